From an optimization exercise on the open Yosys and OpenROAD flow, aimed at small area, a short achievable clock period and few clock cycles per item; shortcuts taken in it are not production practice. Where RTL was checked, it was by simulation tests only, not by an equivalence proof against the original. Runs are listed by start time; runs that overlapped did not see each other's results, and the first one shown may already differ from the original design. Some runs may be left out. An edit can pass the tests and still lose a function that they never use. Only the layout flow was run in runs 1, 2, 9, 10, 13, 15, 16, 19, 21, 27, 29 and 30; the RTL was not checked for function there. Power and IR drop assume default switching activity.

**flow/config.mk**
```make
export PLATFORM = sky130hd
export DESIGN_NAME = single_prec_mult
export DESIGN_NICKNAME = single_prec_mult
export VERILOG_FILES = /design/flow/design.v
export SDC_FILE = /design/flow/constraint.sdc
export NUM_CORES = 4
export LEC_CHECK = 0
export CAP_MARGIN = 20
export CORE_MARGIN = 2
export CORE_UTILIZATION = 40
export SLEW_MARGIN = 20
```
**flow/constraint.sdc**
```tcl
create_clock -name core_clock -period 5.0 [get_ports {clk}]
set_input_delay 1.0000 -clock core_clock [delete_from_list [all_inputs] [get_ports {clk}]]
set_output_delay 1.0000 -clock core_clock [all_outputs]
set_load 0.01 [all_outputs]
```
**flow/design.v**
```verilog
module mant_mult
  (
    input  wire [22:0] x,
    input  wire [22:0] y,
    output wire [47:0] p
  );
assign p = {1'b1, x} * {1'b1, y};
endmodule
module single_prec_mult
  (
    input  wire        clk,
    input  wire        reset,
    input  wire        start,
    input  wire [31:0] a,
    input  wire [31:0] b,
    output reg  [31:0] product,
    output reg         mult_done
  );
wire        o_sign = a[31] ^ b[31];
wire        prod0  = (a[30:0] == 31'd0) || (b[30:0] == 31'd0);
wire [47:0] p;
wire [ 7:0] e_sum  = a[30:23] + b[30:23] + 8'd129 + {7'd0, p[47]};
wire [22:0] man    = p[47] ? p[46:24] : p[45:23];
mant_mult mant_mult (.x(a[22:0]), .y(b[22:0]), .p(p));
always @(posedge clk, posedge reset)
  if (reset)
    mult_done <= 1'b0;
  else if (start)
    mult_done <= 1'b1;
always @(posedge clk)
  if (start)
    product <= prod0 ? {o_sign, 31'd0} : {o_sign, e_sum, man};
endmodule
```
**flow/run.sh**
```bash
#!/bin/bash
# synth_recipe.tcl (not shown) runs the flow's synth.tcl, then flattens the netlist and writes it again
# the make line also repeats each setting of config.mk as NAME=value (left out here)
make -C /OpenROAD-flow-scripts/flow DESIGN_CONFIG=/design/flow/config.mk WORK_HOME=/design/flow/orfs CLKGATE_MAP_FILE= SYNTH_SCRIPT=/design/flow/synth_recipe.tcl finish
```
==> impl.org, run 1 <==
** Status
- The run finished, with violations left.
- In this run the layout check failures are negative setup slack.

** Floorplan
- The die covers 51600 sq um.
- Measured along the y axis, the die boundary spans between 200 and 250 um.
- After floorplanning, the core was sized to cover 49100 sq um.
- # rows :: 81
- 100 I/O pins were placed.
- Width of the die :: 227 um
- Starting density of the core :: 0.406

** Final layout
- Fin area :: 27000 sq um
- Final core utilization :: 0.550
- Relative to the synthesized area, the layout overhead comes to 35.4%.
- After filler insertion, the fill cell instance count of the layout stands at 4345.
- After the last flow step, the layout net total stands at 3351.
- Of the cells placed in the final design, the portion with a size suffix greater than 1 is 0.265.
- Number of diodes added for antenna fixing :: 0

** Clock tree
- CTS placed an instance of clkbuf_16 at the clock tree root.
- Insertion delay of the later-clocked pin in the worst-skew pair :: 0.28 ns
- In this run the deepest clock path goes through 2 buffers.
- Clock tree synthesis inserted a total of 5 buffers.
- The clock net in this run drives a total of 33 sinks.
- Clock H-tree levels :: 2
- TritonCTS clock tree :: built
- Hold repair after CTS inserted 0 buffers.
- After clock tree synthesis, the clock-pin slew on the worst setup and hold paths is 0.06 ns.

** Synthesis
- Synthesis instantiated 53 different standard cells from the library.
- Per-instance average area after synthesis :: between 9 and 10 sq um
- Area share of the largest cell type after synthesis :: 0.485
- YS warnings :: 1
- Synthesis handed over a netlist of roughly 2200 instances.
- Seq cells post-synth :: 33
- For this run, the leading register cell type out of synthesis is edfxtp_1.
- Commonest cells in the synthesized netlist :: 572 x inv_1, 482 x fa_1, 302 x nand2_1
- Yosys instantiated no cell more often than inv_1.
- Of the synthesized area, sequential elements account for 0.0495.
- When the netlist entered floorplanning its net count stood at slightly below 3000.
- By area the synthesized netlist is led by fa_1 48%, ha_1 11%, inv_1 11%, and2_1 6.7%, nand2_1 5.7%.
- The synthesized design contains 32 enable-type register cells.
- Proportion of synthesized flip-flops having asynchronous set or reset :: 0.0303
- Summing every instance area after synthesis gives 19900 sq um.
- Largest area contributor in the synthesized netlist :: fa_1

** Critical path
- Critical Path Slowest Stage Cell :: fa_1
- Of all nets on the critical path, the largest fanout is 4.
- Sort of element at the end of the critical path :: flip-flop
- In this design, the critical path's most frequently occurring cell is fa_1.
- The critical path is of the input port to flip-flop type.
- Maximum single-stage delay on the critical path :: 0.56 ns
- STA classifies the critical path startpoint as an input port.
- Critical path required time :: ~5.0 ns
- Worst EP arrival :: between 8 and 9 ns

** Placement
- Number of buffers inserted by port buffering :: between 90 and 100
- Final GP Congestion :: 0.921
- DPL Wire Length :: 52200 um
- Area post-placement :: 24500 sq um

** Detailed routing
- Wire length on met2 :: 32200 um
- In the final routed layout, each cell accounts on average for 21.1 um.
- For this block, the routed nets add up to 69400 um of wire.
- Metal1 wirelength :: roughly 26000 um
- DRT antenna net count :: 0
- Vias post-DR :: 16793
- After the first detailed-routing iteration, the DRC count stood at 1140.
- Iteration count of the initial detailed-routing pass :: 7
- Using the TritonRoute via totals, the vias-per-cell ratio works out to 5.11.
- Residual DRC count :: 0
- Highest routing layer actually used :: met4
- Routed length on met3 :: about 6000 um

** Global routing
- Overall global routing resource usage :: 0.278
- First-pass GRT wire length :: 105000 um
- The number of antenna violations at the first check in global routing is 0.
- Overflow left after global routing :: 0
- Largest net degree at the start of global routing :: 32
- The via count of the first global-routing pass was 18468.

** STA
- At the pin with the least slew margin, the transition time is about 0.6 ns.
- Max-slew violation count :: 0
- Final Cycle Share :: 1.70
- Worst clock skew :: 0 ns
- Setup repair after global routing could not meet its margin everywhere.
- The worst path in the final design needs a cycle of roughly 8.5 ns, including I/O delays and setup.
- Hold Fails Final Rpt :: 0
- Highest attainable clock frequency :: 0.117 GHz
- Final setup slack of the worst path :: -3.52 ns
- Final-report setup violation count :: 31
- Worst hold slack :: 0.462 ns
- Tightest slew margin relative to the limit :: 0.601

** Flow run
- Max cap viols :: 0

** Hold path
- The tightest min-delay check is of the flip-flop to flip-flop type.
[logic make-up after synthesis]
group / count (synthesis) / share of synthesized area
AO/OA/AOI/OAI: 116 / 0.0395
XOR/XNOR: 36 / 0.0168
adder cells (fa/ha/maj): 664 / 0.599
buffers and inverters: 670 / 0.127
flip-flops: 33 / 0.0495
multiplexers: 23 / 0.0116
AND/OR/NAND/NOR: 650 / 0.157
[final timing paths]
kind,startpoint,endpoint,slack (ns),depth (start not counted)
min reg2reg,mult_done$_DFFE_PP0P_,mult_done$_DFFE_PP0P_,0.46,1
max reg2reg,mult_done$_DFFE_PP0P_,mult_done$_DFFE_PP0P_,4.23,1
min in group asynchronous,reset,mult_done$_DFFE_PP0P_,0.86,2
min,mult_done$_DFFE_PP0P_,mult_done$_DFFE_PP0P_,0.46,1
max,b[7],product[30]$_SDFFCE_PP0P_,-3.52,31
max in group asynchronous,reset,mult_done$_DFFE_PP0P_,4.06,2
[critical path, delay by kind of cell]
family | cells | cell delay [ns]
buffers and inverters | 4 | 0.47
XOR/XNOR | 2 | 0.29
AO/OA/AOI/OAI | 13 | 2.41
adder cells (fa/ha/maj) | 9 | 4.02
AND/OR/NAND/NOR | 3 | 0.32
[layer usage]
metal	up-vias	track usage
met1	8519	0.343
met4	0	0.151
met5	-	0
li1	7296	-
met2	749	0.452
met3	229	0.0638
[flip-flops by register name, summed over array words and instances (netlist names)]
signal	count
product	32
mult_done	1
[area by class of cell]
| class | count | area, sq um | share of cell area |
|---|---|---|---|
| multi-input cells | 1489 | 17300 | 0.641 |
| repair buffers | 517 | 5500 | 0.204 |
| inverters | 574 | 2190 | 0.0812 |
| flip-flops and latches | 33 | 986 | 0.0366 |
| well taps | 664 | 831 | 0.0308 |
| clock buffers | 5 | 125 | 0.00464 |
| clock inverters | 3 | 46.3 | 0.00172 |
[per-stage QoR]
stage | instances | setup slack (ns) | TNS [ns]
after floorplan | 2192 | -3.42 | -75.18
after global placement | 3162 | -4.37 | -110.42
after detailed placement | 3162 | -4.37 | -111.65
after CTS | 3273 | -3.59 | -86.91
after global routing | 3285 | -3.72 | -91.13
final | 3285 | -3.52 | -85.25
[cell usage in the layout (no fill, tap or decap), types with 38 or more instances in the layout]
master / synthesis / final
and2_1: 214 / 183
buf_12: 0 / 59
buf_4: 0 / 310
buf_6: 2 / 38
clkdlybuf4s50_1: 0 / 53
fa_1: 482 / 445
ha_1: 182 / 158
inv_1: 572 / 532
nand2_1: 302 / 275
nor2_1: 78 / 63
[what timing repair did]
action                                  in CTS  in global routing
endpoints found under the setup margin      31                 31
resized for setup                          336                134
buffers inserted                            81                 16
pin swaps                                   95                 66
gates cloned                                24                  0
Power of run 1 is left out: the tool's default activity adds up to more than one toggle a clock period on the data nets, which glitch-free logic cannot reach.
==> run 2, diff against run 1 <==
==> flow/design.v (replaced) <==
module mant_l1
  (
    input  wire [22:0] x,
    input  wire [22:0] y,
    output wire [89:0] cut
  );
wire s1;
wire c2;
wire s3;
wire c4;
wire s5;
wire c6;
wire s7;
wire c8;
wire s9;
wire c10;
wire s11;
wire c12;
wire s13;
wire c14;
wire s15;
wire c16;
wire s17;
wire c18;
wire s19;
wire c20;
wire s21;
wire c22;
wire s23;
wire c24;
wire s25;
wire c26;
wire s27;
wire c28;
wire s29;
wire c30;
wire s31;
wire c32;
wire s33;
wire c34;
wire s35;
wire c36;
wire s37;
wire c38;
wire s39;
wire c40;
wire s41;
wire c42;
wire s43;
wire c44;
wire s45;
wire c46;
wire s47;
wire c48;
wire s49;
wire c50;
wire s51;
wire c52;
wire s53;
wire c54;
wire s55;
wire c56;
wire s57;
wire c58;
wire s59;
wire c60;
wire s61;
wire c62;
wire s63;
wire c64;
wire s65;
wire c66;
wire s67;
wire c68;
wire s69;
wire c70;
wire s71;
wire c72;
wire s73;
wire c74;
wire s75;
wire c76;
wire s77;
wire c78;
wire s79;
wire c80;
wire s81;
wire c82;
wire s83;
wire c84;
wire s85;
wire c86;
wire s87;
wire c88;
wire s89;
wire c90;
wire s91;
wire c92;
wire s93;
wire c94;
wire s95;
wire c96;
wire s97;
wire c98;
wire s99;
wire c100;
wire s101;
wire c102;
wire s103;
wire c104;
wire s105;
wire c106;
wire s107;
wire c108;
wire s109;
wire c110;
wire s111;
wire c112;
wire s113;
wire c114;
wire s115;
wire c116;
wire s117;
wire c118;
wire s119;
wire c120;
wire s121;
wire c122;
wire s123;
wire c124;
wire s125;
wire c126;
wire s127;
wire c128;
wire s129;
wire c130;
wire s131;
wire c132;
wire s133;
wire c134;
wire s135;
wire c136;
wire s137;
wire c138;
wire s139;
wire c140;
wire s141;
wire c142;
wire s143;
wire c144;
wire s145;
wire c146;
wire s147;
wire c148;
wire s149;
wire c150;
wire s151;
wire c152;
wire s153;
wire c154;
wire s155;
wire c156;
wire s157;
wire c158;
wire s159;
wire c160;
wire s161;
wire c162;
wire s163;
wire c164;
wire s165;
wire c166;
wire s167;
wire c168;
wire s169;
wire c170;
wire s171;
wire c172;
wire s173;
wire c174;
wire s175;
wire c176;
wire s177;
wire c178;
wire s179;
wire c180;
wire s181;
wire c182;
wire s183;
wire c184;
wire s185;
wire c186;
wire s187;
wire c188;
wire s189;
wire c190;
wire s191;
wire c192;
wire s193;
wire c194;
wire s195;
wire c196;
wire s197;
wire c198;
wire s199;
wire c200;
wire s201;
wire c202;
wire s203;
wire c204;
wire s205;
wire c206;
wire s207;
wire c208;
wire s209;
wire c210;
wire s211;
wire c212;
wire s213;
wire c214;
wire s215;
wire c216;
wire s217;
wire c218;
wire s219;
wire c220;
wire s221;
wire c222;
wire s223;
wire c224;
wire s225;
wire c226;
wire s227;
wire c228;
wire s229;
wire c230;
wire s231;
wire c232;
wire s233;
wire c234;
wire s235;
wire c236;
wire s237;
wire c238;
wire s239;
wire c240;
wire s241;
wire c242;
wire s243;
wire c244;
wire s245;
wire c246;
wire s247;
wire c248;
wire s249;
wire c250;
wire s251;
wire c252;
wire s253;
wire c254;
wire s255;
wire c256;
wire s257;
wire c258;
wire s259;
wire c260;
wire s261;
wire c262;
wire s263;
wire c264;
wire s265;
wire c266;
wire s267;
wire c268;
wire s269;
wire c270;
wire s271;
wire c272;
wire s273;
wire c274;
wire s275;
wire c276;
wire s277;
wire c278;
wire s279;
wire c280;
wire s281;
wire c282;
wire s283;
wire c284;
wire s285;
wire c286;
wire s287;
wire c288;
wire s289;
wire c290;
wire s291;
wire c292;
wire s293;
wire c294;
wire s295;
wire c296;
wire s297;
wire c298;
wire s299;
wire c300;
wire s301;
wire c302;
wire s303;
wire c304;
wire s305;
wire c306;
wire s307;
wire c308;
wire s309;
wire c310;
wire s311;
wire c312;
wire s313;
wire c314;
wire s315;
wire c316;
wire s317;
wire c318;
wire s319;
wire c320;
wire s321;
wire c322;
wire s323;
wire c324;
wire s325;
wire c326;
wire s327;
wire c328;
wire s329;
wire c330;
wire s331;
wire c332;
wire s333;
wire c334;
wire s335;
wire c336;
wire s337;
wire c338;
wire s339;
wire c340;
wire s341;
wire c342;
wire s343;
wire c344;
wire s345;
wire c346;
wire s347;
wire c348;
wire s349;
wire c350;
wire s351;
wire c352;
wire s353;
wire c354;
wire s355;
wire c356;
wire s357;
wire c358;
wire s359;
wire c360;
wire s361;
wire c362;
wire s363;
wire c364;
wire s365;
wire c366;
wire s367;
wire c368;
wire s369;
wire c370;
wire s371;
wire c372;
wire s373;
wire c374;
wire s375;
wire c376;
wire s377;
wire c378;
wire s379;
wire c380;
wire s381;
wire c382;
wire s383;
wire c384;
wire s385;
wire c386;
wire s387;
wire c388;
wire s389;
wire c390;
wire s391;
wire c392;
wire s393;
wire c394;
wire s395;
wire c396;
wire s397;
wire c398;
wire s399;
wire c400;
wire s401;
wire c402;
wire s403;
wire c404;
wire s405;
wire c406;
wire s407;
wire c408;
wire s409;
wire c410;
wire s411;
wire c412;
wire s413;
wire c414;
wire s415;
wire c416;
wire s417;
wire c418;
wire s419;
wire c420;
wire s421;
wire c422;
wire s423;
wire c424;
wire s425;
wire c426;
wire s427;
wire c428;
wire s429;
wire c430;
wire s431;
wire c432;
wire s433;
wire c434;
wire s435;
wire c436;
wire s437;
wire c438;
wire s439;
wire c440;
wire s441;
wire c442;
wire s443;
wire c444;
wire s445;
wire c446;
wire s447;
wire c448;
wire s449;
wire c450;
wire s451;
wire c452;
wire s453;
wire c454;
wire s455;
wire c456;
wire s457;
wire c458;
wire s459;
wire c460;
wire s461;
wire c462;
wire s463;
wire c464;
wire s465;
wire c466;
wire s467;
wire c468;
wire s469;
wire c470;
wire s471;
wire c472;
wire s473;
wire c474;
wire s475;
wire c476;
wire s477;
wire c478;
wire s479;
wire c480;
wire s481;
wire c482;
wire s483;
wire c484;
wire s485;
wire c486;
wire s487;
wire c488;
wire s489;
wire c490;
wire s491;
wire c492;
wire s493;
wire c494;
wire s495;
wire c496;
wire s497;
wire c498;
wire s499;
wire c500;
wire s501;
wire c502;
wire s503;
wire c504;
wire s505;
wire c506;
wire s507;
wire c508;
wire s509;
wire c510;
wire s511;
wire c512;
wire s513;
wire c514;
wire s515;
wire c516;
wire s517;
wire c518;
wire s519;
wire c520;
wire s521;
wire c522;
wire s523;
wire c524;
wire s525;
wire c526;
wire s527;
wire c528;
wire s529;
wire c530;
wire s531;
wire c532;
wire s533;
wire c534;
wire s535;
wire c536;
wire s537;
wire c538;
wire s539;
wire c540;
wire s541;
wire c542;
wire s543;
wire c544;
wire s545;
wire c546;
wire s547;
wire c548;
wire s549;
wire c550;
wire s551;
wire c552;
wire s553;
wire c554;
wire s555;
wire c556;
wire s557;
wire c558;
wire one0 = y[0] ^ 1'b0;
wire two0 = (y[1] & ~y[0] & ~1'b0) | (~y[1] & y[0] & 1'b0);
wire neg0 = y[1];
wire pp0_0 = ((one0 & x[0]) | (two0 & 1'b0)) ^ neg0;
wire pp0_1 = ((one0 & x[1]) | (two0 & x[0])) ^ neg0;
wire pp0_2 = ((one0 & x[2]) | (two0 & x[1])) ^ neg0;
wire pp0_3 = ((one0 & x[3]) | (two0 & x[2])) ^ neg0;
wire pp0_4 = ((one0 & x[4]) | (two0 & x[3])) ^ neg0;
wire pp0_5 = ((one0 & x[5]) | (two0 & x[4])) ^ neg0;
wire pp0_6 = ((one0 & x[6]) | (two0 & x[5])) ^ neg0;
wire pp0_7 = ((one0 & x[7]) | (two0 & x[6])) ^ neg0;
wire pp0_8 = ((one0 & x[8]) | (two0 & x[7])) ^ neg0;
wire pp0_9 = ((one0 & x[9]) | (two0 & x[8])) ^ neg0;
wire pp0_10 = ((one0 & x[10]) | (two0 & x[9])) ^ neg0;
wire pp0_11 = ((one0 & x[11]) | (two0 & x[10])) ^ neg0;
wire pp0_12 = ((one0 & x[12]) | (two0 & x[11])) ^ neg0;
wire pp0_13 = ((one0 & x[13]) | (two0 & x[12])) ^ neg0;
wire pp0_14 = ((one0 & x[14]) | (two0 & x[13])) ^ neg0;
wire pp0_15 = ((one0 & x[15]) | (two0 & x[14])) ^ neg0;
wire pp0_16 = ((one0 & x[16]) | (two0 & x[15])) ^ neg0;
wire pp0_17 = ((one0 & x[17]) | (two0 & x[16])) ^ neg0;
wire pp0_18 = ((one0 & x[18]) | (two0 & x[17])) ^ neg0;
wire pp0_19 = ((one0 & x[19]) | (two0 & x[18])) ^ neg0;
wire pp0_20 = ((one0 & x[20]) | (two0 & x[19])) ^ neg0;
wire pp0_21 = ((one0 & x[21]) | (two0 & x[20])) ^ neg0;
wire pp0_22 = ((one0 & x[22]) | (two0 & x[21])) ^ neg0;
wire pp0_23 = ((one0 & 1'b1) | (two0 & x[22])) ^ neg0;
wire pp0_24 = ((one0 & 1'b0) | (two0 & 1'b1)) ^ neg0;
wire one1 = y[2] ^ y[1];
wire two1 = (y[3] & ~y[2] & ~y[1]) | (~y[3] & y[2] & y[1]);
wire neg1 = y[3];
wire pp1_0 = ((one1 & x[0]) | (two1 & 1'b0)) ^ neg1;
wire pp1_1 = ((one1 & x[1]) | (two1 & x[0])) ^ neg1;
wire pp1_2 = ((one1 & x[2]) | (two1 & x[1])) ^ neg1;
wire pp1_3 = ((one1 & x[3]) | (two1 & x[2])) ^ neg1;
wire pp1_4 = ((one1 & x[4]) | (two1 & x[3])) ^ neg1;
wire pp1_5 = ((one1 & x[5]) | (two1 & x[4])) ^ neg1;
wire pp1_6 = ((one1 & x[6]) | (two1 & x[5])) ^ neg1;
wire pp1_7 = ((one1 & x[7]) | (two1 & x[6])) ^ neg1;
wire pp1_8 = ((one1 & x[8]) | (two1 & x[7])) ^ neg1;
wire pp1_9 = ((one1 & x[9]) | (two1 & x[8])) ^ neg1;
wire pp1_10 = ((one1 & x[10]) | (two1 & x[9])) ^ neg1;
wire pp1_11 = ((one1 & x[11]) | (two1 & x[10])) ^ neg1;
wire pp1_12 = ((one1 & x[12]) | (two1 & x[11])) ^ neg1;
wire pp1_13 = ((one1 & x[13]) | (two1 & x[12])) ^ neg1;
wire pp1_14 = ((one1 & x[14]) | (two1 & x[13])) ^ neg1;
wire pp1_15 = ((one1 & x[15]) | (two1 & x[14])) ^ neg1;
wire pp1_16 = ((one1 & x[16]) | (two1 & x[15])) ^ neg1;
wire pp1_17 = ((one1 & x[17]) | (two1 & x[16])) ^ neg1;
wire pp1_18 = ((one1 & x[18]) | (two1 & x[17])) ^ neg1;
wire pp1_19 = ((one1 & x[19]) | (two1 & x[18])) ^ neg1;
wire pp1_20 = ((one1 & x[20]) | (two1 & x[19])) ^ neg1;
wire pp1_21 = ((one1 & x[21]) | (two1 & x[20])) ^ neg1;
wire pp1_22 = ((one1 & x[22]) | (two1 & x[21])) ^ neg1;
wire pp1_23 = ((one1 & 1'b1) | (two1 & x[22])) ^ neg1;
wire pp1_24 = ((one1 & 1'b0) | (two1 & 1'b1)) ^ neg1;
wire one2 = y[4] ^ y[3];
wire two2 = (y[5] & ~y[4] & ~y[3]) | (~y[5] & y[4] & y[3]);
wire neg2 = y[5];
wire pp2_0 = ((one2 & x[0]) | (two2 & 1'b0)) ^ neg2;
wire pp2_1 = ((one2 & x[1]) | (two2 & x[0])) ^ neg2;
wire pp2_2 = ((one2 & x[2]) | (two2 & x[1])) ^ neg2;
wire pp2_3 = ((one2 & x[3]) | (two2 & x[2])) ^ neg2;
wire pp2_4 = ((one2 & x[4]) | (two2 & x[3])) ^ neg2;
wire pp2_5 = ((one2 & x[5]) | (two2 & x[4])) ^ neg2;
wire pp2_6 = ((one2 & x[6]) | (two2 & x[5])) ^ neg2;
wire pp2_7 = ((one2 & x[7]) | (two2 & x[6])) ^ neg2;
wire pp2_8 = ((one2 & x[8]) | (two2 & x[7])) ^ neg2;
wire pp2_9 = ((one2 & x[9]) | (two2 & x[8])) ^ neg2;
wire pp2_10 = ((one2 & x[10]) | (two2 & x[9])) ^ neg2;
wire pp2_11 = ((one2 & x[11]) | (two2 & x[10])) ^ neg2;
wire pp2_12 = ((one2 & x[12]) | (two2 & x[11])) ^ neg2;
wire pp2_13 = ((one2 & x[13]) | (two2 & x[12])) ^ neg2;
wire pp2_14 = ((one2 & x[14]) | (two2 & x[13])) ^ neg2;
wire pp2_15 = ((one2 & x[15]) | (two2 & x[14])) ^ neg2;
wire pp2_16 = ((one2 & x[16]) | (two2 & x[15])) ^ neg2;
wire pp2_17 = ((one2 & x[17]) | (two2 & x[16])) ^ neg2;
wire pp2_18 = ((one2 & x[18]) | (two2 & x[17])) ^ neg2;
wire pp2_19 = ((one2 & x[19]) | (two2 & x[18])) ^ neg2;
wire pp2_20 = ((one2 & x[20]) | (two2 & x[19])) ^ neg2;
wire pp2_21 = ((one2 & x[21]) | (two2 & x[20])) ^ neg2;
wire pp2_22 = ((one2 & x[22]) | (two2 & x[21])) ^ neg2;
wire pp2_23 = ((one2 & 1'b1) | (two2 & x[22])) ^ neg2;
wire pp2_24 = ((one2 & 1'b0) | (two2 & 1'b1)) ^ neg2;
wire one3 = y[6] ^ y[5];
wire two3 = (y[7] & ~y[6] & ~y[5]) | (~y[7] & y[6] & y[5]);
wire neg3 = y[7];
wire pp3_0 = ((one3 & x[0]) | (two3 & 1'b0)) ^ neg3;
wire pp3_1 = ((one3 & x[1]) | (two3 & x[0])) ^ neg3;
wire pp3_2 = ((one3 & x[2]) | (two3 & x[1])) ^ neg3;
wire pp3_3 = ((one3 & x[3]) | (two3 & x[2])) ^ neg3;
wire pp3_4 = ((one3 & x[4]) | (two3 & x[3])) ^ neg3;
wire pp3_5 = ((one3 & x[5]) | (two3 & x[4])) ^ neg3;
wire pp3_6 = ((one3 & x[6]) | (two3 & x[5])) ^ neg3;
wire pp3_7 = ((one3 & x[7]) | (two3 & x[6])) ^ neg3;
wire pp3_8 = ((one3 & x[8]) | (two3 & x[7])) ^ neg3;
wire pp3_9 = ((one3 & x[9]) | (two3 & x[8])) ^ neg3;
wire pp3_10 = ((one3 & x[10]) | (two3 & x[9])) ^ neg3;
wire pp3_11 = ((one3 & x[11]) | (two3 & x[10])) ^ neg3;
wire pp3_12 = ((one3 & x[12]) | (two3 & x[11])) ^ neg3;
wire pp3_13 = ((one3 & x[13]) | (two3 & x[12])) ^ neg3;
wire pp3_14 = ((one3 & x[14]) | (two3 & x[13])) ^ neg3;
wire pp3_15 = ((one3 & x[15]) | (two3 & x[14])) ^ neg3;
wire pp3_16 = ((one3 & x[16]) | (two3 & x[15])) ^ neg3;
wire pp3_17 = ((one3 & x[17]) | (two3 & x[16])) ^ neg3;
wire pp3_18 = ((one3 & x[18]) | (two3 & x[17])) ^ neg3;
wire pp3_19 = ((one3 & x[19]) | (two3 & x[18])) ^ neg3;
wire pp3_20 = ((one3 & x[20]) | (two3 & x[19])) ^ neg3;
wire pp3_21 = ((one3 & x[21]) | (two3 & x[20])) ^ neg3;
wire pp3_22 = ((one3 & x[22]) | (two3 & x[21])) ^ neg3;
wire pp3_23 = ((one3 & 1'b1) | (two3 & x[22])) ^ neg3;
wire pp3_24 = ((one3 & 1'b0) | (two3 & 1'b1)) ^ neg3;
wire one4 = y[8] ^ y[7];
wire two4 = (y[9] & ~y[8] & ~y[7]) | (~y[9] & y[8] & y[7]);
wire neg4 = y[9];
wire pp4_0 = ((one4 & x[0]) | (two4 & 1'b0)) ^ neg4;
wire pp4_1 = ((one4 & x[1]) | (two4 & x[0])) ^ neg4;
wire pp4_2 = ((one4 & x[2]) | (two4 & x[1])) ^ neg4;
wire pp4_3 = ((one4 & x[3]) | (two4 & x[2])) ^ neg4;
wire pp4_4 = ((one4 & x[4]) | (two4 & x[3])) ^ neg4;
wire pp4_5 = ((one4 & x[5]) | (two4 & x[4])) ^ neg4;
wire pp4_6 = ((one4 & x[6]) | (two4 & x[5])) ^ neg4;
wire pp4_7 = ((one4 & x[7]) | (two4 & x[6])) ^ neg4;
wire pp4_8 = ((one4 & x[8]) | (two4 & x[7])) ^ neg4;
wire pp4_9 = ((one4 & x[9]) | (two4 & x[8])) ^ neg4;
wire pp4_10 = ((one4 & x[10]) | (two4 & x[9])) ^ neg4;
wire pp4_11 = ((one4 & x[11]) | (two4 & x[10])) ^ neg4;
wire pp4_12 = ((one4 & x[12]) | (two4 & x[11])) ^ neg4;
wire pp4_13 = ((one4 & x[13]) | (two4 & x[12])) ^ neg4;
wire pp4_14 = ((one4 & x[14]) | (two4 & x[13])) ^ neg4;
wire pp4_15 = ((one4 & x[15]) | (two4 & x[14])) ^ neg4;
wire pp4_16 = ((one4 & x[16]) | (two4 & x[15])) ^ neg4;
wire pp4_17 = ((one4 & x[17]) | (two4 & x[16])) ^ neg4;
wire pp4_18 = ((one4 & x[18]) | (two4 & x[17])) ^ neg4;
wire pp4_19 = ((one4 & x[19]) | (two4 & x[18])) ^ neg4;
wire pp4_20 = ((one4 & x[20]) | (two4 & x[19])) ^ neg4;
wire pp4_21 = ((one4 & x[21]) | (two4 & x[20])) ^ neg4;
wire pp4_22 = ((one4 & x[22]) | (two4 & x[21])) ^ neg4;
wire pp4_23 = ((one4 & 1'b1) | (two4 & x[22])) ^ neg4;
wire pp4_24 = ((one4 & 1'b0) | (two4 & 1'b1)) ^ neg4;
wire one5 = y[10] ^ y[9];
wire two5 = (y[11] & ~y[10] & ~y[9]) | (~y[11] & y[10] & y[9]);
wire neg5 = y[11];
wire pp5_0 = ((one5 & x[0]) | (two5 & 1'b0)) ^ neg5;
wire pp5_1 = ((one5 & x[1]) | (two5 & x[0])) ^ neg5;
wire pp5_2 = ((one5 & x[2]) | (two5 & x[1])) ^ neg5;
wire pp5_3 = ((one5 & x[3]) | (two5 & x[2])) ^ neg5;
wire pp5_4 = ((one5 & x[4]) | (two5 & x[3])) ^ neg5;
wire pp5_5 = ((one5 & x[5]) | (two5 & x[4])) ^ neg5;
wire pp5_6 = ((one5 & x[6]) | (two5 & x[5])) ^ neg5;
wire pp5_7 = ((one5 & x[7]) | (two5 & x[6])) ^ neg5;
wire pp5_8 = ((one5 & x[8]) | (two5 & x[7])) ^ neg5;
wire pp5_9 = ((one5 & x[9]) | (two5 & x[8])) ^ neg5;
wire pp5_10 = ((one5 & x[10]) | (two5 & x[9])) ^ neg5;
wire pp5_11 = ((one5 & x[11]) | (two5 & x[10])) ^ neg5;
wire pp5_12 = ((one5 & x[12]) | (two5 & x[11])) ^ neg5;
wire pp5_13 = ((one5 & x[13]) | (two5 & x[12])) ^ neg5;
wire pp5_14 = ((one5 & x[14]) | (two5 & x[13])) ^ neg5;
wire pp5_15 = ((one5 & x[15]) | (two5 & x[14])) ^ neg5;
wire pp5_16 = ((one5 & x[16]) | (two5 & x[15])) ^ neg5;
wire pp5_17 = ((one5 & x[17]) | (two5 & x[16])) ^ neg5;
wire pp5_18 = ((one5 & x[18]) | (two5 & x[17])) ^ neg5;
wire pp5_19 = ((one5 & x[19]) | (two5 & x[18])) ^ neg5;
wire pp5_20 = ((one5 & x[20]) | (two5 & x[19])) ^ neg5;
wire pp5_21 = ((one5 & x[21]) | (two5 & x[20])) ^ neg5;
wire pp5_22 = ((one5 & x[22]) | (two5 & x[21])) ^ neg5;
wire pp5_23 = ((one5 & 1'b1) | (two5 & x[22])) ^ neg5;
wire pp5_24 = ((one5 & 1'b0) | (two5 & 1'b1)) ^ neg5;
wire one6 = y[12] ^ y[11];
wire two6 = (y[13] & ~y[12] & ~y[11]) | (~y[13] & y[12] & y[11]);
wire neg6 = y[13];
wire pp6_0 = ((one6 & x[0]) | (two6 & 1'b0)) ^ neg6;
wire pp6_1 = ((one6 & x[1]) | (two6 & x[0])) ^ neg6;
wire pp6_2 = ((one6 & x[2]) | (two6 & x[1])) ^ neg6;
wire pp6_3 = ((one6 & x[3]) | (two6 & x[2])) ^ neg6;
wire pp6_4 = ((one6 & x[4]) | (two6 & x[3])) ^ neg6;
wire pp6_5 = ((one6 & x[5]) | (two6 & x[4])) ^ neg6;
wire pp6_6 = ((one6 & x[6]) | (two6 & x[5])) ^ neg6;
wire pp6_7 = ((one6 & x[7]) | (two6 & x[6])) ^ neg6;
wire pp6_8 = ((one6 & x[8]) | (two6 & x[7])) ^ neg6;
wire pp6_9 = ((one6 & x[9]) | (two6 & x[8])) ^ neg6;
wire pp6_10 = ((one6 & x[10]) | (two6 & x[9])) ^ neg6;
wire pp6_11 = ((one6 & x[11]) | (two6 & x[10])) ^ neg6;
wire pp6_12 = ((one6 & x[12]) | (two6 & x[11])) ^ neg6;
wire pp6_13 = ((one6 & x[13]) | (two6 & x[12])) ^ neg6;
wire pp6_14 = ((one6 & x[14]) | (two6 & x[13])) ^ neg6;
wire pp6_15 = ((one6 & x[15]) | (two6 & x[14])) ^ neg6;
wire pp6_16 = ((one6 & x[16]) | (two6 & x[15])) ^ neg6;
wire pp6_17 = ((one6 & x[17]) | (two6 & x[16])) ^ neg6;
wire pp6_18 = ((one6 & x[18]) | (two6 & x[17])) ^ neg6;
wire pp6_19 = ((one6 & x[19]) | (two6 & x[18])) ^ neg6;
wire pp6_20 = ((one6 & x[20]) | (two6 & x[19])) ^ neg6;
wire pp6_21 = ((one6 & x[21]) | (two6 & x[20])) ^ neg6;
wire pp6_22 = ((one6 & x[22]) | (two6 & x[21])) ^ neg6;
wire pp6_23 = ((one6 & 1'b1) | (two6 & x[22])) ^ neg6;
wire pp6_24 = ((one6 & 1'b0) | (two6 & 1'b1)) ^ neg6;
wire one7 = y[14] ^ y[13];
wire two7 = (y[15] & ~y[14] & ~y[13]) | (~y[15] & y[14] & y[13]);
wire neg7 = y[15];
wire pp7_0 = ((one7 & x[0]) | (two7 & 1'b0)) ^ neg7;
wire pp7_1 = ((one7 & x[1]) | (two7 & x[0])) ^ neg7;
wire pp7_2 = ((one7 & x[2]) | (two7 & x[1])) ^ neg7;
wire pp7_3 = ((one7 & x[3]) | (two7 & x[2])) ^ neg7;
wire pp7_4 = ((one7 & x[4]) | (two7 & x[3])) ^ neg7;
wire pp7_5 = ((one7 & x[5]) | (two7 & x[4])) ^ neg7;
wire pp7_6 = ((one7 & x[6]) | (two7 & x[5])) ^ neg7;
wire pp7_7 = ((one7 & x[7]) | (two7 & x[6])) ^ neg7;
wire pp7_8 = ((one7 & x[8]) | (two7 & x[7])) ^ neg7;
wire pp7_9 = ((one7 & x[9]) | (two7 & x[8])) ^ neg7;
wire pp7_10 = ((one7 & x[10]) | (two7 & x[9])) ^ neg7;
wire pp7_11 = ((one7 & x[11]) | (two7 & x[10])) ^ neg7;
wire pp7_12 = ((one7 & x[12]) | (two7 & x[11])) ^ neg7;
wire pp7_13 = ((one7 & x[13]) | (two7 & x[12])) ^ neg7;
wire pp7_14 = ((one7 & x[14]) | (two7 & x[13])) ^ neg7;
wire pp7_15 = ((one7 & x[15]) | (two7 & x[14])) ^ neg7;
wire pp7_16 = ((one7 & x[16]) | (two7 & x[15])) ^ neg7;
wire pp7_17 = ((one7 & x[17]) | (two7 & x[16])) ^ neg7;
wire pp7_18 = ((one7 & x[18]) | (two7 & x[17])) ^ neg7;
wire pp7_19 = ((one7 & x[19]) | (two7 & x[18])) ^ neg7;
wire pp7_20 = ((one7 & x[20]) | (two7 & x[19])) ^ neg7;
wire pp7_21 = ((one7 & x[21]) | (two7 & x[20])) ^ neg7;
wire pp7_22 = ((one7 & x[22]) | (two7 & x[21])) ^ neg7;
wire pp7_23 = ((one7 & 1'b1) | (two7 & x[22])) ^ neg7;
wire pp7_24 = ((one7 & 1'b0) | (two7 & 1'b1)) ^ neg7;
wire one8 = y[16] ^ y[15];
wire two8 = (y[17] & ~y[16] & ~y[15]) | (~y[17] & y[16] & y[15]);
wire neg8 = y[17];
wire pp8_0 = ((one8 & x[0]) | (two8 & 1'b0)) ^ neg8;
wire pp8_1 = ((one8 & x[1]) | (two8 & x[0])) ^ neg8;
wire pp8_2 = ((one8 & x[2]) | (two8 & x[1])) ^ neg8;
wire pp8_3 = ((one8 & x[3]) | (two8 & x[2])) ^ neg8;
wire pp8_4 = ((one8 & x[4]) | (two8 & x[3])) ^ neg8;
wire pp8_5 = ((one8 & x[5]) | (two8 & x[4])) ^ neg8;
wire pp8_6 = ((one8 & x[6]) | (two8 & x[5])) ^ neg8;
wire pp8_7 = ((one8 & x[7]) | (two8 & x[6])) ^ neg8;
wire pp8_8 = ((one8 & x[8]) | (two8 & x[7])) ^ neg8;
wire pp8_9 = ((one8 & x[9]) | (two8 & x[8])) ^ neg8;
wire pp8_10 = ((one8 & x[10]) | (two8 & x[9])) ^ neg8;
wire pp8_11 = ((one8 & x[11]) | (two8 & x[10])) ^ neg8;
wire pp8_12 = ((one8 & x[12]) | (two8 & x[11])) ^ neg8;
wire pp8_13 = ((one8 & x[13]) | (two8 & x[12])) ^ neg8;
wire pp8_14 = ((one8 & x[14]) | (two8 & x[13])) ^ neg8;
wire pp8_15 = ((one8 & x[15]) | (two8 & x[14])) ^ neg8;
wire pp8_16 = ((one8 & x[16]) | (two8 & x[15])) ^ neg8;
wire pp8_17 = ((one8 & x[17]) | (two8 & x[16])) ^ neg8;
wire pp8_18 = ((one8 & x[18]) | (two8 & x[17])) ^ neg8;
wire pp8_19 = ((one8 & x[19]) | (two8 & x[18])) ^ neg8;
wire pp8_20 = ((one8 & x[20]) | (two8 & x[19])) ^ neg8;
wire pp8_21 = ((one8 & x[21]) | (two8 & x[20])) ^ neg8;
wire pp8_22 = ((one8 & x[22]) | (two8 & x[21])) ^ neg8;
wire pp8_23 = ((one8 & 1'b1) | (two8 & x[22])) ^ neg8;
wire pp8_24 = ((one8 & 1'b0) | (two8 & 1'b1)) ^ neg8;
wire one9 = y[18] ^ y[17];
wire two9 = (y[19] & ~y[18] & ~y[17]) | (~y[19] & y[18] & y[17]);
wire neg9 = y[19];
wire pp9_0 = ((one9 & x[0]) | (two9 & 1'b0)) ^ neg9;
wire pp9_1 = ((one9 & x[1]) | (two9 & x[0])) ^ neg9;
wire pp9_2 = ((one9 & x[2]) | (two9 & x[1])) ^ neg9;
wire pp9_3 = ((one9 & x[3]) | (two9 & x[2])) ^ neg9;
wire pp9_4 = ((one9 & x[4]) | (two9 & x[3])) ^ neg9;
wire pp9_5 = ((one9 & x[5]) | (two9 & x[4])) ^ neg9;
wire pp9_6 = ((one9 & x[6]) | (two9 & x[5])) ^ neg9;
wire pp9_7 = ((one9 & x[7]) | (two9 & x[6])) ^ neg9;
wire pp9_8 = ((one9 & x[8]) | (two9 & x[7])) ^ neg9;
wire pp9_9 = ((one9 & x[9]) | (two9 & x[8])) ^ neg9;
wire pp9_10 = ((one9 & x[10]) | (two9 & x[9])) ^ neg9;
wire pp9_11 = ((one9 & x[11]) | (two9 & x[10])) ^ neg9;
wire pp9_12 = ((one9 & x[12]) | (two9 & x[11])) ^ neg9;
wire pp9_13 = ((one9 & x[13]) | (two9 & x[12])) ^ neg9;
wire pp9_14 = ((one9 & x[14]) | (two9 & x[13])) ^ neg9;
wire pp9_15 = ((one9 & x[15]) | (two9 & x[14])) ^ neg9;
wire pp9_16 = ((one9 & x[16]) | (two9 & x[15])) ^ neg9;
wire pp9_17 = ((one9 & x[17]) | (two9 & x[16])) ^ neg9;
wire pp9_18 = ((one9 & x[18]) | (two9 & x[17])) ^ neg9;
wire pp9_19 = ((one9 & x[19]) | (two9 & x[18])) ^ neg9;
wire pp9_20 = ((one9 & x[20]) | (two9 & x[19])) ^ neg9;
wire pp9_21 = ((one9 & x[21]) | (two9 & x[20])) ^ neg9;
wire pp9_22 = ((one9 & x[22]) | (two9 & x[21])) ^ neg9;
wire pp9_23 = ((one9 & 1'b1) | (two9 & x[22])) ^ neg9;
wire pp9_24 = ((one9 & 1'b0) | (two9 & 1'b1)) ^ neg9;
wire one10 = y[20] ^ y[19];
wire two10 = (y[21] & ~y[20] & ~y[19]) | (~y[21] & y[20] & y[19]);
wire neg10 = y[21];
wire pp10_0 = ((one10 & x[0]) | (two10 & 1'b0)) ^ neg10;
wire pp10_1 = ((one10 & x[1]) | (two10 & x[0])) ^ neg10;
wire pp10_2 = ((one10 & x[2]) | (two10 & x[1])) ^ neg10;
wire pp10_3 = ((one10 & x[3]) | (two10 & x[2])) ^ neg10;
wire pp10_4 = ((one10 & x[4]) | (two10 & x[3])) ^ neg10;
wire pp10_5 = ((one10 & x[5]) | (two10 & x[4])) ^ neg10;
wire pp10_6 = ((one10 & x[6]) | (two10 & x[5])) ^ neg10;
wire pp10_7 = ((one10 & x[7]) | (two10 & x[6])) ^ neg10;
wire pp10_8 = ((one10 & x[8]) | (two10 & x[7])) ^ neg10;
wire pp10_9 = ((one10 & x[9]) | (two10 & x[8])) ^ neg10;
wire pp10_10 = ((one10 & x[10]) | (two10 & x[9])) ^ neg10;
wire pp10_11 = ((one10 & x[11]) | (two10 & x[10])) ^ neg10;
wire pp10_12 = ((one10 & x[12]) | (two10 & x[11])) ^ neg10;
wire pp10_13 = ((one10 & x[13]) | (two10 & x[12])) ^ neg10;
wire pp10_14 = ((one10 & x[14]) | (two10 & x[13])) ^ neg10;
wire pp10_15 = ((one10 & x[15]) | (two10 & x[14])) ^ neg10;
wire pp10_16 = ((one10 & x[16]) | (two10 & x[15])) ^ neg10;
wire pp10_17 = ((one10 & x[17]) | (two10 & x[16])) ^ neg10;
wire pp10_18 = ((one10 & x[18]) | (two10 & x[17])) ^ neg10;
wire pp10_19 = ((one10 & x[19]) | (two10 & x[18])) ^ neg10;
wire pp10_20 = ((one10 & x[20]) | (two10 & x[19])) ^ neg10;
wire pp10_21 = ((one10 & x[21]) | (two10 & x[20])) ^ neg10;
wire pp10_22 = ((one10 & x[22]) | (two10 & x[21])) ^ neg10;
wire pp10_23 = ((one10 & 1'b1) | (two10 & x[22])) ^ neg10;
wire pp10_24 = ((one10 & 1'b0) | (two10 & 1'b1)) ^ neg10;
wire one11 = y[22] ^ y[21];
wire two11 = (1'b1 & ~y[22] & ~y[21]) | (~1'b1 & y[22] & y[21]);
wire neg11 = 1'b1;
wire pp11_0 = ((one11 & x[0]) | (two11 & 1'b0)) ^ neg11;
wire pp11_1 = ((one11 & x[1]) | (two11 & x[0])) ^ neg11;
wire pp11_2 = ((one11 & x[2]) | (two11 & x[1])) ^ neg11;
wire pp11_3 = ((one11 & x[3]) | (two11 & x[2])) ^ neg11;
wire pp11_4 = ((one11 & x[4]) | (two11 & x[3])) ^ neg11;
wire pp11_5 = ((one11 & x[5]) | (two11 & x[4])) ^ neg11;
wire pp11_6 = ((one11 & x[6]) | (two11 & x[5])) ^ neg11;
wire pp11_7 = ((one11 & x[7]) | (two11 & x[6])) ^ neg11;
wire pp11_8 = ((one11 & x[8]) | (two11 & x[7])) ^ neg11;
wire pp11_9 = ((one11 & x[9]) | (two11 & x[8])) ^ neg11;
wire pp11_10 = ((one11 & x[10]) | (two11 & x[9])) ^ neg11;
wire pp11_11 = ((one11 & x[11]) | (two11 & x[10])) ^ neg11;
wire pp11_12 = ((one11 & x[12]) | (two11 & x[11])) ^ neg11;
wire pp11_13 = ((one11 & x[13]) | (two11 & x[12])) ^ neg11;
wire pp11_14 = ((one11 & x[14]) | (two11 & x[13])) ^ neg11;
wire pp11_15 = ((one11 & x[15]) | (two11 & x[14])) ^ neg11;
wire pp11_16 = ((one11 & x[16]) | (two11 & x[15])) ^ neg11;
wire pp11_17 = ((one11 & x[17]) | (two11 & x[16])) ^ neg11;
wire pp11_18 = ((one11 & x[18]) | (two11 & x[17])) ^ neg11;
wire pp11_19 = ((one11 & x[19]) | (two11 & x[18])) ^ neg11;
wire pp11_20 = ((one11 & x[20]) | (two11 & x[19])) ^ neg11;
wire pp11_21 = ((one11 & x[21]) | (two11 & x[20])) ^ neg11;
wire pp11_22 = ((one11 & x[22]) | (two11 & x[21])) ^ neg11;
wire pp11_23 = ((one11 & 1'b1) | (two11 & x[22])) ^ neg11;
wire pp11_24 = ((one11 & 1'b0) | (two11 & 1'b1)) ^ neg11;
assign s1 = neg1 ^ pp0_2;
assign c2 = neg1 & pp0_2;
assign s3 = pp0_3 ^ pp1_1;
assign c4 = pp0_3 & pp1_1;
assign s5 = neg2 ^ pp0_4 ^ pp1_2;
assign c6 = (neg2 & pp0_4) | (pp1_2 & (neg2 ^ pp0_4));
assign s7 = pp2_0 ^ c4;
assign c8 = pp2_0 & c4;
assign s9 = pp0_5 ^ pp1_3 ^ pp2_1;
assign c10 = (pp0_5 & pp1_3) | (pp2_1 & (pp0_5 ^ pp1_3));
assign s11 = c6 ^ c8;
assign c12 = c6 & c8;
assign s13 = neg3 ^ pp0_6 ^ pp1_4;
assign c14 = (neg3 & pp0_6) | (pp1_4 & (neg3 ^ pp0_6));
assign s15 = pp2_2 ^ pp3_0 ^ c10;
assign c16 = (pp2_2 & pp3_0) | (c10 & (pp2_2 ^ pp3_0));
assign s17 = s13 ^ c12;
assign c18 = s13 & c12;
assign s19 = pp0_7 ^ pp1_5 ^ pp2_3;
assign c20 = (pp0_7 & pp1_5) | (pp2_3 & (pp0_7 ^ pp1_5));
assign s21 = pp3_1 ^ c14 ^ s19;
assign c22 = (pp3_1 & c14) | (s19 & (pp3_1 ^ c14));
assign s23 = c16 ^ c18;
assign c24 = c16 & c18;
assign s25 = neg4 ^ pp0_8 ^ pp1_6;
assign c26 = (neg4 & pp0_8) | (pp1_6 & (neg4 ^ pp0_8));
assign s27 = pp2_4 ^ pp3_2 ^ pp4_0;
assign c28 = (pp2_4 & pp3_2) | (pp4_0 & (pp2_4 ^ pp3_2));
assign s29 = c20 ^ s25 ^ s27;
assign c30 = (c20 & s25) | (s27 & (c20 ^ s25));
assign s31 = c22 ^ s29;
assign c32 = c22 & s29;
assign s33 = pp0_9 ^ pp1_7 ^ pp2_5;
assign c34 = (pp0_9 & pp1_7) | (pp2_5 & (pp0_9 ^ pp1_7));
assign s35 = pp3_3 ^ pp4_1 ^ c26;
assign c36 = (pp3_3 & pp4_1) | (c26 & (pp3_3 ^ pp4_1));
assign s37 = c28 ^ s33 ^ s35;
assign c38 = (c28 & s33) | (s35 & (c28 ^ s33));
assign s39 = c30 ^ c32;
assign c40 = c30 & c32;
wire [10:0] lowsum = {1'b0, s37, c24, s21, s15, s9, s5, c2, pp1_0, pp0_1, neg0} + {1'b0, s39, s31, s23, s17, s11, s7, s3, s1, 1'b0, pp0_0};
assign s41 = neg5 ^ pp0_10 ^ pp1_8;
assign c42 = (neg5 & pp0_10) | (pp1_8 & (neg5 ^ pp0_10));
assign s43 = pp2_6 ^ pp3_4 ^ pp4_2;
assign c44 = (pp2_6 & pp3_4) | (pp4_2 & (pp2_6 ^ pp3_4));
assign s45 = pp5_0 ^ c34 ^ s41;
assign c46 = (pp5_0 & c34) | (s41 & (pp5_0 ^ c34));
assign s47 = s43 ^ c36 ^ s45;
assign c48 = (s43 & c36) | (s45 & (s43 ^ c36));
assign s49 = c38 ^ s47 ^ c40;
assign c50 = (c38 & s47) | (c40 & (c38 ^ s47));
assign s51 = pp0_11 ^ pp1_9 ^ pp2_7;
assign c52 = (pp0_11 & pp1_9) | (pp2_7 & (pp0_11 ^ pp1_9));
assign s53 = pp3_5 ^ pp4_3 ^ pp5_1;
assign c54 = (pp3_5 & pp4_3) | (pp5_1 & (pp3_5 ^ pp4_3));
assign s55 = c42 ^ c44 ^ s51;
assign c56 = (c42 & c44) | (s51 & (c42 ^ c44));
assign s57 = s53 ^ c46 ^ s55;
assign c58 = (s53 & c46) | (s55 & (s53 ^ c46));
assign s59 = c48 ^ s57;
assign c60 = c48 & s57;
assign s61 = neg6 ^ pp0_12 ^ pp1_10;
assign c62 = (neg6 & pp0_12) | (pp1_10 & (neg6 ^ pp0_12));
assign s63 = pp2_8 ^ pp3_6 ^ pp4_4;
assign c64 = (pp2_8 & pp3_6) | (pp4_4 & (pp2_8 ^ pp3_6));
assign s65 = pp5_2 ^ pp6_0 ^ c52;
assign c66 = (pp5_2 & pp6_0) | (c52 & (pp5_2 ^ pp6_0));
assign s67 = c54 ^ s61 ^ s63;
assign c68 = (c54 & s61) | (s63 & (c54 ^ s61));
assign s69 = s65 ^ c56 ^ s67;
assign c70 = (s65 & c56) | (s67 & (s65 ^ c56));
assign s71 = c58 ^ s69;
assign c72 = c58 & s69;
assign s73 = pp0_13 ^ pp1_11 ^ pp2_9;
assign c74 = (pp0_13 & pp1_11) | (pp2_9 & (pp0_13 ^ pp1_11));
assign s75 = pp3_7 ^ pp4_5 ^ pp5_3;
assign c76 = (pp3_7 & pp4_5) | (pp5_3 & (pp3_7 ^ pp4_5));
assign s77 = pp6_1 ^ c62 ^ c64;
assign c78 = (pp6_1 & c62) | (c64 & (pp6_1 ^ c62));
assign s79 = s73 ^ s75 ^ c66;
assign c80 = (s73 & s75) | (c66 & (s73 ^ s75));
assign s81 = c68 ^ s77 ^ s79;
assign c82 = (c68 & s77) | (s79 & (c68 ^ s77));
assign s83 = c70 ^ c72;
assign c84 = c70 & c72;
assign s85 = neg7 ^ pp0_14 ^ pp1_12;
assign c86 = (neg7 & pp0_14) | (pp1_12 & (neg7 ^ pp0_14));
assign s87 = pp2_10 ^ pp3_8 ^ pp4_6;
assign c88 = (pp2_10 & pp3_8) | (pp4_6 & (pp2_10 ^ pp3_8));
assign s89 = pp5_4 ^ pp6_2 ^ pp7_0;
assign c90 = (pp5_4 & pp6_2) | (pp7_0 & (pp5_4 ^ pp6_2));
assign s91 = c74 ^ c76 ^ s85;
assign c92 = (c74 & c76) | (s85 & (c74 ^ c76));
assign s93 = s87 ^ s89 ^ c78;
assign c94 = (s87 & s89) | (c78 & (s87 ^ s89));
assign s95 = s91 ^ c80 ^ s93;
assign c96 = (s91 & c80) | (s93 & (s91 ^ c80));
assign s97 = c82 ^ s95;
assign c98 = c82 & s95;
assign s99 = pp0_15 ^ pp1_13 ^ pp2_11;
assign c100 = (pp0_15 & pp1_13) | (pp2_11 & (pp0_15 ^ pp1_13));
assign s101 = pp3_9 ^ pp4_7 ^ pp5_5;
assign c102 = (pp3_9 & pp4_7) | (pp5_5 & (pp3_9 ^ pp4_7));
assign s103 = pp6_3 ^ pp7_1 ^ c86;
assign c104 = (pp6_3 & pp7_1) | (c86 & (pp6_3 ^ pp7_1));
assign s105 = c88 ^ c90 ^ s101;
assign c106 = (c88 & c90) | (s101 & (c88 ^ c90));
assign s107 = s99 ^ s103 ^ c92;
assign c108 = (s99 & s103) | (c92 & (s99 ^ s103));
assign s109 = s105 ^ c94 ^ s107;
assign c110 = (s105 & c94) | (s107 & (s105 ^ c94));
assign s111 = c96 ^ s109;
assign c112 = c96 & s109;
assign s113 = neg8 ^ pp0_16 ^ pp1_14;
assign c114 = (neg8 & pp0_16) | (pp1_14 & (neg8 ^ pp0_16));
assign s115 = pp2_12 ^ pp3_10 ^ pp4_8;
assign c116 = (pp2_12 & pp3_10) | (pp4_8 & (pp2_12 ^ pp3_10));
assign s117 = pp5_6 ^ pp6_4 ^ pp7_2;
assign c118 = (pp5_6 & pp6_4) | (pp7_2 & (pp5_6 ^ pp6_4));
assign s119 = pp8_0 ^ c100 ^ c102;
assign c120 = (pp8_0 & c100) | (c102 & (pp8_0 ^ c100));
assign s121 = s113 ^ s115 ^ s117;
assign c122 = (s113 & s115) | (s117 & (s113 ^ s115));
assign s123 = c104 ^ c106 ^ s119;
assign c124 = (c104 & c106) | (s119 & (c104 ^ c106));
assign s125 = s121 ^ c108 ^ s123;
assign c126 = (s121 & c108) | (s123 & (s121 ^ c108));
assign s127 = c110 ^ s125;
assign c128 = c110 & s125;
assign s129 = pp0_17 ^ pp1_15 ^ pp2_13;
assign c130 = (pp0_17 & pp1_15) | (pp2_13 & (pp0_17 ^ pp1_15));
assign s131 = pp3_11 ^ pp4_9 ^ pp5_7;
assign c132 = (pp3_11 & pp4_9) | (pp5_7 & (pp3_11 ^ pp4_9));
assign s133 = pp6_5 ^ pp7_3 ^ pp8_1;
assign c134 = (pp6_5 & pp7_3) | (pp8_1 & (pp6_5 ^ pp7_3));
assign s135 = c114 ^ c116 ^ c118;
assign c136 = (c114 & c116) | (c118 & (c114 ^ c116));
assign s137 = s129 ^ s131 ^ s133;
assign c138 = (s129 & s131) | (s133 & (s129 ^ s131));
assign s139 = c120 ^ c122 ^ s135;
assign c140 = (c120 & c122) | (s135 & (c120 ^ c122));
assign s141 = s137 ^ c124 ^ s139;
assign c142 = (s137 & c124) | (s139 & (s137 ^ c124));
assign s143 = c126 ^ s141;
assign c144 = c126 & s141;
assign s145 = neg9 ^ pp0_18 ^ pp1_16;
assign c146 = (neg9 & pp0_18) | (pp1_16 & (neg9 ^ pp0_18));
assign s147 = pp2_14 ^ pp3_12 ^ pp4_10;
assign c148 = (pp2_14 & pp3_12) | (pp4_10 & (pp2_14 ^ pp3_12));
assign s149 = pp5_8 ^ pp6_6 ^ pp7_4;
assign c150 = (pp5_8 & pp6_6) | (pp7_4 & (pp5_8 ^ pp6_6));
assign s151 = pp8_2 ^ pp9_0 ^ c130;
assign c152 = (pp8_2 & pp9_0) | (c130 & (pp8_2 ^ pp9_0));
assign s153 = c132 ^ c134 ^ s145;
assign c154 = (c132 & c134) | (s145 & (c132 ^ c134));
assign s155 = s147 ^ s149 ^ c136;
assign c156 = (s147 & s149) | (c136 & (s147 ^ s149));
assign s157 = s151 ^ c138 ^ s153;
assign c158 = (s151 & c138) | (s153 & (s151 ^ c138));
assign s159 = s155 ^ c140 ^ s157;
assign c160 = (s155 & c140) | (s157 & (s155 ^ c140));
assign s161 = c142 ^ s159;
assign c162 = c142 & s159;
assign s163 = pp0_19 ^ pp1_17 ^ pp2_15;
assign c164 = (pp0_19 & pp1_17) | (pp2_15 & (pp0_19 ^ pp1_17));
assign s165 = pp3_13 ^ pp4_11 ^ pp5_9;
assign c166 = (pp3_13 & pp4_11) | (pp5_9 & (pp3_13 ^ pp4_11));
assign s167 = pp6_7 ^ pp7_5 ^ pp8_3;
assign c168 = (pp6_7 & pp7_5) | (pp8_3 & (pp6_7 ^ pp7_5));
assign s169 = pp9_1 ^ c146 ^ c148;
assign c170 = (pp9_1 & c146) | (c148 & (pp9_1 ^ c146));
assign s171 = c150 ^ s163 ^ s165;
assign c172 = (c150 & s163) | (s165 & (c150 ^ s163));
assign s173 = s167 ^ c152 ^ c154;
assign c174 = (s167 & c152) | (c154 & (s167 ^ c152));
assign s175 = s169 ^ s171 ^ c156;
assign c176 = (s169 & s171) | (c156 & (s169 ^ s171));
assign s177 = s173 ^ c158 ^ s175;
assign c178 = (s173 & c158) | (s175 & (s173 ^ c158));
assign s179 = neg10 ^ pp0_20 ^ pp10_0;
assign c180 = (neg10 & pp0_20) | (pp10_0 & (neg10 ^ pp0_20));
assign s181 = pp1_18 ^ pp2_16 ^ pp3_14;
assign c182 = (pp1_18 & pp2_16) | (pp3_14 & (pp1_18 ^ pp2_16));
assign s183 = pp4_12 ^ pp5_10 ^ pp6_8;
assign c184 = (pp4_12 & pp5_10) | (pp6_8 & (pp4_12 ^ pp5_10));
assign s185 = pp7_6 ^ pp8_4 ^ pp9_2;
assign c186 = (pp7_6 & pp8_4) | (pp9_2 & (pp7_6 ^ pp8_4));
assign s187 = c164 ^ c166 ^ c168;
assign c188 = (c164 & c166) | (c168 & (c164 ^ c166));
assign s189 = s179 ^ s181 ^ s183;
assign c190 = (s179 & s181) | (s183 & (s179 ^ s181));
assign s191 = s185 ^ c170 ^ c172;
assign c192 = (s185 & c170) | (c172 & (s185 ^ c170));
assign s193 = s187 ^ s189 ^ c174;
assign c194 = (s187 & s189) | (c174 & (s187 ^ s189));
assign s195 = s191 ^ c176 ^ s193;
assign c196 = (s191 & c176) | (s193 & (s191 ^ c176));
assign s197 = pp0_21 ^ pp10_1 ^ pp1_19;
assign c198 = (pp0_21 & pp10_1) | (pp1_19 & (pp0_21 ^ pp10_1));
assign s199 = pp2_17 ^ pp3_15 ^ pp4_13;
assign c200 = (pp2_17 & pp3_15) | (pp4_13 & (pp2_17 ^ pp3_15));
assign s201 = pp5_11 ^ pp6_9 ^ pp7_7;
assign c202 = (pp5_11 & pp6_9) | (pp7_7 & (pp5_11 ^ pp6_9));
assign s203 = pp8_5 ^ pp9_3 ^ c180;
assign c204 = (pp8_5 & pp9_3) | (c180 & (pp8_5 ^ pp9_3));
assign s205 = c182 ^ c184 ^ c186;
assign c206 = (c182 & c184) | (c186 & (c182 ^ c184));
assign s207 = s197 ^ s199 ^ s201;
assign c208 = (s197 & s199) | (s201 & (s197 ^ s199));
assign s209 = c188 ^ s203 ^ c190;
assign c210 = (c188 & s203) | (c190 & (c188 ^ s203));
assign s211 = s205 ^ s207 ^ c192;
assign c212 = (s205 & s207) | (c192 & (s205 ^ s207));
assign s213 = 1'b1 ^ pp0_22 ^ pp10_2;
assign c214 = (1'b1 & pp0_22) | (pp10_2 & (1'b1 ^ pp0_22));
assign s215 = pp11_0 ^ pp1_20 ^ pp2_18;
assign c216 = (pp11_0 & pp1_20) | (pp2_18 & (pp11_0 ^ pp1_20));
assign s217 = pp3_16 ^ pp4_14 ^ pp5_12;
assign c218 = (pp3_16 & pp4_14) | (pp5_12 & (pp3_16 ^ pp4_14));
assign s219 = pp6_10 ^ pp7_8 ^ pp8_6;
assign c220 = (pp6_10 & pp7_8) | (pp8_6 & (pp6_10 ^ pp7_8));
assign s221 = pp9_4 ^ c198 ^ c200;
assign c222 = (pp9_4 & c198) | (c200 & (pp9_4 ^ c198));
assign s223 = c202 ^ s213 ^ s215;
assign c224 = (c202 & s213) | (s215 & (c202 ^ s213));
assign s225 = s217 ^ s219 ^ c204;
assign c226 = (s217 & s219) | (c204 & (s217 ^ s219));
assign s227 = c206 ^ c208 ^ s221;
assign c228 = (c206 & c208) | (s221 & (c206 ^ c208));
assign s229 = s223 ^ s225 ^ c210;
assign c230 = (s223 & s225) | (c210 & (s223 ^ s225));
assign s231 = s227 ^ c212;
assign c232 = s227 & c212;
assign s233 = pp0_23 ^ pp10_3 ^ pp11_1;
assign c234 = (pp0_23 & pp10_3) | (pp11_1 & (pp0_23 ^ pp10_3));
assign s235 = pp1_21 ^ pp2_19 ^ pp3_17;
assign c236 = (pp1_21 & pp2_19) | (pp3_17 & (pp1_21 ^ pp2_19));
assign s237 = pp4_15 ^ pp5_13 ^ pp6_11;
assign c238 = (pp4_15 & pp5_13) | (pp6_11 & (pp4_15 ^ pp5_13));
assign s239 = pp7_9 ^ pp8_7 ^ pp9_5;
assign c240 = (pp7_9 & pp8_7) | (pp9_5 & (pp7_9 ^ pp8_7));
assign s241 = c214 ^ c216 ^ c218;
assign c242 = (c214 & c216) | (c218 & (c214 ^ c216));
assign s243 = c220 ^ s233 ^ s235;
assign c244 = (c220 & s233) | (s235 & (c220 ^ s233));
assign s245 = s237 ^ s239 ^ c222;
assign c246 = (s237 & s239) | (c222 & (s237 ^ s239));
assign s247 = c224 ^ s241 ^ s243;
assign c248 = (c224 & s241) | (s243 & (c224 ^ s241));
assign s249 = c226 ^ s245 ^ c228;
assign c250 = (c226 & s245) | (c228 & (c226 ^ s245));
assign s251 = x[0] ^ pp0_24 ^ pp10_4;
assign c252 = (x[0] & pp0_24) | (pp10_4 & (x[0] ^ pp0_24));
assign s253 = pp11_2 ^ pp1_22 ^ pp2_20;
assign c254 = (pp11_2 & pp1_22) | (pp2_20 & (pp11_2 ^ pp1_22));
assign s255 = pp3_18 ^ pp4_16 ^ pp5_14;
assign c256 = (pp3_18 & pp4_16) | (pp5_14 & (pp3_18 ^ pp4_16));
assign s257 = pp6_12 ^ pp7_10 ^ pp8_8;
assign c258 = (pp6_12 & pp7_10) | (pp8_8 & (pp6_12 ^ pp7_10));
assign s259 = pp9_6 ^ c234 ^ c236;
assign c260 = (pp9_6 & c234) | (c236 & (pp9_6 ^ c234));
assign s261 = c238 ^ c240 ^ s251;
assign c262 = (c238 & c240) | (s251 & (c238 ^ c240));
assign s263 = s253 ^ s255 ^ s257;
assign c264 = (s253 & s255) | (s257 & (s253 ^ s255));
assign s265 = c242 ^ c244 ^ s259;
assign c266 = (c242 & c244) | (s259 & (c242 ^ c244));
assign s267 = s261 ^ s263 ^ c246;
assign c268 = (s261 & s263) | (c246 & (s261 ^ s263));
assign s269 = c248 ^ s265 ^ s267;
assign c270 = (c248 & s265) | (s267 & (c248 ^ s265));
assign s271 = 1'b1 ^ x[1] ^ ~neg0;
assign c272 = (1'b1 & x[1]) | (~neg0 & (1'b1 ^ x[1]));
assign s273 = pp10_5 ^ pp11_3 ^ pp1_23;
assign c274 = (pp10_5 & pp11_3) | (pp1_23 & (pp10_5 ^ pp11_3));
assign s275 = pp2_21 ^ pp3_19 ^ pp4_17;
assign c276 = (pp2_21 & pp3_19) | (pp4_17 & (pp2_21 ^ pp3_19));
assign s277 = pp5_15 ^ pp6_13 ^ pp7_11;
assign c278 = (pp5_15 & pp6_13) | (pp7_11 & (pp5_15 ^ pp6_13));
assign s279 = pp8_9 ^ pp9_7 ^ s271;
assign c280 = (pp8_9 & pp9_7) | (s271 & (pp8_9 ^ pp9_7));
assign s281 = c252 ^ c254 ^ c256;
assign c282 = (c252 & c254) | (c256 & (c252 ^ c254));
assign s283 = c258 ^ s273 ^ s275;
assign c284 = (c258 & s273) | (s275 & (c258 ^ s273));
assign s285 = s277 ^ s279 ^ c260;
assign c286 = (s277 & s279) | (c260 & (s277 ^ s279));
assign s287 = c262 ^ c264 ^ s281;
assign c288 = (c262 & c264) | (s281 & (c262 ^ c264));
assign s289 = s283 ^ s285 ^ c266;
assign c290 = (s283 & s285) | (c266 & (s283 ^ s285));
assign s291 = 1'b1 ^ x[2] ^ pp10_6;
assign c292 = (1'b1 & x[2]) | (pp10_6 & (1'b1 ^ x[2]));
assign s293 = pp11_4 ^ pp1_24 ^ pp2_22;
assign c294 = (pp11_4 & pp1_24) | (pp2_22 & (pp11_4 ^ pp1_24));
assign s295 = pp3_20 ^ pp4_18 ^ pp5_16;
assign c296 = (pp3_20 & pp4_18) | (pp5_16 & (pp3_20 ^ pp4_18));
assign s297 = pp6_14 ^ pp7_12 ^ pp8_10;
assign c298 = (pp6_14 & pp7_12) | (pp8_10 & (pp6_14 ^ pp7_12));
assign s299 = pp9_8 ^ c272 ^ c274;
assign c300 = (pp9_8 & c272) | (c274 & (pp9_8 ^ c272));
assign s301 = c276 ^ c278 ^ s291;
assign c302 = (c276 & c278) | (s291 & (c276 ^ c278));
assign s303 = s293 ^ s295 ^ s297;
assign c304 = (s293 & s295) | (s297 & (s293 ^ s295));
assign s305 = c280 ^ c282 ^ s299;
assign c306 = (c280 & c282) | (s299 & (c280 ^ c282));
assign s307 = c284 ^ s301 ^ s303;
assign c308 = (c284 & s301) | (s303 & (c284 ^ s301));
assign s309 = c286 ^ c288 ^ s305;
assign c310 = (c286 & c288) | (s305 & (c286 ^ c288));
assign s311 = s307 ^ c290;
assign c312 = s307 & c290;
assign s313 = x[3] ^ ~neg1 ^ pp10_7;
assign c314 = (x[3] & ~neg1) | (pp10_7 & (x[3] ^ ~neg1));
assign s315 = pp11_5 ^ pp2_23 ^ pp3_21;
assign c316 = (pp11_5 & pp2_23) | (pp3_21 & (pp11_5 ^ pp2_23));
assign s317 = pp4_19 ^ pp5_17 ^ pp6_15;
assign c318 = (pp4_19 & pp5_17) | (pp6_15 & (pp4_19 ^ pp5_17));
assign s319 = pp7_13 ^ pp8_11 ^ pp9_9;
assign c320 = (pp7_13 & pp8_11) | (pp9_9 & (pp7_13 ^ pp8_11));
assign s321 = c292 ^ c294 ^ c296;
assign c322 = (c292 & c294) | (c296 & (c292 ^ c294));
assign s323 = c298 ^ s313 ^ s315;
assign c324 = (c298 & s313) | (s315 & (c298 ^ s313));
assign s325 = s317 ^ s319 ^ c300;
assign c326 = (s317 & s319) | (c300 & (s317 ^ s319));
assign s327 = c302 ^ c304 ^ s321;
assign c328 = (c302 & c304) | (s321 & (c302 ^ c304));
assign s329 = s323 ^ s325 ^ c306;
assign c330 = (s323 & s325) | (c306 & (s323 ^ s325));
assign s331 = 1'b1 ^ x[4] ^ pp10_8;
assign c332 = (1'b1 & x[4]) | (pp10_8 & (1'b1 ^ x[4]));
assign s333 = pp11_6 ^ pp2_24 ^ pp3_22;
assign c334 = (pp11_6 & pp2_24) | (pp3_22 & (pp11_6 ^ pp2_24));
assign s335 = pp4_20 ^ pp5_18 ^ pp6_16;
assign c336 = (pp4_20 & pp5_18) | (pp6_16 & (pp4_20 ^ pp5_18));
assign s337 = pp7_14 ^ pp8_12 ^ pp9_10;
assign c338 = (pp7_14 & pp8_12) | (pp9_10 & (pp7_14 ^ pp8_12));
assign s339 = c314 ^ c316 ^ c318;
assign c340 = (c314 & c316) | (c318 & (c314 ^ c316));
assign s341 = c320 ^ s331 ^ s333;
assign c342 = (c320 & s331) | (s333 & (c320 ^ s331));
assign s343 = s335 ^ s337 ^ c322;
assign c344 = (s335 & s337) | (c322 & (s335 ^ s337));
assign s345 = c324 ^ s339 ^ s341;
assign c346 = (c324 & s339) | (s341 & (c324 ^ s339));
assign s347 = c326 ^ s343 ^ c328;
assign c348 = (c326 & s343) | (c328 & (c326 ^ s343));
assign s349 = s345 ^ c330;
assign c350 = s345 & c330;
assign s351 = x[5] ^ ~neg2 ^ pp10_9;
assign c352 = (x[5] & ~neg2) | (pp10_9 & (x[5] ^ ~neg2));
assign s353 = pp11_7 ^ pp3_23 ^ pp4_21;
assign c354 = (pp11_7 & pp3_23) | (pp4_21 & (pp11_7 ^ pp3_23));
assign s355 = pp5_19 ^ pp6_17 ^ pp7_15;
assign c356 = (pp5_19 & pp6_17) | (pp7_15 & (pp5_19 ^ pp6_17));
assign s357 = pp8_13 ^ pp9_11 ^ c332;
assign c358 = (pp8_13 & pp9_11) | (c332 & (pp8_13 ^ pp9_11));
assign s359 = c334 ^ c336 ^ c338;
assign c360 = (c334 & c336) | (c338 & (c334 ^ c336));
assign s361 = s351 ^ s353 ^ s355;
assign c362 = (s351 & s353) | (s355 & (s351 ^ s353));
assign s363 = s357 ^ c340 ^ c342;
assign c364 = (s357 & c340) | (c342 & (s357 ^ c340));
assign s365 = s359 ^ s361 ^ c344;
assign c366 = (s359 & s361) | (c344 & (s359 ^ s361));
assign s367 = c346 ^ s363 ^ s365;
assign c368 = (c346 & s363) | (s365 & (c346 ^ s363));
assign s369 = c348 ^ c350;
assign c370 = c348 & c350;
assign s371 = 1'b1 ^ x[6] ^ pp10_10;
assign c372 = (1'b1 & x[6]) | (pp10_10 & (1'b1 ^ x[6]));
assign s373 = pp11_8 ^ pp3_24 ^ pp4_22;
assign c374 = (pp11_8 & pp3_24) | (pp4_22 & (pp11_8 ^ pp3_24));
assign s375 = pp5_20 ^ pp6_18 ^ pp7_16;
assign c376 = (pp5_20 & pp6_18) | (pp7_16 & (pp5_20 ^ pp6_18));
assign s377 = pp8_14 ^ pp9_12 ^ c352;
assign c378 = (pp8_14 & pp9_12) | (c352 & (pp8_14 ^ pp9_12));
assign s379 = c354 ^ c356 ^ s371;
assign c380 = (c354 & c356) | (s371 & (c354 ^ c356));
assign s381 = s373 ^ s375 ^ c358;
assign c382 = (s373 & s375) | (c358 & (s373 ^ s375));
assign s383 = s377 ^ c360 ^ c362;
assign c384 = (s377 & c360) | (c362 & (s377 ^ c360));
assign s385 = s379 ^ s381 ^ c364;
assign c386 = (s379 & s381) | (c364 & (s379 ^ s381));
assign s387 = s383 ^ c366 ^ s385;
assign c388 = (s383 & c366) | (s385 & (s383 ^ c366));
assign s389 = x[7] ^ ~neg3 ^ pp10_11;
assign c390 = (x[7] & ~neg3) | (pp10_11 & (x[7] ^ ~neg3));
assign s391 = pp11_9 ^ pp4_23 ^ pp5_21;
assign c392 = (pp11_9 & pp4_23) | (pp5_21 & (pp11_9 ^ pp4_23));
assign s393 = pp6_19 ^ pp7_17 ^ pp8_15;
assign c394 = (pp6_19 & pp7_17) | (pp8_15 & (pp6_19 ^ pp7_17));
assign s395 = pp9_13 ^ c372 ^ c374;
assign c396 = (pp9_13 & c372) | (c374 & (pp9_13 ^ c372));
assign s397 = c376 ^ s389 ^ s391;
assign c398 = (c376 & s389) | (s391 & (c376 ^ s389));
assign s399 = s393 ^ c378 ^ c380;
assign c400 = (s393 & c378) | (c380 & (s393 ^ c378));
assign s401 = s395 ^ s397 ^ c382;
assign c402 = (s395 & s397) | (c382 & (s395 ^ s397));
assign s403 = s399 ^ c384 ^ s401;
assign c404 = (s399 & c384) | (s401 & (s399 ^ c384));
assign s405 = 1'b1 ^ x[8] ^ pp10_12;
assign c406 = (1'b1 & x[8]) | (pp10_12 & (1'b1 ^ x[8]));
assign s407 = pp11_10 ^ pp4_24 ^ pp5_22;
assign c408 = (pp11_10 & pp4_24) | (pp5_22 & (pp11_10 ^ pp4_24));
assign s409 = pp6_20 ^ pp7_18 ^ pp8_16;
assign c410 = (pp6_20 & pp7_18) | (pp8_16 & (pp6_20 ^ pp7_18));
assign s411 = pp9_14 ^ c390 ^ c392;
assign c412 = (pp9_14 & c390) | (c392 & (pp9_14 ^ c390));
assign s413 = c394 ^ s405 ^ s407;
assign c414 = (c394 & s405) | (s407 & (c394 ^ s405));
assign s415 = s409 ^ c396 ^ c398;
assign c416 = (s409 & c396) | (c398 & (s409 ^ c396));
assign s417 = s411 ^ s413 ^ c400;
assign c418 = (s411 & s413) | (c400 & (s411 ^ s413));
assign s419 = s415 ^ c402 ^ s417;
assign c420 = (s415 & c402) | (s417 & (s415 ^ c402));
assign s421 = x[9] ^ ~neg4 ^ pp10_13;
assign c422 = (x[9] & ~neg4) | (pp10_13 & (x[9] ^ ~neg4));
assign s423 = pp11_11 ^ pp5_23 ^ pp6_21;
assign c424 = (pp11_11 & pp5_23) | (pp6_21 & (pp11_11 ^ pp5_23));
assign s425 = pp7_19 ^ pp8_17 ^ pp9_15;
assign c426 = (pp7_19 & pp8_17) | (pp9_15 & (pp7_19 ^ pp8_17));
assign s427 = c406 ^ c408 ^ c410;
assign c428 = (c406 & c408) | (c410 & (c406 ^ c408));
assign s429 = s421 ^ s423 ^ s425;
assign c430 = (s421 & s423) | (s425 & (s421 ^ s423));
assign s431 = c412 ^ c414 ^ s427;
assign c432 = (c412 & c414) | (s427 & (c412 ^ c414));
assign s433 = s429 ^ c416 ^ s431;
assign c434 = (s429 & c416) | (s431 & (s429 ^ c416));
assign s435 = c418 ^ s433;
assign c436 = c418 & s433;
assign s437 = 1'b1 ^ x[10] ^ pp10_14;
assign c438 = (1'b1 & x[10]) | (pp10_14 & (1'b1 ^ x[10]));
assign s439 = pp11_12 ^ pp5_24 ^ pp6_22;
assign c440 = (pp11_12 & pp5_24) | (pp6_22 & (pp11_12 ^ pp5_24));
assign s441 = pp7_20 ^ pp8_18 ^ pp9_16;
assign c442 = (pp7_20 & pp8_18) | (pp9_16 & (pp7_20 ^ pp8_18));
assign s443 = c422 ^ c424 ^ c426;
assign c444 = (c422 & c424) | (c426 & (c422 ^ c424));
assign s445 = s437 ^ s439 ^ s441;
assign c446 = (s437 & s439) | (s441 & (s437 ^ s439));
assign s447 = c428 ^ c430 ^ s443;
assign c448 = (c428 & c430) | (s443 & (c428 ^ c430));
assign s449 = s445 ^ c432 ^ s447;
assign c450 = (s445 & c432) | (s447 & (s445 ^ c432));
assign s451 = c434 ^ s449;
assign c452 = c434 & s449;
assign s453 = x[11] ^ ~neg5 ^ pp10_15;
assign c454 = (x[11] & ~neg5) | (pp10_15 & (x[11] ^ ~neg5));
assign s455 = pp11_13 ^ pp6_23 ^ pp7_21;
assign c456 = (pp11_13 & pp6_23) | (pp7_21 & (pp11_13 ^ pp6_23));
assign s457 = pp8_19 ^ pp9_17 ^ c438;
assign c458 = (pp8_19 & pp9_17) | (c438 & (pp8_19 ^ pp9_17));
assign s459 = c440 ^ c442 ^ s453;
assign c460 = (c440 & c442) | (s453 & (c440 ^ c442));
assign s461 = s455 ^ s457 ^ c444;
assign c462 = (s455 & s457) | (c444 & (s455 ^ s457));
assign s463 = c446 ^ s459 ^ s461;
assign c464 = (c446 & s459) | (s461 & (c446 ^ s459));
assign s465 = 1'b1 ^ x[12] ^ pp10_16;
assign c466 = (1'b1 & x[12]) | (pp10_16 & (1'b1 ^ x[12]));
assign s467 = pp11_14 ^ pp6_24 ^ pp7_22;
assign c468 = (pp11_14 & pp6_24) | (pp7_22 & (pp11_14 ^ pp6_24));
assign s469 = pp8_20 ^ pp9_18 ^ c454;
assign c470 = (pp8_20 & pp9_18) | (c454 & (pp8_20 ^ pp9_18));
assign s471 = c456 ^ s465 ^ s467;
assign c472 = (c456 & s465) | (s467 & (c456 ^ s465));
assign s473 = c458 ^ s469 ^ c460;
assign c474 = (c458 & s469) | (c460 & (c458 ^ s469));
assign s475 = s471 ^ c462 ^ s473;
assign c476 = (s471 & c462) | (s473 & (s471 ^ c462));
assign s477 = x[13] ^ ~neg6 ^ pp10_17;
assign c478 = (x[13] & ~neg6) | (pp10_17 & (x[13] ^ ~neg6));
assign s479 = pp11_15 ^ pp7_23 ^ pp8_21;
assign c480 = (pp11_15 & pp7_23) | (pp8_21 & (pp11_15 ^ pp7_23));
assign s481 = pp9_19 ^ c466 ^ c468;
assign c482 = (pp9_19 & c466) | (c468 & (pp9_19 ^ c466));
assign s483 = s477 ^ s479 ^ c470;
assign c484 = (s477 & s479) | (c470 & (s477 ^ s479));
assign s485 = c472 ^ s481 ^ s483;
assign c486 = (c472 & s481) | (s483 & (c472 ^ s481));
assign s487 = c474 ^ s485;
assign c488 = c474 & s485;
assign s489 = 1'b1 ^ x[14] ^ pp10_18;
assign c490 = (1'b1 & x[14]) | (pp10_18 & (1'b1 ^ x[14]));
assign s491 = pp11_16 ^ pp7_24 ^ pp8_22;
assign c492 = (pp11_16 & pp7_24) | (pp8_22 & (pp11_16 ^ pp7_24));
assign s493 = pp9_20 ^ c478 ^ c480;
assign c494 = (pp9_20 & c478) | (c480 & (pp9_20 ^ c478));
assign s495 = s489 ^ s491 ^ c482;
assign c496 = (s489 & s491) | (c482 & (s489 ^ s491));
assign s497 = s493 ^ c484 ^ s495;
assign c498 = (s493 & c484) | (s495 & (s493 ^ c484));
assign s499 = c486 ^ s497;
assign c500 = c486 & s497;
assign s501 = x[15] ^ ~neg7 ^ pp10_19;
assign c502 = (x[15] & ~neg7) | (pp10_19 & (x[15] ^ ~neg7));
assign s503 = pp11_17 ^ pp8_23 ^ pp9_21;
assign c504 = (pp11_17 & pp8_23) | (pp9_21 & (pp11_17 ^ pp8_23));
assign s505 = c490 ^ c492 ^ s501;
assign c506 = (c490 & c492) | (s501 & (c490 ^ c492));
assign s507 = s503 ^ c494 ^ s505;
assign c508 = (s503 & c494) | (s505 & (s503 ^ c494));
assign s509 = c496 ^ s507 ^ c498;
assign c510 = (c496 & s507) | (c498 & (c496 ^ s507));
assign s511 = 1'b1 ^ x[16] ^ pp10_20;
assign c512 = (1'b1 & x[16]) | (pp10_20 & (1'b1 ^ x[16]));
assign s513 = pp11_18 ^ pp8_24 ^ pp9_22;
assign c514 = (pp11_18 & pp8_24) | (pp9_22 & (pp11_18 ^ pp8_24));
assign s515 = c502 ^ c504 ^ s511;
assign c516 = (c502 & c504) | (s511 & (c502 ^ c504));
assign s517 = s513 ^ c506 ^ s515;
assign c518 = (s513 & c506) | (s515 & (s513 ^ c506));
assign s519 = c508 ^ s517;
assign c520 = c508 & s517;
assign s521 = x[17] ^ ~neg8 ^ pp10_21;
assign c522 = (x[17] & ~neg8) | (pp10_21 & (x[17] ^ ~neg8));
assign s523 = pp11_19 ^ pp9_23 ^ c512;
assign c524 = (pp11_19 & pp9_23) | (c512 & (pp11_19 ^ pp9_23));
assign s525 = c514 ^ s521 ^ s523;
assign c526 = (c514 & s521) | (s523 & (c514 ^ s521));
assign s527 = c516 ^ s525 ^ c518;
assign c528 = (c516 & s525) | (c518 & (c516 ^ s525));
assign s529 = 1'b1 ^ x[18] ^ pp10_22;
assign c530 = (1'b1 & x[18]) | (pp10_22 & (1'b1 ^ x[18]));
assign s531 = pp11_20 ^ pp9_24 ^ c522;
assign c532 = (pp11_20 & pp9_24) | (c522 & (pp11_20 ^ pp9_24));
assign s533 = s529 ^ c524 ^ s531;
assign c534 = (s529 & c524) | (s531 & (s529 ^ c524));
assign s535 = c526 ^ s533;
assign c536 = c526 & s533;
assign s537 = x[19] ^ ~neg9 ^ pp10_23;
assign c538 = (x[19] & ~neg9) | (pp10_23 & (x[19] ^ ~neg9));
assign s539 = pp11_21 ^ c530 ^ s537;
assign c540 = (pp11_21 & c530) | (s537 & (pp11_21 ^ c530));
assign s541 = c532 ^ s539 ^ c534;
assign c542 = (c532 & s539) | (c534 & (c532 ^ s539));
assign s543 = 1'b1 ^ x[20] ^ pp10_24;
assign c544 = (1'b1 & x[20]) | (pp10_24 & (1'b1 ^ x[20]));
assign s545 = pp11_22 ^ c538 ^ s543;
assign c546 = (pp11_22 & c538) | (s543 & (pp11_22 ^ c538));
assign s547 = c540 ^ s545;
assign c548 = c540 & s545;
assign s549 = x[21] ^ ~neg10 ^ pp11_23;
assign c550 = (x[21] & ~neg10) | (pp11_23 & (x[21] ^ ~neg10));
assign s551 = c544 ^ s549 ^ c546;
assign c552 = (c544 & s549) | (c546 & (c544 ^ s549));
assign s553 = 1'b1 ^ x[22] ^ pp11_24;
assign c554 = (1'b1 & x[22]) | (pp11_24 & (1'b1 ^ x[22]));
assign s555 = c550 ^ s553;
assign c556 = c550 & s553;
assign s557 = 1'b1 ^ c554;
assign c558 = 1'b1 & c554;
assign cut = {c556, s557, c552, s555, s551, c548, c542, s547, s541, c536, c528, s535, s527, c520, c510, s519, s509, c500, s499, c488, s487, c476, s475, c464, c452, c450, s463, c448, s451, c436, s435, c420, s419, c404, c388, s403, c386, s387, c370, c368, s369, s367, s349, s347, c312, c310, s329, s327, c308, s311, s309, c270, s289, c268, s287, s269, c250, c232, s249, c230, s247, s231, s229, c196, s211, c194, s209, s195, c178, s177, c162, c160, s161, c144, s143, c128, s127, c112, s111, c98, s97, c84, s83, s81, s71, c60, c50, s59, lowsum[10], s49};
endmodule
module mant_l2
  (
    input  wire [89:0] q,
    output wire [24:0] p
  );
wire s559;
wire c560;
wire s561;
wire c562;
wire s563;
wire c564;
wire s565;
wire c566;
wire s567;
wire c568;
wire s569;
wire c570;
wire s571;
wire c572;
wire s573;
wire c574;
wire s575;
wire c576;
wire s577;
wire c578;
wire s579;
wire c580;
wire s581;
wire c582;
wire s583;
wire c584;
wire s585;
wire c586;
wire s587;
wire c588;
wire s589;
wire c590;
wire s591;
wire c592;
wire s593;
wire c594;
wire s595;
wire c596;
wire s597;
wire c598;
wire s599;
wire c600;
wire s601;
wire c602;
wire s603;
wire c604;
wire s605;
wire c606;
wire s607;
wire c608;
wire s609;
wire c610;
wire s611;
wire c612;
wire s613;
wire c614;
wire s615;
wire c616;
wire s617;
wire c618;
wire s619;
wire c620;
wire s621;
wire c622;
wire s623;
wire c624;
wire s625;
wire c626;
assign s559 = q[18] ^ q[19];
assign c560 = q[18] & q[19];
assign s561 = q[21] ^ q[22];
assign c562 = q[21] & q[22];
assign s563 = q[23] ^ q[24] ^ q[25];
assign c564 = (q[23] & q[24]) | (q[25] & (q[23] ^ q[24]));
assign s565 = q[26] ^ c562;
assign c566 = q[26] & c562;
assign s567 = q[27] ^ q[28] ^ c564;
assign c568 = (q[27] & q[28]) | (c564 & (q[27] ^ q[28]));
assign s569 = q[29] ^ q[30] ^ q[31];
assign c570 = (q[29] & q[30]) | (q[31] & (q[29] ^ q[30]));
assign s571 = q[32] ^ s569;
assign c572 = q[32] & s569;
assign s573 = q[33] ^ q[34] ^ c570;
assign c574 = (q[33] & q[34]) | (c570 & (q[33] ^ q[34]));
assign s575 = q[35] ^ q[36] ^ q[37];
assign c576 = (q[35] & q[36]) | (q[37] & (q[35] ^ q[36]));
assign s577 = q[38] ^ s575;
assign c578 = q[38] & s575;
assign s579 = q[39] ^ q[40] ^ c576;
assign c580 = (q[39] & q[40]) | (c576 & (q[39] ^ q[40]));
assign s581 = q[41] ^ q[42] ^ q[43];
assign c582 = (q[41] & q[42]) | (q[43] & (q[41] ^ q[42]));
assign s583 = q[44] ^ q[45] ^ s581;
assign c584 = (q[44] & q[45]) | (s581 & (q[44] ^ q[45]));
assign s585 = q[46] ^ q[47] ^ c582;
assign c586 = (q[46] & q[47]) | (c582 & (q[46] ^ q[47]));
assign s587 = q[48] ^ q[49];
assign c588 = q[48] & q[49];
assign s589 = q[50] ^ q[51] ^ q[52];
assign c590 = (q[50] & q[51]) | (q[52] & (q[50] ^ q[51]));
assign s591 = q[53] ^ q[54] ^ q[55];
assign c592 = (q[53] & q[54]) | (q[55] & (q[53] ^ q[54]));
assign s593 = q[56] ^ q[57];
assign c594 = q[56] & q[57];
assign s595 = q[58] ^ q[59];
assign c596 = q[58] & q[59];
assign s597 = q[60] ^ q[61];
assign c598 = q[60] & q[61];
assign s599 = q[62] ^ q[63] ^ q[64];
assign c600 = (q[62] & q[63]) | (q[64] & (q[62] ^ q[63]));
assign s601 = q[65] ^ c598;
assign c602 = q[65] & c598;
assign s603 = q[66] ^ q[67] ^ c600;
assign c604 = (q[66] & q[67]) | (c600 & (q[66] ^ q[67]));
assign s605 = q[68] ^ q[69];
assign c606 = q[68] & q[69];
assign s607 = q[70] ^ q[71];
assign c608 = q[70] & q[71];
assign s609 = q[72] ^ q[73];
assign c610 = q[72] & q[73];
assign s611 = q[74] ^ q[75];
assign c612 = q[74] & q[75];
assign s613 = q[76] ^ q[77];
assign c614 = q[76] & q[77];
assign s615 = q[78] ^ q[79];
assign c616 = q[78] & q[79];
assign s617 = q[80] ^ q[81];
assign c618 = q[80] & q[81];
assign s619 = q[82] ^ q[83];
assign c620 = q[82] & q[83];
assign s621 = q[84] ^ q[85];
assign c622 = q[84] & q[85];
assign s623 = q[86] ^ q[87];
assign c624 = q[86] & q[87];
assign s625 = q[88] ^ q[89];
assign c626 = q[88] & q[89];
wire [37:0] fsum = {c624, c622, c620, c618, c616, c614, c612, c610, c608, c606, s605, c602, s599, c596, c594, s593, c590, c588, s587, s585, c580, c578, s577, c572, s571, c566, s563, c560, q[20], q[16], q[14], q[12], q[10], q[8], q[6], q[4], q[2], q[0]} + {s625, s623, s621, s619, s617, s615, s613, s611, s609, s607, c604, s603, s601, s597, s595, c592, s591, s589, c586, c584, s583, s579, c574, s573, c568, s567, s565, s561, s559, q[17], q[15], q[13], q[11], q[9], q[7], q[5], q[3], q[1]};
assign p = fsum[37:13];
endmodule
module mant_pipe
  (
    input  wire        clk,
    input  wire        en,
    input  wire [22:0] x,
    input  wire [22:0] y,
    output wire [24:0] p
  );
wire [89:0] cut;
reg  [89:0] cut_q;
mant_l1 mant_l1 (.x(x), .y(y), .cut(cut));
always @(posedge clk)
  if (en)
    cut_q <= cut;
mant_l2 mant_l2 (.q(cut_q), .p(p));
endmodule
module single_prec_mult
  (
    input  wire        clk,
    input  wire        reset,
    input  wire        start,
    input  wire [31:0] a,
    input  wire [31:0] b,
    output wire [31:0] product,
    output reg         mult_done
  );
wire        prod0 = (a[30:0] == 31'd0) || (b[30:0] == 31'd0);
wire [24:0] p;                    
reg  [ 7:0] e_q;                  
reg         s_q;
reg         z_q;
always @(posedge clk, posedge reset)
  if (reset)
    mult_done <= 1'b0;
  else if (start)
    mult_done <= 1'b1;
always @(posedge clk)
  if (start) begin
    e_q <= a[30:23] + b[30:23] + 8'd129;
    s_q <= a[31] ^ b[31];
    z_q <= prod0;
  end
mant_pipe mant_pipe (.clk(clk), .en(start), .x(a[22:0]), .y(b[22:0]), .p(p));
wire [ 7:0] e_inc = e_q + 8'd1;
wire [ 7:0] o_exp = p[24] ? e_inc : e_q;
wire [22:0] o_man = p[24] ? p[23:1] : p[22:0];
assign product = z_q ? {s_q, 31'd0} : {s_q, o_exp, o_man};
endmodule
==> impl.org, run 2 <==
** Synthesis
- The synthesized design contains 100 enable-type register cells.
- The Yosys step of the flow raised 2 warnings.
- Most frequent cell after synthesis :: nor2_1
- Largest cells by area after synthesis :: fa_1 22%, edfxtp_1 13%, ha_1 6.8%, a21oi_1 6.1%, o21ai_0 5.5%
- After synthesis the netlist holds a flip-flop and latch count of approximately 100.
- Mapped Nets :: about 3300
- Main synth FF type :: edfxtp_1
- The synthesized design spends more area on one cell type than any other, namely fa_1.
- Cell Area, Synth :: 22400 sq um
- Counting flops with an async set or reset pin after synthesis yields a share of 0.00990.
- Of the post-synthesis cell area, the dominant cell type holds 0.224.
- Post-synthesis sequential area ratio :: 0.135
- Commonest cells in the synthesized netlist :: 295 x nor2_1, 293 x inv_1, 273 x a21oi_1, 273 x clkbuf_1, 250 x fa_1
- Per-instance average area after synthesis :: 7.70 sq um
- Cell count after synthesis :: 2904
- The synthesized netlist contains 75 unique library cells.

** Flow run
- Across the run, the number of max-cap violations was 0.

** Floorplan
- # rows :: 86
- Starting density of the core :: 0.405
- Area of the core :: ~55000 sq um
- Area enclosed by the die boundary :: 57800 sq um
- I/O Pins :: 100
- In this run the horizontal extent of the chip is 240 um.
- The die is 240 um tall.

** Critical path
- The critical path is of the flip-flop to output pin type.
- Worst EP arrival :: 4.02 ns
- Of all nets on the critical path, the largest fanout is 3.
- Worst Setup Start Kind :: flip-flop
- Critical path required time :: 4.00 ns
- Sort of element at the end of the critical path :: output pin

** Placement
- Port buffering added 99 buffers.
- Area post-placement :: 25700 sq um
- Pre-CTS setup slack :: -0.148 ns
- After detailed placement, the design holds a cell count of 3748.
- Final GP Congestion :: 0.989
- Detailed placement finished with a half-perimeter wire length of 67000 um.

** Power
- Of the total power, registers draw 0.108.
- Dividing total power by cell area gives a power density of 647 nW/um^2.
- Of the total power, combinational logic draws 0.851.
- Overall power after layout :: approximately 17 mW
- VDD sags by at most between 0.7 and 0.8 mV.
- Net switching power :: between 8 and 9 mW
- Internal power comes to 8.65 mW.
- Of the total power, the share spent switching nets is 0.498.
- Static Leakage :: 11.1 nW
- The share of total power dissipated in the clock network is 0.041.

** Final layout
- Area added between synthesis and finish :: 19.0%
- Largest registers ranked by flip-flop count :: mant_pipe.cut_q x90, e_q x8
- Leaving out fill and tap cells, the most frequent cells in the layout are 302 x buf_4, 288 x nor2_1, 287 x inv_1.
- Ranked by flip-flop count, first place goes to mant_pipe.cut_q.
- Final core utilization :: 0.482
- Number of flip-flops in the largest register :: 90
- After the flow finishes, the layout carries non-filler instances totaling about 3800.
- Fin area :: 26600 sq um
- Leading cell type in the layout, fill and taps excluded :: buf_4
- In the final design database the tool counted 3469 nets.
- Share of final-layout standard cells stronger than drive strength 1 :: 0.177

** Detailed routing
- For this run, the detailed router's first-pass iteration total came to 6.
- Starting DRT DRC Count :: 3090
- Wire length on met2 :: 37500 um
- The routed design uses 8450 um of met3 wire.
- Residual DRC count :: 0
- Vias post-DR :: 22902
- In the routed layout, each cell is associated on average with a via count of 6.05.
- Highest routing layer actually used :: met5
- Metal1 wirelength :: 36600 um
- In this run the remaining antenna-violating nets after routing total 0.
- Summed over all layers, the routed wires come to 85000 um.
- Dividing the detail-routed wire length by the instance count gives 22.5 um.

** STA
- Setup repair after global routing could not meet its margin everywhere.
- Final Cycle Share :: 1.00
- Highest attainable clock frequency :: ~0.2 GHz
- On the final layout, the worst clock skew is 0 ns.
- Transition time at the pin with the least slew margin :: 1.19 ns
- Measured against its own limit, the worst slew margin works out to 0.204.
- Final setup slack of the worst path :: -0.0159 ns
- Period minus WS final :: 5.02 ns
- The number of pins exceeding their max-slew limit in the final report came to 0.
- Hold Fails Final Rpt :: 0
- Final-report setup violation count :: 1

** Status
- Outcome :: failed layout checks
- Violated Checks :: negative setup slack

** Clock tree
- Largest buffer count on any clock path :: 2
- Number of CTS-inserted buffers :: 9
- Insertion delay of the later-clocked pin in the worst-skew pair :: about 0.36 ns
- TritonCTS clock tree :: built
- Clock tree sinks :: just over 100
- In this run the number of H-tree levels came out at 3.
- Clock slew at reported path FFs :: approximately 0.080 ns
- The root buffer cell chosen for the clock tree is clkbuf_16.
- In this run, post-CTS hold repair placed 0 buffers.

** Global routing
- Global routing finished with a remaining overflow of 0.
- The number of antenna violations at the first check in global routing came to 2.
- The via count of the first global-routing pass came to about 21000.
- First-pass GRT wire length :: 128000 um
- Largest net degree at the start of global routing :: 61
- Overall global routing resource usage :: 0.289

** Hold path
- In this run the worst hold path is classified as flip-flop to flip-flop.
## run 2: cell types whose count changed after synthesis, moves of 184 or more
cell      previous run  this run
o21ai_0             19       247
inv_1              572       293
a21oi_1             30       273
nor2_1              78       295
and2_1             214        15
fa_1               482       250
clkbuf_1            89       273
## run 2: final cells by class
class | instances | area (sq um)
clock inverter | 7 | 88.8
sequential | 101 | 3030
clock buffer | 9 | 225
timing repair buffer | 449 | 3760
multi-input combinational | 2174 | 17500
tap | 748 | 936
inverter | 296 | 1110
antenna | 1 | 2.50
fill | 5330 | 28600
## run 2: critical path: stages (launching register included)
cell and delay [ns]:
edfxtp_1 0.35, inv_2 0.05, fa_2 0.38, inv_2 0.06, fa_2 0.45, ha_4 0.26
buf_6 0.12, nor3_2 0.16, nor2_1 0.07, o21ai_1 0.16, o21ai_2 0.11, a221o_1 0.40
buf_6 0.14, nor3_4 0.18, buf_4 0.14, buf_6 0.09, nor2_1 0.04, nor4_2 0.27
buf_2 0.21
## run 2: routing by layer
metal  up-vias  track usage
li1      10430            -
met4         2       0.0794
met2      1240        0.445
met3       165       0.0447
met5         -            0
met1     11065        0.420
## run 2: worst paths after layout
check | start | end | slack [ns] | depth (start not counted)
worst min-delay path | mult_done$_DFFE_PP0P_ | mult_done$_DFFE_PP0P_ | 0.48 | 1
max in group asynchronous | reset | mult_done$_DFFE_PP0P_ | 4.15 | 2
worst min register to register | mult_done$_DFFE_PP0P_ | mult_done$_DFFE_PP0P_ | 0.48 | 1
min in group asynchronous | reset | mult_done$_DFFE_PP0P_ | 0.76 | 2
worst max register to register | mult_done$_DFFE_PP0P_ | mult_done$_DFFE_PP0P_ | 4.22 | 1
worst max-delay path | mant_pipe.cut_q[62]$_DFFE_PP_ | product[8] | -0.02 | 18
## run 2: metrics by stage
step	hold slack, ns	setup TNS, ns
floorplan	0.512	0
finish	0.477	-0.0159
CTS	0.479	-0.500
global placement	0.451	-1.72
detailed placement	0.462	-2.40
global route	0.492	-2.42
## run 2: power by group through the flow
stage	combinational, mW	sequential [mW]	clock, mW
2_1_floorplan	7.73	1.82	0
3_3_place_gp	12.8	1.87	0
3_5_place_dp	13.0	1.88	0
4_1_cts	13.4	1.86	0.732
5_1_grt	16.1	1.89	0.756
6_report	14.7	1.85	0.709
## run 2: kinds of logic (layout without fill, tap and decap cells)
| kind of cell | Yosys count | after routing | synth area share |
|---|---|---|---|
| adders and majority gates | 405 | 405 | 0.307 |
| xor gates and xnor gates | 69 | 69 | 0.0270 |
| buffers and inverters | 630 | 761 | 0.107 |
| and+or+nand+nor | 677 | 678 | 0.133 |
| muxes | 3 | 3 | 0.00134 |
| other | 0 | 1 | 0 |
| AOI/OAI and AO/OA | 1019 | 1019 | 0.290 |
| DFF | 101 | 101 | 0.135 |
## run 2: what timing repair did
| item | CTS | global route |
|---|---|---|
| buffers inserted | 8 | 11 |
| hold endpoints to repair | 0 | 0 |
| endpoints found under the setup margin | 31 | 31 |
| resized for setup | 158 | 96 |
| cloned | 2 | 0 |
| pin swaps | 19 | 35 |
--- run 3: outline of the changes from run 2 ---
flow/design.v: 1653 -> 1593 lines; modules unchanged: 1
  mant_l1: edited, 1461 -> 1537 lines, shown in part
  mant_l2: edited, 144 -> 8 lines, not shown
  mant_pipe: edited, 16 -> 16 lines
==> module mant_l1, changes in run 3, first 52 of 859 lines <==
@@ -2,7 +2,7 @@
   (
     input  wire [22:0] x,
     input  wire [22:0] y,
-    output wire [89:0] cut
+    output wire [75:0] cut
   );
 wire s1;
 wire c2;
@@ -562,6 +562,44 @@
 wire c556;
 wire s557;
 wire c558;
+wire s559;
+wire c560;
+wire s561;
+wire c562;
+wire s563;
+wire c564;
+wire s565;
+wire c566;
+wire s567;
+wire c568;
+wire s569;
+wire c570;
+wire s571;
+wire c572;
+wire s573;
+wire c574;
+wire s575;
+wire c576;
+wire s577;
+wire c578;
+wire s579;
+wire c580;
+wire s581;
+wire c582;
+wire s583;
+wire c584;
+wire s585;
+wire c586;
+wire s587;
+wire c588;
+wire s589;
+wire c590;
+wire s591;
+wire c592;
+wire s593;
+wire c594;
+wire s595;
+wire c596;
 wire one0 = y[0] ^ 1'b0;
==> module mant_pipe, changes in run 3 <==
@@ -6,8 +6,8 @@
     input  wire [22:0] y,
     output wire [24:0] p
   );
-wire [89:0] cut;
-reg  [89:0] cut_q;
+wire [75:0] cut;
+reg  [75:0] cut_q;
 mant_l1 mant_l1 (.x(x), .y(y), .cut(cut));
 always @(posedge clk)
   if (en)
--- a/flow/config.mk
+++ b/flow/config.mk
@@ -5,7 +5,10 @@
 export SDC_FILE = /design/flow/constraint.sdc
 export NUM_CORES = 4
 export LEC_CHECK = 0
+export ABC_AREA = 1
 export CAP_MARGIN = 20
 export CORE_MARGIN = 2
-export CORE_UTILIZATION = 40
+export CORE_UTILIZATION = 60
+export PLACE_DENSITY = 0.72
+export SETUP_SLACK_MARGIN = 0.1
 export SLEW_MARGIN = 20
==> impl.org, run 3 <==
** Power
- Static Leakage :: 10.7 nW
- Across the VDD grid, the largest voltage drop is 0.526 mV.
- PD cells :: 643 nW/um^2
- Summing internal, switching and leakage power gives between 10 and 15 mW.

** Clock tree
- TritonCTS built the clock tree.
- Largest buffer count on any clock path :: 2
- Clock slew at reported path FFs :: 0.07 ns
- Clock tree sinks :: 87
- Buffer type at the clock tree root :: clkbuf_16
- The H-tree was split into 3 levels.
- Number of CTS-inserted buffers :: 9
- Insertion delay of the later-clocked pin in the worst-skew pair :: 0.35 ns
- # hold bufs at CTS :: 0

** Critical path
- Worst EP arrival :: 4.93 ns
- The worst register-to-register path ends at mult_done$_DFFE_PP0P_.
- The setup check on the worst reg-to-reg path leaves a slack of 4.18 ns.
- At the worst endpoint, the required time is 5.08 ns.
- The critical path is of the input port to flip-flop type.
- Maximum net fanout on the critical path :: 5
- Sort of element at the end of the critical path :: flip-flop
- Worst Setup Start Kind :: input port
- Number of cells on the worst reg-to-reg path :: 1
- FF-to-FF Start :: mult_done$_DFFE_PP0P_

** Global routing
- The via count of the first global-routing pass is 16693.
- Overflow left after global routing :: 0
- Antenna violations before repair :: 0
- For this run, the total global-route usage over all layers was measured as 0.397.
- Largest net degree at the start of global routing :: 55
- First-pass GRT wire length :: 93600 um

** Hold path
- The worst hold path terminates at mult_done$_DFFE_PP0P_.
- Worst hold stages :: 1
- Min-delay src :: mult_done$_DFFE_PP0P_
- Hold/Removal Path Class :: flip-flop to flip-flop

** Final layout
- Register containing the most flip-flops in the final layout :: mant_pipe.cut_q
- Most frequent cells in the layout :: 340 x inv_1, 338 x nand2_1, 259 x xor2_1
- From synthesis to final layout, the design area changed by 24.7%.
- Number of diodes added for antenna fixing :: 0
- Share of final-layout standard cells stronger than drive strength 1 :: 0.202
- After the last flow step, the layout net total stands at 2869.
- Largest registers ranked by flip-flop count :: mant_pipe.cut_q x76, e_q x8
- Leading cell type in the layout, fill and taps excluded :: inv_1
- Fin cells :: 2840
- After routing the design area is 22400 sq um.
- Once layout is complete, the utilization of the core stands at 0.758.
- Number of flip-flops in the largest register :: 76

** Synthesis
- Main synth FF type :: edfxtp_1
- Combinational family with the most area after synthesis :: adder cells
- YS warnings :: 2
- The most common cell in the synthesized netlist is inv_1.
- Xor/xnor cell area share of the yosys netlist :: 0.138
- Largest area contributor in the synthesized netlist :: fa_1
- Count of flip-flops with a built-in enable after synthesis :: 86
- Area share of the largest cell type after synthesis :: 0.280
- By count the netlist is led by 360 x inv_1, 349 x nand2_1, 273 x xor2_1.
- Seq cells post-synth :: 87
- Mapped Nets :: 2602
- Of the post-synthesis cell area, the part taken by muxes is 0.
- Of the total synthesized cell area, the portion taken by AND, OR, NAND and NOR gates is 0.135.
- Synth cell types :: 41
- Proportion of synthesized flip-flops having asynchronous set or reset :: 0.0115
- Cell count after synthesis :: 2178
- Compound-Gate Fraction of Synth Area :: 0.117
- Largest cells by area after synthesis :: fa_1 28%, edfxtp_1 14%, xor2_1 13%, o22ai_1 9.2%, inv_1 7.5%
- Per-instance average area after synthesis :: 8.25 sq um
- Post-synthesis sequential area ratio :: 0.145
- Post-synthesis share of cell area spent on full adders, half adders and majority gates :: 0.353
- Cell Area, Synth :: 18000 sq um

** Detailed routing
- The final route contains approximately 17000 vias.
- Iteration count of the initial detailed-routing pass :: 6
- DRT antenna net count :: 0
- In the final routed layout, each cell accounts on average for 21.8 um.
- Residual DRC count :: 0
- The first routing iteration left 2029 violations.
- Vias per std cell :: roughly 5.9
- Summed over all layers, the routed wires come to 61800 um.

** STA
- Final-report setup violation count :: 0
- Between clock sinks in the finished design, the worst skew comes to 0 ns.
- The worst pin sits at a relative slew slack of 0.361.
- In the finished design, the share of the clock period the worst path needs comes to 0.970.
- The number of hold-slack violations in the final timing report was 0.
- The number of pins exceeding their max-slew limit in the final report came to 0.
- Worst hold slack :: 0.525 ns
- Based on the critical path, the design can be clocked at up to 0.206 GHz.
- The worst path in the final design needs a cycle of slightly below 5 ns, including I/O delays and setup.
- Transition time at the pin with the least slew margin :: 0.950 ns
- Setup repair after global routing missed its margin :: yes

** Flow run
- Max-cap violations in this run came to 0.

** Floorplan
- In this run the core area contains 63 standard-cell rows.
- Area enclosed by the die boundary :: 31400 sq um
- Pin placement for this block handled 100 I/O pins.
- Measured along the x axis, the die boundary spans 177 um.
- Starting density of the core :: 0.608
- Height of the chip :: roughly 180 um
- Area of the core :: 29600 sq um

** Status
- The flow ran to the end and the layout has no timing, DRC or antenna violations.

** Placement
- Routability-driven placement finished with a final weighted congestion of 1.04.
- The wire-length estimate of the detail-placed layout is 49400 um.
- During placement, the flow inserted port buffers numbering between 90 and 100.
- Placed Instances :: 2787
- Area post-placement :: around 21000 sq um
[run 3: cell count changes in the layout (fill, tap and decap cells not counted), sizes merged, moves of 30 or more]
cell,delta
a21oi,-245
xor2,+239
o21ai,-220
o22ai,+204
nand2,+155
nor2,-147
buf,-119
a211oi,-113
a22oi,-110
inv,+85
a221oi,-57
maj3,-34
o211ai,-34
clkdlybuf4s50,+30
[run 3: layer usage]
layer | wire length (um) | global-route usage | up-vias | share of wire
li1 | - | - | 7513 | -
met2 | 28200 | 0.637 | 996 | 0.46
met1 | 24300 | 0.536 | 8135 | 0.39
met3 | 5950 | 0.0530 | 210 | 0.096
met4 | 3300 | 0.185 | 0 | 0.053
met5 | 0 | 0 | - | 0
[run 3: through the flow]
| step | setup TNS (ns) | worst slack [ns] |
|---|---|---|
| floorplan | 0 | 0.0798 |
| global placement | -19.49 | -0.676 |
| detailed placement | -21.49 | -0.715 |
| CTS | 0 | 0.101 |
| global route | 0 | 0.0691 |
| finish | 0 | 0.148 |
[run 3: layout make-up]
class | instances | area, sq um
Tap cell | 390 | 488
Clock inverter | 7 | 103
Multi-Input combinational cell | 1576 | 14000
Clock buffer | 9 | 225
Timing Repair inverter | 2 | 15.0
Timing Repair Buffer | 386 | 3440
Inverter | 383 | 1480
Sequential cell | 87 | 2610
Fill cell | 2233 | 7150
[run 3: how the worst max path moves through the flow]
stage	from	end	slack [ns]	depth (start not counted)
after detailed placement	b[19]	mant_pipe.cut_q[43]$_DFFE_PP_	-0.71	16
after floorplan	b[1]	mant_pipe.cut_q[35]$_DFFE_PP_	0.08	14
after global routing	a[11]	mant_pipe.cut_q[43]$_DFFE_PP_	0.07	14
after global placement	b[19]	mant_pipe.cut_q[43]$_DFFE_PP_	-0.68	16
after CTS	b[19]	mant_pipe.cut_q[43]$_DFFE_PP_	0.10	17
final	b[19]	mant_pipe.cut_q[43]$_DFFE_PP_	0.15	17
[run 3: where the power goes]
group | switching, mW | internal (mW)
registers | 0.128 | 1.81
clock network | 0.305 | 0.446
logic | 6.96 | 4.75
[run 3: cell families (layout without fill, tap and decap cells)]
group | after synthesis | count (layout)
compound gates | 346 | 346
xor+xnor | 284 | 284
fa+ha+maj | 357 | 357
buf+inv | 515 | 787
flops | 87 | 87
simple gates | 589 | 589
[run 3: worst max-delay path, stage by stage]
cell and delay, ns:
clkbuf_2 0.23, nor2_4 0.05, buf_4 0.14, o21ai_4 0.13, buf_6 0.16, buf_6 0.11
o22ai_2 0.07, xor2_2 0.19, fa_1 0.55, inv_1 0.05, fa_1 0.50, inv_1 0.05
fa_1 0.50, inv_1 0.06, fa_1 0.56, inv_2 0.05, fa_1 0.52
[run 3: what timing repair did]
action | CTS | global route
endpoints found under the setup margin | 42 | 35
gates resized for setup | 128 | 134
pin swaps | 35 | 34
buffers inserted | 19 | 15
gates cloned | 3 | 0
Testbench counts for the RTL of run 3, summed over its fixed seeds: cycles 2,048, items 2,048.
--- run 4: outline of the changes from run 3 ---
flow/design.v: 1593 -> 1665 lines; modules unchanged: 1
  mant_l1: edited, 1537 -> 1493 lines, shown in part
  mant_l2: edited, 8 -> 124 lines, not shown
  mant_pipe: edited, 16 -> 16 lines
==> module mant_l1 as of run 4, first 100 of 1493 lines <==
module mant_l1
  (
    input  wire [22:0] x,
    input  wire [22:0] y,
    output wire [81:0] cut
  );
wire s1;
wire c2;
wire s3;
wire c4;
wire s5;
wire c6;
wire s7;
wire c8;
wire s9;
wire c10;
wire s11;
wire c12;
wire s13;
wire c14;
wire s15;
wire c16;
wire s17;
wire c18;
wire s19;
wire c20;
wire s21;
wire c22;
wire s23;
wire c24;
wire s25;
wire c26;
wire s27;
wire c28;
wire s29;
wire c30;
wire s31;
wire c32;
wire s33;
wire c34;
wire s35;
wire c36;
wire s37;
wire c38;
wire s39;
wire c40;
wire s41;
wire c42;
wire s43;
wire c44;
wire s45;
wire c46;
wire s47;
wire c48;
wire s49;
wire c50;
wire s51;
wire c52;
wire s53;
wire c54;
wire s55;
wire c56;
wire s57;
wire c58;
wire s59;
wire c60;
wire s61;
wire c62;
wire s63;
wire c64;
wire s65;
wire c66;
wire s67;
wire c68;
wire s69;
wire c70;
wire s71;
wire c72;
wire s73;
wire c74;
wire s75;
wire c76;
wire s77;
wire c78;
wire s79;
wire c80;
wire s81;
wire c82;
wire s83;
wire c84;
wire s85;
wire c86;
wire s87;
wire c88;
wire s89;
wire c90;
wire s91;
wire c92;
wire s93;
wire c94;
==> module mant_pipe, changes in run 4 <==
@@ -6,8 +6,8 @@
     input  wire [22:0] y,
     output wire [24:0] p
   );
-wire [75:0] cut;
-reg  [75:0] cut_q;
+wire [81:0] cut;
+reg  [81:0] cut_q;
 mant_l1 mant_l1 (.x(x), .y(y), .cut(cut));
 always @(posedge clk)
   if (en)
==> impl.org, run 4 <==
** Status
- Outcome :: no timing/DRC/antenna violations

** Placement
- The wire-length estimate of the detail-placed layout is 50000 um.
- Number of buffers inserted by port buffering :: roughly 100
- The congestion estimate from routability-driven global placement came to about 1.
- Pre-CTS setup slack :: -0.396 ns
- Once placement completed, the tool counted placed cells totaling 2844.

** Detailed routing
- The pre-antenna-repair detailed-routing pass consisted of 6 iterations.
- Routed length per instance :: 21.8 um
- Dividing the detail-routed via count by the number of cells gives 5.92.
- Once detail routing completed, the nets flagged for antenna violations numbered 0.
- Residual DRC count :: 0
- Starting DRT DRC Count :: 1939
- The final route contains 17075 vias.
- Sum of routed wire length over all layers :: about 63000 um

** Synthesis
- Ranked by total cell area, the synthesized netlist is headed by fa_1 27%, edfxtp_1 15%, xor2_1 13%, o22ai_1 8.8%, ha_1 8.3%.
- Post-synthesis sequential area ratio :: 0.150
- The synthesized design contains between 90 and 100 enable-type register cells.
- Cell Area, Synth :: 18600 sq um
- Main synth FF type :: edfxtp_1
- In the synthesized netlist the async set-or-reset flop fraction comes to 0.0108.
- When the netlist entered floorplanning its net count stood at 2700.
- The Yosys step of the flow raised 2 warnings.
- After technology mapping, the gate count stands at 2259.
- Most frequent cell after synthesis :: inv_1
- In this run the mean area of a mapped cell was 8.24 sq um.
- Of the post-synthesis cell area, the dominant cell type holds 0.269.
- After synthesis, the netlist uses 39 different library cells.
- Counting flops and latches in the post-synthesis netlist gives 93.
- Commonest cells in the synthesized netlist :: 401 x inv_1, 362 x nand2_1, 276 x xor2_1
- Summed over all instances, the cell type with the most area after synthesis is fa_1.

** Hold path
- Worst hold stages :: 1
- For hold timing, the worst endpoint is mult_done$_DFFE_PP0P_.
- The startpoint identified for the worst hold timing path is mult_done$_DFFE_PP0P_.
- The worst hold path belongs to the class flip-flop to flip-flop.

** Critical path
- Sort of element at the end of the critical path :: flip-flop
- Maximum net fanout on the critical path :: 14
- Launch point of the critical path :: a[9]
- FF-to-FF Start :: mult_done$_DFFE_PP0P_
- Number of cells on the worst reg-to-reg path :: 1
- The endpoint identified for the worst register-to-register timing path is mult_done$_DFFE_PP0P_.
- Category of the most critical setup path :: input port to flip-flop
- Worst setup slack for register-to-register paths :: 4.21 ns
- Worst Setup Start Kind :: input port
- At the worst endpoint, the required time is 5.10 ns.
- At the worst endpoint, the arrival time is 4.97 ns.

** Clock tree
- TritonCTS clock tree :: built
- Insertion delay of the later-clocked pin in the worst-skew pair :: ~0.35 ns
- Clock slew at reported path FFs :: ~0.070 ns
- Number of CTS-inserted buffers :: 9
- Buffer type at the clock tree root :: clkbuf_16
- Largest buffer count on any clock path :: 2
- Clock tree sinks :: 93
- Clock H-tree levels :: 3

** Global routing
- Overflow left after global routing :: 0
- Largest net degree at the start of global routing :: 68
- For this run, the total global-route usage over all layers was measured as 0.382.
- First-pass GRT wire length :: 95200 um
- Number of global-route vias before repair :: roughly 17000
- Antenna violations before repair :: 0

** Final layout
- The register with the most flip-flops in the final layout is mant_pipe.cut_q.
- From synthesis to final layout, the design area changed by 19.5%.
- The largest registers in the layout are mant_pipe.cut_q x82, e_q x8.
- Layout net count :: 2923
- After the flow finishes, the layout carries non-filler instances totaling 2883.
- Number of diodes added for antenna fixing :: 0
- The register with the most flip-flops in the layout has 82 of them.
- Most frequent cells in the layout :: 398 x inv_1, 358 x nand2_1, 276 x xor2_1
- Share of final-layout standard cells stronger than drive strength 1 :: 0.130
- Leading cell type in the layout, fill and taps excluded :: inv_1
- Counting the fill cells in the layout gives 2373.

** STA
- The number of pins exceeding their max-slew limit in the final report was 0.
- The number of hold-slack violations in the final timing report came to 0.
- Final setup slack of the worst path :: roughly 0.12 ns
- Setup repair after global routing missed its margin :: yes
- Period minus WS final :: slightly below 5 ns
- Final Cycle Share :: 0.975
- For the final routed database, the setup TNS stands at 0 ns.
- Setup violations remaining at the end of the flow were counted as 0.
- Headroom to the max-slew limit came out at 0.377.
- Transition time at the pin with the least slew margin :: 0.931 ns
- Based on the critical path, the design can be clocked at up to 0.205 GHz.
- Worst clock skew :: 0 ns

** Flow run
- Max-cap violations in this run came to 0.

** Floorplan
- The floorplan step defined a core boundary enclosing 30600 sq um.
- Height of the chip :: 180 um
- Width of the die :: 180 um
- The die covers around 32000 sq um.
- # rows :: 64
- In this run the count of I/O pins placed on the die edge is 100.
- Starting density of the core :: 0.608
-- run 4: timing repair --
action | in CTS | in global routing
setup buffers | 1 | 16
hold buffers | 0 | 0
pin swaps | 4 | 12
endpoints found under the setup margin | 35 | 49
cloned | 1 | 5
gates resized for setup | 11 | 72
-- run 4: cell type report --
cell class	instances	area [sq um]	area share
clock inverters	5	60.1	0.00270
flip-flops and latches	93	2790	0.125
multi-input cells	1617	13900	0.625
inverters	419	1570	0.0708
repair buffers	342	3190	0.143
clock buffers	11	233	0.0105
well taps	396	495	0.0223
-- run 4: kinds of logic (layout without fill, tap and decap cells) --
kind of cell / after synthesis / after routing / synth area share
xor+xnor: 285 / 285 / 0.134
simple gates: 608 / 613 / 0.135
flops: 93 / 93 / 0.150
compound gates: 345 / 345 / 0.112
buf+inv: 554 / 777 / 0.116
fa+ha+maj: 374 / 374 / 0.352
-- run 4: through the flow --
stage                      util  area, sq um  hold WS (ns)
final                     0.727        22200         0.489
after global routing      0.727        22200         0.491
after CTS                 0.714        21800         0.478
after detailed placement  0.702        21500         0.464
after global placement    0.702        21500         0.451
after floorplan               -        18600         0.512
-- run 4: per-layer routing --
layer | GRT usage | wire [um]
met5 | 0 | 0
met4 | 0.148 | 2830
met3 | 0.0938 | 7190
met2 | 0.599 | 28300
met1 | 0.514 | 24500
-- run 4: how the worst max path moves through the flow --
stage                                                to  slack, ns
final                     mant_pipe.cut_q[19]$_DFFE_PP_       0.12
after global placement    mant_pipe.cut_q[19]$_DFFE_PP_      -0.25
after CTS                                   product[27]       0.14
after floorplan           mant_pipe.cut_q[49]$_DFFE_PP_       0.12
after detailed placement  mant_pipe.cut_q[19]$_DFFE_PP_      -0.40
after global routing                        product[14]      -0.05
-- run 4: critical path: stages --
cell             delay [ns]
clkdlybuf4s50_1        0.44
inv_1                  0.61
o22ai_1                0.21
xor2_1                 0.19
fa_1                   0.46
fa_1                   0.56
inv_1                  0.06
fa_1                   0.51
fa_1                   0.43
ha_1                   0.20
ha_1                   0.28
Testbench counts for the RTL of run 4, summed over its fixed seeds: cycles 2,048, items 2,048.
Power of run 4 is not shown: the default activity estimate is doubtful for this run.
==> run 5, diff against run 4 <==
--- a/flow/config.mk
+++ b/flow/config.mk
@@ -10,5 +10,5 @@
 export CORE_MARGIN = 2
 export CORE_UTILIZATION = 60
 export PLACE_DENSITY = 0.72
-export SETUP_SLACK_MARGIN = 0.1
+export SETUP_SLACK_MARGIN = 1.0
 export SLEW_MARGIN = 20
==> impl.org, run 5 <==
** Status
- Exit stage :: global routing
- Error Message :: [ERROR GRT-0232] Routing congestion too high. Check the congestion heatmap in the GUI.
- The flow did not finish.

** Synthesis
- YS warnings :: 2
- By count the netlist is led by 401 x inv_1, 362 x nand2_1, 276 x xor2_1.
- Each instance of the synthesized netlist takes up on average about 8 sq um.
- Largest area contributor in the synthesized netlist :: fa_1
- After synthesis the netlist holds a flip-flop and latch count of between 90 and 100.
- When the netlist entered floorplanning its net count stood at 2700.
- Of the synthesized area, sequential elements account for 0.150.
- Area share of the largest cell type after synthesis :: 0.269
- Counting flops with an async set or reset pin after synthesis yields a share of 0.0108.
- After synthesis, the cell types taking the most area are fa_1 27%, edfxtp_1 15%, xor2_1 13%, o22ai_1 8.8%, ha_1 8.3%.
- Yosys mapped a number of flops with a built-in enable equal to 92.
- Cell count after synthesis :: 2259
- The cell area that synthesis handed to floorplanning was about 19000 sq um.
- Yosys mapped the design onto 39 distinct sky130hd cell types.
- Among all cell types in the netlist, the one instantiated most often is inv_1.
- For this run, the leading register cell type out of synthesis is edfxtp_1.

** Floorplan
- The die is 180 um wide.
- # rows :: 64
- Height of the chip :: roughly 180 um
- The initial utilization of the core area, before any placement, comes to 0.608.
- For this design the top-level I/O count stands at 100.

** Clock tree
- Buffer type at the clock tree root :: clkbuf_16
- Clock tree synthesis found a total of 93 sinks.
- The H-tree generated during clock tree synthesis spans 3 levels.
- Number of CTS-inserted buffers :: 9
- Hold repair after CTS inserted 0 buffers.
- Largest buffer count on any clock path :: 2

** Placement
- Counting tap cells, the placed design contains a total of ~2800 instances.
- At the end of routability-driven placement, the weighted congestion stood at ~1.1.
- DPL Wire Length :: 50100 um
- The count of buffers added on input and output ports is 99.
- Once placement finished, the instance area stood at 22000 sq um.
- Timing analysis after detailed placement gives a worst setup slack of -0.117 ns.

** Global routing
- Overflow left after global routing :: 10
- Antenna violations before repair :: 6
- Across every metal layer, demand over resource in global routing totals 0.770.
- Largest net degree at the start of global routing :: 63

** STA
- Worst endpoint pin kind :: top-level output
- Endpoint with the least setup slack after the last repair :: product[11]
## run 5: stage by stage
stage | util | hold WS (ns)
floorplan | - | 0.512
global placement | 0.721 | 0.451
detailed placement | 0.721 | 0.459
CTS | 0.823 | 0.480
## run 5: kinds of logic after synthesis
group                      after synthesis  synth area share
xor gates and xnor gates               285             0.134
DFF                                     93             0.150
adders and majority gates              374             0.352
buffers and inverters                  554             0.116
AOI/OAI and AO/OA                      345             0.112
and+or+nand+nor                        608             0.135
## run 5: timing repair
item / CTS
buffers inserted: 144
pin swaps: 134
cloned: 19
endpoints found under the hold margin: 0
setup endpoints to repair: 103
resized for setup: 584
## run 5: worst max-delay path by stage
stage	start	slack [ns]	depth (start not counted)	to
after floorplan	b[11]	0.60	14	mant_pipe.cut_q[30]$_DFFE_PP_
after CTS	mant_pipe.cut_q[52]$_DFFE_PP_	0.43	20	product[2]
after detailed placement	b[5]	-0.12	14	mant_pipe.cut_q[19]$_DFFE_PP_
after global placement	b[21]	-0.03	13	mant_pipe.cut_q[49]$_DFFE_PP_
## run 5: metal layers
layer  overflow  GRT usage
met5          0      0.487
met4          8      0.756
met3          0      0.665
met2          2      0.910
met1          0      0.750
==> run 6, diff against run 5 <==
--- a/flow/config.mk
+++ b/flow/config.mk
@@ -10,5 +10,5 @@
 export CORE_MARGIN = 2
 export CORE_UTILIZATION = 60
 export PLACE_DENSITY = 0.72
-export SETUP_SLACK_MARGIN = 1.0
+export SETUP_SLACK_MARGIN = 0.5
 export SLEW_MARGIN = 20
==> impl.org, run 6 <==
** Floorplan
- I/O Pins :: 100
- The floorplan has 64 rows.
- The die is between 150 and 200 um tall.
- Area enclosed by the die boundary :: 32400 sq um
- Area of the core :: 30600 sq um
- The initial utilization of the core area, before any placement, comes to 0.608.
- Width of the die :: 180 um

** STA
- Setup repair after global routing missed its margin :: yes
- In this run the tightest slew margin relative to its limit is 0.396.
- Static timing analysis puts the maximum clock frequency at between 0.2 and 0.25 GHz.
- Max-slew violation count :: 0
- Transition time at the pin with the least slew margin :: 0.905 ns
- Of the available clock period, the critical path in the final layout requires 0.912.
- Hold is met by 0.493 ns.
- In the final timing run, aggregate negative setup slack is 0 ns.
- Period minus WS final :: 4.56 ns
- On the final layout, the worst clock skew is 0 ns.
- Setup violations remaining at the end of the flow were counted as 0.
- Hold Fails Final Rpt :: 0

** Detailed routing
- Vias post-DR :: 18083
- In the routed layout, each cell is associated on average with a via count of just over 6.
- Iteration count of the initial detailed-routing pass :: 8
- Residual DRC count :: 0
- DRT antenna net count :: 0
- Starting DRT DRC Count :: 2401
- Sum of routed wire length over all layers :: 68900 um
- Routed length per instance :: about 23 um

** Final layout
- Final core utilization :: 0.788
- Number of flip-flops in the largest register :: 82
- In the final design database the tool counted ~3000 nets.
- In the layout the commonest cells are 371 x inv_1, 318 x nand2_1, 258 x xor2_1.
- Area added between synthesis and finish :: 29.6%
- Largest registers ranked by flip-flop count :: mant_pipe.cut_q x82, e_q x8
- Counting flops per register, the top entry is mant_pipe.cut_q.
- Fin cells :: 2963
- The library cell used most frequently in the layout, excluding fill and tap cells, is inv_1.
- Of the cells placed in the final design, the portion with a size suffix greater than 1 is 0.258.

** Global routing
- After global routing the overflow that remains totals 0.
- Antenna violations before repair :: 4
- Met1 usage :: 0.524
- The via count of the first global-routing pass was 17772.
- Largest net degree at the start of global routing :: between 60 and 70
- For met2 alone, demand over resource in global routing was 0.631.
- GR Layer Usage met3 :: 0.104
- First-pass GRT wire length :: 100000 um
- The global routing stage identified its most utilized layer as met2.
- Overall global routing resource usage :: 0.402

** Synthesis
- Synthesis produced a netlist with a net count of 2700.
- Seq cells post-synth :: 93
- Cell count after synthesis :: 2259
- Of all flip-flops after synthesis, the portion carrying an async set or reset was 0.0108.
- Largest area contributor in the synthesized netlist :: fa_1
- Among all cell types in the netlist, the one instantiated most often is inv_1.
- The share of the Yosys chip area taken by registers is 0.150.
- Count of flip-flops with a built-in enable after synthesis :: 92
- Main synth FF type :: edfxtp_1
- Synth cell types :: 39
- Summing every instance area after synthesis gives 18600 sq um.
- Area share of the largest cell type after synthesis :: 0.269
- A synthesized cell averages 8.24 sq um.
- By count the netlist is led by 401 x inv_1, 362 x nand2_1, 276 x xor2_1.
- By area the synthesized netlist is led by fa_1 27%, edfxtp_1 15%, xor2_1 13%, o22ai_1 8.8%, ha_1 8.3%.
- YS warnings :: 2

** Hold path
- Min-delay src :: mult_done$_DFFE_PP0P_
- The tightest min-delay check is of the flip-flop to flip-flop type.

** Status
- The run finished with no timing, DRC or antenna violations.

** Critical path
- Launch point of the critical path :: mant_pipe.cut_q[51]$_DFFE_PP_
- Critical path required time :: 4.00 ns
- STA classifies the critical path startpoint as a flip-flop.
- Sort of element at the end of the critical path :: output pin
- Of all nets on the critical path, the largest fanout is 6.
- The critical path is of the flip-flop to output pin type.
- In this run the critical register-to-register path is launched from mult_done$_DFFE_PP0P_.
- Data arrives at the worst endpoint at 3.56 ns.

** Clock tree
- The clock reaches the later pin of the worst-skew pair after 0.36 ns.
- Number of CTS-inserted buffers :: 9
- The root buffer cell chosen for the clock tree is clkbuf_16.
- Largest buffer count on any clock path :: 2
- The clock drives 93 sinks.
- CTS built an H-tree with a depth of 3.
- TritonCTS clock tree :: built
- Clock slew at reported path FFs :: ~0.080 ns

** Placement
- Input and output buffers added on the ports amount to 99.
- Placed Instances :: 2835
- DPL Wire Length :: 49600 um
- At the end of routability-driven placement, the weighted congestion stood at 1.01.

** Flow run
- Max cap viols :: 0
==> run 6: cell counts after synthesis <==
No cell type changed its count.
==> run 6: stage by stage <==
| stage | instance area [sq um] | setup slack, ns |
|---|---|---|
| 6_report | 24100 | 0.439 |
| 3_3_place_gp | 21500 | -0.329 |
| 4_1_cts | 23000 | 0.474 |
| 2_1_floorplan | 18900 | 0.467 |
| 5_1_grt | 24100 | 0.304 |
| 3_5_place_dp | 21500 | -0.379 |
==> run 6: final cells by class <==
type                            instances  area [sq um]
Multi-Input combinational cell       1620         15000
Fill cell                            2012          6470
Timing Repair Buffer                  417          3870
Sequential cell                        93          2790
Inverter                              419          1650
Tap cell                              396           495
Clock buffer                            9           225
Clock inverter                          7          92.6
Timing Repair inverter                  1          7.51
Antenna cell                            1          2.50
==> run 6: final timing paths <==
check                           slack, ns  cells past startpoint                    end
worst max-delay path                 0.44                     21             product[7]
worst min-delay path                 0.49                      1  mult_done$_DFFE_PP0P_
worst max register to register       4.21                      1  mult_done$_DFFE_PP0P_
worst min register to register       0.49                      1  mult_done$_DFFE_PP0P_
max in group asynchronous            4.14                      2  mult_done$_DFFE_PP0P_
min in group asynchronous            0.76                      2  mult_done$_DFFE_PP0P_
==> run 6: cells by family after synthesis <==
group                    share of synthesized area
AO/OA/AOI/OAI                                0.112
XOR/XNOR                                     0.134
adder cells (fa/ha/maj)                      0.352
buffers and inverters                        0.116
flip-flops                                   0.150
AND/OR/NAND/NOR                              0.135
==> run 6: repair_timing <==
item | in CTS | in global routing
endpoints found under the setup margin | 89 | 73
gates resized for setup | 307 | 236
gates cloned | 12 | 4
buffers inserted | 60 | 35
hold buffers | 0 | 0
pin swaps | 84 | 105
==> run 6: critical path, stage by stage (launching register included) <==
cell	delay [ns]
edfxtp_1	0.36
inv_2	0.05
fa_2	0.38
inv_2	0.07
fa_2	0.46
ha_4	0.33
nand2_4	0.08
inv_2	0.07
nand2_2	0.05
nand2_2	0.08
a21oi_2	0.06
nor2_2	0.13
nor2_4	0.06
buf_6	0.13
nand3_4	0.08
nand2_4	0.08
buf_6	0.12
buf_6	0.12
nand2_1	0.07
nand2_1	0.08
nor2_1	0.17
buf_2	0.15
==> run 6: per-layer routing <==
layer,share of wire,up-vias
li1,-,7809
met1,0.37,8626
met2,0.44,1290
met3,0.12,352
met4,0.065,6
met5,0.00057,-
Power of run 6 is not shown: the default activity estimate is doubtful for this run.
==> run 7, diff against run 6 <==
==> flow/flow/run.sh (new file) <==
#!/bin/bash
# Standard layout, but the port buffers use buf_2 instead of the resizer's
# default pick (a slow delay buffer).
set -euo pipefail
export BUFFER_PORTS_ARGS="-buffer_cell sky130_fd_sc_hd__buf_2"
bash standard.sh > standard.log 2>&1
==> flow/standard.sh (new file) <==
#!/bin/bash
# synth_recipe.tcl (not shown) runs the flow's synth.tcl, then flattens the netlist and writes it again
# the make line also repeats each setting of config.mk as NAME=value (left out here)
make -C /OpenROAD-flow-scripts/flow DESIGN_CONFIG=/design/flow/config.mk WORK_HOME=/design/flow/orfs CLKGATE_MAP_FILE= SYNTH_SCRIPT=/design/flow/synth_recipe.tcl "${@:-finish}"
--- a/flow/config.mk
+++ b/flow/config.mk
@@ -10,5 +10,5 @@
 export CORE_MARGIN = 2
 export CORE_UTILIZATION = 60
 export PLACE_DENSITY = 0.72
-export SETUP_SLACK_MARGIN = 0.5
+export SETUP_SLACK_MARGIN = 0.1
 export SLEW_MARGIN = 20
removed: flow/run.sh
==> impl.org, run 7 <==
** Clock tree
- Clock H-tree levels :: 3
- The tree built by TritonCTS fans out to 93 sinks.
- Clock slew at reported path FFs :: 0.07 ns
- Largest buffer count on any clock path :: 2
- The tree is rooted in a clkbuf_16.
- TritonCTS built the clock tree.
- Insertion delay of the later-clocked pin in the worst-skew pair :: 0.35 ns
- # hold bufs at CTS :: 0
- Buffers inserted during clock tree synthesis total 9.

** Detailed routing
- Routed length per instance :: 21.6 um
- Vias post-DR :: between 15000 and 20000
- In the routed design, unresolved DRC markers number 0.
- The detailed router finished its first iteration with 1926 violations.
- Iteration count of the initial detailed-routing pass :: 6
- DRT antenna net count :: 0
- Dividing the detail-routed via count by the number of cells gives a little under 6.
- For this block, the routed nets add up to 59400 um of wire.

** Final layout
- Register containing the most flip-flops in the final layout :: mant_pipe.cut_q
- Largest registers ranked by flip-flop count :: mant_pipe.cut_q x82, e_q x8
- Number of flip-flops in the largest register :: 82
- The final layout contains 2794 nets.
- Share of final-layout standard cells stronger than drive strength 1 :: 0.115
- Leaving out fill and tap cells, the most frequent cell in the layout is inv_1.
- Most frequent cells in the layout :: 401 x inv_1, 362 x nand2_1, 276 x xor2_1
- Relative to the synthesized area, the layout overhead comes to 10.0%.
- Number of diodes added for antenna fixing :: 0

** Floorplan
- The floorplan step defined a die boundary enclosing 32400 sq um.
- From bottom edge to top edge, the die measures 180 um.
- Measured along the x axis, the die boundary spans between 150 and 200 um.
- Area of the core :: 30600 sq um
- For this configuration, the core starts out at a cell density of 0.608.
- In this run the core area contains 64 standard-cell rows.
- I/O Pins :: 100

** Synthesis
- Ranked by total cell area, the synthesized netlist is headed by fa_1 27%, edfxtp_1 15%, xor2_1 13%, o22ai_1 8.8%, ha_1 8.3%.
- The netlist uses 39 different library cells.
- The synthesized netlist occupies a cell area of 18600 sq um.
- Mapped Nets :: 2700
- Post-synthesis sequential area ratio :: 0.150
- Counting flops and latches in the post-synthesis netlist gives 93.
- Dividing the synthesized area by the synthesized cell count gives 8.24 sq um.
- YS warnings :: 2
- In the synthesized netlist the dominant register cell turns out to be edfxtp_1.
- Commonest cells in the synthesized netlist :: 401 x inv_1, 362 x nand2_1, 276 x xor2_1
- Most frequent cell after synthesis :: inv_1
- Of all cell types, the one taking the most synthesized area is fa_1.
- In this run, synthesis inferred ~90 flip-flops with an integrated enable.
- Proportion of synthesized flip-flops having asynchronous set or reset :: 0.0108
- Area share of the largest cell type after synthesis :: 0.269
- Cell count after synthesis :: ~2300

** STA
- Final setup slack of the worst path :: between 0.3 and 0.4 ns
- Derived from the worst setup path, the maximum achievable clock frequency is 0.216 GHz.
- Final Cycle Share :: 0.927
- Setup repair after global routing missed its margin :: no
- The smallest clock period supported by the final layout is computed as approximately 4.6 ns.
- Final-report setup violation count :: 0
- The worst pin sits at a relative slew slack of 0.405.
- Max-slew violation count :: 0
- For the pin with the worst max-slew slack, the measured transition is 0.893 ns.
- The number of hold-slack violations in the final timing report was 0.
- Worst clock skew :: 0 ns

** Global routing
- Overall global routing resource usage :: 0.370
- For met2 alone, demand over resource in global routing was 0.567.
- Entering global routing, the biggest net connects 67 pins.
- For met1 alone, demand over resource in global routing was 0.512.
- GR Layer Usage met3 :: 0.0855
- Antenna violations before repair :: 0
- met2 is the most crowded layer.
- Overflow left after global routing :: 0
- First-pass GRT wire length :: 92400 um
- The via count of the first global-routing pass was about 16000.

** Critical path
- Crit-path cells :: buf_2 > nor2_1 > buf_4 > inv_1 > nand2_1 > buf_12 > o22ai_1 > xor2_1 > fa_1 > inv_1 > fa_1 > fa_1 > fa_1 > inv_1 > fa_1
- Of all nets on the critical path, the largest fanout is 15.
- For this design, the slowest cell found on the critical path is fa_1.
- Cell repeated most along the worst path :: fa_1
- Worst Setup Start Kind :: input port
- Worst EP arrival :: about 4.7 ns
- Data on the critical path is required at its endpoint by 5.09 ns.
- Maximum single-stage delay on the critical path :: 0.55 ns
- Sort of element at the end of the critical path :: flip-flop
- Category of the most critical setup path :: input port to flip-flop

** Status
- Outcome :: no timing/DRC/antenna violations

** Placement
- Routability-driven placement finished with a final weighted congestion of about 1.
- Timing analysis after detailed placement gives a worst setup slack of -0.0968 ns.
- After legalization and detailed placement, the total HPWL measured 47200 um.
- Number of buffers inserted by port buffering :: 99

** Flow run
- Max cap viols :: 0

** Hold path
- Hold/Removal Path Class :: input port to async pin
[run 7: final cells by class]
cell class              instances  area [sq um]
fillers                      2648         10100
clock buffers                   9           225
well taps                     396           495
multi-input cells            1612         13700
inverters                     419          1570
clock inverters                 7          87.6
repair buffers                218          1620
flip-flops and latches         93          2790
[run 7: timing repair]
| item | CTS | global route |
|---|---|---|
| resized for setup | 0 | 5 |
| hold endpoints to repair | 0 | 0 |
| setup endpoints to repair | 0 | 32 |
| buffers inserted | 0 | 0 |
[run 7: critical path: cells and delay by family]
family / cells / cell delay (ns)
simple gates: 2 / 0.44
compound gates: 1 / 0.09
buf+inv: 6 / 0.68
xor+xnor: 1 / 0.19
fa+ha+maj: 5 / 2.31
[run 7: worst paths after layout]
kind	startpoint	end	slack, ns	cells past startpoint
min in group core_clock	mult_done$_DFFE_PP0P_	mult_done$_DFFE_PP0P_	0.49	1
setup / recovery	b[9]	mant_pipe.cut_q[28]$_DFFE_PP_	0.36	15
max in group asynchronous	reset	mult_done$_DFFE_PP0P_	4.44	2
hold reg to reg	mult_done$_DFFE_PP0P_	mult_done$_DFFE_PP0P_	0.49	1
setup reg to reg	mult_done$_DFFE_PP0P_	mult_done$_DFFE_PP0P_	4.21	1
hold / removal	reset	mult_done$_DFFE_PP0P_	0.47	2
[run 7: per-layer routing]
layer | wire, um | share of wire
met1 | 24000 | 0.40
met2 | 26000 | 0.44
met3 | 6680 | 0.11
met4 | 2820 | 0.048
met5 | 0 | 0
[run 7: cell families (layout without fill, tap and decap cells)]
| group | after synthesis | count (layout) | synth area share |
|---|---|---|---|
| AO/OA/AOI/OAI | 345 | 345 | 0.112 |
| XOR/XNOR | 285 | 285 | 0.134 |
| flip-flops | 93 | 93 | 0.150 |
| AND/OR/NAND/NOR | 608 | 608 | 0.135 |
| adder cells (fa/ha/maj) | 374 | 374 | 0.352 |
| buffers and inverters | 554 | 653 | 0.116 |
[run 7: metrics by stage]
| step | cells | utilization | area [sq um] | setup TNS (ns) | hold slack [ns] |
|---|---|---|---|---|---|
| after global routing | 2754 | 0.669 | 20500 | 0 | 0.473 |
| after global placement | 2738 | 0.658 | 20100 | -0.319 | 0.446 |
| after CTS | 2754 | 0.668 | 20400 | 0 | 0.457 |
| after floorplan | 2259 | - | 18600 | 0 | 0.512 |
| after detailed placement | 2738 | 0.658 | 20100 | -0.224 | 0.460 |
| final | 2754 | 0.669 | 20500 | 0 | 0.467 |
Power of run 7 is not shown: the default activity estimate is doubtful for this run.
==> run 8, diff against run 7 <==
==> flow/flow/run.sh (replaced) <==
#!/bin/bash
# Standard layout with two changes:
#  - the port buffers are buf_2 cells rather than the resizer's default pick
#    (a slow delay buffer);
#  - after the standard synthesis, polarity.py flips full adders (which are
#    self-dual) to remove inverters between them; registers are untouched.
set -euo pipefail
export BUFFER_PORTS_ARGS="-buffer_cell sky130_fd_sc_hd__buf_2"
R="$PWD/orfs/results/$FLOW_PLATFORM/single_prec_mult/base"
bash standard.sh "$R/1_2_yosys.v" > synth.log 2>&1
python3 flow/polarity.py "$R/1_2_yosys.v" "$R/1_2_yosys.pol.v" > polarity.log 2>&1
cp "$R/1_2_yosys.v" "$R/1_2_yosys.std.v"
mv "$R/1_2_yosys.pol.v" "$R/1_2_yosys.v"
bash standard.sh > standard.log 2>&1
==> flow/flow/polarity.py (new file) <==
#!/usr/bin/env python3
"""Remove inverters around full adders in a mapped sky130 netlist.

A full adder is self-dual: FA(~a,~b,~c) = (~sum, ~cout).  So a full adder may be
replaced by the same cell fed with the complements of its inputs, its outputs then
carrying the complements.  This picks, by local search, which full adders to flip
so that fewest signals need an inverted copy, and rebuilds the inverters: one
inverter per signal whose inverted copy some load still needs.  Everything else
in the netlist (registers included) is kept as it is.

usage: polarity.py IN.v OUT.v
"""
import re, sys, collections

src = open(sys.argv[1]).read()
m = re.search(r'^(module .*?;\n)(.*)^endmodule', src, re.S | re.M)
head, body = m.group(1), m.group(2)
inst_re = re.compile(r'^\s*(sky130_fd_sc_hd__\w+)\s+(\S+)\s*\((.*?)\);\n', re.S | re.M)
decls = []
cells = []
pos = 0
for mm in inst_re.finditer(body):
    pre = body[pos:mm.start()]
    decls.append(pre)
    pins = [(p, n.strip()) for p, n in re.findall(r'\.(\w+)\(([^()]*)\)', mm.group(3))]
    cells.append([mm.group(1), mm.group(2), pins])
    pos = mm.end()
tail = body[pos:]
decl_txt = ''.join(decls)
assert 'assign' not in decl_txt and 'assign' not in tail, 'assign statements not handled'

OUTPINS = {'X', 'Y', 'Q', 'Q_N', 'SUM', 'COUT', 'HI', 'LO'}
def is_inv(t):
    return re.match(r'sky130_fd_sc_hd__(clk)?inv_\d+$', t) is not None
def is_fa(t):
    return re.match(r'sky130_fd_sc_hd__fa_\d+$', t) is not None

ports_out = set()
for mm in re.finditer(r'^\s*output\s+(\[(\d+):(\d+)\]\s+)?(\S+);', head + decl_txt, re.M):
    name = mm.group(4)
    if mm.group(1):
        hi, lo = int(mm.group(2)), int(mm.group(3))
        for i in range(min(hi, lo), max(hi, lo) + 1):
            ports_out.add('%s[%d]' % (name, i))
    else:
        ports_out.add(name)

driver = {}
for ci, (t, n, pins) in enumerate(cells):
    for p, net in pins:
        if p in OUTPINS:
            driver[net] = (ci, p)
invs = set(ci for ci, c in enumerate(cells) if is_inv(c[0]))
fas = [ci for ci, c in enumerate(cells) if is_fa(c[0])]

def base_of(net):
    par = 0
    seen = 0
    while net in driver and driver[net][0] in invs:
        ci = driver[net][0]
        net = dict(cells[ci][2])['A']
        par ^= 1
        seen += 1
        assert seen < 100
    return net, par

# loads: every input pin of a non-inverter cell, plus output ports driven through inverters
loads = []   # (cell index or None, pin, base, parity)
for ci, (t, n, pins) in enumerate(cells):
    if ci in invs:
        continue
    for pi, (p, net) in enumerate(pins):
        if p in OUTPINS:
            continue
        if net.startswith("1'") or net == '':
            continue
        b, par = base_of(net)
        loads.append((ci, pi, b, par))
# output ports driven by inverters need a load entry too
port_loads = []
for net in ports_out:
    if net in driver and driver[net][0] in invs:
        b, par = base_of(net)
        port_loads.append((net, b, par))

fixed = set()
for ci in fas:
    for p, net in cells[ci][2]:
        if p in ('SUM', 'COUT') and net in ports_out:
            fixed.add(ci)
fa_set = set(fas)
flip = collections.defaultdict(int)

by_base = collections.defaultdict(list)
for L in loads:
    by_base[L[2]].append(L)
for net, b, par in port_loads:
    by_base[b].append((None, net, b, par))
cell_bases = collections.defaultdict(set)   # bases touching an FA (as load or driver)
for b, Ls in by_base.items():
    for L in Ls:
        if L[0] is not None and L[0] in fa_set:
            cell_bases[L[0]].add(b)
    if b in driver and driver[b][0] in fa_set:
        cell_bases[driver[b][0]].add(b)

def need_inv(b):
    d = flip[driver[b][0]] if b in driver and driver[b][0] in fa_set else 0
    for ci, pi, bb, par in by_base[b]:
        f = flip[ci] if ci is not None and ci in fa_set else 0
        if par ^ f ^ d:
            return 1
    return 0

def cost_around(ci):
    return sum(need_inv(b) for b in cell_bases[ci])

before = sum(need_inv(b) for b in by_base)
changed = True
passes = 0
while changed and passes < 50:
    changed = False
    passes += 1
    for ci in fas:
        if ci in fixed:
            continue
        c0 = cost_around(ci)
        flip[ci] ^= 1
        c1 = cost_around(ci)
        if c1 < c0:
            changed = True
        else:
            flip[ci] ^= 1
# simulated annealing from the greedy result (deterministic seed)
import random, math
rng = random.Random(1)
cur = sum(need_inv(b) for b in by_base)
best = cur; best_flip = dict(flip)
free = [c for c in fas if c not in fixed]
T = 2.0
for it in range(200000):
    ci = free[rng.randrange(len(free))]
    c0 = cost_around(ci)
    flip[ci] ^= 1
    c1 = cost_around(ci)
    dlt = c1 - c0
    if dlt <= 0 or rng.random() < math.exp(-dlt / T):
        cur += dlt
        if cur < best:
            best = cur; best_flip = dict(flip)
    else:
        flip[ci] ^= 1
    T = max(0.05, 2.0 * (1 - it / 150000.0))
flip = collections.defaultdict(int, best_flip)
after = sum(need_inv(b) for b in by_base)

# rebuild
newcells = []
inv_net = {}
extra_wires = []
cnt = [0]
def inverted(b):
    if b not in inv_net:
        cnt[0] += 1
        nn = '_pol_n%d_' % cnt[0]
        extra_wires.append(nn)
        inv_net[b] = nn
        newcells.append(['sky130_fd_sc_hd__inv_1', '_pol_i%d_' % cnt[0], [('A', b), ('Y', nn)]])
    return inv_net[b]
load_map = {}
for b, Ls in by_base.items():
    d = flip[driver[b][0]] if b in driver and driver[b][0] in fa_set else 0
    for ci, pi, bb, par in Ls:
        f = flip[ci] if ci is not None and ci in fa_set else 0
        want_inv = par ^ f ^ d
        load_map[(ci, pi)] = inverted(b) if want_inv else b
out_cells = []
port_assign = []
for ci, (t, n, pins) in enumerate(cells):
    if ci in invs:
        continue
    newpins = []
    for pi, (p, net) in enumerate(pins):
        if (ci, pi) in load_map:
            net = load_map[(ci, pi)]
        newpins.append((p, net))
    out_cells.append([t, n, newpins])
# output ports that were driven by inverters: drive them with a buffer-free inverter or direct
for (ci, net), nn in ((k, v) for k, v in load_map.items() if k[0] is None):
    pass
for net, b, par in port_loads:
    d = flip[driver[b][0]] if b in driver and driver[b][0] in fa_set else 0
    if par ^ d:
        cnt[0] += 1
        out_cells.append(['sky130_fd_sc_hd__inv_1', '_pol_o%d_' % cnt[0], [('A', b), ('Y', net)]])
    else:
        cnt[0] += 1
        out_cells.append(['sky130_fd_sc_hd__buf_1', '_pol_o%d_' % cnt[0], [('A', b), ('X', net)]])
out_cells.extend(newcells)

# drop declarations of nets no longer used? keep them (dangling wires are harmless)
o = [head, decl_txt]
for w in extra_wires:
    o.append('  wire %s;\n' % w)
for t, n, pins in out_cells:
    o.append('  %s %s (\n%s\n  );\n' % (t, n, ',\n'.join('    .%s(%s%s)' % (p, net, ' ' if net.startswith('\\') else '') for p, net in pins)))
o.append(tail)
o.append('endmodule\n')
open(sys.argv[2], 'w').write(''.join(o) + src[m.end():])
sys.stderr.write('polarity: %d FAs, %d flipped, inverters %d -> %d (old inverter cells %d), %d passes\n'
                 % (len(fas), sum(flip[c] for c in fas), before, after, len(invs), passes))
==> impl.org, run 8 <==
** Status
- Outcome :: no timing/DRC/antenna violations

** Synthesis
- Cell Area, Synth :: about 18000 sq um
- The number of nets in the synthesized netlist is 2587.
- YS warnings :: 2
- After technology mapping, the gate count stands at 2146.
- Averaged over all synthesized cells, the footprint is 8.47 sq um.

** Critical path
- In this run the critical register-to-register path is launched from mult_done$_DFFE_PP0P_.
- The worst setup path is launched from an input port.
- Crit Reg-Reg Endpoint :: mult_done$_DFFE_PP0P_
- For the worst flop-to-flop path, the logic depth is 1.
- On the worst path, the slowest cell contributes a delay of about 0.50 ns.
- Crit-path cells :: buf_2 > buf_4 > nor2_1 > o21ai_1 > buf_12 > o22ai_1 > xor2_1 > fa_1 > fa_1 > fa_1 > fa_1 > inv_1 > ha_1 > ha_1
- Worst setup slack for register-to-register paths :: around 4.2 ns
- Cell repeated most along the worst path :: fa_1
- Critical Path Slowest Stage Cell :: fa_1
- Maximum net fanout on the critical path :: 23
- Worst EP arrival :: 4.85 ns
- Launch point of the critical path :: b[15]
- Grouping stages by cell kind, the critical path spends the most delay in adder cells.
- Sort of element at the end of the critical path :: flip-flop
- Critical path required time :: 5.13 ns
- Count of buffering cells on the critical path with inverters included :: 4
- The worst setup path is of the input port to flip-flop kind.

** Clock tree
- Post-CTS sizing :: 0
- Counting the buffers created by CTS gives 9.
- # hold bufs at CTS :: 0
- Counting along the longest clock path gives a buffer depth of 2.
- TritonCTS built the clock tree.
- Insertion delay of the later-clocked pin in the worst-skew pair :: around 0.36 ns
- Clock slew at reported path FFs :: 0.09 ns
- Buffer type at the clock tree root :: clkbuf_16
- Post-CTS timing repair inserted 0 buffers for setup.
- For this design, the sink count on the clock tree is 93.
- In this run the number of H-tree levels came out at 3.

** Final layout
- The library cell used most frequently in the layout, excluding fill and tap cells, is nand2_1.
- Layout filler cell count :: 2463
- Area added between synthesis and finish :: 10.9%
- Share of final-layout standard cells stronger than drive strength 1 :: 0.123
- Most frequent cells in the layout :: 361 x nand2_1, 305 x inv_1, 276 x xor2_1
- The largest registers in the layout are mant_pipe.cut_q x82, e_q x8.
- Fin cells :: 2658
- Ranked by flip-flop count, first place goes to mant_pipe.cut_q.
- The sequential cells in the finished layout cover a total of 2790 sq um.
- Area of combinational cells with multiple inputs :: 13700 sq um
- Number of diodes added for antenna fixing :: 0
- Number of flip-flops in the largest register :: roughly 80
- Layout net count :: roughly 2700

** Floorplan
- The floorplan step defined a die boundary enclosing 31700 sq um.
- The region available for standard cell placement spans 29700 sq um.
- In this run the core area contains 63 standard-cell rows.
- For this configuration, the core starts out at a cell density of 0.612.
- Measured along the y axis, the die boundary spans approximately 180 um.
- The die is 178 um wide.
- In this run the count of I/O pins placed on the die edge is 100.

** STA
- Worst clock skew :: 0 ns
- Hold Fails Final Rpt :: 0
- Tightest slew margin relative to the limit :: 0.412
- Setup repair after global routing missed its margin :: yes
- Highest attainable clock frequency :: 0.212 GHz
- Final Cycle Share :: 0.945
- At the pin with the least slew margin, the transition time is just under 0.9 ns.
- The smallest clock period supported by the final layout is computed as 4.73 ns.
- Max-slew violation count :: 0
- Setup violations remaining at the end of the flow were counted as 0.
- Adding up every negative setup slack in the final design gives 0 ns.

** Detailed routing
- For this run, design rule violations remaining after detail routing come to 0.
- Vias per std cell :: 6.05
- Starting DRT DRC Count :: 1741
- For this run, the detailed router's first-pass iteration total came to 6.
- Detailed routing inserted a total of 16090 vias.
- After detailed routing, the average wire length per cell comes to 22.7 um.
- The routed design has ~60000 um of wire.
- Once detail routing completed, the nets flagged for antenna violations numbered 0.

** Global routing
- Antenna violations before repair :: 1
- Overflow left after global routing :: 0
- Largest net degree at the start of global routing :: 60
- Across every metal layer, demand over resource in global routing totals 0.389.
- First-pass GRT wire length :: 91000 um
- Number of global-route vias before repair :: 15637

** Placement
- Routability-driven placement finished with a final weighted congestion of 1.03.
- DPL Wire Length :: 49100 um
- After detailed placement, the design holds a cell count of 2642.
- Number of buffers inserted by port buffering :: 99

** Hold path
- Hold/Removal Path Class :: input port to async pin

** Flow run
- The tool flagged a number of max-cap violations equal to 0.
==> run 8: area by class of cell <==
| class | instances | share of cell area |
|---|---|---|
| tap | 390 | 0.0242 |
| multi-input combinational | 1612 | 0.679 |
| inverter | 306 | 0.0570 |
| timing repair buffer | 241 | 0.0875 |
| clock buffer | 9 | 0.0112 |
| sequential | 93 | 0.138 |
| clock inverter | 7 | 0.00329 |
==> run 8: through the flow <==
| stage | hold slack, ns | utilization | area [sq um] | setup WS, ns |
|---|---|---|---|---|
| after floorplan | 0.512 | - | 18200 | 0.140 |
| after global placement | 0.453 | 0.668 | 19800 | 0.00886 |
| after detailed placement | 0.451 | 0.668 | 19800 | 0.00221 |
| after CTS | 0.452 | 0.678 | 20100 | 0.209 |
| after global routing | 0.472 | 0.678 | 20200 | 0.101 |
| final | 0.462 | 0.678 | 20200 | 0.273 |
==> run 8: routing by layer <==
layer / up-vias / track usage / share of wire
met5: - / 0 / 0
met3: 175 / 0.0987 / 0.11
met2: 975 / 0.578 / 0.43
met4: 0 / 0.157 / 0.046
met1: 7723 / 0.544 / 0.41
li1: 7217 / - / -
==> run 8: how the worst max path moves through the flow <==
stage                                          to  cells past startpoint
floorplan           mant_pipe.cut_q[49]$_DFFE_PP_                     14
global route                           product[0]                     16
global placement    mant_pipe.cut_q[19]$_DFFE_PP_                     14
CTS                                   product[21]                     17
finish              mant_pipe.cut_q[19]$_DFFE_PP_                     14
detailed placement  mant_pipe.cut_q[19]$_DFFE_PP_                     14
Power of run 8 is not shown: the default activity estimate is doubtful for this run.
==> run 9, diff against run 8 <==
--- a/flow/design.v
+++ b/flow/design.v
@@ -1612,7 +1612,145 @@
 assign c630 = q[78] & q[79];
 assign s631 = q[80] ^ q[81];
 assign c632 = q[80] & q[81];
-wire [37:0] fsum = {c630, c628, c626, c624, c622, c620, c618, c616, c614, c612, c610, c608, s607, c604, s601, c598, s597, c594, c592, s591, c588, s587, c584, c582, c580, c578, c576, q[22], q[18], q[16], q[14], q[12], q[10], q[8], q[6], q[4], q[2], q[0]} + {s631, s629, s627, s625, s623, s621, s619, s617, s615, s613, s611, s609, c606, s605, s603, s599, c596, s595, s593, c590, s589, c586, s585, s583, s581, s579, s577, s575, q[19], q[17], q[15], q[13], q[11], q[9], q[7], q[5], q[3], q[1]};
+wire [37:0] fa_a = {c630, c628, c626, c624, c622, c620, c618, c616, c614, c612, c610, c608, s607, c604, s601, c598, s597, c594, c592, s591, c588, s587, c584, c582, c580, c578, c576, q[22], q[18], q[16], q[14], q[12], q[10], q[8], q[6], q[4], q[2], q[0]};
+wire [37:0] fa_b = {s631, s629, s627, s625, s623, s621, s619, s617, s615, s613, s611, s609, c606, s605, s603, s599, c596, s595, s593, c590, s589, c586, s585, s583, s581, s579, s577, s575, q[19], q[17], q[15], q[13], q[11], q[9], q[7], q[5], q[3], q[1]};
+wire [37:0] fg = fa_a & fa_b;
+wire [37:0] fp = fa_a ^ fa_b;
+wire bg1 = fg[1] | (fp[1] & fg[0]);
+wire bp1 = fp[1] & fp[0];
+wire bg2 = fg[3] | (fp[3] & fg[2]);
+wire bp2 = fp[3] & fp[2];
+wire bg3 = fg[5] | (fp[5] & fg[4]);
+wire bp3 = fp[5] & fp[4];
+wire bg4 = fg[7] | (fp[7] & fg[6]);
+wire bp4 = fp[7] & fp[6];
+wire bg5 = fg[9] | (fp[9] & fg[8]);
+wire bp5 = fp[9] & fp[8];
+wire bg6 = fg[11] | (fp[11] & fg[10]);
+wire bp6 = fp[11] & fp[10];
+wire bg7 = fg[13] | (fp[13] & fg[12]);
+wire bp7 = fp[13] & fp[12];
+wire bg8 = fg[15] | (fp[15] & fg[14]);
+wire bp8 = fp[15] & fp[14];
+wire bg9 = fg[17] | (fp[17] & fg[16]);
+wire bp9 = fp[17] & fp[16];
+wire bg10 = fg[19] | (fp[19] & fg[18]);
+wire bp10 = fp[19] & fp[18];
+wire bg11 = fg[21] | (fp[21] & fg[20]);
+wire bp11 = fp[21] & fp[20];
+wire bg12 = fg[23] | (fp[23] & fg[22]);
+wire bp12 = fp[23] & fp[22];
+wire bg13 = fg[25] | (fp[25] & fg[24]);
+wire bp13 = fp[25] & fp[24];
+wire bg14 = fg[27] | (fp[27] & fg[26]);
+wire bp14 = fp[27] & fp[26];
+wire bg15 = fg[29] | (fp[29] & fg[28]);
+wire bp15 = fp[29] & fp[28];
+wire bg16 = fg[31] | (fp[31] & fg[30]);
+wire bp16 = fp[31] & fp[30];
+wire bg17 = fg[33] | (fp[33] & fg[32]);
+wire bp17 = fp[33] & fp[32];
+wire bg18 = fg[35] | (fp[35] & fg[34]);
+wire bp18 = fp[35] & fp[34];
+wire bg19 = fg[37] | (fp[37] & fg[36]);
+wire bp19 = fp[37] & fp[36];
+wire bg20 = bg2 | (bp2 & bg1);
+wire bp20 = bp2 & bp1;
+wire bg21 = bg4 | (bp4 & bg3);
+wire bp21 = bp4 & bp3;
+wire bg22 = bg6 | (bp6 & bg5);
+wire bp22 = bp6 & bp5;
+wire bg23 = bg8 | (bp8 & bg7);
+wire bp23 = bp8 & bp7;
+wire bg24 = bg10 | (bp10 & bg9);
+wire bp24 = bp10 & bp9;
+wire bg25 = bg12 | (bp12 & bg11);
+wire bp25 = bp12 & bp11;
+wire bg26 = bg14 | (bp14 & bg13);
+wire bp26 = bp14 & bp13;
+wire bg27 = bg16 | (bp16 & bg15);
+wire bp27 = bp16 & bp15;
+wire bg28 = bg18 | (bp18 & bg17);
+wire bp28 = bp18 & bp17;
+wire bg29 = bg21 | (bp21 & bg20);
+wire bp29 = bp21 & bp20;
+wire bg30 = bg23 | (bp23 & bg22);
+wire bp30 = bp23 & bp22;
+wire bg31 = bg25 | (bp25 & bg24);
+wire bp31 = bp25 & bp24;
+wire bg32 = bg27 | (bp27 & bg26);
+wire bp32 = bp27 & bp26;
+wire bg33 = bg30 | (bp30 & bg29);
+wire bp33 = bp30 & bp29;
+wire bg34 = bg32 | (bp32 & bg31);
+wire bp34 = bp32 & bp31;
+wire bg35 = bg34 | (bp34 & bg33);
+wire bp35 = bp34 & bp33;
+wire bg36 = bg31 | (bp31 & bg33);
+wire bp36 = bp31 & bp33;
+wire bg37 = bg22 | (bp22 & bg29);
+wire bp37 = bp22 & bp29;
+wire bg38 = bg24 | (bp24 & bg33);
+wire bp38 = bp24 & bp33;
+wire bg39 = bg26 | (bp26 & bg36);
+wire bp39 = bp26 & bp36;
+wire bg40 = bg28 | (bp28 & bg35);
+wire bp40 = bp28 & bp35;
+wire bg41 = bg3 | (bp3 & bg20);
+wire bp41 = bp3 & bp20;
+wire bg42 = bg5 | (bp5 & bg29);
+wire bp42 = bp5 & bp29;
+wire bg43 = bg7 | (bp7 & bg37);
+wire bp43 = bp7 & bp37;
+wire bg44 = bg9 | (bp9 & bg33);
+wire bp44 = bp9 & bp33;
+wire bg45 = bg11 | (bp11 & bg38);
+wire bp45 = bp11 & bp38;
+wire bg46 = bg13 | (bp13 & bg36);
+wire bp46 = bp13 & bp36;
+wire bg47 = bg15 | (bp15 & bg39);
+wire bp47 = bp15 & bp39;
+wire bg48 = bg17 | (bp17 & bg35);
+wire bp48 = bp17 & bp35;
+wire bg49 = bg19 | (bp19 & bg40);
+wire bp49 = bp19 & bp40;
+wire bg50 = fg[2] | (fp[2] & bg1);
+wire bp50 = fp[2] & bp1;
+wire bg51 = fg[4] | (fp[4] & bg20);
+wire bp51 = fp[4] & bp20;
+wire bg52 = fg[6] | (fp[6] & bg41);
+wire bp52 = fp[6] & bp41;
+wire bg53 = fg[8] | (fp[8] & bg29);
+wire bp53 = fp[8] & bp29;
+wire bg54 = fg[10] | (fp[10] & bg42);
+wire bp54 = fp[10] & bp42;
+wire bg55 = fg[12] | (fp[12] & bg37);
+wire bp55 = fp[12] & bp37;
+wire bg56 = fg[14] | (fp[14] & bg43);
+wire bp56 = fp[14] & bp43;
+wire bg57 = fg[16] | (fp[16] & bg33);
+wire bp57 = fp[16] & bp33;
+wire bg58 = fg[18] | (fp[18] & bg44);
+wire bp58 = fp[18] & bp44;
+wire bg59 = fg[20] | (fp[20] & bg38);
+wire bp59 = fp[20] & bp38;
+wire bg60 = fg[22] | (fp[22] & bg45);
+wire bp60 = fp[22] & bp45;
+wire bg61 = fg[24] | (fp[24] & bg36);
+wire bp61 = fp[24] & bp36;
+wire bg62 = fg[26] | (fp[26] & bg46);
+wire bp62 = fp[26] & bp46;
+wire bg63 = fg[28] | (fp[28] & bg39);
+wire bp63 = fp[28] & bp39;
+wire bg64 = fg[30] | (fp[30] & bg47);
+wire bp64 = fp[30] & bp47;
+wire bg65 = fg[32] | (fp[32] & bg35);
+wire bp65 = fp[32] & bp35;
+wire bg66 = fg[34] | (fp[34] & bg48);
+wire bp66 = fp[34] & bp48;
+wire bg67 = fg[36] | (fp[36] & bg40);
+wire bp67 = fp[36] & bp40;
+wire [37:0] fsum = {fp[37] ^ bg67, fp[36] ^ bg40, fp[35] ^ bg66, fp[34] ^ bg48, fp[33] ^ bg65, fp[32] ^ bg35, fp[31] ^ bg64, fp[30] ^ bg47, fp[29] ^ bg63, fp[28] ^ bg39, fp[27] ^ bg62, fp[26] ^ bg46, fp[25] ^ bg61, fp[24] ^ bg36, fp[23] ^ bg60, fp[22] ^ bg45, fp[21] ^ bg59, fp[20] ^ bg38, fp[19] ^ bg58, fp[18] ^ bg44, fp[17] ^ bg57, fp[16] ^ bg33, fp[15] ^ bg56, fp[14] ^ bg43, fp[13] ^ bg55, fp[12] ^ bg37, fp[11] ^ bg54, fp[10] ^ bg42, fp[9] ^ bg53, fp[8] ^ bg29, fp[7] ^ bg52, fp[6] ^ bg41, fp[5] ^ bg51, fp[4] ^ bg20, fp[3] ^ bg50, fp[2] ^ bg1, fp[1] ^ fg[0], fp[0]};
 assign p = fsum[37:13];
 endmodule
 module mant_pipe
@@ -1658,8 +1796,10 @@
     z_q <= prod0;
   end
 mant_pipe mant_pipe (.clk(clk), .en(start), .x(a[22:0]), .y(b[22:0]), .p(p));
-wire [ 7:0] e_inc = e_q + 8'd1;
-wire [ 7:0] o_exp = p[24] ? e_inc : e_q;
-wire [22:0] o_man = p[24] ? p[23:1] : p[22:0];
-assign product = z_q ? {s_q, 31'd0} : {s_q, o_exp, o_man};
+wire        sel_hi = ~z_q &  p[24];
+wire        sel_lo = ~z_q & ~p[24];
+wire [ 7:0] e_inc  = e_q + 8'd1;
+wire [ 7:0] o_exp  = ({8{sel_hi}} & e_inc) | ({8{sel_lo}} & e_q);
+wire [22:0] o_man  = ({23{sel_hi}} & p[23:1]) | ({23{sel_lo}} & p[22:0]);
+assign product = {s_q, o_exp, o_man};
 endmodule
==> impl.org, run 9 <==
** Clock tree
- Clock slew at reported path FFs :: approximately 0.08 ns
- Buffer type at the clock tree root :: clkbuf_16
- At the later pin of the worst-skew pair, clock insertion delay measures 0.37 ns.
- Clock tree sinks :: 93
- TritonCTS clock tree :: built
- The clock tree synthesis step divided the H-tree into 3 levels.
- Largest buffer count on any clock path :: 2
- In this run, CTS created clock tree buffers numbering 9.

** Synthesis
- When the netlist entered floorplanning its net count stood at 2131.
- Yosys printed 2 warnings.
- Summing every instance area after synthesis gives 17000 sq um.
- Per-instance average area after synthesis :: 10.1 sq um
- Cell count after synthesis :: 1679

** Final layout
- Number of flip-flops in the largest register :: 82
- Layout filler cell count :: 2168
- 0 antenna diodes ended up in the layout.
- The top cell types in the final layout, fill and taps aside, are 276 x xor2_1, 260 x fa_1, 237 x inv_1.
- Largest registers ranked by flip-flop count :: mant_pipe.cut_q x82, e_q x8
- Layout net count :: 2260
- FF+latch area :: 2790 sq um
- Summing all non-filler instances in the final layout gives an area of about 19000 sq um.
- Area of combinational cells with multiple inputs :: about 13000 sq um
- Area added between synthesis and finish :: 11.6%
- mant_pipe.cut_q holds more flip-flops than any other register.
- The library cell used most frequently in the layout, excluding fill and tap cells, is xor2_1.
- Of the cells placed in the final design, the portion with a size suffix greater than 1 is 0.203.

** Status
- Outcome :: failed layout checks
- Violated Checks :: negative setup slack

** STA
- The number of pins exceeding their max-slew limit in the final report came to 0.
- In the finished design, the share of the clock period the worst path needs comes to 1.03.
- Final sum of negative setup slack :: -3.26 ns
- Final setup slack of the worst path :: -0.142 ns
- The routed design could run at a clock period as short as 5.14 ns.
- Tightest slew margin relative to the limit :: 0.348
- Transition time at the pin with the least slew margin :: 0.977 ns
- Between clock sinks in the finished design, the worst skew comes to 0 ns.
- Setup repair after global routing missed its margin :: yes
- Highest attainable clock frequency :: 0.194 GHz
- Final-report setup violation count :: 29
- Hold Fails Final Rpt :: 0

** Critical path
- Traced cell by cell, the critical path runs through fa_2 > fa_1 > ha_4 > a21o_1 > nand2_1 > nand2_1 > a21oi_2 > nand3_2 > a21oi_2 > fa_2 > xnor2_2 > or2_4 > nand2_4 > clkinvlp_4 > nor2_8 > inv_2 > buf_12 > o22ai_2 > buf_2.
- Data arrives at the worst endpoint at 4.14 ns.
- Of all nets on the critical path, the largest fanout is 23.
- The worst setup path is launched from a flip-flop.
- Number of cells on the worst reg-to-reg path :: 1
- The largest single stage delay on the critical path is 0.43 ns.
- Critical path required time :: around 4.0 ns
- The setup check on the worst reg-to-reg path leaves a slack of 4.23 ns.
- Sort of element at the end of the critical path :: output pin
- FF-to-FF Start :: mult_done$_DFFE_PP0P_
- Category of the most critical setup path :: flip-flop to output pin
- The worst register-to-register path ends at mult_done$_DFFE_PP0P_.
- The slowest stage of the critical path belongs to the cell fa_1.

** Placement
- Pre-CTS setup slack :: -0.00725 ns
- During placement, the flow inserted port buffers numbering just under 100.
- DPL Wire Length :: 41600 um
- The congestion estimate from routability-driven global placement came to 1.05.
- After detailed placement, the total cell area comes to 18500 sq um.

** Detailed routing
- Iteration count of the initial detailed-routing pass :: 7
- Across all layers, the routed design uses 13650 vias.
- Using the TritonRoute via totals, the vias-per-cell ratio works out to 6.23.
- DRT antenna net count :: 0
- Routed length per instance :: 24.0 um
- Residual DRC count :: 0
- Sum of routed wire length over all layers :: ~53000 um
- The first routing iteration left 1510 violations.

** Power
- Power spread over the standard cell area amounts to 643 nW/um^2.
- Static Leakage :: 8.67 nW
- The worst-case IR drop observed on VDD is 0.602 mV.

** Floorplan
- Starting density of the core :: 0.612
- Height of the chip :: 173 um
- Width of the die :: 173 um
- # rows :: 61
- The core region is 27900 sq um.
- Area enclosed by the die boundary :: 29800 sq um
- In this run the count of I/O pins placed on the die edge is 100.

** Global routing
- Largest net degree at the start of global routing :: 68
- For this run, the total global-route usage over all layers was measured as 0.361.
- The first global-routing pass estimated 82100 um of wire.
- Number of global-route vias before repair :: 14246
- Antenna violations before repair :: 1
- Global routing finished with a remaining overflow of 0.

** Flow run
- Max cap viols :: 0

** Hold path
- In this run the worst hold path is classified as input port to async pin.
[run 9: worst max-delay path by stage]
stage	end	cells after the start	slack (ns)	from
after floorplan	mant_pipe.cut_q[49]$_DFFE_PP_	14	0.12	b[21]
after global placement	product[3]	19	0.08	mant_pipe.cut_q[50]$_DFFE_PP_
after detailed placement	product[9]	19	-0.007	mant_pipe.cut_q[50]$_DFFE_PP_
after CTS	product[30]	20	-0.11	mant_pipe.cut_q[50]$_DFFE_PP_
after global routing	product[29]	20	-0.37	mant_pipe.cut_q[50]$_DFFE_PP_
final	product[30]	19	-0.14	mant_pipe.cut_q[50]$_DFFE_PP_
[run 9: layout make-up]
cell class              instances  share of cell area
clock buffers                  10              0.0120
repair buffers                247              0.0914
well taps                     378              0.0249
clock inverters                 5             0.00322
multi-input cells            1216               0.674
flip-flops and latches         93               0.147
inverters                     241              0.0478
[run 9: per-layer routing]
metal | share of wire | up-vias | wire length, um | global-route usage
li1 | - | 5896 | - | -
met1 | 0.40 | 6733 | 21200 | 0.503
met2 | 0.44 | 863 | 23000 | 0.540
met3 | 0.12 | 158 | 6230 | 0.101
met4 | 0.042 | 0 | 2210 | 0.140
met5 | 0 | - | 0 | 0
[run 9: timing repair]
action                                  4_1_cts  5_1_grt
gates resized for setup                      13       22
hold buffers                                  0        0
buffers inserted                              5        1
endpoints found under the setup margin       31       31
pin swaps                                     4        4
[run 9: critical path, delay by kind of cell (launching register included)]
| kind | cells | cell delay [ns] |
|---|---|---|
| AND/OR/NAND/NOR | 6 | 0.74 |
| flip-flops | 1 | 0.41 |
| adder cells (fa/ha/maj) | 4 | 1.51 |
| XOR/XNOR | 1 | 0.14 |
| AO/OA/AOI/OAI | 4 | 0.43 |
| buffers and inverters | 4 | 0.50 |
[run 9: stage by stage]
stage | cells | power (mW) | utilization | hold WS, ns
6_report | 2190 | 12.2 | 0.683 | 0.451
5_1_grt | 2190 | 13.5 | 0.683 | 0.447
4_1_cts | 2190 | 12.0 | 0.679 | 0.451
3_5_place_dp | 2170 | 11.0 | 0.664 | 0.448
3_3_place_gp | 2170 | 10.7 | 0.664 | 0.446
2_1_floorplan | 1679 | 8.01 | - | 0.512
[run 9: report_power, final]
part	leakage (nW)	total, mW	internal, mW	switching (mW)
registers	0.906	1.91	1.77	0.138
logic	7.64	9.62	4.13	5.49
clock network	0.131	0.711	0.387	0.324
==> run 10: too many edits to list; what changed since run 9 <==
flow/design.v: 1805 -> 1809 lines; modules unchanged: 1
  mant_l1: edited, 1493 -> 1529 lines, not shown
  mant_l2: edited, 262 -> 230 lines, not shown
  mant_pipe: edited, 16 -> 16 lines
==> module mant_pipe, changes in run 10 <==
@@ -6,8 +6,8 @@
     input  wire [22:0] y,
     output wire [24:0] p
   );
-wire [81:0] cut;
-reg  [81:0] cut_q;
+wire [77:0] cut;
+reg  [77:0] cut_q;
 mant_l1 mant_l1 (.x(x), .y(y), .cut(cut));
 always @(posedge clk)
   if (en)
==> impl.org, run 10 <==
** Detailed routing
- Vias post-DR :: between 10000 and 15000
- Vias per std cell :: 6.17
- The routed design has 51400 um of wire.
- Routed length per instance :: ~23 um
- Starting DRT DRC Count :: 1475
- DRT antenna net count :: 0
- The first detailed-routing pass ran for 6 iterations.
- In the routed design, unresolved DRC markers number 0.

** Global routing
- For this run, the total global-route usage over all layers was measured as 0.342.
- The via count of the first global-routing pass is 13963.
- The number of antenna violations at the first check in global routing is 0.
- The first global-routing pass estimated 77800 um of wire.
- Largest net degree at the start of global routing :: 48
- Overflow left after global routing :: 0

** Floorplan
- The die covers 29800 sq um.
- Area of the core :: 27900 sq um
- For this configuration, the core starts out at a cell density of 0.612.
- The floorplan step set the die width to 173 um.
- From bottom edge to top edge, the die measures between 150 and 200 um.
- I/O Pins :: 100
- Row generation in the floorplan step produced between 60 and 70 rows.

** Final layout
- The final layout contains 2278 nets.
- Number of diodes added for antenna fixing :: 0
- For this run, the share of the core covered by cells in the final layout is 0.699.
- Area added between synthesis and finish :: 14.2%
- Number of flip-flops in the largest register :: 78
- Leading cell type in the layout, fill and taps excluded :: xor2_1
- The register with the most flip-flops in the final layout is mant_pipe.cut_q.
- In the final layout, the share of cells above drive strength 1 is 0.236.
- Most frequent cells in the layout :: 276 x xor2_1, 261 x fa_1, 228 x inv_1
- In the final layout, the registers with the most flip-flops are mant_pipe.cut_q x78, e_q x8.

** Power
- Net switching power :: 6.22 mW
- Overall power after layout :: 12.8 mW
- The share of total power dissipated in the clock network is 0.051.
- Of the total power, the share spent switching nets is 0.487.
- Flop pwr share :: 0.154
- PD cells :: approximately 660 nW/um^2
- Internal power of the cells :: 6.56 mW
- Across the VDD grid, the largest voltage drop is approximately 0.47 mV.
- Combinational cell fraction of total power :: 0.794
- Static Leakage :: 8.87 nW

** Clock tree
- Buffer type at the clock tree root :: clkbuf_16
- Clock-pin slew was measured on the worst setup and hold paths at 0.06 ns.
- Largest buffer count on any clock path :: 2
- In this run the number of H-tree levels came out at 3.
- TritonCTS clock tree :: built
- The clock reaches the later pin of the worst-skew pair after ~0.35 ns.
- Number of CTS-inserted buffers :: 9
- Clock tree sinks :: 89

** Critical path
- Sort of element at the end of the critical path :: output pin
- Number of cells on the worst reg-to-reg path :: 1
- The cell that appears most often on the critical path is nand2_1.
- The worst setup path is launched from a flip-flop.
- Crit-path cells :: fa_1 > ha_4 > a21o_1 > nand3_1 > nand2_1 > nand2_1 > nand3_2 > a21oi_2 > nand2_1 > a21oi_2 > fa_2 > xnor2_2 > or2_1 > nand2_4 > nand2_8 > clkbuf_16 > o22ai_2 > buf_2
- In this run the critical register-to-register path is captured at mult_done$_DFFE_PP0P_.
- Data on the critical path is required at its endpoint by about 4 ns.
- For this run, the slowest stage of the critical path takes ~0.54 ns.
- Worst EP arrival :: ~3.9 ns
- FF-to-FF Start :: mult_done$_DFFE_PP0P_
- Critical Path Slowest Stage Cell :: fa_1
- Worst setup slack for register-to-register paths :: between 4 and 5 ns
- The setup path with the least slack is of type flip-flop to output pin.
- Maximum net fanout on the critical path :: 6

** STA
- Period minus WS final :: 4.85 ns
- In this run the tightest slew margin relative to its limit is 0.446.
- Final Cycle Share :: 0.970
- On the final layout, the worst clock skew is 0 ns.
- For the pin with the worst max-slew slack, the measured transition is 0.825 ns.
- The number of pins exceeding their max-slew limit in the final report is 0.
- Setup violations remaining at the end of the flow were counted as 0.
- Timing would allow up to ~0.21 GHz.
- The number of hold-slack violations in the final timing report is 0.
- Setup repair after global routing missed its margin :: yes

** Synthesis
- A synthesized cell averages 10.3 sq um.
- YS warnings :: 2
- Cell Area, Synth :: 17000 sq um
- Mapped Nets :: 2110
- The cell count after synthesis came out at around 1700.

** Status
- Outcome :: no timing/DRC/antenna violations

** Placement
- Final GP Congestion :: 1.01
- Summed over all nets, the half-perimeter wirelength after detailed placement is just over 40000 um.
- Number of buffers inserted by port buffering :: 99

** Flow run
- Max cap viols :: 0

** Hold path
- Hold/Removal Path Class :: input port to async pin
## run 10: layout make-up
class / count / area, sq um
multi-input combinational: 1210 / 13000
fill: 2111 / 8390
sequential: 89 / 2670
timing repair buffer: 284 / 2180
inverter: 231 / 878
tap: 378 / 473
clock buffer: 9 / 225
clock inverter: 7 / 46.3
## run 10: metal layers
| layer | routed length [um] | track usage |
|---|---|---|
| met1 | 20700 | 0.478 |
| met2 | 22400 | 0.513 |
| met3 | 6380 | 0.104 |
| met4 | 1860 | 0.114 |
| met5 | 0 | 0 |
## run 10: repair_timing
item                                    in CTS  in global routing
hold endpoints to repair                     0                  0
setup buffers                                0                 10
cloned                                       0                  4
endpoints found under the setup margin      29                 34
hold buffers                                 0                  0
pin swaps                                    0                  9
gates resized for setup                      5                 48
## run 10: worst max path at each step
stage / from / to / slack (ns)
final: mant_pipe.cut_q[36]$_DFFE_PP_ / product[7] / 0.15
after global routing: mant_pipe.cut_q[45]$_DFFE_PP_ / product[27] / -0.02
after CTS: mant_pipe.cut_q[34]$_DFFE_PP_ / product[0] / 0.11
after detailed placement: b[11] / mant_pipe.cut_q[23]$_DFFE_PP_ / -0.14
after global placement: b[9] / mant_pipe.cut_q[29]$_DFFE_PP_ / -0.14
after floorplan: b[21] / mant_pipe.cut_q[49]$_DFFE_PP_ / 0.11
## run 10: through the flow
stage	hold slack (ns)	cell area (sq um)	TNS, ns	instances	setup slack [ns]
after global routing	0.453	19500	-0.148	2208	-0.0249
after global placement	0.448	18700	-0.367	2178	-0.139
after floorplan	0.512	17100	0	1657	0.114
after detailed placement	0.454	18700	-1.14	2178	-0.141
final	0.462	19500	0	2208	0.151
after CTS	0.443	19000	0	2194	0.106
## run 10: power by group through the flow
stage	Sequential [mW]	Combinational (mW)	Clock (mW)
after floorplan	1.91	6.42	0
after global placement	1.97	8.86	0
after detailed placement	1.98	9.24	0
after CTS	1.97	9.39	0.664
after global routing	2.00	11.5	0.691
final	1.97	10.2	0.654
## run 10: worst max-delay path: cells and delay by family, from the launching register on
family	cells	cell delay [ns]
simple gates	8	0.94
compound gates	4	0.41
flops	1	0.40
fa+ha+maj	3	1.23
buf+inv	2	0.35
xor+xnor	1	0.14
==> run 11: too many edits to list; what changed since run 10 <==
flow/design.v: 1809 -> 1857 lines; modules unchanged: 1
  mant_l1: edited, 1529 -> 1493 lines, shown in part
  mant_l2: edited, 230 -> 314 lines, not shown
  mant_pipe: edited, 16 -> 16 lines
==> module mant_l1 as of run 11, first 100 of 1493 lines <==
module mant_l1
  (
    input  wire [22:0] x,
    input  wire [22:0] y,
    output wire [81:0] cut
  );
wire s1;
wire c2;
wire s3;
wire c4;
wire s5;
wire c6;
wire s7;
wire c8;
wire s9;
wire c10;
wire s11;
wire c12;
wire s13;
wire c14;
wire s15;
wire c16;
wire s17;
wire c18;
wire s19;
wire c20;
wire s21;
wire c22;
wire s23;
wire c24;
wire s25;
wire c26;
wire s27;
wire c28;
wire s29;
wire c30;
wire s31;
wire c32;
wire s33;
wire c34;
wire s35;
wire c36;
wire s37;
wire c38;
wire s39;
wire c40;
wire s41;
wire c42;
wire s43;
wire c44;
wire s45;
wire c46;
wire s47;
wire c48;
wire s49;
wire c50;
wire s51;
wire c52;
wire s53;
wire c54;
wire s55;
wire c56;
wire s57;
wire c58;
wire s59;
wire c60;
wire s61;
wire c62;
wire s63;
wire c64;
wire s65;
wire c66;
wire s67;
wire c68;
wire s69;
wire c70;
wire s71;
wire c72;
wire s73;
wire c74;
wire s75;
wire c76;
wire s77;
wire c78;
wire s79;
wire c80;
wire s81;
wire c82;
wire s83;
wire c84;
wire s85;
wire c86;
wire s87;
wire c88;
wire s89;
wire c90;
wire s91;
wire c92;
wire s93;
wire c94;
==> module mant_pipe, changes in run 11 <==
@@ -6,8 +6,8 @@
     input  wire [22:0] y,
     output wire [24:0] p
   );
-wire [77:0] cut;
-reg  [77:0] cut_q;
+wire [81:0] cut;
+reg  [81:0] cut_q;
 mant_l1 mant_l1 (.x(x), .y(y), .cut(cut));
 always @(posedge clk)
   if (en)
==> impl.org, run 11 <==
** STA
- Final sum of negative setup slack :: 0 ns
- The clock period could shrink to 4.74 ns.
- The number of pins exceeding their max-slew limit in the final report came to 0.
- Worst clock skew :: 0 ns
- Transition time at the pin with the least slew margin :: 1.07 ns
- In this run the tightest slew margin relative to its limit is 0.280.
- The number of hold-slack violations in the final timing report was 0.
- Based on the critical path, the design can be clocked at up to around 0.21 GHz.
- Setup repair after global routing left no endpoint under its margin.
- Final Cycle Share :: 0.948
- Final-report setup violation count :: 0

** Detailed routing
- The final layout contains routed wiring with a total length of approximately 54000 um.
- Dividing the detail-routed via count by the number of cells gives 6.19.
- Starting DRT DRC Count :: 1522
- The first TritonRoute pass finished after 6 iterations.
- In this run the remaining antenna-violating nets after routing total 0.
- Detailed routing inserted a total of around 14000 vias.
- After detailed routing, the average wire length per cell comes to 23.3 um.
- Residual DRC count :: 0

** Critical path
- At the worst endpoint, the required time is 4.00 ns.
- Top delay family on crit path :: simple AND/OR/NAND/NOR gates
- For the worst setup path, the data arrival time is 3.74 ns.
- Maximum net fanout on the critical path :: 15
- Counting buffers and inverters, the worst setup path is 18 cells deep.
- Number of cells on the worst reg-to-reg path :: 1
- Traced cell by cell, the critical path runs through fa_2 > fa_1 > ha_4 > nand2_2 > nor2_4 > nand2_4 > nor2_4 > nand2_2 > nor2_1 > a21oi_2 > nand2_4 > nand2_4 > nand2_4 > nand2_4 > nand2_4 > nand3_2 > nand2_1 > buf_2.
- Critical Path Slowest Stage Cell :: fa_1
- In this design, the stage delay of the slowest critical-path cell is 0.53 ns.
- Among the stages of the critical path, the cell type that occurs most often is nand2_4.
- The number of buffers and inverters on the critical path is 1.
- Sort of element at the end of the critical path :: output pin
- Setup slack on the worst reg-to-reg path comes out at 4.22 ns.
- The critical path is of the flip-flop to output pin type.
- The worst setup path is launched from a flip-flop.
- Crit Reg-Reg Endpoint :: mult_done$_DFFE_PP0P_
- FF-to-FF Start :: mult_done$_DFFE_PP0P_

** Power
- PD cells :: 658 nW/um^2
- Of the total power, the share spent switching nets is 0.507.
- In this run the static leakage power is 9.00 nW.
- In this run the power spent charging and discharging nets is about 6.4 mW.
- Of the total power, registers draw 0.152.
- The internal portion of the total power is 6.24 mW.
- Combinational cell fraction of total power :: 0.793
- The share of total power dissipated in the clock network is 0.055.
- Peak supply drop :: 0.465 mV

** Clock tree
- For the worst-skew pair, the clock arrives at the later sink with an insertion delay of 0.37 ns.
- The tree is rooted in a clkbuf_16.
- Largest buffer count on any clock path :: 2
- Clock-pin slew was measured on the worst setup and hold paths at 0.07 ns.
- The tree built by TritonCTS fans out to 93 sinks.
- In this run the post-CTS setup repair buffer count came out at 0.
- Hold repair after CTS inserted 0 buffers.
- Clock H-tree levels :: 3
- TritonCTS clock tree :: built
- Number of CTS-inserted buffers :: 9

** Global routing
- The via count of the first global-routing pass is 14404.
- The first global-routing pass estimated slightly above 80000 um of wire.
- The number of antenna violations at the first check in global routing is 0.
- Entering global routing, the biggest net connects 49 pins.
- Overflow left after global routing :: 0
- In the global route stage, overall resource usage came out at 0.361.

** Final layout
- Most frequent cells in the layout :: 281 x xor2_1, 262 x o22ai_1, 254 x inv_1
- Once layout is complete, the cells apart from fillers number 2321.
- Compared with the post-synthesis result, the final layout area differs by 11.0%.
- mant_pipe.cut_q holds more flip-flops than any other register.
- In the final layout, the registers with the most flip-flops are mant_pipe.cut_q x82, e_q x8.
- Number of flip-flops in the largest register :: about 80
- The library cell used most frequently in the layout, excluding fill and tap cells, is xor2_1.
- In the final design database the tool counted 2374 nets.
- Of the cells placed in the final design, the portion with a size suffix greater than 1 is 0.154.

** Placement
- Number of buffers inserted by port buffering :: 99
- Placed Instances :: 2301
- Detailed placement finished with a half-perimeter wire length of 41800 um.
- Final GP Congestion :: around 0.99

** Floorplan
- I/O Pins :: 100
- # rows :: 62
- Height of the chip :: 174 um
- Area of the core :: around 29000 sq um
- For this configuration, the core starts out at a cell density of 0.607.
- Measured along the x axis, the die boundary spans 174 um.
- The die covers 30200 sq um.

** Synthesis
- Cell Area, Synth :: between 15000 and 20000 sq um
- Mapped Nets :: 2276
- Averaged over all synthesized cells, the footprint is 9.45 sq um.
- Cell count after synthesis :: 1833
- YS warnings :: 2

** Flow run
- Max cap viols :: 0

** Status
- Outcome :: no timing/DRC/antenna violations

** Hold path
- Hold/Removal Path Class :: input port to async pin
[run 11: changes by cell type in the layout (fill, tap and decap cells not counted), moves of 12 or more]
cell	before	now
buf_4	164	105
inv_1	228	254
nand2_1	84	157
nand3_1	10	58
nand3_2	1	32
nor2_1	26	38
o22ai_1	206	262
o22ai_2	77	0
[run 11: final cells by class]
cell class              instances  area, sq um
clock inverters                 4         51.3
fillers                      2355         9320
inverters                     256          961
clock buffers                  12          236
flip-flops and latches         93         2790
well taps                     384          480
repair buffers                224         1700
diodes                          1         2.50
multi-input cells            1347        13000
[run 11: how the worst max path moves through the flow]
stage / startpoint / slack [ns] / endpoint
final: mant_pipe.cut_q[50]$_DFFE_PP_ / 0.26 / product[24]
after floorplan: b[21] / 0.13 / mant_pipe.cut_q[49]$_DFFE_PP_
after CTS: mant_pipe.cut_q[50]$_DFFE_PP_ / 0.12 / product[0]
after detailed placement: b[13] / 0.09 / mant_pipe.cut_q[44]$_DFFE_PP_
after global placement: b[15] / 0.14 / mant_pipe.cut_q[44]$_DFFE_PP_
after global routing: mant_pipe.cut_q[50]$_DFFE_PP_ / 0.11 / product[3]
[run 11: timing repair]
action                                 4_1_cts  5_1_grt
cloned                                       0        3
pin swaps                                    0        2
resized for setup                            2        6
endpoints found under the hold margin        0        0
setup endpoints to repair                   15       31
[run 11: layer usage]
metal	track usage	part of all wire	wire, um	vias up
li1	-	-	-	6323
met1	0.505	0.41	22000	7051
met2	0.551	0.45	24100	843
met3	0.0919	0.11	5990	141
met4	0.124	0.035	1880	0
met5	0	0	0	-
[run 11: per-stage QoR]
stage                     total power [mW]  hold WS (ns)  setup slack, ns  cell area (sq um)   util
after floorplan                       8.91         0.512            0.127              17300      -
after global placement                11.4         0.448            0.144              18800  0.660
after detailed placement              11.8         0.450           0.0932              18900  0.660
after CTS                             12.5         0.444            0.122              19200  0.671
after global routing                  14.1         0.445            0.111              19200  0.673
final                                 12.7         0.449            0.258              19200  0.673
[run 11: power groups by stage]
stage | clock, mW | sequential (mW) | combinational [mW]
CTS | 0.706 | 1.92 | 9.92
floorplan | 0 | 1.88 | 7.03
detailed placement | 0 | 1.94 | 9.83
global placement | 0 | 1.92 | 9.47
global route | 0.731 | 1.95 | 11.4
finish | 0.696 | 1.92 | 10.0
Testbench counts for the RTL of run 11, summed over its fixed seeds: cycles 2,048, items 2,048.
==> run 12, diff against run 11 <==
--- a/flow/config.mk
+++ b/flow/config.mk
@@ -8,7 +8,7 @@
 export ABC_AREA = 1
 export CAP_MARGIN = 20
 export CORE_MARGIN = 2
-export CORE_UTILIZATION = 60
-export PLACE_DENSITY = 0.72
+export CORE_UTILIZATION = 70
+export PLACE_DENSITY = 0.8
 export SETUP_SLACK_MARGIN = 0.1
 export SLEW_MARGIN = 20
==> impl.org, run 12 <==
** Synthesis
- The Yosys step of the flow raised 2 warnings.
- After synthesis, the mean cell area works out to 9.45 sq um.
- Synthesis produced 1833 cells.
- The synthesized netlist occupies a cell area of about 17000 sq um.
- The number of nets in the synthesized netlist is 2276.

** Clock tree
- In this run the post-CTS setup repair buffer count came out at 0.
- After clock tree synthesis, the flow added hold-fix buffers numbering 0.
- Clock tree sinks :: 93
- TritonCTS built the clock tree.
- TritonCTS created 9 clock buffers.
- Buffer type at the clock tree root :: clkbuf_16
- Clock H-tree levels :: 3
- Clock-pin slew was measured on the worst setup and hold paths at 0.08 ns.
- At the later pin of the worst-skew pair, clock insertion delay measures 0.37 ns.
- The clock passes through at most 2 buffers.

** Detailed routing
- Detailed routing inserted a total of ~15000 vias.
- Iteration count of the initial detailed-routing pass :: 7
- Summed over all layers, the routed wires come to 56000 um.
- For this run, design rule violations remaining after detail routing come to 0.
- Vias per std cell :: about 6.6
- Starting DRT DRC Count :: between 1500 and 2000
- Routed length per instance :: 24.8 um
- DRT antenna net count :: 0

** Floorplan
- In this run the count of I/O pins placed on the die edge is 100.
- Width of the die :: 161 um
- For this configuration, the core starts out at a cell density of 0.712.
- The floorplan step set the die height to 161 um.
- The floorplan step defined a core boundary enclosing around 24000 sq um.
- After floorplanning, the core was divided into 57 placement rows.
- The floorplan step defined a die boundary enclosing 26000 sq um.

** STA
- After layout, the minimum clock period comes to ~4.7 ns.
- Summed over all failing endpoints, the final setup total negative slack is 0 ns.
- Setup repair after global routing missed its margin :: no
- Dividing the final minimum period by the clock period gives 0.944.
- The number of pins exceeding their max-slew limit in the final report was 0.
- Tightest slew margin relative to the limit :: 0.350
- Transition time at the pin with the least slew margin :: 0.974 ns
- Worst clock skew :: 0 ns
- Timing would allow up to around 0.21 GHz.
- Setup violations remaining at the end of the flow were counted as 0.
- Hold Fails Final Rpt :: 0

** Placement
- DPL Wire Length :: 42900 um
- Number of buffers inserted by port buffering :: 99
- Area post-placement :: 18600 sq um
- Final GP Congestion :: 1.03
- Placed Instances :: 2235

** Critical path
- The worst setup path is captured at an output pin.
- Traced cell by cell, the critical path runs through fa_2 > fa_2 > ha_4 > nand2_2 > nor2_4 > nand2_4 > nor2_4 > nand2_2 > nor2_1 > a21oi_2 > nand2_4 > nand2_4 > nand2_4 > nand2_4 > nand2_4 > nand3_2 > nand2_1 > buf_2.
- The worst setup path is launched from a flip-flop.
- For this run, the slowest stage of the critical path takes 0.49 ns.
- The largest individual stage delay along the critical path comes from the cell fa_2.
- In this design, the critical path's most frequently occurring cell is nand2_4.
- The critical path in this run is classified as flip-flop to output pin.
- Data on the critical path arrives at its endpoint at ~3.7 ns.
- Critical path required time :: 4.00 ns
- For the worst flop-to-flop path, the logic depth is 1.
- Along the worst path, the maximum fanout reaches 8.

** Flow run
- Max cap viols :: 0

** Global routing
- The number of antenna violations at the first check in global routing is 0.
- First-pass GRT wire length :: 85400 um
- The via count of the first global-routing pass is 15108.
- Entering global routing, the biggest net connects 63 pins.
- Overall global routing resource usage :: 0.439
- Global routing finished with a remaining overflow of 0.

** Final layout
- Final core utilization :: 0.783
- In the final layout, the share of cells above drive strength 1 is 0.155.
- Register containing the most flip-flops in the final layout :: mant_pipe.cut_q
- Number of diodes added for antenna fixing :: 0
- The largest registers in the layout are mant_pipe.cut_q x82, e_q x8.
- Leaving out fill and tap cells, the most frequent cell in the layout is xor2_1.
- Fin cells :: 2255
- Layout net count :: 2369
- Most frequent cells in the layout :: 281 x xor2_1, 262 x o22ai_1, 254 x inv_1
- The register with the most flip-flops in the layout has 82 of them.
- Fin area :: ~19000 sq um
- From synthesis to final layout, the design area changed by 9.99%.

** Power
- Summed over all cells, the static leakage comes to 8.95 nW.
- Peak supply drop :: 0.638 mV
- Overall power after layout :: 12.9 mW
- For this design the ratio of total power to cell area is between 600 and 700 nW/um^2.

** Hold path
- In this run the worst hold path is classified as input port to async pin.

** Status
- Outcome :: no timing/DRC/antenna violations
## run 12: through the flow
stage / worst slack [ns] / hold WS, ns
floorplan: 0.127 / 0.512
global placement: 0.126 / 0.449
detailed placement: 0.0671 / 0.456
CTS: 0.116 / 0.473
global route: 0.115 / 0.485
finish: 0.278 / 0.474
## run 12: area by class of cell
class | instances | area (sq um)
Clock inverter | 7 | 82.6
Fill cell | 1664 | 5280
Timing Repair Buffer | 218 | 1540
Tap cell | 324 | 405
Multi-Input combinational cell | 1348 | 13000
Inverter | 256 | 962
Clock buffer | 9 | 225
Sequential cell | 93 | 2790
## run 12: repair_timing
action                                  in CTS  in global routing
endpoints found under the hold margin        0                  0
resized for setup                            3                  7
pin swaps                                    1                  4
endpoints found under the setup margin      31                 31
gates cloned                                 1                  3
## run 12: final timing paths
check                                                   start  slack (ns)               endpoint
worst min register to register          mult_done$_DFFE_PP0P_        0.48  mult_done$_DFFE_PP0P_
worst max-delay path            mant_pipe.cut_q[50]$_DFFE_PP_        0.28             product[3]
min in group core_clock                 mult_done$_DFFE_PP0P_        0.48  mult_done$_DFFE_PP0P_
worst min-delay path                                    reset        0.47  mult_done$_DFFE_PP0P_
max in group asynchronous                               reset        4.42  mult_done$_DFFE_PP0P_
worst max register to register          mult_done$_DFFE_PP0P_        4.22  mult_done$_DFFE_PP0P_
## run 12: where the power goes
group	internal [mW]	switching, mW
clock	0.398	0.355
sequential	1.77	0.159
combinational	4.07	6.10
total	6.25	6.62
## run 12: per-layer routing
| layer | track usage | part of all wire | vias up |
|---|---|---|---|
| li1 | - | - | 6299 |
| met1 | 0.587 | 0.37 | 7132 |
| met2 | 0.677 | 0.44 | 1113 |
| met3 | 0.126 | 0.13 | 256 |
| met4 | 0.190 | 0.055 | 0 |
| met5 | 0 | 0 | - |
## run 12: critical path, delay by kind of cell, from the launching register on
family	cells	cell delay [ns]
AO/OA/AOI/OAI	1	0.09
adder cells (fa/ha/maj)	3	1.25
AND/OR/NAND/NOR	13	1.49
flip-flops	1	0.40
buffers and inverters	1	0.13
## Run 13: large edit since run 12, in outline
flow/design.v: 1857 -> 1865 lines; modules unchanged: 1
  mant_l1: edited, 1493 -> 1513 lines, not shown
  mant_l2: edited, 314 -> 302 lines, not shown
  mant_pipe: edited, 16 -> 16 lines
==> module mant_pipe, changes in run 13 <==
@@ -6,8 +6,8 @@
     input  wire [22:0] y,
     output wire [24:0] p
   );
-wire [81:0] cut;
-reg  [81:0] cut_q;
+wire [80:0] cut;
+reg  [80:0] cut_q;
 mant_l1 mant_l1 (.x(x), .y(y), .cut(cut));
 always @(posedge clk)
   if (en)
==> impl.org, run 13 <==
** STA
- Highest attainable clock frequency :: 0.211 GHz
- Tightest slew margin relative to the limit :: 0.396
- Hold Fails Final Rpt :: 0
- Period minus WS final :: 4.74 ns
- The number of pins exceeding their max-slew limit in the final report was 0.
- Transition time at the pin with the least slew margin :: ~0.91 ns
- Final setup slack of the worst path :: 0.258 ns
- Worst clock skew :: 0 ns
- Of the available clock period, the critical path in the final layout requires 0.948.
- Setup repair after global routing missed its margin :: yes
- Final-report setup violation count :: 0

** Detailed routing
- The routed layout has between 10000 and 15000 vias.
- Residual DRC count :: 0
- Once detail routing completed, the nets flagged for antenna violations numbered 0.
- Vias per std cell :: 6.47
- Routed length per instance :: 23.4 um
- The detailed router finished its first iteration with 1788 violations.
- Iteration count of the initial detailed-routing pass :: 8
- Sum of routed wire length over all layers :: approximately 52000 um

** Global routing
- Overflow left after global routing :: 0
- Antenna violations before repair :: 0
- Number of global-route vias before repair :: 14914
- The first global-routing pass estimated 82300 um of wire.
- Overall global routing resource usage :: 0.418
- Largest net degree at the start of global routing :: 63

** Final layout
- Area added between synthesis and finish :: 10.2%
- Layout filler cell count :: 1626
- Layout net count :: 2339
- Largest registers ranked by flip-flop count :: mant_pipe.cut_q x81, e_q x8
- The register with the most flip-flops in the layout has around 80 of them.
- Leading cell type in the layout, fill and taps excluded :: xor2_1
- Most frequent cells in the layout :: 279 x xor2_1, 263 x o22ai_1, 252 x fa_1
- Number of diodes added for antenna fixing :: 0
- In the final layout, the share of cells above drive strength 1 is 0.149.
- Ranked by flip-flop count, first place goes to mant_pipe.cut_q.

** Critical path
- Maximum net fanout on the critical path :: 12
- Critical path required time :: 5.10 ns
- Worst Setup Start Kind :: input port
- Sort of element at the end of the critical path :: flip-flop
- Data on the critical path arrives at its endpoint at about 4.9 ns.
- The worst setup path is of the input port to flip-flop kind.

** Power
- Summed over all cells, the static leakage comes to 8.86 nW.
- Peak supply drop :: 0.702 mV
- Overall power after layout :: ~13 mW
- For this design the ratio of total power to cell area is 682 nW/um^2.

** Placement
- In this run the tool buffered the top-level ports with 99 buffer cells.
- Routability-driven placement finished with a final weighted congestion of 1.02.
- Prior to clock tree synthesis, the placed netlist has a worst setup slack of -0.0386 ns.
- DPL Wire Length :: roughly 40000 um

** Synthesis
- YS warnings :: 2
- Cell count after synthesis :: between 1500 and 2000
- Counting every net in the synthesized netlist gives 2258.
- Summing every instance area after synthesis gives roughly 17000 sq um.
- The average instance in the mapped netlist occupies 9.46 sq um.

** Clock tree
- # hold bufs at CTS :: 0
- Post-CTS repair changed the size of 0 cells.
- Clock H-tree levels :: 3
- Clock slew at reported path FFs :: approximately 0.070 ns
- TritonCTS built the clock tree.
- Clock tree sinks :: between 90 and 100
- Largest buffer count on any clock path :: 2
- Insertion delay of the later-clocked pin in the worst-skew pair :: 0.35 ns
- Buffer type at the clock tree root :: clkbuf_16
- The number of clock buffers added by TritonCTS is 9.
- In this run the post-CTS setup repair buffer count came out at 0.

** Status
- Outcome :: no timing/DRC/antenna violations

** Flow run
- The tool flagged a number of max-cap violations equal to 0.

** Hold path
- The path class of the tightest hold or removal check is input port to async pin.

** Floorplan
- I/O Pins :: 100
- Area enclosed by the die boundary :: approximately 26000 sq um
- Area of the core :: 24200 sq um
- Row generation in the floorplan step produced 57 rows.
- The floorplan step set the die height to roughly 160 um.
- For this configuration, the core starts out at a cell density of 0.710.
- Width of the die :: 161 um
run 13: cell types whose count changed in the layout (fill, tap and decap cells not counted), sizes merged, moves of 2 or more:
cell and delta:
nor4 +2, nand4 -4, or2 +8, o2111ai -2, buf -8, o21ai -11
o21bai +2, ha +2, xor2 -2, a21oi -2, inv -28, nand2 +11
run 13: area by class of cell:
class | instances | area [sq um] | area share
clock buffer | 10 | 229 | 0.0121
clock inverter | 6 | 71.3 | 0.00377
sequential | 92 | 2760 | 0.146
tap | 324 | 405 | 0.0215
multi-input combinational | 1352 | 12900 | 0.685
inverter | 229 | 861 | 0.0456
timing repair buffer | 210 | 1630 | 0.0863
run 13: through the flow:
step	hold WS [ns]	cells	area [sq um]	setup TNS [ns]	util
final	0.470	2223	18900	0	0.782
after global routing	0.468	2223	18900	0	0.782
after CTS	0.462	2223	18900	0	0.781
after detailed placement	0.460	2207	18600	-0.111	0.768
after global placement	0.448	2207	18600	0	0.768
after floorplan	0.512	1813	17200	0	-
run 13: power by group:
group          internal (mW)  switching (mW)  leakage [nW]
clock network          0.394           0.360         0.140
logic                   4.16            6.02          7.83
registers               1.81           0.143         0.896
total                   6.36            6.52          8.86
run 13: final timing paths:
kind                                       start                       endpoint  slack [ns]  cells past startpoint
min                                        reset          mult_done$_DFFE_PP0P_        0.47                      2
min in group core_clock    mult_done$_DFFE_PP0P_          mult_done$_DFFE_PP0P_        0.47                      1
max                                        b[15]  mant_pipe.cut_q[42]$_DFFE_PP_        0.26                     13
min reg2reg                mult_done$_DFFE_PP0P_          mult_done$_DFFE_PP0P_        0.47                      1
max in group asynchronous                  reset          mult_done$_DFFE_PP0P_        4.44                      2
max reg2reg                mult_done$_DFFE_PP0P_          mult_done$_DFFE_PP0P_        4.23                      1
run 13: per-layer routing:
| layer | vias to the layer above | part of all wire | global-route usage |
|---|---|---|---|
| met3 | 220 | 0.13 | 0.123 |
| met2 | 1029 | 0.44 | 0.638 |
| met5 | - | 0 | 0 |
| li1 | 6216 | - | - |
| met1 | 6918 | 0.38 | 0.566 |
| met4 | 0 | 0.048 | 0.172 |
run 13: worst max-delay path, stage by stage:
cell	delay, ns
buf_2	0.14
or2_2	0.32
nand2_1	0.07
nand2_1	0.31
buf_4	0.33
o22ai_1	0.25
xor2_1	0.26
fa_1	0.47
fa_1	0.42
fa_1	0.46
fa_1	0.50
inv_1	0.05
ha_1	0.27
==> run 14, diff against run 13 <==
==> flow/design.v: back to that of run 11 <==
==> flow/flow/run.sh (replaced) <==
#!/bin/bash
# Standard layout with two changes:
#  - the port buffers are buf_1 cells rather than the resizer's default pick
#    (a slow delay buffer);
#  - after the standard synthesis, polarity.py flips full adders (which are
#    self-dual) to remove inverters between them; registers are untouched.
set -euo pipefail
export BUFFER_PORTS_ARGS="-buffer_cell sky130_fd_sc_hd__buf_1"
R="$PWD/orfs/results/$FLOW_PLATFORM/single_prec_mult/base"
bash standard.sh "$R/1_2_yosys.v" > synth.log 2>&1
python3 flow/polarity.py "$R/1_2_yosys.v" "$R/1_2_yosys.pol.v" > polarity.log 2>&1
cp "$R/1_2_yosys.v" "$R/1_2_yosys.std.v"
mv "$R/1_2_yosys.pol.v" "$R/1_2_yosys.v"
bash standard.sh > standard.log 2>&1
==> impl.org, run 14 <==
** Status
- Outcome :: no timing/DRC/antenna violations

** Final layout
- The layout has 1651 filler cells.
- Relative to the synthesized area, the layout overhead comes to 10.3%.
- Most frequent cells in the layout :: 281 x xor2_1, 262 x o22ai_1, 254 x inv_1
- Register containing the most flip-flops in the final layout :: mant_pipe.cut_q
- Share of final-layout standard cells stronger than drive strength 1 :: 0.112
- Number of flip-flops in the largest register :: 82
- The largest registers in the layout are mant_pipe.cut_q x82, e_q x8.
- The net count of the finished layout is 2387.
- Leading cell type in the layout, fill and taps excluded :: xor2_1
- The finished layout holds 2275 standard cells, fillers aside.
- Final core utilization :: 0.785

** Floorplan
- Height of the chip :: approximately 160 um
- Starting density of the core :: 0.712
- The floorplan step defined a core boundary enclosing 24300 sq um.
- The floorplan step defined a die boundary enclosing about 26000 sq um.
- Width of the die :: between 150 and 200 um
- After floorplanning, the core was divided into 57 placement rows.
- I/O Pins :: 100

** STA
- Hold Fails Final Rpt :: 0
- The number of pins exceeding their max-slew limit in the final report is 0.
- Period minus WS final :: 4.78 ns
- Worst clock skew :: 0 ns
- Static timing analysis puts the maximum clock frequency at 0.209 GHz.
- Summed over all failing endpoints, the final setup total negative slack is 0 ns.
- For the pin with the worst max-slew slack, the measured transition is 0.978 ns.
- Tightest slew margin relative to the limit :: 0.342
- Setup repair after global routing left no endpoint under its margin.
- In the finished design, the share of the clock period the worst path needs comes to 0.956.
- Setup violations remaining at the end of the flow were counted as 0.

** Clock tree
- Clock tree synthesis inserted a total of 9 buffers.
- Clock slew at reported path FFs :: 0.08 ns
- TritonCTS clock tree :: built
- Clock H-tree levels :: 3
- After clock tree synthesis, the flow added hold-fix buffers numbering 0.
- Largest buffer count on any clock path :: 2
- Clock latency on the worst-skew pair, taken at its later pin, is around 0.36 ns.
- Clock tree sinks :: 93
- The tree is rooted in a clkbuf_16.

** Power
- The internal portion of the total power is 6.18 mW.
- Flop pwr share :: 0.151
- Of the total power, the clock network draws 0.057.
- Of the total power, the share spent switching nets is 0.518.
- Summed over all cells, the static leakage comes to 8.75 nW.
- Net switching power :: roughly 6.7 mW
- Peak supply drop :: 0.731 mV
- Combinational cell fraction of total power :: 0.792
- PD cells :: 672 nW/um^2
- After layout, the design draws a total of around 13 mW.

** Global routing
- Largest net degree at the start of global routing :: 60
- First-pass GRT wire length :: 84000 um
- For this run, the total global-route usage over all layers was measured as 0.429.
- The via count of the first global-routing pass was 15267.
- Overflow left after global routing :: 0
- The number of antenna violations at the first check in global routing came to 2.

** Critical path
- Grouping stages by cell kind, the critical path spends the most delay in simple AND/OR/NAND/NOR gates.
- Category of the most critical setup path :: flip-flop to output pin
- At the worst endpoint, the required time is about 4.0 ns.
- FF-to-FF Start :: mult_done$_DFFE_PP0P_
- Critical Path Slowest Stage Cell :: fa_1
- Worst Setup Start Kind :: flip-flop
- Counting stages on the worst path, the most repeated cell is nand2_4.
- Of all nets on the critical path, the largest fanout is 15.
- Number of cells on the worst reg-to-reg path :: 1
- Maximum single-stage delay on the critical path :: about 0.53 ns
- Data on the critical path arrives at its endpoint at 3.78 ns.
- Worst setup slack for register-to-register paths :: 4.19 ns
- Crit-path cells :: fa_2 > fa_1 > ha_4 > nand2_2 > nor2_4 > nand2_4 > nor2_4 > nand2_2 > nor3_2 > nand2_2 > nand2_4 > nand2_4 > nand2_4 > nand2_4 > nand2_8 > nand3_2 > nand2_1 > buf_1
- Count of buffering cells on the critical path with inverters included :: 1
- Sort of element at the end of the critical path :: output pin
- Crit Reg-Reg Endpoint :: mult_done$_DFFE_PP0P_

** Synthesis
- After synthesis the cells add up to 17300 sq um.
- Per-instance average area after synthesis :: 9.45 sq um
- When the netlist entered floorplanning its net count stood at 2276.
- Cell count after synthesis :: 1833
- For this run, the number of Yosys warnings is 2.

** Detailed routing
- Residual DRC count :: 0
- Before antenna repair, the detailed router went through 7 iterations.
- The final layout contains routed wiring with a total length of 54900 um.
- Starting DRT DRC Count :: roughly 1700
- Routed length per instance :: 24.1 um
- DRT antenna net count :: 0
- The routed layout has 14919 vias.
- Vias per std cell :: 6.56

** Placement
- In this run, placement finished with an instance count of roughly 2300.
- The HPWL after detailed placement is 41900 um.
- Number of buffers inserted by port buffering :: between 90 and 100
- At the end of routability-driven placement, the weighted congestion stood at 1.03.

** Hold path
- The worst hold path belongs to the class input port to async pin.

** Flow run
- Max cap viols :: 0
run 14: timing repair:
action,4_1_cts,5_1_grt
pin swaps,1,4
resized for setup,3,6
buffers inserted,0,0
setup endpoints to repair,31,31
hold endpoints to repair,0,0
cloned,2,2
run 14: how the worst max path moves through the flow:
| stage | start | endpoint | slack (ns) | cells after the start |
|---|---|---|---|---|
| detailed placement | b[1] | mant_pipe.cut_q[19]$_DFFE_PP_ | 0.02 | 14 |
| floorplan | b[21] | mant_pipe.cut_q[49]$_DFFE_PP_ | 0.13 | 14 |
| CTS | mant_pipe.cut_q[50]$_DFFE_PP_ | product[29] | 0.12 | 18 |
| global route | mant_pipe.cut_q[50]$_DFFE_PP_ | product[5] | 0.09 | 18 |
| finish | mant_pipe.cut_q[50]$_DFFE_PP_ | product[5] | 0.22 | 18 |
| global placement | b[1] | mant_pipe.cut_q[19]$_DFFE_PP_ | 0.13 | 13 |
run 14: metrics by stage:
step                hold WS, ns  instance area [sq um]  worst slack (ns)
floorplan                 0.512                  17300             0.127
global placement          0.451                  18700             0.132
detailed placement        0.492                  18700            0.0171
CTS                       0.429                  19000             0.117
global route              0.440                  19100            0.0935
finish                    0.436                  19100             0.219
run 14: cell type report:
class | instances | area (sq um) | share of cell area
multi-input combinational | 1348 | 13000 | 0.683
clock inverter | 6 | 68.8 | 0.00360
sequential | 93 | 2790 | 0.146
clock buffer | 10 | 229 | 0.0120
timing repair buffer | 236 | 1600 | 0.0840
tap | 324 | 405 | 0.0212
antenna | 2 | 5.00 | 0.000262
inverter | 256 | 961 | 0.0503
run 14: power groups by stage:
stage	Clock [mW]	Sequential, mW	Combinational (mW)
global placement	0	1.92	9.15
global route	0.759	1.96	11.4
detailed placement	0	1.95	9.72
CTS	0.743	1.93	9.98
finish	0.735	1.93	10.2
floorplan	0	1.88	7.03
run 14: routing by layer:
metal / GRT usage / up-vias / wire [um]
met2: 0.681 / 1141 / 25000
li1: - / 6348 / -
met5: 0 / - / 13
met1: 0.563 / 7211 / 20500
met3: 0.114 / 217 / 6730
met4: 0.182 / 2 / 2630
Testbench counts for the RTL of run 14, summed over its fixed seeds: cycles 2,048, items 2,048.
==> run 15, diff against run 14 <==
--- a/flow/design.v
+++ b/flow/design.v
@@ -2,7 +2,7 @@
   (
     input  wire [22:0] x,
     input  wire [22:0] y,
-    output wire [81:0] cut
+    output wire [80:0] cut
   );
 wire s1;
 wire c2;
@@ -578,6 +578,10 @@
 wire c572;
 wire s573;
 wire c574;
+wire s575;
+wire c576;
+wire s577;
+wire c578;
 wire one0 = y[0] ^ 1'b0;
 wire two0 = (y[1] & ~y[0] & ~1'b0) | (~y[1] & y[0] & 1'b0);
 wire neg0 = y[1];
@@ -1365,141 +1369,141 @@
 assign c448 = (c426 & c428) | (s443 & (c426 ^ c428));
 assign s449 = s445 ^ c430 ^ s447;
 assign c450 = (s445 & c430) | (s447 & (s445 ^ c430));
-assign s451 = 1'b1 ^ x[10] ^ pp10_14;
-assign c452 = (1'b1 & x[10]) | (pp10_14 & (1'b1 ^ x[10]));
-assign s453 = pp11_12 ^ pp5_24 ^ pp6_22;
-assign c454 = (pp11_12 & pp5_24) | (pp6_22 & (pp11_12 ^ pp5_24));
-assign s455 = pp7_20 ^ pp8_18 ^ pp9_16;
-assign c456 = (pp7_20 & pp8_18) | (pp9_16 & (pp7_20 ^ pp8_18));
-assign s457 = c438 ^ c440 ^ c442;
-assign c458 = (c438 & c440) | (c442 & (c438 ^ c440));
-assign s459 = s451 ^ s453 ^ s455;
-assign c460 = (s451 & s453) | (s455 & (s451 ^ s453));
-assign s461 = c444 ^ c446 ^ s457;
-assign c462 = (c444 & c446) | (s457 & (c444 ^ c446));
-assign s463 = s459 ^ c448 ^ s461;
-assign c464 = (s459 & c448) | (s461 & (s459 ^ c448));
-assign s465 = x[11] ^ ~neg5 ^ pp10_15;
-assign c466 = (x[11] & ~neg5) | (pp10_15 & (x[11] ^ ~neg5));
-assign s467 = pp11_13 ^ pp6_23 ^ pp7_21;
-assign c468 = (pp11_13 & pp6_23) | (pp7_21 & (pp11_13 ^ pp6_23));
-assign s469 = pp8_19 ^ pp9_17 ^ c452;
-assign c470 = (pp8_19 & pp9_17) | (c452 & (pp8_19 ^ pp9_17));
-assign s471 = c454 ^ c456 ^ s465;
-assign c472 = (c454 & c456) | (s465 & (c454 ^ c456));
-assign s473 = s467 ^ s469 ^ c458;
-assign c474 = (s467 & s469) | (c458 & (s467 ^ s469));
-assign s475 = c460 ^ s471 ^ s473;
-assign c476 = (c460 & s471) | (s473 & (c460 ^ s471));
-assign s477 = c462 ^ s475;
-assign c478 = c462 & s475;
-assign s479 = 1'b1 ^ x[12] ^ pp10_16;
-assign c480 = (1'b1 & x[12]) | (pp10_16 & (1'b1 ^ x[12]));
-assign s481 = pp11_14 ^ pp6_24 ^ pp7_22;
-assign c482 = (pp11_14 & pp6_24) | (pp7_22 & (pp11_14 ^ pp6_24));
-assign s483 = pp8_20 ^ pp9_18 ^ c466;
-assign c484 = (pp8_20 & pp9_18) | (c466 & (pp8_20 ^ pp9_18));
-assign s485 = c468 ^ s479 ^ s481;
-assign c486 = (c468 & s479) | (s481 & (c468 ^ s479));
-assign s487 = c470 ^ s483 ^ c472;
-assign c488 = (c470 & s483) | (c472 & (c470 ^ s483));
-assign s489 = s485 ^ c474 ^ s487;
-assign c490 = (s485 & c474) | (s487 & (s485 ^ c474));
-assign s491 = c476 ^ s489;
-assign c492 = c476 & s489;
-assign s493 = x[13] ^ ~neg6 ^ pp10_17;
-assign c494 = (x[13] & ~neg6) | (pp10_17 & (x[13] ^ ~neg6));
-assign s495 = pp11_15 ^ pp7_23 ^ pp8_21;
-assign c496 = (pp11_15 & pp7_23) | (pp8_21 & (pp11_15 ^ pp7_23));
-assign s497 = pp9_19 ^ c480 ^ c482;
-assign c498 = (pp9_19 & c480) | (c482 & (pp9_19 ^ c480));
-assign s499 = s493 ^ s495 ^ c484;
-assign c500 = (s493 & s495) | (c484 & (s493 ^ s495));
-assign s501 = c486 ^ s497 ^ s499;
-assign c502 = (c486 & s497) | (s499 & (c486 ^ s497));
-assign s503 = c488 ^ s501 ^ c490;
-assign c504 = (c488 & s501) | (c490 & (c488 ^ s501));
-assign s505 = 1'b1 ^ x[14] ^ pp10_18;
-assign c506 = (1'b1 & x[14]) | (pp10_18 & (1'b1 ^ x[14]));
-assign s507 = pp11_16 ^ pp7_24 ^ pp8_22;
-assign c508 = (pp11_16 & pp7_24) | (pp8_22 & (pp11_16 ^ pp7_24));
-assign s509 = pp9_20 ^ c494 ^ c496;
-assign c510 = (pp9_20 & c494) | (c496 & (pp9_20 ^ c494));
-assign s511 = s505 ^ s507 ^ c498;
-assign c512 = (s505 & s507) | (c498 & (s505 ^ s507));
-assign s513 = s509 ^ c500 ^ s511;
-assign c514 = (s509 & c500) | (s511 & (s509 ^ c500));
-assign s515 = c502 ^ s513;
-assign c516 = c502 & s513;
-assign s517 = x[15] ^ ~neg7 ^ pp10_19;
-assign c518 = (x[15] & ~neg7) | (pp10_19 & (x[15] ^ ~neg7));
-assign s519 = pp11_17 ^ pp8_23 ^ pp9_21;
-assign c520 = (pp11_17 & pp8_23) | (pp9_21 & (pp11_17 ^ pp8_23));
-assign s521 = c506 ^ c508 ^ s517;
-assign c522 = (c506 & c508) | (s517 & (c506 ^ c508));
-assign s523 = s519 ^ c510 ^ s521;
-assign c524 = (s519 & c510) | (s521 & (s519 ^ c510));
-assign s525 = c512 ^ s523 ^ c514;
-assign c526 = (c512 & s523) | (c514 & (c512 ^ s523));
-assign s527 = 1'b1 ^ x[16] ^ pp10_20;
-assign c528 = (1'b1 & x[16]) | (pp10_20 & (1'b1 ^ x[16]));
-assign s529 = pp11_18 ^ pp8_24 ^ pp9_22;
-assign c530 = (pp11_18 & pp8_24) | (pp9_22 & (pp11_18 ^ pp8_24));
-assign s531 = c518 ^ c520 ^ s527;
-assign c532 = (c518 & c520) | (s527 & (c518 ^ c520));
-assign s533 = s529 ^ c522 ^ s531;
-assign c534 = (s529 & c522) | (s531 & (s529 ^ c522));
-assign s535 = c524 ^ s533;
-assign c536 = c524 & s533;
-assign s537 = x[17] ^ ~neg8 ^ pp10_21;
-assign c538 = (x[17] & ~neg8) | (pp10_21 & (x[17] ^ ~neg8));
-assign s539 = pp11_19 ^ pp9_23 ^ c528;
-assign c540 = (pp11_19 & pp9_23) | (c528 & (pp11_19 ^ pp9_23));
-assign s541 = c530 ^ s537 ^ s539;
-assign c542 = (c530 & s537) | (s539 & (c530 ^ s537));
-assign s543 = c532 ^ s541 ^ c534;
-assign c544 = (c532 & s541) | (c534 & (c532 ^ s541));
-assign s545 = 1'b1 ^ x[18] ^ pp10_22;
-assign c546 = (1'b1 & x[18]) | (pp10_22 & (1'b1 ^ x[18]));
-assign s547 = pp11_20 ^ pp9_24 ^ c538;
-assign c548 = (pp11_20 & pp9_24) | (c538 & (pp11_20 ^ pp9_24));
-assign s549 = s545 ^ c540 ^ s547;
-assign c550 = (s545 & c540) | (s547 & (s545 ^ c540));
-assign s551 = c542 ^ s549;
-assign c552 = c542 & s549;
-assign s553 = x[19] ^ ~neg9 ^ pp10_23;
-assign c554 = (x[19] & ~neg9) | (pp10_23 & (x[19] ^ ~neg9));
-assign s555 = pp11_21 ^ c546 ^ s553;
-assign c556 = (pp11_21 & c546) | (s553 & (pp11_21 ^ c546));
-assign s557 = c548 ^ s555 ^ c550;
-assign c558 = (c548 & s555) | (c550 & (c548 ^ s555));
-assign s559 = 1'b1 ^ x[20] ^ pp10_24;
-assign c560 = (1'b1 & x[20]) | (pp10_24 & (1'b1 ^ x[20]));
-assign s561 = pp11_22 ^ c554 ^ s559;
-assign c562 = (pp11_22 & c554) | (s559 & (pp11_22 ^ c554));
-assign s563 = c556 ^ s561;
-assign c564 = c556 & s561;
-assign s565 = x[21] ^ ~neg10 ^ pp11_23;
-assign c566 = (x[21] & ~neg10) | (pp11_23 & (x[21] ^ ~neg10));
-assign s567 = c560 ^ s565 ^ c562;
-assign c568 = (c560 & s565) | (c562 & (c560 ^ s565));
-assign s569 = 1'b1 ^ x[22] ^ pp11_24;
-assign c570 = (1'b1 & x[22]) | (pp11_24 & (1'b1 ^ x[22]));
-assign s571 = c566 ^ s569;
-assign c572 = c566 & s569;
-assign s573 = 1'b1 ^ c570;
-assign c574 = 1'b1 & c570;
-assign cut = {c572, s573, c568, s571, s567, c564, c558, s563, s557, c552, c544, s551, s543, c536, c526, s535, s525, c516, c504, s515, s503, c492, s491, c478, s477, c464, s463, c450, c436, c434, s449, c432, s435, c418, s417, c400, c382, s399, c380, s381, c362, s361, c342, c322, s341, c320, s321, c300, c278, s299, c276, s277, c256, s255, c236, s235, c216, s215, c198, c180, s197, c178, s179, s177, s161, c144, s143, c128, s127, c112, s111, c98, s97, c84, s83, s81, s71, c60, c50, s59, lowsum[10], s49};
+assign s451 = c432 ^ s449;
+assign c452 = c432 & s449;
+assign s453 = 1'b1 ^ x[10] ^ pp10_14;
+assign c454 = (1'b1 & x[10]) | (pp10_14 & (1'b1 ^ x[10]));
+assign s455 = pp11_12 ^ pp5_24 ^ pp6_22;
+assign c456 = (pp11_12 & pp5_24) | (pp6_22 & (pp11_12 ^ pp5_24));
+assign s457 = pp7_20 ^ pp8_18 ^ pp9_16;
+assign c458 = (pp7_20 & pp8_18) | (pp9_16 & (pp7_20 ^ pp8_18));
+assign s459 = c438 ^ c440 ^ c442;
+assign c460 = (c438 & c440) | (c442 & (c438 ^ c440));
+assign s461 = s453 ^ s455 ^ s457;
+assign c462 = (s453 & s455) | (s457 & (s453 ^ s455));
+assign s463 = c444 ^ c446 ^ s459;
+assign c464 = (c444 & c446) | (s459 & (c444 ^ c446));
+assign s465 = s461 ^ c448 ^ s463;
+assign c466 = (s461 & c448) | (s463 & (s461 ^ c448));
+assign s467 = c450 ^ s465;
+assign c468 = c450 & s465;
+assign s469 = x[11] ^ ~neg5 ^ pp10_15;
+assign c470 = (x[11] & ~neg5) | (pp10_15 & (x[11] ^ ~neg5));
+assign s471 = pp11_13 ^ pp6_23 ^ pp7_21;
+assign c472 = (pp11_13 & pp6_23) | (pp7_21 & (pp11_13 ^ pp6_23));
+assign s473 = pp8_19 ^ pp9_17 ^ c454;
+assign c474 = (pp8_19 & pp9_17) | (c454 & (pp8_19 ^ pp9_17));
+assign s475 = c456 ^ c458 ^ s469;
+assign c476 = (c456 & c458) | (s469 & (c456 ^ c458));
+assign s477 = s471 ^ s473 ^ c460;
+assign c478 = (s471 & s473) | (c460 & (s471 ^ s473));
+assign s479 = c462 ^ s475 ^ s477;
+assign c480 = (c462 & s475) | (s477 & (c462 ^ s475));
+assign s481 = c464 ^ s479 ^ c466;
+assign c482 = (c464 & s479) | (c466 & (c464 ^ s479));
+assign s483 = 1'b1 ^ x[12] ^ pp10_16;
+assign c484 = (1'b1 & x[12]) | (pp10_16 & (1'b1 ^ x[12]));
+assign s485 = pp11_14 ^ pp6_24 ^ pp7_22;
+assign c486 = (pp11_14 & pp6_24) | (pp7_22 & (pp11_14 ^ pp6_24));
+assign s487 = pp8_20 ^ pp9_18 ^ c470;
+assign c488 = (pp8_20 & pp9_18) | (c470 & (pp8_20 ^ pp9_18));
+assign s489 = c472 ^ s483 ^ s485;
+assign c490 = (c472 & s483) | (s485 & (c472 ^ s483));
+assign s491 = c474 ^ s487 ^ c476;
+assign c492 = (c474 & s487) | (c476 & (c474 ^ s487));
+assign s493 = s489 ^ c478 ^ s491;
+assign c494 = (s489 & c478) | (s491 & (s489 ^ c478));
+assign s495 = c480 ^ s493;
+assign c496 = c480 & s493;
+assign s497 = x[13] ^ ~neg6 ^ pp10_17;
+assign c498 = (x[13] & ~neg6) | (pp10_17 & (x[13] ^ ~neg6));
+assign s499 = pp11_15 ^ pp7_23 ^ pp8_21;
+assign c500 = (pp11_15 & pp7_23) | (pp8_21 & (pp11_15 ^ pp7_23));
+assign s501 = pp9_19 ^ c484 ^ c486;
+assign c502 = (pp9_19 & c484) | (c486 & (pp9_19 ^ c484));
+assign s503 = s497 ^ s499 ^ c488;
+assign c504 = (s497 & s499) | (c488 & (s497 ^ s499));
+assign s505 = c490 ^ s501 ^ s503;
+assign c506 = (c490 & s501) | (s503 & (c490 ^ s501));
+assign s507 = c492 ^ s505 ^ c494;
+assign c508 = (c492 & s505) | (c494 & (c492 ^ s505));
+assign s509 = 1'b1 ^ x[14] ^ pp10_18;
+assign c510 = (1'b1 & x[14]) | (pp10_18 & (1'b1 ^ x[14]));
+assign s511 = pp11_16 ^ pp7_24 ^ pp8_22;
+assign c512 = (pp11_16 & pp7_24) | (pp8_22 & (pp11_16 ^ pp7_24));
+assign s513 = pp9_20 ^ c498 ^ c500;
+assign c514 = (pp9_20 & c498) | (c500 & (pp9_20 ^ c498));
+assign s515 = s509 ^ s511 ^ c502;
+assign c516 = (s509 & s511) | (c502 & (s509 ^ s511));
+assign s517 = s513 ^ c504 ^ s515;
+assign c518 = (s513 & c504) | (s515 & (s513 ^ c504));
+assign s519 = c506 ^ s517;
+assign c520 = c506 & s517;
+assign s521 = x[15] ^ ~neg7 ^ pp10_19;
+assign c522 = (x[15] & ~neg7) | (pp10_19 & (x[15] ^ ~neg7));
+assign s523 = pp11_17 ^ pp8_23 ^ pp9_21;
+assign c524 = (pp11_17 & pp8_23) | (pp9_21 & (pp11_17 ^ pp8_23));
+assign s525 = c510 ^ c512 ^ s521;
+assign c526 = (c510 & c512) | (s521 & (c510 ^ c512));
+assign s527 = s523 ^ c514 ^ s525;
+assign c528 = (s523 & c514) | (s525 & (s523 ^ c514));
+assign s529 = c516 ^ s527 ^ c518;
+assign c530 = (c516 & s527) | (c518 & (c516 ^ s527));
+assign s531 = 1'b1 ^ x[16] ^ pp10_20;
+assign c532 = (1'b1 & x[16]) | (pp10_20 & (1'b1 ^ x[16]));
+assign s533 = pp11_18 ^ pp8_24 ^ pp9_22;
+assign c534 = (pp11_18 & pp8_24) | (pp9_22 & (pp11_18 ^ pp8_24));
+assign s535 = c522 ^ c524 ^ s531;
+assign c536 = (c522 & c524) | (s531 & (c522 ^ c524));
+assign s537 = s533 ^ c526 ^ s535;
+assign c538 = (s533 & c526) | (s535 & (s533 ^ c526));
+assign s539 = c528 ^ s537;
+assign c540 = c528 & s537;
+assign s541 = x[17] ^ ~neg8 ^ pp10_21;
+assign c542 = (x[17] & ~neg8) | (pp10_21 & (x[17] ^ ~neg8));
+assign s543 = pp11_19 ^ pp9_23 ^ c532;
+assign c544 = (pp11_19 & pp9_23) | (c532 & (pp11_19 ^ pp9_23));
+assign s545 = c534 ^ s541 ^ s543;
+assign c546 = (c534 & s541) | (s543 & (c534 ^ s541));
+assign s547 = c536 ^ s545 ^ c538;
+assign c548 = (c536 & s545) | (c538 & (c536 ^ s545));
+assign s549 = 1'b1 ^ x[18] ^ pp10_22;
+assign c550 = (1'b1 & x[18]) | (pp10_22 & (1'b1 ^ x[18]));
+assign s551 = pp11_20 ^ pp9_24 ^ c542;
+assign c552 = (pp11_20 & pp9_24) | (c542 & (pp11_20 ^ pp9_24));
+assign s553 = s549 ^ c544 ^ s551;
+assign c554 = (s549 & c544) | (s551 & (s549 ^ c544));
+assign s555 = c546 ^ s553;
+assign c556 = c546 & s553;
+assign s557 = x[19] ^ ~neg9 ^ pp10_23;
+assign c558 = (x[19] & ~neg9) | (pp10_23 & (x[19] ^ ~neg9));
+assign s559 = pp11_21 ^ c550 ^ s557;
+assign c560 = (pp11_21 & c550) | (s557 & (pp11_21 ^ c550));
+assign s561 = c552 ^ s559 ^ c554;
+assign c562 = (c552 & s559) | (c554 & (c552 ^ s559));
+assign s563 = 1'b1 ^ x[20] ^ pp10_24;
+assign c564 = (1'b1 & x[20]) | (pp10_24 & (1'b1 ^ x[20]));
+assign s565 = pp11_22 ^ c558 ^ s563;
+assign c566 = (pp11_22 & c558) | (s563 & (pp11_22 ^ c558));
+assign s567 = c560 ^ s565;
+assign c568 = c560 & s565;
+assign s569 = x[21] ^ ~neg10 ^ pp11_23;
+assign c570 = (x[21] & ~neg10) | (pp11_23 & (x[21] ^ ~neg10));
+assign s571 = c564 ^ s569 ^ c566;
+assign c572 = (c564 & s569) | (c566 & (c564 ^ s569));
+assign s573 = 1'b1 ^ x[22] ^ pp11_24;
+assign c574 = (1'b1 & x[22]) | (pp11_24 & (1'b1 ^ x[22]));
+assign s575 = c570 ^ s573;
+assign c576 = c570 & s573;
+assign s577 = 1'b1 ^ c574;
+assign c578 = 1'b1 & c574;
+assign cut = {c576, s577, c572, s575, s571, c568, c562, s567, s561, c556, c548, s555, s547, c540, c530, s539, s529, c520, c508, s519, s507, c496, c482, s495, s481, c468, s467, c452, c436, s451, c434, s435, c418, s417, c400, c382, s399, c380, s381, c362, s361, c342, c322, s341, c320, s321, c300, c278, s299, c276, s277, c256, s255, c236, s235, c216, s215, c198, c180, s197, c178, s179, s177, s161, c144, s143, c128, s127, c112, s111, c98, s97, c84, s83, s81, s71, c60, c50, s59, lowsum[10], s49};
 endmodule
 module mant_l2
   (
-    input  wire [81:0] q,
+    input  wire [80:0] q,
     output wire [24:0] p
   );
-wire s575;
-wire c576;
-wire s577;
-wire c578;
 wire s579;
 wire c580;
 wire s581;
@@ -1554,66 +1558,66 @@
 wire c630;
 wire s631;
 wire c632;
-assign s575 = q[20] ^ q[21];
-assign c576 = q[20] & q[21];
-assign s577 = q[23] ^ q[24];
-assign c578 = q[23] & q[24];
-assign s579 = q[25] ^ q[26];
-assign c580 = q[25] & q[26];
-assign s581 = q[27] ^ q[28];
-assign c582 = q[27] & q[28];
-assign s583 = q[29] ^ q[30];
-assign c584 = q[29] & q[30];
-assign s585 = q[31] ^ q[32] ^ q[33];
-assign c586 = (q[31] & q[32]) | (q[33] & (q[31] ^ q[32]));
-assign s587 = q[34] ^ q[35];
-assign c588 = q[34] & q[35];
-assign s589 = q[36] ^ q[37] ^ q[38];
-assign c590 = (q[36] & q[37]) | (q[38] & (q[36] ^ q[37]));
-assign s591 = q[39] ^ q[40];
-assign c592 = q[39] & q[40];
-assign s593 = q[41] ^ q[42];
-assign c594 = q[41] & q[42];
-assign s595 = q[43] ^ q[44] ^ q[45];
-assign c596 = (q[43] & q[44]) | (q[45] & (q[43] ^ q[44]));
-assign s597 = q[46] ^ q[47];
-assign c598 = q[46] & q[47];
-assign s599 = q[48] ^ q[49];
-assign c600 = q[48] & q[49];
-assign s601 = q[50] ^ q[51] ^ q[52];
-assign c602 = (q[50] & q[51]) | (q[52] & (q[50] ^ q[51]));
-assign s603 = q[53] ^ c600;
-assign c604 = q[53] & c600;
-assign s605 = q[54] ^ q[55] ^ c602;
-assign c606 = (q[54] & q[55]) | (c602 & (q[54] ^ q[55]));
-assign s607 = q[56] ^ q[57];
-assign c608 = q[56] & q[57];
-assign s609 = q[58] ^ q[59];
-assign c610 = q[58] & q[59];
-assign s611 = q[60] ^ q[61];
-assign c612 = q[60] & q[61];
-assign s613 = q[62] ^ q[63];
-assign c614 = q[62] & q[63];
-assign s615 = q[64] ^ q[65];
-assign c616 = q[64] & q[65];
-assign s617 = q[66] ^ q[67];
-assign c618 = q[66] & q[67];
-assign s619 = q[68] ^ q[69];
-assign c620 = q[68] & q[69];
-assign s621 = q[70] ^ q[71];
-assign c622 = q[70] & q[71];
-assign s623 = q[72] ^ q[73];
-assign c624 = q[72] & q[73];
-assign s625 = q[74] ^ q[75];
-assign c626 = q[74] & q[75];
-assign s627 = q[76] ^ q[77];
-assign c628 = q[76] & q[77];
-assign s629 = q[78] ^ q[79];
-assign c630 = q[78] & q[79];
-assign s631 = q[80] ^ q[81];
-assign c632 = q[80] & q[81];
-wire [37:0] fa_a = {c630, c628, c626, c624, c622, c620, c618, c616, c614, c612, c610, c608, s607, c604, s601, c598, s597, c594, c592, s591, c588, s587, c584, c582, c580, c578, c576, q[22], q[18], q[16], q[14], q[12], q[10], q[8], q[6], q[4], q[2], q[0]};
-wire [37:0] fa_b = {s631, s629, s627, s625, s623, s621, s619, s617, s615, s613, s611, s609, c606, s605, s603, s599, c596, s595, s593, c590, s589, c586, s585, s583, s581, s579, s577, s575, q[19], q[17], q[15], q[13], q[11], q[9], q[7], q[5], q[3], q[1]};
+wire s633;
+wire c634;
+assign s579 = q[20] ^ q[21];
+assign c580 = q[20] & q[21];
+assign s581 = q[23] ^ q[24];
+assign c582 = q[23] & q[24];
+assign s583 = q[25] ^ q[26];
+assign c584 = q[25] & q[26];
+assign s585 = q[27] ^ q[28];
+assign c586 = q[27] & q[28];
+assign s587 = q[29] ^ q[30];
+assign c588 = q[29] & q[30];
+assign s589 = q[31] ^ q[32] ^ q[33];
+assign c590 = (q[31] & q[32]) | (q[33] & (q[31] ^ q[32]));
+assign s591 = q[34] ^ q[35];
+assign c592 = q[34] & q[35];
+assign s593 = q[36] ^ q[37] ^ q[38];
+assign c594 = (q[36] & q[37]) | (q[38] & (q[36] ^ q[37]));
+assign s595 = q[39] ^ q[40];
+assign c596 = q[39] & q[40];
+assign s597 = q[41] ^ q[42];
+assign c598 = q[41] & q[42];
+assign s599 = q[43] ^ q[44] ^ q[45];
+assign c600 = (q[43] & q[44]) | (q[45] & (q[43] ^ q[44]));
+assign s601 = q[46] ^ q[47];
+assign c602 = q[46] & q[47];
+assign s603 = q[48] ^ q[49];
+assign c604 = q[48] & q[49];
+assign s605 = q[50] ^ q[51] ^ q[52];
+assign c606 = (q[50] & q[51]) | (q[52] & (q[50] ^ q[51]));
+assign s607 = q[53] ^ q[54];
+assign c608 = q[53] & q[54];
+assign s609 = q[55] ^ q[56];
+assign c610 = q[55] & q[56];
+assign s611 = q[57] ^ q[58];
+assign c612 = q[57] & q[58];
+assign s613 = q[59] ^ q[60];
+assign c614 = q[59] & q[60];
+assign s615 = q[61] ^ q[62];
+assign c616 = q[61] & q[62];
+assign s617 = q[63] ^ q[64];
+assign c618 = q[63] & q[64];
+assign s619 = q[65] ^ q[66];
+assign c620 = q[65] & q[66];
+assign s621 = q[67] ^ q[68];
+assign c622 = q[67] & q[68];
+assign s623 = q[69] ^ q[70];
+assign c624 = q[69] & q[70];
+assign s625 = q[71] ^ q[72];
+assign c626 = q[71] & q[72];
+assign s627 = q[73] ^ q[74];
+assign c628 = q[73] & q[74];
+assign s629 = q[75] ^ q[76];
+assign c630 = q[75] & q[76];
+assign s631 = q[77] ^ q[78];
+assign c632 = q[77] & q[78];
+assign s633 = q[79] ^ q[80];
+assign c634 = q[79] & q[80];
+wire [37:0] fa_a = {c632, c630, c628, c626, c624, c622, c620, c618, c616, c614, c612, c610, c608, s607, c604, c602, s601, c598, c596, s595, c592, s591, c588, c586, c584, c582, c580, q[22], q[18], q[16], q[14], q[12], q[10], q[8], q[6], q[4], q[2], q[0]};
+wire [37:0] fa_b = {s633, s631, s629, s627, s625, s623, s621, s619, s617, s615, s613, s611, s609, c606, s605, s603, c600, s599, s597, c594, s593, c590, s589, s587, s585, s583, s581, s579, q[19], q[17], q[15], q[13], q[11], q[9], q[7], q[5], q[3], q[1]};
 wire [37:0] fg = fa_a & fa_b;
 wire [37:0] fp = fa_a ^ fa_b;
 wire bg1 = fg[1] | (fp[1] & fg[0]);
@@ -1813,8 +1817,8 @@
     input  wire [22:0] y,
     output wire [24:0] p
   );
-wire [81:0] cut;
-reg  [81:0] cut_q;
+wire [80:0] cut;
+reg  [80:0] cut_q;
 mant_l1 mant_l1 (.x(x), .y(y), .cut(cut));
 always @(posedge clk)
   if (en)
==> flow/flow/run.sh (replaced) <==
#!/bin/bash
# Standard layout with two changes:
#  - the port buffers are buf_2 cells rather than the resizer's default pick
#    (a slow delay buffer);
#  - after the standard synthesis, polarity.py flips full adders (which are
#    self-dual) to remove inverters between them; registers are untouched.
set -euo pipefail
export BUFFER_PORTS_ARGS="-buffer_cell sky130_fd_sc_hd__buf_2"
R="$PWD/orfs/results/$FLOW_PLATFORM/single_prec_mult/base"
bash standard.sh "$R/1_2_yosys.v" > synth.log 2>&1
python3 flow/polarity.py "$R/1_2_yosys.v" "$R/1_2_yosys.pol.v" > polarity.log 2>&1
cp "$R/1_2_yosys.v" "$R/1_2_yosys.std.v"
mv "$R/1_2_yosys.pol.v" "$R/1_2_yosys.v"
bash standard.sh > standard.log 2>&1
==> impl.org, run 15 <==
** Floorplan
- During I/O placement, the number of pins put on the boundary was 100.
- Starting density of the core :: 0.719
- After floorplanning, the core was divided into 56 placement rows.
- The floorplan step defined a die boundary enclosing 25500 sq um.
- Height of the chip :: 160 um
- Width of the die :: 160 um
- Area of the core :: 23600 sq um

** Final layout
- The register with the most flip-flops in the layout has 81 of them.
- For this run, the post-layout net count is 2360.
- Relative to the synthesized area, the layout overhead comes to 10.8%.
- Most frequent cells in the layout :: 282 x xor2_1, 263 x o22ai_1, 252 x fa_1
- Summing all multi-input logic gate instances after layout gives 12800 sq um.
- In the final layout, flip-flops and latches occupy 2760 sq um.
- Register containing the most flip-flops in the final layout :: mant_pipe.cut_q
- The largest registers in the layout are mant_pipe.cut_q x81, e_q x8.
- Share of final-layout standard cells stronger than drive strength 1 :: 0.149
- Counting the fill cells in the layout gives between 1500 and 2000.
- Leading cell type in the layout, fill and taps excluded :: xor2_1

** STA
- Final sum of negative setup slack :: 0 ns
- Final-report setup violation count :: 0
- Worst hold slack :: between 0.4 and 0.5 ns
- Hold Fails Final Rpt :: 0
- Tightest slew margin relative to the limit :: 0.272
- Max-slew violation count :: 0
- Setup repair after global routing missed its margin :: no
- The clock period could shrink to 4.67 ns.
- Highest attainable clock frequency :: 0.214 GHz
- Worst clock skew :: 0 ns
- In the finished design, the share of the clock period the worst path needs comes to 0.934.
- Transition time at the pin with the least slew margin :: 1.08 ns
- In the post-route analysis, the smallest setup slack over all paths is between 0.3 and 0.4 ns.

** Clock tree
- Largest buffer count on any clock path :: 2
- CTS built an H-tree with a depth of 3.
- Clock tree sinks :: 92
- After clock tree synthesis, the clock-pin slew on the worst setup and hold paths is roughly 0.080 ns.
- # hold bufs at CTS :: 0
- Setup fix buffers added after clock tree synthesis :: 0
- Buffer type at the clock tree root :: clkbuf_16
- For the worst-skew pair, the clock arrives at the later sink with an insertion delay of 0.36 ns.
- TritonCTS built the clock tree.
- Number of CTS-inserted buffers :: 9

** Power
- Static Leakage :: roughly 8.9 nW
- VDD sags by at most approximately 0.6 mV.
- Dividing total power by cell area gives a power density of 681 nW/um^2.

** Critical path
- Worst EP arrival :: 4.78 ns
- Worst Setup Start Kind :: input port
- Sort of element at the end of the critical path :: flip-flop
- In this run the worst path has a maximum fanout of 14.
- STA puts the critical path data required time at slightly above 5 ns.
- By startpoint and endpoint, the worst setup path is classified as input port to flip-flop.

** Flow run
- Max cap viols :: 0

** Placement
- Buffers placed on the I/O ports in this run total 99.
- Final GP Congestion :: 1.01
- Pre-CTS setup slack :: 0.00352 ns
- DPL Wire Length :: about 43000 um

** Detailed routing
- In the routed layout, each cell is associated on average with a via count of 6.55.
- Vias post-DR :: approximately 15000
- For this block, the routed nets add up to 55100 um of wire.
- In the routed design, unresolved DRC markers number 0.
- The first detailed-routing pass ran for 7 iterations.
- The detail route stage leaves a number of antenna-violating nets equal to 0.
- Starting DRT DRC Count :: 2108
- Routed length per instance :: approximately 25 um

** Global routing
- The number of antenna violations at the first check in global routing is 1.
- First-pass GRT wire length :: 84800 um
- In the global route stage, overall resource usage came out at 0.439.
- Largest net degree at the start of global routing :: 63
- Overflow left after global routing :: 0
- Number of global-route vias before repair :: 14923

** Synthesis
- Mapped Nets :: 2246
- For this run, the number of Yosys warnings is 2.
- In this run the mean area of a mapped cell was 9.42 sq um.
- Cell count after synthesis :: about 1800
- Summing every instance area after synthesis gives 17000 sq um.

** Hold path
- The min-delay analysis places its worst path in the category input port to async pin.

** Status
- The flow ran to the end and the layout has no timing, DRC or antenna violations.
==> run 15: final timing paths <==
| path | start | to | slack [ns] | cells after the start |
|---|---|---|---|---|
| max | b[3] | mant_pipe.cut_q[30]$_DFFE_PP_ | 0.33 | 12 |
| min | reset | mult_done$_DFFE_PP0P_ | 0.47 | 2 |
| max reg2reg | mult_done$_DFFE_PP0P_ | mult_done$_DFFE_PP0P_ | 4.21 | 1 |
| min reg2reg | mult_done$_DFFE_PP0P_ | mult_done$_DFFE_PP0P_ | 0.49 | 1 |
| max in group asynchronous | reset | mult_done$_DFFE_PP0P_ | 4.45 | 2 |
| min in group core_clock | mult_done$_DFFE_PP0P_ | mult_done$_DFFE_PP0P_ | 0.49 | 1 |
==> run 15: cell type report <==
cell class                 count  share of cell area
multi-input combinational   1341               0.679
sequential                    92               0.147
timing repair buffer         243              0.0913
inverter                     229              0.0457
tap                          319              0.0212
clock buffer                   9              0.0120
clock inverter                 7             0.00459
antenna                        1            0.000133
==> run 15: stage by stage <==
step                      total power [mW]   util  cell area [sq um]  instances
after floorplan                       8.61      -              17000       1802
after global placement                11.1  0.783              18500       2224
after detailed placement              11.8  0.783              18500       2224
after CTS                             12.6  0.796              18800       2240
after global routing                  14.0  0.797              18800       2240
final                                 12.8  0.797              18800       2241
==> run 15: routing by layer <==
layer / part of all wire / GRT usage / vias up
met3: 0.15 / 0.155 / 234
met4: 0.048 / 0.176 / 0
met1: 0.37 / 0.596 / 7014
met5: 0 / 0 / -
met2: 0.43 / 0.649 / 1169
li1: - / - / 6259
==> run 15: power breakdown <==
part / leakage, nW / total (mW) / internal (mW) / switching, mW
clock network: 0.148 / 0.760 / 0.398 / 0.362
logic: 7.83 / 10.1 / 4.03 / 6.09
registers: 0.896 / 1.93 / 1.77 / 0.155
total: 8.87 / 12.8 / 6.20 / 6.61
==> run 15: critical path, cell delays in order <==
cell and delay (ns):
buf_2 0.10, or2_2 0.32, nand2_1 0.07, nand2_1 0.34
o22ai_1 0.28, xor2_1 0.13, fa_1 0.50, fa_1 0.41
fa_1 0.40, fa_1 0.52, fa_1 0.42, ha_1 0.29
==> run 15: what timing repair did <==
item,in CTS,in global routing
endpoints found under the hold margin,0,0
gates resized for setup,0,2
endpoints found under the setup margin,0,31
==> run 16, diff against run 15 <==
--- a/flow/design.v
+++ b/flow/design.v
@@ -2,7 +2,7 @@
   (
     input  wire [22:0] x,
     input  wire [22:0] y,
-    output wire [80:0] cut
+    output wire [72:0] cut
   );
 wire s1;
 wire c2;
@@ -958,7 +958,6 @@
 assign c38 = (c28 & s33) | (s35 & (c28 ^ s33));
 assign s39 = c30 ^ c32;
 assign c40 = c30 & c32;
-wire [10:0] lowsum = {1'b0, s37, c24, s21, s15, s9, s5, c2, pp1_0, pp0_1, neg0} + {1'b0, s39, s31, s23, s17, s11, s7, s3, s1, 1'b0, pp0_0};
 assign s41 = neg5 ^ pp0_10 ^ pp1_8;
 assign c42 = (neg5 & pp0_10) | (pp1_8 & (neg5 ^ pp0_10));
 assign s43 = pp2_6 ^ pp3_4 ^ pp4_2;
@@ -967,8 +966,8 @@
 assign c46 = (pp5_0 & c34) | (s41 & (pp5_0 ^ c34));
 assign s47 = s43 ^ c36 ^ s45;
 assign c48 = (s43 & c36) | (s45 & (s43 ^ c36));
-assign s49 = c38 ^ s47 ^ c40;
-assign c50 = (c38 & s47) | (c40 & (c38 ^ s47));
+assign s49 = c38 ^ s47;
+assign c50 = c38 & s47;
 assign s51 = pp0_11 ^ pp1_9 ^ pp2_7;
 assign c52 = (pp0_11 & pp1_9) | (pp2_7 & (pp0_11 ^ pp1_9));
 assign s53 = pp3_5 ^ pp4_3 ^ pp5_1;
@@ -1003,6 +1002,7 @@
 assign c82 = (c68 & s77) | (s79 & (c68 ^ s77));
 assign s83 = c70 ^ c72;
 assign c84 = c70 & c72;
+wire [14:0] lowsum = {1'b0, s81, c60, c50, c40, s37, c24, s21, s15, s9, s5, c2, pp1_0, pp0_1, neg0} + {1'b0, s83, s71, s59, s49, s39, s31, s23, s17, s11, s7, s3, s1, 1'b0, pp0_0};
 assign s85 = neg7 ^ pp0_14 ^ pp1_12;
 assign c86 = (neg7 & pp0_14) | (pp1_12 & (neg7 ^ pp0_14));
 assign s87 = pp2_10 ^ pp3_8 ^ pp4_6;
@@ -1015,8 +1015,8 @@
 assign c94 = (s87 & s89) | (c78 & (s87 ^ s89));
 assign s95 = s91 ^ c80 ^ s93;
 assign c96 = (s91 & c80) | (s93 & (s91 ^ c80));
-assign s97 = c82 ^ s95;
-assign c98 = c82 & s95;
+assign s97 = c82 ^ s95 ^ c84;
+assign c98 = (c82 & s95) | (c84 & (c82 ^ s95));
 assign s99 = pp0_15 ^ pp1_13 ^ pp2_11;
 assign c100 = (pp0_15 & pp1_13) | (pp2_11 & (pp0_15 ^ pp1_13));
 assign s101 = pp3_9 ^ pp4_7 ^ pp5_5;
@@ -1497,11 +1497,11 @@
 assign c576 = c570 & s573;
 assign s577 = 1'b1 ^ c574;
 assign c578 = 1'b1 & c574;
-assign cut = {c576, s577, c572, s575, s571, c568, c562, s567, s561, c556, c548, s555, s547, c540, c530, s539, s529, c520, c508, s519, s507, c496, c482, s495, s481, c468, s467, c452, c436, s451, c434, s435, c418, s417, c400, c382, s399, c380, s381, c362, s361, c342, c322, s341, c320, s321, c300, c278, s299, c276, s277, c256, s255, c236, s235, c216, s215, c198, c180, s197, c178, s179, s177, s161, c144, s143, c128, s127, c112, s111, c98, s97, c84, s83, s81, s71, c60, c50, s59, lowsum[10], s49};
+assign cut = {c576, s577, c572, s575, s571, c568, c562, s567, s561, c556, c548, s555, s547, c540, c530, s539, s529, c520, c508, s519, s507, c496, c482, s495, s481, c468, s467, c452, c436, s451, c434, s435, c418, s417, c400, c382, s399, c380, s381, c362, s361, c342, c322, s341, c320, s321, c300, c278, s299, c276, s277, c256, s255, c236, s235, c216, s215, c198, c180, s197, c178, s179, s177, s161, c144, s143, c128, s127, c112, c98, s111, lowsum[14], s97};
 endmodule
 module mant_l2
   (
-    input  wire [80:0] q,
+    input  wire [72:0] q,
     output wire [24:0] p
   );
 wire s579;
@@ -1560,66 +1560,66 @@
 wire c632;
 wire s633;
 wire c634;
-assign s579 = q[20] ^ q[21];
-assign c580 = q[20] & q[21];
-assign s581 = q[23] ^ q[24];
-assign c582 = q[23] & q[24];
-assign s583 = q[25] ^ q[26];
-assign c584 = q[25] & q[26];
-assign s585 = q[27] ^ q[28];
-assign c586 = q[27] & q[28];
-assign s587 = q[29] ^ q[30];
-assign c588 = q[29] & q[30];
-assign s589 = q[31] ^ q[32] ^ q[33];
-assign c590 = (q[31] & q[32]) | (q[33] & (q[31] ^ q[32]));
-assign s591 = q[34] ^ q[35];
-assign c592 = q[34] & q[35];
-assign s593 = q[36] ^ q[37] ^ q[38];
-assign c594 = (q[36] & q[37]) | (q[38] & (q[36] ^ q[37]));
-assign s595 = q[39] ^ q[40];
-assign c596 = q[39] & q[40];
-assign s597 = q[41] ^ q[42];
-assign c598 = q[41] & q[42];
-assign s599 = q[43] ^ q[44] ^ q[45];
-assign c600 = (q[43] & q[44]) | (q[45] & (q[43] ^ q[44]));
-assign s601 = q[46] ^ q[47];
-assign c602 = q[46] & q[47];
-assign s603 = q[48] ^ q[49];
-assign c604 = q[48] & q[49];
-assign s605 = q[50] ^ q[51] ^ q[52];
-assign c606 = (q[50] & q[51]) | (q[52] & (q[50] ^ q[51]));
-assign s607 = q[53] ^ q[54];
-assign c608 = q[53] & q[54];
-assign s609 = q[55] ^ q[56];
-assign c610 = q[55] & q[56];
-assign s611 = q[57] ^ q[58];
-assign c612 = q[57] & q[58];
-assign s613 = q[59] ^ q[60];
-assign c614 = q[59] & q[60];
-assign s615 = q[61] ^ q[62];
-assign c616 = q[61] & q[62];
-assign s617 = q[63] ^ q[64];
-assign c618 = q[63] & q[64];
-assign s619 = q[65] ^ q[66];
-assign c620 = q[65] & q[66];
-assign s621 = q[67] ^ q[68];
-assign c622 = q[67] & q[68];
-assign s623 = q[69] ^ q[70];
-assign c624 = q[69] & q[70];
-assign s625 = q[71] ^ q[72];
-assign c626 = q[71] & q[72];
-assign s627 = q[73] ^ q[74];
-assign c628 = q[73] & q[74];
-assign s629 = q[75] ^ q[76];
-assign c630 = q[75] & q[76];
-assign s631 = q[77] ^ q[78];
-assign c632 = q[77] & q[78];
-assign s633 = q[79] ^ q[80];
-assign c634 = q[79] & q[80];
-wire [37:0] fa_a = {c632, c630, c628, c626, c624, c622, c620, c618, c616, c614, c612, c610, c608, s607, c604, c602, s601, c598, c596, s595, c592, s591, c588, c586, c584, c582, c580, q[22], q[18], q[16], q[14], q[12], q[10], q[8], q[6], q[4], q[2], q[0]};
-wire [37:0] fa_b = {s633, s631, s629, s627, s625, s623, s621, s619, s617, s615, s613, s611, s609, c606, s605, s603, c600, s599, s597, c594, s593, c590, s589, s587, s585, s583, s581, s579, q[19], q[17], q[15], q[13], q[11], q[9], q[7], q[5], q[3], q[1]};
-wire [37:0] fg = fa_a & fa_b;
-wire [37:0] fp = fa_a ^ fa_b;
+assign s579 = q[12] ^ q[13];
+assign c580 = q[12] & q[13];
+assign s581 = q[15] ^ q[16];
+assign c582 = q[15] & q[16];
+assign s583 = q[17] ^ q[18];
+assign c584 = q[17] & q[18];
+assign s585 = q[19] ^ q[20];
+assign c586 = q[19] & q[20];
+assign s587 = q[21] ^ q[22];
+assign c588 = q[21] & q[22];
+assign s589 = q[23] ^ q[24] ^ q[25];
+assign c590 = (q[23] & q[24]) | (q[25] & (q[23] ^ q[24]));
+assign s591 = q[26] ^ q[27];
+assign c592 = q[26] & q[27];
+assign s593 = q[28] ^ q[29] ^ q[30];
+assign c594 = (q[28] & q[29]) | (q[30] & (q[28] ^ q[29]));
+assign s595 = q[31] ^ q[32];
+assign c596 = q[31] & q[32];
+assign s597 = q[33] ^ q[34];
+assign c598 = q[33] & q[34];
+assign s599 = q[35] ^ q[36] ^ q[37];
+assign c600 = (q[35] & q[36]) | (q[37] & (q[35] ^ q[36]));
+assign s601 = q[38] ^ q[39];
+assign c602 = q[38] & q[39];
+assign s603 = q[40] ^ q[41];
+assign c604 = q[40] & q[41];
+assign s605 = q[42] ^ q[43] ^ q[44];
+assign c606 = (q[42] & q[43]) | (q[44] & (q[42] ^ q[43]));
+assign s607 = q[45] ^ q[46];
+assign c608 = q[45] & q[46];
+assign s609 = q[47] ^ q[48];
+assign c610 = q[47] & q[48];
+assign s611 = q[49] ^ q[50];
+assign c612 = q[49] & q[50];
+assign s613 = q[51] ^ q[52];
+assign c614 = q[51] & q[52];
+assign s615 = q[53] ^ q[54];
+assign c616 = q[53] & q[54];
+assign s617 = q[55] ^ q[56];
+assign c618 = q[55] & q[56];
+assign s619 = q[57] ^ q[58];
+assign c620 = q[57] & q[58];
+assign s621 = q[59] ^ q[60];
+assign c622 = q[59] & q[60];
+assign s623 = q[61] ^ q[62];
+assign c624 = q[61] & q[62];
+assign s625 = q[63] ^ q[64];
+assign c626 = q[63] & q[64];
+assign s627 = q[65] ^ q[66];
+assign c628 = q[65] & q[66];
+assign s629 = q[67] ^ q[68];
+assign c630 = q[67] & q[68];
+assign s631 = q[69] ^ q[70];
+assign c632 = q[69] & q[70];
+assign s633 = q[71] ^ q[72];
+assign c634 = q[71] & q[72];
+wire [33:0] fa_a = {c632, c630, c628, c626, c624, c622, c620, c618, c616, c614, c612, c610, c608, s607, c604, c602, s601, c598, c596, s595, c592, s591, c588, c586, c584, c582, c580, q[14], q[10], q[8], q[6], q[4], q[2], q[0]};
+wire [33:0] fa_b = {s633, s631, s629, s627, s625, s623, s621, s619, s617, s615, s613, s611, s609, c606, s605, s603, c600, s599, s597, c594, s593, c590, s589, s587, s585, s583, s581, s579, q[11], q[9], q[7], q[5], q[3], q[1]};
+wire [33:0] fg = fa_a & fa_b;
+wire [33:0] fp = fa_a ^ fa_b;
 wire bg1 = fg[1] | (fp[1] & fg[0]);
 wire bp1 = fp[1] & fp[0];
 wire bg2 = fg[3] | (fp[3] & fg[2]);
@@ -1654,160 +1654,140 @@
 wire bp16 = fp[31] & fp[30];
 wire bg17 = fg[33] | (fp[33] & fg[32]);
 wire bp17 = fp[33] & fp[32];
-wire bg18 = fg[35] | (fp[35] & fg[34]);
-wire bp18 = fp[35] & fp[34];
-wire bg19 = fg[37] | (fp[37] & fg[36]);
-wire bp19 = fp[37] & fp[36];
-wire bg20 = fg[2] | (fp[2] & bg1);
-wire bp20 = fp[2] & bp1;
-wire bg21 = bg2 | (bp2 & bg1);
-wire bp21 = bp2 & bp1;
-wire bg22 = fg[6] | (fp[6] & bg3);
-wire bp22 = fp[6] & bp3;
-wire bg23 = bg4 | (bp4 & bg3);
-wire bp23 = bp4 & bp3;
-wire bg24 = fg[10] | (fp[10] & bg5);
-wire bp24 = fp[10] & bp5;
-wire bg25 = bg6 | (bp6 & bg5);
-wire bp25 = bp6 & bp5;
-wire bg26 = fg[14] | (fp[14] & bg7);
-wire bp26 = fp[14] & bp7;
-wire bg27 = bg8 | (bp8 & bg7);
-wire bp27 = bp8 & bp7;
-wire bg28 = fg[18] | (fp[18] & bg9);
-wire bp28 = fp[18] & bp9;
-wire bg29 = bg10 | (bp10 & bg9);
-wire bp29 = bp10 & bp9;
-wire bg30 = fg[22] | (fp[22] & bg11);
-wire bp30 = fp[22] & bp11;
-wire bg31 = bg12 | (bp12 & bg11);
-wire bp31 = bp12 & bp11;
-wire bg32 = fg[26] | (fp[26] & bg13);
-wire bp32 = fp[26] & bp13;
-wire bg33 = bg14 | (bp14 & bg13);
-wire bp33 = bp14 & bp13;
-wire bg34 = fg[30] | (fp[30] & bg15);
-wire bp34 = fp[30] & bp15;
-wire bg35 = bg16 | (bp16 & bg15);
-wire bp35 = bp16 & bp15;
-wire bg36 = fg[34] | (fp[34] & bg17);
-wire bp36 = fp[34] & bp17;
-wire bg37 = bg18 | (bp18 & bg17);
-wire bp37 = bp18 & bp17;
-wire bg38 = fg[4] | (fp[4] & bg21);
-wire bp38 = fp[4] & bp21;
-wire bg39 = bg3 | (bp3 & bg21);
-wire bp39 = bp3 & bp21;
-wire bg40 = bg22 | (bp22 & bg21);
-wire bp40 = bp22 & bp21;
-wire bg41 = bg23 | (bp23 & bg21);
-wire bp41 = bp23 & bp21;
-wire bg42 = fg[12] | (fp[12] & bg25);
-wire bp42 = fp[12] & bp25;
-wire bg43 = bg7 | (bp7 & bg25);
-wire bp43 = bp7 & bp25;
-wire bg44 = bg26 | (bp26 & bg25);
-wire bp44 = bp26 & bp25;
-wire bg45 = bg27 | (bp27 & bg25);
-wire bp45 = bp27 & bp25;
-wire bg46 = fg[20] | (fp[20] & bg29);
-wire bp46 = fp[20] & bp29;
-wire bg47 = bg11 | (bp11 & bg29);
-wire bp47 = bp11 & bp29;
-wire bg48 = bg30 | (bp30 & bg29);
-wire bp48 = bp30 & bp29;
-wire bg49 = bg31 | (bp31 & bg29);
-wire bp49 = bp31 & bp29;
-wire bg50 = fg[28] | (fp[28] & bg33);
-wire bp50 = fp[28] & bp33;
-wire bg51 = bg15 | (bp15 & bg33);
-wire bp51 = bp15 & bp33;
-wire bg52 = bg34 | (bp34 & bg33);
-wire bp52 = bp34 & bp33;
-wire bg53 = bg35 | (bp35 & bg33);
-wire bp53 = bp35 & bp33;
-wire bg54 = fg[36] | (fp[36] & bg37);
-wire bp54 = fp[36] & bp37;
-wire bg55 = bg19 | (bp19 & bg37);
-wire bp55 = bp19 & bp37;
-wire bg56 = fg[8] | (fp[8] & bg41);
-wire bp56 = fp[8] & bp41;
-wire bg57 = bg5 | (bp5 & bg41);
-wire bp57 = bp5 & bp41;
-wire bg58 = bg24 | (bp24 & bg41);
-wire bp58 = bp24 & bp41;
-wire bg59 = bg25 | (bp25 & bg41);
-wire bp59 = bp25 & bp41;
-wire bg60 = bg42 | (bp42 & bg41);
-wire bp60 = bp42 & bp41;
-wire bg61 = bg43 | (bp43 & bg41);
-wire bp61 = bp43 & bp41;
-wire bg62 = bg44 | (bp44 & bg41);
-wire bp62 = bp44 & bp41;
-wire bg63 = bg45 | (bp45 & bg41);
-wire bp63 = bp45 & bp41;
-wire bg64 = fg[24] | (fp[24] & bg49);
-wire bp64 = fp[24] & bp49;
-wire bg65 = bg13 | (bp13 & bg49);
-wire bp65 = bp13 & bp49;
-wire bg66 = bg32 | (bp32 & bg49);
-wire bp66 = bp32 & bp49;
-wire bg67 = bg33 | (bp33 & bg49);
-wire bp67 = bp33 & bp49;
-wire bg68 = bg50 | (bp50 & bg49);
-wire bp68 = bp50 & bp49;
-wire bg69 = bg51 | (bp51 & bg49);
-wire bp69 = bp51 & bp49;
-wire bg70 = bg52 | (bp52 & bg49);
-wire bp70 = bp52 & bp49;
-wire bg71 = bg53 | (bp53 & bg49);
-wire bp71 = bp53 & bp49;
-wire bg72 = fg[16] | (fp[16] & bg63);
-wire bp72 = fp[16] & bp63;
-wire bg73 = bg9 | (bp9 & bg63);
-wire bp73 = bp9 & bp63;
-wire bg74 = bg28 | (bp28 & bg63);
-wire bp74 = bp28 & bp63;
-wire bg75 = bg29 | (bp29 & bg63);
-wire bp75 = bp29 & bp63;
-wire bg76 = bg46 | (bp46 & bg63);
-wire bp76 = bp46 & bp63;
-wire bg77 = bg47 | (bp47 & bg63);
-wire bp77 = bp47 & bp63;
-wire bg78 = bg48 | (bp48 & bg63);
-wire bp78 = bp48 & bp63;
-wire bg79 = bg49 | (bp49 & bg63);
-wire bp79 = bp49 & bp63;
-wire bg80 = bg64 | (bp64 & bg63);
-wire bp80 = bp64 & bp63;
-wire bg81 = bg65 | (bp65 & bg63);
-wire bp81 = bp65 & bp63;
-wire bg82 = bg66 | (bp66 & bg63);
-wire bp82 = bp66 & bp63;
-wire bg83 = bg67 | (bp67 & bg63);
-wire bp83 = bp67 & bp63;
-wire bg84 = bg68 | (bp68 & bg63);
-wire bp84 = bp68 & bp63;
-wire bg85 = bg69 | (bp69 & bg63);
-wire bp85 = bp69 & bp63;
-wire bg86 = bg70 | (bp70 & bg63);
-wire bp86 = bp70 & bp63;
-wire bg87 = bg71 | (bp71 & bg63);
-wire bp87 = bp71 & bp63;
-wire bg88 = fg[32] | (fp[32] & bg87);
-wire bp88 = fp[32] & bp87;
-wire bg89 = bg17 | (bp17 & bg87);
-wire bp89 = bp17 & bp87;
-wire bg90 = bg36 | (bp36 & bg87);
-wire bp90 = bp36 & bp87;
-wire bg91 = bg37 | (bp37 & bg87);
-wire bp91 = bp37 & bp87;
-wire bg92 = bg54 | (bp54 & bg87);
-wire bp92 = bp54 & bp87;
-wire bg93 = bg55 | (bp55 & bg87);
-wire bp93 = bp55 & bp87;
-wire [37:0] fsum = {fp[37] ^ bg92, fp[36] ^ bg91, fp[35] ^ bg90, fp[34] ^ bg89, fp[33] ^ bg88, fp[32] ^ bg87, fp[31] ^ bg86, fp[30] ^ bg85, fp[29] ^ bg84, fp[28] ^ bg83, fp[27] ^ bg82, fp[26] ^ bg81, fp[25] ^ bg80, fp[24] ^ bg79, fp[23] ^ bg78, fp[22] ^ bg77, fp[21] ^ bg76, fp[20] ^ bg75, fp[19] ^ bg74, fp[18] ^ bg73, fp[17] ^ bg72, fp[16] ^ bg63, fp[15] ^ bg62, fp[14] ^ bg61, fp[13] ^ bg60, fp[12] ^ bg59, fp[11] ^ bg58, fp[10] ^ bg57, fp[9] ^ bg56, fp[8] ^ bg41, fp[7] ^ bg40, fp[6] ^ bg39, fp[5] ^ bg38, fp[4] ^ bg21, fp[3] ^ bg20, fp[2] ^ bg1, fp[1] ^ fg[0], fp[0]};
-assign p = fsum[37:13];
+wire bg18 = fg[2] | (fp[2] & bg1);
+wire bp18 = fp[2] & bp1;
+wire bg19 = bg2 | (bp2 & bg1);
+wire bp19 = bp2 & bp1;
+wire bg20 = fg[6] | (fp[6] & bg3);
+wire bp20 = fp[6] & bp3;
+wire bg21 = bg4 | (bp4 & bg3);
+wire bp21 = bp4 & bp3;
+wire bg22 = fg[10] | (fp[10] & bg5);
+wire bp22 = fp[10] & bp5;
+wire bg23 = bg6 | (bp6 & bg5);
+wire bp23 = bp6 & bp5;
+wire bg24 = fg[14] | (fp[14] & bg7);
+wire bp24 = fp[14] & bp7;
+wire bg25 = bg8 | (bp8 & bg7);
+wire bp25 = bp8 & bp7;
+wire bg26 = fg[18] | (fp[18] & bg9);
+wire bp26 = fp[18] & bp9;
+wire bg27 = bg10 | (bp10 & bg9);
+wire bp27 = bp10 & bp9;
+wire bg28 = fg[22] | (fp[22] & bg11);
+wire bp28 = fp[22] & bp11;
+wire bg29 = bg12 | (bp12 & bg11);
+wire bp29 = bp12 & bp11;
+wire bg30 = fg[26] | (fp[26] & bg13);
+wire bp30 = fp[26] & bp13;
+wire bg31 = bg14 | (bp14 & bg13);
+wire bp31 = bp14 & bp13;
+wire bg32 = fg[30] | (fp[30] & bg15);
+wire bp32 = fp[30] & bp15;
+wire bg33 = bg16 | (bp16 & bg15);
+wire bp33 = bp16 & bp15;
+wire bg34 = fg[4] | (fp[4] & bg19);
+wire bp34 = fp[4] & bp19;
+wire bg35 = bg3 | (bp3 & bg19);
+wire bp35 = bp3 & bp19;
+wire bg36 = bg20 | (bp20 & bg19);
+wire bp36 = bp20 & bp19;
+wire bg37 = bg21 | (bp21 & bg19);
+wire bp37 = bp21 & bp19;
+wire bg38 = fg[12] | (fp[12] & bg23);
+wire bp38 = fp[12] & bp23;
+wire bg39 = bg7 | (bp7 & bg23);
+wire bp39 = bp7 & bp23;
+wire bg40 = bg24 | (bp24 & bg23);
+wire bp40 = bp24 & bp23;
+wire bg41 = bg25 | (bp25 & bg23);
+wire bp41 = bp25 & bp23;
+wire bg42 = fg[20] | (fp[20] & bg27);
+wire bp42 = fp[20] & bp27;
+wire bg43 = bg11 | (bp11 & bg27);
+wire bp43 = bp11 & bp27;
+wire bg44 = bg28 | (bp28 & bg27);
+wire bp44 = bp28 & bp27;
+wire bg45 = bg29 | (bp29 & bg27);
+wire bp45 = bp29 & bp27;
+wire bg46 = fg[28] | (fp[28] & bg31);
+wire bp46 = fp[28] & bp31;
+wire bg47 = bg15 | (bp15 & bg31);
+wire bp47 = bp15 & bp31;
+wire bg48 = bg32 | (bp32 & bg31);
+wire bp48 = bp32 & bp31;
+wire bg49 = bg33 | (bp33 & bg31);
+wire bp49 = bp33 & bp31;
+wire bg50 = fg[8] | (fp[8] & bg37);
+wire bp50 = fp[8] & bp37;
+wire bg51 = bg5 | (bp5 & bg37);
+wire bp51 = bp5 & bp37;
+wire bg52 = bg22 | (bp22 & bg37);
+wire bp52 = bp22 & bp37;
+wire bg53 = bg23 | (bp23 & bg37);
+wire bp53 = bp23 & bp37;
+wire bg54 = bg38 | (bp38 & bg37);
+wire bp54 = bp38 & bp37;
+wire bg55 = bg39 | (bp39 & bg37);
+wire bp55 = bp39 & bp37;
+wire bg56 = bg40 | (bp40 & bg37);
+wire bp56 = bp40 & bp37;
+wire bg57 = bg41 | (bp41 & bg37);
+wire bp57 = bp41 & bp37;
+wire bg58 = fg[24] | (fp[24] & bg45);
+wire bp58 = fp[24] & bp45;
+wire bg59 = bg13 | (bp13 & bg45);
+wire bp59 = bp13 & bp45;
+wire bg60 = bg30 | (bp30 & bg45);
+wire bp60 = bp30 & bp45;
+wire bg61 = bg31 | (bp31 & bg45);
+wire bp61 = bp31 & bp45;
+wire bg62 = bg46 | (bp46 & bg45);
+wire bp62 = bp46 & bp45;
+wire bg63 = bg47 | (bp47 & bg45);
+wire bp63 = bp47 & bp45;
+wire bg64 = bg48 | (bp48 & bg45);
+wire bp64 = bp48 & bp45;
+wire bg65 = bg49 | (bp49 & bg45);
+wire bp65 = bp49 & bp45;
+wire bg66 = fg[16] | (fp[16] & bg57);
+wire bp66 = fp[16] & bp57;
+wire bg67 = bg9 | (bp9 & bg57);
+wire bp67 = bp9 & bp57;
+wire bg68 = bg26 | (bp26 & bg57);
+wire bp68 = bp26 & bp57;
+wire bg69 = bg27 | (bp27 & bg57);
+wire bp69 = bp27 & bp57;
+wire bg70 = bg42 | (bp42 & bg57);
+wire bp70 = bp42 & bp57;
+wire bg71 = bg43 | (bp43 & bg57);
+wire bp71 = bp43 & bp57;
+wire bg72 = bg44 | (bp44 & bg57);
+wire bp72 = bp44 & bp57;
+wire bg73 = bg45 | (bp45 & bg57);
+wire bp73 = bp45 & bp57;
+wire bg74 = bg58 | (bp58 & bg57);
+wire bp74 = bp58 & bp57;
+wire bg75 = bg59 | (bp59 & bg57);
+wire bp75 = bp59 & bp57;
+wire bg76 = bg60 | (bp60 & bg57);
+wire bp76 = bp60 & bp57;
+wire bg77 = bg61 | (bp61 & bg57);
+wire bp77 = bp61 & bp57;
+wire bg78 = bg62 | (bp62 & bg57);
+wire bp78 = bp62 & bp57;
+wire bg79 = bg63 | (bp63 & bg57);
+wire bp79 = bp63 & bp57;
+wire bg80 = bg64 | (bp64 & bg57);
+wire bp80 = bp64 & bp57;
+wire bg81 = bg65 | (bp65 & bg57);
+wire bp81 = bp65 & bp57;
+wire bg82 = fg[32] | (fp[32] & bg81);
+wire bp82 = fp[32] & bp81;
+wire bg83 = bg17 | (bp17 & bg81);
+wire bp83 = bp17 & bp81;
+wire [33:0] fsum = {fp[33] ^ bg82, fp[32] ^ bg81, fp[31] ^ bg80, fp[30] ^ bg79, fp[29] ^ bg78, fp[28] ^ bg77, fp[27] ^ bg76, fp[26] ^ bg75, fp[25] ^ bg74, fp[24] ^ bg73, fp[23] ^ bg72, fp[22] ^ bg71, fp[21] ^ bg70, fp[20] ^ bg69, fp[19] ^ bg68, fp[18] ^ bg67, fp[17] ^ bg66, fp[16] ^ bg57, fp[15] ^ bg56, fp[14] ^ bg55, fp[13] ^ bg54, fp[12] ^ bg53, fp[11] ^ bg52, fp[10] ^ bg51, fp[9] ^ bg50, fp[8] ^ bg37, fp[7] ^ bg36, fp[6] ^ bg35, fp[5] ^ bg34, fp[4] ^ bg19, fp[3] ^ bg18, fp[2] ^ bg1, fp[1] ^ fg[0], fp[0]};
+assign p = fsum[33:9];
 endmodule
 module mant_pipe
   (
@@ -1817,8 +1797,8 @@
     input  wire [22:0] y,
     output wire [24:0] p
   );
-wire [80:0] cut;
-reg  [80:0] cut_q;
+wire [72:0] cut;
+reg  [72:0] cut_q;
 mant_l1 mant_l1 (.x(x), .y(y), .cut(cut));
 always @(posedge clk)
   if (en)
==> impl.org, run 16 <==
** Status
- Outcome :: failed layout checks
- Violated Checks :: negative setup slack

** Critical path
- Worst Setup Start Kind :: flip-flop
- Top delay family on crit path :: adder cells
- Along the worst path, the maximum fanout reaches 7.
- The critical path in this run is classified as flip-flop to output pin.
- The signal on the critical path passes through fa_1 > ha_4 > nand2_4 > inv_2 > nand2_2 > nor3_2 > nand2_1 > nand2_2 > nand2_2 > nand2_2 > a31oi_4 > fa_2 > xor2_2 > or2_1 > nand3_2 > clkinvlp_4 > bufbuf_16 > nand3_1 > nand2_1 > buf_2.
- Cell repeated most along the worst path :: nand2_2
- The worst setup path is captured at an output pin.
- The most critical setup path has its startpoint at mant_pipe.cut_q[23]$_DFFE_PP_.
- For this design, the slowest cell found on the critical path is fa_1.
- The number of buffers and inverters on the critical path is 4.
- FF-to-FF Start :: mult_done$_DFFE_PP0P_
- Maximum single-stage delay on the critical path :: ~0.54 ns
- Critical path required time :: 4.00 ns
- Worst EP arrival :: 4.04 ns

** STA
- Final setup slack of the worst path :: -0.0364 ns
- The number of pins exceeding their max-slew limit in the final report was 0.
- Transition time at the pin with the least slew margin :: 1.04 ns
- Hold is met by 0.460 ns.
- The number of hold-slack violations in the final timing report was 0.
- In the finished design, the share of the clock period the worst path needs comes to 1.01.
- The routed design could run at a clock period as short as between 5 and 6 ns.
- For the final database, setup skew stands at 0 ns.
- Headroom to the max-slew limit came out at 0.298.
- Highest attainable clock frequency :: 0.199 GHz
- Final-report setup violation count :: 13
- Summed over all failing endpoints, the final setup total negative slack is -0.209 ns.
- Setup repair after global routing missed its margin :: yes

** Final layout
- The register with the most flip-flops in the layout has 73 of them.
- Most frequent cells in the layout :: 269 x xor2_1, 250 x fa_1, 247 x inv_1
- Largest registers ranked by flip-flop count :: mant_pipe.cut_q x73, e_q x8
- For this run, the post-layout net count is 2371.
- Leading cell type in the layout, fill and taps excluded :: xor2_1
- Fin area :: 19200 sq um
- Area added between synthesis and finish :: 12.5%
- Counting flops per register, the top entry is mant_pipe.cut_q.
- Number of diodes added for antenna fixing :: 0
- Share of final-layout standard cells stronger than drive strength 1 :: 0.194
- Layout filler cell count :: roughly 1500

** Placement
- Final GP Congestion :: around 1.0
- Area post-placement :: 18500 sq um
- DPL Wire Length :: 43700 um
- Pre-CTS setup slack :: approximately 0.050 ns
- Input and output buffers added on the ports amount to 99.

** Clock tree
- After clock tree synthesis, the clock-pin slew on the worst setup and hold paths is about 0.07 ns.
- Clock latency on the worst-skew pair, taken at its later pin, is 0.36 ns.
- TritonCTS built the clock tree.
- Largest buffer count on any clock path :: 2
- Buffer type at the clock tree root :: clkbuf_16
- # hold bufs at CTS :: 0
- Number of CTS-inserted buffers :: 9
- Clock tree sinks :: 84
- The clock tree synthesis step divided the H-tree into 3 levels.

** Floorplan
- The floorplan step defined a die boundary enclosing 25600 sq um.
- During I/O placement, the number of pins put on the boundary was 100.
- Area of the core :: 24100 sq um
- Width of the die :: 160 um
- Height of the chip :: 160 um
- # rows :: 57
- Starting density of the core :: 0.707

** Global routing
- The number of antenna violations at the first check in global routing is 0.
- The first global-routing pass estimated 88300 um of wire.
- Number of global-route vias before repair :: 15476
- Overflow left after global routing :: 0
- Entering global routing, the biggest net connects 54 pins.
- For this run, the total global-route usage over all layers was measured as 0.455.

** Synthesis
- Cell Area, Synth :: 17100 sq um
- Counting every instance in the synthesized netlist gives 1799.
- Mapped Nets :: 2242
- The Yosys step of the flow raised 2 warnings.
- Per-instance average area after synthesis :: 9.48 sq um

** Power
- For this design the static power due to leakage is 8.95 nW.
- The worst-case IR drop observed on VDD is 0.639 mV.
- Dividing total power by cell area gives a power density of 689 nW/um^2.

** Detailed routing
- In this run, the number of DRC markers left after iteration 0 of detailed routing was 2253.
- Dividing the detail-routed via count by the number of cells gives 6.66.
- For this block, the routed nets add up to roughly 58000 um of wire.
- Vias post-DR :: about 15000
- For this run, the detailed router's first-pass iteration total came to 9.
- Routed length per instance :: between 20 and 30 um
- DRT antenna net count :: 0
- After detailed routing, the number of remaining DRC violations is 0.

** Flow run
- The tool flagged a number of max-cap violations equal to 0.

** Hold path
- The min-delay analysis places its worst path in the category input port to async pin.
## run 16: per-stage QoR
stage / power [mW] / instances / utilization
CTS: 12.6 / 2255 / 0.790
global route: 14.4 / 2257 / 0.796
finish: 13.2 / 2257 / 0.796
global placement: 10.7 / 2228 / 0.766
floorplan: 8.31 / 1799 / -
detailed placement: 11.4 / 2228 / 0.766
## run 16: report_power, final
group | switching [mW] | internal, mW
logic | 6.30 | 4.40
registers | 0.147 | 1.64
clock network | 0.306 | 0.441
## run 16: path summary, 6_finish.rpt
path,to,depth (start not counted),slack (ns)
max in group asynchronous,mult_done$_DFFE_PP0P_,2,4.45
hold / removal,mult_done$_DFFE_PP0P_,2,0.46
hold reg to reg,mult_done$_DFFE_PP0P_,1,0.50
setup / recovery,product[16],20,-0.04
min in group core_clock,mult_done$_DFFE_PP0P_,1,0.50
setup reg to reg,mult_done$_DFFE_PP0P_,1,4.20
## run 16: repair_timing
action,CTS,global route
resized for setup,24,30
endpoints found under the hold margin,0,0
setup endpoints to repair,27,30
setup buffers,9,3
cloned,2,0
pin swaps,7,17
## run 16: layout make-up
| type | instances | area [sq um] | share of cell area |
|---|---|---|---|
| sequential | 84 | 2520 | 0.131 |
| clock inverter | 7 | 98.8 | 0.00515 |
| inverter | 251 | 951 | 0.0496 |
| clock buffer | 9 | 225 | 0.0117 |
| timing repair buffer | 249 | 1880 | 0.0982 |
| tap | 324 | 405 | 0.0211 |
| multi-input combinational | 1333 | 13100 | 0.683 |
## run 16: per-layer routing
metal | GRT usage | routed length, um | vias up | part of all wire
met2 | 0.702 | 25500 | 1253 | 0.44
met1 | 0.601 | 20900 | 7257 | 0.36
met3 | 0.141 | 8090 | 252 | 0.14
met4 | 0.196 | 3010 | 0 | 0.052
li1 | - | - | 6271 | -
met5 | 0 | 0 | - | 0
==> run 17, diff against run 16 <==
--- a/flow/design.v
+++ b/flow/design.v
@@ -2,7 +2,7 @@
   (
     input  wire [22:0] x,
     input  wire [22:0] y,
-    output wire [72:0] cut
+    output wire [76:0] cut
   );
 wire s1;
 wire c2;
@@ -978,6 +978,7 @@
 assign c58 = (s53 & c46) | (s55 & (s53 ^ c46));
 assign s59 = c48 ^ s57;
 assign c60 = c48 & s57;
+wire [12:0] lowsum = {1'b0, c50, c40, s37, c24, s21, s15, s9, s5, c2, pp1_0, pp0_1, neg0} + {1'b0, s59, s49, s39, s31, s23, s17, s11, s7, s3, s1, 1'b0, pp0_0};
 assign s61 = neg6 ^ pp0_12 ^ pp1_10;
 assign c62 = (neg6 & pp0_12) | (pp1_10 & (neg6 ^ pp0_12));
 assign s63 = pp2_8 ^ pp3_6 ^ pp4_4;
@@ -988,8 +989,8 @@
 assign c68 = (c54 & s61) | (s63 & (c54 ^ s61));
 assign s69 = s65 ^ c56 ^ s67;
 assign c70 = (s65 & c56) | (s67 & (s65 ^ c56));
-assign s71 = c58 ^ s69;
-assign c72 = c58 & s69;
+assign s71 = c58 ^ s69 ^ c60;
+assign c72 = (c58 & s69) | (c60 & (c58 ^ s69));
 assign s73 = pp0_13 ^ pp1_11 ^ pp2_9;
 assign c74 = (pp0_13 & pp1_11) | (pp2_9 & (pp0_13 ^ pp1_11));
 assign s75 = pp3_7 ^ pp4_5 ^ pp5_3;
@@ -1000,9 +1001,8 @@
 assign c80 = (s73 & s75) | (c66 & (s73 ^ s75));
 assign s81 = c68 ^ s77 ^ s79;
 assign c82 = (c68 & s77) | (s79 & (c68 ^ s77));
-assign s83 = c70 ^ c72;
-assign c84 = c70 & c72;
-wire [14:0] lowsum = {1'b0, s81, c60, c50, c40, s37, c24, s21, s15, s9, s5, c2, pp1_0, pp0_1, neg0} + {1'b0, s83, s71, s59, s49, s39, s31, s23, s17, s11, s7, s3, s1, 1'b0, pp0_0};
+assign s83 = c70 ^ s81;
+assign c84 = c70 & s81;
 assign s85 = neg7 ^ pp0_14 ^ pp1_12;
 assign c86 = (neg7 & pp0_14) | (pp1_12 & (neg7 ^ pp0_14));
 assign s87 = pp2_10 ^ pp3_8 ^ pp4_6;
@@ -1015,8 +1015,8 @@
 assign c94 = (s87 & s89) | (c78 & (s87 ^ s89));
 assign s95 = s91 ^ c80 ^ s93;
 assign c96 = (s91 & c80) | (s93 & (s91 ^ c80));
-assign s97 = c82 ^ s95 ^ c84;
-assign c98 = (c82 & s95) | (c84 & (c82 ^ s95));
+assign s97 = c82 ^ s95;
+assign c98 = c82 & s95;
 assign s99 = pp0_15 ^ pp1_13 ^ pp2_11;
 assign c100 = (pp0_15 & pp1_13) | (pp2_11 & (pp0_15 ^ pp1_13));
 assign s101 = pp3_9 ^ pp4_7 ^ pp5_5;
@@ -1497,11 +1497,11 @@
 assign c576 = c570 & s573;
 assign s577 = 1'b1 ^ c574;
 assign c578 = 1'b1 & c574;
-assign cut = {c576, s577, c572, s575, s571, c568, c562, s567, s561, c556, c548, s555, s547, c540, c530, s539, s529, c520, c508, s519, s507, c496, c482, s495, s481, c468, s467, c452, c436, s451, c434, s435, c418, s417, c400, c382, s399, c380, s381, c362, s361, c342, c322, s341, c320, s321, c300, c278, s299, c276, s277, c256, s255, c236, s235, c216, s215, c198, c180, s197, c178, s179, s177, s161, c144, s143, c128, s127, c112, c98, s111, lowsum[14], s97};
+assign cut = {c576, s577, c572, s575, s571, c568, c562, s567, s561, c556, c548, s555, s547, c540, c530, s539, s529, c520, c508, s519, s507, c496, c482, s495, s481, c468, s467, c452, c436, s451, c434, s435, c418, s417, c400, c382, s399, c380, s381, c362, s361, c342, c322, s341, c320, s321, c300, c278, s299, c276, s277, c256, s255, c236, s235, c216, s215, c198, c180, s197, c178, s179, s177, s161, c144, s143, c128, s127, c112, s111, c98, s97, c84, c72, s83, lowsum[12], s71};
 endmodule
 module mant_l2
   (
-    input  wire [72:0] q,
+    input  wire [76:0] q,
     output wire [24:0] p
   );
 wire s579;
@@ -1560,66 +1560,66 @@
 wire c632;
 wire s633;
 wire c634;
-assign s579 = q[12] ^ q[13];
-assign c580 = q[12] & q[13];
-assign s581 = q[15] ^ q[16];
-assign c582 = q[15] & q[16];
-assign s583 = q[17] ^ q[18];
-assign c584 = q[17] & q[18];
-assign s585 = q[19] ^ q[20];
-assign c586 = q[19] & q[20];
-assign s587 = q[21] ^ q[22];
-assign c588 = q[21] & q[22];
-assign s589 = q[23] ^ q[24] ^ q[25];
-assign c590 = (q[23] & q[24]) | (q[25] & (q[23] ^ q[24]));
-assign s591 = q[26] ^ q[27];
-assign c592 = q[26] & q[27];
-assign s593 = q[28] ^ q[29] ^ q[30];
-assign c594 = (q[28] & q[29]) | (q[30] & (q[28] ^ q[29]));
-assign s595 = q[31] ^ q[32];
-assign c596 = q[31] & q[32];
-assign s597 = q[33] ^ q[34];
-assign c598 = q[33] & q[34];
-assign s599 = q[35] ^ q[36] ^ q[37];
-assign c600 = (q[35] & q[36]) | (q[37] & (q[35] ^ q[36]));
-assign s601 = q[38] ^ q[39];
-assign c602 = q[38] & q[39];
-assign s603 = q[40] ^ q[41];
-assign c604 = q[40] & q[41];
-assign s605 = q[42] ^ q[43] ^ q[44];
-assign c606 = (q[42] & q[43]) | (q[44] & (q[42] ^ q[43]));
-assign s607 = q[45] ^ q[46];
-assign c608 = q[45] & q[46];
-assign s609 = q[47] ^ q[48];
-assign c610 = q[47] & q[48];
-assign s611 = q[49] ^ q[50];
-assign c612 = q[49] & q[50];
-assign s613 = q[51] ^ q[52];
-assign c614 = q[51] & q[52];
-assign s615 = q[53] ^ q[54];
-assign c616 = q[53] & q[54];
-assign s617 = q[55] ^ q[56];
-assign c618 = q[55] & q[56];
-assign s619 = q[57] ^ q[58];
-assign c620 = q[57] & q[58];
-assign s621 = q[59] ^ q[60];
-assign c622 = q[59] & q[60];
-assign s623 = q[61] ^ q[62];
-assign c624 = q[61] & q[62];
-assign s625 = q[63] ^ q[64];
-assign c626 = q[63] & q[64];
-assign s627 = q[65] ^ q[66];
-assign c628 = q[65] & q[66];
-assign s629 = q[67] ^ q[68];
-assign c630 = q[67] & q[68];
-assign s631 = q[69] ^ q[70];
-assign c632 = q[69] & q[70];
-assign s633 = q[71] ^ q[72];
-assign c634 = q[71] & q[72];
-wire [33:0] fa_a = {c632, c630, c628, c626, c624, c622, c620, c618, c616, c614, c612, c610, c608, s607, c604, c602, s601, c598, c596, s595, c592, s591, c588, c586, c584, c582, c580, q[14], q[10], q[8], q[6], q[4], q[2], q[0]};
-wire [33:0] fa_b = {s633, s631, s629, s627, s625, s623, s621, s619, s617, s615, s613, s611, s609, c606, s605, s603, c600, s599, s597, c594, s593, c590, s589, s587, s585, s583, s581, s579, q[11], q[9], q[7], q[5], q[3], q[1]};
-wire [33:0] fg = fa_a & fa_b;
-wire [33:0] fp = fa_a ^ fa_b;
+assign s579 = q[16] ^ q[17];
+assign c580 = q[16] & q[17];
+assign s581 = q[19] ^ q[20];
+assign c582 = q[19] & q[20];
+assign s583 = q[21] ^ q[22];
+assign c584 = q[21] & q[22];
+assign s585 = q[23] ^ q[24];
+assign c586 = q[23] & q[24];
+assign s587 = q[25] ^ q[26];
+assign c588 = q[25] & q[26];
+assign s589 = q[27] ^ q[28] ^ q[29];
+assign c590 = (q[27] & q[28]) | (q[29] & (q[27] ^ q[28]));
+assign s591 = q[30] ^ q[31];
+assign c592 = q[30] & q[31];
+assign s593 = q[32] ^ q[33] ^ q[34];
+assign c594 = (q[32] & q[33]) | (q[34] & (q[32] ^ q[33]));
+assign s595 = q[35] ^ q[36];
+assign c596 = q[35] & q[36];
+assign s597 = q[37] ^ q[38];
+assign c598 = q[37] & q[38];
+assign s599 = q[39] ^ q[40] ^ q[41];
+assign c600 = (q[39] & q[40]) | (q[41] & (q[39] ^ q[40]));
+assign s601 = q[42] ^ q[43];
+assign c602 = q[42] & q[43];
+assign s603 = q[44] ^ q[45];
+assign c604 = q[44] & q[45];
+assign s605 = q[46] ^ q[47] ^ q[48];
+assign c606 = (q[46] & q[47]) | (q[48] & (q[46] ^ q[47]));
+assign s607 = q[49] ^ q[50];
+assign c608 = q[49] & q[50];
+assign s609 = q[51] ^ q[52];
+assign c610 = q[51] & q[52];
+assign s611 = q[53] ^ q[54];
+assign c612 = q[53] & q[54];
+assign s613 = q[55] ^ q[56];
+assign c614 = q[55] & q[56];
+assign s615 = q[57] ^ q[58];
+assign c616 = q[57] & q[58];
+assign s617 = q[59] ^ q[60];
+assign c618 = q[59] & q[60];
+assign s619 = q[61] ^ q[62];
+assign c620 = q[61] & q[62];
+assign s621 = q[63] ^ q[64];
+assign c622 = q[63] & q[64];
+assign s623 = q[65] ^ q[66];
+assign c624 = q[65] & q[66];
+assign s625 = q[67] ^ q[68];
+assign c626 = q[67] & q[68];
+assign s627 = q[69] ^ q[70];
+assign c628 = q[69] & q[70];
+assign s629 = q[71] ^ q[72];
+assign c630 = q[71] & q[72];
+assign s631 = q[73] ^ q[74];
+assign c632 = q[73] & q[74];
+assign s633 = q[75] ^ q[76];
+assign c634 = q[75] & q[76];
+wire [35:0] fa_a = {c632, c630, c628, c626, c624, c622, c620, c618, c616, c614, c612, c610, c608, s607, c604, c602, s601, c598, c596, s595, c592, s591, c588, c586, c584, c582, c580, q[18], q[14], q[12], q[10], q[8], q[6], q[4], q[2], q[0]};
+wire [35:0] fa_b = {s633, s631, s629, s627, s625, s623, s621, s619, s617, s615, s613, s611, s609, c606, s605, s603, c600, s599, s597, c594, s593, c590, s589, s587, s585, s583, s581, s579, q[15], q[13], q[11], q[9], q[7], q[5], q[3], q[1]};
+wire [35:0] fg = fa_a & fa_b;
+wire [35:0] fp = fa_a ^ fa_b;
 wire bg1 = fg[1] | (fp[1] & fg[0]);
 wire bp1 = fp[1] & fp[0];
 wire bg2 = fg[3] | (fp[3] & fg[2]);
@@ -1654,140 +1654,150 @@
 wire bp16 = fp[31] & fp[30];
 wire bg17 = fg[33] | (fp[33] & fg[32]);
 wire bp17 = fp[33] & fp[32];
-wire bg18 = fg[2] | (fp[2] & bg1);
-wire bp18 = fp[2] & bp1;
-wire bg19 = bg2 | (bp2 & bg1);
-wire bp19 = bp2 & bp1;
-wire bg20 = fg[6] | (fp[6] & bg3);
-wire bp20 = fp[6] & bp3;
-wire bg21 = bg4 | (bp4 & bg3);
-wire bp21 = bp4 & bp3;
-wire bg22 = fg[10] | (fp[10] & bg5);
-wire bp22 = fp[10] & bp5;
-wire bg23 = bg6 | (bp6 & bg5);
-wire bp23 = bp6 & bp5;
-wire bg24 = fg[14] | (fp[14] & bg7);
-wire bp24 = fp[14] & bp7;
-wire bg25 = bg8 | (bp8 & bg7);
-wire bp25 = bp8 & bp7;
-wire bg26 = fg[18] | (fp[18] & bg9);
-wire bp26 = fp[18] & bp9;
-wire bg27 = bg10 | (bp10 & bg9);
-wire bp27 = bp10 & bp9;
-wire bg28 = fg[22] | (fp[22] & bg11);
-wire bp28 = fp[22] & bp11;
-wire bg29 = bg12 | (bp12 & bg11);
-wire bp29 = bp12 & bp11;
-wire bg30 = fg[26] | (fp[26] & bg13);
-wire bp30 = fp[26] & bp13;
-wire bg31 = bg14 | (bp14 & bg13);
-wire bp31 = bp14 & bp13;
-wire bg32 = fg[30] | (fp[30] & bg15);
-wire bp32 = fp[30] & bp15;
-wire bg33 = bg16 | (bp16 & bg15);
-wire bp33 = bp16 & bp15;
-wire bg34 = fg[4] | (fp[4] & bg19);
-wire bp34 = fp[4] & bp19;
-wire bg35 = bg3 | (bp3 & bg19);
-wire bp35 = bp3 & bp19;
-wire bg36 = bg20 | (bp20 & bg19);
-wire bp36 = bp20 & bp19;
-wire bg37 = bg21 | (bp21 & bg19);
-wire bp37 = bp21 & bp19;
-wire bg38 = fg[12] | (fp[12] & bg23);
-wire bp38 = fp[12] & bp23;
-wire bg39 = bg7 | (bp7 & bg23);
-wire bp39 = bp7 & bp23;
-wire bg40 = bg24 | (bp24 & bg23);
-wire bp40 = bp24 & bp23;
-wire bg41 = bg25 | (bp25 & bg23);
-wire bp41 = bp25 & bp23;
-wire bg42 = fg[20] | (fp[20] & bg27);
-wire bp42 = fp[20] & bp27;
-wire bg43 = bg11 | (bp11 & bg27);
-wire bp43 = bp11 & bp27;
-wire bg44 = bg28 | (bp28 & bg27);
-wire bp44 = bp28 & bp27;
-wire bg45 = bg29 | (bp29 & bg27);
-wire bp45 = bp29 & bp27;
-wire bg46 = fg[28] | (fp[28] & bg31);
-wire bp46 = fp[28] & bp31;
-wire bg47 = bg15 | (bp15 & bg31);
-wire bp47 = bp15 & bp31;
-wire bg48 = bg32 | (bp32 & bg31);
-wire bp48 = bp32 & bp31;
-wire bg49 = bg33 | (bp33 & bg31);
-wire bp49 = bp33 & bp31;
-wire bg50 = fg[8] | (fp[8] & bg37);
-wire bp50 = fp[8] & bp37;
-wire bg51 = bg5 | (bp5 & bg37);
-wire bp51 = bp5 & bp37;
-wire bg52 = bg22 | (bp22 & bg37);
-wire bp52 = bp22 & bp37;
-wire bg53 = bg23 | (bp23 & bg37);
-wire bp53 = bp23 & bp37;
-wire bg54 = bg38 | (bp38 & bg37);
-wire bp54 = bp38 & bp37;
-wire bg55 = bg39 | (bp39 & bg37);
-wire bp55 = bp39 & bp37;
-wire bg56 = bg40 | (bp40 & bg37);
-wire bp56 = bp40 & bp37;
-wire bg57 = bg41 | (bp41 & bg37);
-wire bp57 = bp41 & bp37;
-wire bg58 = fg[24] | (fp[24] & bg45);
-wire bp58 = fp[24] & bp45;
-wire bg59 = bg13 | (bp13 & bg45);
-wire bp59 = bp13 & bp45;
-wire bg60 = bg30 | (bp30 & bg45);
-wire bp60 = bp30 & bp45;
-wire bg61 = bg31 | (bp31 & bg45);
-wire bp61 = bp31 & bp45;
-wire bg62 = bg46 | (bp46 & bg45);
-wire bp62 = bp46 & bp45;
-wire bg63 = bg47 | (bp47 & bg45);
-wire bp63 = bp47 & bp45;
-wire bg64 = bg48 | (bp48 & bg45);
-wire bp64 = bp48 & bp45;
-wire bg65 = bg49 | (bp49 & bg45);
-wire bp65 = bp49 & bp45;
-wire bg66 = fg[16] | (fp[16] & bg57);
-wire bp66 = fp[16] & bp57;
-wire bg67 = bg9 | (bp9 & bg57);
-wire bp67 = bp9 & bp57;
-wire bg68 = bg26 | (bp26 & bg57);
-wire bp68 = bp26 & bp57;
-wire bg69 = bg27 | (bp27 & bg57);
-wire bp69 = bp27 & bp57;
-wire bg70 = bg42 | (bp42 & bg57);
-wire bp70 = bp42 & bp57;
-wire bg71 = bg43 | (bp43 & bg57);
-wire bp71 = bp43 & bp57;
-wire bg72 = bg44 | (bp44 & bg57);
-wire bp72 = bp44 & bp57;
-wire bg73 = bg45 | (bp45 & bg57);
-wire bp73 = bp45 & bp57;
-wire bg74 = bg58 | (bp58 & bg57);
-wire bp74 = bp58 & bp57;
-wire bg75 = bg59 | (bp59 & bg57);
-wire bp75 = bp59 & bp57;
-wire bg76 = bg60 | (bp60 & bg57);
-wire bp76 = bp60 & bp57;
-wire bg77 = bg61 | (bp61 & bg57);
-wire bp77 = bp61 & bp57;
-wire bg78 = bg62 | (bp62 & bg57);
-wire bp78 = bp62 & bp57;
-wire bg79 = bg63 | (bp63 & bg57);
-wire bp79 = bp63 & bp57;
-wire bg80 = bg64 | (bp64 & bg57);
-wire bp80 = bp64 & bp57;
-wire bg81 = bg65 | (bp65 & bg57);
-wire bp81 = bp65 & bp57;
-wire bg82 = fg[32] | (fp[32] & bg81);
-wire bp82 = fp[32] & bp81;
-wire bg83 = bg17 | (bp17 & bg81);
-wire bp83 = bp17 & bp81;
-wire [33:0] fsum = {fp[33] ^ bg82, fp[32] ^ bg81, fp[31] ^ bg80, fp[30] ^ bg79, fp[29] ^ bg78, fp[28] ^ bg77, fp[27] ^ bg76, fp[26] ^ bg75, fp[25] ^ bg74, fp[24] ^ bg73, fp[23] ^ bg72, fp[22] ^ bg71, fp[21] ^ bg70, fp[20] ^ bg69, fp[19] ^ bg68, fp[18] ^ bg67, fp[17] ^ bg66, fp[16] ^ bg57, fp[15] ^ bg56, fp[14] ^ bg55, fp[13] ^ bg54, fp[12] ^ bg53, fp[11] ^ bg52, fp[10] ^ bg51, fp[9] ^ bg50, fp[8] ^ bg37, fp[7] ^ bg36, fp[6] ^ bg35, fp[5] ^ bg34, fp[4] ^ bg19, fp[3] ^ bg18, fp[2] ^ bg1, fp[1] ^ fg[0], fp[0]};
-assign p = fsum[33:9];
+wire bg18 = fg[35] | (fp[35] & fg[34]);
+wire bp18 = fp[35] & fp[34];
+wire bg19 = fg[2] | (fp[2] & bg1);
+wire bp19 = fp[2] & bp1;
+wire bg20 = bg2 | (bp2 & bg1);
+wire bp20 = bp2 & bp1;
+wire bg21 = fg[6] | (fp[6] & bg3);
+wire bp21 = fp[6] & bp3;
+wire bg22 = bg4 | (bp4 & bg3);
+wire bp22 = bp4 & bp3;
+wire bg23 = fg[10] | (fp[10] & bg5);
+wire bp23 = fp[10] & bp5;
+wire bg24 = bg6 | (bp6 & bg5);
+wire bp24 = bp6 & bp5;
+wire bg25 = fg[14] | (fp[14] & bg7);
+wire bp25 = fp[14] & bp7;
+wire bg26 = bg8 | (bp8 & bg7);
+wire bp26 = bp8 & bp7;
+wire bg27 = fg[18] | (fp[18] & bg9);
+wire bp27 = fp[18] & bp9;
+wire bg28 = bg10 | (bp10 & bg9);
+wire bp28 = bp10 & bp9;
+wire bg29 = fg[22] | (fp[22] & bg11);
+wire bp29 = fp[22] & bp11;
+wire bg30 = bg12 | (bp12 & bg11);
+wire bp30 = bp12 & bp11;
+wire bg31 = fg[26] | (fp[26] & bg13);
+wire bp31 = fp[26] & bp13;
+wire bg32 = bg14 | (bp14 & bg13);
+wire bp32 = bp14 & bp13;
+wire bg33 = fg[30] | (fp[30] & bg15);
+wire bp33 = fp[30] & bp15;
+wire bg34 = bg16 | (bp16 & bg15);
+wire bp34 = bp16 & bp15;
+wire bg35 = fg[34] | (fp[34] & bg17);
+wire bp35 = fp[34] & bp17;
+wire bg36 = bg18 | (bp18 & bg17);
+wire bp36 = bp18 & bp17;
+wire bg37 = fg[4] | (fp[4] & bg20);
+wire bp37 = fp[4] & bp20;
+wire bg38 = bg3 | (bp3 & bg20);
+wire bp38 = bp3 & bp20;
+wire bg39 = bg21 | (bp21 & bg20);
+wire bp39 = bp21 & bp20;
+wire bg40 = bg22 | (bp22 & bg20);
+wire bp40 = bp22 & bp20;
+wire bg41 = fg[12] | (fp[12] & bg24);
+wire bp41 = fp[12] & bp24;
+wire bg42 = bg7 | (bp7 & bg24);
+wire bp42 = bp7 & bp24;
+wire bg43 = bg25 | (bp25 & bg24);
+wire bp43 = bp25 & bp24;
+wire bg44 = bg26 | (bp26 & bg24);
+wire bp44 = bp26 & bp24;
+wire bg45 = fg[20] | (fp[20] & bg28);
+wire bp45 = fp[20] & bp28;
+wire bg46 = bg11 | (bp11 & bg28);
+wire bp46 = bp11 & bp28;
+wire bg47 = bg29 | (bp29 & bg28);
+wire bp47 = bp29 & bp28;
+wire bg48 = bg30 | (bp30 & bg28);
+wire bp48 = bp30 & bp28;
+wire bg49 = fg[28] | (fp[28] & bg32);
+wire bp49 = fp[28] & bp32;
+wire bg50 = bg15 | (bp15 & bg32);
+wire bp50 = bp15 & bp32;
+wire bg51 = bg33 | (bp33 & bg32);
+wire bp51 = bp33 & bp32;
+wire bg52 = bg34 | (bp34 & bg32);
+wire bp52 = bp34 & bp32;
+wire bg53 = fg[8] | (fp[8] & bg40);
+wire bp53 = fp[8] & bp40;
+wire bg54 = bg5 | (bp5 & bg40);
+wire bp54 = bp5 & bp40;
+wire bg55 = bg23 | (bp23 & bg40);
+wire bp55 = bp23 & bp40;
+wire bg56 = bg24 | (bp24 & bg40);
+wire bp56 = bp24 & bp40;
+wire bg57 = bg41 | (bp41 & bg40);
+wire bp57 = bp41 & bp40;
+wire bg58 = bg42 | (bp42 & bg40);
+wire bp58 = bp42 & bp40;
+wire bg59 = bg43 | (bp43 & bg40);
+wire bp59 = bp43 & bp40;
+wire bg60 = bg44 | (bp44 & bg40);
+wire bp60 = bp44 & bp40;
+wire bg61 = fg[24] | (fp[24] & bg48);
+wire bp61 = fp[24] & bp48;
+wire bg62 = bg13 | (bp13 & bg48);
+wire bp62 = bp13 & bp48;
+wire bg63 = bg31 | (bp31 & bg48);
+wire bp63 = bp31 & bp48;
+wire bg64 = bg32 | (bp32 & bg48);
+wire bp64 = bp32 & bp48;
+wire bg65 = bg49 | (bp49 & bg48);
+wire bp65 = bp49 & bp48;
+wire bg66 = bg50 | (bp50 & bg48);
+wire bp66 = bp50 & bp48;
+wire bg67 = bg51 | (bp51 & bg48);
+wire bp67 = bp51 & bp48;
+wire bg68 = bg52 | (bp52 & bg48);
+wire bp68 = bp52 & bp48;
+wire bg69 = fg[16] | (fp[16] & bg60);
+wire bp69 = fp[16] & bp60;
+wire bg70 = bg9 | (bp9 & bg60);
+wire bp70 = bp9 & bp60;
+wire bg71 = bg27 | (bp27 & bg60);
+wire bp71 = bp27 & bp60;
+wire bg72 = bg28 | (bp28 & bg60);
+wire bp72 = bp28 & bp60;
+wire bg73 = bg45 | (bp45 & bg60);
+wire bp73 = bp45 & bp60;
+wire bg74 = bg46 | (bp46 & bg60);
+wire bp74 = bp46 & bp60;
+wire bg75 = bg47 | (bp47 & bg60);
+wire bp75 = bp47 & bp60;
+wire bg76 = bg48 | (bp48 & bg60);
+wire bp76 = bp48 & bp60;
+wire bg77 = bg61 | (bp61 & bg60);
+wire bp77 = bp61 & bp60;
+wire bg78 = bg62 | (bp62 & bg60);
+wire bp78 = bp62 & bp60;
+wire bg79 = bg63 | (bp63 & bg60);
+wire bp79 = bp63 & bp60;
+wire bg80 = bg64 | (bp64 & bg60);
+wire bp80 = bp64 & bp60;
+wire bg81 = bg65 | (bp65 & bg60);
+wire bp81 = bp65 & bp60;
+wire bg82 = bg66 | (bp66 & bg60);
+wire bp82 = bp66 & bp60;
+wire bg83 = bg67 | (bp67 & bg60);
+wire bp83 = bp67 & bp60;
+wire bg84 = bg68 | (bp68 & bg60);
+wire bp84 = bp68 & bp60;
+wire bg85 = fg[32] | (fp[32] & bg84);
+wire bp85 = fp[32] & bp84;
+wire bg86 = bg17 | (bp17 & bg84);
+wire bp86 = bp17 & bp84;
+wire bg87 = bg35 | (bp35 & bg84);
+wire bp87 = bp35 & bp84;
+wire bg88 = bg36 | (bp36 & bg84);
+wire bp88 = bp36 & bp84;
+wire [35:0] fsum = {fp[35] ^ bg87, fp[34] ^ bg86, fp[33] ^ bg85, fp[32] ^ bg84, fp[31] ^ bg83, fp[30] ^ bg82, fp[29] ^ bg81, fp[28] ^ bg80, fp[27] ^ bg79, fp[26] ^ bg78, fp[25] ^ bg77, fp[24] ^ bg76, fp[23] ^ bg75, fp[22] ^ bg74, fp[21] ^ bg73, fp[20] ^ bg72, fp[19] ^ bg71, fp[18] ^ bg70, fp[17] ^ bg69, fp[16] ^ bg60, fp[15] ^ bg59, fp[14] ^ bg58, fp[13] ^ bg57, fp[12] ^ bg56, fp[11] ^ bg55, fp[10] ^ bg54, fp[9] ^ bg53, fp[8] ^ bg40, fp[7] ^ bg39, fp[6] ^ bg38, fp[5] ^ bg37, fp[4] ^ bg20, fp[3] ^ bg19, fp[2] ^ bg1, fp[1] ^ fg[0], fp[0]};
+assign p = fsum[35:11];
 endmodule
 module mant_pipe
   (
@@ -1797,8 +1807,8 @@
     input  wire [22:0] y,
     output wire [24:0] p
   );
-wire [72:0] cut;
-reg  [72:0] cut_q;
+wire [76:0] cut;
+reg  [76:0] cut_q;
 mant_l1 mant_l1 (.x(x), .y(y), .cut(cut));
 always @(posedge clk)
   if (en)
--- a/flow/config.mk
+++ b/flow/config.mk
@@ -8,7 +8,7 @@
 export ABC_AREA = 1
 export CAP_MARGIN = 20
 export CORE_MARGIN = 2
-export CORE_UTILIZATION = 70
-export PLACE_DENSITY = 0.8
+export CORE_UTILIZATION = 76
+export PLACE_DENSITY = 0.86
 export SETUP_SLACK_MARGIN = 0.1
 export SLEW_MARGIN = 20
==> impl.org, run 17 <==
** Status
- Outcome :: no timing/DRC/antenna violations

** Detailed routing
- The first TritonRoute pass finished after 13 iterations.
- After detailed routing, the average wire length per cell comes to 24.6 um.
- Vias post-DR :: 15130
- The first routing iteration left 2630 violations.
- After detailed routing, the total wire length is 54700 um.
- After detailed routing, the number of remaining DRC violations is 0.
- After detailed routing, the number of vias per cell comes to 6.81.
- DRT antenna net count :: 0

** Clock tree
- In this run, CTS created clock tree buffers numbering 9.
- After clock tree synthesis, the repair step resized 0 gates.
- Buffers added to address setup during post-CTS repair amount to 0.
- In this run the number of H-tree levels came out at 3.
- The later pin in the worst-skew pair is clocked with a latency of 0.36 ns.
- Clock tree sinks :: about 90
- Clock-pin slew was measured on the worst setup and hold paths at 0.08 ns.
- TritonCTS built the clock tree.
- The cell sitting at the root of the clock tree is a clkbuf_16.
- Largest buffer count on any clock path :: 2
- In this run, post-CTS hold repair placed 0 buffers.

** Final layout
- Leaving out filler cells and counting taps, the final layout contains between 2000 and 2500.
- Most frequent cells in the layout :: 280 x xor2_1, 262 x o22ai_1, 252 x fa_1
- Leading cell type in the layout, fill and taps excluded :: xor2_1
- The register with the most flip-flops in the final layout is mant_pipe.cut_q.
- At the end of the flow, the number of nets in the layout was 2379.
- The largest registers in the layout are mant_pipe.cut_q x77, e_q x8.
- Number of flip-flops in the largest register :: 77
- Compared with the post-synthesis result, the final layout area differs by 10.3%.
- In the final layout, the share of cells above drive strength 1 is 0.144.
- Layout filler cell count :: 1209

** Power
- The share of total power dissipated in combinational logic is 0.795.
- Across the VDD grid, the largest voltage drop is 0.776 mV.
- Static Leakage :: 8.87 nW
- Overall power after layout :: 12.8 mW
- Flop pwr share :: 0.145
- Sw Ratio :: 0.517
- Cell internal power was estimated by the tool at approximately 6 mW.
- PD cells :: 684 nW/um^2
- Of the total power, the clock network draws 0.060.
- Net switching power :: 6.60 mW

** Global routing
- First-pass GRT wire length :: 85300 um
- The number of antenna violations at the first check in global routing is 2.
- Largest net degree at the start of global routing :: 63
- Overflow left after global routing :: 0
- Number of global-route vias before repair :: roughly 15000
- For this run, the total global-route usage over all layers was measured as 0.478.

** Synthesis
- During synthesis, Yosys emitted a total of 2 warnings.
- Cell Area, Synth :: 16900 sq um
- In this run the mean area of a mapped cell was 9.29 sq um.
- Counting every instance in the synthesized netlist gives approximately 1800.
- Counting every net in the synthesized netlist gives approximately 2300.

** Critical path
- Traced cell by cell, the critical path runs through fa_1 > ha_1 > nand2_1 > nor4_2 > nand2_1 > nand2_2 > nand2_2 > nand2_4 > nand2_2 > nand2_2 > nand2_2 > nand2_4 > nand3_1 > nand2_1 > buf_2.
- Category of the most critical setup path :: flip-flop to output pin
- Critical Path Slowest Stage Cell :: fa_1
- Cell repeated most along the worst path :: nand2_2
- Counting both buffers and inverters, the worst setup path holds a total of 1.
- The largest single stage delay on the critical path is around 0.56 ns.
- Maximum net fanout on the critical path :: 31
- Worst Setup Start Kind :: flip-flop
- STA puts the critical path data arrival time at 3.72 ns.
- Top delay family on crit path :: simple AND/OR/NAND/NOR gates
- The worst setup path is captured at an output pin.
- Critical path required time :: ~4 ns

** STA
- Final Cycle Share :: 0.944
- Max-slew violation count :: 0
- Worst clock skew :: 0 ns
- The worst pin sits at a relative slew slack of 0.328.
- Setup repair after global routing missed its margin :: no
- Hold Fails Final Rpt :: 0
- Setup violations remaining at the end of the flow were counted as 0.
- After layout, the minimum clock period comes to 4.72 ns.
- Adding up every negative setup slack in the final design gives 0 ns.
- Highest attainable clock frequency :: 0.212 GHz
- In the post-route analysis, the smallest setup slack over all paths is 0.282 ns.
- Transition time at the pin with the least slew margin :: 1.01 ns

** Floorplan
- Width of the die :: roughly 150 um
- The initial utilization of the core area, before any placement, comes to 0.776.
- The die is between 150 and 200 um tall.
- The core region is 21800 sq um.
- 100 I/O pins were placed.
- The floorplan step defined a die boundary enclosing about 23000 sq um.
- # rows :: 54

** Placement
- Number of buffers inserted by port buffering :: 99
- The wire-length estimate of the detail-placed layout is around 43000 um.
- Placed Instances :: 2204
- Pre-CTS setup slack :: roughly 0.031 ns
- Final GP Congestion :: 1.03

** Hold path
- The worst hold path belongs to the class input port to async pin.

** Flow run
- Across the run, the number of max-cap violations was 0.
==> run 17: cell count changes in the layout (fill, tap and decap cells not counted), moves of 7 or more <==
cell,change
buf_12,-9
nand3_1,+54
nand2_1,-19
xor2_1,+11
nand4_1,-7
nand3_2,-12
o22ai_2,-42
buf_4,+8
o22ai_1,+39
o21ai_0,+10
==> run 17: cell type report <==
class	count	area, sq um	share of cell area
multi-input combinational	1347	12800	0.684
sequential	88	2640	0.141
inverter	247	927	0.0497
antenna	2	5.00	0.000268
clock inverter	6	77.6	0.00416
tap	280	350	0.0188
timing repair buffer	242	1660	0.0891
clock buffer	10	239	0.0128
==> run 17: worst paths after layout <==
check	from	endpoint	slack [ns]	cells after the start
worst max register to register	mult_done$_DFFE_PP0P_	mult_done$_DFFE_PP0P_	4.21	1
worst min register to register	mult_done$_DFFE_PP0P_	mult_done$_DFFE_PP0P_	0.49	1
min in group core_clock	mult_done$_DFFE_PP0P_	mult_done$_DFFE_PP0P_	0.49	1
max in group asynchronous	reset	mult_done$_DFFE_PP0P_	4.45	2
worst min-delay path	reset	mult_done$_DFFE_PP0P_	0.46	2
worst max-delay path	mant_pipe.cut_q[32]$_DFFE_PP_	product[4]	0.28	15
==> run 17: power groups by stage <==
stage | clock network [mW] | logic [mW] | registers, mW
2_1_floorplan | 0 | 6.80 | 1.81
3_3_place_gp | 0 | 9.07 | 1.84
3_5_place_dp | 0 | 9.83 | 1.87
4_1_cts | 0.758 | 9.93 | 1.85
5_1_grt | 0.783 | 11.3 | 1.88
6_report | 0.762 | 10.2 | 1.85
==> run 17: per-layer routing <==
metal  track usage  vias to the layer above  wire length, um
li1              -                     6328                -
met1         0.612                     7153            18700
met2         0.737                     1284            24200
met3         0.143                      363             7770
met4         0.258                        2             4060
met5             0                        -               13
==> run 17: per-stage QoR <==
| step | util | hold WS [ns] | area [sq um] |
|---|---|---|---|
| finish | 0.855 | 0.457 | 18700 |
| CTS | 0.855 | 0.454 | 18600 |
| global route | 0.855 | 0.449 | 18700 |
| global placement | 0.840 | 0.454 | 18300 |
| detailed placement | 0.840 | 0.470 | 18300 |
| floorplan | - | 0.512 | 16900 |
Testbench counts for the RTL of run 17, summed over its fixed seeds: cycles 2,048, items 2,048.
==> run 18, diff against run 17 <==
--- a/flow/config.mk
+++ b/flow/config.mk
@@ -8,7 +8,7 @@
 export ABC_AREA = 1
 export CAP_MARGIN = 20
 export CORE_MARGIN = 2
-export CORE_UTILIZATION = 76
-export PLACE_DENSITY = 0.86
+export CORE_UTILIZATION = 70
+export PLACE_DENSITY = 0.8
 export SETUP_SLACK_MARGIN = 0.1
 export SLEW_MARGIN = 20
==> impl.org, run 18 <==
** Floorplan
- The core region is 23600 sq um.
- The die covers between 20000 and 30000 sq um.
- # rows :: 56
- Measured along the y axis, the die boundary spans ~160 um.
- Starting density of the core :: 0.717
- I/O Pins :: 100
- Width of the die :: 160 um

** Synthesis
- Cell count after synthesis :: roughly 1800
- A synthesized cell averages 9.29 sq um.
- YS warnings :: 2
- In this run the cell area of the synthesized design comes to 16900 sq um.
- Synthesis produced a netlist with a net count of 2266.

** Final layout
- Final core utilization :: 0.792
- Layout net count :: about 2400
- Fin area :: 18700 sq um
- Area added between synthesis and finish :: 10.5%
- Once layout is complete, the cells apart from fillers number 2243.
- Number of flip-flops in the largest register :: 77
- Leading cell type in the layout, fill and taps excluded :: xor2_1
- Of the cells placed in the final design, the portion with a size suffix greater than 1 is 0.136.
- The largest registers in the layout are mant_pipe.cut_q x77, e_q x8.
- The layout has roughly 1600 filler cells.
- The top cell types in the final layout, fill and taps aside, are 280 x xor2_1, 262 x o22ai_1, 252 x fa_1.
- Register containing the most flip-flops in the final layout :: mant_pipe.cut_q

** Global routing
- Antenna violations before repair :: 1
- Global routing finished with a remaining overflow of 0.
- Entering global routing, the biggest net connects 74 pins.
- Number of global-route vias before repair :: 15069
- Overall global routing resource usage :: 0.434
- First-pass GRT wire length :: 84700 um

** Status
- The flow ran to the end and the layout has no timing, DRC or antenna violations.

** Placement
- Number of buffers inserted by port buffering :: 99
- OpenSTA, run right after detailed placement, puts the worst setup slack at 0.0614 ns.
- DPL Wire Length :: 41900 um
- Area post-placement :: roughly 18000 sq um
- At the end of routability-driven placement, the weighted congestion stood at 1.05.
- Including well taps, the total number of placed cells is 2226.

** Hold path
- The worst hold path belongs to the class input port to async pin.

** STA
- Worst hold slack :: 0.447 ns
- Highest attainable clock frequency :: 0.216 GHz
- Transition time at the pin with the least slew margin :: 0.977 ns
- Between clock sinks in the finished design, the worst skew comes to 0 ns.
- Headroom to the max-slew limit came out at 0.349.
- Final setup slack of the worst path :: 0.365 ns
- Setup repair after global routing missed its margin :: no
- Period minus WS final :: between 4 and 5 ns
- Final sum of negative setup slack :: 0 ns
- Max-slew violation count :: 0
- Setup violations remaining at the end of the flow were counted as 0.
- Of the available clock period, the critical path in the final layout requires 0.927.
- The number of hold-slack violations in the final timing report came to 0.

** Flow run
- Max cap viols :: 0

** Critical path
- Number of cells on the worst reg-to-reg path :: 1
- On the critical path the largest part of the delay comes from simple AND/OR/NAND/NOR gates.
- In this run the critical register-to-register path is launched from mult_done$_DFFE_PP0P_.
- Worst setup slack for register-to-register paths :: around 4.2 ns
- Maximum net fanout on the critical path :: 19
- The setup path with the least slack is of type flip-flop to output pin.
- Sort of element at the end of the critical path :: output pin
- Critical path required time :: 4.00 ns
- Worst EP arrival :: 3.63 ns
- The worst register-to-register path ends at mult_done$_DFFE_PP0P_.
- In this design, the stage delay of the slowest critical-path cell is 0.56 ns.
- The slowest stage of the critical path belongs to the cell fa_1.
- Worst Setup Start Kind :: flip-flop
- By instance count, the cell type seen most on the critical path is nand2_2.
- The number of buffers and inverters on the critical path is 2.
- Crit-path cells :: fa_1 > ha_1 > nand2_1 > nor4_2 > nand2_1 > nand2_2 > nand2_2 > nand2_4 > nand2_2 > nand2_2 > nand2_1 > nand2_2 > buf_4 > nand3_1 > nand2_1 > buf_2

** Power
- Power spread over the standard cell area amounts to 679 nW/um^2.
- Peak supply drop :: 0.733 mV
- Total power for the finished layout comes to between 10 and 15 mW.
- For this design the static power due to leakage is just under 9 nW.

** Clock tree
- After clock tree synthesis, the clock-pin slew on the worst setup and hold paths is 0.07 ns.
- TritonCTS built the clock tree.
- Clock tree synthesis selected as its root buffer the cell clkbuf_16.
- Insertion delay of the later-clocked pin in the worst-skew pair :: ~0.37 ns
- In this run the number of H-tree levels came out at 3.
- Clock tree sinks :: 88
- Clock tree synthesis inserted a total of 9 buffers.
- Setup fix buffers added after clock tree synthesis :: 0
- Largest buffer count on any clock path :: 2

** Detailed routing
- The detailed router placed 14728 vias in this run.
- DRT antenna net count :: 0
- Routed length per instance :: about 24 um
- After detailed routing, the total wire length is around 54000 um.
- Iteration count of the initial detailed-routing pass :: 6
- Vias per std cell :: 6.57
- After detailed routing, the number of remaining DRC violations is 0.
- The detailed router finished its first iteration with between 1500 and 2000 violations.
run 18: metal layers:
metal  track usage  routed length [um]
met5             0                   0
met4         0.181                2810
met3         0.139                7680
met2         0.665               23800
met1         0.573               19600
run 18: power breakdown:
group	internal (mW)	switching (mW)
Clock	0.443	0.335
Combinational	4.06	6.00
Sequential	1.71	0.144
run 18: cell type report:
cell class | instances | area, sq um | share of cell area
Antenna cell | 1 | 2.50 | 0.000134
Clock buffer | 10 | 229 | 0.0122
Clock inverter | 6 | 91.3 | 0.00488
Inverter | 247 | 927 | 0.0496
Multi-Input combinational cell | 1347 | 12800 | 0.682
Sequential cell | 88 | 2640 | 0.141
Tap cell | 319 | 399 | 0.0213
Timing Repair Buffer | 225 | 1660 | 0.0886
run 18: worst max path at each step:
| stage | startpoint | depth (start not counted) | end |
|---|---|---|---|
| finish | mant_pipe.cut_q[32]$_DFFE_PP_ | 16 | product[8] |
| global route | mant_pipe.cut_q[39]$_DFFE_PP_ | 16 | product[20] |
| CTS | mant_pipe.cut_q[32]$_DFFE_PP_ | 16 | product[8] |
| detailed placement | b[9] | 13 | mant_pipe.cut_q[45]$_DFFE_PP_ |
| global placement | b[9] | 12 | mant_pipe.cut_q[26]$_DFFE_PP_ |
| floorplan | b[21] | 14 | mant_pipe.cut_q[45]$_DFFE_PP_ |
run 18: what timing repair did:
| item | 4_1_cts | 5_1_grt |
|---|---|---|
| setup endpoints to repair | 0 | 13 |
| resized for setup | 0 | 1 |
| hold buffers | 0 | 0 |
## Run 19: large edit since run 18, in outline
flow/design.v: 1851 -> 1835 lines; modules unchanged: 2
  mant_l1: edited, 1501 -> 1481 lines, shown in part
  mant_l2: edited, 300 -> 304 lines, not shown
==> module mant_l1 as of run 19, first 126 of 1481 lines <==
module mant_l1
  (
    input  wire [22:0] x,
    input  wire [22:0] y,
    output wire [76:0] cut
  );
wire s1;
wire c2;
wire s3;
wire c4;
wire s5;
wire c6;
wire s7;
wire c8;
wire s9;
wire c10;
wire s11;
wire c12;
wire s13;
wire c14;
wire s15;
wire c16;
wire s17;
wire c18;
wire s19;
wire c20;
wire s21;
wire c22;
wire s23;
wire c24;
wire s25;
wire c26;
wire s27;
wire c28;
wire s29;
wire c30;
wire s31;
wire c32;
wire s33;
wire c34;
wire s35;
wire c36;
wire s37;
wire c38;
wire s39;
wire c40;
wire s41;
wire c42;
wire s43;
wire c44;
wire s45;
wire c46;
wire s47;
wire c48;
wire s49;
wire c50;
wire s51;
wire c52;
wire s53;
wire c54;
wire s55;
wire c56;
wire s57;
wire c58;
wire s59;
wire c60;
wire s61;
wire c62;
wire s63;
wire c64;
wire s65;
wire c66;
wire s67;
wire c68;
wire s69;
wire c70;
wire s71;
wire c72;
wire s73;
wire c74;
wire s75;
wire c76;
wire s77;
wire c78;
wire s79;
wire c80;
wire s81;
wire c82;
wire s83;
wire c84;
wire s85;
wire c86;
wire s87;
wire c88;
wire s89;
wire c90;
wire s91;
wire c92;
wire s93;
wire c94;
wire s95;
wire c96;
wire s97;
wire c98;
wire s99;
wire c100;
wire s101;
wire c102;
wire s103;
wire c104;
wire s105;
wire c106;
wire s107;
wire c108;
wire s109;
wire c110;
wire s111;
wire c112;
wire s113;
wire c114;
wire s115;
wire c116;
wire s117;
wire c118;
wire s119;
wire c120;
==> impl.org, run 19 <==
** Status
- The flow ran to the end and the layout has no timing, DRC or antenna violations.

** Final layout
- For this run, the share of the core covered by cells in the final layout is 0.778.
- The largest registers in the layout are mant_pipe.cut_q x77, e_q x8.
- Compared with the post-synthesis result, the final layout area differs by 9.89%.
- The top cell types in the final layout, fill and taps aside, are 279 x xor2_1, 262 x o22ai_1, 252 x fa_1.
- Number of flip-flops in the largest register :: 77
- Layout net count :: ~2300
- Fin area :: approximately 19000 sq um
- Register containing the most flip-flops in the final layout :: mant_pipe.cut_q
- The library cell used most frequently in the layout, excluding fill and tap cells, is xor2_1.
- For this run, the number of standard cells in the final layout without fillers is 2218.
- Share of final-layout standard cells stronger than drive strength 1 :: 0.156

** Detailed routing
- In the routed layout, each cell is associated on average with a via count of 6.56.
- Vias post-DR :: 14549
- After detailed routing, the number of remaining DRC violations is 0.
- In this run the remaining antenna-violating nets after routing total 0.
- Iteration count of the initial detailed-routing pass :: 6
- Routed length per instance :: approximately 24 um
- Sum of routed wire length over all layers :: around 53000 um
- Starting DRT DRC Count :: 2102

** Critical path
- Worst Setup Start Kind :: input port
- Worst EP arrival :: 4.75 ns
- Top delay family on crit path :: adder cells
- Category of the most critical setup path :: input port to flip-flop
- Sort of element at the end of the critical path :: flip-flop
- Counting stages on the worst path, the most repeated cell is fa_1.
- In this run the worst path has a maximum fanout of 15.
- Critical path required time :: 5.13 ns
- For this design, the slowest cell found on the critical path is fa_1.
- Count of buffering cells on the critical path with inverters included :: 4
- Traced cell by cell, the critical path runs through buf_2 > nor2_1 > o21ai_1 > buf_4 > o22ai_1 > xor2_1 > fa_1 > inv_1 > fa_1 > fa_1 > fa_1 > fa_1 > inv_1.
- On the worst path, the slowest cell contributes a delay of 0.57 ns.

** Clock tree
- CTS placed an instance of clkbuf_16 at the clock tree root.
- For this design, the CTS-stage hold fixing added 0 buffers.
- The number of clock buffers added by TritonCTS is 9.
- Clock slew at reported path FFs :: 0.07 ns
- Clock tree sinks :: 88
- The H-tree was split into 3 levels.
- The clock passes through at most 2 buffers.
- Insertion delay of the later-clocked pin in the worst-skew pair :: roughly 0.36 ns
- TritonCTS clock tree :: built

** Power
- The worst-case IR drop observed on VDD is 0.603 mV.
- Flop pwr share :: 0.142
- In this run the power spent charging and discharging nets is roughly 6.7 mW.
- The analysis attributes to cell leakage a power of roughly 9 nW.
- Clock Power Share :: 0.054
- Cell internal power was estimated by the tool at slightly above 6 mW.
- Dividing total power by cell area gives a power density of between 600 and 700 nW/um^2.
- Of the total power, the share spent switching nets is 0.521.
- Overall power after layout :: 12.8 mW
- Combinational cell fraction of total power :: 0.804

** STA
- For this run, the top clock speed supported by timing is 0.216 GHz.
- Worst clock skew :: 0 ns
- Setup repair after global routing left no endpoint under its margin.
- The number of pins exceeding their max-slew limit in the final report is 0.
- In this run the tightest slew margin relative to its limit is 0.346.
- Final Cycle Share :: 0.926
- Transition time at the pin with the least slew margin :: 0.980 ns
- Once routing completed, OpenROAD measured the worst setup slack at 0.372 ns.
- Period minus WS final :: 4.63 ns
- Setup violations remaining at the end of the flow were counted as 0.
- The number of hold-slack violations in the final timing report came to 0.
- Across all hold checks on the routed design, the worst slack comes to 0.456 ns.
- Final sum of negative setup slack :: 0 ns

** Placement
- DPL Wire Length :: about 41000 um
- At the placement stage, the worst setup path has a slack of 0.116 ns.
- Area post-placement :: 18400 sq um
- Final GP Congestion :: 0.985
- Number of buffers inserted by port buffering :: 99
- Counting tap cells, the placed design contains a total of 2201 instances.

** Synthesis
- Summing every instance area after synthesis gives ~17000 sq um.
- The Yosys step of the flow raised 2 warnings.
- The number of nets in the synthesized netlist is 2237.
- Cell count after synthesis :: between 1500 and 2000
- A synthesized cell averages 9.49 sq um.

** Floorplan
- Measured along the x axis, the die boundary spans 160 um.
- # rows :: 57
- Starting density of the core :: 0.708
- The region available for standard cell placement spans 24100 sq um.
- Pin placement for this block handled 100 I/O pins.
- The floorplan step set the die height to 160 um.
- Area enclosed by the die boundary :: 25600 sq um

** Hold path
- Hold/Removal Path Class :: input port to async pin

** Global routing
- The number of antenna violations at the first check in global routing came to 1.
- Overflow left after global routing :: 0
- For this run, the total global-route usage over all layers was measured as 0.425.
- The first global-routing pass estimated 83300 um of wire.
- Entering global routing, the biggest net connects 63 pins.
- Number of global-route vias before repair :: about 15000

** Flow run
- Max cap viols :: 0
run 19: cell type report:
cell class                 instances  area, sq um
antenna                            1         2.50
clock buffer                      11          243
clock inverter                     5         40.0
fill                            1671         5360
inverter                         234          880
multi-input combinational       1334        12900
sequential                        88         2640
tap                              324          405
timing repair buffer             221         1630
run 19: timing repair:
item	in CTS	in global routing
resized for setup	0	2
endpoints found under the hold margin	0	0
buffers inserted	0	0
setup endpoints to repair	0	7
run 19: layer usage:
layer	vias to the layer above	track usage	wire length, um
li1	6220	-	-
met4	0	0.172	2580
met3	258	0.109	6840
met5	-	0	0
met2	1117	0.661	23400
met1	6954	0.577	20100
run 19: power groups by stage:
stage	Sequential, mW	Combinational, mW	Clock, mW
final	1.82	10.3	0.693
after global routing	1.85	11.5	0.714
after global placement	1.81	9.51	0
after detailed placement	1.83	10.1	0
after floorplan	1.78	7.19	0
after CTS	1.82	10.2	0.689
run 19: worst paths after layout:
| kind | start | endpoint | slack [ns] | cells after the start |
|---|---|---|---|---|
| max | b[11] | mant_pipe.cut_q[24]$_DFFE_PP_ | 0.37 | 13 |
| min reg2reg | mult_done$_DFFE_PP0P_ | mult_done$_DFFE_PP0P_ | 0.49 | 1 |
| min | reset | mult_done$_DFFE_PP0P_ | 0.46 | 2 |
| max in group asynchronous | reset | mult_done$_DFFE_PP0P_ | 4.45 | 2 |
| max reg2reg | mult_done$_DFFE_PP0P_ | mult_done$_DFFE_PP0P_ | 4.21 | 1 |
| min in group core_clock | mult_done$_DFFE_PP0P_ | mult_done$_DFFE_PP0P_ | 0.49 | 1 |
==> run 20, diff against run 19 <==
==> flow/design.v: back to that of run 17 <==
--- a/flow/config.mk
+++ b/flow/config.mk
@@ -6,9 +6,9 @@
 export NUM_CORES = 4
 export LEC_CHECK = 0
 export ABC_AREA = 1
-export CAP_MARGIN = 20
+export CAP_MARGIN = 10
 export CORE_MARGIN = 2
 export CORE_UTILIZATION = 70
 export PLACE_DENSITY = 0.8
-export SETUP_SLACK_MARGIN = 0.1
-export SLEW_MARGIN = 20
+export SETUP_SLACK_MARGIN = 0.0
+export SLEW_MARGIN = 10
==> impl.org, run 20 <==
** Status
- The run finished with no timing, DRC or antenna violations.

** Floorplan
- Height of the chip :: between 150 and 200 um
- The die is 160 um wide.
- The die covers roughly 25000 sq um.
- # rows :: 56
- Starting density of the core :: 0.717
- I/O Pins :: 100
- Area of the core :: 23600 sq um

** Clock tree
- Largest buffer count on any clock path :: 2
- TritonCTS built the clock tree.
- The H-tree was split into 3 levels.
- Clock-pin slew was measured on the worst setup and hold paths at approximately 0.070 ns.
- Clock tree sinks :: 88
- For the worst-skew pair, the clock arrives at the later sink with an insertion delay of 0.36 ns.
- The cell sitting at the root of the clock tree is a clkbuf_16.
- Number of CTS-inserted buffers :: 9
- # hold bufs at CTS :: 0
- Setup fix buffers added after clock tree synthesis :: 0

** Synthesis
- YS warnings :: 2
- Cell Area, Synth :: 16900 sq um
- Averaged over all synthesized cells, the footprint is 9.29 sq um.
- Mapped Nets :: about 2300
- Cell count after synthesis :: 1822

** STA
- Subtracting the final worst setup slack from the clock period gives approximately 4.6 ns.
- Final hold analysis gives a worst-case slack of 0.467 ns.
- For the final database, setup skew stands at 0 ns.
- Setup violations remaining at the end of the flow were counted as 0.
- Setup repair after global routing missed its margin :: no
- The number of pins exceeding their max-slew limit in the final report came to 0.
- The number of hold-slack violations in the final timing report was 0.
- Highest attainable clock frequency :: 0.216 GHz
- For the pin with the worst max-slew slack, the measured transition is about 0.89 ns.
- Final sum of negative setup slack :: 0 ns
- Of the available clock period, the critical path in the final layout requires 0.927.
- Tightest slew margin relative to the limit :: 0.407

** Critical path
- The worst setup path is captured at an output pin.
- Traced cell by cell, the critical path runs through fa_1 > ha_1 > nand2_1 > nor2_1 > nand2_1 > nor2_1 > nand2_2 > nand2_4 > nand2_2 > nand2_2 > nand2_1 > nand2_2 > buf_4 > nand3_1 > nand2_1 > buf_2.
- Worst Setup Start Kind :: flip-flop
- The worst register-to-register path begins at mult_done$_DFFE_PP0P_.
- In this run the worst path has a maximum fanout of 19.
- Maximum single-stage delay on the critical path :: 0.56 ns
- Critical path required time :: 4.00 ns
- The worst register-to-register path has a depth of 1.
- By startpoint and endpoint, the worst setup path is classified as flip-flop to output pin.
- STA puts the critical path data arrival time at 3.64 ns.
- Critical Path Slowest Stage Cell :: fa_1
- The setup check on the worst reg-to-reg path leaves a slack of around 4.2 ns.
- The cell family contributing the most delay on the critical path is simple AND/OR/NAND/NOR gates.
- Count of buffering cells on the critical path with inverters included :: 2
- The worst register-to-register path ends at mult_done$_DFFE_PP0P_.

** Detailed routing
- Vias post-DR :: about 15000
- Iteration count of the initial detailed-routing pass :: 8
- For this block, the initial DRC count from the detailed router was 1901.
- For this run, design rule violations remaining after detail routing come to 0.
- DRT antenna net count :: 0
- Sum of routed wire length over all layers :: 54500 um
- Vias per std cell :: 6.61
- Routed length per instance :: 24.4 um

** Final layout
- The register with the most flip-flops in the layout has 77 of them.
- Largest registers ranked by flip-flop count :: mant_pipe.cut_q x77, e_q x8
- Summing all flip-flop and latch instances after layout gives roughly 2600 sq um.
- Register containing the most flip-flops in the final layout :: mant_pipe.cut_q
- Share of final-layout standard cells stronger than drive strength 1 :: 0.132
- Area of combinational cells with multiple inputs :: 12800 sq um
- In the layout the commonest cells are 280 x xor2_1, 262 x o22ai_1, 252 x fa_1.
- The filler cells instantiated in the layout total 1566.
- In the final design database the tool counted 2353 nets.
- Compared with the post-synthesis result, the final layout area differs by 10.4%.
- Leading cell type in the layout, fill and taps excluded :: xor2_1

** Hold path
- Hold/Removal Path Class :: input port to async pin

** Global routing
- Entering global routing, the biggest net connects 46 pins.
- Number of global-route vias before repair :: 15131
- The number of antenna violations at the first check in global routing is 2.
- Overall global routing resource usage :: 0.439
- First-pass GRT wire length :: 84900 um
- Global routing finished with a remaining overflow of 0.

** Placement
- The congestion estimate from routability-driven global placement came to 1.00.
- Detailed placement finished with a half-perimeter wire length of between 40000 and 50000 um.
- During placement, the flow inserted port buffers numbering 99.

** Flow run
- The tool flagged a number of max-cap violations equal to 0.

** Power
- Summed over all cells, the static leakage comes to roughly 8.8 nW.
- Peak supply drop :: 0.691 mV
- For this design the ratio of total power to cell area is between 600 and 700 nW/um^2.
-- run 20: routing by layer --
| layer | routed length [um] | vias up | share of wire | GRT usage |
|---|---|---|---|---|
| met1 | 19700 | 7066 | 0.36 | 0.593 |
| met3 | 7620 | 242 | 0.14 | 0.117 |
| li1 | - | 6277 | - | - |
| met5 | 11 | - | 0.00020 | 0 |
| met2 | 23900 | 1190 | 0.44 | 0.659 |
| met4 | 3330 | 2 | 0.061 | 0.223 |
-- run 20: what timing repair did --
item	in CTS	in global routing
hold endpoints to repair	0	0
endpoints found under the setup margin	0	5
resized for setup	0	1
-- run 20: how the worst max path moves through the flow --
stage	startpoint	endpoint	cells past startpoint
2_1_floorplan	b[21]	mant_pipe.cut_q[45]$_DFFE_PP_	14
3_3_place_gp	b[11]	mant_pipe.cut_q[15]$_DFFE_PP_	13
3_5_place_dp	b[11]	mant_pipe.cut_q[15]$_DFFE_PP_	13
4_1_cts	mant_pipe.cut_q[32]$_DFFE_PP_	product[14]	16
5_1_grt	mant_pipe.cut_q[32]$_DFFE_PP_	product[9]	16
6_report	mant_pipe.cut_q[32]$_DFFE_PP_	product[9]	16
-- run 20: area by class of cell --
type / count / share of cell area
clock buffer: 9 / 0.0121
antenna: 1 / 0.000134
inverter: 247 / 0.0496
timing repair buffer: 216 / 0.0884
multi-input combinational: 1347 / 0.683
tap: 319 / 0.0214
sequential: 88 / 0.141
clock inverter: 7 / 0.00415
-- run 20: report_power, final --
part	switching, mW	total, mW	internal (mW)
Sequential	0.140	1.85	1.71
Clock	0.344	0.737	0.393
Combinational	6.02	10.1	4.08
Total	6.50	12.7	6.18
-- run 20: stage by stage --
stage               area, sq um  cells  power, mW   util  setup WS [ns]
finish                    18700   2234       12.7  0.791          0.365
global route              18700   2234       14.0  0.791          0.103
CTS                       18700   2233       12.5  0.791          0.330
detailed placement        18400   2217       11.7  0.778         0.0778
global placement          18400   2217       11.0  0.778          0.158
floorplan                 16900   1822       8.61      -         0.0599
Testbench counts for the RTL of run 20, summed over its fixed seeds: cycles 2,048, items 2,048.
## Run 21: large edit since run 20, in outline
flow/design.v: 1851 -> 1867 lines; modules unchanged: 1
  mant_l1: edited, 1501 -> 1533 lines, shown in part
  mant_l2: edited, 300 -> 284 lines, not shown
  mant_pipe: edited, 16 -> 16 lines
==> module mant_l1, changes in run 21, first 35 of 809 lines <==
@@ -2,7 +2,7 @@
   (
     input  wire [22:0] x,
     input  wire [22:0] y,
-    output wire [76:0] cut
+    output wire [74:0] cut
   );
 wire s1;
 wire c2;
@@ -582,6 +582,22 @@
 wire c576;
 wire s577;
 wire c578;
+wire s579;
+wire c580;
+wire s581;
+wire c582;
+wire s583;
+wire c584;
+wire s585;
+wire c586;
+wire s587;
+wire c588;
+wire s589;
+wire c590;
+wire s591;
+wire c592;
+wire s593;
+wire c594;
 wire one0 = y[0] ^ 1'b0;
 wire two0 = (y[1] & ~y[0] & ~1'b0) | (~y[1] & y[0] & 1'b0);
 wire neg0 = y[1];
@@ -1117,385 +1133,401 @@
 assign c196 = (s189 & s191) | (c174 & (s189 ^ s191));
 assign s197 = s193 ^ c176 ^ s195;
==> module mant_pipe, changes in run 21 <==
@@ -6,8 +6,8 @@
     input  wire [22:0] y,
     output wire [24:0] p
   );
-wire [76:0] cut;
-reg  [76:0] cut_q;
+wire [74:0] cut;
+reg  [74:0] cut_q;
 mant_l1 mant_l1 (.x(x), .y(y), .cut(cut));
 always @(posedge clk)
   if (en)
--- a/flow/config.mk
+++ b/flow/config.mk
@@ -6,9 +6,9 @@
 export NUM_CORES = 4
 export LEC_CHECK = 0
 export ABC_AREA = 1
-export CAP_MARGIN = 10
+export CAP_MARGIN = 20
 export CORE_MARGIN = 2
 export CORE_UTILIZATION = 70
 export PLACE_DENSITY = 0.8
-export SETUP_SLACK_MARGIN = 0.0
-export SLEW_MARGIN = 10
+export SETUP_SLACK_MARGIN = 0.1
+export SLEW_MARGIN = 20
==> impl.org, run 21 <==
** Placement
- After detailed placement, the total cell area comes to 18300 sq um.
- During placement, the flow inserted port buffers numbering 99.
- DPL Wire Length :: 37700 um
- The congestion estimate from routability-driven global placement came to 0.991.
- Pre-CTS setup slack :: -0.101 ns

** STA
- Setup repair after global routing missed its margin :: no
- Of the available clock period, the critical path in the final layout requires 0.928.
- Worst clock skew :: 0 ns
- Period minus WS final :: 4.64 ns
- For the pin with the worst max-slew slack, the measured transition is 1.01 ns.
- Final-report setup violation count :: 0
- Final setup slack of the worst path :: roughly 0.36 ns
- The number of pins exceeding their max-slew limit in the final report was 0.
- Hold Fails Final Rpt :: 0
- In this run the tightest slew margin relative to its limit is 0.323.
- For this run, the top clock speed supported by timing is 0.215 GHz.

** Final layout
- Register containing the most flip-flops in the final layout :: mant_pipe.cut_q
- Leading cell type in the layout, fill and taps excluded :: xor2_1
- After the last flow step, the layout net total stands at 2331.
- The repair_antennas step left the layout with diodes totalling 0.
- The register with the most flip-flops in the layout has 75 of them.
- Share of final-layout standard cells stronger than drive strength 1 :: 0.137
- Most frequent cells in the layout :: 277 x xor2_1, 262 x o22ai_1, 252 x fa_1
- Relative to the synthesized area, the layout overhead comes to 11.2%.
- Final core utilization :: 0.795
- Largest registers ranked by flip-flop count :: mant_pipe.cut_q x75, e_q x8
- Fin area :: between 15000 and 20000 sq um

** Synthesis
- YS warnings :: 2
- Synthesis produced a netlist whose cell count is around 1800.
- Counting every net in the synthesized netlist gives 2238.
- In this run the cell area of the synthesized design comes to around 17000 sq um.
- Each instance of the synthesized netlist takes up on average 9.37 sq um.

** Critical path
- On the worst path, the slowest cell contributes a delay of 0.53 ns.
- In this design, the largest share of critical-path delay is due to adder cells.
- In this run the number of cells on the critical path is 13.
- The largest individual stage delay along the critical path comes from the cell fa_1.
- Crit-path cells :: buf_2 > inv_2 > ha_1 > inv_1 > buf_4 > o22ai_1 > fa_1 > fa_1 > fa_1 > fa_1 > fa_1 > inv_1 > ha_1
- Worst Setup Start Kind :: input port
- Category of the most critical setup path :: input port to flip-flop
- In this run the critical register-to-register path is captured at mult_done$_DFFE_PP0P_.
- The worst setup path is captured at a flip-flop.
- Maximum net fanout on the critical path :: 9
- For the worst setup path, the data required time is 5.10 ns.
- The worst register-to-register path begins at mult_done$_DFFE_PP0P_.
- Setup slack on the worst reg-to-reg path comes out at 4.23 ns.
- The most numerous cell type found on the critical path is fa_1.
- Data on the critical path arrives at its endpoint at 4.75 ns.
- Count of buffering cells on the critical path with inverters included :: 5
- Number of cells on the worst reg-to-reg path :: 1

** Power
- For this design the ratio of total power to cell area is 687 nW/um^2.
- Overall power after layout :: 12.8 mW
- Peak supply drop :: ~0.53 mV
- In this run the static leakage power is 8.75 nW.

** Detailed routing
- Sum of routed wire length over all layers :: 49700 um
- After detailed routing, the number of remaining DRC violations is 0.
- Vias post-DR :: 14429
- After detailed routing, the average wire length per cell comes to 22.5 um.
- Using the TritonRoute via totals, the vias-per-cell ratio works out to 6.54.
- After the first detailed-routing iteration, the DRC count stood at around 2000.
- DRT antenna net count :: 0
- Iteration count of the initial detailed-routing pass :: 8

** Global routing
- The first global-routing pass estimated 79300 um of wire.
- In the global route stage, overall resource usage came out at 0.404.
- Antenna violations before repair :: 0
- Largest net degree at the start of global routing :: 63
- Overflow left after global routing :: 0
- The via count of the first global-routing pass came to 14856.

** Flow run
- The tool flagged a number of max-cap violations equal to 0.

** Status
- The flow ran to the end and the layout has no timing, DRC or antenna violations.

** Clock tree
- Clock tree synthesis inserted a total of 9 buffers.
- Clock tree sinks :: 86
- TritonCTS built the clock tree.
- Setup fix buffers added after clock tree synthesis :: 0
- Buffer type at the clock tree root :: clkbuf_16
- Insertion delay of the later-clocked pin in the worst-skew pair :: about 0.36 ns
- The H-tree was split into 3 levels.
- Largest buffer count on any clock path :: 2
- Clock-pin slew was measured on the worst setup and hold paths at 0.07 ns.
- In this run, post-CTS hold repair placed 0 buffers.
- Once the clock tree was built, the resizer swapped 0 gates to a different size.

** Floorplan
- The floorplan step defined a die boundary enclosing 25200 sq um.
- The die is 159 um tall.
- Width of the die :: 159 um
- # rows :: 56
- I/O Pins :: 100
- For this configuration, the core starts out at a cell density of 0.715.
- The floorplan step defined a core boundary enclosing approximately 23000 sq um.

** Hold path
- The min-delay analysis places its worst path in the category input port to async pin.
## run 21: layout make-up
class                   count  area (sq um)
clock inverters             7          72.6
inverters                 229           860
repair buffers            216          1730
clock buffers               9           225
multi-input cells        1341         12800
fillers                  1518          4820
well taps                 319           399
flip-flops and latches     86          2580
## run 21: worst max-delay path by stage
stage                                              from                       endpoint  slack [ns]
after CTS                                          b[3]   mant_pipe.cut_q[1]$_DFFE_PP_        0.24
after global placement                             b[3]   mant_pipe.cut_q[1]$_DFFE_PP_       -0.07
after floorplan                                   b[19]  mant_pipe.cut_q[42]$_DFFE_PP_        0.10
after global routing      mant_pipe.cut_q[29]$_DFFE_PP_                     product[4]        0.14
after detailed placement                           b[3]   mant_pipe.cut_q[1]$_DFFE_PP_       -0.10
final                                             b[21]  mant_pipe.cut_q[28]$_DFFE_PP_        0.36
## run 21: metrics by stage
| step | TNS, ns | hold WS (ns) | instances |
|---|---|---|---|
| floorplan | 0 | 0.512 | 1790 |
| finish | 0 | 0.455 | 2207 |
| global route | 0 | 0.456 | 2207 |
| global placement | -0.0715 | 0.446 | 2191 |
| detailed placement | -0.132 | 0.451 | 2191 |
| CTS | 0 | 0.444 | 2207 |
## run 21: layer usage
layer | vias up | global-route usage | wire, um
met5 | - | 0 | 0
met4 | 0 | 0.182 | 2560
met3 | 241 | 0.113 | 6850
met2 | 1086 | 0.621 | 21800
met1 | 6874 | 0.537 | 18600
li1 | 6228 | - | -
## run 21: power by group
part | internal, mW | switching (mW)
clock network | 0.389 | 0.324
logic | 4.24 | 5.93
registers | 1.77 | 0.153
total | 6.40 | 6.41
==> run 22, diff against run 21 <==
==> flow/design.v: back to that of run 17 <==
--- a/flow/flow/run.sh
+++ b/flow/flow/run.sh
@@ -3,7 +3,8 @@
 #  - the port buffers are buf_2 cells rather than the resizer's default pick
 #    (a slow delay buffer);
 #  - after the standard synthesis, polarity.py flips full adders (which are
-#    self-dual) to remove inverters between them; registers are untouched.
+#    self-dual) and swaps XOR/XNOR gates to remove inverters around them;
+#    registers are untouched.
 set -euo pipefail
 export BUFFER_PORTS_ARGS="-buffer_cell sky130_fd_sc_hd__buf_2"
 R="$PWD/orfs/results/$FLOW_PLATFORM/single_prec_mult/base"
--- a/flow/flow/polarity.py
+++ b/flow/flow/polarity.py
@@ -1,10 +1,11 @@
 #!/usr/bin/env python3
-"""Remove inverters around full adders in a mapped sky130 netlist.
+"""Remove inverters around full adders and XOR gates in a mapped sky130 netlist.
 
 A full adder is self-dual: FA(~a,~b,~c) = (~sum, ~cout).  So a full adder may be
 replaced by the same cell fed with the complements of its inputs, its outputs then
-carrying the complements.  This picks, by local search, which full adders to flip
-so that fewest signals need an inverted copy, and rebuilds the inverters: one
+carrying the complements.  A 2-input XOR absorbs an inversion of any input or of
+its output by becoming an XNOR (and the other way round).  This picks, by local
+search, which full adders to flip so that fewest signals need an inverted copy, and rebuilds the inverters: one
 inverter per signal whose inverted copy some load still needs.  Everything else
 in the netlist (registers included) is kept as it is.
 
@@ -32,6 +33,10 @@
 OUTPINS = {'X', 'Y', 'Q', 'Q_N', 'SUM', 'COUT', 'HI', 'LO'}
 def is_inv(t):
     return re.match(r'sky130_fd_sc_hd__(clk)?inv_\d+$', t) is not None
+def is_xor(t):
+    return re.match(r'sky130_fd_sc_hd__x(n)?or2_\d+$', t) is not None
+def xor_swap(t):
+    return t.replace('__xor2_', '__XNOR2_').replace('__xnor2_', '__xor2_').replace('__XNOR2_', '__xnor2_')
 def is_fa(t):
     return re.match(r'sky130_fd_sc_hd__fa_\d+$', t) is not None
 
@@ -52,6 +57,7 @@
             driver[net] = (ci, p)
 invs = set(ci for ci, c in enumerate(cells) if is_inv(c[0]))
 fas = [ci for ci, c in enumerate(cells) if is_fa(c[0])]
+xors = set(ci for ci, c in enumerate(cells) if is_xor(c[0]))
 
 def base_of(net):
     par = 0
@@ -101,16 +107,36 @@
     for L in Ls:
         if L[0] is not None and L[0] in fa_set:
             cell_bases[L[0]].add(b)
+            # an FA output feeding an xor: the xor's output base is unaffected
     if b in driver and driver[b][0] in fa_set:
         cell_bases[driver[b][0]].add(b)
 
+def wants(b):
+    w = set()
+    for ci, pi, bb, par in by_base[b]:
+        if ci is not None and ci in xors:
+            continue
+        f = flip[ci] if ci is not None and ci in fa_set else 0
+        w.add(par ^ f)
+    return w
+
+def out_pol(b):
+    # polarity of the physical net b relative to its original value
+    if b in driver:
+        dc = driver[b][0]
+        if dc in fa_set:
+            return flip[dc]
+        if dc in xors:
+            w = wants(b)
+            return min(w) if len(w) == 1 else 0
+    return 0
+
 def need_inv(b):
-    d = flip[driver[b][0]] if b in driver and driver[b][0] in fa_set else 0
-    for ci, pi, bb, par in by_base[b]:
-        f = flip[ci] if ci is not None and ci in fa_set else 0
-        if par ^ f ^ d:
-            return 1
-    return 0
+    w = wants(b)
+    if b in driver and driver[b][0] in xors:
+        return 1 if len(w) > 1 else 0
+    d = out_pol(b)
+    return 1 if any(x != d for x in w) else 0
 
 def cost_around(ci):
     return sum(need_inv(b) for b in cell_bases[ci])
@@ -168,12 +194,23 @@
         newcells.append(['sky130_fd_sc_hd__inv_1', '_pol_i%d_' % cnt[0], [('A', b), ('Y', nn)]])
     return inv_net[b]
 load_map = {}
+xor_fix = collections.defaultdict(int)   # parity of input corrections per xor cell
 for b, Ls in by_base.items():
-    d = flip[driver[b][0]] if b in driver and driver[b][0] in fa_set else 0
+    d = out_pol(b)
     for ci, pi, bb, par in Ls:
+        if ci is not None and ci in xors:
+            load_map[(ci, pi)] = b
+            xor_fix[ci] ^= par ^ d
+            continue
         f = flip[ci] if ci is not None and ci in fa_set else 0
         want_inv = par ^ f ^ d
         load_map[(ci, pi)] = inverted(b) if want_inv else b
+for ci in xors:
+    onet = [net for p, net in cells[ci][2] if p in OUTPINS][0]
+    if xor_fix[ci] ^ out_pol(onet):
+        cells[ci][0] = xor_swap(cells[ci][0])
+        newout = 'Y' if '__xnor2_' in cells[ci][0] else 'X'
+        cells[ci][2] = [((newout if p in ('X', 'Y') else p), net) for p, net in cells[ci][2]]
 out_cells = []
 port_assign = []
 for ci, (t, n, pins) in enumerate(cells):
@@ -189,7 +226,7 @@
 for (ci, net), nn in ((k, v) for k, v in load_map.items() if k[0] is None):
     pass
 for net, b, par in port_loads:
-    d = flip[driver[b][0]] if b in driver and driver[b][0] in fa_set else 0
+    d = out_pol(b)
     if par ^ d:
         cnt[0] += 1
         out_cells.append(['sky130_fd_sc_hd__inv_1', '_pol_o%d_' % cnt[0], [('A', b), ('Y', net)]])
==> impl.org, run 22 <==
** Clock tree
- The later pin in the worst-skew pair is clocked with a latency of roughly 0.35 ns.
- TritonCTS built the clock tree.
- The tree built by TritonCTS fans out to 88 sinks.
- The root buffer cell chosen for the clock tree is clkbuf_16.
- Number of CTS-inserted buffers :: 9
- Clock slew at reported path FFs :: around 0.08 ns
- Post-CTS sizing :: 0
- # hold bufs at CTS :: 0
- Counting along the longest clock path gives a buffer depth of 2.
- Once the clock tree was built, the setup fixing pass inserted 0 buffers.
- Clock H-tree levels :: 3

** STA
- In the finished design, the share of the clock period the worst path needs comes to 0.933.
- Setup violations remaining at the end of the flow were counted as 0.
- Measured against its own limit, the worst slew margin works out to 0.350.
- Transition time at the pin with the least slew margin :: 0.973 ns
- Timing would allow up to 0.214 GHz.
- Period minus WS final :: 4.67 ns
- Hold Fails Final Rpt :: 0
- Worst hold slack :: about 0.47 ns
- Setup repair after global routing missed its margin :: no
- Final sum of negative setup slack :: 0 ns
- Max-slew violation count :: 0
- The clock arrives with 0 ns of skew.

** Floorplan
- Width of the die :: 158 um
- The die covers 25000 sq um.
- I/O Pins :: 100
- Height of the chip :: 158 um
- Area of the core :: 23400 sq um
- Starting density of the core :: 0.710
- The floorplan has 56 rows.

** Global routing
- First-pass GRT wire length :: 82200 um
- Entering global routing, the biggest net connects 68 pins.
- For this run the aggregate overflow at the end of global routing stands at 0.
- The via count of the first global-routing pass came to 14741.
- Antenna violations before repair :: 2
- Across every metal layer, demand over resource in global routing totals 0.445.

** Critical path
- Worst Setup Start Kind :: input port
- Crit Reg-Reg Endpoint :: mult_done$_DFFE_PP0P_
- Number of cells on the worst reg-to-reg path :: 1
- Category of the most critical setup path :: input port to flip-flop
- Worst setup slack for register-to-register paths :: 4.23 ns
- FF-to-FF Start :: mult_done$_DFFE_PP0P_
- The slowest stage of the critical path belongs to the cell fa_1.
- Data arrives at the worst endpoint at 4.87 ns.
- Sort of element at the end of the critical path :: flip-flop
- Cell repeated most along the worst path :: fa_1
- Walking the worst path, the cells encountered are buf_2 > nor2_1 > nor2_1 > inv_1 > buf_4 > o22ai_1 > xor2_1 > fa_1 > fa_1 > fa_1 > ha_1 > ha_1 > nand2_1 > nor4_1 > o21ai_0 > o2111ai_1.
- In this run the worst path has a maximum fanout of 18.
- STA puts the critical path data required time at 5.20 ns.
- Maximum single-stage delay on the critical path :: between 0.5 and 0.6 ns

** Hold path
- The tightest min-delay check is of the flip-flop to flip-flop type.
- Counting instances, the worst hold path has a depth of 1.
- The startpoint identified for the worst hold timing path is mult_done$_DFFE_PP0P_.
- For hold timing, the worst endpoint is mult_done$_DFFE_PP0P_.

** Flow run
- Max-cap violations in this run came to 0.

** Placement
- Area post-placement :: roughly 18000 sq um
- Final GP Congestion :: 0.976
- Including well taps, the total number of placed cells is 2134.
- Number of buffers inserted by port buffering :: just under 100
- DPL Wire Length :: 41300 um

** Synthesis
- Per-instance average area after synthesis :: 9.56 sq um
- YS warnings :: 2
- Synthesis handed over a netlist of 1738 instances.
- The mapped netlist covers 16600 sq um.
- Mapped Nets :: 2182

** Status
- The flow ran to the end and the layout has no timing, DRC or antenna violations.

** Final layout
- Register containing the most flip-flops in the final layout :: mant_pipe.cut_q
- Layout net count :: 2270
- Largest registers ranked by flip-flop count :: mant_pipe.cut_q x77, e_q x8
- Fin area :: 18300 sq um
- Share of final-layout standard cells stronger than drive strength 1 :: 0.138
- Leaving out fill and tap cells, the most frequent cell in the layout is o22ai_1.
- The top cell types in the final layout, fill and taps aside, are 262 x o22ai_1, 252 x fa_1, 162 x inv_1.
- Compared with the post-synthesis result, the final layout area differs by 10.3%.
- The register with the most flip-flops in the layout has 77 of them.
- The finished layout holds 2152 standard cells, fillers aside.

** Power
- PD cells :: 671 nW/um^2
- In this run the static leakage power is 7.91 nW.
- After layout, the design draws a total of between 10 and 15 mW.
- Peak supply drop :: around 0.79 mV

** Detailed routing
- For this run, design rule violations remaining after detail routing come to 0.
- Dividing the detail-routed via count by the number of cells gives 6.72.
- Vias post-DR :: 14466
- Routed length per instance :: 25.0 um
- In this run the remaining antenna-violating nets after routing total 0.
- Sum of routed wire length over all layers :: 53700 um
- In this run, the number of DRC markers left after iteration 0 of detailed routing was 2173.
- The first TritonRoute pass finished after 5 iterations.
run 22: metrics by stage:
step | utilization | worst slack [ns]
floorplan | - | 0.0294
global placement | 0.771 | 0.143
detailed placement | 0.771 | 0.0734
CTS | 0.782 | 0.339
global route | 0.783 | 0.132
finish | 0.783 | 0.334
run 22: critical path: cells and delay by family:
family                     cells  cell delay [ns]
adders and majority gates      5             1.99
buffers and inverters          3             0.54
and+or+nand+nor                4             0.63
xor gates and xnor gates       1             0.23
AOI/OAI and AO/OA              3             0.45
run 22: how the worst max path moves through the flow:
stage / startpoint / to / slack, ns / cells past startpoint
after floorplan: b[21] / mant_pipe.cut_q[45]$_DFFE_PP_ / 0.03 / 14
after global placement: b[9] / mant_pipe.cut_q[52]$_DFFE_PP_ / 0.14 / 13
after detailed placement: b[1] / mant_pipe.cut_q[1]$_DFFE_PP_ / 0.07 / 16
after CTS: mant_pipe.cut_q[32]$_DFFE_PP_ / product[0] / 0.34 / 16
after global routing: b[1] / mant_pipe.cut_q[1]$_DFFE_PP_ / 0.13 / 16
final: b[1] / mant_pipe.cut_q[1]$_DFFE_PP_ / 0.33 / 16
run 22: routing by layer:
metal | wire (um) | part of all wire | track usage | vias to the layer above
met2 | 23600 | 0.44 | 0.687 | 1114
met3 | 7250 | 0.13 | 0.127 | 275
met4 | 2860 | 0.053 | 0.199 | 0
li1 | - | - | - | 6111
met1 | 20000 | 0.37 | 0.591 | 6966
met5 | 0 | 0 | 0 | -
run 22: cell type report:
class | count | area, sq um
Antenna cell | 3 | 7.51
Fill cell | 1644 | 5070
Multi-Input combinational cell | 1347 | 12800
Sequential cell | 88 | 2640
Clock inverter | 6 | 43.8
Timing Repair Buffer | 217 | 1640
Inverter | 163 | 612
Tap cell | 319 | 399
Clock buffer | 9 | 225
run 22: report_power, final:
part / internal, mW / total [mW] / leakage [nW] / switching (mW)
Clock: 0.338 / 0.675 / 0.132 / 0.336
Sequential: 1.71 / 1.85 / 0.857 / 0.144
Combinational: 4.02 / 9.77 / 6.92 / 5.75
Testbench counts for the RTL of run 22, summed over its fixed seeds: cycles 2,048, items 2,048.
==> run 23, diff against run 22 <==
--- a/flow/flow/run.sh
+++ b/flow/flow/run.sh
@@ -7,6 +7,7 @@
 #    registers are untouched.
 set -euo pipefail
 export BUFFER_PORTS_ARGS="-buffer_cell sky130_fd_sc_hd__buf_2"
+export RECOVER_POWER=100
 R="$PWD/orfs/results/$FLOW_PLATFORM/single_prec_mult/base"
 bash standard.sh "$R/1_2_yosys.v" > synth.log 2>&1
 python3 flow/polarity.py "$R/1_2_yosys.v" "$R/1_2_yosys.pol.v" > polarity.log 2>&1
==> impl.org, run 23 <==
** Status
- Outcome :: failed layout checks
- The violated checks flagged are max-capacitance violations, max-slew violations.

** STA
- Transition time at the pin with the least slew margin :: 3.75 ns
- Final-report setup violation count :: 0
- Hold Fails Final Rpt :: 0
- The number of pins exceeding their max-slew limit in the final report came to 68.
- Setup total negative slack on the finished layout was measured at 0 ns.
- Worst clock skew :: 0 ns
- Static timing analysis puts the maximum clock frequency at around 0.21 GHz.
- Final Cycle Share :: 0.956
- Period minus WS final :: 4.78 ns
- Tightest slew margin relative to the limit :: -1.50
- Setup repair after global routing missed its margin :: no

** Critical path
- The slowest stage of the critical path is the clkbuf_1 cell.
- Sort of element at the end of the critical path :: flip-flop
- Along the worst path, the maximum fanout reaches 13.
- Category of the most critical setup path :: input port to flip-flop
- Worst EP arrival :: 4.89 ns
- On the worst path, the slowest cell contributes a delay of 0.56 ns.
- By instance count, the cell type seen most on the critical path is fa_1.
- At the worst endpoint, the required time is a little over 5 ns.
- The worst setup path is launched from an input port.
- Crit-path cells :: clkbuf_1 > inv_1 > clkbuf_1 > o22ai_1 > xor2_1 > fa_1 > fa_1 > fa_1 > fa_1 > fa_1

** Synthesis
- YS warnings :: 2
- Cell Area, Synth :: roughly 17000 sq um
- Synthesis handed over a netlist of 1738 instances.
- Synthesis produced a netlist with a net count of 2182.
- After synthesis, the mean cell area works out to 9.56 sq um.

** Final layout
- After the flow finishes, the layout carries non-filler instances totaling 2151.
- Leaving out fill and tap cells, the most frequent cells in the layout are 262 x o22ai_1, 252 x fa_1, 162 x inv_1.
- Layout filler cell count :: 1676
- Share of final-layout standard cells stronger than drive strength 1 :: 0.120
- Largest registers ranked by flip-flop count :: mant_pipe.cut_q x77, e_q x8
- Leading cell type in the layout, fill and taps excluded :: o22ai_1
- At the end of the flow, the number of nets in the layout was 2270.
- More flip-flops sit in one register than any other, and that register is mant_pipe.cut_q.
- The register with the most flip-flops in the layout has 77 of them.
- Compared with the post-synthesis result, the final layout area differs by 9.91%.

** Clock tree
- TritonCTS clock tree :: built
- Setup fix buffers added after clock tree synthesis :: 0
- Clock slew at reported path FFs :: approximately 0.07 ns
- Buffer type at the clock tree root :: clkbuf_16
- The clock passes through at most 2 buffers.
- Clock tree sinks :: 88
- Post-CTS sizing :: 0
- The H-tree generated during clock tree synthesis spans 3 levels.
- Insertion delay of the later-clocked pin in the worst-skew pair :: 0.35 ns
- Counting the buffers created by CTS gives 9.
- # hold bufs at CTS :: 0

** Global routing
- Largest net degree at the start of global routing :: between 60 and 70
- For this run, the total global-route usage over all layers was measured as 0.445.
- First-pass GRT wire length :: 82200 um
- The number of antenna violations at the first check in global routing was 2.
- After global routing the overflow that remains totals 0.
- The via count of the first global-routing pass is ~15000.

** Detailed routing
- DRT antenna net count :: 0
- Sum of routed wire length over all layers :: 53700 um
- Iteration count of the initial detailed-routing pass :: 6
- Vias post-DR :: 14473
- Vias per std cell :: approximately 6.7
- Residual DRC count :: 0
- Starting DRT DRC Count :: 2083
- Routed length per instance :: 24.9 um

** Placement
- Placed Instances :: 2134
- DPL Wire Length :: just over 40000 um
- Number of buffers inserted by port buffering :: 99
- Final GP Congestion :: 0.976

** Power
- The analysis attributes to cell leakage a power of around 7.8 nW.
- Peak supply drop :: 0.790 mV
- For this design the ratio of total power to cell area is roughly 670 nW/um^2.

** Hold path
- The path class of the tightest hold or removal check is input port to async pin.

** Flow run
- Max cap viols :: 1

** Floorplan
- Height of the chip :: 158 um
- Measured along the x axis, the die boundary spans approximately 160 um.
- The floorplan step defined a die boundary enclosing 25000 sq um.
- 100 I/O pins were placed.
- Starting density of the core :: 0.710
- Area of the core :: between 20000 and 25000 sq um
- The floorplan has 56 rows.
==> run 23: worst paths after layout <==
path,start,end,slack [ns],cells after the start
setup / recovery,a[21],mant_pipe.cut_q[31]$_DFFE_PP_,0.22,10
hold / removal,reset,mult_done$_DFFE_PP0P_,0.48,2
setup reg to reg,mult_done$_DFFE_PP0P_,mult_done$_DFFE_PP0P_,4.21,1
hold reg to reg,mult_done$_DFFE_PP0P_,mult_done$_DFFE_PP0P_,0.48,1
max in group asynchronous,reset,mult_done$_DFFE_PP0P_,4.42,2
min in group core_clock,mult_done$_DFFE_PP0P_,mult_done$_DFFE_PP0P_,0.48,1
==> run 23: area by class of cell <==
cell class,instances,area (sq um),share of cell area
diodes,2,5.00,0.000274
clock buffers,9,225,0.0123
clock inverters,6,43.8,0.00240
inverters,163,612,0.0335
multi-input cells,1347,12800,0.699
flip-flops and latches,88,2640,0.144
well taps,319,399,0.0219
repair buffers,217,1580,0.0863
==> run 23: stage by stage <==
step	util	setup WS (ns)	instance area [sq um]	total power, mW	hold slack [ns]
global placement	0.771	0.143	18000	10.8	0.448
detailed placement	0.771	0.0734	18000	11.4	0.456
finish	0.780	0.218	18300	12.2	0.475
floorplan	-	0.0294	16600	8.39	0.512
CTS	0.782	0.339	18300	12.1	0.471
global route	0.780	0.0774	18300	13.5	0.493
==> run 23: critical path: cells and delay by family <==
family,cells,cell delay (ns)
adders and majority gates,5,2.28
buffers and inverters,3,1.16
xor gates and xnor gates,1,0.23
AOI/OAI and AO/OA,1,0.20
==> run 23: report_power, final <==
| group | switching [mW] | leakage [nW] | total, mW | internal (mW) |
|---|---|---|---|---|
| combinational | 5.77 | 6.81 | 9.72 | 3.95 |
| clock | 0.341 | 0.132 | 0.679 | 0.338 |
| sequential | 0.144 | 0.857 | 1.85 | 1.71 |
==> run 23: routing by layer <==
layer,wire (um),global-route usage
met1,19600,0.591
met2,23400,0.687
met3,7490,0.127
met4,3100,0.199
met5,0,0
==> run 24, diff against run 23 <==
--- a/flow/flow/run.sh
+++ b/flow/flow/run.sh
@@ -7,7 +7,6 @@
 #    registers are untouched.
 set -euo pipefail
 export BUFFER_PORTS_ARGS="-buffer_cell sky130_fd_sc_hd__buf_2"
-export RECOVER_POWER=100
 R="$PWD/orfs/results/$FLOW_PLATFORM/single_prec_mult/base"
 bash standard.sh "$R/1_2_yosys.v" > synth.log 2>&1
 python3 flow/polarity.py "$R/1_2_yosys.v" "$R/1_2_yosys.pol.v" > polarity.log 2>&1
--- a/flow/config.mk
+++ b/flow/config.mk
@@ -9,6 +9,7 @@
 export CAP_MARGIN = 20
 export CORE_MARGIN = 2
 export CORE_UTILIZATION = 70
+export CTS_BUF_LIST = sky130_fd_sc_hd__clkbuf_8
 export PLACE_DENSITY = 0.8
 export SETUP_SLACK_MARGIN = 0.1
 export SLEW_MARGIN = 20
==> impl.org, run 24 <==
** Clock tree
- After clock tree synthesis, the clock-pin slew on the worst setup and hold paths is around 0.10 ns.
- The tree is rooted in a clkbuf_8.
- At the later pin of the worst-skew pair, clock insertion delay measures about 0.39 ns.
- Largest buffer count on any clock path :: 2
- Number of CTS-inserted buffers :: 9
- The H-tree generated during clock tree synthesis spans 3 levels.
- The number of setup buffers added after CTS is 0.
- # hold bufs at CTS :: 0
- Clock tree sinks :: 88
- Post-CTS sizing :: 0
- TritonCTS built the clock tree.

** Global routing
- First-pass GRT wire length :: 81700 um
- The number of antenna violations at the first check in global routing was 3.
- The via count of the first global-routing pass came to 14775.
- Largest net degree at the start of global routing :: 68
- Global Route met2 Usage :: 0.680
- For met1 alone, demand over resource in global routing was 0.584.
- Overall global routing resource usage :: 0.443
- Overflow left after global routing :: 0
- Global-route layer with the greatest usage :: met2
- In the global route stage, met3 resource usage came out at 0.132.

** Critical path
- The slowest stage of the critical path belongs to the cell fa_1.
- The most critical setup path has its startpoint at mant_pipe.cut_q[32]$_DFFE_PP_.
- Critical path required time :: 4.00 ns
- In this run the critical register-to-register path is captured at mult_done$_DFFE_PP0P_.
- In this run the worst path has a maximum fanout of 12.
- FF-to-FF Start :: mult_done$_DFFE_PP0P_
- Measured in cells, the most critical reg-to-reg path has a length of 1.
- Worst setup slack for register-to-register paths :: 4.22 ns
- Sort of element at the end of the critical path :: output pin
- Among the stages of the critical path, the cell type that occurs most often is nand2_2.
- Crit-path cells :: fa_1 > ha_1 > nand2_1 > nor4_2 > nand2_1 > nand2_2 > nand2_2 > nand2_4 > nand2_2 > nand2_2 > nand2_2 > nand2_4 > buf_4 > nand3_1 > nand2_1 > buf_2
- The cell family contributing the most delay on the critical path is simple AND/OR/NAND/NOR gates.
- The worst setup path is of the flip-flop to output pin kind.
- On the worst path, the slowest cell contributes a delay of 0.56 ns.
- Data on the critical path arrives at its endpoint at 3.70 ns.
- The worst setup path is launched from a flip-flop.
- Count of buffering cells on the critical path with inverters included :: 2

** Detailed routing
- The detail route stage leaves a number of antenna-violating nets equal to 0.
- For this block, the routed nets add up to 53200 um of wire.
- Routed length per instance :: 24.7 um
- For this run, design rule violations remaining after detail routing come to 0.
- After the first detailed-routing iteration, the DRC count stood at ~1900.
- Dividing the detail-routed via count by the number of cells gives 6.69.
- Vias post-DR :: roughly 14000
- The pre-antenna-repair detailed-routing pass consisted of 9 iterations.

** Final layout
- Fin cells :: 2150
- The register with the most flip-flops in the final layout is mant_pipe.cut_q.
- Most frequent cells in the layout :: 262 x o22ai_1, 252 x fa_1, 162 x inv_1
- Leading cell type in the layout, fill and taps excluded :: o22ai_1
- Number of flip-flops in the largest register :: 77
- From synthesis to final layout, the design area changed by 9.72%.
- Fin area :: 18200 sq um
- Share of final-layout standard cells stronger than drive strength 1 :: 0.138
- Layout net count :: between 2000 and 2500
- Largest registers ranked by flip-flop count :: mant_pipe.cut_q x77, e_q x8

** Flow run
- Max cap viols :: 0

** Placement
- The count of buffers added on input and output ports is 99.
- Placed Instances :: about 2100
- Final GP Congestion :: slightly below 1
- The wire-length estimate of the detail-placed layout is 41300 um.
- Area post-placement :: 18000 sq um
- Pre-CTS setup slack :: 0.0734 ns

** Power
- The analysis attributes to cell leakage a power of 7.87 nW.
- Power spread over the standard cell area amounts to 666 nW/um^2.
- Peak supply drop :: ~0.79 mV

** Floorplan
- # rows :: 56
- Width of the die :: 158 um
- The core region is 23400 sq um.
- The die is 158 um tall.
- I/O Pins :: 100
- The floorplan step defined a die boundary enclosing about 25000 sq um.
- Starting density of the core :: 0.710

** STA
- Max-slew violation count :: 0
- Highest attainable clock frequency :: between 0.2 and 0.25 GHz
- Worst hold slack :: about 0.44 ns
- Counting I/O delays and the setup requirement, the final critical path takes roughly 4.7 ns.
- In the final timing run, aggregate negative setup slack is 0 ns.
- Setup violations remaining at the end of the flow were counted as 0.
- Worst clock skew :: 0 ns
- Hold Fails Final Rpt :: 0
- For the pin with the worst max-slew slack, the measured transition is 0.973 ns.
- Tightest slew margin relative to the limit :: 0.350
- Setup repair after global routing missed its margin :: no
- Final setup slack of the worst path :: 0.301 ns
- Final Cycle Share :: 0.940

** Synthesis
- Summing every instance area after synthesis gives 16600 sq um.
- Yosys printed 2 warnings.
- A synthesized cell averages 9.56 sq um.
- Synthesis produced a netlist with a net count of 2182.
- In the synthesized netlist, the number of instances is 1738.

** Status
- Outcome :: no timing/DRC/antenna violations

** Hold path
- The min-delay analysis places its worst path in the category input port to async pin.
[run 24: cell count changes in the layout (fill, tap and decap cells not counted), moves of 3 or more]
cell and change:
clkbuf_1 -33, clkbuf_8 +9, buf_4 +9, clkbuf_2 -3
buf_2 +28, clkbuf_16 -9
[run 24: final cells by class]
cell class / instances / area (sq um)
multi-input combinational: 1347 / 12800
inverter: 163 / 612
antenna: 1 / 2.50
clock inverter: 6 / 43.8
sequential: 88 / 2640
timing repair buffer: 217 / 1640
clock buffer: 9 / 124
fill: 1664 / 5170
tap: 319 / 399
[run 24: metal layers]
metal	wire, um	vias to the layer above	share of wire
met5	17	-	0.00032
met4	2710	2	0.051
met3	7180	232	0.13
met2	23500	1091	0.44
met1	19800	6958	0.37
li1	-	6107	-
[run 24: per-stage QoR]
stage	utilization	power, mW
after floorplan	-	8.39
after detailed placement	0.771	11.4
after global placement	0.771	10.8
final	0.779	12.1
after CTS	0.778	12.0
after global routing	0.779	13.4
[run 24: worst max-delay path by stage]
stage / end / slack, ns / depth (start not counted)
finish: product[0] / 0.30 / 16
CTS: product[0] / 0.29 / 16
global placement: mant_pipe.cut_q[52]$_DFFE_PP_ / 0.14 / 13
global route: product[0] / 0.11 / 16
detailed placement: mant_pipe.cut_q[1]$_DFFE_PP_ / 0.07 / 16
floorplan: mant_pipe.cut_q[45]$_DFFE_PP_ / 0.03 / 14
[run 24: report_power, final]
| group | internal (mW) | total [mW] | switching, mW | leakage [nW] |
|---|---|---|---|---|
| logic | 4.02 | 9.78 | 5.76 | 6.92 |
| clock network | 0.181 | 0.502 | 0.321 | 0.0859 |
| registers | 1.71 | 1.85 | 0.143 | 0.857 |
| total | 5.91 | 12.1 | 6.22 | 7.87 |
==> run 25, diff against run 24 <==
--- a/flow/config.mk
+++ b/flow/config.mk
@@ -9,7 +9,7 @@
 export CAP_MARGIN = 20
 export CORE_MARGIN = 2
 export CORE_UTILIZATION = 70
-export CTS_BUF_LIST = sky130_fd_sc_hd__clkbuf_8
+export CTS_BUF_LIST = sky130_fd_sc_hd__clkbuf_4 sky130_fd_sc_hd__clkbuf_8
 export PLACE_DENSITY = 0.8
 export SETUP_SLACK_MARGIN = 0.1
 export SLEW_MARGIN = 20
==> impl.org, run 25 <==
** Final layout
- Largest registers ranked by flip-flop count :: mant_pipe.cut_q x77, e_q x8
- Area added between synthesis and finish :: 9.72%
- Number of flip-flops in the largest register :: 77
- The library cells used most frequently in the layout, excluding fill and tap cells, are 262 x o22ai_1, 252 x fa_1, 162 x inv_1.
- Measured on the finished design, the core utilization comes to 0.779.
- Share of final-layout standard cells stronger than drive strength 1 :: 0.138
- The final layout contains roughly 2300 nets.
- Register containing the most flip-flops in the final layout :: mant_pipe.cut_q
- Fin cells :: 2150
- After routing the design area is 18200 sq um.
- Leaving out fill and tap cells, the most frequent cell in the layout is o22ai_1.

** Status
- Outcome :: no timing/DRC/antenna violations

** STA
- Final Cycle Share :: 0.940
- For the pin with the worst max-slew slack, the measured transition is about 0.97 ns.
- Tightest slew margin relative to the limit :: 0.350
- Worst clock skew :: 0 ns
- The number of pins exceeding their max-slew limit in the final report was 0.
- Setup repair after global routing left no endpoint under its margin.
- Timing would allow up to 0.213 GHz.
- The number of hold-slack violations in the final timing report came to 0.
- Final-report setup violation count :: 0
- The worst path in the final design needs a cycle of 4.70 ns, including I/O delays and setup.
- Worst hold slack :: 0.436 ns
- Final sum of negative setup slack :: 0 ns

** Global routing
- The via count of the first global-routing pass is 14775.
- Largest net degree at the start of global routing :: 68
- First-pass GRT wire length :: 81700 um
- Overflow left after global routing :: 0
- Overall global routing resource usage :: 0.443
- Antenna violations before repair :: 3

** Power
- Summed over all cells, the static leakage comes to a little under 8 nW.
- Dividing total power by cell area gives a power density of 666 nW/um^2.
- IR analysis of the VDD net gives a maximum drop of approximately 0.79 mV.

** Floorplan
- Area of the core :: 23400 sq um
- I/O Pins :: 100
- Row generation in the floorplan step produced 56 rows.
- From bottom edge to top edge, the die measures between 150 and 200 um.
- The floorplan step set the die width to roughly 160 um.
- The initial utilization of the core area, before any placement, comes to 0.710.
- Area enclosed by the die boundary :: 25000 sq um

** Clock tree
- Number of CTS-inserted buffers :: 9
- # hold bufs at CTS :: 0
- Clock slew at reported path FFs :: 0.10 ns
- TritonCTS built the clock tree.
- The H-tree was split into 3 levels.
- For this design, the sink count on the clock tree is 88.
- Counting along the longest clock path gives a buffer depth of 2.
- Buffer type at the clock tree root :: clkbuf_8
- Insertion delay of the later-clocked pin in the worst-skew pair :: 0.39 ns

** Synthesis
- YS warnings :: 2
- Cell count after synthesis :: 1738
- When the netlist entered floorplanning its net count stood at 2182.
- Cell Area, Synth :: 16600 sq um
- Per-instance average area after synthesis :: about 9.6 sq um

** Critical path
- The largest individual stage delay along the critical path comes from the cell fa_1.
- Cell repeated most along the worst path :: nand2_2
- Maximum single-stage delay on the critical path :: about 0.56 ns
- FF-to-FF Start :: mult_done$_DFFE_PP0P_
- Count of buffering cells on the critical path with inverters included :: 2
- Crit Reg-Reg Endpoint :: mult_done$_DFFE_PP0P_
- The cell family contributing the most delay on the critical path is simple AND/OR/NAND/NOR gates.
- STA classifies the critical path endpoint as an output pin.
- Worst setup slack for register-to-register paths :: 4.22 ns
- In this run the worst setup path begins at mant_pipe.cut_q[32]$_DFFE_PP_.
- The critical path in this run is classified as flip-flop to output pin.
- Measured in cells, the most critical reg-to-reg path has a length of 1.
- Worst EP arrival :: 3.70 ns
- Critical path required time :: 4.00 ns
- Walking the worst path, the cells encountered are fa_1 > ha_1 > nand2_1 > nor4_2 > nand2_1 > nand2_2 > nand2_2 > nand2_4 > nand2_2 > nand2_2 > nand2_2 > nand2_4 > buf_4 > nand3_1 > nand2_1 > buf_2.
- The worst setup path is launched from a flip-flop.
- In this run the worst path has a maximum fanout of 12.

** Placement
- Routability-driven placement finished with a final weighted congestion of 0.976.
- Number of buffers inserted by port buffering :: 99
- The placed instances occupy a cell area of 18000 sq um.
- Placed Instances :: 2134
- Detailed placement finished with a half-perimeter wire length of 41300 um.

** Hold path
- Hold/Removal Path Class :: input port to async pin

** Flow run
- Max cap viols :: 0

** Detailed routing
- In the routed layout, each cell is associated on average with a via count of around 6.7.
- Iteration count of the initial detailed-routing pass :: 9
- Residual DRC count :: 0
- Sum of routed wire length over all layers :: 53200 um
- After detailed routing, the average wire length per cell comes to between 20 and 25 um.
- The first routing iteration left 1870 violations.
- In this run the remaining antenna-violating nets after routing total 0.
- Vias post-DR :: 14390
==> run 25: metal layers <==
metal	track usage	share of wire
met3	0.132	0.13
met5	0	0.00032
met4	0.199	0.051
met1	0.584	0.37
met2	0.680	0.44
==> run 25: worst max path at each step <==
| stage | end | cells past startpoint |
|---|---|---|
| after floorplan | mant_pipe.cut_q[45]$_DFFE_PP_ | 14 |
| after global placement | mant_pipe.cut_q[52]$_DFFE_PP_ | 13 |
| after detailed placement | mant_pipe.cut_q[1]$_DFFE_PP_ | 16 |
| after CTS | product[0] | 16 |
| after global routing | product[0] | 16 |
| final | product[0] | 16 |
==> run 25: area by class of cell <==
class / instances / area [sq um]
multi-input cells: 1347 / 12800
fillers: 1664 / 5170
flip-flops and latches: 88 / 2640
repair buffers: 217 / 1640
inverters: 163 / 612
well taps: 319 / 399
clock buffers: 9 / 124
clock inverters: 6 / 43.8
diodes: 1 / 2.50
==> run 25: stage by stage <==
| stage | total power, mW | setup slack (ns) |
|---|---|---|
| after floorplan | 8.39 | 0.0294 |
| after detailed placement | 11.4 | 0.0734 |
| after global routing | 13.4 | 0.107 |
| after CTS | 12.0 | 0.286 |
| final | 12.1 | 0.301 |
| after global placement | 10.8 | 0.143 |
==> run 25: where the power goes <==
| part | internal [mW] | switching (mW) |
|---|---|---|
| combinational | 4.02 | 5.76 |
| sequential | 1.71 | 0.143 |
| clock | 0.181 | 0.321 |
==> run 25: timing repair <==
item	4_1_cts	5_1_grt
endpoints found under the setup margin	0	31
resized for setup	0	4
buffers inserted	0	0
==> run 26, diff against run 25 <==
==> flow/flow/run.sh (replaced) <==
#!/bin/bash
# Standard layout with two changes:
#  - the port buffers are buf_4 cells rather than the resizer's default pick
#    (a slow delay buffer);
#  - after the standard synthesis, polarity.py flips full adders (which are
#    self-dual) and swaps XOR/XNOR gates to remove inverters around them;
#    registers are untouched.
set -euo pipefail
export BUFFER_PORTS_ARGS="-buffer_cell sky130_fd_sc_hd__buf_4"
R="$PWD/orfs/results/$FLOW_PLATFORM/single_prec_mult/base"
bash standard.sh "$R/1_2_yosys.v" > synth.log 2>&1
python3 flow/polarity.py "$R/1_2_yosys.v" "$R/1_2_yosys.pol.v" > polarity.log 2>&1
cp "$R/1_2_yosys.v" "$R/1_2_yosys.std.v"
mv "$R/1_2_yosys.pol.v" "$R/1_2_yosys.v"
bash standard.sh > standard.log 2>&1
==> impl.org, run 26 <==
** Placement
- Area post-placement :: 18200 sq um
- Timing analysis after detailed placement gives a worst setup slack of 0.138 ns.
- Port buffering added 99 buffers.
- The HPWL after detailed placement is 41000 um.
- Final GP Congestion :: slightly above 1

** Detailed routing
- Vias per std cell :: between 6 and 7
- The routed layout has 14420 vias.
- The first TritonRoute pass finished after 6 iterations.
- Routed length per instance :: 24.5 um
- After detailed routing, the total wire length is 52700 um.
- Starting DRT DRC Count :: 1742
- After detailed routing, the number of remaining DRC violations is 0.
- Once detail routing completed, the nets flagged for antenna violations numbered 0.

** Clock tree
- After clock tree synthesis, the clock-pin slew on the worst setup and hold paths is 0.11 ns.
- Counting the buffers created by CTS gives 9.
- Counting every sink on the clock net gives 88.
- Post-CTS sizing :: 0
- Buffers added to address setup during post-CTS repair amount to 0.
- # hold bufs at CTS :: 0
- Clock H-tree levels :: 3
- TritonCTS built the clock tree.
- Largest buffer count on any clock path :: 2
- Buffer type at the clock tree root :: clkbuf_8
- Insertion delay of the later-clocked pin in the worst-skew pair :: 0.40 ns

** Critical path
- Worst Setup Start Kind :: flip-flop
- FF-to-FF Start :: mult_done$_DFFE_PP0P_
- Category of the most critical setup path :: flip-flop to output pin
- Maximum net fanout on the critical path :: 19
- Measured in cells, the most critical reg-to-reg path has a length of 1.
- For flop-to-flop paths, the worst setup slack is around 4.2 ns.
- Worst EP arrival :: 3.69 ns
- The worst register-to-register path ends at mult_done$_DFFE_PP0P_.
- For the worst setup path, the data required time is approximately 4.0 ns.
- The worst setup path is captured at an output pin.

** Final layout
- Layout net count :: 2269
- Final core utilization :: 0.788
- Of the cells placed in the final design, the portion with a size suffix greater than 1 is 0.138.
- Number of flip-flops in the largest register :: 77
- More flip-flops sit in one register than any other, and that register is mant_pipe.cut_q.
- Area added between synthesis and finish :: 11.0%
- Number of diodes added for antenna fixing :: 0
- Once layout is done, the placed cells without fillers occupy between 15000 and 20000 sq um.
- Layout filler cell count :: 1646
- Largest registers ranked by flip-flop count :: mant_pipe.cut_q x77, e_q x8
- In the layout the commonest cells are 262 x o22ai_1, 252 x fa_1, 199 x buf_4.
- The library cell used most frequently in the layout, excluding fill and tap cells, is o22ai_1.

** Hold path
- In this run the worst hold path is classified as input port to async pin.

** Floorplan
- After floorplanning, the core was divided into 56 placement rows.
- The floorplan step defined a core boundary enclosing 23400 sq um.
- Height of the chip :: roughly 160 um
- In this run the horizontal extent of the chip is 158 um.
- Pin placement for this block handled 100 I/O pins.
- For this configuration, the core starts out at a cell density of 0.710.
- The die covers 25000 sq um.

** STA
- Final-report setup violation count :: 0
- Derived from the worst setup path, the maximum achievable clock frequency is 0.213 GHz.
- After routing, the total negative slack on setup checks comes to 0 ns.
- Period minus WS final :: 4.69 ns
- Final hold analysis gives a worst-case slack of between 0.4 and 0.5 ns.
- The number of pins exceeding their max-slew limit in the final report was 0.
- Hold Fails Final Rpt :: 0
- Worst clock skew :: 0 ns
- Final setup slack of the worst path :: 0.315 ns
- Measured against its own limit, the worst slew margin works out to 0.427.
- At the pin with the least slew margin, the transition time is 0.859 ns.
- Setup repair after global routing left no endpoint under its margin.
- Final Cycle Share :: 0.937

** Synthesis
- Cell count after synthesis :: ~1700
- Yosys printed 2 warnings.
- Each instance of the synthesized netlist takes up on average about 9.6 sq um.
- The number of nets handed over by synthesis was about 2200.
- Summing every instance area after synthesis gives 16600 sq um.

** Power
- PD cells :: 676 nW/um^2
- The worst-case IR drop observed on VDD is 0.786 mV.
- In this run the static leakage power is 7.92 nW.

** Global routing
- The number of antenna violations at the first check in global routing came to 1.
- The via count of the first global-routing pass was around 15000.
- First-pass GRT wire length :: 81000 um
- Overflow left after global routing :: 0
- For this run, the total global-route usage over all layers was measured as 0.439.
- Entering global routing, the biggest net connects 63 pins.

** Flow run
- Across the run, the number of max-cap violations was 0.

** Status
- The flow ran to the end and the layout has no timing, DRC or antenna violations.
## run 26: worst max-delay path by stage
| stage | from | end |
|---|---|---|
| final | mant_pipe.cut_q[33]$_DFFE_PP_ | product[8] |
| after global routing | mant_pipe.cut_q[33]$_DFFE_PP_ | product[12] |
| after CTS | mant_pipe.cut_q[33]$_DFFE_PP_ | product[0] |
| after detailed placement | b[5] | mant_pipe.cut_q[15]$_DFFE_PP_ |
| after global placement | b[3] | mant_pipe.cut_q[22]$_DFFE_PP_ |
| after floorplan | b[21] | mant_pipe.cut_q[45]$_DFFE_PP_ |
## run 26: metal layers
| metal | vias up | wire length [um] | global-route usage |
|---|---|---|---|
| met3 | 240 | 7000 | 0.133 |
| li1 | 6102 | - | - |
| met5 | - | 13 | 0 |
| met4 | 2 | 2920 | 0.200 |
| met2 | 1096 | 23300 | 0.670 |
| met1 | 6980 | 19500 | 0.580 |
## run 26: cell type report
cell class / count / area (sq um) / share of cell area
Sequential cell: 88 / 2640 / 0.143
Clock buffer: 10 / 131 / 0.00712
Timing Repair Buffer: 216 / 1830 / 0.0990
Inverter: 163 / 612 / 0.0332
Multi-Input combinational cell: 1347 / 12800 / 0.692
Tap cell: 319 / 399 / 0.0216
Clock inverter: 6 / 68.8 / 0.00373
## run 26: per-stage QoR
step | std cells | power [mW]
3_3_place_gp | 2133 | 10.9
4_1_cts | 2149 | 12.3
5_1_grt | 2149 | 13.7
6_report | 2149 | 12.5
3_5_place_dp | 2133 | 11.7
2_1_floorplan | 1738 | 8.39
## run 26: critical path, cell delays in order (launching register included)
cell,delay (ns)
edfxtp_1,0.44
fa_1,0.56
ha_1,0.37
nand2_1,0.11
nor4_2,0.30
nand2_1,0.22
nand2_2,0.13
nand2_2,0.06
nand2_4,0.07
nand2_2,0.07
nand2_2,0.08
nand2_1,0.07
nand2_2,0.22
buf_6,0.23
nand3_1,0.09
nand2_1,0.11
buf_4,0.13
## run 26: power breakdown
group / leakage [nW] / internal [mW] / switching (mW) / total, mW
Combinational: 6.97 / 4.22 / 5.84 / 10.1
Clock: 0.100 / 0.240 / 0.314 / 0.554
Sequential: 0.857 / 1.70 / 0.140 / 1.84
Total: 7.92 / 6.16 / 6.30 / 12.5
--- run 27: outline of the changes from run 26 ---
flow/design.v: 1851 -> 1854 lines; modules unchanged: 1
  mant_l1: edited, 1501 -> 1514 lines, not shown
  mant_l2: edited, 300 -> 290 lines, shown in part
  mant_pipe: edited, 16 -> 16 lines
==> module mant_l2 as of run 27, first 36 of 290 lines <==
module mant_l2
  (
    input  wire [72:0] q,
    output wire [24:0] p
  );
wire s579;
wire c580;
wire s581;
wire c582;
wire s583;
wire c584;
wire s585;
wire c586;
wire s587;
wire c588;
wire s589;
wire c590;
wire s591;
wire c592;
wire s593;
wire c594;
wire s595;
wire c596;
wire s597;
wire c598;
wire s599;
wire c600;
wire s601;
wire c602;
wire s603;
wire c604;
wire s605;
wire c606;
wire s607;
wire c608;
wire s609;
==> module mant_pipe, changes in run 27 <==
@@ -6,8 +6,8 @@
     input  wire [22:0] y,
     output wire [24:0] p
   );
-wire [76:0] cut;
-reg  [76:0] cut_q;
+wire [72:0] cut;
+reg  [72:0] cut_q;
 mant_l1 mant_l1 (.x(x), .y(y), .cut(cut));
 always @(posedge clk)
   if (en)
==> flow/flow/run.sh (replaced) <==
#!/bin/bash
# Standard layout with two changes:
#  - the port buffers are buf_2 cells rather than the resizer's default pick
#    (a slow delay buffer);
#  - after the standard synthesis, polarity.py flips full adders (which are
#    self-dual) and swaps XOR/XNOR gates to remove inverters around them;
#    registers are untouched.
set -euo pipefail
export BUFFER_PORTS_ARGS="-buffer_cell sky130_fd_sc_hd__buf_2"
R="$PWD/orfs/results/$FLOW_PLATFORM/single_prec_mult/base"
bash standard.sh "$R/1_2_yosys.v" > synth.log 2>&1
python3 flow/polarity.py "$R/1_2_yosys.v" "$R/1_2_yosys.pol.v" > polarity.log 2>&1
cp "$R/1_2_yosys.v" "$R/1_2_yosys.std.v"
mv "$R/1_2_yosys.pol.v" "$R/1_2_yosys.v"
bash standard.sh > standard.log 2>&1
==> impl.org, run 27 <==
** STA
- Setup repair after global routing could not meet its margin everywhere.
- Derived from the worst setup path, the maximum achievable clock frequency is 0.187 GHz.
- The number of hold-slack violations in the final timing report came to 0.
- Final setup slack of the worst path :: -0.353 ns
- In the finished design, the share of the clock period the worst path needs comes to 1.07.
- Measured against its own limit, the worst slew margin works out to 0.484.
- On the final layout, the worst hold slack is 0.434 ns.
- Transition time at the pin with the least slew margin :: about 0.77 ns
- Setup violations remaining at the end of the flow were counted as 31.
- Period minus WS final :: 5.35 ns
- Worst clock skew :: 0 ns
- The number of pins exceeding their max-slew limit in the final report is 0.

** Global routing
- Met1 usage :: 0.577
- For this run the aggregate overflow at the end of global routing stands at 0.
- met2 is the most crowded layer.
- In the global route stage, overall resource usage came out at 0.422.
- In the global route stage, met2 resource usage came out at 0.654.
- Number of global-route vias before repair :: about 14000
- The number of antenna violations at the first check in global routing is 0.
- The first global-routing pass estimated 78100 um of wire.
- Largest net degree at the start of global routing :: 48
- In the global route stage, met3 resource usage came out at 0.119.

** Final layout
- The library cells used most frequently in the layout, excluding fill and tap cells, are 265 x o22ai_1, 250 x fa_1, 168 x inv_1.
- The library cell used most frequently in the layout, excluding fill and tap cells, is o22ai_1.
- Number of flip-flops in the largest register :: 73
- Number of diodes added for antenna fixing :: 0
- Register containing the most flip-flops in the final layout :: mant_pipe.cut_q
- In the final layout, the share of cells above drive strength 1 is 0.177.
- Compared with the post-synthesis result, the final layout area differs by 12.6%.
- Final core utilization :: 0.804
- In the final design database the tool counted between 2000 and 2500 nets.
- The layout has roughly 1400 filler cells.
- Summing all non-filler instances in the final layout gives an area of 18200 sq um.
- The count of cells in the finished layout, fillers not included, comes to approximately 2100.
- The largest registers in the layout are mant_pipe.cut_q x73, e_q x8.

** Critical path
- Number of cells on the worst reg-to-reg path :: 1
- Maximum net fanout on the critical path :: 6
- Sort of element at the end of the critical path :: output pin
- Worst EP arrival :: roughly 4.4 ns
- The worst setup path is launched from a flip-flop.
- By startpoint and endpoint, the worst setup path is classified as flip-flop to output pin.
- Critical path required time :: 4.00 ns

** Detailed routing
- After detailed routing, the number of remaining DRC violations is 0.
- Vias post-DR :: ~14000
- The detailed router finished its first iteration with 1792 violations.
- Iteration count of the initial detailed-routing pass :: 7
- Sum of routed wire length over all layers :: 50300 um
- Routed length per instance :: 24.1 um
- Vias per std cell :: 6.72
- DRT antenna net count :: 0

** Clock tree
- Counting along the longest clock path gives a buffer depth of 2.
- TritonCTS built the clock tree.
- The H-tree generated during clock tree synthesis spans 3 levels.
- Buffers inserted to repair hold after CTS numbered 0.
- Number of CTS-inserted buffers :: 9
- In this run the clock root is driven by a clkbuf_8.
- Insertion delay of the later-clocked pin in the worst-skew pair :: 0.38 ns
- Clock-pin slew was measured on the worst setup and hold paths at approximately 0.09 ns.
- Clock tree sinks :: 84

** Placement
- Final GP Congestion :: 1.07
- Area post-placement :: approximately 18000 sq um
- During placement, the flow inserted port buffers numbering 99.
- Placed Instances :: 2060
- Detailed placement ended at an HPWL of roughly 38000 um.

** Power
- The analysis attributes to cell leakage a power of 7.80 nW.
- The worst-case IR drop observed on VDD is 0.522 mV.
- PD cells :: 668 nW/um^2

** Floorplan
- The total area inside the core boundary comes to 22600 sq um.
- The die is 156 um tall.
- Width of the die :: 156 um
- For this configuration, the core starts out at a cell density of 0.714.
- # rows :: 55
- During I/O placement, the number of pins put on the boundary was 100.
- Area enclosed by the die boundary :: about 24000 sq um

** Synthesis
- Synthesis produced roughly 1700 cells.
- YS warnings :: 2
- Cell Area, Synth :: 16200 sq um
- Each instance of the synthesized netlist takes up on average 9.57 sq um.
- Mapped Nets :: 2121

** Status
- The violated checks flagged are negative setup slack.
- Outcome :: failed layout checks

** Flow run
- Max cap viols :: 0

** Hold path
- Hold/Removal Path Class :: input port to async pin
[run 27: path summary, 6_finish.rpt]
| kind | from | to | slack, ns |
|---|---|---|---|
| setup / recovery | mant_pipe.cut_q[28]$_DFFE_PP_ | product[0] | -0.35 |
| hold / removal | reset | mult_done$_DFFE_PP0P_ | 0.43 |
| setup reg to reg | mult_done$_DFFE_PP0P_ | mult_done$_DFFE_PP0P_ | 4.22 |
| hold reg to reg | mult_done$_DFFE_PP0P_ | mult_done$_DFFE_PP0P_ | 0.48 |
| max in group asynchronous | reset | mult_done$_DFFE_PP0P_ | 4.48 |
| min in group core_clock | mult_done$_DFFE_PP0P_ | mult_done$_DFFE_PP0P_ | 0.48 |
[run 27: cell type report]
class | count | area (sq um) | share of cell area
multi-input cells | 1302 | 12700 | 0.698
flip-flops and latches | 84 | 2520 | 0.138
repair buffers | 233 | 1760 | 0.0969
inverters | 172 | 652 | 0.0358
well taps | 285 | 357 | 0.0196
clock buffers | 9 | 124 | 0.00680
clock inverters | 7 | 76.3 | 0.00419
[run 27: critical path, stage by stage, from the launching register on]
cell	delay, ns
edfxtp_1	0.41
fa_1	0.50
ha_1	0.36
a21oi_2	0.21
o21ai_0	0.12
a21oi_2	0.18
nand2_4	0.13
nand3b_1	0.15
nand2_2	0.08
a21oi_2	0.11
inv_1	0.06
fa_2	0.35
xnor2_2	0.15
or2_4	0.24
nand2_4	0.08
inv_4	0.04
nor2_4	0.09
buf_8	0.16
clkinvlp_4	0.20
o22ai_1	0.20
buf_2	0.16
[run 27: routing by layer]
layer / routed length, um / vias to the layer above
met4: 1930 / 0
li1: - / 5990
met3: 7190 / 179
met2: 22800 / 1081
met1: 18400 / 6817
met5: 0 / -
[run 27: where the power goes]
part	internal [mW]	switching, mW	total (mW)	leakage, nW
Sequential	1.63	0.127	1.76	0.818
Combinational	4.27	5.59	9.86	6.89
Clock	0.234	0.309	0.542	0.0958
Total	6.13	6.02	12.2	7.80
[run 27: through the flow]
stage | setup WS [ns] | TNS [ns] | power [mW]
finish | -0.353 | -7.74 | 12.2
global route | -0.494 | -12.88 | 13.3
CTS | -0.388 | -10.50 | 11.7
detailed placement | -0.138 | -0.868 | 10.8
global placement | 0.0461 | 0 | 10.1
floorplan | 0.144 | 0 | 7.98
[run 27: repair_timing]
item / 4_1_cts / 5_1_grt
pin swaps: 24 / 23
hold endpoints to repair: 0 / 0
gates resized for setup: 39 / 39
gates cloned: 0 / 0
setup endpoints to repair: 31 / 31
buffers inserted: 16 / 5
--- run 28: outline of the changes from run 27 ---
flow/design.v: 1854 -> 1862 lines; modules unchanged: 1
  mant_l1: edited, 1514 -> 1512 lines, not shown
  mant_l2: edited, 290 -> 300 lines, shown in part
  mant_pipe: edited, 16 -> 16 lines
==> module mant_l2 as of run 28, first 72 of 300 lines <==
module mant_l2
  (
    input  wire [76:0] q,
    output wire [24:0] p
  );
wire s579;
wire c580;
wire s581;
wire c582;
wire s583;
wire c584;
wire s585;
wire c586;
wire s587;
wire c588;
wire s589;
wire c590;
wire s591;
wire c592;
wire s593;
wire c594;
wire s595;
wire c596;
wire s597;
wire c598;
wire s599;
wire c600;
wire s601;
wire c602;
wire s603;
wire c604;
wire s605;
wire c606;
wire s607;
wire c608;
wire s609;
wire c610;
wire s611;
wire c612;
wire s613;
wire c614;
wire s615;
wire c616;
wire s617;
wire c618;
wire s619;
wire c620;
wire s621;
wire c622;
wire s623;
wire c624;
wire s625;
wire c626;
wire s627;
wire c628;
wire s629;
wire c630;
wire s631;
wire c632;
wire s633;
wire c634;
assign s579 = q[16] ^ q[17];
assign c580 = q[16] & q[17];
assign s581 = q[19] ^ q[20];
assign c582 = q[19] & q[20];
assign s583 = q[21] ^ q[22];
assign c584 = q[21] & q[22];
assign s585 = q[23] ^ q[24];
assign c586 = q[23] & q[24];
assign s587 = q[25] ^ q[26];
assign c588 = q[25] & q[26];
assign s589 = q[27] ^ q[28] ^ q[29];
==> module mant_pipe, changes in run 28 <==
@@ -6,8 +6,8 @@
     input  wire [22:0] y,
     output wire [24:0] p
   );
-wire [72:0] cut;
-reg  [72:0] cut_q;
+wire [76:0] cut;
+reg  [76:0] cut_q;
 mant_l1 mant_l1 (.x(x), .y(y), .cut(cut));
 always @(posedge clk)
   if (en)
==> impl.org, run 28 <==
** Placement
- Input and output buffers added on the ports amount to 99.
- The congestion estimate from routability-driven global placement came to 1.06.
- In this run, placement finished with an instance count of 2136.
- DPL Wire Length :: 40100 um

** STA
- In the finished design, the share of the clock period the worst path needs comes to 0.924.
- Setup repair after global routing left no endpoint under its margin.
- Transition time at the pin with the least slew margin :: 0.987 ns
- For the final database, setup skew stands at 0 ns.
- Final-report setup violation count :: 0
- Highest attainable clock frequency :: 0.217 GHz
- Period minus WS final :: ~4.6 ns
- Max-slew violation count :: 0
- In this run the tightest slew margin relative to its limit is 0.341.
- The number of hold-slack violations in the final timing report is 0.
- Adding up every negative setup slack in the final design gives 0 ns.

** Detailed routing
- After detailed routing, the average wire length per cell comes to 23.9 um.
- Iteration count of the initial detailed-routing pass :: 8
- Using the TritonRoute via totals, the vias-per-cell ratio works out to about 6.6.
- Summed over all layers, the routed wires come to about 51000 um.
- In this run, the number of DRC markers left after iteration 0 of detailed routing was around 1700.
- After detailed routing, the number of remaining DRC violations is 0.
- DRT antenna net count :: 0
- Vias post-DR :: 14191

** Final layout
- Measured on the finished design, the core utilization comes to 0.775.
- Number of diodes added for antenna fixing :: 0
- Layout filler cell count :: roughly 1600
- Once layout is complete, the cells apart from fillers number 2152.
- In the layout the commonest cells are 264 x o22ai_1, 252 x fa_1, 179 x nand2_1.
- Across the whole layout, storage elements account for 2640 sq um.
- Largest registers ranked by flip-flop count :: mant_pipe.cut_q x77, e_q x8
- More flip-flops sit in one register than any other, and that register is mant_pipe.cut_q.
- The net count of the finished layout is about 2300.
- The register with the most flip-flops in the layout has 77 of them.
- Leading cell type in the layout, fill and taps excluded :: o22ai_1
- The multi-input combinational cells in the finished layout cover a total of 12800 sq um.
- Compared with the post-synthesis result, the final layout area differs by 9.32%.
- Share of final-layout standard cells stronger than drive strength 1 :: 0.143

** Floorplan
- After floorplanning, the core was divided into 56 placement rows.
- Width of the die :: 158 um
- In this run the count of I/O pins placed on the die edge is 100.
- Starting density of the core :: 0.709
- The floorplan step defined a core boundary enclosing 23400 sq um.
- Height of the chip :: 158 um
- The die covers 25000 sq um.

** Synthesis
- After synthesis, the mean cell area works out to 9.52 sq um.
- Cell count after synthesis :: 1743
- Yosys printed 2 warnings.
- Mapped Nets :: 2177
- Cell Area, Synth :: 16600 sq um

** Clock tree
- Clock H-tree levels :: 3
- The cell sitting at the root of the clock tree is a clkbuf_8.
- Number of CTS-inserted buffers :: 9
- Insertion delay of the later-clocked pin in the worst-skew pair :: 0.39 ns
- CTS saw 88 sinks.
- Setup fix buffers added after clock tree synthesis :: 0
- TritonCTS clock tree :: built
- Largest buffer count on any clock path :: 2
- Clock slew at reported path FFs :: ~0.10 ns

** Critical path
- The worst setup path is captured at an output pin.
- Worst Setup Start Kind :: flip-flop
- By startpoint and endpoint, the worst setup path is classified as flip-flop to output pin.
- Worst EP arrival :: 3.62 ns
- Critical path required time :: 4.00 ns
- Of all nets on the critical path, the largest fanout is 9.

** Power
- Static Leakage :: 7.90 nW
- Peak supply drop :: 0.523 mV
- PD cells :: 666 nW/um^2

** Global routing
- For this run the aggregate overflow at the end of global routing stands at 0.
- Overall global routing resource usage :: 0.429
- The via count of the first global-routing pass came to 14071.
- The number of antenna violations at the first check in global routing is 0.
- Largest net degree at the start of global routing :: 66
- The first global-routing pass estimated 79000 um of wire.

** Hold path
- Hold/Removal Path Class :: input port to async pin

** Status
- The run finished with no timing, DRC or antenna violations.

** Flow run
- Max-cap violations in this run came to 0.
## run 28: worst paths after layout
path | from | end | slack, ns | depth (start not counted)
max | mant_pipe.cut_q[46]$_DFFE_PP_ | product[22] | 0.38 | 12
min | reset | mult_done$_DFFE_PP0P_ | 0.42 | 2
max reg2reg | mult_done$_DFFE_PP0P_ | mult_done$_DFFE_PP0P_ | 4.21 | 1
min reg2reg | mult_done$_DFFE_PP0P_ | mult_done$_DFFE_PP0P_ | 0.49 | 1
max in group asynchronous | reset | mult_done$_DFFE_PP0P_ | 4.48 | 2
min in group core_clock | mult_done$_DFFE_PP0P_ | mult_done$_DFFE_PP0P_ | 0.49 | 1
## run 28: per-layer routing
metal,wire length (um),GRT usage,up-vias
met3,7050,0.130,204
met4,2370,0.164,0
met2,22500,0.657,1104
met1,19500,0.581,6789
met5,0,0,-
li1,-,-,6094
## run 28: metrics by stage
step | worst slack (ns) | power [mW] | instance area (sq um) | hold WS [ns]
2_1_floorplan | 0.125 | 8.43 | 16600 | 0.512
3_3_place_gp | 0.141 | 10.8 | 17900 | 0.451
3_5_place_dp | 0.0569 | 11.3 | 17900 | 0.464
4_1_cts | 0.188 | 11.9 | 18100 | 0.424
5_1_grt | 0.164 | 13.3 | 18100 | 0.423
6_report | 0.382 | 12.1 | 18100 | 0.424
## run 28: final cells by class
cell class                 count  share of cell area
sequential                    88               0.145
inverter                     162              0.0335
clock inverter                 5             0.00310
multi-input combinational   1353               0.703
clock buffer                  11             0.00766
timing repair buffer         214              0.0854
tap                          319              0.0220
## run 28: worst max-delay path, stage by stage, from the launching register on
cell and delay (ns):
edfxtp_1 0.42, fa_1 0.49, ha_1 0.38, a21o_1 0.28, a21boi_1 0.17, nand2_2 0.17
a21oi_2 0.22, nand2_4 0.10, fa_1 0.38, xor2_1 0.19, nand4_1 0.13, o21ai_0 0.14
buf_2 0.16
## run 28: repair_timing
action	CTS	global route
endpoints found under the setup margin	0	31
gates resized for setup	0	3
hold buffers	0	0
## run 28: report_power, final
| part | leakage [nW] | switching (mW) | internal, mW |
|---|---|---|---|
| logic | 6.95 | 5.74 | 3.96 |
| registers | 0.857 | 0.143 | 1.71 |
| clock network | 0.102 | 0.298 | 0.243 |
Testbench counts for the RTL of run 28, summed over its fixed seeds: cycles 2,048, items 2,048.
--- run 29: outline of the changes from run 28 ---
flow/design.v: 1862 -> 1870 lines; modules unchanged: 1
  mant_l1: edited, 1512 -> 1532 lines, not shown
  mant_l2: edited, 300 -> 288 lines, not shown
  mant_pipe: edited, 16 -> 16 lines
==> module mant_pipe, changes in run 29 <==
@@ -6,8 +6,8 @@
     input  wire [22:0] y,
     output wire [24:0] p
   );
-wire [76:0] cut;
-reg  [76:0] cut_q;
+wire [75:0] cut;
+reg  [75:0] cut_q;
 mant_l1 mant_l1 (.x(x), .y(y), .cut(cut));
 always @(posedge clk)
   if (en)
==> impl.org, run 29 <==
** Status
- The flow ran to the end and the layout has no timing, DRC or antenna violations.

** Critical path
- Grouping stages by cell kind, the critical path spends the most delay in adder cells.
- Category of the most critical setup path :: input port to flip-flop
- Critical Path Slowest Stage Cell :: fa_1
- Together, buffers and inverters on the worst path number 4.
- Maximum net fanout on the critical path :: 13
- Setup slack on the worst reg-to-reg path comes out at 4.21 ns.
- Worst Setup Start Kind :: input port
- Critical path required time :: 5.15 ns
- Crit Reg-Reg Endpoint :: mult_done$_DFFE_PP0P_
- Cell repeated most along the worst path :: fa_1
- Counting cells, the worst reg-to-reg path comes to 1.
- For this run, the slowest stage of the critical path takes 0.58 ns.
- FF-to-FF Start :: mult_done$_DFFE_PP0P_
- Sort of element at the end of the critical path :: flip-flop
- At the worst endpoint, the arrival time is 4.88 ns.
- Crit-path cells :: buf_2 > or2_2 > nand2_1 > nand2_1 > buf_4 > o22ai_1 > xnor2_1 > fa_1 > fa_1 > inv_1 > fa_1 > fa_1 > inv_1 > fa_1

** Final layout
- Final core utilization :: 0.792
- Layout filler cell count :: between 1500 and 2000
- Area added between synthesis and finish :: 10.6%
- 0 antenna diodes ended up in the layout.
- The library cell used most frequently in the layout, excluding fill and tap cells, is o22ai_1.
- For this run, the post-layout net count is 2248.
- Fin cells :: 2130
- In the final layout, the share of cells above drive strength 1 is 0.152.
- Register containing the most flip-flops in the final layout :: mant_pipe.cut_q
- Most frequent cells in the layout :: 265 x o22ai_1, 252 x fa_1, 213 x nand2_1
- The register with the most flip-flops in the layout has 76 of them.
- Largest registers ranked by flip-flop count :: mant_pipe.cut_q x76, e_q x8

** Floorplan
- For this configuration, the core starts out at a cell density of 0.716.
- The floorplan has 55 rows.
- Area of the core :: 22800 sq um
- Height of the chip :: between 150 and 200 um
- Area enclosed by the die boundary :: between 20000 and 25000 sq um
- Width of the die :: 157 um
- I/O Pins :: 100

** Power
- For this design the ratio of total power to cell area is 667 nW/um^2.
- Overall power after layout :: roughly 12 mW
- In this run the static leakage power is 7.74 nW.
- VDD sags by at most approximately 0.64 mV.

** Detailed routing
- Iteration count of the initial detailed-routing pass :: 7
- After detailed routing, the number of remaining DRC violations is 0.
- The detailed router finished its first iteration with 2206 violations.
- Routed length per instance :: 23.9 um
- Vias post-DR :: 14010
- Sum of routed wire length over all layers :: a little over 50000 um
- In the routed layout, each cell is associated on average with a via count of 6.58.
- DRT antenna net count :: 0

** STA
- Hold Fails Final Rpt :: 0
- Measured against its own limit, the worst slew margin works out to 0.300.
- The number of pins exceeding their max-slew limit in the final report is 0.
- Final-report setup violation count :: 0
- Subtracting the final worst setup slack from the clock period gives 4.74 ns.
- Worst hold slack :: roughly 0.42 ns
- Static timing analysis puts the maximum clock frequency at between 0.2 and 0.25 GHz.
- Final sum of negative setup slack :: 0 ns
- Transition time at the pin with the least slew margin :: 1.04 ns
- Setup repair after global routing missed its margin :: no
- Final Cycle Share :: 0.948
- Across the routed clock network, the largest skew measured is 0 ns.

** Placement
- Placed Instances :: 2113
- After legalization and detailed placement, the total HPWL measured 39700 um.
- The congestion estimate from routability-driven global placement came to 1.02.
- Number of buffers inserted by port buffering :: 99

** Synthesis
- The number of nets handed over by synthesis was 2138.
- A synthesized cell averages roughly 9.6 sq um.
- The cell area that synthesis handed to floorplanning was 16300 sq um.
- The cell count after synthesis came out at 1702.
- YS warnings :: 2

** Clock tree
- Clock tree sinks :: 87
- The H-tree generated during clock tree synthesis spans 3 levels.
- Buffer type at the clock tree root :: clkbuf_8
- Number of CTS-inserted buffers :: 9
- Insertion delay of the later-clocked pin in the worst-skew pair :: 0.39 ns
- TritonCTS built the clock tree.
- Clock slew at reported path FFs :: 0.11 ns
- Setup fix buffers added after clock tree synthesis :: 0
- Largest buffer count on any clock path :: 2

** Hold path
- The min-delay analysis places its worst path in the category input port to async pin.

** Global routing
- Overflow left after global routing :: 0
- Overall global routing resource usage :: 0.427
- Antenna violations before repair :: 0
- Entering global routing, the biggest net connects 48 pins.
- The first global-routing pass estimated 78100 um of wire.
- The via count of the first global-routing pass came to 14259.

** Flow run
- Max cap viols :: 0
==> run 29: per-layer routing <==
layer	track usage	share of wire	vias to the layer above
met1	0.574	0.37	6671
met2	0.668	0.45	1113
met5	0	0	-
met4	0.171	0.049	0
met3	0.113	0.13	218
li1	-	-	6008
==> run 29: repair_timing <==
item,in CTS,in global routing
gates resized for setup,0,3
endpoints found under the setup margin,0,31
hold buffers,0,0
==> run 29: how the worst max path moves through the flow <==
stage | cells past startpoint | end | slack (ns) | from
2_1_floorplan | 14 | mant_pipe.cut_q[47]$_DFFE_PP_ | 0.04 | b[21]
3_3_place_gp | 14 | mant_pipe.cut_q[51]$_DFFE_PP_ | -0.17 | b[13]
3_5_place_dp | 14 | mant_pipe.cut_q[51]$_DFFE_PP_ | -0.17 | b[13]
4_1_cts | 14 | mant_pipe.cut_q[51]$_DFFE_PP_ | 0.23 | b[13]
5_1_grt | 17 | product[12] | 0.16 | mant_pipe.cut_q[41]$_DFFE_PP_
6_report | 14 | mant_pipe.cut_q[51]$_DFFE_PP_ | 0.26 | b[15]
==> run 29: area by class of cell <==
class / instances / area, sq um / share of cell area
multi-input cells: 1333 / 12600 / 0.698
well taps: 313 / 392 / 0.0217
clock inverters: 7 / 104 / 0.00576
inverters: 148 / 556 / 0.0308
flip-flops and latches: 87 / 2610 / 0.145
clock buffers: 9 / 124 / 0.00687
repair buffers: 233 / 1660 / 0.0919
==> run 29: through the flow <==
step | worst slack, ns | area (sq um)
floorplan | 0.0410 | 16300
global placement | -0.165 | 17800
detailed placement | -0.172 | 17800
CTS | 0.228 | 18000
global route | 0.156 | 18000
finish | 0.262 | 18000
==> run 29: power breakdown <==
group	internal, mW	switching, mW	total (mW)
Clock	0.290	0.310	0.600
Combinational	4.03	5.51	9.54
Sequential	1.74	0.142	1.88
Total	6.06	5.96	12.0
## Run 30: large edit since run 29, in outline
flow/design.v: 1870 -> 1871 lines; modules unchanged: 1
  mant_l1: edited, 1532 -> 1515 lines, shown in part
  mant_l2: edited, 288 -> 306 lines, not shown
  mant_pipe: edited, 16 -> 16 lines
==> module mant_l1 as of run 30, first 61 of 1515 lines <==
module mant_l1
  (
    input  wire [22:0] x,
    input  wire [22:0] y,
    output wire [71:0] cut
  );
wire s1;
wire c2;
wire s3;
wire c4;
wire s5;
wire c6;
wire s7;
wire c8;
wire s9;
wire c10;
wire s11;
wire c12;
wire s13;
wire c14;
wire s15;
wire c16;
wire s17;
wire c18;
wire s19;
wire c20;
wire s21;
wire c22;
wire s23;
wire c24;
wire s25;
wire c26;
wire s27;
wire c28;
wire s29;
wire c30;
wire s31;
wire c32;
wire s33;
wire c34;
wire s35;
wire c36;
wire s37;
wire c38;
wire s39;
wire c40;
wire s41;
wire c42;
wire s43;
wire c44;
wire s45;
wire c46;
wire s47;
wire c48;
wire s49;
wire c50;
wire s51;
wire c52;
wire s53;
wire c54;
wire s55;
==> module mant_pipe, changes in run 30 <==
@@ -6,8 +6,8 @@
     input  wire [22:0] y,
     output wire [24:0] p
   );
-wire [75:0] cut;
-reg  [75:0] cut_q;
+wire [71:0] cut;
+reg  [71:0] cut_q;
 mant_l1 mant_l1 (.x(x), .y(y), .cut(cut));
 always @(posedge clk)
   if (en)
--- a/flow/config.mk
+++ b/flow/config.mk
@@ -9,7 +9,7 @@
 export CAP_MARGIN = 20
 export CORE_MARGIN = 2
 export CORE_UTILIZATION = 70
-export CTS_BUF_LIST = sky130_fd_sc_hd__clkbuf_4 sky130_fd_sc_hd__clkbuf_8
+export CTS_BUF_LIST = sky130_fd_sc_hd__clkbuf_8 sky130_fd_sc_hd__clkbuf_16
 export PLACE_DENSITY = 0.8
 export SETUP_SLACK_MARGIN = 0.1
 export SLEW_MARGIN = 20
==> impl.org, run 30 <==
** Status
- Outcome :: no timing/DRC/antenna violations

** Global routing
- Number of global-route vias before repair :: 13762
- The number of antenna violations at the first check in global routing is 0.
- The first global-routing pass estimated just under 80000 um of wire.
- Overall global routing resource usage :: 0.432
- Entering global routing, the biggest net connects 49 pins.
- Overflow left after global routing :: 0

** Clock tree
- Largest buffer count on any clock path :: 2
- After clock tree synthesis, the clock-pin slew on the worst setup and hold paths is 0.09 ns.
- Clock H-tree levels :: 3
- Buffer type at the clock tree root :: clkbuf_16
- TritonCTS built the clock tree.
- Number of CTS-inserted buffers :: 9
- Clock latency on the worst-skew pair, taken at its later pin, is 0.35 ns.
- Clock tree sinks :: 83

** Placement
- DPL Wire Length :: between 30000 and 40000 um
- Pre-CTS setup slack :: 0.0712 ns
- Final GP Congestion :: 0.999
- Number of buffers inserted by port buffering :: 99

** Floorplan
- Measured along the y axis, the die boundary spans 156 um.
- I/O Pins :: 100
- The floorplan step defined a die boundary enclosing 24300 sq um.
- Area of the core :: about 23000 sq um
- For this configuration, the core starts out at a cell density of 0.712.
- Width of the die :: 156 um
- # rows :: 55

** Detailed routing
- Routed length per instance :: 24.8 um
- In the routed design, unresolved DRC markers number 0.
- Sum of routed wire length over all layers :: 50600 um
- After the first detailed-routing iteration, the DRC count stood at around 2100.
- For this run, the detailed router's first-pass iteration total came to 6.
- Across all layers, the routed design uses 13925 vias.
- Using the TritonRoute via totals, the vias-per-cell ratio works out to 6.83.
- DRT antenna net count :: 0

** Final layout
- Layout net count :: 2184
- Most frequent cells in the layout :: 268 x o22ai_1, 252 x fa_1, 158 x inv_1
- Summing all flip-flop and latch instances after layout gives 2490 sq um.
- The largest registers in the layout are mant_pipe.cut_q x72, e_q x8.
- Ranked by flip-flop count, first place goes to mant_pipe.cut_q.
- Layout filler cell count :: 1509
- Of the cells placed in the final design, the portion with a size suffix greater than 1 is 0.144.
- 0 antenna diodes ended up in the layout.
- Leading cell type in the layout, fill and taps excluded :: o22ai_1
- In the final layout, the multi-input gates occupy 12500 sq um.
- Area added between synthesis and finish :: 10.9%
- The register with the most flip-flops in the layout has 72 of them.

** Power
- The completed layout was analyzed and its total power is 12.0 mW.
- Peak supply drop :: about 0.66 mV
- Static Leakage :: 7.66 nW
- PD cells :: 668 nW/um^2

** Synthesis
- In this run the cell area of the synthesized design comes to 16100 sq um.
- Cell count after synthesis :: 1657
- Per-instance average area after synthesis :: 9.73 sq um
- Yosys printed 2 warnings.
- When the netlist entered floorplanning its net count stood at 2093.

** Critical path
- Worst EP arrival :: 3.71 ns
- In this run the worst path has a maximum fanout of 15.
- Counting cells, the worst reg-to-reg path comes to 1.
- Traced cell by cell, the critical path runs through fa_1 > ha_1 > a21oi_1 > o21a_1 > nand2_1 > nand3_1 > nand2_1 > buf_4 > fa_1 > xnor2_1 > nand3b_1 > o21ai_0 > buf_2.
- The critical path is of the flip-flop to output pin type.
- Data on the critical path is required at its endpoint by 4.00 ns.
- On the worst path, the slowest cell contributes a delay of just under 0.5 ns.
- Worst Setup Start Kind :: flip-flop
- STA classifies the critical path endpoint as an output pin.
- Critical Path Slowest Stage Cell :: fa_1

** STA
- Hold Fails Final Rpt :: 0
- Setup violations remaining at the end of the flow were counted as 0.
- The number of pins exceeding their max-slew limit in the final report is 0.
- Transition time at the pin with the least slew margin :: 0.917 ns
- Dividing the final minimum period by the clock period gives 0.942.
- Highest attainable clock frequency :: 0.212 GHz
- Final setup slack of the worst path :: 0.292 ns
- Period minus WS final :: 4.71 ns
- Hold timing on the final database bottoms out at a slack of 0.465 ns.
- Final sum of negative setup slack :: 0 ns
- Setup repair after global routing missed its margin :: no
- Tightest slew margin relative to the limit :: 0.383
- Clock skew on the completed layout was measured at 0 ns.

** Flow run
- Max cap viols :: 0

** Hold path
- The worst hold path belongs to the class input port to async pin.
## run 30: what timing repair did
item | 4_1_cts | 5_1_grt
hold buffers | 0 | 0
gates resized for setup | 0 | 2
setup endpoints to repair | 0 | 15
setup buffers | 0 | 1
## run 30: metrics by stage
step | util | instance area [sq um] | instances
5_1_grt | 0.790 | 17900 | 2038
2_1_floorplan | - | 16100 | 1657
4_1_cts | 0.789 | 17900 | 2037
3_5_place_dp | 0.775 | 17500 | 2021
6_report | 0.790 | 17900 | 2038
3_3_place_gp | 0.775 | 17500 | 2021
## run 30: where the power goes
group,switching [mW],internal (mW)
Combinational,5.45,3.99
Sequential,0.134,1.61
Clock,0.330,0.444
Total,5.91,6.04
## run 30: path summary, 6_finish.rpt
path / end / slack [ns] / startpoint
max: product[9] / 0.29 / mant_pipe.cut_q[11]$_DFFE_PP_
min: mult_done$_DFFE_PP0P_ / 0.47 / reset
max reg2reg: mult_done$_DFFE_PP0P_ / 4.19 / mult_done$_DFFE_PP0P_
min reg2reg: mult_done$_DFFE_PP0P_ / 0.50 / mult_done$_DFFE_PP0P_
max in group asynchronous: mult_done$_DFFE_PP0P_ / 4.45 / reset
min in group core_clock: mult_done$_DFFE_PP0P_ / 0.50 / mult_done$_DFFE_PP0P_
## run 30: per-layer routing
metal	track usage	wire length, um	up-vias
met4	0.171	2670	0
met2	0.635	21500	1204
met1	0.603	18900	6648
met3	0.135	7520	216
li1	-	-	5857
met5	0.00207	0	-
## run 30: critical path, delay by kind of cell (launching register included)
family | cells | cell delay, ns
buffers and inverters | 2 | 0.38
XOR/XNOR | 1 | 0.40
AND/OR/NAND/NOR | 4 | 0.57
flip-flops | 1 | 0.41
adder cells (fa/ha/maj) | 3 | 1.20
AO/OA/AOI/OAI | 3 | 0.36
## run 30: final cells by class
cell class | count | area share
Clock buffer | 9 | 0.0126
Clock inverter | 7 | 0.00559
Inverter | 158 | 0.0334
Multi-Input combinational cell | 1283 | 0.699
Sequential cell | 83 | 0.139
Tap cell | 285 | 0.0199
Timing Repair Buffer | 213 | 0.0904
==> run 31, diff against run 30 <==
==> flow/design.v: back to that of run 28 <==
--- a/flow/config.mk
+++ b/flow/config.mk
@@ -8,8 +8,8 @@
 export ABC_AREA = 1
 export CAP_MARGIN = 20
 export CORE_MARGIN = 2
-export CORE_UTILIZATION = 70
-export CTS_BUF_LIST = sky130_fd_sc_hd__clkbuf_8 sky130_fd_sc_hd__clkbuf_16
-export PLACE_DENSITY = 0.8
+export CORE_UTILIZATION = 66
+export CTS_BUF_LIST = sky130_fd_sc_hd__clkbuf_4 sky130_fd_sc_hd__clkbuf_8
+export PLACE_DENSITY = 0.74
 export SETUP_SLACK_MARGIN = 0.1
 export SLEW_MARGIN = 20
==> impl.org, run 31 <==
** Global routing
- The number of antenna violations at the first check in global routing came to 0.
- The via count of the first global-routing pass came to 14118.
- The total overflow left after global routing is 0.
- Across every metal layer, demand over resource in global routing totals 0.396.
- Largest net degree at the start of global routing :: 64
- The first global-routing pass estimated 78800 um of wire.

** Final layout
- Relative to the synthesized area, the layout overhead comes to 9.19%.
- Share of final-layout standard cells stronger than drive strength 1 :: 0.140
- Final core utilization :: 0.726
- Fin area :: 18100 sq um
- The repair_antennas step left the layout with diodes totalling 0.
- Leading cell type in the layout, fill and taps excluded :: o22ai_1
- In the final layout, the registers with the most flip-flops are mant_pipe.cut_q x77, e_q x8.
- Excluding fillers, the count of instances in the completed layout stands at 2158.
- The library cells used most frequently in the layout, excluding fill and tap cells, are 264 x o22ai_1, 252 x fa_1, 179 x nand2_1.
- The register with the most flip-flops in the layout has 77 of them.
- For this run, the post-layout net count is roughly 2300.
- Counting flops per register, the top entry is mant_pipe.cut_q.

** Critical path
- Count of buffering cells on the critical path with inverters included :: 2
- Critical Path Slowest Stage Cell :: fa_1
- Worst setup slack for register-to-register paths :: 4.22 ns
- The worst setup path is captured at an output pin.
- Of all nets on the critical path, the largest fanout is 7.
- STA puts the critical path data arrival time at 3.62 ns.
- Broken down by cell family, the worst path's largest delay share belongs to adder cells.
- Worst Setup Start Kind :: flip-flop
- FF-to-FF Start :: mult_done$_DFFE_PP0P_
- Crit. path cell count :: 12
- The worst register-to-register path ends at mult_done$_DFFE_PP0P_.
- Crit-path cells :: fa_1 > ha_1 > a21oi_1 > o21ai_0 > a21oi_1 > nand2_4 > buf_4 > fa_1 > xor2_1 > nand3_1 > nand2_1 > buf_2
- Capture point of the worst path :: product[6]
- The critical path is of the flip-flop to output pin type.
- Tracing the worst setup path back leads to its startpoint at mant_pipe.cut_q[32]$_DFFE_PP_.
- Number of cells on the worst reg-to-reg path :: 1
- For this run, the slowest stage of the critical path takes 0.65 ns.
- Critical path required time :: 4.00 ns

** Floorplan
- Area of the core :: 25000 sq um
- Height of the chip :: about 160 um
- # rows :: 58
- In this run the horizontal extent of the chip is 163 um.
- Starting density of the core :: 0.665
- Area enclosed by the die boundary :: 26400 sq um
- Pin placement for this block handled 100 I/O pins.

** Placement
- Placed Instances :: 2138
- The placed instances occupy a cell area of roughly 18000 sq um.
- DPL Wire Length :: 39100 um
- Final GP Congestion :: 1.03
- Port buffering added 99 buffers.
- At the placement stage, the worst setup path has a slack of around 0.12 ns.

** Detailed routing
- Residual DRC count :: 0
- Iteration count of the initial detailed-routing pass :: 6
- For this block, the initial DRC count from the detailed router was 1693.
- The routed layout has 14117 vias.
- The detail route stage leaves a number of antenna-violating nets equal to 0.
- In the final routed layout, each cell accounts on average for 23.6 um.
- Wires add up to 50900 um.
- In the routed layout, each cell is associated on average with a via count of 6.54.

** Clock tree
- TritonCTS built the clock tree.
- Clock tree sinks :: between 80 and 90
- In this run the number of H-tree levels came out at 3.
- Buffer type at the clock tree root :: clkbuf_8
- Largest buffer count on any clock path :: 2
- For the worst-skew pair, the clock arrives at the later sink with an insertion delay of a little under 0.4 ns.
- Clock slew at reported path FFs :: 0.11 ns
- Number of CTS-inserted buffers :: 9

** Synthesis
- YS warnings :: 2
- Cell Area, Synth :: 16600 sq um
- Mapped Nets :: ~2200
- Synthesis handed over a netlist of 1743 instances.
- A synthesized cell averages 9.52 sq um.

** STA
- Worst clock skew :: 0 ns
- Setup repair after global routing left no endpoint under its margin.
- For this run, the top clock speed supported by timing is 0.216 GHz.
- Final sum of negative setup slack :: 0 ns
- In this run the tightest slew margin relative to its limit is 0.314.
- Hold Fails Final Rpt :: 0
- Final setup slack of the worst path :: 0.375 ns
- Final Cycle Share :: 0.925
- The number of pins exceeding their max-slew limit in the final report was 0.
- Setup violations remaining at the end of the flow were counted as 0.
- Period minus WS final :: 4.62 ns
- Transition time at the pin with the least slew margin :: a little over 1 ns

** Power
- Of the total power, registers draw 0.155.
- Peak supply drop :: 0.756 mV
- Combinational cell fraction of total power :: 0.804
- Sw Ratio :: 0.509
- Cell internal power was estimated by the tool at roughly 5.9 mW.
- Of the total power, the clock network draws 0.041.
- Summed over all cells, the static leakage comes to between 7 and 8 nW.
- Dividing total power by cell area gives a power density of 658 nW/um^2.
- In this run the power spent charging and discharging nets is ~6.1 mW.

** Status
- The flow ran to the end and the layout has no timing, DRC or antenna violations.

** Flow run
- Max-cap violations in this run came to 0.

** Hold path
- Hold/Removal Path Class :: input port to async pin
## run 31: power groups by stage
| stage | Sequential (mW) | Combinational, mW | Clock [mW] |
|---|---|---|---|
| after global routing | 1.88 | 10.9 | 0.513 |
| after floorplan | 1.81 | 6.62 | 0 |
| final | 1.85 | 9.59 | 0.488 |
| after CTS | 1.85 | 9.43 | 0.493 |
| after detailed placement | 1.87 | 9.35 | 0 |
| after global placement | 1.85 | 8.95 | 0 |
## run 31: cell type report
cell class / count / area [sq um]
inverter: 162 / 608
clock inverter: 7 / 46.3
multi-input combinational: 1353 / 12800
tap: 330 / 413
fill: 1886 / 6850
clock buffer: 9 / 124
timing repair buffer: 209 / 1540
sequential: 88 / 2640
## run 31: per-stage QoR
step / hold slack, ns / power, mW
final: 0.424 / 11.9
after global routing: 0.419 / 13.3
after CTS: 0.410 / 11.8
after detailed placement: 0.447 / 11.2
after global placement: 0.444 / 10.8
after floorplan: 0.512 / 8.43
## run 31: worst min path at each step
stage | end | slack [ns] | cells past startpoint
floorplan | mult_done$_DFFE_PP0P_ | 0.51 | 1
global placement | mult_done$_DFFE_PP0P_ | 0.44 | 1
detailed placement | mult_done$_DFFE_PP0P_ | 0.45 | 1
CTS | mult_done$_DFFE_PP0P_ | 0.41 | 2
global route | mult_done$_DFFE_PP0P_ | 0.42 | 2
finish | mult_done$_DFFE_PP0P_ | 0.42 | 2
## run 31: repair_timing
action,CTS,global route
pin swaps,0,1
buffers inserted,0,4
hold buffers,0,0
endpoints found under the setup margin,3,29
gates resized for setup,1,1
## run 31: metal layers
layer,global-route usage,wire length [um],vias up,share of wire
met4,0.142,2140,0,0.042
met3,0.112,6740,207,0.13
met5,0,0,-,0
met1,0.551,20100,6762,0.40
li1,-,-,6089,-
met2,0.598,21900,1059,0.43
Testbench counts for the RTL of run 31, summed over its fixed seeds: cycles 2,048, items 2,048.
==> run 32: too many edits to list; what changed since run 31 <==
flow/design.v: 1862 -> 1846 lines; modules unchanged: 2
  mant_l1: edited, 1512 -> 1492 lines, shown in part
  mant_l2: edited, 300 -> 304 lines, not shown
==> module mant_l1 as of run 32, first 91 of 1492 lines <==
module mant_l1
  (
    input  wire [22:0] x,
    input  wire [22:0] y,
    output wire [76:0] cut
  );
wire s1;
wire c2;
wire s3;
wire c4;
wire s5;
wire c6;
wire s7;
wire c8;
wire s9;
wire c10;
wire s11;
wire c12;
wire s13;
wire c14;
wire s15;
wire c16;
wire s17;
wire c18;
wire s19;
wire c20;
wire s21;
wire c22;
wire s23;
wire c24;
wire s25;
wire c26;
wire s27;
wire c28;
wire s29;
wire c30;
wire s31;
wire c32;
wire s33;
wire c34;
wire s35;
wire c36;
wire s37;
wire c38;
wire s39;
wire c40;
wire s41;
wire c42;
wire s43;
wire c44;
wire s45;
wire c46;
wire s47;
wire c48;
wire s49;
wire c50;
wire s51;
wire c52;
wire s53;
wire c54;
wire s55;
wire c56;
wire s57;
wire c58;
wire s59;
wire c60;
wire s61;
wire c62;
wire s63;
wire c64;
wire s65;
wire c66;
wire s67;
wire c68;
wire s69;
wire c70;
wire s71;
wire c72;
wire s73;
wire c74;
wire s75;
wire c76;
wire s77;
wire c78;
wire s79;
wire c80;
wire s81;
wire c82;
wire s83;
wire c84;
wire s85;
--- a/flow/config.mk
+++ b/flow/config.mk
@@ -8,8 +8,8 @@
 export ABC_AREA = 1
 export CAP_MARGIN = 20
 export CORE_MARGIN = 2
-export CORE_UTILIZATION = 66
+export CORE_UTILIZATION = 70
 export CTS_BUF_LIST = sky130_fd_sc_hd__clkbuf_4 sky130_fd_sc_hd__clkbuf_8
-export PLACE_DENSITY = 0.74
+export PLACE_DENSITY = 0.8
 export SETUP_SLACK_MARGIN = 0.1
 export SLEW_MARGIN = 20
==> impl.org, run 32 <==
** Final layout
- The finished cells cover 17900 sq um.
- Layout net count :: 2227
- Largest registers ranked by flip-flop count :: mant_pipe.cut_q x77, e_q x8
- Number of diodes added for antenna fixing :: 0
- Compared with the post-synthesis result, the final layout area differs by 9.57%.
- More flip-flops sit in one register than any other, and that register is mant_pipe.cut_q.
- Share of final-layout standard cells stronger than drive strength 1 :: 0.139
- Leading cell type in the layout, fill and taps excluded :: o22ai_1
- The count of cells in the finished layout, fillers not included, comes to 2115.
- Final core utilization :: 0.787
- Number of flip-flops in the largest register :: 77
- In the layout the commonest cells are 264 x o22ai_1, 252 x fa_1, 169 x nand2_1, 169 x inv_1, 165 x xnor2_1.
- Layout filler cell count :: 1642

** STA
- Final setup slack of the worst path :: around 0.36 ns
- At the pin with the least slew margin, the transition time is 0.978 ns.
- Headroom to the max-slew limit came out at 0.342.
- Setup repair after global routing missed its margin :: no
- Max-slew violation count :: 0
- Hold timing on the final database bottoms out at a slack of 0.424 ns.
- Setup violations remaining at the end of the flow were counted as 0.
- Hold Fails Final Rpt :: 0
- Final sum of negative setup slack :: 0 ns
- Period minus WS final :: 4.64 ns
- Worst clock skew :: 0 ns
- Final Cycle Share :: 0.928
- Highest attainable clock frequency :: 0.216 GHz

** Floorplan
- Starting density of the core :: 0.718
- The region available for standard cell placement spans 22800 sq um.
- In this run the vertical extent of the chip is 157 um.
- The floorplan step set the die width to around 160 um.
- Area enclosed by the die boundary :: 24600 sq um
- # rows :: 55
- I/O Pins :: 100

** Status
- The run finished with no timing, DRC or antenna violations.

** Placement
- Final GP Congestion :: 1.04
- Number of buffers inserted by port buffering :: 99
- Once placement finished, the instance area stood at 17700 sq um.
- Detailed placement finished with a half-perimeter wire length of between 30000 and 40000 um.
- Placed Instances :: 2099
- At the placement stage, the worst setup path has a slack of 0.0694 ns.

** Critical path
- Sort of element at the end of the critical path :: flip-flop
- Maximum net fanout on the critical path :: 9
- By startpoint and endpoint, the worst setup path is classified as input port to flip-flop.
- Worst EP arrival :: 4.77 ns
- Worst Setup Start Kind :: input port
- Critical path required time :: between 5 and 6 ns

** Clock tree
- Clock H-tree levels :: 3
- Counting the buffers created by CTS gives 9.
- TritonCTS clock tree :: built
- For the worst-skew pair, the clock arrives at the later sink with an insertion delay of 0.39 ns.
- CTS placed an instance of clkbuf_8 at the clock tree root.
- Clock tree sinks :: between 80 and 90
- After clock tree synthesis, the setup repair step added 0 buffers.
- Largest buffer count on any clock path :: 2
- Clock-pin slew was measured on the worst setup and hold paths at ~0.1 ns.

** Synthesis
- In this run the cell area of the synthesized design comes to 16400 sq um.
- YS warnings :: 2
- Cell count after synthesis :: about 1700
- A synthesized cell averages 9.56 sq um.
- Mapped Nets :: 2142

** Detailed routing
- Residual DRC count :: 0
- In the routed layout, each cell is associated on average with a via count of approximately 6.7.
- Iteration count of the initial detailed-routing pass :: 7
- In this run the top signal layer used is met4.
- For this block, the via count after detailed routing is ~14000.
- In the final routed layout, each cell accounts on average for 24.8 um.
- DRT antenna net count :: 0
- In the final routing, the length of wire on met1 measures 19600 um.
- Routed length on met3 :: 7060 um
- For this block, the routed nets add up to ~52000 um of wire.
- Wire length on met2 :: 22500 um
- The first routing iteration left 2103 violations.

** Global routing
- For this run, the total global-route usage over all layers was measured as 0.441.
- Number of global-route vias before repair :: 14403
- The number of antenna violations at the first check in global routing is 0.
- Overflow left after global routing :: 0
- The first global-routing pass estimated 80400 um of wire.
- Largest net degree at the start of global routing :: 61

** Power
- PD cells :: 655 nW/um^2
- VDD sags by at most 0.495 mV.
- For this design the static power due to leakage is 7.68 nW.
- Overall power after layout :: approximately 12 mW

** Hold path
- Hold/Removal Path Class :: input port to async pin

** Flow run
- Max cap viols :: 0
-- run 32: where the power goes --
part           leakage [nW]  switching (mW)  total (mW)  internal [mW]
combinational          6.71            5.42        9.30           3.88
clock                 0.114           0.300       0.591          0.291
sequential            0.858           0.183        1.86           1.67
-- run 32: area by class of cell --
type | count | area, sq um | share of cell area
well taps | 313 | 392 | 0.0218
clock inverters | 6 | 95.1 | 0.00531
inverters | 169 | 634 | 0.0354
multi-input cells | 1322 | 12600 | 0.701
clock buffers | 10 | 131 | 0.00733
repair buffers | 207 | 1470 | 0.0821
flip-flops and latches | 88 | 2640 | 0.147
-- run 32: critical path, cell delays in order --
cell	delay, ns
buf_2	0.14
nand2_1	0.09
inv_1	0.06
o21ai_1	0.55
buf_4	0.31
o22ai_1	0.11
xnor2_1	0.21
fa_1	0.41
fa_1	0.44
fa_1	0.48
fa_1	0.54
fa_1	0.40
-- run 32: routing by layer --
layer / GRT usage / vias up
met5: 0 / -
met4: 0.208 / 0
met3: 0.141 / 280
met2: 0.663 / 1119
met1: 0.585 / 6757
li1: - / 5983
-- run 32: timing repair --
action / CTS / global route
gates resized for setup: 0 / 3
hold buffers: 0 / 0
endpoints found under the setup margin: 0 / 24
-- run 32: final timing paths --
path	endpoint	cells past startpoint	slack, ns	from
max	mant_pipe.cut_q[31]$_DFFE_PP_	12	0.36	b[17]
min	mult_done$_DFFE_PP0P_	2	0.42	reset
max reg2reg	mult_done$_DFFE_PP0P_	1	4.22	mult_done$_DFFE_PP0P_
min reg2reg	mult_done$_DFFE_PP0P_	1	0.48	mult_done$_DFFE_PP0P_
max in group asynchronous	mult_done$_DFFE_PP0P_	2	4.49	reset
min in group core_clock	mult_done$_DFFE_PP0P_	1	0.48	mult_done$_DFFE_PP0P_
Testbench counts for the RTL of run 32, summed over its fixed seeds: cycles 2,048, items 2,048.
==> run 33, diff against run 32 <==
--- a/flow/config.mk
+++ b/flow/config.mk
@@ -11,5 +11,5 @@
 export CORE_UTILIZATION = 70
 export CTS_BUF_LIST = sky130_fd_sc_hd__clkbuf_4 sky130_fd_sc_hd__clkbuf_8
 export PLACE_DENSITY = 0.8
-export SETUP_SLACK_MARGIN = 0.1
+export SETUP_SLACK_MARGIN = 0.4
 export SLEW_MARGIN = 20
==> impl.org, run 33 <==
** Final layout
- Area of combinational cells with multiple inputs :: 12600 sq um
- In the final layout, flip-flops and latches occupy approximately 2600 sq um.
- For this run, the share of the core covered by cells in the final layout is 0.792.
- Most frequent cells in the layout :: 263 x o22ai_1, 250 x fa_1, 169 x inv_1
- The register with the most flip-flops in the layout has 77 of them.
- Share of final-layout standard cells stronger than drive strength 1 :: 0.148
- The largest registers in the layout are mant_pipe.cut_q x77, e_q x8.
- Layout net count :: 2235
- Layout filler cell count :: ~1500
- Leading cell type in the layout, fill and taps excluded :: o22ai_1
- Ranked by flip-flop count, first place goes to mant_pipe.cut_q.
- Area added between synthesis and finish :: 10.3%

** Detailed routing
- Routed length per instance :: around 24 um
- Summed over all layers, the routed wires come to 51400 um.
- Vias post-DR :: roughly 14000
- In the routed layout, each cell is associated on average with a via count of 6.64.
- After detailed routing, the number of remaining DRC violations is 0.
- The first routing iteration left 1891 violations.
- In this run the remaining antenna-violating nets after routing total 0.
- Iteration count of the initial detailed-routing pass :: 6

** Critical path
- Worst EP arrival :: 4.64 ns
- The critical path is of the input port to flip-flop type.
- Grouping stages by cell kind, the critical path spends the most delay in adder cells.
- Cell repeated most along the worst path :: fa_1
- Crit-path cells :: buf_2 > or2_2 > nand2_1 > nand2_1 > buf_4 > o22ai_1 > xor2_1 > fa_1 > fa_1 > fa_1 > fa_1 > ha_1
- Maximum net fanout on the critical path :: 7
- Maximum single-stage delay on the critical path :: roughly 0.63 ns
- The setup check on the worst reg-to-reg path leaves a slack of 4.22 ns.
- For the worst setup path, the data required time is about 5.1 ns.
- Sort of element at the end of the critical path :: flip-flop
- The slowest stage of the critical path belongs to the cell fa_1.
- Together, buffers and inverters on the worst path number 2.
- The worst setup path is launched from an input port.

** Synthesis
- Mapped Nets :: 2142
- Cell count after synthesis :: 1712
- Summing every instance area after synthesis gives 16400 sq um.
- Each instance of the synthesized netlist takes up on average 9.56 sq um.
- For this run, the number of Yosys warnings is 2.

** Power
- Sw Ratio :: 0.501
- Static Leakage :: 7.73 nW
- Flop pwr share :: 0.151
- Of the total power, the clock network draws 0.049.
- The worst-case IR drop observed on VDD is 0.496 mV.
- Internal power of the cells :: 6.05 mW
- The share of total power dissipated in combinational logic is 0.800.
- Net switching power :: 6.07 mW
- Dividing total power by cell area gives a power density of 672 nW/um^2.

** Global routing
- After global routing the overflow that remains totals 0.
- Largest net degree at the start of global routing :: 49
- Antenna violations before repair :: 1
- First-pass GRT wire length :: 78500 um
- Across every metal layer, demand over resource in global routing totals 0.429.
- Number of global-route vias before repair :: 14225

** Clock tree
- Clock tree sinks :: 88
- In this run, CTS created clock tree buffers numbering 9.
- Clock-pin slew was measured on the worst setup and hold paths at 0.10 ns.
- Buffer type at the clock tree root :: clkbuf_8
- Clock H-tree levels :: 3
- # hold bufs at CTS :: 0
- The clock passes through at most 2 buffers.
- For the worst-skew pair, the clock arrives at the later sink with an insertion delay of 0.38 ns.
- TritonCTS clock tree :: built

** Floorplan
- The die is about 160 um tall.
- # rows :: 55
- The initial utilization of the core area, before any placement, comes to 0.718.
- In this run the standard cell core region covers around 23000 sq um.
- Width of the die :: 157 um
- I/O Pins :: 100
- Area enclosed by the die boundary :: 24600 sq um

** Placement
- Number of buffers inserted by port buffering :: 99
- Final GP Congestion :: 1.01
- Detailed placement finished with a half-perimeter wire length of 38900 um.

** STA
- Final Cycle Share :: 0.904
- Transition time at the pin with the least slew margin :: 0.970 ns
- Worst clock skew :: 0 ns
- The number of hold-slack violations in the final timing report is 0.
- The number of pins exceeding their max-slew limit in the final report is 0.
- After layout, the minimum clock period comes to 4.52 ns.
- Setup repair after global routing left no endpoint under its margin.
- Final-report setup violation count :: 0
- The tightest hold path in the finished design has a slack of about 0.42 ns.
- Highest attainable clock frequency :: 0.221 GHz
- Final sum of negative setup slack :: 0 ns
- Tightest slew margin relative to the limit :: 0.347

** Status
- The run finished with no timing, DRC or antenna violations.

** Hold path
- Hold/Removal Path Class :: input port to async pin

** Flow run
- Max cap viols :: 0
run 33: metal layers:
layer	vias up	global-route usage	share of wire
li1	6010	-	-
met1	6680	0.560	0.36
met2	1137	0.635	0.43
met3	279	0.150	0.15
met4	0	0.227	0.069
met5	-	0	0
run 33: what timing repair did:
action                                  4_1_cts  5_1_grt
endpoints found under the setup margin        1       33
gates cloned                                  0        2
pin swaps                                     0        5
buffers inserted                              0        8
resized for setup                             1       14
run 33: power groups by stage:
stage / Clock [mW] / Combinational [mW] / Sequential [mW]
6_report: 0.590 / 9.70 / 1.83
3_5_place_dp: 0 / 9.10 / 1.84
5_1_grt: 0.615 / 10.8 / 1.86
3_3_place_gp: 0 / 8.61 / 1.82
2_1_floorplan: 0 / 6.33 / 1.77
4_1_cts: 0.596 / 9.18 / 1.83
run 33: area by class of cell:
class                           instances  share of cell area
Timing Repair Buffer                  213              0.0840
Clock inverter                          5             0.00458
Sequential cell                        88               0.146
Multi-Input combinational cell       1324               0.701
Antenna cell                            1            0.000139
Clock buffer                           11             0.00769
Tap cell                              313              0.0217
Inverter                              169              0.0351
run 33: metrics by stage:
stage | setup WS (ns) | power [mW] | cells | instance area (sq um)
after floorplan | 0.389 | 8.10 | 1712 | 16400
final | 0.482 | 12.1 | 2124 | 18000
after global routing | 0.385 | 13.2 | 2123 | 18000
after global placement | 0.210 | 10.4 | 2097 | 17700
after detailed placement | 0.128 | 10.9 | 2097 | 17700
after CTS | 0.459 | 11.6 | 2113 | 17900
run 33: final timing paths:
kind | startpoint | endpoint | depth (start not counted)
setup / recovery | b[19] | mant_pipe.cut_q[50]$_DFFE_PP_ | 12
hold / removal | reset | mult_done$_DFFE_PP0P_ | 2
setup reg to reg | mult_done$_DFFE_PP0P_ | mult_done$_DFFE_PP0P_ | 1
hold reg to reg | mult_done$_DFFE_PP0P_ | mult_done$_DFFE_PP0P_ | 1
max in group asynchronous | reset | mult_done$_DFFE_PP0P_ | 2
min in group core_clock | mult_done$_DFFE_PP0P_ | mult_done$_DFFE_PP0P_ | 1
==> run 34, diff against run 33 <==
--- a/flow/config.mk
+++ b/flow/config.mk
@@ -11,5 +11,5 @@
 export CORE_UTILIZATION = 70
 export CTS_BUF_LIST = sky130_fd_sc_hd__clkbuf_4 sky130_fd_sc_hd__clkbuf_8
 export PLACE_DENSITY = 0.8
-export SETUP_SLACK_MARGIN = 0.4
+export SETUP_SLACK_MARGIN = 0.25
 export SLEW_MARGIN = 20
==> impl.org, run 34 <==
** Critical path
- Cell repeated most along the worst path :: nand2_2
- At the worst endpoint, the required time is ~4 ns.
- Category of the most critical setup path :: flip-flop to output pin
- For this run, the slowest stage of the critical path takes 0.55 ns.
- Worst EP arrival :: 3.55 ns
- For the worst flop-to-flop path, the logic depth is 1.
- STA classifies the critical path startpoint as a flip-flop.
- Along the worst path, the maximum fanout reaches 26.
- Count of buffering cells on the critical path with inverters included :: 1
- STA classifies the critical path endpoint as an output pin.
- Worst setup slack for register-to-register paths :: 4.22 ns
- Top delay family on crit path :: simple AND/OR/NAND/NOR gates
- The slowest stage of the critical path belongs to the cell fa_1.
- Traced cell by cell, the critical path runs through fa_1 > ha_1 > nand2_1 > nor4_1 > nand2_1 > nand2_4 > nand2_1 > nand2_2 > nand2_2 > nand2_2 > nand2_2 > nand2_8 > nand2_2 > o21ai_1 > buf_2.
- Crit. path cell count :: 15

** Floorplan
- The initial utilization of the core area, before any placement, comes to 0.718.
- In this run the standard cell core region covers between 20000 and 25000 sq um.
- The die covers 24600 sq um.
- Measured along the y axis, the die boundary spans 157 um.
- I/O Pins :: 100
- Width of the die :: between 150 and 200 um
- The floorplan has 55 rows.

** STA
- Setup repair after global routing left no endpoint under its margin.
- Max-slew violation count :: 0
- Of the available clock period, the critical path in the final layout requires 0.910.
- Setup violations remaining at the end of the flow were counted as 0.
- The worst path meets setup with 0.448 ns of slack.
- Across all hold checks on the routed design, the worst slack comes to 0.412 ns.
- Static timing analysis puts the maximum clock frequency at 0.220 GHz.
- The number of hold-slack violations in the final timing report came to 0.
- Transition time at the pin with the least slew margin :: 0.940 ns
- Clock skew on the completed layout was measured at 0 ns.
- Tightest slew margin relative to the limit :: 0.368
- The smallest clock period supported by the final layout is computed as around 4.6 ns.

** Placement
- Including well taps, the total number of placed cells is about 2100.
- DPL Wire Length :: 38400 um
- Pre-CTS setup slack :: -0.107 ns
- Area post-placement :: 17700 sq um
- Routability-driven placement finished with a final weighted congestion of roughly 1.0.
- During placement, the flow inserted port buffers numbering 99.

** Final layout
- Fin cells :: around 2100
- Layout filler cell count :: approximately 1600
- The library cell used most frequently in the layout, excluding fill and tap cells, is o22ai_1.
- The register with the most flip-flops in the layout has 77 of them.
- Number of diodes added for antenna fixing :: 0
- The final layout contains 2221 nets.
- Compared with the post-synthesis result, the final layout area differs by 9.41%.
- Share of final-layout standard cells stronger than drive strength 1 :: 0.135
- The largest registers in the layout are mant_pipe.cut_q x77, e_q x8.
- Fin area :: 17900 sq um
- In the layout the commonest cells are 264 x o22ai_1, 252 x fa_1, 169 x nand2_1, 169 x inv_1, 165 x xnor2_1.
- The register with the most flip-flops in the final layout is mant_pipe.cut_q.

** Clock tree
- # hold bufs at CTS :: 0
- After clock tree synthesis, the clock-pin slew on the worst setup and hold paths is 0.11 ns.
- Buffers inserted during clock tree synthesis total 9.
- CTS built an H-tree with a depth of 3.
- TritonCTS clock tree :: built
- The tree is rooted in a clkbuf_8.
- For the worst-skew pair, the clock arrives at the later sink with an insertion delay of 0.40 ns.
- Clock tree sinks :: 88
- The longest clock path from root to sink contains 2 buffers.

** Global routing
- Global routing finished with a remaining overflow of 0.
- For this run, the total global-route usage over all layers was measured as 0.427.
- The first global-routing pass estimated 77700 um of wire.
- Number of global-route vias before repair :: 13848
- The number of antenna violations at the first check in global routing is 0.
- Entering global routing, the biggest net connects 64 pins.

** Detailed routing
- The detailed router finished its first iteration with around 1900 violations.
- In the routed design, unresolved DRC markers number 0.
- The count of nets left with antenna violations once routing finished came out at 0.
- Summing over every cut layer, the via total after detailed routing is 13912.
- After detailed routing, the average wire length per cell comes to 24.0 um.
- Sum of routed wire length over all layers :: between 50000 and 60000 um
- Dividing the detail-routed via count by the number of cells gives 6.60.
- Iteration count of the initial detailed-routing pass :: 8

** Hold path
- Hold/Removal Path Class :: input port to async pin

** Power
- The completed layout was analyzed and its total power is between 10 and 15 mW.
- PD cells :: approximately 650 nW/um^2
- Peak supply drop :: 0.516 mV
- Static Leakage :: between 7 and 8 nW
- Clock Power Share :: 0.043
- Combinational cell fraction of total power :: 0.798
- Sw Ratio :: 0.503
- For this design the total switching power over the nets is 5.84 mW.
- Flop pwr share :: 0.160
- Internal power of the cells :: 5.77 mW

** Flow run
- Max cap viols :: 0

** Status
- The run finished with no timing, DRC or antenna violations.

** Synthesis
- Cell count after synthesis :: approximately 1700
- Mapped Nets :: 2142
- Cell Area, Synth :: around 16000 sq um
- YS warnings :: 2
- Per-instance average area after synthesis :: 9.56 sq um
[run 34: final cells by class]
cell class                      instances  area [sq um]  area share
Timing Repair Buffer                  201          1500      0.0839
Tap cell                              313           392      0.0219
Inverter                              169           634      0.0354
Clock inverter                          6          45.0     0.00252
Clock buffer                           10           131     0.00734
Multi-Input combinational cell       1322         12600       0.702
Sequential cell                        88          2640       0.147
[run 34: power by group through the flow]
stage | Clock [mW] | Combinational [mW] | Sequential [mW]
final | 0.496 | 9.26 | 1.85
after global routing | 0.516 | 10.4 | 1.88
after CTS | 0.496 | 9.04 | 1.84
after detailed placement | 0 | 8.97 | 1.86
after global placement | 0 | 8.50 | 1.85
after floorplan | 0 | 6.32 | 1.77
[run 34: path summary, 6_finish.rpt]
check	end	from
setup / recovery	product[22]	mant_pipe.cut_q[32]$_DFFE_PP_
hold / removal	mult_done$_DFFE_PP0P_	reset
setup reg to reg	mult_done$_DFFE_PP0P_	mult_done$_DFFE_PP0P_
hold reg to reg	mult_done$_DFFE_PP0P_	mult_done$_DFFE_PP0P_
max in group asynchronous	mult_done$_DFFE_PP0P_	reset
min in group core_clock	mult_done$_DFFE_PP0P_	mult_done$_DFFE_PP0P_
[run 34: repair_timing]
action                     CTS  global route
pin swaps                    0             1
setup endpoints to repair    1            13
gates resized for setup      1             1
setup buffers                0             4
[run 34: stage by stage]
step	TNS, ns	utilization
final	0	0.786
after global routing	0	0.786
after CTS	0	0.784
after detailed placement	-0.217	0.776
after global placement	0	0.776
after floorplan	0	-
[run 34: per-layer routing]
metal  track usage  routed length [um]
met1         0.589               19600
met2         0.632               21300
met3         0.135                7390
met4         0.170                2400
met5        0.0166                  50
==> run 35, diff against run 34 <==
--- a/flow/config.mk
+++ b/flow/config.mk
@@ -11,5 +11,5 @@
 export CORE_UTILIZATION = 70
 export CTS_BUF_LIST = sky130_fd_sc_hd__clkbuf_4 sky130_fd_sc_hd__clkbuf_8
 export PLACE_DENSITY = 0.8
-export SETUP_SLACK_MARGIN = 0.25
+export SETUP_SLACK_MARGIN = 0.32
 export SLEW_MARGIN = 20
==> impl.org, run 35 <==
** Clock tree
- Largest buffer count on any clock path :: 2
- In this run, CTS created clock tree buffers numbering 9.
- Clock-pin slew was measured on the worst setup and hold paths at 0.10 ns.
- The clock tree synthesis step divided the H-tree into 3 levels.
- The number of hold buffers added after CTS was 0.
- TritonCTS clock tree :: built
- For this design, the sink count on the clock tree is 88.
- Buffer type at the clock tree root :: clkbuf_8
- The clock reaches the later pin of the worst-skew pair after 0.38 ns.

** Flow run
- Max cap viols :: 0

** Critical path
- Number of cells on the worst reg-to-reg path :: 1
- The worst register-to-register path begins at mult_done$_DFFE_PP0P_.
- Crit Reg-Reg Endpoint :: mult_done$_DFFE_PP0P_
- STA classifies the critical path startpoint as an input port.
- Across all register-to-register paths, the minimum setup slack is 4.22 ns.
- Worst EP arrival :: about 4.7 ns
- Sort of element at the end of the critical path :: flip-flop
- STA puts the critical path data required time at 5.14 ns.
- Category of the most critical setup path :: input port to flip-flop
- Maximum net fanout on the critical path :: 10

** Final layout
- The sequential cells in the finished layout cover a total of 2640 sq um.
- The library cells used most frequently in the layout, excluding fill and tap cells, are 264 x o22ai_1, 251 x fa_1, 169 x nand2_1, 169 x inv_1, 165 x xnor2_1.
- Area of combinational cells with multiple inputs :: roughly 13000 sq um
- Counting the fill cells in the layout gives 1540.
- Register containing the most flip-flops in the final layout :: mant_pipe.cut_q
- From synthesis to final layout, the design area changed by 9.78%.
- Number of flip-flops in the largest register :: 77
- Largest registers ranked by flip-flop count :: mant_pipe.cut_q x77, e_q x8
- Layout net count :: 2227
- Final core utilization :: 0.788
- In the final layout, the share of cells above drive strength 1 is 0.139.
- Leaving out fill and tap cells, the most frequent cell in the layout is o22ai_1.

** Power
- The completed layout was analyzed and its total power is roughly 12 mW.
- Power spread over the standard cell area amounts to 665 nW/um^2.
- Peak supply drop :: 0.714 mV
- Summed over all cells, the static leakage comes to roughly 7.7 nW.

** STA
- Final Cycle Share :: 0.917
- Headroom to the max-slew limit came out at 0.319.
- Hold Fails Final Rpt :: 0
- Max-slew violation count :: 0
- Setup violations remaining at the end of the flow were counted as 0.
- For the final routed database, the setup TNS stands at 0 ns.
- Counting I/O delays and the setup requirement, the final critical path takes 4.58 ns.
- Setup repair after global routing left no endpoint under its margin.
- Final setup slack of the worst path :: 0.417 ns
- For this run, the top clock speed supported by timing is 0.218 GHz.
- On the final layout, the worst clock skew is 0 ns.
- For the pin with the worst max-slew slack, the measured transition is 1.02 ns.

** Detailed routing
- Routed length per instance :: around 25 um
- The detail route stage leaves a number of antenna-violating nets equal to 0.
- Before antenna repair, the detailed router went through 9 iterations.
- Summing over every cut layer, the via total after detailed routing is between 10000 and 15000.
- For this run, design rule violations remaining after detail routing come to 0.
- Vias per std cell :: just under 7
- For this block, the initial DRC count from the detailed router was about 2200.
- Sum of routed wire length over all layers :: 52600 um

** Global routing
- Number of global-route vias before repair :: 14494
- Overall global routing resource usage :: 0.443
- Summed over all layers, the global routing overflow is 0.
- The first global-routing pass estimated approximately 80000 um of wire.
- Entering global routing, the biggest net connects 63 pins.
- The number of antenna violations at the first check in global routing was 1.

** Floorplan
- In this run the count of I/O pins placed on the die edge is 100.
- Starting density of the core :: 0.718
- The die covers around 25000 sq um.
- From bottom edge to top edge, the die measures 157 um.
- The floorplan has 55 rows.
- Width of the die :: roughly 160 um
- After floorplanning, the core was sized to cover 22800 sq um.

** Synthesis
- In this run the mean area of a mapped cell was 9.56 sq um.
- Mapped Nets :: 2142
- During synthesis, Yosys emitted a total of 2 warnings.
- Synthesis produced a netlist whose cell count is 1712.
- Summing every instance area after synthesis gives 16400 sq um.

** Placement
- OpenSTA, run right after detailed placement, puts the worst setup slack at 0.0608 ns.
- Once detailed placement completed, the half-perimeter wirelength came to 39500 um.
- At the end of routability-driven placement, the weighted congestion stood at just over 1.
- During placement, the flow inserted port buffers numbering 99.

** Status
- Outcome :: no timing/DRC/antenna violations

** Hold path
- Hold/Removal Path Class :: input port to async pin
run 35: cell type report:
type | count | share of cell area
diodes | 1 | 0.000139
clock buffers | 12 | 0.00850
clock inverters | 4 | 0.00314
inverters | 169 | 0.0353
multi-input cells | 1323 | 0.701
flip-flops and latches | 88 | 0.147
well taps | 313 | 0.0218
repair buffers | 206 | 0.0836
run 35: power breakdown:
| group | internal, mW | switching [mW] | leakage (nW) | total (mW) |
|---|---|---|---|---|
| registers | 1.67 | 0.196 | 0.858 | 1.87 |
| logic | 3.98 | 5.53 | 6.72 | 9.50 |
| clock network | 0.260 | 0.304 | 0.108 | 0.564 |
run 35: worst max-delay path by stage:
stage	start	endpoint	slack, ns	cells after the start
after detailed placement	b[21]	mant_pipe.cut_q[24]$_DFFE_PP_	0.06	13
final	b[21]	mant_pipe.cut_q[24]$_DFFE_PP_	0.42	13
after global placement	b[17]	mant_pipe.cut_q[24]$_DFFE_PP_	0.16	9
after floorplan	b[3]	mant_pipe.cut_q[31]$_DFFE_PP_	0.30	12
after CTS	mant_pipe.cut_q[32]$_DFFE_PP_	product[22]	0.42	15
after global routing	mant_pipe.cut_q[25]$_DFFE_PP_	product[12]	0.33	15
run 35: stage by stage:
step                      instances  instance area, sq um  hold slack, ns
final                          2116                 18000           0.435
after global placement         2093                 17700           0.450
after floorplan                1712                 16400           0.512
after global routing           2115                 18000           0.418
after CTS                      2109                 17900           0.423
after detailed placement       2093                 17700           0.467
run 35: what timing repair did:
| item | CTS | global route |
|---|---|---|
| setup buffers | 0 | 5 |
| cloned | 0 | 1 |
| resized for setup | 1 | 4 |
| setup endpoints to repair | 1 | 31 |
| pin swaps | 0 | 2 |
run 35: worst max-delay path, stage by stage:
cell and delay [ns]:
buf_2 0.10, inv_1 0.10, buf_4 0.27, nand2_1 0.12, nand2_1 0.11, buf_4 0.22
o22ai_1 0.10, xnor2_1 0.30, fa_1 0.52, fa_1 0.50, fa_1 0.45, fa_1 0.51
fa_1 0.40
run 35: metal layers:
layer / vias to the layer above / part of all wire / wire (um) / track usage
met5: - / 0 / 0 / 0
met4: 0 / 0.056 / 2940 / 0.191
met3: 281 / 0.15 / 7760 / 0.140
met2: 1205 / 0.43 / 22800 / 0.674
met1: 6840 / 0.36 / 19100 / 0.587
li1: 5987 / - / - / -
==> run 36, diff against run 35 <==
==> flow/design.v: back to that of run 28 <==
--- a/flow/config.mk
+++ b/flow/config.mk
@@ -11,5 +11,5 @@
 export CORE_UTILIZATION = 70
 export CTS_BUF_LIST = sky130_fd_sc_hd__clkbuf_4 sky130_fd_sc_hd__clkbuf_8
 export PLACE_DENSITY = 0.8
-export SETUP_SLACK_MARGIN = 0.32
+export SETUP_SLACK_MARGIN = 0.25
 export SLEW_MARGIN = 20
==> impl.org, run 36 <==
** Critical path
- Critical path required time :: 4.00 ns
- STA classifies the critical path endpoint as an output pin.
- Maximum net fanout on the critical path :: 13
- The critical path in this run is classified as flip-flop to output pin.
- Worst EP arrival :: around 3.7 ns
- STA classifies the critical path startpoint as a flip-flop.

** Power
- Dividing total power by cell area gives a power density of 671 nW/um^2.
- Peak supply drop :: 0.605 mV
- Static Leakage :: 8.00 nW

** Global routing
- In the global route stage, overall resource usage came out at 0.421.
- Number of global-route vias before repair :: 14060
- The first global-routing pass estimated roughly 78000 um of wire.
- Overflow left after global routing :: 0
- Antenna violations before repair :: 1
- Largest net degree at the start of global routing :: 63

** STA
- Headroom to the max-slew limit came out at 0.336.
- Final-report setup violation count :: 0
- Highest attainable clock frequency :: 0.212 GHz
- Max-slew violation count :: 0
- Transition time at the pin with the least slew margin :: 0.995 ns
- Worst clock skew :: 0 ns
- Period minus WS final :: roughly 4.7 ns
- Dividing the final minimum period by the clock period gives 0.942.
- Hold Fails Final Rpt :: 0
- Final sum of negative setup slack :: 0 ns
- Setup repair after global routing left no endpoint under its margin.

** Clock tree
- TritonCTS created 9 clock buffers.
- The tree built by TritonCTS fans out to 88 sinks.
- TritonCTS built the clock tree.
- Buffer type at the clock tree root :: clkbuf_8
- Insertion delay of the later-clocked pin in the worst-skew pair :: 0.39 ns
- Clock slew at reported path FFs :: about 0.11 ns
- The longest clock path from root to sink contains 2 buffers.
- In this run the number of H-tree levels came out at 3.

** Detailed routing
- After detailed routing, the average wire length per cell comes to 23.8 um.
- For this block, the initial DRC count from the detailed router was 1947.
- For this run, design rule violations remaining after detail routing come to 0.
- DRT antenna net count :: 0
- Dividing the detail-routed via count by the number of cells gives 6.62.
- Detailed routing inserted a total of about 14000 vias.
- Sum of routed wire length over all layers :: 51700 um
- The pre-antenna-repair detailed-routing pass consisted of 7 iterations.

** Final layout
- Most frequent cells in the layout :: 264 x o22ai_1, 251 x fa_1, 178 x nand2_1
- The library cell used most frequently in the layout, excluding fill and tap cells, is o22ai_1.
- Counting the fill cells in the layout gives 1668.
- Compared with the post-synthesis result, the final layout area differs by 10.4%.
- The register with the most flip-flops in the final layout is mant_pipe.cut_q.
- The register with the most flip-flops in the layout has 77 of them.
- Once layout is complete, the cells apart from fillers number 2171.
- Measured on the finished design, the core utilization comes to 0.783.
- In the final layout, the share of cells above drive strength 1 is 0.156.
- The largest registers in the layout are mant_pipe.cut_q x77, e_q x8.
- Layout net count :: 2280

** Floorplan
- Height of the chip :: about 160 um
- The die covers 25000 sq um.
- # rows :: 56
- Area of the core :: 23400 sq um
- In this run the count of I/O pins placed on the die edge is 100.
- Starting density of the core :: 0.709
- Width of the die :: roughly 160 um

** Hold path
- The path class of the tightest hold or removal check is input port to async pin.

** Synthesis
- The Yosys step of the flow raised 2 warnings.
- Per-instance average area after synthesis :: 9.52 sq um
- Cell count after synthesis :: 1743
- Counting every net in the synthesized netlist gives between 2000 and 2500.
- In this run the cell area of the synthesized design comes to 16600 sq um.

** Placement
- In this run the tool buffered the top-level ports with just under 100 buffer cells.
- Detailed placement ended at an HPWL of just under 40000 um.
- Placed Instances :: approximately 2100
- Routability-driven placement finished with a final weighted congestion of roughly 1.0.

** Flow run
- Max cap viols :: 0

** Status
- Outcome :: no timing/DRC/antenna violations
[run 36: report_power, final]
group | internal, mW | switching [mW]
clock network | 0.289 | 0.315
registers | 1.70 | 0.143
logic | 4.01 | 5.83
[run 36: timing repair]
item,in CTS,in global routing
resized for setup,2,8
setup buffers,0,5
setup endpoints to repair,31,26
cloned,0,1
hold buffers,0,0
pin swaps,0,2
[run 36: area by class of cell]
cell class / count / area [sq um] / area share
Multi-Input combinational cell: 1354 / 12800 / 0.699
Clock buffer: 9 / 124 / 0.00676
Antenna cell: 1 / 2.50 / 0.000137
Clock inverter: 7 / 103 / 0.00560
Timing Repair Buffer: 231 / 1640 / 0.0894
Sequential cell: 88 / 2640 / 0.144
Inverter: 162 / 608 / 0.0332
Tap cell: 319 / 399 / 0.0218
[run 36: worst paths after layout]
kind	cells past startpoint	slack, ns	endpoint	start
max	13	0.29	product[22]	mant_pipe.cut_q[33]$_DFFE_PP_
min	2	0.42	mult_done$_DFFE_PP0P_	reset
max reg2reg	1	4.23	mult_done$_DFFE_PP0P_	mult_done$_DFFE_PP0P_
min reg2reg	1	0.47	mult_done$_DFFE_PP0P_	mult_done$_DFFE_PP0P_
max in group asynchronous	2	4.49	mult_done$_DFFE_PP0P_	reset
min in group core_clock	1	0.47	mult_done$_DFFE_PP0P_	mult_done$_DFFE_PP0P_
[run 36: layer usage]
| layer | vias up | GRT usage | routed length [um] |
|---|---|---|---|
| met3 | 213 | 0.110 | 7310 |
| li1 | 6126 | - | - |
| met4 | 0 | 0.157 | 2370 |
| met2 | 1135 | 0.637 | 22200 |
| met1 | 6905 | 0.591 | 19800 |
| met5 | - | 0 | 0 |
[run 36: metrics by stage]
step	cell area (sq um)	hold slack [ns]	total power, mW	setup slack (ns)
2_1_floorplan	16600	0.512	8.43	0.241
3_3_place_gp	18000	0.450	10.8	-0.396
3_5_place_dp	18000	0.446	11.3	-0.114
4_1_cts	18200	0.415	12.0	0.300
5_1_grt	18300	0.428	13.5	0.238
6_report	18300	0.418	12.3	0.290
[run 36: critical path, cell delays in order, from the launching register on]
cell      delay, ns
edfxtp_1       0.45
fa_1           0.56
ha_1           0.38
a21oi_1        0.17
o21ai_0        0.14
a21oi_2        0.20
nand2_4        0.18
nand2_2        0.12
nand2_4        0.07
fa_1           0.38
xor2_1         0.23
nand4_1        0.14
o21ai_0        0.13
buf_2          0.15
Testbench counts for the RTL of run 36, summed over its fixed seeds: cycles 2,048, items 2,048.
==> run 37, diff against run 36 <==
==> flow/design.v: back to that of run 32 <==
--- a/flow/config.mk
+++ b/flow/config.mk
@@ -11,5 +11,5 @@
 export CORE_UTILIZATION = 70
 export CTS_BUF_LIST = sky130_fd_sc_hd__clkbuf_4 sky130_fd_sc_hd__clkbuf_8
 export PLACE_DENSITY = 0.8
-export SETUP_SLACK_MARGIN = 0.25
+export SETUP_SLACK_MARGIN = 0.2
 export SLEW_MARGIN = 20
==> impl.org, run 37 <==
** Status
- The run finished with no timing, DRC or antenna violations.

** Final layout
- Layout net count :: between 2000 and 2500
- The finished layout holds ~2100 standard cells, fillers aside.
- Most frequent cells in the layout :: 264 x o22ai_1, 252 x fa_1, 169 x nand2_1, 169 x inv_1, 165 x xnor2_1
- Number of flip-flops in the largest register :: 77
- Number of diodes added for antenna fixing :: 0
- The finished cells cover 17800 sq um.
- From synthesis to final layout, the design area changed by 8.88%.
- Share of final-layout standard cells stronger than drive strength 1 :: 0.133
- The largest registers in the layout are mant_pipe.cut_q x77, e_q x8.
- Leading cell type in the layout, fill and taps excluded :: o22ai_1
- Register containing the most flip-flops in the final layout :: mant_pipe.cut_q
- Once layout is complete, the utilization of the core stands at 0.782.

** Detailed routing
- Starting DRT DRC Count :: approximately 2200
- Once detail routing completed, the nets flagged for antenna violations numbered 0.
- The final layout contains routed wiring with a total length of 50800 um.
- Residual DRC count :: 0
- Summing over every cut layer, the via total after detailed routing is 14052.
- The first TritonRoute pass finished after 10 iterations.
- Dividing the detail-routed wire length by the instance count gives about 24 um.
- Dividing the detail-routed via count by the number of cells gives 6.67.

** STA
- Final Cycle Share :: 0.922
- The number of pins exceeding their max-slew limit in the final report came to 0.
- Transition time at the pin with the least slew margin :: 0.966 ns
- In this run the tightest slew margin relative to its limit is 0.355.
- The number of hold-slack violations in the final timing report came to 0.
- The tightest hold path in the finished design has a slack of about 0.42 ns.
- On the final layout, the worst clock skew is 0 ns.
- Setup repair after global routing missed its margin :: no
- Highest attainable clock frequency :: approximately 0.22 GHz
- The worst path in the final design needs a cycle of 4.61 ns, including I/O delays and setup.
- Final-report setup violation count :: 0
- For the final routed database, the setup TNS stands at 0 ns.

** Placement
- The number of placed instances, taps included, is 2090.
- DPL Wire Length :: 38600 um
- Area post-placement :: 17600 sq um
- During placement, the flow inserted port buffers numbering about 100.
- Routability-driven placement finished with a final weighted congestion of 1.02.

** Flow run
- Max cap viols :: 0

** Global routing
- Largest net degree at the start of global routing :: 65
- First-pass GRT wire length :: 78100 um
- The via count of the first global-routing pass was 14130.
- Overall global routing resource usage :: 0.428
- Antenna violations before repair :: 0
- For this run the aggregate overflow at the end of global routing stands at 0.

** Floorplan
- The die is between 150 and 200 um tall.
- Starting density of the core :: 0.718
- # rows :: 55
- 100 I/O pins were placed.
- Area of the core :: 22800 sq um
- Width of the die :: around 160 um
- The floorplan step defined a die boundary enclosing 24600 sq um.

** Clock tree
- Buffer type at the clock tree root :: clkbuf_8
- Buffers inserted during clock tree synthesis total 9.
- TritonCTS built the clock tree.
- Setup fix buffers added after clock tree synthesis :: 0
- The H-tree was split into 3 levels.
- Clock tree sinks :: 88
- For the worst-skew pair, the clock arrives at the later sink with an insertion delay of 0.39 ns.
- Clock slew at reported path FFs :: 0.10 ns
- Largest buffer count on any clock path :: 2

** Critical path
- The critical path in this run is classified as input port to flip-flop.
- Worst EP arrival :: 4.74 ns
- FF-to-FF Start :: mult_done$_DFFE_PP0P_
- Crit Reg-Reg Endpoint :: mult_done$_DFFE_PP0P_
- STA classifies the critical path endpoint as a flip-flop.
- STA classifies the critical path startpoint as an input port.
- Along the worst path, the maximum fanout reaches 14.
- In this run the register-to-register setup slack is 4.22 ns.
- Measured in cells, the most critical reg-to-reg path has a length of 1.
- STA puts the critical path data required time at 5.13 ns.

** Synthesis
- The average instance in the mapped netlist occupies 9.56 sq um.
- YS warnings :: 2
- In this run the cell area of the synthesized design comes to 16400 sq um.
- Cell count after synthesis :: 1712
- Mapped Nets :: approximately 2100

** Power
- Peak supply drop :: 0.542 mV
- PD cells :: 655 nW/um^2
- Static Leakage :: 7.60 nW

** Hold path
- The worst hold path belongs to the class input port to async pin.
run 37: power by group:
part | internal, mW | leakage [nW] | total, mW | switching, mW
sequential | 1.67 | 0.858 | 1.83 | 0.163
clock | 0.188 | 0.0804 | 0.492 | 0.303
combinational | 3.89 | 6.67 | 9.34 | 5.46
run 37: through the flow:
step	power, mW	worst slack (ns)
after floorplan	8.09	0.201
after global placement	10.4	0.173
after detailed placement	10.9	0.0997
after CTS	11.5	0.280
after global routing	12.8	0.203
final	11.7	0.390
run 37: area by class of cell:
type	instances	area, sq um
fillers	1543	4970
clock inverters	6	43.8
well taps	313	392
inverters	169	634
clock buffers	10	131
multi-input cells	1322	12600
flip-flops and latches	88	2640
repair buffers	198	1420
run 37: how the worst max path moves through the flow:
stage	startpoint	endpoint	slack [ns]
2_1_floorplan	b[21]	mant_pipe.cut_q[31]$_DFFE_PP_	0.20
3_3_place_gp	b[15]	mant_pipe.cut_q[31]$_DFFE_PP_	0.17
3_5_place_dp	b[15]	mant_pipe.cut_q[31]$_DFFE_PP_	0.1
4_1_cts	mant_pipe.cut_q[32]$_DFFE_PP_	product[22]	0.28
5_1_grt	mant_pipe.cut_q[32]$_DFFE_PP_	product[17]	0.20
6_report	b[19]	mant_pipe.cut_q[31]$_DFFE_PP_	0.39
run 37: per-layer routing:
layer / track usage / share of wire
met4: 0.204 / 0.063
met2: 0.621 / 0.42
met3: 0.156 / 0.15
met1: 0.574 / 0.37
met5: 0 / 0
run 37: timing repair:
action                                  in CTS  in global routing
endpoints found under the setup margin       0                 14
gates resized for setup                      0                  2
hold buffers                                 0                  0
run 37: worst max-delay path: stages:
cell and delay [ns]:
buf_2 0.11, or2_2 0.38, nand2_1 0.09, nand2_1 0.13, buf_4 0.25, o22ai_1 0.15, xor2_1 0.21, fa_1 0.46
fa_1 0.42, fa_1 0.54, fa_1 0.56, fa_1 0.42
Testbench counts for the RTL of run 37, summed over its fixed seeds: cycles 2,048, items 2,048.

## static timing again, ports no longer ideal
No port has a modelled driver above. Below, the same layouts with a new extraction and two added sets of constraints.
Step 1 (the two cells are an assumption about what drives the block):
set clk [get_ports {clk}]
set_driving_cell -lib_cell sky130_fd_sc_hd__clkbuf_16 $clk
set_driving_cell -lib_cell sky130_fd_sc_hd__buf_2 [delete_from_list [all_inputs] $clk]
Step 2 also shifts input and output timing later by t, the mid clock arrival at the registers, as if the neighbouring blocks saw the same clock.
Slacks: no drivers / after step 1 / after step 2; pairs: no drivers / after step 1.
run | t, ns | setup WS [ns] | worst hold slack (ns) | worst slew at a driven data input, ns | cell pins on the clock port's net
run 1 | 0.308 | -3.518 / -3.536 / -3.845 | 0.462 / 0.462 / 0.462 | 0.06 | 1
run 2 | 0.402 | -0.016 / -0.062 / -0.142 | 0.477 / 0.477 / 0.477 | 0.08 | 1
run 3 | 0.386 | 0.148 / 0.166 / -0.219 | 0.525 / 0.525 / 0.525 | 0.05 | 1
run 4 | 0.407 | 0.125 / 0.106 / -0.243 | 0.489 / 0.489 / 0.489 | 0.09 | 1
run 6 | 0.416 | 0.439 / 0.385 / 0.116 | 0.493 / 0.493 / 0.493 | 0.08 | 1
run 7 | 0.409 | 0.364 / 0.398 / -0.011 | 0.467 / 0.440 / 0.490 | 0.04 | 1
run 8 | 0.408 | 0.273 / 0.293 / -0.100 | 0.462 / 0.429 / 0.476 | 0.08 | 1
run 9 | 0.419 | -0.142 / -0.193 / -0.033 | 0.451 / 0.427 / 0.460 | 0.06 | 1
run 10 | 0.409 | 0.151 / 0.103 / -0.165 | 0.462 / 0.435 / 0.462 | 0.05 | 1
run 11 | 0.416 | 0.258 / 0.206 / 0.050 | 0.449 / 0.415 / 0.475 | 0.04 | 1
run 12 | 0.413 | 0.278 / 0.227 / -0.115 | 0.474 / 0.445 / 0.480 | 0.13 | 1
run 13 | 0.408 | 0.258 / 0.211 / -0.118 | 0.470 / 0.440 / 0.470 | 0.05 | 1
run 14 | 0.408 | 0.219 / 0.171 / -0.148 | 0.436 / 0.411 / 0.505 | 0.09 | 1
run 15 | 0.408 | 0.330 / 0.350 / -0.058 | 0.465 / 0.437 / 0.487 | 0.11 | 1
run 16 | 0.402 | -0.036 / -0.082 / 0.002 | 0.460 / 0.450 / 0.495 | 0.05 | 1
run 17 | 0.409 | 0.282 / 0.233 / -0.074 | 0.457 / 0.431 / 0.490 | 0.07 | 1
run 18 | 0.413 | 0.365 / 0.317 / 0.008 | 0.447 / 0.423 / 0.476 | 0.09 | 1
run 19 | 0.408 | 0.372 / 0.329 / -0.006 | 0.456 / 0.431 / 0.488 | 0.12 | 1
run 20 | 0.409 | 0.365 / 0.318 / -0.015 | 0.467 / 0.439 / 0.473 | 0.07 | 1
run 21 | 0.407 | 0.358 / 0.374 / -0.033 | 0.455 / 0.427 / 0.464 | 0.06 | 1
run 22 | 0.404 | 0.334 / 0.303 / -0.053 | 0.471 / 0.456 / 0.471 | 0.08 | 1
run 23 | 0.404 | 0.218 / 0.211 / -0.161 | 0.475 / 0.455 / 0.475 | 0.07 | 1
run 24 | 0.437 | 0.301 / 0.258 / -0.048 | 0.436 / 0.415 / 0.478 | 0.08 | 1
run 25 | 0.437 | 0.301 / 0.258 / -0.048 | 0.436 / 0.415 / 0.478 | 0.08 | 1
run 26 | 0.440 | 0.315 / 0.274 / 0.093 | 0.439 / 0.437 / 0.488 | 0.06 | 1
run 27 | 0.435 | -0.353 / -0.401 / -0.054 | 0.434 / 0.408 / 0.482 | 0.05 | 1
run 28 | 0.427 | 0.382 / 0.338 / -0.002 | 0.424 / 0.403 / 0.489 | 0.05 | 1
run 29 | 0.434 | 0.262 / 0.280 / -0.155 | 0.419 / 0.395 / 0.492 | 0.04 | 1
run 30 | 0.406 | 0.292 / 0.241 / -0.039 | 0.465 / 0.435 / 0.505 | 0.05 | 1
run 31 | 0.429 | 0.375 / 0.332 / 0.022 | 0.424 / 0.399 / 0.476 | 0.05 | 1
run 32 | 0.434 | 0.361 / 0.335 / -0.076 | 0.424 / 0.396 / 0.478 | 0.06 | 1
run 33 | 0.424 | 0.482 / 0.499 / 0.074 | 0.422 / 0.401 / 0.476 | 0.07 | 1
run 34 | 0.433 | 0.448 / 0.402 / 0.092 | 0.412 / 0.388 / 0.483 | 0.07 | 1
run 35 | 0.431 | 0.417 / 0.398 / -0.033 | 0.435 / 0.408 / 0.484 | 0.12 | 1
run 36 | 0.434 | 0.290 / 0.247 / 0.004 | 0.418 / 0.397 / 0.470 | 0.06 | 1
run 37 | 0.434 | 0.390 / 0.413 / -0.021 | 0.418 / 0.395 / 0.479 | 0.07 | 1
The setup slack of run 35, which loses most, moves by -0.019 ns with the drivers and by -0.450 ns with both steps.
